Context: an optimization exercise on an open-source flow, tuned for small area and a short achievable clock period. The choices shown serve that exercise and are no tape-out recipe. RTL that was checked went through simulation tests only; none was proved equivalent to the original. The runs stand in the order in which they began. Some may have run side by side, so a run need not build on the results above it, and the first need not be the original design. Not every run is shown, and edits may drop behaviour that the tests do not exercise. Function not checked in runs 8 to 10 and 12 to 15: the RTL went through the layout flow alone. No activity file was given, so power comes from the tool's default toggle rates.

==> flow/design.v <==
module alu_top (
    input             clk,
    input      [7:0]  a,
    input      [7:0]  b,
    input      [3:0]  sel,
    output reg [15:0] out
);
    reg  [7:0]  a_q, b_q;
    reg  [3:0]  sel_q;
    wire [15:0] alu_out;
    always @(posedge clk) begin
        a_q   <= a;
        b_q   <= b;
        sel_q <= sel;
        out   <= alu_out;
    end
    alu u_alu (.a(a_q), .b(b_q), .sel(sel_q), .out(alu_out));
endmodule

`timescale 1ns / 1ps
module alu(
    input [7:0] a,b,
    input [3:0] sel,
    output reg [15:0] out
    );
    always@(*)
        begin
            case(sel)
                4'b0000 : out=a+b;
                4'b0001 : out=a+1;
                4'b0010 : out=a-b;
                4'b0011 : out=a*b;
                4'b0100 : out=(b==0) ? 16'd0 : a/b;
                4'b0101 : out=(b==0) ? 16'd0 : a%b;
                4'b0110 : out=a&b;
                4'b0111 : out=a|b;
                4'b1000 : out=~(a&b);
                4'b1001 : out=~(a|b);
                4'b1010 : out=a^b;
                default: out=0;
            endcase        
        end    
endmodule
==> flow/run.sh <==
#!/bin/bash
# synth_recipe.tcl (not shown) runs the flow's synth.tcl, then flattens the netlist and writes it again
# the make line also repeats each setting of config.mk as NAME=value (left out here)
make -C /OpenROAD-flow-scripts/flow DESIGN_CONFIG=/design/flow/config.mk WORK_HOME=/design/flow/orfs CLKGATE_MAP_FILE= SYNTH_SCRIPT=/design/flow/synth_recipe.tcl finish
==> flow/config.mk <==
export PLATFORM = sky130hd
export DESIGN_NAME = alu_top
export DESIGN_NICKNAME = alu_top
export VERILOG_FILES = /design/flow/design.v
export SDC_FILE = /design/flow/constraint.sdc
export NUM_CORES = 4
export LEC_CHECK = 0
export CAP_MARGIN = 20
export CORE_MARGIN = 2
export CORE_UTILIZATION = 40
export SLEW_MARGIN = 20
==> flow/constraint.sdc <==
create_clock -name core_clock -period 32.0 [get_ports {clk}]
set_input_delay 6.4000 -clock core_clock [delete_from_list [all_inputs] [get_ports {clk}]]
set_output_delay 6.4000 -clock core_clock [all_outputs]
set_load 0.01 [all_outputs]
==> impl_metrics.json, run 1 <==
{
  "drive_above_1_share_pct": 10.6,
  "tightest_slew_ns": 1.04,
  "crit_slowest_cell": "or4_4",
  "synth.avg_cell_area_um2": 7.61,
  "numCtsBuffers": 5,
  "synth_flop_cell": "dfxtp_1",
  "finalHoldViolations": 0,
  "wl_per_cell_um": 19.4,
  "dp_hpwl_mm": 26.8,
  "max_freq_mhz": 33.4,
  "synth_edf_count": 0,
  "dieArea_um2": 27600,
  "crit_path_start_kind": "flop",
  "pre_cts_slack_ns": -0.926,
  "grt_pass1_wl_mm": 54.6,
  "critPathKind": "reg2reg",
  "start_util_pct": 40.5,
  "relSlewSlack_pct": 29.4,
  "async_reset_ff_share_pct": 0,
  "cts_tree": "built",
  "portBuffers": 36,
  "clk_pin_slew_ns": 0.07,
  "finalSetupViolCount": 0,
  "dieWidth_um": 166,
  "dieHeight_um": 166,
  "fin_nets": 1660,
  "grt_use_total_pct": 24.3,
  "ys_warn_count": 2,
  "min_period_ns": 29.98,
  "grt_pass1_vias": 9868,
  "rr_worst_depth": 136,
  "viasPerCell": 5.99,
  "status": "finished clean",
  "grt_overflow": 0,
  "grt_max_degree": 29,
  "htree_levels": 2,
  "drtAntennaViolNets": 0,
  "yosys_register_bits": 36,
  "path_max_fanout": 20,
  "critPathRequiredTime_ns": 32.12,
  "rows": 59,
  "syn2layout_area_growth_pct": 12.1,
  "slew_viol_final": 0,
  "critPathCaptureType": "flop",
  "hold_path.class": "reg2reg",
  "max_stage_delay_ns": 0.64,
  "clockBufferDepth": 2,
  "worstSetupStartpoint": "b_q[4]",
  "core-area_um2": 26000,
  "synthesis.area_um2": 10500,
  "whs_ns": 0.762,
  "drt-total-wl_mm": 34.3,
  "route.vias.total": 10600,
  "clock_skew_ns": 0.0118,
  "drt_pass1_iterations": 7,
  "period_share_pct": 93.7,
  "gp_congestion": 0.935,
  "holdBufCountCts": 0,
  "crit_end": "out[10]",
  "netlist_instances": 1384,
  "ys_types": 100,
  "clock_sink_count": 36,
  "drt_iter0_drc": 915,
  "antenna_found_initial": 0,
  "crit_top_cell": "o21a_1",
  "clock-root-buffer": "clkbuf_16",
  "antenna_cells": 0,
  "arrival_ns": 30.11,
  "post-route-drc-count": 0,
  "maxCapViolations": 0,
  "ys_seq_area_share_pct": 6.84,
  "worstSkewPairLatency_ns": 0.31,
  "regToRegSetupSlack_ns": 2.02,
  "timing.rr.end": "out[10]",
  "r2r-start": "b_q[4]",
  "pin_count": 37,
  "worst_slack_ns": 2.02
}
-- layout by cell type (no fill, tap or decap), types with 21 or more instances in the layout --
cell type,synthesis,layout
ha_1,170,169
nor2_1,156,152
nand2_1,108,106
inv_1,97,96
a21oi_1,74,70
nor3_1,64,62
o21ai_0,61,56
xnor2_1,51,51
o21a_1,50,50
fa_1,39,39
dfxtp_1,36,36
clkdlybuf4s50_1,0,36
buf_4,1,36
a21o_1,35,35
nand3_1,32,32
mux2_2,21,21
-- cell families (layout without fill, tap and decap cells) --
kind of cell / after synthesis / in the layout / synth area share (%)
AOI/OAI and AO/OA: 395 / 395 / 26.9
xor gates and xnor gates: 67 / 67 / 5.57
adders and majority gates: 209 / 209 / 27.6
buffers and inverters: 138 / 178 / 5.30
DFF: 36 / 36 / 6.84
muxes: 43 / 43 / 4.53
other: 1 / 8 / 0.0356
and+or+nand+nor: 495 / 495 / 23.2
-- state kept, by name, indices dropped and copies added (netlist names) --
name	flops
a_q	8
b_q	8
out	16
sel_q	4
-- critical path: cells and delay by family (launching register included) --
family,cells,cell delay [ns]
compound gates,74,14.62
flops,1,0.40
simple gates,39,8.29
fa+ha+maj,14,4.31
buf+inv,4,0.59
mux,5,1.56
-- timing repair --
action / in CTS / in global routing
gates resized for setup: 7 / 47
pin swaps: 0 / 7
endpoints found under the setup margin: 16 / 16
setup buffers: 0 / 5
-- area by class of cell --
class / instances / area (um2)
Fill cell: 2651 / 14200
Tap cell: 335 / 419
Clock inverter: 3 / 46.3
Clock buffer: 5 / 125
Sequential cell: 36 / 721
Multi-Input combinational cell: 1217 / 9500
Timing Repair Buffer: 72 / 631
Inverter: 98 / 368
-- cell usage after synthesis, drive strengths merged, types with 20 or more instances --
master,n,share of area [%]
o21ai,68,3.3
nand4,20,1.2
nand3,33,1.6
o21a,51,3.7
dfxtp,36,6.8
a21o,35,2.5
mux2i,21,2.1
inv,97,3.5
a21oi,74,3.5
or3,21,1.3
nor3,65,3.1
clkbuf,30,1.1
ha,170,20
mux2,22,2.4
nand2,109,3.9
nor2,156,5.6
xnor2,51,4.2
fa,39,7.4
-- how the worst min path moves through the flow --
| stage | startpoint | endpoint | slack, ns | cells after the start |
|---|---|---|---|---|
| global route | a_q[0] | out[0] | 0.84 | 2 |
| floorplan | a_q[0] | out[0] | 0.56 | 2 |
| global placement | sel_q[0] | out[0] | 0.76 | 3 |
| finish | sel_q[0] | out[0] | 0.76 | 3 |
| detailed placement | sel_q[0] | out[0] | 0.76 | 3 |
| CTS | sel_q[0] | out[0] | 0.77 | 3 |
-- routing by layer --
| layer | vias up | track usage (%) | part of all wire (%) |
|---|---|---|---|
| li1 | 5180 | - | - |
| met1 | 4982 | 35.7 | 47 |
| met2 | 374 | 38.5 | 44 |
| met3 | 36 | 2.31 | 6.9 |
| met4 | 0 | 5.70 | 2.0 |
| met5 | - | 0 | 0 |
-- metrics by stage --
stage / utilization, % / TNS (ns) / instances / area, um2
2_1_floorplan: - / 0 / 1391 / 10600
3_3_place_gp: 43.8 / -0.766 / 1753 / 11400
3_5_place_dp: 43.8 / -4.75 / 1753 / 11400
4_1_cts: 44.5 / 0 / 1761 / 11600
5_1_grt: 45.4 / -1.15 / 1766 / 11800
6_report: 45.4 / 0 / 1766 / 11800
Power of run 1 is left out: the tool's default activity adds up to more than one toggle a clock period on the data nets, which glitch-free logic cannot reach.
==> inputs of run 2 (changes only) <==
==> flow/design.v (replaced) <==
module alu_top (
    input             clk,
    input      [7:0]  a,
    input      [7:0]  b,
    input      [3:0]  sel,
    output reg [15:0] out
);
    reg  [7:0]  a_q, b_q;
    reg  [3:0]  sel_q;
    wire [15:0] alu_out;
    always @(posedge clk) begin
        a_q   <= a;
        b_q   <= b;
        sel_q <= sel;
        out   <= alu_out;
    end
    alu u_alu (.a(a_q), .b(b_q), .sel(sel_q), .out(alu_out));
endmodule

`timescale 1ns / 1ps
module alu(
    input  [7:0]  a, b,
    input  [3:0]  sel,
    output reg [15:0] out
    );
    wire        is_inc = (sel == 4'd1);
    wire        is_sub = (sel == 4'd2);
    wire [7:0]  bop    = is_inc ? 8'd0 : (is_sub ? ~b : b);
    wire [8:0]  sum    = {1'b0, a} + {1'b0, bop} + {8'd0, (is_inc | is_sub)};
    wire [15:0] prod = a * b;
    wire [7:0] q;
    wire [7:0] r7, r6, r5, r4, r3, r2, r1, r0;
    wire [0:0] t7 = a[7];
    assign q[7] = (b[7:1] == 0) && (t7 >= b[0:0]);
    assign r7   = q[7] ? {7'd0, t7 - b[0:0]} : {7'd0, t7};
    wire [1:0] t6 = {r7[0], a[6]};
    assign q[6] = (b[7:2] == 0) && (t6 >= b[1:0]);
    assign r6   = q[6] ? {6'd0, t6 - b[1:0]} : {6'd0, t6};
    wire [2:0] t5 = {r6[1:0], a[5]};
    assign q[5] = (b[7:3] == 0) && (t5 >= b[2:0]);
    assign r5   = q[5] ? {5'd0, t5 - b[2:0]} : {5'd0, t5};
    wire [3:0] t4 = {r5[2:0], a[4]};
    assign q[4] = (b[7:4] == 0) && (t4 >= b[3:0]);
    assign r4   = q[4] ? {4'd0, t4 - b[3:0]} : {4'd0, t4};
    wire [4:0] t3 = {r4[3:0], a[3]};
    assign q[3] = (b[7:5] == 0) && (t3 >= b[4:0]);
    assign r3   = q[3] ? {3'd0, t3 - b[4:0]} : {3'd0, t3};
    wire [5:0] t2 = {r3[4:0], a[2]};
    assign q[2] = (b[7:6] == 0) && (t2 >= b[5:0]);
    assign r2   = q[2] ? {2'd0, t2 - b[5:0]} : {2'd0, t2};
    wire [6:0] t1 = {r2[5:0], a[1]};
    assign q[1] = (b[7] == 1'b0) && (t1 >= b[6:0]);
    assign r1   = q[1] ? {1'd0, t1 - b[6:0]} : {1'd0, t1};
    wire [7:0] t0 = {r1[6:0], a[0]};
    assign q[0] = (t0 >= b);
    assign r0   = q[0] ? (t0 - b) : t0;
    wire bz = (b == 8'd0);
    always @(*) begin
        case (sel)
            4'd0:  out = {7'd0, sum};
            4'd1:  out = {7'd0, sum};
            4'd2:  out = {{8{~sum[8]}}, sum[7:0]};
            4'd3:  out = prod;
            4'd4:  out = bz ? 16'd0 : {8'd0, q};
            4'd5:  out = bz ? 16'd0 : {8'd0, r0};
            4'd6:  out = {8'd0, a & b};
            4'd7:  out = {8'd0, a | b};
            4'd8:  out = {8'hff, ~(a & b)};
            4'd9:  out = {8'hff, ~(a | b)};
            4'd10: out = {8'd0, a ^ b};
            default: out = 16'd0;
        endcase
    end
endmodule
==> run 2 against run 1 <==
  * Critical path type unchanged
  * Critical path depth fell by 94
  * Die area down 42%
  * Area after synthesis fell by 43%
  * First-iteration DRC count shrank 51%
==> impl_metrics.json, run 2 <==
{
  "clock-root-buffer": "clkbuf_16",
  "drtAntennaViolNets": 0,
  "ys_types": 62,
  "grt_max_degree": 35,
  "route.vias.total": 5591,
  "post_cts_buffers": 0,
  "pre_cts_slack_ns": 19.15,
  "pin_count": 37,
  "finalHoldViolations": 0,
  "grt_use_total_pct": 22.5,
  "critPathRequiredTime_ns": 32.18,
  "htree_levels": 2,
  "viasPerCell": 5.83,
  "clock_skew_ns": 0.0105,
  "maxCapViolations": 0,
  "dp_hpwl_mm": 13.9,
  "period_share_pct": 40.8,
  "top_register": "out",
  "syn2layout_area_growth_pct": 12.1,
  "holdBufCountCts": 0,
  "hold_path.class": "reg2reg",
  "rows": 44,
  "antenna_cells": 0,
  "crit_slowest_cell": "dfxtp_1",
  "gp_congestion": 0.963,
  "synth_top_area_share_pct": 21.3,
  "design_area_um2": 6720,
  "slew_viol_final": 0,
  "hold_depth": 3,
  "netlist_instances": 741,
  "synth_area_leaders": "ha_1 (21%), fa_1 (15%), dfxtp_1 (12%)",
  "dpl_cell_area_um2": 6570,
  "grt_pass1_wl_mm": 29.0,
  "fin_util_pct": 46.1,
  "synth_common_cells": "ha_1 (102), nor2_1 (89), inv_1 (86)",
  "dieWidth_um": 126,
  "start_util_pct": 41.1,
  "tns_ns": 0,
  "ys_seq_area_share_pct": 12.0,
  "synthesis.area_um2": 6000,
  "reg.largest.list": "out (16), a_q (8), b_q (8)",
  "vdd_drop_max_v": 0.0000357,
  "status": "finished clean",
  "worst_slack_ns": 18.94,
  "worstSkewPairLatency_ns": 0.29,
  "crit_top_cell": "ha_1",
  "numPlacedInstances": 952,
  "synth_edf_count": 0,
  "largest_register_ffs": 16,
  "portBuffers": 36,
  "numCtsBuffers": 5,
  "synth_most_common_cell": "ha_1",
  "async_reset_ff_share_pct": 0,
  "layout_common_cells": "ha_1 (102), nor2_1 (89), inv_1 (86)",
  "max_freq_mhz": 76.6,
  "finalSetupViolCount": 0,
  "max_stage_delay_ns": 0.85,
  "p_total_mw": 0.296,
  "tightest_slew_ns": 1.07,
  "grt_pass1_vias": 5661,
  "cts_tree": "built",
  "crit_path_start_kind": "flop",
  "critPathKind": "reg2reg",
  "cts_resized": 0,
  "rsz0062_at_grt": "false",
  "fin_nets": 943,
  "layoutNonFillerInstCount": 959,
  "min_period_ns": 13.06,
  "drt_iter0_drc": 447,
  "critPathCaptureType": "flop",
  "wl_per_cell_um": 18.3,
  "clock_sink_count": 36,
  "antenna_found_initial": 0,
  "dieHeight_um": 126,
  "synth_flop_cell": "dfxtp_1",
  "cellPowerDensity_nw_per_um2": 44.0,
  "dieArea_um2": 16000,
  "rr_worst_depth": 42,
  "final_common_cell": "ha_1",
  "drt-total-wl_mm": 17.6,
  "relSlewSlack_pct": 28.3,
  "ys_warn_count": 2,
  "fillers": 1456,
  "yosys_register_bits": 36,
  "clockBufferDepth": 2,
  "core-area_um2": 14600,
  "synth.avg_cell_area_um2": 8.10,
  "clk_pin_slew_ns": 0.06,
  "drt_pass1_iterations": 5,
  "arrival_ns": 13.24,
  "synth_top_cell_by_area": "ha_1",
  "drive_above_1_share_pct": 3.61,
  "post-route-drc-count": 0,
  "whs_ns": 0.819,
  "leakage_nw": 3.17,
  "grt_overflow": 0,
  "path_max_fanout": 15
}
## run 2: cell count changes after synthesis, sizes merged, moves of 33 or more
cell / previous run / this run
ha: 170 / 102
xnor2: 51 / 18
nor2: 156 / 89
o21a: 51 / 15
nor3: 65 / 16
a21oi: 74 / 33
nand2: 109 / 60
## run 2: kinds of logic (layout without fill, tap and decap cells)
| kind of cell | after synthesis | after routing | synth area share [%] |
|---|---|---|---|
| simple gates | 222 | 222 | 16.6 |
| mux | 9 | 9 | 1.58 |
| xor+xnor | 27 | 27 | 3.94 |
| fa+ha+maj | 147 | 147 | 36.3 |
| buf+inv | 102 | 136 | 6.44 |
| compound gates | 198 | 198 | 23.1 |
| flops | 36 | 36 | 12.0 |
## run 2: worst paths after layout
check           start     end  slack, ns
max            b_q[1]  out[4]      18.94
min          sel_q[0]  out[7]       0.82
max reg2reg    b_q[1]  out[4]      18.94
min reg2reg  sel_q[0]  out[7]       0.82
## run 2: worst max-delay path, delay by kind of cell (launching register included)
kind / cells / cell delay [ns]
AOI/OAI and AO/OA: 22 / 6.64
adders and majority gates: 7 / 2.52
buffers and inverters: 3 / 0.74
DFF: 1 / 0.85
muxes: 3 / 1.03
and+or+nand+nor: 7 / 1.17
## run 2: report_power, final
part / switching [mW] / internal (mW) / total (mW)
Sequential: 0.00522 / 0.0497 / 0.0549
Combinational: 0.105 / 0.0842 / 0.189
Clock: 0.0193 / 0.0327 / 0.0520
Total: 0.129 / 0.167 / 0.296
## run 2: layout make-up
type / instances / area (um2) / share of cell area [%]
timing repair buffer: 41 / 398 / 5.92
sequential: 36 / 721 / 10.7
multi-input combinational: 603 / 4890 / 72.8
tap: 184 / 230 / 3.42
inverter: 88 / 330 / 4.91
clock buffer: 7 / 153 / 2.27
## run 2: layer usage
layer / global-route usage (%) / vias to the layer above / wire, um / part of all wire (%)
met1: 29.6 / 2655 / 7730 / 44
met4: 8.73 / 0 / 621 / 3.5
li1: - / 2666 / - / -
met2: 36.9 / 229 / 8040 / 46
met3: 4.05 / 41 / 1180 / 6.7
met5: 0 / - / 0 / 0
==> inputs of run 3 (changes only) <==
--- a/flow/config.mk
+++ b/flow/config.mk
@@ -7,5 +7,6 @@
 export LEC_CHECK = 0
+export ABC_AREA = 1
 export CAP_MARGIN = 20
 export CORE_MARGIN = 2
-export CORE_UTILIZATION = 40
+export CORE_UTILIZATION = 70
 export SLEW_MARGIN = 20
==> run 3 against run 2 <==
  * Still clean on timing, DRC and antenna
  * Combinational power down 6%
  * Wire length down 7.2%
  * First-iteration DRC count shrank 13%
  * Global-route usage up 13 points
  * Clock skew grew 0.0081 ns
  * Register-to-register slack better by 2.3 ns
  * Hold slack worse by 0.15 ns
  * Power decreased by 9.3%
  * Sequential share of layout area increased by 0.19 points
  * Largest power group unchanged
==> impl_metrics.json, run 3 <==
{
  "ys_warn_count": 2,
  "netlist_instances": 836,
  "drive_above_1_share_pct": 6.71,
  "layout_common_cells": "nand2_1 (177), inv_1 (158), ha_1 (102)",
  "async_reset_ff_share_pct": 0,
  "leakage_nw": 3.64,
  "numCtsBuffers": 5,
  "path_delay_family": "simple AND/OR/NAND/NOR gates",
  "viasPerCell": 5.87,
  "core-area_um2": 8590,
  "route.vias.total": 5714,
  "design_area_um2": 6610,
  "crit_path_start_kind": "flop",
  "min_to": "out[8]",
  "arrival_ns": 10.96,
  "top_register": "out",
  "grt_pass1_vias": 5917,
  "multi_input_area_um2": 4660,
  "cts_resized": 0,
  "syn2layout_area_growth_pct": 7.87,
  "fin_util_pct": 76.9,
  "gp_congestion": 0.959,
  "synthesis.area_um2": 6120,
  "tightest_slew_ns": 0.776,
  "whs_ns": 0.670,
  "ys_types": 48,
  "p_comb_share_pct": 66.4,
  "status": "finished clean",
  "dp_hpwl_mm": 13.1,
  "critPathCaptureType": "flop",
  "holdBufCountCts": 0,
  "rows": 34,
  "grt_overflow": 0,
  "worstSkewPairLatency_ns": 0.31,
  "hp-start": "sel_q[3]",
  "cts_tree": "built",
  "p_total_mw": 0.268,
  "antenna_cells": 0,
  "pin_count": 37,
  "relSlewSlack_pct": 48.2,
  "cellPowerDensity_nw_per_um2": 40.6,
  "dieHeight_um": 97.5,
  "ys_seq_area_share_pct": 11.8,
  "final_common_cell": "nand2_1",
  "period_share_pct": 33.8,
  "yosys_register_bits": 36,
  "timing.rr.end": "out[1]",
  "synth_most_common_cell": "nand2_1",
  "r2r-start": "a_q[7]",
  "hold_path.class": "reg2reg",
  "drt_iter0_drc": 389,
  "htree_levels": 2,
  "synth_top_cell_by_area": "ha_1",
  "clk_pin_slew_ns": 0.08,
  "vdd_drop_max_v": 0.0000384,
  "min_period_ns": 10.80,
  "path_max_fanout": 11,
  "pwr-share-clk_pct": 13.1,
  "clock_sink_count": 36,
  "intPower_mw": 0.136,
  "grt_max_degree": 18,
  "start_util_pct": 71.3,
  "maxCapViolations": 0,
  "synth_common_cells": "nand2_1 (177), inv_1 (158), ha_1 (102)",
  "p_sw_share_pct": 49.4,
  "dieWidth_um": 97.5,
  "path_buf_inv": 9,
  "finalHoldViolations": 0,
  "tns_ns": 0,
  "rr_worst_depth": 58,
  "finalSetupViolCount": 0,
  "largest_register_ffs": 16,
  "critPathKind": "reg2reg",
  "critPathRequiredTime_ns": 32.15,
  "drt-total-wl_mm": 16.3,
  "clockBufferDepth": 2,
  "p_switching_mw": 0.133,
  "dpl_cell_area_um2": 6520,
  "pre_cts_slack_ns": 21.53,
  "synth_top_area_share_pct": 20.8,
  "hold_depth": 3,
  "clock_skew_ns": 0.0186,
  "dieArea_um2": 9510,
  "crit_slowest_cell": "dfxtp_1",
  "layoutNonFillerInstCount": 973,
  "clock-root-buffer": "clkbuf_8",
  "wl_per_cell_um": 16.8,
  "fillers": 650,
  "portBuffers": 36,
  "fin_nets": 1032,
  "crit_top_cell": "nand2_1",
  "grt_use_total_pct": 36.0,
  "post_cts_buffers": 0,
  "synth_flop_cell": "dfxtp_1",
  "pwr-share-seq_pct": 20.5,
  "synth.avg_cell_area_um2": 7.32,
  "seqCellArea_um2": 721,
  "regToRegSetupSlack_ns": 21.20,
  "worstSetupStartpoint": "a_q[7]",
  "grt_pass1_wl_mm": 27.9,
  "worst_slack_ns": 21.20,
  "slew_viol_final": 0,
  "max_freq_mhz": 92.6,
  "reg.largest.list": "out (16), a_q (8), b_q (8)",
  "antenna_found_initial": 0,
  "numPlacedInstances": 965,
  "drt_pass1_iterations": 8,
  "post-route-drc-count": 0,
  "drtAntennaViolNets": 0,
  "synth_area_leaders": "ha_1 (21%), fa_1 (15%), dfxtp_1 (12%)",
  "synth_edf_count": 0,
  "rsz0062_at_grt": "false",
  "max_stage_delay_ns": 0.62
}
[run 3: worst max-delay path by stage]
| stage | endpoint | slack, ns | cells past startpoint |
|---|---|---|---|
| final | out[1] | 21.20 | 58 |
| after global placement | out[1] | 22.10 | 58 |
| after CTS | out[1] | 21.38 | 58 |
| after global routing | out[1] | 20.29 | 58 |
| after detailed placement | out[1] | 21.53 | 58 |
| after floorplan | out[1] | 22.95 | 60 |
[run 3: layer usage]
layer  GRT usage (%)  vias up  share of wire [%]
li1                -     2743                  -
met1            46.8     2648                 43
met2            57.9      260                 45
met3            6.83       63                7.5
met4            16.7        0                4.2
met5               0        -                  0
[run 3: cells by family after synthesis]
logic type / synth area share (%)
and+or+nand+nor: 23.6
DFF: 11.8
AOI/OAI and AO/OA: 14.3
xor gates and xnor gates: 2.72
buffers and inverters: 12.1
adders and majority gates: 35.6
[run 3: cell type report]
type	count	share of cell area, %
multi-input combinational	617	70.6
sequential	36	10.9
tap	108	2.05
clock inverter	2	0.246
timing repair buffer	38	5.68
inverter	166	9.43
clock buffer	6	1.10
[run 3: power groups by stage]
stage / clock (mW) / sequential, mW / combinational (mW)
3_5_place_dp: 0 / 0.0558 / 0.174
3_3_place_gp: 0 / 0.0556 / 0.166
5_1_grt: 0.0369 / 0.0555 / 0.202
6_report: 0.0351 / 0.0550 / 0.178
2_1_floorplan: 0 / 0.0550 / 0.131
4_1_cts: 0.0353 / 0.0548 / 0.176
[run 3: worst min-delay path, cell delays in order, from the launching register on]
cell	delay (ns)
dfxtp_1	0.34
nor2_1	0.08
nand3_1	0.11
nand3_1	0.09
==> inputs of run 4 (changes only) <==
==> flow/flow/run.sh (new file) <==
#!/bin/bash
# Standard ORFS layout, with the resizer asked to keep a larger setup slack
# margin (so it sizes the critical paths instead of stopping at the 32 ns
# constraint) and with the smallest buffer on the ports.
set -euo pipefail
MARGIN=${MARGIN:-24}
bash standard.sh SETUP_SLACK_MARGIN=$MARGIN \
  "BUFFER_PORTS_ARGS=-buffer_cell sky130_fd_sc_hd__buf_1" finish > orfs_make.log 2>&1
==> flow/standard.sh (new file) <==
#!/bin/bash
# synth_recipe.tcl (not shown) runs the flow's synth.tcl, then flattens the netlist and writes it again
# the make line also repeats each setting of config.mk as NAME=value (left out here)
make -C /OpenROAD-flow-scripts/flow DESIGN_CONFIG=/design/flow/config.mk WORK_HOME=/design/flow/orfs CLKGATE_MAP_FILE= SYNTH_SCRIPT=/design/flow/synth_recipe.tcl "${@:-finish}"
removed: flow/run.sh
==> run 4 against run 3 <==
  * Die area stayed put
  * Final cell count rose by 7.6%
  * Clock power decreased by 2%
  * Combinational power grew 35%
  * Setup slack improved by 0.89 ns
  * Highest routed layer unchanged
  * Largest cell class unchanged
  * Sequential power is 1% higher
  * Via count rose by 23%
  * First-iteration DRC count rose to 2.6 times the previous value
  * Clock skew down 0.0072 ns
  * Synthesized cell count unchanged
==> impl_metrics.json, run 4 <==
{
  "critPathRequiredTime_ns": 32.20,
  "wl_per_cell_um": 23.4,
  "synth-simple-area-share_pct": 23.6,
  "synth.avg_cell_area_um2": 7.32,
  "synth_flop_cell": "dfxtp_1",
  "synth_fa_ha_area_share_pct": 35.6,
  "numCtsBuffers": 5,
  "start_util_pct": 71.3,
  "drt_iter0_drc": 1004,
  "design_area_um2": 7800,
  "cts_tree": "built",
  "dp_hpwl_mm": 13.0,
  "min_period_ns": 9.91,
  "grt_use_total_pct": 40.3,
  "finalSetupViolCount": 0,
  "final_common_cell": "inv_1",
  "path_max_fanout": 8,
  "synth_top_cell_by_area": "ha_1",
  "drive_above_1_share_pct": 27.7,
  "slew_viol_final": 0,
  "status": "finished clean",
  "async_reset_ff_share_pct": 0,
  "clockBufferDepth": 2,
  "synth_most_common_cell": "nand2_1",
  "clock_sink_count": 36,
  "drt-total-wl_mm": 24.4,
  "fin_nets": 1107,
  "drt_pass1_iterations": 10,
  "htree_levels": 2,
  "critPathCaptureType": "flop",
  "antenna_found_initial": 0,
  "reg.largest.list": "out (16), a_q (8), b_q (8)",
  "wl_met2_mm": 10.4,
  "dieHeight_um": 97.5,
  "synth_top_family_by_area": "adder cells",
  "dpl_cell_area_um2": 6630,
  "top_layer_used": "met4",
  "routed-wl-met3_mm": 3.32,
  "synth_compound_area_share_pct": 14.3,
  "pin_count": 37,
  "vdd_drop_max_v": 0.0000418,
  "ys_types": 48,
  "grt_pass1_vias": 6374,
  "ys_warn_count": 2,
  "antenna_cells": 0,
  "worstSkewPairLatency_ns": 0.32,
  "rows": 34,
  "max_freq_mhz": 101,
  "syn2layout_area_growth_pct": 27.4,
  "p_total_mw": 0.332,
  "route.vias.total": 7052,
  "crit_slowest_cell": "fa_2",
  "drtAntennaViolNets": 0,
  "critPathKind": "reg2reg",
  "ys_seq_area_share_pct": 11.8,
  "tns_ns": 0,
  "viasPerCell": 6.74,
  "clock_skew_ns": 0.0114,
  "synth_edf_count": 0,
  "cellPowerDensity_nw_per_um2": 42.5,
  "synth_common_cells": "nand2_1 (177), inv_1 (158), ha_1 (102)",
  "clock-root-buffer": "clkbuf_8",
  "synthesis.area_um2": 6120,
  "relSlewSlack_pct": 35.8,
  "dieArea_um2": 9510,
  "dieWidth_um": 97.5,
  "tightest_slew_ns": 0.962,
  "post-route-drc-count": 0,
  "core-area_um2": 8590,
  "crit_path_start_kind": "flop",
  "finalHoldViolations": 0,
  "synth_area_leaders": "ha_1 (21%), fa_1 (15%), dfxtp_1 (12%)",
  "gp_congestion": 0.980,
  "portBuffers": 36,
  "synth_xor_area_share_pct": 2.72,
  "grt_pass1_wl_mm": 30.8,
  "period_share_pct": 31.0,
  "synth_top_area_share_pct": 20.8,
  "max_stage_delay_ns": 0.44,
  "arrival_ns": 10.11,
  "largest_register_ffs": 16,
  "grt_max_degree": 18,
  "grt_overflow": 0,
  "netlist_instances": 836,
  "layout_common_cells": "inv_1 (147), nand2_1 (134), ha_1 (79)",
  "rsz0062_at_grt": "true",
  "leakage_nw": 4.01,
  "synthMuxAreaShare_pct": 0,
  "clk_pin_slew_ns": 0.09,
  "maxCapViolations": 0,
  "top_register": "out",
  "met1_length_mm": 8.37,
  "yosys_register_bits": 36,
  "hold_path.class": "reg2reg"
}
==> run 4: path summary, 6_finish.rpt <==
check,slack [ns],startpoint,to,cells past startpoint
worst max-delay path,22.09,a_q[7],out[7],58
worst min-delay path,0.67,sel_q[3],out[8],3
worst max register to register,22.09,a_q[7],out[7],58
worst min register to register,0.67,sel_q[3],out[8],3
==> run 4: worst max-delay path, delay by kind of cell (launching register included) <==
| kind | cells | cell delay (ns) |
|---|---|---|
| buffers and inverters | 9 | 0.90 |
| XOR/XNOR | 2 | 0.47 |
| AND/OR/NAND/NOR | 29 | 3.90 |
| adder cells (fa/ha/maj) | 8 | 2.34 |
| flip-flops | 1 | 0.39 |
| AO/OA/AOI/OAI | 10 | 1.76 |
==> run 4: routing by layer <==
metal,GRT usage (%),up-vias
met2,66.4,742
li1,-,2899
met3,8.13,290
met4,17.2,0
met5,0,-
met1,51.6,3121
==> run 4: cell families (layout without fill, tap and decap cells) <==
| logic type | Yosys count | after routing |
|---|---|---|
| simple gates | 308 | 309 |
| buf+inv | 183 | 285 |
| fa+ha+maj | 147 | 147 |
| flops | 36 | 36 |
| compound gates | 143 | 143 |
| xor+xnor | 19 | 19 |
==> run 4: what timing repair did <==
action / 4_1_cts / 5_1_grt
buffers inserted: 57 / 19
pin swaps: 54 / 25
endpoints found under the setup margin: 8 / 8
resized for setup: 68 / 58
cloned: 1 / 0
hold buffers: 0 / 0
==> run 4: layout make-up <==
cell class	instances	area [um2]
multi-input combinational	618	5460
fill	352	791
sequential	36	746
timing repair buffer	112	732
inverter	166	657
tap	108	135
clock buffer	6	72.6
clock inverter	1	5.00
==> run 4: metrics by stage <==
stage / std cells / hold slack [ns] / util, % / setup WS, ns
6_report: 1047 / 0.666 / 90.8 / 22.09
5_1_grt: 1047 / 0.695 / 90.8 / 22.00
4_1_cts: 1028 / 0.670 / 85.8 / 23.58
3_5_place_dp: 963 / 0.656 / 77.1 / 22.48
3_3_place_gp: 963 / 0.649 / 77.1 / 22.82
2_1_floorplan: 836 / 0.552 / - / 23.88
==> run 4: where the power goes <==
part	switching (mW)	leakage [nW]	internal, mW
sequential	0.00615	0.304	0.0496
clock	0.0197	0.0410	0.0149
combinational	0.144	3.66	0.0969
==> inputs of run 5 (changes only) <==
==> flow/design.v (replaced) <==
module alu_top (
    input             clk,
    input      [7:0]  a,
    input      [7:0]  b,
    input      [3:0]  sel,
    output reg [15:0] out
);
    reg  [7:0]  a_q, b_q;
    reg  [3:0]  sel_q;
    wire [15:0] alu_out;
    always @(posedge clk) begin
        a_q   <= a;
        b_q   <= b;
        sel_q <= sel;
        out   <= alu_out;
    end
    alu u_alu (.a(a_q), .b(b_q), .sel(sel_q), .out(alu_out));
endmodule

`timescale 1ns / 1ps
module alu(
    input  [7:0]  a, b,
    input  [3:0]  sel,
    output reg [15:0] out
    );
    wire        is_inc = (sel == 4'd1);
    wire        is_sub = (sel == 4'd2);
    wire [7:0]  bop    = is_inc ? 8'd0 : (is_sub ? ~b : b);
    wire [8:0]  sum    = {1'b0, a} + {1'b0, bop} + {8'd0, (is_inc | is_sub)};
    wire pp0_0 = a[0] & b[0];
    wire pp0_1 = a[1] & b[0];
    wire pp0_2 = a[2] & b[0];
    wire pp0_3 = a[3] & b[0];
    wire pp0_4 = a[4] & b[0];
    wire pp0_5 = a[5] & b[0];
    wire pp0_6 = a[6] & b[0];
    wire pp0_7 = a[7] & b[0];
    wire pp1_0 = a[0] & b[1];
    wire pp1_1 = a[1] & b[1];
    wire pp1_2 = a[2] & b[1];
    wire pp1_3 = a[3] & b[1];
    wire pp1_4 = a[4] & b[1];
    wire pp1_5 = a[5] & b[1];
    wire pp1_6 = a[6] & b[1];
    wire pp1_7 = a[7] & b[1];
    wire pp2_0 = a[0] & b[2];
    wire pp2_1 = a[1] & b[2];
    wire pp2_2 = a[2] & b[2];
    wire pp2_3 = a[3] & b[2];
    wire pp2_4 = a[4] & b[2];
    wire pp2_5 = a[5] & b[2];
    wire pp2_6 = a[6] & b[2];
    wire pp2_7 = a[7] & b[2];
    wire pp3_0 = a[0] & b[3];
    wire pp3_1 = a[1] & b[3];
    wire pp3_2 = a[2] & b[3];
    wire pp3_3 = a[3] & b[3];
    wire pp3_4 = a[4] & b[3];
    wire pp3_5 = a[5] & b[3];
    wire pp3_6 = a[6] & b[3];
    wire pp3_7 = a[7] & b[3];
    wire pp4_0 = a[0] & b[4];
    wire pp4_1 = a[1] & b[4];
    wire pp4_2 = a[2] & b[4];
    wire pp4_3 = a[3] & b[4];
    wire pp4_4 = a[4] & b[4];
    wire pp4_5 = a[5] & b[4];
    wire pp4_6 = a[6] & b[4];
    wire pp4_7 = a[7] & b[4];
    wire pp5_0 = a[0] & b[5];
    wire pp5_1 = a[1] & b[5];
    wire pp5_2 = a[2] & b[5];
    wire pp5_3 = a[3] & b[5];
    wire pp5_4 = a[4] & b[5];
    wire pp5_5 = a[5] & b[5];
    wire pp5_6 = a[6] & b[5];
    wire pp5_7 = a[7] & b[5];
    wire pp6_0 = a[0] & b[6];
    wire pp6_1 = a[1] & b[6];
    wire pp6_2 = a[2] & b[6];
    wire pp6_3 = a[3] & b[6];
    wire pp6_4 = a[4] & b[6];
    wire pp6_5 = a[5] & b[6];
    wire pp6_6 = a[6] & b[6];
    wire pp6_7 = a[7] & b[6];
    wire pp7_0 = a[0] & b[7];
    wire pp7_1 = a[1] & b[7];
    wire pp7_2 = a[2] & b[7];
    wire pp7_3 = a[3] & b[7];
    wire pp7_4 = a[4] & b[7];
    wire pp7_5 = a[5] & b[7];
    wire pp7_6 = a[6] & b[7];
    wire pp7_7 = a[7] & b[7];
    wire ms1 = pp0_6 ^ pp1_5;
    wire mc2 = pp0_6 & pp1_5;
    wire ms3 = pp0_7 ^ pp1_6 ^ pp2_5;
    wire mc4 = (pp0_7 & pp1_6) | (pp0_7 & pp2_5) | (pp1_6 & pp2_5);
    wire ms5 = pp3_4 ^ pp4_3;
    wire mc6 = pp3_4 & pp4_3;
    wire ms7 = pp1_7 ^ pp2_6 ^ pp3_5;
    wire mc8 = (pp1_7 & pp2_6) | (pp1_7 & pp3_5) | (pp2_6 & pp3_5);
    wire ms9 = pp4_4 ^ pp5_3;
    wire mc10 = pp4_4 & pp5_3;
    wire ms11 = pp2_7 ^ pp3_6 ^ pp4_5;
    wire mc12 = (pp2_7 & pp3_6) | (pp2_7 & pp4_5) | (pp3_6 & pp4_5);
    wire ms13 = pp0_4 ^ pp1_3;
    wire mc14 = pp0_4 & pp1_3;
    wire ms15 = pp0_5 ^ pp1_4 ^ pp2_3;
    wire mc16 = (pp0_5 & pp1_4) | (pp0_5 & pp2_3) | (pp1_4 & pp2_3);
    wire ms17 = pp3_2 ^ pp4_1;
    wire mc18 = pp3_2 & pp4_1;
    wire ms19 = ms1 ^ pp2_4 ^ pp3_3;
    wire mc20 = (ms1 & pp2_4) | (ms1 & pp3_3) | (pp2_4 & pp3_3);
    wire ms21 = pp4_2 ^ pp5_1 ^ pp6_0;
    wire mc22 = (pp4_2 & pp5_1) | (pp4_2 & pp6_0) | (pp5_1 & pp6_0);
    wire ms23 = mc2 ^ ms3 ^ ms5;
    wire mc24 = (mc2 & ms3) | (mc2 & ms5) | (ms3 & ms5);
    wire ms25 = pp5_2 ^ pp6_1 ^ pp7_0;
    wire mc26 = (pp5_2 & pp6_1) | (pp5_2 & pp7_0) | (pp6_1 & pp7_0);
    wire ms27 = mc4 ^ mc6 ^ ms7;
    wire mc28 = (mc4 & mc6) | (mc4 & ms7) | (mc6 & ms7);
    wire ms29 = ms9 ^ pp6_2 ^ pp7_1;
    wire mc30 = (ms9 & pp6_2) | (ms9 & pp7_1) | (pp6_2 & pp7_1);
    wire ms31 = mc8 ^ mc10 ^ ms11;
    wire mc32 = (mc8 & mc10) | (mc8 & ms11) | (mc10 & ms11);
    wire ms33 = pp5_4 ^ pp6_3 ^ pp7_2;
    wire mc34 = (pp5_4 & pp6_3) | (pp5_4 & pp7_2) | (pp6_3 & pp7_2);
    wire ms35 = mc12 ^ pp3_7 ^ pp4_6;
    wire mc36 = (mc12 & pp3_7) | (mc12 & pp4_6) | (pp3_7 & pp4_6);
    wire ms37 = pp5_5 ^ pp6_4 ^ pp7_3;
    wire mc38 = (pp5_5 & pp6_4) | (pp5_5 & pp7_3) | (pp6_4 & pp7_3);
    wire ms39 = pp4_7 ^ pp5_6 ^ pp6_5;
    wire mc40 = (pp4_7 & pp5_6) | (pp4_7 & pp6_5) | (pp5_6 & pp6_5);
    wire ms41 = pp0_3 ^ pp1_2;
    wire mc42 = pp0_3 & pp1_2;
    wire ms43 = ms13 ^ pp2_2 ^ pp3_1;
    wire mc44 = (ms13 & pp2_2) | (ms13 & pp3_1) | (pp2_2 & pp3_1);
    wire ms45 = mc14 ^ ms15 ^ ms17;
    wire mc46 = (mc14 & ms15) | (mc14 & ms17) | (ms15 & ms17);
    wire ms47 = mc16 ^ mc18 ^ ms19;
    wire mc48 = (mc16 & mc18) | (mc16 & ms19) | (mc18 & ms19);
    wire ms49 = mc20 ^ mc22 ^ ms23;
    wire mc50 = (mc20 & mc22) | (mc20 & ms23) | (mc22 & ms23);
    wire ms51 = mc24 ^ mc26 ^ ms27;
    wire mc52 = (mc24 & mc26) | (mc24 & ms27) | (mc26 & ms27);
    wire ms53 = mc28 ^ mc30 ^ ms31;
    wire mc54 = (mc28 & mc30) | (mc28 & ms31) | (mc30 & ms31);
    wire ms55 = mc32 ^ mc34 ^ ms35;
    wire mc56 = (mc32 & mc34) | (mc32 & ms35) | (mc34 & ms35);
    wire ms57 = mc36 ^ mc38 ^ ms39;
    wire mc58 = (mc36 & mc38) | (mc36 & ms39) | (mc38 & ms39);
    wire ms59 = mc40 ^ pp5_7 ^ pp6_6;
    wire mc60 = (mc40 & pp5_7) | (mc40 & pp6_6) | (pp5_7 & pp6_6);
    wire ms61 = pp0_2 ^ pp1_1;
    wire mc62 = pp0_2 & pp1_1;
    wire ms63 = ms41 ^ pp2_1 ^ pp3_0;
    wire mc64 = (ms41 & pp2_1) | (ms41 & pp3_0) | (pp2_1 & pp3_0);
    wire ms65 = mc42 ^ ms43 ^ pp4_0;
    wire mc66 = (mc42 & ms43) | (mc42 & pp4_0) | (ms43 & pp4_0);
    wire ms67 = mc44 ^ ms45 ^ pp5_0;
    wire mc68 = (mc44 & ms45) | (mc44 & pp5_0) | (ms45 & pp5_0);
    wire ms69 = mc46 ^ ms47 ^ ms21;
    wire mc70 = (mc46 & ms47) | (mc46 & ms21) | (ms47 & ms21);
    wire ms71 = mc48 ^ ms49 ^ ms25;
    wire mc72 = (mc48 & ms49) | (mc48 & ms25) | (ms49 & ms25);
    wire ms73 = mc50 ^ ms51 ^ ms29;
    wire mc74 = (mc50 & ms51) | (mc50 & ms29) | (ms51 & ms29);
    wire ms75 = mc52 ^ ms53 ^ ms33;
    wire mc76 = (mc52 & ms53) | (mc52 & ms33) | (ms53 & ms33);
    wire ms77 = mc54 ^ ms55 ^ ms37;
    wire mc78 = (mc54 & ms55) | (mc54 & ms37) | (ms55 & ms37);
    wire ms79 = mc56 ^ ms57 ^ pp7_4;
    wire mc80 = (mc56 & ms57) | (mc56 & pp7_4) | (ms57 & pp7_4);
    wire ms81 = mc58 ^ ms59 ^ pp7_5;
    wire mc82 = (mc58 & ms59) | (mc58 & pp7_5) | (ms59 & pp7_5);
    wire ms83 = mc60 ^ pp6_7 ^ pp7_6;
    wire mc84 = (mc60 & pp6_7) | (mc60 & pp7_6) | (pp6_7 & pp7_6);
    wire ms85 = pp0_1 ^ pp1_0;
    wire mc86 = pp0_1 & pp1_0;
    wire ms87 = ms61 ^ pp2_0 ^ mc86;
    wire mc88 = (ms61 & pp2_0) | (ms61 & mc86) | (pp2_0 & mc86);
    wire ms89 = mc62 ^ ms63 ^ mc88;
    wire mc90 = (mc62 & ms63) | (mc62 & mc88) | (ms63 & mc88);
    wire ms91 = mc64 ^ ms65 ^ mc90;
    wire mc92 = (mc64 & ms65) | (mc64 & mc90) | (ms65 & mc90);
    wire ms93 = mc66 ^ ms67 ^ mc92;
    wire mc94 = (mc66 & ms67) | (mc66 & mc92) | (ms67 & mc92);
    wire ms95 = mc68 ^ ms69 ^ mc94;
    wire mc96 = (mc68 & ms69) | (mc68 & mc94) | (ms69 & mc94);
    wire ms97 = mc70 ^ ms71 ^ mc96;
    wire mc98 = (mc70 & ms71) | (mc70 & mc96) | (ms71 & mc96);
    wire ms99 = mc72 ^ ms73 ^ mc98;
    wire mc100 = (mc72 & ms73) | (mc72 & mc98) | (ms73 & mc98);
    wire ms101 = mc74 ^ ms75 ^ mc100;
    wire mc102 = (mc74 & ms75) | (mc74 & mc100) | (ms75 & mc100);
    wire ms103 = mc76 ^ ms77 ^ mc102;
    wire mc104 = (mc76 & ms77) | (mc76 & mc102) | (ms77 & mc102);
    wire ms105 = mc78 ^ ms79 ^ mc104;
    wire mc106 = (mc78 & ms79) | (mc78 & mc104) | (ms79 & mc104);
    wire ms107 = mc80 ^ ms81 ^ mc106;
    wire mc108 = (mc80 & ms81) | (mc80 & mc106) | (ms81 & mc106);
    wire ms109 = mc82 ^ ms83 ^ mc108;
    wire mc110 = (mc82 & ms83) | (mc82 & mc108) | (ms83 & mc108);
    wire ms111 = mc84 ^ pp7_7 ^ mc110;
    wire mc112 = (mc84 & pp7_7) | (mc84 & mc110) | (pp7_7 & mc110);
    wire [15:0] prod = {mc112, ms111, ms109, ms107, ms105, ms103, ms101, ms99, ms97, ms95, ms93, ms91, ms89, ms87, ms85, pp0_0};
    wire [7:0] q;
    wire gs7_113 = (a[7] | ~b[0]);
    assign q[7] = (b[7:1] == 0) & gs7_113;
    wire [0:0] r7 = q[7] ? {(a[7] ^ b[0])} : {a[7]};
    wire gs6_114 = (a[6] | ~b[0]);
    wire gs6_115 = (r7[0] & ~b[1]);
    wire es6_116 = ~(r7[0] ^ b[1]);
    wire ps6_117 = gs6_115 | (es6_116 & gs6_114);
    assign q[6] = (b[7:2] == 0) & ps6_117;
    wire [1:0] r6 = q[6] ? {(r7[0] ^ b[1] ^ ~gs6_114), (a[6] ^ b[0])} : {r7[0], a[6]};
    wire gs5_118 = (a[5] | ~b[0]);
    wire gs5_119 = (r6[0] & ~b[1]);
    wire es5_120 = ~(r6[0] ^ b[1]);
    wire gs5_121 = (r6[1] & ~b[2]);
    wire es5_122 = ~(r6[1] ^ b[2]);
    wire ps5_123 = gs5_119 | (es5_120 & gs5_118);
    wire ps5_124 = gs5_121 | (es5_122 & ps5_123);
    assign q[5] = (b[7:3] == 0) & ps5_124;
    wire [2:0] r5 = q[5] ? {(r6[1] ^ b[2] ^ ~ps5_123), (r6[0] ^ b[1] ^ ~gs5_118), (a[5] ^ b[0])} : {r6[1], r6[0], a[5]};
    wire gs4_125 = (a[4] | ~b[0]);
    wire gs4_126 = (r5[0] & ~b[1]);
    wire es4_127 = ~(r5[0] ^ b[1]);
    wire gs4_128 = (r5[1] & ~b[2]);
    wire es4_129 = ~(r5[1] ^ b[2]);
    wire gs4_130 = (r5[2] & ~b[3]);
    wire es4_131 = ~(r5[2] ^ b[3]);
    wire ps4_132 = gs4_126 | (es4_127 & gs4_125);
    wire ps4_133 = gs4_130 | (es4_131 & gs4_128);
    wire qs4_134 = es4_131 & es4_129;
    wire ps4_135 = gs4_128 | (es4_129 & ps4_132);
    wire ps4_136 = ps4_133 | (qs4_134 & ps4_132);
    assign q[4] = (b[7:4] == 0) & ps4_136;
    wire [3:0] r4 = q[4] ? {(r5[2] ^ b[3] ^ ~ps4_135), (r5[1] ^ b[2] ^ ~ps4_132), (r5[0] ^ b[1] ^ ~gs4_125), (a[4] ^ b[0])} : {r5[2], r5[1], r5[0], a[4]};
    wire gs3_137 = (a[3] | ~b[0]);
    wire gs3_138 = (r4[0] & ~b[1]);
    wire es3_139 = ~(r4[0] ^ b[1]);
    wire gs3_140 = (r4[1] & ~b[2]);
    wire es3_141 = ~(r4[1] ^ b[2]);
    wire gs3_142 = (r4[2] & ~b[3]);
    wire es3_143 = ~(r4[2] ^ b[3]);
    wire gs3_144 = (r4[3] & ~b[4]);
    wire es3_145 = ~(r4[3] ^ b[4]);
    wire ps3_146 = gs3_138 | (es3_139 & gs3_137);
    wire ps3_147 = gs3_142 | (es3_143 & gs3_140);
    wire qs3_148 = es3_143 & es3_141;
    wire ps3_149 = gs3_140 | (es3_141 & ps3_146);
    wire ps3_150 = ps3_147 | (qs3_148 & ps3_146);
    wire ps3_151 = gs3_144 | (es3_145 & ps3_150);
    assign q[3] = (b[7:5] == 0) & ps3_151;
    wire [4:0] r3 = q[3] ? {(r4[3] ^ b[4] ^ ~ps3_150), (r4[2] ^ b[3] ^ ~ps3_149), (r4[1] ^ b[2] ^ ~ps3_146), (r4[0] ^ b[1] ^ ~gs3_137), (a[3] ^ b[0])} : {r4[3], r4[2], r4[1], r4[0], a[3]};
    wire gs2_152 = (a[2] | ~b[0]);
    wire gs2_153 = (r3[0] & ~b[1]);
    wire es2_154 = ~(r3[0] ^ b[1]);
    wire gs2_155 = (r3[1] & ~b[2]);
    wire es2_156 = ~(r3[1] ^ b[2]);
    wire gs2_157 = (r3[2] & ~b[3]);
    wire es2_158 = ~(r3[2] ^ b[3]);
    wire gs2_159 = (r3[3] & ~b[4]);
    wire es2_160 = ~(r3[3] ^ b[4]);
    wire gs2_161 = (r3[4] & ~b[5]);
    wire es2_162 = ~(r3[4] ^ b[5]);
    wire ps2_163 = gs2_153 | (es2_154 & gs2_152);
    wire ps2_164 = gs2_157 | (es2_158 & gs2_155);
    wire qs2_165 = es2_158 & es2_156;
    wire ps2_166 = gs2_161 | (es2_162 & gs2_159);
    wire qs2_167 = es2_162 & es2_160;
    wire ps2_168 = gs2_155 | (es2_156 & ps2_163);
    wire ps2_169 = ps2_164 | (qs2_165 & ps2_163);
    wire ps2_170 = gs2_159 | (es2_160 & ps2_169);
    wire ps2_171 = ps2_166 | (qs2_167 & ps2_169);
    assign q[2] = (b[7:6] == 0) & ps2_171;
    wire [5:0] r2 = q[2] ? {(r3[4] ^ b[5] ^ ~ps2_170), (r3[3] ^ b[4] ^ ~ps2_169), (r3[2] ^ b[3] ^ ~ps2_168), (r3[1] ^ b[2] ^ ~ps2_163), (r3[0] ^ b[1] ^ ~gs2_152), (a[2] ^ b[0])} : {r3[4], r3[3], r3[2], r3[1], r3[0], a[2]};
    wire gs1_172 = (a[1] | ~b[0]);
    wire gs1_173 = (r2[0] & ~b[1]);
    wire es1_174 = ~(r2[0] ^ b[1]);
    wire gs1_175 = (r2[1] & ~b[2]);
    wire es1_176 = ~(r2[1] ^ b[2]);
    wire gs1_177 = (r2[2] & ~b[3]);
    wire es1_178 = ~(r2[2] ^ b[3]);
    wire gs1_179 = (r2[3] & ~b[4]);
    wire es1_180 = ~(r2[3] ^ b[4]);
    wire gs1_181 = (r2[4] & ~b[5]);
    wire es1_182 = ~(r2[4] ^ b[5]);
    wire gs1_183 = (r2[5] & ~b[6]);
    wire es1_184 = ~(r2[5] ^ b[6]);
    wire ps1_185 = gs1_173 | (es1_174 & gs1_172);
    wire ps1_186 = gs1_177 | (es1_178 & gs1_175);
    wire qs1_187 = es1_178 & es1_176;
    wire ps1_188 = gs1_181 | (es1_182 & gs1_179);
    wire qs1_189 = es1_182 & es1_180;
    wire ps1_190 = gs1_175 | (es1_176 & ps1_185);
    wire ps1_191 = ps1_186 | (qs1_187 & ps1_185);
    wire ps1_192 = gs1_183 | (es1_184 & ps1_188);
    wire qs1_193 = es1_184 & qs1_189;
    wire ps1_194 = gs1_179 | (es1_180 & ps1_191);
    wire ps1_195 = ps1_188 | (qs1_189 & ps1_191);
    wire ps1_196 = ps1_192 | (qs1_193 & ps1_191);
    assign q[1] = (b[7:7] == 0) & ps1_196;
    wire [6:0] r1 = q[1] ? {(r2[5] ^ b[6] ^ ~ps1_195), (r2[4] ^ b[5] ^ ~ps1_194), (r2[3] ^ b[4] ^ ~ps1_191), (r2[2] ^ b[3] ^ ~ps1_190), (r2[1] ^ b[2] ^ ~ps1_185), (r2[0] ^ b[1] ^ ~gs1_172), (a[1] ^ b[0])} : {r2[5], r2[4], r2[3], r2[2], r2[1], r2[0], a[1]};
    wire gs0_197 = (a[0] | ~b[0]);
    wire gs0_198 = (r1[0] & ~b[1]);
    wire es0_199 = ~(r1[0] ^ b[1]);
    wire gs0_200 = (r1[1] & ~b[2]);
    wire es0_201 = ~(r1[1] ^ b[2]);
    wire gs0_202 = (r1[2] & ~b[3]);
    wire es0_203 = ~(r1[2] ^ b[3]);
    wire gs0_204 = (r1[3] & ~b[4]);
    wire es0_205 = ~(r1[3] ^ b[4]);
    wire gs0_206 = (r1[4] & ~b[5]);
    wire es0_207 = ~(r1[4] ^ b[5]);
    wire gs0_208 = (r1[5] & ~b[6]);
    wire es0_209 = ~(r1[5] ^ b[6]);
    wire gs0_210 = (r1[6] & ~b[7]);
    wire es0_211 = ~(r1[6] ^ b[7]);
    wire ps0_212 = gs0_198 | (es0_199 & gs0_197);
    wire ps0_213 = gs0_202 | (es0_203 & gs0_200);
    wire qs0_214 = es0_203 & es0_201;
    wire ps0_215 = gs0_206 | (es0_207 & gs0_204);
    wire qs0_216 = es0_207 & es0_205;
    wire ps0_217 = gs0_210 | (es0_211 & gs0_208);
    wire qs0_218 = es0_211 & es0_209;
    wire ps0_219 = gs0_200 | (es0_201 & ps0_212);
    wire ps0_220 = ps0_213 | (qs0_214 & ps0_212);
    wire ps0_221 = gs0_208 | (es0_209 & ps0_215);
    wire qs0_222 = es0_209 & qs0_216;
    wire ps0_223 = ps0_217 | (qs0_218 & ps0_215);
    wire qs0_224 = qs0_218 & qs0_216;
    wire ps0_225 = gs0_204 | (es0_205 & ps0_220);
    wire ps0_226 = ps0_215 | (qs0_216 & ps0_220);
    wire ps0_227 = ps0_221 | (qs0_222 & ps0_220);
    wire ps0_228 = ps0_223 | (qs0_224 & ps0_220);
    assign q[0] = 1'b1 & ps0_228;
    wire [7:0] r0 = q[0] ? {(r1[6] ^ b[7] ^ ~ps0_227), (r1[5] ^ b[6] ^ ~ps0_226), (r1[4] ^ b[5] ^ ~ps0_225), (r1[3] ^ b[4] ^ ~ps0_220), (r1[2] ^ b[3] ^ ~ps0_219), (r1[1] ^ b[2] ^ ~ps0_212), (r1[0] ^ b[1] ^ ~gs0_197), (a[0] ^ b[0])} : {r1[6], r1[5], r1[4], r1[3], r1[2], r1[1], r1[0], a[0]};
    wire bz = (b == 8'd0);
    always @(*) begin
        case (sel)
            4'd0:  out = {7'd0, sum};
            4'd1:  out = {7'd0, sum};
            4'd2:  out = {{8{~sum[8]}}, sum[7:0]};
            4'd3:  out = prod;
            4'd4:  out = bz ? 16'd0 : {8'd0, q};
            4'd5:  out = bz ? 16'd0 : {8'd0, r0};
            4'd6:  out = {8'd0, a & b};
            4'd7:  out = {8'd0, a | b};
            4'd8:  out = {8'hff, ~(a & b)};
            4'd9:  out = {8'hff, ~(a | b)};
            4'd10: out = {8'd0, a ^ b};
            default: out = 16'd0;
        endcase
    end
endmodule
==> flow/flow/run.sh (replaced) <==
#!/bin/bash
# Standard ORFS layout (standard.sh) with these changes:
#  - no Yosys full/half-adder cell mapping, so ABC maps all the logic;
#  - the resizer keeps a larger setup margin, so it sizes the critical
#    paths instead of stopping at the 32 ns constraint;
#  - the smallest buffer on each port.
set -euo pipefail
MARGIN=24
bash standard.sh ADDER_MAP_FILE= SETUP_SLACK_MARGIN=$MARGIN \
  "BUFFER_PORTS_ARGS=-buffer_cell sky130_fd_sc_hd__buf_1" finish > orfs_make.log 2>&1
--- a/flow/config.mk
+++ b/flow/config.mk
@@ -10,3 +10,3 @@
 export CORE_MARGIN = 2
-export CORE_UTILIZATION = 70
+export CORE_UTILIZATION = 60
 export SLEW_MARGIN = 20
==> run 5 against run 4 <==
  * Power fell by 35%
  * Count of clock-buffer cells in the layout unchanged
  * Hold slack better by 0.056 ns
  * Critical path type is now reg2out
  * Largest cell class unchanged
  * Largest power group unchanged
==> impl_metrics.json, run 5 <==
{
  "status": "finished clean",
  "relSlewSlack_pct": 39.2,
  "synth_area_leaders": "nand2_1 (26%), dfxtp_1 (12%), nand3_1 (9.4%)",
  "syn2layout_area_growth_pct": 4.70,
  "cts_resized": 0,
  "arrival_ns": 0.75,
  "portBuffers": 36,
  "ys_warn_count": 2,
  "synth_flop_cell": "dfxtp_1",
  "finalSetupViolCount": 0,
  "synth_most_common_cell": "nand2_1",
  "synth_top_cell_by_area": "nand2_1",
  "gp_congestion": 1.04,
  "rows": 36,
  "largest_register_ffs": 16,
  "core-area_um2": 9680,
  "reg.largest.list": "out (16), a_q (8), b_q (8)",
  "clk_pin_slew_ns": 0.07,
  "vdd_drop_max_v": 0.0000220,
  "synth.avg_cell_area_um2": 5.27,
  "start_util_pct": 61.3,
  "numCtsBuffers": 5,
  "grt_use_total_pct": 32.4,
  "path_max_fanout": 1,
  "final_common_cell": "nand2_1",
  "grt_max_degree": 25,
  "pin_count": 37,
  "synth_common_cells": "nand2_1 (414), inv_1 (146), nor2_1 (113)",
  "path_buf_inv": 1,
  "post-route-drc-count": 0,
  "synth_top_area_share_pct": 26.2,
  "period_share_pct": 22.3,
  "maxCapViolations": 0,
  "htree_levels": 2,
  "multi_input_area_um2": 4480,
  "critPathCaptureType": "primary output",
  "max_freq_mhz": 140,
  "async_reset_ff_share_pct": 0,
  "clock_skew_ns": 0.0118,
  "fin_nets": 1172,
  "netlist_instances": 1126,
  "clockBufferDepth": 2,
  "ys_seq_area_share_pct": 12.1,
  "dp_hpwl_mm": 13.1,
  "synthesis.area_um2": 5940,
  "dieWidth_um": 103,
  "finalHoldViolations": 0,
  "hold_path.class": "reg2reg",
  "crit_path_start_kind": "flop",
  "leakage_nw": 3.48,
  "min_period_ns": 7.15,
  "top_register": "out",
  "path_delay_family": "flip-flops",
  "crit_path_cell_trace": "buf_1",
  "fillers": 989,
  "ys_types": 47,
  "drive_above_1_share_pct": 9.38,
  "grt_pass1_vias": 5712,
  "grt_pass1_wl_mm": 27.5,
  "antenna_found_initial": 0,
  "synth_edf_count": 0,
  "route.vias.total": 6760,
  "viasPerCell": 5.26,
  "yosys_register_bits": 36,
  "seqCellArea_um2": 721,
  "post_cts_buffers": 0,
  "holdBufCountCts": 0,
  "cellPowerDensity_nw_per_um2": 34.5,
  "rsz0062_at_grt": "false",
  "drt-total-wl_mm": 16.6,
  "drt_iter0_drc": 599,
  "worstSkewPairLatency_ns": 0.31,
  "fin_util_pct": 64.2,
  "tns_ns": 0,
  "cts_tree": "built",
  "wl_per_cell_um": 12.9,
  "crit_slowest_cell": "dfxtp_1",
  "clock-root-buffer": "clkbuf_8",
  "antenna_cells": 0,
  "dieHeight_um": 103,
  "clock_sink_count": 36,
  "layoutNonFillerInstCount": 1284,
  "slew_viol_final": 0,
  "grt_overflow": 0,
  "layout_common_cells": "nand2_1 (414), inv_1 (146), nor2_1 (113)",
  "max_stage_delay_ns": 0.31,
  "critPathKind": "reg2out",
  "tightest_slew_ns": 0.889,
  "p_total_mw": 0.215,
  "critPathRequiredTime_ns": 25.60,
  "numPlacedInstances": 1277,
  "drtAntennaViolNets": 0,
  "drt_pass1_iterations": 5,
  "dieArea_um2": 10700
}
==> run 5: cell count changes after synthesis, moves of 12 or more <==
cell	delta
a21oi_1	-21
nor2_1	+68
xor2_1	+28
ha_1	-102
o21ai_0	+18
nand3_1	+81
inv_1	-12
fa_1	-45
nand2_2	+24
nand2_1	+237
==> run 5: cell type report <==
class / instances / area share [%]
clock buffers: 6 / 1.17
clock inverters: 1 / 0.0805
inverters: 159 / 9.60
multi-input cells: 907 / 72.0
flip-flops and latches: 36 / 11.6
well taps: 133 / 2.68
repair buffers: 42 / 2.90
==> run 5: kinds of logic after synthesis <==
kind of cell | Yosys count | share of synthesized area [%]
flops | 36 | 12.1
buf+inv | 183 | 12.5
xor+xnor | 46 | 6.78
fa+ha+maj | 2 | 0.337
simple gates | 731 | 55.7
compound gates | 128 | 12.6
==> run 5: path summary, 6_finish.rpt <==
kind | cells past startpoint | endpoint | start | slack (ns)
setup reg to reg | 65 | out[4] | b_q[1] | 25.02
setup / recovery | 1 | out[14] | out[14] | 24.85
hold reg to reg | 3 | out[8] | sel_q[1] | 0.72
hold / removal | 3 | out[8] | sel_q[1] | 0.72
==> run 5: routing by layer <==
layer	wire [um]	share of wire [%]	GRT usage [%]
met5	0	0	0
met4	464	2.8	9.11
met3	1680	10	5.91
met2	6830	41	49.3
met1	7630	46	46.7
==> run 5: per-stage QoR <==
stage | instance area [um2] | hold WS, ns | setup slack (ns)
after global placement | 6140 | 0.709 | 25.17
after detailed placement | 6140 | 0.703 | 25.16
after global routing | 6220 | 0.772 | 24.14
final | 6220 | 0.722 | 24.85
after CTS | 6220 | 0.720 | 24.86
after floorplan | 5940 | 0.618 | 25.27
==> run 5: where the power goes <==
group	total (mW)	internal (mW)	switching [mW]
logic	0.130	0.0438	0.0858
clock network	0.0319	0.0148	0.0171
registers	0.0533	0.0492	0.00415
total	0.215	0.108	0.107
==> inputs of run 6 (changes only) <==
==> flow/flow/run.sh (replaced) <==
#!/bin/bash
# Layout flow: the standard ORFS layout (standard.sh) with these changes:
#  - synthesis is synth_recipe.tcl unchanged except that ABC runs flow/synth.abc;
#  - no Yosys full/half-adder cell mapping (ADDER_MAP_FILE empty), so ABC maps
#    all of the logic;
#  - the resizer keeps a larger setup slack margin, so it sizes the critical
#    paths instead of stopping at the 32 ns constraint;
#  - the smallest buffer (buf_1) on each port.
# Each tool's output goes to a log file in this folder.
set -euo pipefail
W=$(pwd)
MARGIN=$(cat flow/margin.txt 2>/dev/null || echo 24)
{
  echo "proc abc {args} {"
  echo "  set i [lsearch \$args -script]"
  echo "  if {\$i >= 0} { lset args [expr {\$i + 1}] $W/flow/synth.abc }"
  echo "  yosys abc {*}\$args"
  echo "}"
  cat synth_recipe.tcl
} > my_synth.tcl
bash standard.sh SYNTH_SCRIPT=$W/my_synth.tcl ADDER_MAP_FILE= SETUP_SLACK_MARGIN=$MARGIN \
  "BUFFER_PORTS_ARGS=-buffer_cell sky130_fd_sc_hd__buf_1" finish > orfs_make.log 2>&1
cp orfs/logs/*/alu_top/base/*.log . 2>/dev/null || true
==> flow/flow/margin.txt (new file) <==
24
==> flow/flow/synth.abc (new file) <==
strash
 dch
 map -B 0.9
 topo
 stime -c
==> run 6 against run 5 <==
  * Still clean
  * Setup slack worse by 0.024 ns
  * Sequential power up 2%
  * Count of clock-buffer cells in the layout did not move
  * Largest power group unchanged
==> impl_metrics.json, run 6 <==
{
  "synth_flop_cell": "dfxtp_1",
  "path_delay_family": "flip-flops",
  "max_freq_mhz": 139,
  "dp_hpwl_mm": 13.0,
  "clock_sink_count": 36,
  "numCtsBuffers": 5,
  "netlist_instances": 1102,
  "route.vias.total": 7099,
  "ys_types": 29,
  "synth_common_cells": "nand2_1 (455), clkinv_1 (159), nand3_1 (132)",
  "synthesis.area_um2": 5430,
  "grt_overflow": 0,
  "critPathKind": "reg2out",
  "hold_path.class": "reg2reg",
  "rows": 34,
  "synth_area_leaders": "nand2_1 (31%), dfxtp_1 (13%), nand3_1 (12%)",
  "crit_slowest_cell": "dfxtp_1",
  "reg.largest.list": "out (16), a_q (8), b_q (8)",
  "status": "finished clean",
  "largest_register_ffs": 16,
  "async_reset_ff_share_pct": 0,
  "finalHoldViolations": 0,
  "drt_iter0_drc": 570,
  "finalSetupViolCount": 0,
  "arrival_ns": 0.77,
  "ys_warn_count": 2,
  "post-route-drc-count": 0,
  "gp_congestion": 1.03,
  "synth_most_common_cell": "nand2_1",
  "p_sw_share_pct": 50.4,
  "cellPowerDensity_nw_per_um2": 36.3,
  "drtAntennaViolNets": 0,
  "worstSkewPairLatency_ns": 0.31,
  "clockBufferDepth": 2,
  "max_stage_delay_ns": 0.32,
  "vdd_drop_max_v": 0.0000241,
  "critPathCaptureType": "primary output",
  "clock-root-buffer": "clkbuf_8",
  "relSlewSlack_pct": 44.0,
  "syn2layout_area_growth_pct": 11.9,
  "synth_top_cell_by_area": "nand2_1",
  "dieArea_um2": 9820,
  "numPlacedInstances": 1250,
  "synth_top_area_share_pct": 31.5,
  "period_share_pct": 22.4,
  "top_register": "out",
  "clk_pin_slew_ns": 0.10,
  "portBuffers": 36,
  "p_comb_share_pct": 57.3,
  "crit_path_cell_trace": "buf_1",
  "layoutNonFillerInstCount": 1269,
  "intPower_mw": 0.109,
  "crit_path_start_kind": "flop",
  "drt-total-wl_mm": 17.4,
  "dieHeight_um": 99.1,
  "ys_seq_area_share_pct": 13.3,
  "tightest_slew_ns": 0.818,
  "wl_per_cell_um": 13.7,
  "start_util_pct": 61.9,
  "p_switching_mw": 0.111,
  "fin_nets": 1181,
  "rsz0062_at_grt": "false",
  "fillers": 916,
  "tns_ns": 0,
  "yosys_register_bits": 36,
  "leakage_nw": 2.96,
  "grt_pass1_wl_mm": 28.9,
  "core-area_um2": 8760,
  "pwr-share-seq_pct": 24.6,
  "layout_common_cells": "nand2_1 (441), clkinv_1 (152), nand3_1 (129)",
  "drt_pass1_iterations": 9,
  "maxCapViolations": 0,
  "htree_levels": 2,
  "min_period_ns": 7.17,
  "cts_tree": "built",
  "slew_viol_final": 0,
  "critPathRequiredTime_ns": 25.60,
  "pwr-share-clk_pct": 18.0,
  "viasPerCell": 5.59,
  "final_common_cell": "nand2_1",
  "antenna_found_initial": 0,
  "path_buf_inv": 1,
  "clock_skew_ns": 0.0150,
  "grt_pass1_vias": 6284,
  "synth.avg_cell_area_um2": 4.93,
  "holdBufCountCts": 0,
  "dieWidth_um": 99.1,
  "pin_count": 37,
  "drive_above_1_share_pct": 6.12,
  "path_max_fanout": 1,
  "grt_use_total_pct": 35.9,
  "antenna_cells": 0,
  "synth_edf_count": 0,
  "grt_max_degree": 25
}
==> run 6: repair_timing <==
| action | 4_1_cts | 5_1_grt |
|---|---|---|
| endpoints found under the setup margin | 8 | 8 |
| gates resized for setup | 17 | 39 |
| buffers inserted | 1 | 10 |
| pin swaps | 1 | 2 |
==> run 6: through the flow <==
step / hold slack (ns) / total power, mW / setup slack, ns / instance area (um2) / util, %
finish: 0.715 / 0.221 / 24.83 / 6080 / 69.3
CTS: 0.718 / 0.215 / 24.02 / 5860 / 66.9
global route: 0.778 / 0.242 / 24.01 / 6080 / 69.3
global placement: 0.701 / 0.173 / 22.98 / 5730 / 65.4
floorplan: 0.612 / 0.149 / 24.47 / 5430 / -
detailed placement: 0.704 / 0.174 / 22.73 / 5730 / 65.4
==> run 6: cell families after synthesis <==
family	synth area share (%)
and+or+nand+nor	54.8
buffers and inverters	11.0
AOI/OAI and AO/OA	13.2
xor gates and xnor gates	7.42
DFF	13.3
adders and majority gates	0.369
==> run 6: path summary, 6_finish.rpt <==
check / start / end / slack, ns / cells after the start
min reg2reg: sel_q[1] / out[8] / 0.72 / 3
min: sel_q[1] / out[8] / 0.72 / 3
max reg2reg: b_q[6] / out[5] / 24.86 / 57
max: out[12] / out[12] / 24.83 / 1
==> run 6: routing by layer <==
layer | part of all wire (%) | vias to the layer above | global-route usage (%)
li1 | - | 3638 | -
met1 | 42 | 3045 | 46.1
met2 | 44 | 341 | 59.5
met3 | 9.7 | 75 | 5.97
met4 | 4.6 | 0 | 15.3
met5 | 0 | - | 0
==> run 6: layout make-up <==
type                    instances  area (um2)  share of cell area [%]
repair buffers                 51         248                    4.08
multi-input cells             907        4240                    69.7
well taps                     108         135                    2.22
inverters                     159         619                    10.2
clock buffers                   6        82.6                    1.36
clock inverters                 2        13.8                   0.227
flip-flops and latches         36         739                    12.2
==> run 6: power groups by stage <==
stage | Combinational (mW) | Clock (mW) | Sequential [mW]
after floorplan | 0.0936 | 0 | 0.0557
after global placement | 0.118 | 0 | 0.0550
after detailed placement | 0.119 | 0 | 0.0550
after CTS | 0.120 | 0.0400 | 0.0541
after global routing | 0.145 | 0.0426 | 0.0547
final | 0.127 | 0.0398 | 0.0544
==> inputs of run 7 (changes only) <==
==> flow/flow/synth.abc (replaced) <==
&get -n
 &st
 &dch
 &nf
 &put
 topo
 stime -c
 buffer -c
 upsize -c
 dnsize -c
==> run 7 against run 6 <==
  * Still clean
  * Critical path depth grew 35
  * Final cell count decreased by 27%
  * Area after synthesis decreased by 6.5%
  * Setup slack worse by 2.0 ns
  * Core utilization rose by 12 points
  * Power up 31%
  * Flip-flop and latch count unchanged
  * Combinational power grew 53%
  * Count of clock-buffer cells in the layout unchanged
  * First-iteration DRC count increased by 79%
  * Synthesized cell count is 32% lower
  * Critical endpoint is now out[6]
  * Largest cell class unchanged
  * Highest routed layer unchanged
==> impl_metrics.json, run 7 <==
{
  "ys_types": 72,
  "seqCellArea_um2": 748,
  "critPathKind": "reg2reg",
  "period_share_pct": 28.8,
  "synth_edf_count": 0,
  "synth_area_leaders": "xnor2_1 (16%), dfxtp_1 (14%), nand2_1 (7.9%)",
  "crit_top_cell": "maj3_2",
  "numCtsBuffers": 5,
  "max_stage_delay_ns": 0.46,
  "cellPowerDensity_nw_per_um2": 43.0,
  "synth_most_common_cell": "nand2_1",
  "ys_warn_count": 2,
  "finalSetupViolCount": 0,
  "ys_seq_area_share_pct": 14.2,
  "antenna_found_initial": 0,
  "use_met2_pct": 65.3,
  "synth_top_area_share_pct": 16.2,
  "viasPerCell": 6.75,
  "fillers": 484,
  "leakage_nw": 2.56,
  "cts_tree": "built",
  "hp-start": "a_q[7]",
  "async_reset_ff_share_pct": 0,
  "clock-root-buffer": "clkbuf_8",
  "tns_ns": 0,
  "core-area_um2": 8220,
  "crit_slowest_cell": "o31ai_1",
  "drt-total-wl_mm": 20.8,
  "holdBufCountCts": 0,
  "status": "finished clean",
  "synth_top_cell_by_area": "xnor2_1",
  "regToRegSetupSlack_ns": 22.79,
  "synth_flop_cell": "dfxtp_1",
  "largest_register_ffs": 16,
  "critPathCaptureType": "flop",
  "worstSkewPairLatency_ns": 0.32,
  "grt_use_total_pct": 38.0,
  "clockBufferDepth": 2,
  "hold_path.class": "reg2reg",
  "worstSetupStartpoint": "b_q[1]",
  "grt_pass1_wl_mm": 27.2,
  "final_common_cell": "nand2_1",
  "yosys_register_bits": 36,
  "synth_common_cells": "nand2_1 (107), nor2_1 (103), xnor2_1 (94)",
  "use_met1_pct": 43.3,
  "grt_overflow": 0,
  "design_area_um2": 6710,
  "pre_cts_slack_ns": 22.01,
  "route.vias.total": 6260,
  "dieWidth_um": 96.0,
  "reg.largest.list": "out (16), a_q (8), b_q (8)",
  "drtAntennaViolNets": 0,
  "synth.avg_cell_area_um2": 6.82,
  "start_util_pct": 61.8,
  "worst_slack_ns": 22.79,
  "drt_pass1_iterations": 6,
  "drt_iter0_drc": 1020,
  "gp_congestion": 0.925,
  "max_freq_mhz": 109,
  "rsz0062_at_grt": "true",
  "clock_skew_ns": 0.0226,
  "grt_util_met3_pct": 7.83,
  "pin_count": 37,
  "htree_levels": 2,
  "vdd_drop_max_v": 0.0000347,
  "grt_pass1_vias": 5450,
  "r2r-start": "b_q[1]",
  "slew_viol_final": 0,
  "dpl_cell_area_um2": 5290,
  "syn2layout_area_growth_pct": 32.2,
  "tightest_slew_ns": 0.920,
  "busiest_layer": "met2",
  "critPathRequiredTime_ns": 32.21,
  "arrival_ns": 9.42,
  "layout_common_cells": "nand2_1 (105), nor2_1 (98), xnor2_1 (79)",
  "relSlewSlack_pct": 38.6,
  "drive_above_1_share_pct": 23.7,
  "multi_input_area_um2": 4780,
  "antenna_cells": 0,
  "maxCapViolations": 0,
  "wl_per_cell_um": 22.4,
  "clk_pin_slew_ns": 0.11,
  "finalHoldViolations": 0,
  "portBuffers": 36,
  "fin_nets": 843,
  "dieHeight_um": 96.0,
  "clock_sink_count": 36,
  "post-route-drc-count": 0,
  "dp_hpwl_mm": 10.4,
  "grt_max_degree": 31,
  "synthesis.area_um2": 5080,
  "netlist_instances": 744,
  "rows": 33,
  "crit_path_start_kind": "flop",
  "top_register": "out",
  "dieArea_um2": 9210,
  "path_max_fanout": 7,
  "fin_util_pct": 81.7,
  "min_period_ns": 9.21
}
[run 7: repair_timing]
| action | CTS | global route |
|---|---|---|
| pin swaps | 31 | 26 |
| gates cloned | 1 | 3 |
| setup buffers | 45 | 19 |
| resized for setup | 96 | 46 |
| endpoints found under the setup margin | 8 | 8 |
[run 7: worst paths after layout]
path	cells after the start	end
setup reg to reg	36	out[6]
hold / removal	2	out[15]
hold reg to reg	2	out[15]
setup / recovery	36	out[6]
[run 7: kinds of logic after synthesis]
family / after synthesis / synth area share (%)
adders and majority gates: 23 / 4.68
and+or+nand+nor: 315 / 28.4
AOI/OAI and AO/OA: 163 / 21.8
buffers and inverters: 60 / 4.61
DFF: 36 / 14.2
muxes: 15 / 3.10
xor gates and xnor gates: 132 / 23.2
[run 7: final cells by class]
class / count / share of cell area [%]
Multi-Input combinational cell: 648 / 71.2
Timing Repair Buffer: 112 / 13.1
Sequential cell: 36 / 11.1
Clock buffer: 6 / 1.23
Clock inverter: 2 / 0.224
Inverter: 19 / 1.12
Tap cell: 105 / 1.96
[run 7: metal layers]
| layer | wire [um] | vias to the layer above |
|---|---|---|
| li1 | - | 2721 |
| met4 | 1840 | 0 |
| met2 | 9270 | 527 |
| met1 | 7210 | 2816 |
| met3 | 2470 | 196 |
| met5 | 0 | - |
[run 7: worst max-delay path: cells and delay by family, from the launching register on]
kind | cells | cell delay [ns]
AO/OA/AOI/OAI | 12 | 3.18
XOR/XNOR | 5 | 1.04
buffers and inverters | 4 | 0.62
adder cells (fa/ha/maj) | 4 | 1.39
multiplexers | 1 | 0.36
flip-flops | 1 | 0.36
AND/OR/NAND/NOR | 10 | 2.15
[run 7: power by group]
group          switching, mW  total, mW  leakage, nW  internal [mW]
combinational          0.109      0.194         2.21         0.0849
clock                 0.0218     0.0393       0.0434         0.0175
sequential           0.00603     0.0553        0.304         0.0493
[run 7: stage by stage]
step           power (mW)  hold WS [ns]  cells
2_1_floorplan       0.166         0.527    744
3_3_place_gp        0.185         0.713    852
3_5_place_dp        0.189         0.721    852
4_1_cts             0.256         0.640    906
5_1_grt             0.301         0.675    928
6_report            0.289         0.650    928
==> inputs of run 8 (changes only) <==
==> flow/design.v (replaced) <==
module alu_top (
    input             clk,
    input      [7:0]  a,
    input      [7:0]  b,
    input      [3:0]  sel,
    output reg [15:0] out
);
    reg  [7:0]  a_q, b_q;
    reg  [3:0]  sel_q;
    wire [15:0] alu_out;
    always @(posedge clk) begin
        a_q   <= a;
        b_q   <= b;
        sel_q <= sel;
        out   <= alu_out;
    end
    alu u_alu (.a(a_q), .b(b_q), .sel(sel_q), .out(alu_out));
endmodule

`timescale 1ns / 1ps
module alu(
    input  [7:0]  a, b,
    input  [3:0]  sel,
    output reg [15:0] out
    );
    wire        is_inc = (sel == 4'd1);
    wire        is_sub = (sel == 4'd2);
    wire [7:0]  bop    = is_inc ? 8'd0 : (is_sub ? ~b : b);
    wire [8:0]  sum    = {1'b0, a} + {1'b0, bop} + {8'd0, (is_inc | is_sub)};
    wire pp0_0 = a[0] & b[0];
    wire pp0_1 = a[1] & b[0];
    wire pp0_2 = a[2] & b[0];
    wire pp0_3 = a[3] & b[0];
    wire pp0_4 = a[4] & b[0];
    wire pp0_5 = a[5] & b[0];
    wire pp0_6 = a[6] & b[0];
    wire pp0_7 = a[7] & b[0];
    wire pp1_0 = a[0] & b[1];
    wire pp1_1 = a[1] & b[1];
    wire pp1_2 = a[2] & b[1];
    wire pp1_3 = a[3] & b[1];
    wire pp1_4 = a[4] & b[1];
    wire pp1_5 = a[5] & b[1];
    wire pp1_6 = a[6] & b[1];
    wire pp1_7 = a[7] & b[1];
    wire pp2_0 = a[0] & b[2];
    wire pp2_1 = a[1] & b[2];
    wire pp2_2 = a[2] & b[2];
    wire pp2_3 = a[3] & b[2];
    wire pp2_4 = a[4] & b[2];
    wire pp2_5 = a[5] & b[2];
    wire pp2_6 = a[6] & b[2];
    wire pp2_7 = a[7] & b[2];
    wire pp3_0 = a[0] & b[3];
    wire pp3_1 = a[1] & b[3];
    wire pp3_2 = a[2] & b[3];
    wire pp3_3 = a[3] & b[3];
    wire pp3_4 = a[4] & b[3];
    wire pp3_5 = a[5] & b[3];
    wire pp3_6 = a[6] & b[3];
    wire pp3_7 = a[7] & b[3];
    wire pp4_0 = a[0] & b[4];
    wire pp4_1 = a[1] & b[4];
    wire pp4_2 = a[2] & b[4];
    wire pp4_3 = a[3] & b[4];
    wire pp4_4 = a[4] & b[4];
    wire pp4_5 = a[5] & b[4];
    wire pp4_6 = a[6] & b[4];
    wire pp4_7 = a[7] & b[4];
    wire pp5_0 = a[0] & b[5];
    wire pp5_1 = a[1] & b[5];
    wire pp5_2 = a[2] & b[5];
    wire pp5_3 = a[3] & b[5];
    wire pp5_4 = a[4] & b[5];
    wire pp5_5 = a[5] & b[5];
    wire pp5_6 = a[6] & b[5];
    wire pp5_7 = a[7] & b[5];
    wire pp6_0 = a[0] & b[6];
    wire pp6_1 = a[1] & b[6];
    wire pp6_2 = a[2] & b[6];
    wire pp6_3 = a[3] & b[6];
    wire pp6_4 = a[4] & b[6];
    wire pp6_5 = a[5] & b[6];
    wire pp6_6 = a[6] & b[6];
    wire pp6_7 = a[7] & b[6];
    wire pp7_0 = a[0] & b[7];
    wire pp7_1 = a[1] & b[7];
    wire pp7_2 = a[2] & b[7];
    wire pp7_3 = a[3] & b[7];
    wire pp7_4 = a[4] & b[7];
    wire pp7_5 = a[5] & b[7];
    wire pp7_6 = a[6] & b[7];
    wire pp7_7 = a[7] & b[7];
    wire ms1 = pp0_1 ^ pp1_0;
    wire mc2 = pp0_1 & pp1_0;
    wire ms3 = pp0_2 ^ pp1_1 ^ pp2_0;
    wire mc4 = (pp0_2 & pp1_1) | (pp0_2 & pp2_0) | (pp1_1 & pp2_0);
    wire ms5 = mc2 ^ ms3;
    wire mc6 = mc2 & ms3;
    wire ms7 = pp0_3 ^ pp1_2 ^ pp2_1;
    wire mc8 = (pp0_3 & pp1_2) | (pp0_3 & pp2_1) | (pp1_2 & pp2_1);
    wire ms9 = pp3_0 ^ mc4 ^ mc6;
    wire mc10 = (pp3_0 & mc4) | (pp3_0 & mc6) | (mc4 & mc6);
    wire ms11 = ms7 ^ ms9;
    wire mc12 = ms7 & ms9;
    wire ms13 = pp0_4 ^ pp1_3 ^ pp2_2;
    wire mc14 = (pp0_4 & pp1_3) | (pp0_4 & pp2_2) | (pp1_3 & pp2_2);
    wire ms15 = pp3_1 ^ pp4_0 ^ mc8;
    wire mc16 = (pp3_1 & pp4_0) | (pp3_1 & mc8) | (pp4_0 & mc8);
    wire ms17 = mc10 ^ mc12 ^ ms13;
    wire mc18 = (mc10 & mc12) | (mc10 & ms13) | (mc12 & ms13);
    wire ms19 = ms15 ^ ms17;
    wire mc20 = ms15 & ms17;
    wire ms21 = pp0_5 ^ pp1_4 ^ pp2_3;
    wire mc22 = (pp0_5 & pp1_4) | (pp0_5 & pp2_3) | (pp1_4 & pp2_3);
    wire ms23 = pp3_2 ^ pp4_1 ^ pp5_0;
    wire mc24 = (pp3_2 & pp4_1) | (pp3_2 & pp5_0) | (pp4_1 & pp5_0);
    wire ms25 = mc14 ^ mc16 ^ mc18;
    wire mc26 = (mc14 & mc16) | (mc14 & mc18) | (mc16 & mc18);
    wire ms27 = mc20 ^ ms21 ^ ms23;
    wire mc28 = (mc20 & ms21) | (mc20 & ms23) | (ms21 & ms23);
    wire ms29 = ms25 ^ ms27;
    wire mc30 = ms25 & ms27;
    wire ms31 = pp0_6 ^ pp1_5 ^ pp2_4;
    wire mc32 = (pp0_6 & pp1_5) | (pp0_6 & pp2_4) | (pp1_5 & pp2_4);
    wire ms33 = pp3_3 ^ pp4_2 ^ pp5_1;
    wire mc34 = (pp3_3 & pp4_2) | (pp3_3 & pp5_1) | (pp4_2 & pp5_1);
    wire ms35 = pp6_0 ^ mc22 ^ mc24;
    wire mc36 = (pp6_0 & mc22) | (pp6_0 & mc24) | (mc22 & mc24);
    wire ms37 = mc26 ^ mc28 ^ mc30;
    wire mc38 = (mc26 & mc28) | (mc26 & mc30) | (mc28 & mc30);
    wire ms39 = ms31 ^ ms33 ^ ms35;
    wire mc40 = (ms31 & ms33) | (ms31 & ms35) | (ms33 & ms35);
    wire ms41 = ms37 ^ ms39;
    wire mc42 = ms37 & ms39;
    wire ms43 = pp0_7 ^ pp1_6 ^ pp2_5;
    wire mc44 = (pp0_7 & pp1_6) | (pp0_7 & pp2_5) | (pp1_6 & pp2_5);
    wire ms45 = pp3_4 ^ pp4_3 ^ pp5_2;
    wire mc46 = (pp3_4 & pp4_3) | (pp3_4 & pp5_2) | (pp4_3 & pp5_2);
    wire ms47 = pp6_1 ^ pp7_0 ^ mc32;
    wire mc48 = (pp6_1 & pp7_0) | (pp6_1 & mc32) | (pp7_0 & mc32);
    wire ms49 = mc34 ^ mc36 ^ mc38;
    wire mc50 = (mc34 & mc36) | (mc34 & mc38) | (mc36 & mc38);
    wire ms51 = mc40 ^ mc42 ^ ms43;
    wire mc52 = (mc40 & mc42) | (mc40 & ms43) | (mc42 & ms43);
    wire ms53 = ms45 ^ ms47 ^ ms49;
    wire mc54 = (ms45 & ms47) | (ms45 & ms49) | (ms47 & ms49);
    wire ms55 = ms51 ^ ms53;
    wire mc56 = ms51 & ms53;
    wire ms57 = pp1_7 ^ pp2_6 ^ pp3_5;
    wire mc58 = (pp1_7 & pp2_6) | (pp1_7 & pp3_5) | (pp2_6 & pp3_5);
    wire ms59 = pp4_4 ^ pp5_3 ^ pp6_2;
    wire mc60 = (pp4_4 & pp5_3) | (pp4_4 & pp6_2) | (pp5_3 & pp6_2);
    wire ms61 = pp7_1 ^ mc44 ^ mc46;
    wire mc62 = (pp7_1 & mc44) | (pp7_1 & mc46) | (mc44 & mc46);
    wire ms63 = mc48 ^ mc50 ^ mc52;
    wire mc64 = (mc48 & mc50) | (mc48 & mc52) | (mc50 & mc52);
    wire ms65 = mc54 ^ mc56 ^ ms57;
    wire mc66 = (mc54 & mc56) | (mc54 & ms57) | (mc56 & ms57);
    wire ms67 = ms59 ^ ms61 ^ ms63;
    wire mc68 = (ms59 & ms61) | (ms59 & ms63) | (ms61 & ms63);
    wire ms69 = ms65 ^ ms67;
    wire mc70 = ms65 & ms67;
    wire ms71 = pp2_7 ^ pp3_6 ^ pp4_5;
    wire mc72 = (pp2_7 & pp3_6) | (pp2_7 & pp4_5) | (pp3_6 & pp4_5);
    wire ms73 = pp5_4 ^ pp6_3 ^ pp7_2;
    wire mc74 = (pp5_4 & pp6_3) | (pp5_4 & pp7_2) | (pp6_3 & pp7_2);
    wire ms75 = mc58 ^ mc60 ^ mc62;
    wire mc76 = (mc58 & mc60) | (mc58 & mc62) | (mc60 & mc62);
    wire ms77 = mc64 ^ mc66 ^ mc68;
    wire mc78 = (mc64 & mc66) | (mc64 & mc68) | (mc66 & mc68);
    wire ms79 = mc70 ^ ms71 ^ ms73;
    wire mc80 = (mc70 & ms71) | (mc70 & ms73) | (ms71 & ms73);
    wire ms81 = ms75 ^ ms77 ^ ms79;
    wire mc82 = (ms75 & ms77) | (ms75 & ms79) | (ms77 & ms79);
    wire ms83 = pp3_7 ^ pp4_6 ^ pp5_5;
    wire mc84 = (pp3_7 & pp4_6) | (pp3_7 & pp5_5) | (pp4_6 & pp5_5);
    wire ms85 = pp6_4 ^ pp7_3 ^ mc72;
    wire mc86 = (pp6_4 & pp7_3) | (pp6_4 & mc72) | (pp7_3 & mc72);
    wire ms87 = mc74 ^ mc76 ^ mc78;
    wire mc88 = (mc74 & mc76) | (mc74 & mc78) | (mc76 & mc78);
    wire ms89 = mc80 ^ mc82 ^ ms83;
    wire mc90 = (mc80 & mc82) | (mc80 & ms83) | (mc82 & ms83);
    wire ms91 = ms85 ^ ms87 ^ ms89;
    wire mc92 = (ms85 & ms87) | (ms85 & ms89) | (ms87 & ms89);
    wire ms93 = pp4_7 ^ pp5_6 ^ pp6_5;
    wire mc94 = (pp4_7 & pp5_6) | (pp4_7 & pp6_5) | (pp5_6 & pp6_5);
    wire ms95 = pp7_4 ^ mc84 ^ mc86;
    wire mc96 = (pp7_4 & mc84) | (pp7_4 & mc86) | (mc84 & mc86);
    wire ms97 = mc88 ^ mc90 ^ mc92;
    wire mc98 = (mc88 & mc90) | (mc88 & mc92) | (mc90 & mc92);
    wire ms99 = ms93 ^ ms95 ^ ms97;
    wire mc100 = (ms93 & ms95) | (ms93 & ms97) | (ms95 & ms97);
    wire ms101 = pp5_7 ^ pp6_6 ^ pp7_5;
    wire mc102 = (pp5_7 & pp6_6) | (pp5_7 & pp7_5) | (pp6_6 & pp7_5);
    wire ms103 = mc94 ^ mc96 ^ mc98;
    wire mc104 = (mc94 & mc96) | (mc94 & mc98) | (mc96 & mc98);
    wire ms105 = mc100 ^ ms101 ^ ms103;
    wire mc106 = (mc100 & ms101) | (mc100 & ms103) | (ms101 & ms103);
    wire ms107 = pp6_7 ^ pp7_6 ^ mc102;
    wire mc108 = (pp6_7 & pp7_6) | (pp6_7 & mc102) | (pp7_6 & mc102);
    wire ms109 = mc104 ^ mc106 ^ ms107;
    wire mc110 = (mc104 & mc106) | (mc104 & ms107) | (mc106 & ms107);
    wire ms111 = pp7_7 ^ mc108 ^ mc110;
    wire mc112 = (pp7_7 & mc108) | (pp7_7 & mc110) | (mc108 & mc110);
    wire [15:0] prod = {mc112, ms111, ms109, ms105, ms99, ms91, ms81, ms69, ms55, ms41, ms29, ms19, ms11, ms5, ms1, pp0_0};
    wire [7:0] q;
    wire gs7_113 = (a[7] | ~b[0]);
    assign q[7] = (b[7:1] == 0) & gs7_113;
    wire [0:0] r7 = q[7] ? {(a[7] ^ b[0])} : {a[7]};
    wire gs6_114 = (a[6] | ~b[0]);
    wire gs6_115 = (r7[0] & ~b[1]);
    wire es6_116 = ~(r7[0] ^ b[1]);
    wire cs6_117 = gs6_115 | (es6_116 & gs6_114);
    assign q[6] = (b[7:2] == 0) & cs6_117;
    wire [1:0] r6 = q[6] ? {(r7[0] ^ b[1] ^ ~gs6_114), (a[6] ^ b[0])} : {r7[0], a[6]};
    wire gs5_118 = (a[5] | ~b[0]);
    wire gs5_119 = (r6[0] & ~b[1]);
    wire es5_120 = ~(r6[0] ^ b[1]);
    wire gs5_121 = (r6[1] & ~b[2]);
    wire es5_122 = ~(r6[1] ^ b[2]);
    wire cs5_123 = gs5_119 | (es5_120 & gs5_118);
    wire cs5_124 = gs5_121 | (es5_122 & cs5_123);
    assign q[5] = (b[7:3] == 0) & cs5_124;
    wire [2:0] r5 = q[5] ? {(r6[1] ^ b[2] ^ ~cs5_123), (r6[0] ^ b[1] ^ ~gs5_118), (a[5] ^ b[0])} : {r6[1], r6[0], a[5]};
    wire gs4_125 = (a[4] | ~b[0]);
    wire gs4_126 = (r5[0] & ~b[1]);
    wire es4_127 = ~(r5[0] ^ b[1]);
    wire gs4_128 = (r5[1] & ~b[2]);
    wire es4_129 = ~(r5[1] ^ b[2]);
    wire gs4_130 = (r5[2] & ~b[3]);
    wire es4_131 = ~(r5[2] ^ b[3]);
    wire cs4_132 = gs4_126 | (es4_127 & gs4_125);
    wire cs4_133 = gs4_128 | (es4_129 & cs4_132);
    wire cs4_134 = gs4_130 | (es4_131 & cs4_133);
    assign q[4] = (b[7:4] == 0) & cs4_134;
    wire [3:0] r4 = q[4] ? {(r5[2] ^ b[3] ^ ~cs4_133), (r5[1] ^ b[2] ^ ~cs4_132), (r5[0] ^ b[1] ^ ~gs4_125), (a[4] ^ b[0])} : {r5[2], r5[1], r5[0], a[4]};
    wire gs3_135 = (a[3] | ~b[0]);
    wire gs3_136 = (r4[0] & ~b[1]);
    wire es3_137 = ~(r4[0] ^ b[1]);
    wire gs3_138 = (r4[1] & ~b[2]);
    wire es3_139 = ~(r4[1] ^ b[2]);
    wire gs3_140 = (r4[2] & ~b[3]);
    wire es3_141 = ~(r4[2] ^ b[3]);
    wire gs3_142 = (r4[3] & ~b[4]);
    wire es3_143 = ~(r4[3] ^ b[4]);
    wire cs3_144 = gs3_136 | (es3_137 & gs3_135);
    wire cs3_145 = gs3_138 | (es3_139 & cs3_144);
    wire cs3_146 = gs3_140 | (es3_141 & cs3_145);
    wire cs3_147 = gs3_142 | (es3_143 & cs3_146);
    assign q[3] = (b[7:5] == 0) & cs3_147;
    wire [4:0] r3 = q[3] ? {(r4[3] ^ b[4] ^ ~cs3_146), (r4[2] ^ b[3] ^ ~cs3_145), (r4[1] ^ b[2] ^ ~cs3_144), (r4[0] ^ b[1] ^ ~gs3_135), (a[3] ^ b[0])} : {r4[3], r4[2], r4[1], r4[0], a[3]};
    wire gs2_148 = (a[2] | ~b[0]);
    wire gs2_149 = (r3[0] & ~b[1]);
    wire es2_150 = ~(r3[0] ^ b[1]);
    wire gs2_151 = (r3[1] & ~b[2]);
    wire es2_152 = ~(r3[1] ^ b[2]);
    wire gs2_153 = (r3[2] & ~b[3]);
    wire es2_154 = ~(r3[2] ^ b[3]);
    wire gs2_155 = (r3[3] & ~b[4]);
    wire es2_156 = ~(r3[3] ^ b[4]);
    wire gs2_157 = (r3[4] & ~b[5]);
    wire es2_158 = ~(r3[4] ^ b[5]);
    wire cs2_159 = gs2_149 | (es2_150 & gs2_148);
    wire cs2_160 = gs2_151 | (es2_152 & cs2_159);
    wire cs2_161 = gs2_153 | (es2_154 & cs2_160);
    wire cs2_162 = gs2_155 | (es2_156 & cs2_161);
    wire cs2_163 = gs2_157 | (es2_158 & cs2_162);
    assign q[2] = (b[7:6] == 0) & cs2_163;
    wire [5:0] r2 = q[2] ? {(r3[4] ^ b[5] ^ ~cs2_162), (r3[3] ^ b[4] ^ ~cs2_161), (r3[2] ^ b[3] ^ ~cs2_160), (r3[1] ^ b[2] ^ ~cs2_159), (r3[0] ^ b[1] ^ ~gs2_148), (a[2] ^ b[0])} : {r3[4], r3[3], r3[2], r3[1], r3[0], a[2]};
    wire gs1_164 = (a[1] | ~b[0]);
    wire gs1_165 = (r2[0] & ~b[1]);
    wire es1_166 = ~(r2[0] ^ b[1]);
    wire gs1_167 = (r2[1] & ~b[2]);
    wire es1_168 = ~(r2[1] ^ b[2]);
    wire gs1_169 = (r2[2] & ~b[3]);
    wire es1_170 = ~(r2[2] ^ b[3]);
    wire gs1_171 = (r2[3] & ~b[4]);
    wire es1_172 = ~(r2[3] ^ b[4]);
    wire gs1_173 = (r2[4] & ~b[5]);
    wire es1_174 = ~(r2[4] ^ b[5]);
    wire gs1_175 = (r2[5] & ~b[6]);
    wire es1_176 = ~(r2[5] ^ b[6]);
    wire cs1_177 = gs1_165 | (es1_166 & gs1_164);
    wire cs1_178 = gs1_167 | (es1_168 & cs1_177);
    wire cs1_179 = gs1_169 | (es1_170 & cs1_178);
    wire cs1_180 = gs1_171 | (es1_172 & cs1_179);
    wire cs1_181 = gs1_173 | (es1_174 & cs1_180);
    wire cs1_182 = gs1_175 | (es1_176 & cs1_181);
    assign q[1] = (b[7:7] == 0) & cs1_182;
    wire [6:0] r1 = q[1] ? {(r2[5] ^ b[6] ^ ~cs1_181), (r2[4] ^ b[5] ^ ~cs1_180), (r2[3] ^ b[4] ^ ~cs1_179), (r2[2] ^ b[3] ^ ~cs1_178), (r2[1] ^ b[2] ^ ~cs1_177), (r2[0] ^ b[1] ^ ~gs1_164), (a[1] ^ b[0])} : {r2[5], r2[4], r2[3], r2[2], r2[1], r2[0], a[1]};
    wire gs0_183 = (a[0] | ~b[0]);
    wire gs0_184 = (r1[0] & ~b[1]);
    wire es0_185 = ~(r1[0] ^ b[1]);
    wire gs0_186 = (r1[1] & ~b[2]);
    wire es0_187 = ~(r1[1] ^ b[2]);
    wire gs0_188 = (r1[2] & ~b[3]);
    wire es0_189 = ~(r1[2] ^ b[3]);
    wire gs0_190 = (r1[3] & ~b[4]);
    wire es0_191 = ~(r1[3] ^ b[4]);
    wire gs0_192 = (r1[4] & ~b[5]);
    wire es0_193 = ~(r1[4] ^ b[5]);
    wire gs0_194 = (r1[5] & ~b[6]);
    wire es0_195 = ~(r1[5] ^ b[6]);
    wire gs0_196 = (r1[6] & ~b[7]);
    wire es0_197 = ~(r1[6] ^ b[7]);
    wire cs0_198 = gs0_184 | (es0_185 & gs0_183);
    wire cs0_199 = gs0_186 | (es0_187 & cs0_198);
    wire cs0_200 = gs0_188 | (es0_189 & cs0_199);
    wire cs0_201 = gs0_190 | (es0_191 & cs0_200);
    wire cs0_202 = gs0_192 | (es0_193 & cs0_201);
    wire cs0_203 = gs0_194 | (es0_195 & cs0_202);
    wire cs0_204 = gs0_196 | (es0_197 & cs0_203);
    assign q[0] = 1'b1 & cs0_204;
    wire [7:0] r0 = q[0] ? {(r1[6] ^ b[7] ^ ~cs0_203), (r1[5] ^ b[6] ^ ~cs0_202), (r1[4] ^ b[5] ^ ~cs0_201), (r1[3] ^ b[4] ^ ~cs0_200), (r1[2] ^ b[3] ^ ~cs0_199), (r1[1] ^ b[2] ^ ~cs0_198), (r1[0] ^ b[1] ^ ~gs0_183), (a[0] ^ b[0])} : {r1[6], r1[5], r1[4], r1[3], r1[2], r1[1], r1[0], a[0]};
    wire bz = (b == 8'd0);
    wire s_as  = (sel == 4'd0) | (sel == 4'd1) | (sel == 4'd2);
    wire s_sub = (sel == 4'd2);
    wire s_addc= (sel == 4'd0) | (sel == 4'd1);
    wire s_mul = (sel == 4'd3);
    wire s_div = (sel == 4'd4) & ~bz;
    wire s_rem = (sel == 4'd5) & ~bz;
    wire s_and = (sel == 4'd6);
    wire s_or  = (sel == 4'd7);
    wire s_nand= (sel == 4'd8);
    wire s_nor = (sel == 4'd9);
    wire s_xor = (sel == 4'd10);
    wire s_ones = s_nand | s_nor | (s_sub & ~sum[8]);
    wire [7:0] lg = ({8{s_and}} & (a & b)) | ({8{s_or}} & (a | b)) | ({8{s_nand}} & ~(a & b))
                  | ({8{s_nor}} & ~(a | b)) | ({8{s_xor}} & (a ^ b));
    always @(*) begin
        out[7:0]  = ({8{s_as}} & sum[7:0]) | ({8{s_mul}} & prod[7:0]) | ({8{s_div}} & q) | ({8{s_rem}} & r0) | lg;
        out[8]    = (s_addc & sum[8]) | (s_mul & prod[8]) | s_ones;
        out[15:9] = ({7{s_mul}} & prod[15:9]) | {7{s_ones}};
    end
endmodule
==> flow/flow/synth.abc (replaced) <==
strash
 dch
 map -B 0.9
 topo
 stime -c
==> run 8 against run 7 <==
  * Sequential power is 2% lower
  * Clock power down 5.9%
  * Area after synthesis is 1.2% lower
  * Synthesized cell count grew 31%
  * Still clean on timing, DRC and antenna
  * Largest power group unchanged
  * Global-route usage fell by 1.7 points
  * Combinational power fell by about 20%
==> impl_metrics.json, run 8 <==
{
  "antenna_found_initial": 0,
  "synth_area_leaders": "nand2_1 (31%), dfxtp_1 (14%), nand3_1 (10%)",
  "clk_pin_slew_ns": 0.10,
  "max_stage_delay_ns": 0.35,
  "clock-root-buffer": "clkbuf_8",
  "vdd_drop_max_v": 0.0000301,
  "tns_ns": 0,
  "intPower_mw": 0.122,
  "grt_use_total_pct": 36.2,
  "drt-total-wl_mm": 19.9,
  "pwr-share-clk_pct": 15.0,
  "cellPowerDensity_nw_per_um2": 38.1,
  "synth_flop_cell": "dfxtp_1",
  "synth.avg_cell_area_um2": 5.16,
  "fillers": 624,
  "netlist_instances": 973,
  "numCtsBuffers": 5,
  "critPathCaptureType": "flop",
  "p_switching_mw": 0.125,
  "ys_seq_area_share_pct": 14.4,
  "crit_slowest_cell": "dfxtp_1",
  "drt_pass1_iterations": 10,
  "relSlewSlack_pct": 36.4,
  "start_util_pct": 61.4,
  "grt_pass1_vias": 5455,
  "grt_pass1_wl_mm": 26.0,
  "largest_register_ffs": 16,
  "multi_input_area_um2": 4390,
  "final_common_cell": "nand2_1",
  "reg.largest.list": "out (16), a_q (8), b_q (8)",
  "hold_path.class": "reg2reg",
  "leakage_nw": 3.07,
  "synth_top_area_share_pct": 31.0,
  "synth_top_cell_by_area": "nand2_1",
  "met1_length_mm": 7.39,
  "pin_count": 37,
  "finalHoldViolations": 0,
  "wl_met2_mm": 8.53,
  "grt_overflow": 0,
  "p_sw_share_pct": 50.6,
  "top_register": "out",
  "fin_nets": 1093,
  "pwr-share-seq_pct": 22.0,
  "arrival_ns": 8.29,
  "dieArea_um2": 9110,
  "ys_warn_count": 2,
  "clock_skew_ns": 0.0213,
  "post-route-drc-count": 0,
  "core-area_um2": 8180,
  "rows": 33,
  "maxCapViolations": 0,
  "wl_per_cell_um": 16.9,
  "grt_max_degree": 21,
  "clock_sink_count": 36,
  "holdBufCountCts": 0,
  "drt_iter0_drc": 952,
  "drive_above_1_share_pct": 21.3,
  "top_layer_used": "met4",
  "rsz0062_at_grt": "true",
  "clockBufferDepth": 2,
  "path_max_fanout": 10,
  "synth_edf_count": 0,
  "viasPerCell": 6.11,
  "seqCellArea_um2": 751,
  "crit_path_start_kind": "flop",
  "route.vias.total": 7203,
  "critPathKind": "reg2reg",
  "min_period_ns": 8.06,
  "synth_common_cells": "nand2_1 (415), clkinv_1 (115), nand3_1 (100)",
  "dp_hpwl_mm": 12.0,
  "status": "finished clean",
  "regToRegSetupSlack_ns": 23.94,
  "synthesis.area_um2": 5020,
  "critPathRequiredTime_ns": 32.24,
  "period_share_pct": 25.2,
  "design_area_um2": 6480,
  "cts_tree": "built",
  "yosys_register_bits": 36,
  "async_reset_ff_share_pct": 0,
  "layout_common_cells": "nand2_1 (344), clkinv_1 (102), nor2_1 (81)",
  "dieWidth_um": 95.4,
  "p_comb_share_pct": 63.0,
  "max_freq_mhz": 124,
  "dpl_cell_area_um2": 5320,
  "antenna_cells": 0,
  "finalSetupViolCount": 0,
  "dieHeight_um": 95.4,
  "crit_top_cell": "nand2_2",
  "synth_most_common_cell": "nand2_1",
  "slew_viol_final": 0,
  "syn2layout_area_growth_pct": 29.1,
  "tightest_slew_ns": 0.929,
  "routed-wl-met3_mm": 2.49,
  "ys_types": 32,
  "drtAntennaViolNets": 0,
  "portBuffers": 36,
  "gp_congestion": 0.990,
  "worstSkewPairLatency_ns": 0.31,
  "htree_levels": 2
}
## run 8: power groups by stage
| stage | clock network, mW | logic, mW | registers (mW) |
|---|---|---|---|
| 2_1_floorplan | 0 | 0.101 | 0.0559 |
| 3_3_place_gp | 0 | 0.124 | 0.0551 |
| 3_5_place_dp | 0 | 0.125 | 0.0552 |
| 4_1_cts | 0.0362 | 0.130 | 0.0538 |
| 5_1_grt | 0.0380 | 0.174 | 0.0547 |
| 6_report | 0.0370 | 0.155 | 0.0543 |
## run 8: cell families (layout without fill, tap and decap cells)
| kind of cell | after synthesis | after routing | synth area share [%] |
|---|---|---|---|
| simple gates | 649 | 650 | 53.1 |
| buf+inv | 115 | 214 | 8.60 |
| compound gates | 109 | 109 | 12.7 |
| xor+xnor | 60 | 60 | 10.5 |
| flops | 36 | 36 | 14.4 |
| fa+ha+maj | 4 | 4 | 0.798 |
## run 8: metrics by stage
stage	utilization (%)	hold slack (ns)	instances	power [mW]	setup slack, ns
finish	79.2	0.683	1178	0.246	23.94
global route	79.2	0.725	1178	0.267	23.37
CTS	68.4	0.680	1135	0.220	24.01
detailed placement	65.1	0.644	1119	0.181	22.47
global placement	65.1	0.639	1119	0.180	22.76
floorplan	-	0.561	973	0.157	24.06
## run 8: final timing paths
| check | endpoint | startpoint | cells past startpoint |
|---|---|---|---|
| setup reg to reg | out[5] | b_q[3] | 82 |
| setup / recovery | out[5] | b_q[3] | 82 |
| hold reg to reg | out[8] | sel_q[3] | 3 |
| hold / removal | out[8] | sel_q[3] | 3 |
## run 8: repair_timing
| item | 4_1_cts | 5_1_grt |
|---|---|---|
| cloned | 0 | 2 |
| buffers inserted | 8 | 41 |
| endpoints found under the hold margin | 0 | 0 |
| resized for setup | 43 | 163 |
| pin swaps | 5 | 59 |
| endpoints found under the setup margin | 8 | 12 |
## run 8: final cells by class
cell class / instances / share of cell area (%)
clock inverter: 3 / 0.290
inverter: 115 / 7.69
tap: 105 / 2.03
sequential: 36 / 11.6
clock buffer: 5 / 1.06
timing repair buffer: 91 / 9.49
multi-input combinational: 823 / 67.9
## run 8: worst max-delay path: cells and delay by family (launching register included)
kind / cells / cell delay, ns
AND/OR/NAND/NOR: 73 / 6.37
buffers and inverters: 5 / 0.43
AO/OA/AOI/OAI: 2 / 0.28
XOR/XNOR: 2 / 0.50
flip-flops: 1 / 0.35
## run 8: routing by layer
metal | GRT usage (%) | vias to the layer above
met5 | 0 | -
met1 | 48.3 | 3086
li1 | - | 3322
met2 | 57.9 | 607
met4 | 14.0 | 0
met3 | 6.64 | 188
==> inputs of run 9 (changes only) <==
==> flow/flow/synth.abc (replaced) <==
strash
dch
map -B 0.9
topo
stime -c
buffer -c
upsize -c
dnsize -c
==> run 9 against run 8 <==
  * Area after synthesis up 8.5%
  * Clock power is 12% higher
  * Critical endpoint is now out[4]
  * Via count is 12% lower
  * Register-to-register slack improved by 0.62 ns
  * Die area up 8.1%
  * Synthesized cell count up 2.5%
==> impl_metrics.json, run 9 <==
{
  "status": "finished clean",
  "grt_use_total_pct": 33.1,
  "numPlacedInstances": 1124,
  "rows": 34,
  "max_stage_delay_ns": 0.31,
  "dieArea_um2": 9850,
  "crit_slowest_cell": "dfxtp_1",
  "drt_pass1_iterations": 6,
  "clock_sink_count": 36,
  "p_comb_share_pct": 59.4,
  "period_share_pct": 23.2,
  "fin_nets": 1054,
  "tns_ns": 0,
  "dieHeight_um": 99.3,
  "clockBufferDepth": 2,
  "critPathRequiredTime_ns": 32.25,
  "maxCapViolations": 0,
  "viasPerCell": 5.56,
  "path_max_fanout": 12,
  "hold_depth": 3,
  "final_common_cell": "nand2_1",
  "finalHoldViolations": 0,
  "portBuffers": 36,
  "synth_top_area_share_pct": 25.1,
  "synth.avg_cell_area_um2": 5.46,
  "p_switching_mw": 0.112,
  "gp_congestion": 0.960,
  "start_util_pct": 62.1,
  "cts_tree": "built",
  "critPathKind": "reg2reg",
  "drt_iter0_drc": 618,
  "min_to": "out[8]",
  "r2r-start": "b_q[7]",
  "top_register": "out",
  "ys_warn_count": 2,
  "antenna_found_initial": 0,
  "yosys_register_bits": 36,
  "reg.largest.list": "out (16), a_q (8), b_q (8)",
  "design_area_um2": 5950,
  "dieWidth_um": 99.3,
  "max_freq_mhz": 134,
  "layout_common_cells": "nand2_1 (357), inv_1 (98), nor2_1 (88), nand3_1 (88)",
  "dpl_cell_area_um2": 5640,
  "layoutNonFillerInstCount": 1142,
  "drt-total-wl_mm": 16.3,
  "fillers": 875,
  "drive_above_1_share_pct": 13.0,
  "slew_viol_final": 0,
  "rsz0062_at_grt": "true",
  "worstSkewPairLatency_ns": 0.31,
  "clk_pin_slew_ns": 0.08,
  "syn2layout_area_growth_pct": 9.24,
  "min_period_ns": 7.44,
  "crit_path_start_kind": "flop",
  "async_reset_ff_share_pct": 0,
  "wl_per_cell_um": 14.3,
  "cellPowerDensity_nw_per_um2": 39.4,
  "grt_overflow": 0,
  "antenna_cells": 0,
  "largest_register_ffs": 16,
  "grt_max_degree": 21,
  "finalSetupViolCount": 0,
  "pwr-share-seq_pct": 22.9,
  "synth_most_common_cell": "nand2_1",
  "synth_top_cell_by_area": "nand2_1",
  "arrival_ns": 7.68,
  "ys_types": 54,
  "p_sw_share_pct": 47.8,
  "numCtsBuffers": 5,
  "ys_seq_area_share_pct": 13.2,
  "synth_common_cells": "nand2_1 (364), inv_1 (99), nand3_1 (94)",
  "rr_worst_depth": 78,
  "holdBufCountCts": 0,
  "clock-root-buffer": "clkbuf_8",
  "tightest_slew_ns": 0.847,
  "netlist_instances": 997,
  "pwr-share-clk_pct": 17.8,
  "path_delay_family": "simple AND/OR/NAND/NOR gates",
  "crit_top_cell": "nand2_2",
  "vdd_drop_max_v": 0.0000221,
  "grt_pass1_vias": 5857,
  "leakage_nw": 3.11,
  "hold_path.class": "reg2reg",
  "intPower_mw": 0.122,
  "drtAntennaViolNets": 0,
  "hp-start": "sel_q[3]",
  "clock_skew_ns": 0.00563,
  "pin_count": 37,
  "route.vias.total": 6346,
  "post-route-drc-count": 0,
  "htree_levels": 2,
  "critPathCaptureType": "flop",
  "dp_hpwl_mm": 12.1,
  "synth_flop_cell": "dfxtp_1",
  "timing.rr.end": "out[4]",
  "grt_pass1_wl_mm": 26.7,
  "regToRegSetupSlack_ns": 24.56,
  "path_buf_inv": 3,
  "synthesis.area_um2": 5440,
  "core-area_um2": 8760,
  "relSlewSlack_pct": 43.1,
  "synth_area_leaders": "nand2_1 (25%), dfxtp_1 (13%), nand3_1 (8.6%)",
  "synth_edf_count": 0
}
-- run 9: changes by cell type in the layout (fill, tap and decap cells not counted), sizes merged, moves of 3 or more --
cell,previous run,this run
clkinvlp,0,3
inv,8,108
clkinv,110,6
buf,90,53
-- run 9: cell type report --
class / count / area, um2 / area share [%]
multi-input cells: 822 / 4240 / 71.2
clock buffers: 5 / 68.8 / 1.16
flip-flops and latches: 36 / 728 / 12.2
inverters: 115 / 469 / 7.89
repair buffers: 53 / 267 / 4.48
well taps: 108 / 135 / 2.27
clock inverters: 3 / 42.5 / 0.715
-- run 9: worst max path at each step --
stage                     startpoint  endpoint  slack (ns)  cells past startpoint
after detailed placement      b_q[1]    out[0]       24.40                     85
after floorplan               out[0]    out[0]       25.27                      0
final                         b_q[7]    out[4]       24.56                     78
after global routing          b_q[7]    out[4]       23.88                     82
after CTS                     b_q[1]    out[0]       24.37                     85
after global placement        b_q[0]    out[0]       24.62                     75
-- run 9: worst reg2reg max path: cells and delay by family, from the launching register on --
family | cells | cell delay, ns
AO/OA/AOI/OAI | 2 | 0.36
buffers and inverters | 3 | 0.35
XOR/XNOR | 2 | 0.43
AND/OR/NAND/NOR | 71 | 5.89
flip-flops | 1 | 0.31
-- run 9: kinds of logic after synthesis --
group / synth area share [%]
xor gates and xnor gates: 9.93
DFF: 13.2
buffers and inverters: 10.4
adders and majority gates: 0.735
AOI/OAI and AO/OA: 11.9
and+or+nand+nor: 53.8
-- run 9: timing repair --
action	in CTS	in global routing
gates resized for setup	0	34
endpoints found under the hold margin	0	0
setup endpoints to repair	0	11
buffers inserted	0	10
-- run 9: stage by stage --
step | setup slack, ns | power, mW | util (%) | hold WS, ns
detailed placement | 24.40 | 0.188 | 64.4 | 0.629
global route | 23.88 | 0.256 | 67.9 | 0.709
CTS | 24.37 | 0.229 | 65.6 | 0.647
floorplan | 25.27 | 0.165 | - | 0.552
global placement | 24.62 | 0.186 | 64.4 | 0.630
finish | 24.56 | 0.234 | 67.9 | 0.630
-- run 9: per-layer routing --
metal | global-route usage, % | part of all wire [%]
met4 | 13.3 | 3.4
met3 | 5.48 | 10
met2 | 54.1 | 44
met5 | 0 | 0
met1 | 43.5 | 43
-- run 9: power by group through the flow --
stage / Clock, mW / Combinational [mW] / Sequential, mW
global route: 0.0433 / 0.158 / 0.0540
CTS: 0.0419 / 0.134 / 0.0532
global placement: 0 / 0.132 / 0.0543
finish: 0.0416 / 0.139 / 0.0535
detailed placement: 0 / 0.134 / 0.0543
floorplan: 0 / 0.112 / 0.0534
==> inputs of run 10 (changes only) <==
==> flow/design.v (replaced) <==
module alu_top (
    input             clk,
    input      [7:0]  a,
    input      [7:0]  b,
    input      [3:0]  sel,
    output reg [15:0] out
);
    reg  [7:0]  a_q, b_q;
    reg  [3:0]  sel_q;
    wire [15:0] alu_out;
    always @(posedge clk) begin
        a_q   <= a;
        b_q   <= b;
        sel_q <= sel;
        out   <= alu_out;
    end
    alu u_alu (.a(a_q), .b(b_q), .sel(sel_q), .out(alu_out));
endmodule

`timescale 1ns / 1ps
module alu_addsub(
    input  [7:0] a, b,
    input        inc, sub, cin,
    output [8:0] sum
    );
    wire [7:0] bop = inc ? 8'd0 : (sub ? ~b : b);
    wire as1 = a[0] ^ bop[0] ^ cin;
    wire ac2 = (a[0] & bop[0]) | (a[0] & cin) | (bop[0] & cin);
    wire as3 = a[1] ^ bop[1] ^ ac2;
    wire ac4 = (a[1] & bop[1]) | (a[1] & ac2) | (bop[1] & ac2);
    wire as5 = a[2] ^ bop[2] ^ ac4;
    wire ac6 = (a[2] & bop[2]) | (a[2] & ac4) | (bop[2] & ac4);
    wire as7 = a[3] ^ bop[3] ^ ac6;
    wire ac8 = (a[3] & bop[3]) | (a[3] & ac6) | (bop[3] & ac6);
    wire as9 = a[4] ^ bop[4] ^ ac8;
    wire ac10 = (a[4] & bop[4]) | (a[4] & ac8) | (bop[4] & ac8);
    wire as11 = a[5] ^ bop[5] ^ ac10;
    wire ac12 = (a[5] & bop[5]) | (a[5] & ac10) | (bop[5] & ac10);
    wire as13 = a[6] ^ bop[6] ^ ac12;
    wire ac14 = (a[6] & bop[6]) | (a[6] & ac12) | (bop[6] & ac12);
    wire as15 = a[7] ^ bop[7] ^ ac14;
    wire ac16 = (a[7] & bop[7]) | (a[7] & ac14) | (bop[7] & ac14);
    assign sum = {ac16, as15, as13, as11, as9, as7, as5, as3, as1};
endmodule
module alu_mul(
    input  [7:0]  a, b,
    output [15:0] prod
    );
    wire pp0_0 = a[0] & b[0];
    wire pp0_1 = a[1] & b[0];
    wire pp0_2 = a[2] & b[0];
    wire pp0_3 = a[3] & b[0];
    wire pp0_4 = a[4] & b[0];
    wire pp0_5 = a[5] & b[0];
    wire pp0_6 = a[6] & b[0];
    wire pp0_7 = a[7] & b[0];
    wire pp1_0 = a[0] & b[1];
    wire pp1_1 = a[1] & b[1];
    wire pp1_2 = a[2] & b[1];
    wire pp1_3 = a[3] & b[1];
    wire pp1_4 = a[4] & b[1];
    wire pp1_5 = a[5] & b[1];
    wire pp1_6 = a[6] & b[1];
    wire pp1_7 = a[7] & b[1];
    wire pp2_0 = a[0] & b[2];
    wire pp2_1 = a[1] & b[2];
    wire pp2_2 = a[2] & b[2];
    wire pp2_3 = a[3] & b[2];
    wire pp2_4 = a[4] & b[2];
    wire pp2_5 = a[5] & b[2];
    wire pp2_6 = a[6] & b[2];
    wire pp2_7 = a[7] & b[2];
    wire pp3_0 = a[0] & b[3];
    wire pp3_1 = a[1] & b[3];
    wire pp3_2 = a[2] & b[3];
    wire pp3_3 = a[3] & b[3];
    wire pp3_4 = a[4] & b[3];
    wire pp3_5 = a[5] & b[3];
    wire pp3_6 = a[6] & b[3];
    wire pp3_7 = a[7] & b[3];
    wire pp4_0 = a[0] & b[4];
    wire pp4_1 = a[1] & b[4];
    wire pp4_2 = a[2] & b[4];
    wire pp4_3 = a[3] & b[4];
    wire pp4_4 = a[4] & b[4];
    wire pp4_5 = a[5] & b[4];
    wire pp4_6 = a[6] & b[4];
    wire pp4_7 = a[7] & b[4];
    wire pp5_0 = a[0] & b[5];
    wire pp5_1 = a[1] & b[5];
    wire pp5_2 = a[2] & b[5];
    wire pp5_3 = a[3] & b[5];
    wire pp5_4 = a[4] & b[5];
    wire pp5_5 = a[5] & b[5];
    wire pp5_6 = a[6] & b[5];
    wire pp5_7 = a[7] & b[5];
    wire pp6_0 = a[0] & b[6];
    wire pp6_1 = a[1] & b[6];
    wire pp6_2 = a[2] & b[6];
    wire pp6_3 = a[3] & b[6];
    wire pp6_4 = a[4] & b[6];
    wire pp6_5 = a[5] & b[6];
    wire pp6_6 = a[6] & b[6];
    wire pp6_7 = a[7] & b[6];
    wire pp7_0 = a[0] & b[7];
    wire pp7_1 = a[1] & b[7];
    wire pp7_2 = a[2] & b[7];
    wire pp7_3 = a[3] & b[7];
    wire pp7_4 = a[4] & b[7];
    wire pp7_5 = a[5] & b[7];
    wire pp7_6 = a[6] & b[7];
    wire pp7_7 = a[7] & b[7];
    wire ms17 = pp0_6 ^ pp1_5;
    wire mc18 = pp0_6 & pp1_5;
    wire ms19 = pp0_7 ^ pp1_6 ^ pp2_5;
    wire mc20 = (pp0_7 & pp1_6) | (pp0_7 & pp2_5) | (pp1_6 & pp2_5);
    wire ms21 = pp3_4 ^ pp4_3;
    wire mc22 = pp3_4 & pp4_3;
    wire ms23 = pp1_7 ^ pp2_6 ^ pp3_5;
    wire mc24 = (pp1_7 & pp2_6) | (pp1_7 & pp3_5) | (pp2_6 & pp3_5);
    wire ms25 = pp4_4 ^ pp5_3;
    wire mc26 = pp4_4 & pp5_3;
    wire ms27 = pp2_7 ^ pp3_6 ^ pp4_5;
    wire mc28 = (pp2_7 & pp3_6) | (pp2_7 & pp4_5) | (pp3_6 & pp4_5);
    wire ms29 = pp0_4 ^ pp1_3;
    wire mc30 = pp0_4 & pp1_3;
    wire ms31 = pp0_5 ^ pp1_4 ^ pp2_3;
    wire mc32 = (pp0_5 & pp1_4) | (pp0_5 & pp2_3) | (pp1_4 & pp2_3);
    wire ms33 = pp3_2 ^ pp4_1;
    wire mc34 = pp3_2 & pp4_1;
    wire ms35 = ms17 ^ pp2_4 ^ pp3_3;
    wire mc36 = (ms17 & pp2_4) | (ms17 & pp3_3) | (pp2_4 & pp3_3);
    wire ms37 = pp4_2 ^ pp5_1 ^ pp6_0;
    wire mc38 = (pp4_2 & pp5_1) | (pp4_2 & pp6_0) | (pp5_1 & pp6_0);
    wire ms39 = mc18 ^ ms19 ^ ms21;
    wire mc40 = (mc18 & ms19) | (mc18 & ms21) | (ms19 & ms21);
    wire ms41 = pp5_2 ^ pp6_1 ^ pp7_0;
    wire mc42 = (pp5_2 & pp6_1) | (pp5_2 & pp7_0) | (pp6_1 & pp7_0);
    wire ms43 = mc20 ^ mc22 ^ ms23;
    wire mc44 = (mc20 & mc22) | (mc20 & ms23) | (mc22 & ms23);
    wire ms45 = ms25 ^ pp6_2 ^ pp7_1;
    wire mc46 = (ms25 & pp6_2) | (ms25 & pp7_1) | (pp6_2 & pp7_1);
    wire ms47 = mc24 ^ mc26 ^ ms27;
    wire mc48 = (mc24 & mc26) | (mc24 & ms27) | (mc26 & ms27);
    wire ms49 = pp5_4 ^ pp6_3 ^ pp7_2;
    wire mc50 = (pp5_4 & pp6_3) | (pp5_4 & pp7_2) | (pp6_3 & pp7_2);
    wire ms51 = mc28 ^ pp3_7 ^ pp4_6;
    wire mc52 = (mc28 & pp3_7) | (mc28 & pp4_6) | (pp3_7 & pp4_6);
    wire ms53 = pp5_5 ^ pp6_4 ^ pp7_3;
    wire mc54 = (pp5_5 & pp6_4) | (pp5_5 & pp7_3) | (pp6_4 & pp7_3);
    wire ms55 = pp4_7 ^ pp5_6 ^ pp6_5;
    wire mc56 = (pp4_7 & pp5_6) | (pp4_7 & pp6_5) | (pp5_6 & pp6_5);
    wire ms57 = pp0_3 ^ pp1_2;
    wire mc58 = pp0_3 & pp1_2;
    wire ms59 = ms29 ^ pp2_2 ^ pp3_1;
    wire mc60 = (ms29 & pp2_2) | (ms29 & pp3_1) | (pp2_2 & pp3_1);
    wire ms61 = mc30 ^ ms31 ^ ms33;
    wire mc62 = (mc30 & ms31) | (mc30 & ms33) | (ms31 & ms33);
    wire ms63 = mc32 ^ mc34 ^ ms35;
    wire mc64 = (mc32 & mc34) | (mc32 & ms35) | (mc34 & ms35);
    wire ms65 = mc36 ^ mc38 ^ ms39;
    wire mc66 = (mc36 & mc38) | (mc36 & ms39) | (mc38 & ms39);
    wire ms67 = mc40 ^ mc42 ^ ms43;
    wire mc68 = (mc40 & mc42) | (mc40 & ms43) | (mc42 & ms43);
    wire ms69 = mc44 ^ mc46 ^ ms47;
    wire mc70 = (mc44 & mc46) | (mc44 & ms47) | (mc46 & ms47);
    wire ms71 = mc48 ^ mc50 ^ ms51;
    wire mc72 = (mc48 & mc50) | (mc48 & ms51) | (mc50 & ms51);
    wire ms73 = mc52 ^ mc54 ^ ms55;
    wire mc74 = (mc52 & mc54) | (mc52 & ms55) | (mc54 & ms55);
    wire ms75 = mc56 ^ pp5_7 ^ pp6_6;
    wire mc76 = (mc56 & pp5_7) | (mc56 & pp6_6) | (pp5_7 & pp6_6);
    wire ms77 = pp0_2 ^ pp1_1;
    wire mc78 = pp0_2 & pp1_1;
    wire ms79 = ms57 ^ pp2_1 ^ pp3_0;
    wire mc80 = (ms57 & pp2_1) | (ms57 & pp3_0) | (pp2_1 & pp3_0);
    wire ms81 = mc58 ^ ms59 ^ pp4_0;
    wire mc82 = (mc58 & ms59) | (mc58 & pp4_0) | (ms59 & pp4_0);
    wire ms83 = mc60 ^ ms61 ^ pp5_0;
    wire mc84 = (mc60 & ms61) | (mc60 & pp5_0) | (ms61 & pp5_0);
    wire ms85 = mc62 ^ ms63 ^ ms37;
    wire mc86 = (mc62 & ms63) | (mc62 & ms37) | (ms63 & ms37);
    wire ms87 = mc64 ^ ms65 ^ ms41;
    wire mc88 = (mc64 & ms65) | (mc64 & ms41) | (ms65 & ms41);
    wire ms89 = mc66 ^ ms67 ^ ms45;
    wire mc90 = (mc66 & ms67) | (mc66 & ms45) | (ms67 & ms45);
    wire ms91 = mc68 ^ ms69 ^ ms49;
    wire mc92 = (mc68 & ms69) | (mc68 & ms49) | (ms69 & ms49);
    wire ms93 = mc70 ^ ms71 ^ ms53;
    wire mc94 = (mc70 & ms71) | (mc70 & ms53) | (ms71 & ms53);
    wire ms95 = mc72 ^ ms73 ^ pp7_4;
    wire mc96 = (mc72 & ms73) | (mc72 & pp7_4) | (ms73 & pp7_4);
    wire ms97 = mc74 ^ ms75 ^ pp7_5;
    wire mc98 = (mc74 & ms75) | (mc74 & pp7_5) | (ms75 & pp7_5);
    wire ms99 = mc76 ^ pp6_7 ^ pp7_6;
    wire mc100 = (mc76 & pp6_7) | (mc76 & pp7_6) | (pp6_7 & pp7_6);
    wire ms101 = pp0_1 ^ pp1_0;
    wire mc102 = pp0_1 & pp1_0;
    wire ms103 = ms77 ^ pp2_0 ^ mc102;
    wire mc104 = (ms77 & pp2_0) | (ms77 & mc102) | (pp2_0 & mc102);
    wire ms105 = mc78 ^ ms79 ^ mc104;
    wire mc106 = (mc78 & ms79) | (mc78 & mc104) | (ms79 & mc104);
    wire ms107 = mc80 ^ ms81 ^ mc106;
    wire mc108 = (mc80 & ms81) | (mc80 & mc106) | (ms81 & mc106);
    wire ms109 = mc82 ^ ms83 ^ mc108;
    wire mc110 = (mc82 & ms83) | (mc82 & mc108) | (ms83 & mc108);
    wire ms111 = mc84 ^ ms85 ^ mc110;
    wire mc112 = (mc84 & ms85) | (mc84 & mc110) | (ms85 & mc110);
    wire ms113 = mc86 ^ ms87 ^ mc112;
    wire mc114 = (mc86 & ms87) | (mc86 & mc112) | (ms87 & mc112);
    wire ms115 = mc88 ^ ms89 ^ mc114;
    wire mc116 = (mc88 & ms89) | (mc88 & mc114) | (ms89 & mc114);
    wire ms117 = mc90 ^ ms91 ^ mc116;
    wire mc118 = (mc90 & ms91) | (mc90 & mc116) | (ms91 & mc116);
    wire ms119 = mc92 ^ ms93 ^ mc118;
    wire mc120 = (mc92 & ms93) | (mc92 & mc118) | (ms93 & mc118);
    wire ms121 = mc94 ^ ms95 ^ mc120;
    wire mc122 = (mc94 & ms95) | (mc94 & mc120) | (ms95 & mc120);
    wire ms123 = mc96 ^ ms97 ^ mc122;
    wire mc124 = (mc96 & ms97) | (mc96 & mc122) | (ms97 & mc122);
    wire ms125 = mc98 ^ ms99 ^ mc124;
    wire mc126 = (mc98 & ms99) | (mc98 & mc124) | (ms99 & mc124);
    wire ms127 = mc100 ^ pp7_7 ^ mc126;
    wire mc128 = (mc100 & pp7_7) | (mc100 & mc126) | (pp7_7 & mc126);
    assign prod = {mc128, ms127, ms125, ms123, ms121, ms119, ms117, ms115, ms113, ms111, ms109, ms107, ms105, ms103, ms101, pp0_0};
endmodule
module alu(
    input  [7:0]  a, b,
    input  [3:0]  sel,
    output reg [15:0] out
    );
    wire is_inc = (sel == 4'd1);
    wire is_sub = (sel == 4'd2);
    wire [8:0]  sum;
    wire [15:0] prod;
    alu_addsub u_addsub (.a(a), .b(b), .inc(is_inc), .sub(is_sub), .cin(is_inc | is_sub), .sum(sum));
    alu_mul    u_mul    (.a(a), .b(b), .prod(prod));
    wire [7:0] q;
    wire gs7_129 = a[7] | ~b[0];
    assign q[7] = (b[7:1] == 0) & gs7_129;
    wire [0:0] r7 = q[7] ? {(a[7] ^ b[0])} : {a[7]};
    wire gs6_130 = a[6] | ~b[0];
    wire gs6_131 = r7[0] & ~b[1];
    wire es6_132 = ~(r7[0] ^ b[1]);
    wire cs6_133 = gs6_131 | (es6_132 & gs6_130);
    assign q[6] = (b[7:2] == 0) & cs6_133;
    wire [1:0] r6 = q[6] ? {(r7[0] ^ b[1] ^ ~gs6_130), (a[6] ^ b[0])} : {r7[0], a[6]};
    wire gs5_134 = a[5] | ~b[0];
    wire gs5_135 = r6[0] & ~b[1];
    wire es5_136 = ~(r6[0] ^ b[1]);
    wire gs5_137 = r6[1] & ~b[2];
    wire es5_138 = ~(r6[1] ^ b[2]);
    wire cs5_139 = gs5_135 | (es5_136 & gs5_134);
    wire cs5_140 = gs5_137 | (es5_138 & cs5_139);
    assign q[5] = (b[7:3] == 0) & cs5_140;
    wire [2:0] r5 = q[5] ? {(r6[1] ^ b[2] ^ ~cs5_139), (r6[0] ^ b[1] ^ ~gs5_134), (a[5] ^ b[0])} : {r6[1], r6[0], a[5]};
    wire gs4_141 = a[4] | ~b[0];
    wire gs4_142 = r5[0] & ~b[1];
    wire es4_143 = ~(r5[0] ^ b[1]);
    wire gs4_144 = r5[1] & ~b[2];
    wire es4_145 = ~(r5[1] ^ b[2]);
    wire gs4_146 = r5[2] & ~b[3];
    wire es4_147 = ~(r5[2] ^ b[3]);
    wire cs4_148 = gs4_142 | (es4_143 & gs4_141);
    wire cs4_149 = gs4_144 | (es4_145 & cs4_148);
    wire cs4_150 = gs4_146 | (es4_147 & cs4_149);
    assign q[4] = (b[7:4] == 0) & cs4_150;
    wire [3:0] r4 = q[4] ? {(r5[2] ^ b[3] ^ ~cs4_149), (r5[1] ^ b[2] ^ ~cs4_148), (r5[0] ^ b[1] ^ ~gs4_141), (a[4] ^ b[0])} : {r5[2], r5[1], r5[0], a[4]};
    wire gs3_151 = a[3] | ~b[0];
    wire gs3_152 = r4[0] & ~b[1];
    wire es3_153 = ~(r4[0] ^ b[1]);
    wire gs3_154 = r4[1] & ~b[2];
    wire es3_155 = ~(r4[1] ^ b[2]);
    wire gs3_156 = r4[2] & ~b[3];
    wire es3_157 = ~(r4[2] ^ b[3]);
    wire gs3_158 = r4[3] & ~b[4];
    wire es3_159 = ~(r4[3] ^ b[4]);
    wire cs3_160 = gs3_152 | (es3_153 & gs3_151);
    wire cs3_161 = gs3_154 | (es3_155 & cs3_160);
    wire cs3_162 = gs3_156 | (es3_157 & cs3_161);
    wire cs3_163 = gs3_158 | (es3_159 & cs3_162);
    assign q[3] = (b[7:5] == 0) & cs3_163;
    wire [4:0] r3 = q[3] ? {(r4[3] ^ b[4] ^ ~cs3_162), (r4[2] ^ b[3] ^ ~cs3_161), (r4[1] ^ b[2] ^ ~cs3_160), (r4[0] ^ b[1] ^ ~gs3_151), (a[3] ^ b[0])} : {r4[3], r4[2], r4[1], r4[0], a[3]};
    wire gs2_164 = a[2] | ~b[0];
    wire gs2_165 = r3[0] & ~b[1];
    wire es2_166 = ~(r3[0] ^ b[1]);
    wire gs2_167 = r3[1] & ~b[2];
    wire es2_168 = ~(r3[1] ^ b[2]);
    wire gs2_169 = r3[2] & ~b[3];
    wire es2_170 = ~(r3[2] ^ b[3]);
    wire gs2_171 = r3[3] & ~b[4];
    wire es2_172 = ~(r3[3] ^ b[4]);
    wire gs2_173 = r3[4] & ~b[5];
    wire es2_174 = ~(r3[4] ^ b[5]);
    wire cs2_175 = gs2_165 | (es2_166 & gs2_164);
    wire cs2_176 = gs2_167 | (es2_168 & cs2_175);
    wire cs2_177 = gs2_169 | (es2_170 & cs2_176);
    wire cs2_178 = gs2_171 | (es2_172 & cs2_177);
    wire cs2_179 = gs2_173 | (es2_174 & cs2_178);
    assign q[2] = (b[7:6] == 0) & cs2_179;
    wire [5:0] r2 = q[2] ? {(r3[4] ^ b[5] ^ ~cs2_178), (r3[3] ^ b[4] ^ ~cs2_177), (r3[2] ^ b[3] ^ ~cs2_176), (r3[1] ^ b[2] ^ ~cs2_175), (r3[0] ^ b[1] ^ ~gs2_164), (a[2] ^ b[0])} : {r3[4], r3[3], r3[2], r3[1], r3[0], a[2]};
    wire gs1_180 = a[1] | ~b[0];
    wire gs1_181 = r2[0] & ~b[1];
    wire es1_182 = ~(r2[0] ^ b[1]);
    wire gs1_183 = r2[1] & ~b[2];
    wire es1_184 = ~(r2[1] ^ b[2]);
    wire gs1_185 = r2[2] & ~b[3];
    wire es1_186 = ~(r2[2] ^ b[3]);
    wire gs1_187 = r2[3] & ~b[4];
    wire es1_188 = ~(r2[3] ^ b[4]);
    wire gs1_189 = r2[4] & ~b[5];
    wire es1_190 = ~(r2[4] ^ b[5]);
    wire gs1_191 = r2[5] & ~b[6];
    wire es1_192 = ~(r2[5] ^ b[6]);
    wire cs1_193 = gs1_181 | (es1_182 & gs1_180);
    wire cs1_194 = gs1_183 | (es1_184 & cs1_193);
    wire cs1_195 = gs1_185 | (es1_186 & cs1_194);
    wire cs1_196 = gs1_187 | (es1_188 & cs1_195);
    wire cs1_197 = gs1_189 | (es1_190 & cs1_196);
    wire cs1_198 = gs1_191 | (es1_192 & cs1_197);
    assign q[1] = (b[7:7] == 0) & cs1_198;
    wire [6:0] r1 = q[1] ? {(r2[5] ^ b[6] ^ ~cs1_197), (r2[4] ^ b[5] ^ ~cs1_196), (r2[3] ^ b[4] ^ ~cs1_195), (r2[2] ^ b[3] ^ ~cs1_194), (r2[1] ^ b[2] ^ ~cs1_193), (r2[0] ^ b[1] ^ ~gs1_180), (a[1] ^ b[0])} : {r2[5], r2[4], r2[3], r2[2], r2[1], r2[0], a[1]};
    wire gs0_199 = a[0] | ~b[0];
    wire gs0_200 = r1[0] & ~b[1];
    wire es0_201 = ~(r1[0] ^ b[1]);
    wire gs0_202 = r1[1] & ~b[2];
    wire es0_203 = ~(r1[1] ^ b[2]);
    wire gs0_204 = r1[2] & ~b[3];
    wire es0_205 = ~(r1[2] ^ b[3]);
    wire gs0_206 = r1[3] & ~b[4];
    wire es0_207 = ~(r1[3] ^ b[4]);
    wire gs0_208 = r1[4] & ~b[5];
    wire es0_209 = ~(r1[4] ^ b[5]);
    wire gs0_210 = r1[5] & ~b[6];
    wire es0_211 = ~(r1[5] ^ b[6]);
    wire gs0_212 = r1[6] & ~b[7];
    wire es0_213 = ~(r1[6] ^ b[7]);
    wire cs0_214 = gs0_200 | (es0_201 & gs0_199);
    wire cs0_215 = gs0_202 | (es0_203 & cs0_214);
    wire cs0_216 = gs0_204 | (es0_205 & cs0_215);
    wire cs0_217 = gs0_206 | (es0_207 & cs0_216);
    wire cs0_218 = gs0_208 | (es0_209 & cs0_217);
    wire cs0_219 = gs0_210 | (es0_211 & cs0_218);
    wire cs0_220 = gs0_212 | (es0_213 & cs0_219);
    assign q[0] = 1'b1 & cs0_220;
    wire [7:0] r0 = q[0] ? {(r1[6] ^ b[7] ^ ~cs0_219), (r1[5] ^ b[6] ^ ~cs0_218), (r1[4] ^ b[5] ^ ~cs0_217), (r1[3] ^ b[4] ^ ~cs0_216), (r1[2] ^ b[3] ^ ~cs0_215), (r1[1] ^ b[2] ^ ~cs0_214), (r1[0] ^ b[1] ^ ~gs0_199), (a[0] ^ b[0])} : {r1[6], r1[5], r1[4], r1[3], r1[2], r1[1], r1[0], a[0]};
    wire bz = (b == 8'd0);
    wire s_as   = (sel == 4'd0) | (sel == 4'd1) | (sel == 4'd2);
    wire s_addc = (sel == 4'd0) | (sel == 4'd1);
    wire s_mul  = (sel == 4'd3);
    wire s_div  = (sel == 4'd4) & ~bz;
    wire s_rem  = (sel == 4'd5) & ~bz;
    wire s_and  = (sel == 4'd6);
    wire s_or   = (sel == 4'd7);
    wire s_nand = (sel == 4'd8);
    wire s_nor  = (sel == 4'd9);
    wire s_xor  = (sel == 4'd10);
    wire s_ones = s_nand | s_nor | (is_sub & ~sum[8]);
    wire [7:0] lg = ({8{s_and}} & (a & b)) | ({8{s_or}} & (a | b)) | ({8{s_nand}} & ~(a & b))
                  | ({8{s_nor}} & ~(a | b)) | ({8{s_xor}} & (a ^ b));
    always @(*) begin
        out[7:0]  = ({8{s_as}} & sum[7:0]) | ({8{s_mul}} & prod[7:0]) | ({8{s_div}} & q) | ({8{s_rem}} & r0) | lg;
        out[8]    = (s_addc & sum[8]) | (s_mul & prod[8]) | s_ones;
        out[15:9] = ({7{s_mul}} & prod[15:9]) | {7{s_ones}};
    end
endmodule
==> flow/flow/run.sh (replaced) <==
#!/bin/bash
# Layout flow: the standard ORFS layout (standard.sh) with these changes:
#  - synthesis is synth_recipe.tcl, except that ABC runs flow/synth.abc and
#    Yosys's full/half-adder extraction (extract_fa) is applied only to the
#    adder and multiplier modules (flow/fa_modules.txt), which are kept as
#    separate modules until the end of synthesis (SYNTH_HIERARCHICAL=1) and
#    then flattened by synth_recipe.tcl as usual;
#  - the resizer keeps a larger setup slack margin (flow/margin.txt), so it
#    sizes the critical paths instead of stopping at the 32 ns constraint;
#  - the smallest buffer (buf_1) on each port.
# Each tool's output goes to a log file in this folder.
set -euo pipefail
W=$(pwd)
MARGIN=$(cat flow/margin.txt)
FAMODS=$(cat flow/fa_modules.txt)
{
  echo "proc abc {args} {"
  echo "  set i [lsearch \$args -script]"
  echo "  if {\$i >= 0} { lset args [expr {\$i + 1}] $W/flow/synth.abc }"
  echo "  yosys abc {*}\$args"
  echo "}"
  echo "proc extract_fa {args} { yosys extract_fa {*}\$args $FAMODS }"
  cat synth_recipe.tcl
} > my_synth.tcl
EXTRA=()
[ -n "$FAMODS" ] && EXTRA+=(SYNTH_HIERARCHICAL=1 SYNTH_INSBUF=0)
[ -z "$FAMODS" ] && EXTRA+=(ADDER_MAP_FILE=)
bash standard.sh SYNTH_SCRIPT=$W/my_synth.tcl SETUP_SLACK_MARGIN=$MARGIN "${EXTRA[@]}" \
  "BUFFER_PORTS_ARGS=-buffer_cell sky130_fd_sc_hd__buf_1" finish > orfs_make.log 2>&1
cp orfs/logs/*/alu_top/base/*.log . 2>/dev/null || true
==> flow/flow/fa_modules.txt (new file) <==
alu_addsub alu_mul
==> flow/flow/synth.abc (replaced) <==
strash
 dch
 map -B 0.9
 topo
 stime -c
==> run 10 against run 9 <==
  * Still clean on timing, DRC and antenna
  * Via count shrank 17%
  * Critical path depth is 56 lower
  * Power decreased by 15%
  * Global-route usage fell by 0.48 points
  * Clock skew rose by 0.0029 ns
  * Sequential share of layout area is 0.61 points higher
  * Final cell count shrank 15%
  * Final area shrank 4.5%
  * Synthesized cell count decreased by 19%
  * Combinational power is 19% lower
  * Flip-flop and latch count unchanged
  * Critical path type unchanged
==> impl_metrics.json, run 10 <==
{
  "status": "finished clean",
  "vdd_drop_max_v": 0.0000329,
  "tns_ns": 0,
  "gp_congestion": 0.925,
  "p_sw_share_pct": 45.5,
  "dpl_cell_area_um2": 5220,
  "finalSetupViolCount": 0,
  "tightest_slew_ns": 0.846,
  "path_max_fanout": 15,
  "worstSkewPairLatency_ns": 0.28,
  "path_buf_inv": 5,
  "dieWidth_um": 94.4,
  "core-area_um2": 7810,
  "reg.largest.list": "out (16), a_q (8), b_q (8)",
  "netlist_instances": 808,
  "antenna_found_initial": 0,
  "grt_overflow": 0,
  "syn2layout_area_growth_pct": 15.9,
  "finalHoldViolations": 0,
  "dieHeight_um": 94.4,
  "viasPerCell": 5.41,
  "numCtsBuffers": 5,
  "clock_sink_count": 36,
  "ys_types": 27,
  "drt-total-wl_mm": 13.8,
  "start_util_pct": 62.7,
  "whs_ns": 0.677,
  "top_register": "out",
  "drt_pass1_iterations": 6,
  "portBuffers": 36,
  "clock-root-buffer": "clkbuf_8",
  "clk_pin_slew_ns": 0.08,
  "min_period_ns": 7.58,
  "post-route-drc-count": 0,
  "crit_path_cell_trace": "nand2_1 > clkinv_1 > ha_1 > fa_1 > clkinv_1 > fa_1 > clkinv_1 > fa_1 > clkinv_1 > fa_1 > clkinv_1 > fa_1 > fa_1 > fa_1 > fa_1 > fa_1 > fa_1 > fa_1 > fa_1 > fa_1 > nand2_1 > nand2_1",
  "pwr-share-clk_pct": 15.7,
  "design_area_um2": 5680,
  "layout_common_cells": "nand2_1 (283), clkinv_1 (167), nand3_1 (61)",
  "synth.avg_cell_area_um2": 6.06,
  "cts_tree": "built",
  "synth_top_cell_by_area": "nand2_1",
  "critPathKind": "reg2reg",
  "p_switching_mw": 0.0903,
  "max_stage_delay_ns": 0.75,
  "synth_top_area_share_pct": 24.8,
  "crit_slowest_cell": "dfxtp_1",
  "clock_skew_ns": 0.00853,
  "synth_flop_cell": "dfxtp_1",
  "synth_area_leaders": "nand2_1 (25%), fa_1 (23%), dfxtp_1 (15%)",
  "hold_path.class": "reg2reg",
  "grt_use_total_pct": 32.6,
  "seqCellArea_um2": 729,
  "arrival_ns": 7.80,
  "ys_warn_count": 8,
  "grt_max_degree": 24,
  "pin_count": 37,
  "grt_pass1_vias": 5121,
  "ys_seq_area_share_pct": 14.7,
  "path_delay_family": "adder cells",
  "rows": 32,
  "dp_hpwl_mm": 10.0,
  "htree_levels": 2,
  "synthesis.area_um2": 4900,
  "p_comb_share_pct": 57.0,
  "crit_top_cell": "fa_1",
  "rsz0062_at_grt": "false",
  "clockBufferDepth": 2,
  "critPathRequiredTime_ns": 32.22,
  "leakage_nw": 2.66,
  "async_reset_ff_share_pct": 0,
  "pwr-share-seq_pct": 27.3,
  "maxCapViolations": 0,
  "yosys_register_bits": 36,
  "synth_edf_count": 0,
  "slew_viol_final": 0,
  "max_freq_mhz": 132,
  "p_total_mw": 0.199,
  "route.vias.total": 5261,
  "grt_pass1_wl_mm": 22.6,
  "drt_iter0_drc": 372,
  "fin_nets": 955,
  "largest_register_ffs": 16,
  "critPathCaptureType": "flop",
  "drtAntennaViolNets": 0,
  "period_share_pct": 23.7,
  "crit_path_start_kind": "flop",
  "cellPowerDensity_nw_per_um2": 35.0,
  "intPower_mw": 0.108,
  "antenna_cells": 0,
  "drive_above_1_share_pct": 12.4,
  "fillers": 704,
  "synth_common_cells": "nand2_1 (323), clkinv_1 (181), nand3_1 (75)",
  "synth_most_common_cell": "nand2_1",
  "final_common_cell": "nand2_1",
  "multi_input_area_um2": 3750,
  "wl_per_cell_um": 14.2,
  "relSlewSlack_pct": 43.2,
  "dieArea_um2": 8900
}
run 10: cell count changes after synthesis, moves of 28 or more:
| cell | delta |
|---|---|
| clkinv_1 | +176 |
| inv_1 | -99 |
| fa_1 | +56 |
| nand2_1 | -41 |
| nand2_2 | -38 |
| xor2_1 | -36 |
| nor2_1 | -31 |
| o21ai_0 | -28 |
run 10: power groups by stage:
stage	Clock, mW	Sequential (mW)	Combinational [mW]
after global routing	0.0340	0.0548	0.131
final	0.0311	0.0542	0.113
after global placement	0	0.0551	0.102
after floorplan	0	0.0567	0.0768
after detailed placement	0	0.0551	0.105
after CTS	0.0314	0.0541	0.107
run 10: per-module statistics from Yosys, one instance, submodules excluded:
module / flops+latches / area [um2] / copies in the design / cells
alu_top: 36 / 721 / 1 / 36
alu_addsub: 0 / 304 / 1 / 46
alu_mul: 0 / 1690 / 1 / 224
alu: 0 / 2180 / 1 / 502
run 10: path summary, 6_finish.rpt:
path              slack, ns      end      from  depth (start not counted)
hold reg to reg        0.68   out[8]  sel_q[3]                          3
hold / removal         0.68   out[8]  sel_q[3]                          3
setup reg to reg      24.42  out[14]    a_q[3]                         22
setup / recovery      24.42  out[14]    a_q[3]                         22
run 10: cells by family after synthesis:
logic type / count (synthesis) / share of synthesized area (%)
AO/OA/AOI/OAI: 37 / 4.88
XOR/XNOR: 10 / 1.79
adder cells (fa/ha/maj): 64 / 24.9
buffers and inverters: 181 / 13.9
flip-flops: 36 / 14.7
AND/OR/NAND/NOR: 480 / 39.8
run 10: final cells by class:
cell class	instances	area share, %
Multi-Input combinational cell	592	66.0
Sequential cell	36	12.8
Inverter	181	12.5
Timing Repair Buffer	54	5.09
Tap cell	102	2.25
Clock buffer	6	1.28
Clock inverter	1	0.0882
run 10: per-layer routing:
layer,vias to the layer above,routed length [um],global-route usage [%]
met3,59,975,4.31
met2,217,6760,57.4
met1,2406,5490,39.6
li1,2579,-,-
met4,0,619,15.1
met5,-,0,0
run 10: timing repair:
action / in CTS / in global routing
setup endpoints to repair: 8 / 8
hold endpoints to repair: 0 / 0
gates cloned: 0 / 1
hold buffers: 0 / 0
pin swaps: 2 / 12
buffers inserted: 2 / 9
gates resized for setup: 22 / 78
run 10: stage by stage:
step	instances	setup slack [ns]	utilization, %
2_1_floorplan	808	24.55	-
3_3_place_gp	953	23.39	66.8
3_5_place_dp	953	22.82	66.8
4_1_cts	962	24.00	68.7
5_1_grt	972	23.85	72.7
6_report	972	24.42	72.7
run 10: tightest hold or removal path, stage by stage (launching register included):
cell and delay, ns:
dfxtp_1 0.35, nor2_1 0.08, nand3_1 0.11, nand3_1 0.08
==> inputs of run 11 (changes only) <==
==> flow/design.v: back to that of run 5 <==
==> flow/flow/fa_modules.txt (replaced) <==

==> flow/flow/margin.txt (replaced) <==
25
==> flow/flow/synth.abc (replaced) <==
strash
dch
map -B 0.9
topo
stime -c
buffer -c
upsize -c
dnsize -c
==> run 11 against run 10 <==
  * Flip-flop and latch count unchanged
  * First-iteration DRC count up 55%
  * Power up 13%
  * Sequential power up 0.7%
  * Still clean on timing, DRC and antenna
  * Count of clock-buffer cells in the layout did not move
  * Non-clock buffer count is 3 higher
  * Critical path depth fell by 21
==> impl_metrics.json, run 11 <==
{
  "whs_ns": 0.711,
  "clk_pin_slew_ns": 0.07,
  "maxCapViolations": 0,
  "rr_worst_depth": 61,
  "arrival_ns": 0.72,
  "dieHeight_um": 103,
  "rsz0062_at_grt": "true",
  "synthesis.area_um2": 5940,
  "synth_top_area_share_pct": 26.2,
  "path_delay_family": "flip-flops",
  "critPathCaptureType": "primary output",
  "critPathRequiredTime_ns": 25.60,
  "fillers": 951,
  "drtAntennaViolNets": 0,
  "crit_path_cell_trace": "buf_6",
  "reg.largest.list": "out (16), a_q (8), b_q (8)",
  "synth_most_common_cell": "nand2_1",
  "top_register": "out",
  "dieArea_um2": 10700,
  "antenna_found_initial": 0,
  "gp_congestion": 1.04,
  "grt_pass1_wl_mm": 27.6,
  "path_depth": 1,
  "synth_area_leaders": "nand2_1 (26%), dfxtp_1 (12%), nand3_1 (9.4%)",
  "hp-start": "sel_q[1]",
  "grt_pass1_vias": 5721,
  "post-route-drc-count": 0,
  "drive_above_1_share_pct": 14.3,
  "wl_per_cell_um": 13.3,
  "hold_path.class": "reg2reg",
  "portBuffers": 36,
  "hold_depth": 3,
  "slew_viol_final": 0,
  "viasPerCell": 5.31,
  "largest_register_ffs": 16,
  "r2r-start": "b_q[6]",
  "dieWidth_um": 103,
  "finalSetupViolCount": 0,
  "tightest_slew_ns": 1.08,
  "leakage_nw": 3.64,
  "cellPowerDensity_nw_per_um2": 34.1,
  "antenna_cells": 0,
  "pin_count": 37,
  "critPathKind": "reg2out",
  "yosys_register_bits": 36,
  "async_reset_ff_share_pct": 0,
  "worstSetupStartpoint": "out[14]",
  "min_period_ns": 7.12,
  "status": "finished clean",
  "finalHoldViolations": 0,
  "synth_top_cell_by_area": "nand2_1",
  "synth.avg_cell_area_um2": 5.27,
  "drt_iter0_drc": 578,
  "start_util_pct": 61.3,
  "cts_tree": "built",
  "grt_overflow": 0,
  "clock-root-buffer": "clkbuf_8",
  "worstSkewPairLatency_ns": 0.30,
  "grt_use_total_pct": 32.5,
  "tns_ns": 0,
  "crit_slowest_cell": "dfxtp_2",
  "layout_common_cells": "nand2_1 (409), inv_1 (144), nor2_1 (110)",
  "max_stage_delay_ns": 0.32,
  "fin_nets": 1188,
  "ys_types": 47,
  "period_share_pct": 22.3,
  "clock_skew_ns": 0.00952,
  "ys_warn_count": 2,
  "htree_levels": 2,
  "ys_seq_area_share_pct": 12.1,
  "clock_sink_count": 36,
  "final_common_cell": "nand2_1",
  "netlist_instances": 1126,
  "synth_flop_cell": "dfxtp_1",
  "grt_max_degree": 25,
  "rows": 36,
  "synth_edf_count": 0,
  "relSlewSlack_pct": 26.2,
  "vdd_drop_max_v": 0.0000225,
  "drt-total-wl_mm": 17.3,
  "dp_hpwl_mm": 13.1,
  "syn2layout_area_growth_pct": 10.4,
  "drt_pass1_iterations": 6,
  "holdBufCountCts": 0,
  "numCtsBuffers": 5,
  "core-area_um2": 9680,
  "crit_path_start_kind": "flop",
  "path_buf_inv": 1,
  "max_freq_mhz": 140,
  "synth_common_cells": "nand2_1 (414), inv_1 (146), nor2_1 (113)",
  "path_max_fanout": 1,
  "route.vias.total": 6899,
  "clockBufferDepth": 2
}
[run 11: final cells by class]
cell class              count  area [um2]  area share (%)
clock inverters             1        5.00          0.0763
clock buffers               6        72.6            1.11
multi-input cells         908        4540            69.3
flip-flops and latches     36         744            11.4
inverters                 159         629            9.60
repair buffers             57         398            6.07
well taps                 133         166            2.54
[run 11: metrics by stage]
| step | worst slack, ns | total power [mW] | util (%) | cells | cell area (um2) |
|---|---|---|---|---|---|
| after floorplan | 25.27 | 0.159 | - | 1126 | 5940 |
| after global placement | 25.17 | 0.181 | 63.4 | 1277 | 6140 |
| after detailed placement | 25.16 | 0.182 | 63.4 | 1277 | 6140 |
| after CTS | 24.88 | 0.214 | 64.4 | 1284 | 6240 |
| after global routing | 24.85 | 0.246 | 67.7 | 1300 | 6560 |
| final | 24.88 | 0.224 | 67.7 | 1300 | 6560 |
[run 11: logic make-up after synthesis]
| kind of cell | share of synthesized area [%] |
|---|---|
| flip-flops | 12.1 |
| buffers and inverters | 12.5 |
| AND/OR/NAND/NOR | 55.7 |
| AO/OA/AOI/OAI | 12.6 |
| adder cells (fa/ha/maj) | 0.337 |
| XOR/XNOR | 6.78 |
[run 11: repair_timing]
action,in CTS,in global routing
endpoints found under the setup margin,16,24
buffers inserted,0,15
hold endpoints to repair,0,0
gates cloned,0,1
pin swaps,0,9
gates resized for setup,16,59
[run 11: worst paths after layout]
| path | to | slack (ns) |
|---|---|---|
| worst max-delay path | out[14] | 24.88 |
| worst min-delay path | out[8] | 0.71 |
| worst max register to register | out[5] | 25.62 |
| worst min register to register | out[8] | 0.71 |
[run 11: routing by layer]
layer  up-vias  GRT usage, %  part of all wire [%]
met5         -             0                     0
met4         0          9.11                   2.7
met3        42          5.91                    10
met2       314          49.4                    42
met1      2903          46.7                    45
li1       3640             -                     -
[run 11: power breakdown]
group / switching, mW / internal, mW
clock: 0.0168 / 0.0148
sequential: 0.00498 / 0.0497
combinational: 0.0882 / 0.0492
==> inputs of run 12 (changes only) <==
==> flow/design.v: back to that of run 10 <==
==> flow/flow/fa_modules.txt (replaced) <==
alu_addsub alu_mul
==> flow/flow/synth.abc (replaced) <==
strash
 dch
 map -a
 topo
 stime -c
 buffer -c
 upsize -c
 dnsize -c
==> run 12 against run 11 <==
  * Synthesized cell count fell by 43%
  * Via count is 27% lower
  * Clock power rose by 14%
  * Core utilization rose by 11 points
  * Critical endpoint is now out[6]
  * Hold slack lost 0.061 ns
  * Critical path type is now reg2reg
  * Sequential share of layout area is 1.1 points higher
  * Clock skew rose by 0.0031 ns
  * First-iteration DRC count shrank 8.1%
  * Die area is 20% lower
  * Highest routed layer unchanged
  * Maximum frequency fell by 20%
  * Still clean
==> impl_metrics.json, run 12 <==
{
  "maxCapViolations": 0,
  "relSlewSlack_pct": 41.1,
  "tns_ns": 0,
  "path_max_fanout": 6,
  "htree_levels": 2,
  "gp_congestion": 0.938,
  "synth_edf_count": 0,
  "ys_warn_count": 8,
  "vdd_drop_max_v": 0.0000278,
  "yosys_register_bits": 36,
  "period_share_pct": 28.0,
  "rr_worst_depth": 71,
  "finalSetupViolCount": 0,
  "pin_count": 37,
  "status": "finished clean",
  "rsz0062_at_grt": "true",
  "synth_top_cell_by_area": "fa_1",
  "critPathCaptureType": "flop",
  "synth-simple-area-share_pct": 25.2,
  "grt_use_total_pct": 35.5,
  "synth_area_leaders": "fa_1 (24%), dfxtp_1 (15%), inv_1 (9.0%)",
  "wl_per_cell_um": 17.5,
  "layout_common_cells": "inv_1 (110), nor2_1 (104), nand2_1 (92)",
  "synth_flop_cell": "dfxtp_1",
  "fillers": 545,
  "top_register": "out",
  "drt_pass1_iterations": 8,
  "dieHeight_um": 92.7,
  "portBuffers": 36,
  "largest_register_ffs": 16,
  "ys_seq_area_share_pct": 15.3,
  "cellPowerDensity_nw_per_um2": 38.1,
  "dieWidth_um": 92.7,
  "p_total_mw": 0.231,
  "grt_overflow": 0,
  "antenna_found_initial": 0,
  "reg.largest.list": "out (16), a_q (8), b_q (8)",
  "core-area_um2": 7690,
  "grt_max_degree": 19,
  "grt_pass1_wl_mm": 23.8,
  "synth_common_cells": "inv_1 (113), nor2_1 (113), nand2_1 (98)",
  "cts_tree": "built",
  "synth_fa_ha_area_share_pct": 26.3,
  "synthMuxAreaShare_pct": 0.450,
  "async_reset_ff_share_pct": 0,
  "holdBufCountCts": 0,
  "crit_path_start_kind": "flop",
  "drt-total-wl_mm": 15.3,
  "synth_compound_area_share_pct": 15.7,
  "hold_path.class": "reg2reg",
  "antenna_cells": 0,
  "syn2layout_area_growth_pct": 28.2,
  "clock_skew_ns": 0.0126,
  "dieArea_um2": 8600,
  "multi_input_area_um2": 3650,
  "regToRegSetupSlack_ns": 23.05,
  "synth_xor_area_share_pct": 5.19,
  "drtAntennaViolNets": 0,
  "fin_util_pct": 78.8,
  "final_common_cell": "inv_1",
  "clock-root-buffer": "clkbuf_8",
  "slew_viol_final": 0,
  "post-route-drc-count": 0,
  "viasPerCell": 5.76,
  "synth_top_family_by_area": "adder cells",
  "drt_iter0_drc": 531,
  "start_util_pct": 61.4,
  "clock_sink_count": 36,
  "synthesis.area_um2": 4720,
  "leakage_nw": 2.95,
  "finalHoldViolations": 0,
  "route.vias.total": 5032,
  "worstSkewPairLatency_ns": 0.30,
  "max_stage_delay_ns": 0.37,
  "clk_pin_slew_ns": 0.08,
  "arrival_ns": 9.10,
  "clockBufferDepth": 2,
  "netlist_instances": 643,
  "seqCellArea_um2": 757,
  "rows": 32,
  "synth_top_area_share_pct": 23.7,
  "critPathRequiredTime_ns": 32.15,
  "fin_nets": 855,
  "max_freq_mhz": 112,
  "drive_above_1_share_pct": 32.7,
  "min_period_ns": 8.95,
  "dp_hpwl_mm": 9.89,
  "synth.avg_cell_area_um2": 7.34,
  "tightest_slew_ns": 0.861,
  "crit_slowest_cell": "dfxtp_4",
  "grt_pass1_vias": 4882,
  "numCtsBuffers": 5,
  "hold_depth": 3,
  "critPathKind": "reg2reg",
  "ys_types": 48
}
-- run 12: cell types whose count changed after synthesis, sizes merged, moves of 7 or more --
cell,change
nor3,+8
ha,+8
nand3,-123
o21ai,-32
nand2,-344
fa,+56
xor2,-17
inv,-34
buf,-7
-- run 12: timing repair --
item | CTS | global route
hold endpoints to repair | 0 | 0
endpoints found under the setup margin | 27 | 26
setup buffers | 70 | 22
pin swaps | 29 | 41
gates resized for setup | 69 | 33
cloned | 1 | 0
-- run 12: power by group --
| part | switching (mW) | internal [mW] | total [mW] |
|---|---|---|---|
| Clock | 0.0184 | 0.0176 | 0.0360 |
| Sequential | 0.00476 | 0.0495 | 0.0542 |
| Combinational | 0.0759 | 0.0644 | 0.140 |
-- run 12: modules after synthesis, one instance, submodules excluded --
module      times used  flip-flops and latches  cells inside  area (um2)
alu_addsub           1                       0            31         308
alu                  1                       0           388        2140
alu_top              1                      36            36         721
alu_mul              1                       0           188        1560
-- run 12: per-stage QoR --
step                std cells  hold WS [ns]  instance area [um2]  setup slack [ns]
CTS                       851         0.647                 5770             23.41
global placement          772         0.617                 4960             22.85
finish                    873         0.650                 6050             23.05
floorplan                 643         0.567                 4770             24.08
global route              873         0.697                 6050             22.53
detailed placement        772         0.627                 4960             22.56
-- run 12: path summary, 6_finish.rpt --
| path | startpoint | end |
|---|---|---|
| max | b_q[7] | out[6] |
| min | sel_q[1] | out[8] |
| max reg2reg | b_q[7] | out[6] |
| min reg2reg | sel_q[1] | out[8] |
-- run 12: cell type report --
cell class                 count  share of cell area (%)
inverter                     126                    8.10
clock buffer                   6                    1.36
clock inverter                 2                   0.227
multi-input combinational    470                    60.3
tap                          102                    2.11
sequential                    36                    12.5
timing repair buffer         130                    15.3
timing repair inverter         1                  0.0620
-- run 12: critical path: cells and delay by family (launching register included) --
kind                       cells  cell delay, ns
AOI/OAI and AO/OA             22            3.10
DFF                            1            0.37
adders and majority gates      1            0.31
and+or+nand+nor               31            3.22
buffers and inverters         17            1.77
-- run 12: logic make-up after synthesis --
group,count (synthesis)
compound gates,104
xor+xnor,28
fa+ha+maj,66
buf+inv,137
flops,36
mux,2
simple gates,270
-- run 12: routing by layer --
| metal | global-route usage, % | share of wire [%] | vias to the layer above |
|---|---|---|---|
| met4 | 14.1 | 5.7 | 0 |
| met5 | 0 | 0 | - |
| met1 | 45.6 | 37 | 2355 |
| li1 | - | - | 2259 |
| met3 | 6.10 | 9.2 | 99 |
| met2 | 59.9 | 48 | 319 |
==> inputs of run 13 (changes only) <==
--- a/flow/design.v
+++ b/flow/design.v
@@ -352,10 +352,17 @@
     wire s_rem  = (sel == 4'd5) & ~bz;
-    wire s_and  = (sel == 4'd6);
-    wire s_or   = (sel == 4'd7);
     wire s_nand = (sel == 4'd8);
     wire s_nor  = (sel == 4'd9);
-    wire s_xor  = (sel == 4'd10);
     wire s_ones = s_nand | s_nor | (is_sub & ~sum[8]);
-    wire [7:0] lg = ({8{s_and}} & (a & b)) | ({8{s_or}} & (a | b)) | ({8{s_nand}} & ~(a & b))
-                  | ({8{s_nor}} & ~(a | b)) | ({8{s_xor}} & (a ^ b));
+    wire [3:0] tt = (sel == 4'd6)  ? 4'b1000 :    
+                    (sel == 4'd7)  ? 4'b1110 :    
+                    (sel == 4'd8)  ? 4'b0111 :    
+                    (sel == 4'd9)  ? 4'b0001 :    
+                    (sel == 4'd10) ? 4'b0110 :    
+                                     4'b0000;
+    reg [7:0] lg;
+    integer i;
+    always @(*) begin
+        for (i = 0; i < 8; i = i + 1)
+            lg[i] = tt[{a[i], b[i]}];
+    end
     always @(*) begin
--- a/flow/flow/run.sh
+++ b/flow/flow/run.sh
@@ -9,2 +9,4 @@
 #    sizes the critical paths instead of stopping at the 32 ns constraint;
+#  - Yosys's synth runs with -noabc, so the adder extraction sees the logic as
+#    written and the one ABC run (flow/synth.abc) maps everything;
 #  - the smallest buffer (buf_1) on each port.
@@ -24,3 +26,3 @@
 } > my_synth.tcl
-EXTRA=()
+EXTRA=(SYNTH_ARGS=-noabc)
 [ -n "$FAMODS" ] && EXTRA+=(SYNTH_HIERARCHICAL=1 SYNTH_INSBUF=0)
==> flow/flow/margin.txt (replaced) <==
24
==> flow/flow/synth.abc (replaced) <==
strash
 dch
 map -B 0.9
 topo
 stime -c
==> run 13 against run 12 <==
  * Via count shrank 3.8%
  * Wire length shrank 17%
  * Area after synthesis shrank 4.9%
  * Setup slack gained 1.5 ns
  * Sequential share of layout area grew 1.6 points
==> impl_metrics.json, run 13 <==
{
  "status": "finished clean",
  "grt_use_total_pct": 31.3,
  "gp_congestion": 0.929,
  "rows": 31,
  "synth_most_common_cell": "nand2_1",
  "core-area_um2": 7250,
  "grt_max_degree": 22,
  "path_max_fanout": 20,
  "viasPerCell": 5.54,
  "drt_pass1_iterations": 5,
  "netlist_instances": 708,
  "synth_common_cells": "nand2_1 (285), clkinv_1 (128), nand3_1 (71)",
  "ys_types": 22,
  "syn2layout_area_growth_pct": 17.1,
  "tightest_slew_ns": 0.929,
  "fin_util_pct": 72.5,
  "synth.avg_cell_area_um2": 6.34,
  "relSlewSlack_pct": 37.6,
  "async_reset_ff_share_pct": 0,
  "start_util_pct": 61.9,
  "wl_per_cell_um": 14.6,
  "numCtsBuffers": 5,
  "maxCapViolations": 0,
  "dieWidth_um": 90.5,
  "grt_overflow": 0,
  "critPathCaptureType": "flop",
  "reg.largest.list": "out (16), a_q (8), b_q (8)",
  "tns_ns": 0,
  "ys_warn_count": 8,
  "ys_seq_area_share_pct": 16.0,
  "synth_edf_count": 0,
  "top_register": "out",
  "max_freq_mhz": 134,
  "vdd_drop_max_v": 0.0000281,
  "use_met1_pct": 44.6,
  "hp-start": "sel_q[1]",
  "max_stage_delay_ns": 0.47,
  "holdBufCountCts": 0,
  "clock_skew_ns": 0.00924,
  "slew_viol_final": 0,
  "post-route-drc-count": 0,
  "rsz0062_at_grt": "false",
  "yosys_register_bits": 36,
  "crit_path_start_kind": "flop",
  "use_met2_pct": 49.3,
  "synth_flop_cell": "dfxtp_1",
  "cts_tree": "built",
  "p_total_mw": 0.193,
  "fin_nets": 859,
  "synthesis.area_um2": 4490,
  "synth_top_cell_by_area": "fa_1",
  "drtAntennaViolNets": 0,
  "largest_register_ffs": 16,
  "finalHoldViolations": 0,
  "busiest_layer": "met2",
  "clock-root-buffer": "clkbuf_8",
  "min_period_ns": 7.49,
  "dieArea_um2": 8190,
  "dieHeight_um": 90.5,
  "hold_path.class": "reg2reg",
  "grt_pass1_wl_mm": 20.8,
  "portBuffers": 36,
  "period_share_pct": 23.4,
  "antenna_found_initial": 0,
  "finalSetupViolCount": 0,
  "final_common_cell": "nand2_1",
  "clockBufferDepth": 2,
  "regToRegSetupSlack_ns": 24.51,
  "synth_top_area_share_pct": 25.0,
  "r2r-start": "b_q[3]",
  "pin_count": 37,
  "route.vias.total": 4840,
  "cellPowerDensity_nw_per_um2": 36.8,
  "min_to": "out[8]",
  "htree_levels": 2,
  "arrival_ns": 7.68,
  "dp_hpwl_mm": 9.08,
  "leakage_nw": 2.53,
  "crit_top_cell": "nand2_1",
  "timing.rr.end": "out[0]",
  "clock_sink_count": 36,
  "critPathRequiredTime_ns": 32.19,
  "worstSkewPairLatency_ns": 0.30,
  "antenna_cells": 0,
  "grt_util_met3_pct": 4.92,
  "drive_above_1_share_pct": 11.7,
  "synth_area_leaders": "fa_1 (25%), nand2_1 (24%), dfxtp_1 (16%)",
  "critPathKind": "reg2reg",
  "crit_slowest_cell": "nor4_1",
  "drt_iter0_drc": 473,
  "grt_pass1_vias": 4431,
  "drt-total-wl_mm": 12.8,
  "clk_pin_slew_ns": 0.09,
  "hold_depth": 3,
  "layout_common_cells": "nand2_1 (265), clkinv_1 (123), nand3_1 (59)",
  "rr_worst_depth": 65
}
## run 13: worst max path at each step
stage	start	to	slack, ns	cells after the start
6_report	b_q[3]	out[0]	24.51	65
5_1_grt	b_q[3]	out[2]	23.83	73
4_1_cts	b_q[7]	out[0]	24.05	71
3_5_place_dp	b_q[1]	out[0]	22.80	68
3_3_place_gp	b_q[1]	out[0]	23.43	68
2_1_floorplan	b_q[1]	out[0]	24.65	68
## run 13: what timing repair did
action | 4_1_cts | 5_1_grt
buffers inserted | 0 | 15
cloned | 0 | 1
gates resized for setup | 21 | 59
setup endpoints to repair | 8 | 8
pin swaps | 0 | 10
## run 13: report_power, final
part	total [mW]	internal (mW)	switching, mW
combinational	0.104	0.0419	0.0623
clock	0.0347	0.0154	0.0193
sequential	0.0544	0.0491	0.00523
## run 13: logic make-up after synthesis
logic type,after synthesis,synth area share [%]
AO/OA/AOI/OAI,62,8.16
adder cells (fa/ha/maj),64,27.2
AND/OR/NAND/NOR,417,37.7
buffers and inverters,128,10.7
flip-flops,36,16.0
XOR/XNOR,1,0.195
## run 13: modules after synthesis, one instance, submodules excluded
module / cell area [um2] / times used
alu_mul: 1540 / 1
alu_top: 721 / 1
alu_addsub: 284 / 1
alu: 1940 / 1
## run 13: cell type report
class,count,area [um2]
repair buffers,58,320
inverters,128,494
well taps,99,124
clock buffers,5,68.8
flip-flops and latches,36,742
clock inverters,3,23.8
fillers,635,2000
multi-input cells,545,3480
## run 13: critical path: cells and delay by family, from the launching register on
family                 cells  cell delay (ns)
AOI/OAI and AO/OA          3             0.35
buffers and inverters      8             1.22
DFF                        1             0.31
and+or+nand+nor           54             5.49
## run 13: stage by stage
step	hold WS [ns]	std cells	setup slack [ns]	instance area [um2]
after floorplan	0.563	708	24.65	4490
after global placement	0.657	850	23.43	4800
after detailed placement	0.657	850	22.80	4800
after CTS	0.676	858	24.05	4930
after global routing	0.738	874	23.83	5260
final	0.704	874	24.51	5260
## run 13: per-layer routing
metal | wire length, um | up-vias
met2 | 5970 | 252
met3 | 1150 | 30
met1 | 5340 | 2214
li1 | - | 2344
met4 | 298 | 0
met5 | 0 | -
==> inputs of run 14 (changes only) <==
==> flow/flow/synth.abc (replaced) <==
strash
 dch
 map -D 5000
 topo
 stime -c
--- a/flow/config.mk
+++ b/flow/config.mk
@@ -10,3 +10,3 @@
 export CORE_MARGIN = 2
-export CORE_UTILIZATION = 60
+export CORE_UTILIZATION = 50
 export SLEW_MARGIN = 20
==> run 14 against run 13 <==
  * Clock skew is essentially flat
  * Final area shrank 2.5%
  * Hold slack lost 0.050 ns
  * Highest routed layer unchanged
==> impl_metrics.json, run 14 <==
{
  "clock_skew_ns": 0.00909,
  "grt_max_degree": 24,
  "rows": 33,
  "clk_pin_slew_ns": 0.08,
  "drt_iter0_drc": 240,
  "max_freq_mhz": 130,
  "r2r-start": "b_q[4]",
  "yosys_register_bits": 36,
  "arrival_ns": 7.81,
  "dieHeight_um": 97.0,
  "finalHoldViolations": 0,
  "finalSetupViolCount": 0,
  "synth_common_cells": "nor2_1 (116), nand2_1 (99), clkinv_1 (69)",
  "synth_top_area_share_pct": 25.9,
  "grt_use_total_pct": 27.4,
  "grt_pass1_vias": 4514,
  "start_util_pct": 52.1,
  "regToRegSetupSlack_ns": 24.34,
  "drtAntennaViolNets": 0,
  "hp-start": "sel_q[1]",
  "clock-root-buffer": "clkbuf_8",
  "min_to": "out[8]",
  "layout_common_cells": "nor2_1 (115), nand2_1 (94), clkinv_1 (63)",
  "async_reset_ff_share_pct": 0,
  "critPathCaptureType": "flop",
  "tns_ns": 0,
  "p_total_mw": 0.210,
  "top_register": "out",
  "antenna_found_initial": 0,
  "largest_register_ffs": 16,
  "final_common_cell": "nor2_1",
  "ys_warn_count": 8,
  "ys_seq_area_share_pct": 16.7,
  "fin_nets": 742,
  "status": "finished clean",
  "multi_input_area_um2": 3640,
  "reg.largest.list": "out (16), a_q (8), b_q (8)",
  "grt_pass1_wl_mm": 20.9,
  "relSlewSlack_pct": 34.5,
  "seqCellArea_um2": 743,
  "vdd_drop_max_v": 0.0000294,
  "grt_overflow": 0,
  "pre_cts_slack_ns": 22.45,
  "design_area_um2": 5130,
  "drive_above_1_share_pct": 13.4,
  "crit_path_start_kind": "flop",
  "dieWidth_um": 97.0,
  "wl_per_cell_um": 16.9,
  "clock_sink_count": 36,
  "dp_hpwl_mm": 9.61,
  "synth_area_leaders": "fa_1 (26%), dfxtp_1 (17%), nor2_1 (10%)",
  "dpl_cell_area_um2": 4610,
  "gp_congestion": 0.925,
  "critPathRequiredTime_ns": 32.15,
  "critPathKind": "reg2reg",
  "portBuffers": 36,
  "hold_path.class": "reg2reg",
  "numCtsBuffers": 5,
  "min_period_ns": 7.66,
  "crit_top_cell": "a21oi_2",
  "leakage_nw": 2.09,
  "dieArea_um2": 9410,
  "path_max_fanout": 12,
  "drt_pass1_iterations": 5,
  "hold_depth": 3,
  "rsz0062_at_grt": "false",
  "period_share_pct": 24.0,
  "pin_count": 37,
  "synth_flop_cell": "dfxtp_1",
  "synth_edf_count": 0,
  "timing.rr.end": "out[5]",
  "rr_worst_depth": 41,
  "core-area_um2": 8300,
  "clockBufferDepth": 2,
  "worst_slack_ns": 24.34,
  "synth.avg_cell_area_um2": 7.19,
  "viasPerCell": 5.84,
  "maxCapViolations": 0,
  "fillers": 809,
  "synth_most_common_cell": "nor2_1",
  "synthesis.area_um2": 4320,
  "fin_util_pct": 61.8,
  "route.vias.total": 4454,
  "max_stage_delay_ns": 0.55,
  "cellPowerDensity_nw_per_um2": 41.0,
  "netlist_instances": 601,
  "syn2layout_area_growth_pct": 18.5,
  "crit_slowest_cell": "dfxtp_2",
  "drt-total-wl_mm": 12.9,
  "cts_tree": "built",
  "tightest_slew_ns": 0.978,
  "synth_top_cell_by_area": "fa_1",
  "antenna_cells": 0,
  "slew_viol_final": 0,
  "post-route-drc-count": 0,
  "ys_types": 31,
  "worstSkewPairLatency_ns": 0.29,
  "htree_levels": 2
}
run 14: changes by cell type after synthesis, sizes merged, moves of 8 or more:
cell,change
nor2,+72
a21oi,+45
nand2,-186
o21a,+11
xor2,+17
nand3,-44
o21bai,+8
clkinv,-59
o21ai,+18
run 14: through the flow:
| stage | hold WS, ns | std cells |
|---|---|---|
| finish | 0.654 | 763 |
| detailed placement | 0.638 | 744 |
| global placement | 0.640 | 744 |
| floorplan | 0.566 | 601 |
| global route | 0.724 | 763 |
| CTS | 0.655 | 753 |
run 14: cell type report:
| cell class | count | share of cell area [%] |
|---|---|---|
| inverter | 69 | 5.35 |
| tap | 105 | 2.56 |
| clock buffer | 6 | 1.42 |
| multi-input combinational | 497 | 71.1 |
| timing repair buffer | 48 | 4.39 |
| sequential | 36 | 14.5 |
| clock inverter | 2 | 0.683 |
run 14: logic make-up (layout without fill, tap and decap cells):
| kind of cell | count (synthesis) | in the layout | synth area share (%) |
|---|---|---|---|
| compound gates | 158 | 159 | 21.6 |
| buf+inv | 69 | 125 | 5.99 |
| xor+xnor | 20 | 20 | 4.05 |
| fa+ha+maj | 64 | 64 | 28.2 |
| flops | 36 | 36 | 16.7 |
| simple gates | 254 | 254 | 23.4 |
run 14: modules after synthesis, one instance, submodules excluded:
module | flip-flops and latches | area, um2 | copies in the design
alu | 0 | 1980 | 1
alu_addsub | 0 | 260 | 1
alu_mul | 0 | 1360 | 1
alu_top | 36 | 721 | 1
run 14: how the worst max path moves through the flow:
stage | from | end | cells after the start
finish | b_q[4] | out[5] | 41
CTS | b_q[5] | out[2] | 45
global placement | b_q[1] | out[2] | 43
detailed placement | b_q[1] | out[2] | 43
floorplan | b_q[1] | out[2] | 45
global route | b_q[3] | out[0] | 41
run 14: critical path: cells and delay by family (launching register included):
family	cells	cell delay [ns]
buffers and inverters	4	0.69
xor gates and xnor gates	1	0.24
DFF	1	0.55
AOI/OAI and AO/OA	29	5.11
and+or+nand+nor	7	0.91
run 14: per-layer routing:
metal / routed length, um / share of wire, % / vias up / GRT usage [%]
li1: - / - / 2134 / -
met1: 5140 / 40 / 2138 / 32.7
met2: 6580 / 51 / 141 / 48.6
met3: 635 / 4.9 / 41 / 4.19
met4: 534 / 4.1 / 0 / 12.5
met5: 0 / 0 / - / 0
run 14: power by group:
group	leakage, nW	switching [mW]	internal (mW)
Combinational	1.73	0.0686	0.0473
Sequential	0.304	0.00511	0.0492
Clock	0.0552	0.0168	0.0231
Total	2.09	0.0906	0.120
run 14: what timing repair did:
item / CTS / global route
hold buffers: 0 / 0
pin swaps: 1 / 16
buffers inserted: 1 / 9
resized for setup: 27 / 61
cloned: 0 / 1
setup endpoints to repair: 8 / 8
==> inputs of run 15 (changes only) <==
==> flow/flow/synth.abc (replaced) <==
strash
 dch
 map -D 6000
 topo
 stime -c
==> run 15 against run 14 <==
  * Still clean on timing, DRC and antenna
  * Sequential share of layout area is 1.6 points lower
  * Combinational power increased by 16%
  * Count of clock-buffer cells in the layout is 1 lower
  * Hold slack better by 0.0018 ns
  * First-iteration DRC count up 13%
  * Die area decreased by 2.9%
  * Via count increased by 4.2%
  * Setup slack got worse by 0.42 ns
  * Clock power decreased by 12%
  * Largest power group unchanged
==> impl_metrics.json, run 15 <==
{
  "timing.rr.end": "out[3]",
  "route.vias.total": 4643,
  "regToRegSetupSlack_ns": 23.92,
  "portBuffers": 36,
  "path_depth": 57,
  "pwr-share-clk_pct": 15.7,
  "htree_levels": 2,
  "seqCellArea_um2": 746,
  "pin_count": 37,
  "dp_hpwl_mm": 9.36,
  "crit_slowest_cell": "dfxtp_4",
  "numCtsBuffers": 5,
  "status": "finished clean",
  "worstSkewPairLatency_ns": 0.30,
  "grt_pass1_wl_mm": 22.2,
  "fillers": 661,
  "cellPowerDensity_nw_per_um2": 38.8,
  "top_register": "out",
  "clockBufferDepth": 2,
  "maxCapViolations": 0,
  "rows": 33,
  "dieHeight_um": 95.6,
  "layout_common_cells": "nor2_1 (99), buf_4 (71), nand2_1 (70)",
  "hold_depth": 3,
  "critPathKind": "reg2reg",
  "clock-root-buffer": "clkbuf_8",
  "rsz0062_at_grt": "true",
  "start_util_pct": 51.3,
  "path_delay_family": "compound AO/OA/AOI/OAI gates",
  "cts_tree": "built",
  "netlist_instances": 567,
  "core-area_um2": 8180,
  "pwr-share-seq_pct": 24.2,
  "drive_above_1_share_pct": 29.7,
  "crit_path_start_kind": "flop",
  "tns_ns": 0,
  "grt_max_degree": 18,
  "finalHoldViolations": 0,
  "largest_register_ffs": 16,
  "intPower_mw": 0.124,
  "wl_per_cell_um": 18.5,
  "finalSetupViolCount": 0,
  "holdBufCountCts": 0,
  "syn2layout_area_growth_pct": 38.4,
  "min_period_ns": 8.08,
  "critPathCaptureType": "flop",
  "async_reset_ff_share_pct": 0,
  "antenna_cells": 0,
  "synth.avg_cell_area_um2": 7.39,
  "arrival_ns": 8.33,
  "clk_pin_slew_ns": 0.09,
  "p_total_mw": 0.225,
  "crit_end": "out[3]",
  "ys_warn_count": 8,
  "reg.largest.list": "out (16), a_q (8), b_q (8)",
  "drt-total-wl_mm": 14.7,
  "p_switching_mw": 0.101,
  "max_stage_delay_ns": 0.37,
  "hold_path.class": "reg2reg",
  "path_buf_inv": 5,
  "whs_ns": 0.656,
  "leakage_nw": 2.44,
  "drt_pass1_iterations": 5,
  "drtAntennaViolNets": 0,
  "worstSetupStartpoint": "b_q[7]",
  "vdd_drop_max_v": 0.0000208,
  "r2r-start": "b_q[7]",
  "ys_types": 32,
  "post-route-drc-count": 0,
  "grt_use_total_pct": 31.8,
  "synthesis.area_um2": 4190,
  "slew_viol_final": 0,
  "synth_top_area_share_pct": 26.7,
  "ys_seq_area_share_pct": 17.2,
  "synth_top_cell_by_area": "fa_1",
  "synth_most_common_cell": "nor2_1",
  "period_share_pct": 25.3,
  "clock_sink_count": 36,
  "yosys_register_bits": 36,
  "synth_common_cells": "nor2_1 (115), nand2_1 (89), clkinv_1 (61)",
  "fin_nets": 774,
  "grt_pass1_vias": 4619,
  "p_comb_share_pct": 60.1,
  "synth_flop_cell": "dfxtp_1",
  "critPathRequiredTime_ns": 32.24,
  "final_common_cell": "nor2_1",
  "dieArea_um2": 9130,
  "tightest_slew_ns": 0.994,
  "drt_iter0_drc": 272,
  "clock_skew_ns": 0.00618,
  "synth_area_leaders": "fa_1 (27%), dfxtp_1 (17%), nor2_1 (10%)",
  "viasPerCell": 5.84,
  "dieWidth_um": 95.6,
  "grt_overflow": 0,
  "relSlewSlack_pct": 33.5,
  "antenna_found_initial": 0,
  "synth_edf_count": 0,
  "path_max_fanout": 7,
  "crit_top_cell": "nand2_1",
  "max_freq_mhz": 124,
  "multi_input_area_um2": 3840,
  "gp_congestion": 0.896,
  "p_sw_share_pct": 44.9,
  "rr_worst_depth": 57
}
-- run 15: changes by cell type after synthesis, moves of 4 or more --
cell / change
nand2_1: -10
a21oi_1: -8
clkinv_1: -8
nand3_1: -8
o21a_1: +4
-- run 15: routing by layer --
metal  vias to the layer above  GRT usage [%]  part of all wire, %  wire, um
li1                       2127              -                    -         -
met1                      2210           36.7                   37      5470
met2                       234           57.6                   51      7520
met3                        72           4.43                  7.6      1110
met4                         0           14.9                  4.3       638
met5                         -              0                    0         0
-- run 15: worst min-delay path by stage --
stage                   from     end  slack, ns
finish              sel_q[1]  out[8]       0.66
global route        sel_q[1]  out[8]       0.70
CTS                 sel_q[1]  out[8]       0.66
detailed placement  sel_q[1]  out[8]       0.64
global placement    sel_q[1]  out[8]       0.63
floorplan           sel_q[1]  out[8]       0.57
-- run 15: Yosys stat by module, one instance, submodules excluded --
module	cells	flops+latches	times used
alu	371	0	1
alu_addsub	24	0	1
alu_top	36	36	1
alu_mul	136	0	1
-- run 15: layout make-up --
type / instances / share of cell area [%]
tap: 105 / 2.26
multi-input combinational: 471 / 66.2
clock buffer: 5 / 1.19
inverter: 61 / 4.18
timing repair buffer: 114 / 12.9
sequential: 36 / 12.9
clock inverter: 3 / 0.410
-- run 15: worst reg2reg max path: cells and delay by family, from the launching register on --
kind            cells  cell delay (ns)
compound gates     24             3.55
flops               1             0.37
simple gates       26             3.17
buf+inv             5             0.55
xor+xnor            2             0.39
-- run 15: logic make-up after synthesis --
kind of cell	share of synthesized area (%)
adders and majority gates	29.1
DFF	17.2
xor gates and xnor gates	5.22
AOI/OAI and AO/OA	20.5
and+or+nand+nor	22.5
buffers and inverters	5.46
-- run 15: timing repair --
action,4_1_cts,5_1_grt
gates cloned,1,0
buffers inserted,49,27
pin swaps,45,61
gates resized for setup,89,89
setup endpoints to repair,8,8
-- run 15: power groups by stage --
stage,sequential [mW],clock [mW],combinational (mW)
after floorplan,0.0553,0,0.0724
final,0.0545,0.0353,0.135
after detailed placement,0.0550,0,0.104
after global placement,0.0550,0,0.102
after CTS,0.0540,0.0358,0.121
after global routing,0.0550,0.0368,0.150
-- run 15: through the flow --
step / cell area, um2 / worst slack (ns) / utilization (%) / cells
after floorplan: 4220 / 24.02 / - / 567
after global placement: 4500 / 22.38 / 55.0 / 710
after detailed placement: 4500 / 22.26 / 55.0 / 710
after CTS: 5250 / 24.00 / 64.3 / 768
after global routing: 5800 / 23.47 / 71.0 / 795
final: 5800 / 23.92 / 71.0 / 795
==> inputs of run 16 (changes only) <==
--- a/flow/design.v
+++ b/flow/design.v
@@ -244,4 +244,4 @@
     wire es6_132 = ~(r7[0] ^ b[1]);
-    wire cs6_133 = gs6_131 | (es6_132 & gs6_130);
-    assign q[6] = (b[7:2] == 0) & cs6_133;
+    wire ps6_133 = gs6_131 | (es6_132 & gs6_130);
+    assign q[6] = (b[7:2] == 0) & ps6_133;
     wire [1:0] r6 = q[6] ? {(r7[0] ^ b[1] ^ ~gs6_130), (a[6] ^ b[0])} : {r7[0], a[6]};
@@ -252,6 +252,6 @@
     wire es5_138 = ~(r6[1] ^ b[2]);
-    wire cs5_139 = gs5_135 | (es5_136 & gs5_134);
-    wire cs5_140 = gs5_137 | (es5_138 & cs5_139);
-    assign q[5] = (b[7:3] == 0) & cs5_140;
-    wire [2:0] r5 = q[5] ? {(r6[1] ^ b[2] ^ ~cs5_139), (r6[0] ^ b[1] ^ ~gs5_134), (a[5] ^ b[0])} : {r6[1], r6[0], a[5]};
+    wire ps5_139 = gs5_135 | (es5_136 & gs5_134);
+    wire ps5_140 = gs5_137 | (es5_138 & ps5_139);
+    assign q[5] = (b[7:3] == 0) & ps5_140;
+    wire [2:0] r5 = q[5] ? {(r6[1] ^ b[2] ^ ~ps5_139), (r6[0] ^ b[1] ^ ~gs5_134), (a[5] ^ b[0])} : {r6[1], r6[0], a[5]};
     wire gs4_141 = a[4] | ~b[0];
@@ -263,85 +263,109 @@
     wire es4_147 = ~(r5[2] ^ b[3]);
-    wire cs4_148 = gs4_142 | (es4_143 & gs4_141);
-    wire cs4_149 = gs4_144 | (es4_145 & cs4_148);
-    wire cs4_150 = gs4_146 | (es4_147 & cs4_149);
-    assign q[4] = (b[7:4] == 0) & cs4_150;
-    wire [3:0] r4 = q[4] ? {(r5[2] ^ b[3] ^ ~cs4_149), (r5[1] ^ b[2] ^ ~cs4_148), (r5[0] ^ b[1] ^ ~gs4_141), (a[4] ^ b[0])} : {r5[2], r5[1], r5[0], a[4]};
-    wire gs3_151 = a[3] | ~b[0];
-    wire gs3_152 = r4[0] & ~b[1];
-    wire es3_153 = ~(r4[0] ^ b[1]);
-    wire gs3_154 = r4[1] & ~b[2];
-    wire es3_155 = ~(r4[1] ^ b[2]);
-    wire gs3_156 = r4[2] & ~b[3];
-    wire es3_157 = ~(r4[2] ^ b[3]);
-    wire gs3_158 = r4[3] & ~b[4];
-    wire es3_159 = ~(r4[3] ^ b[4]);
-    wire cs3_160 = gs3_152 | (es3_153 & gs3_151);
-    wire cs3_161 = gs3_154 | (es3_155 & cs3_160);
-    wire cs3_162 = gs3_156 | (es3_157 & cs3_161);
-    wire cs3_163 = gs3_158 | (es3_159 & cs3_162);
-    assign q[3] = (b[7:5] == 0) & cs3_163;
-    wire [4:0] r3 = q[3] ? {(r4[3] ^ b[4] ^ ~cs3_162), (r4[2] ^ b[3] ^ ~cs3_161), (r4[1] ^ b[2] ^ ~cs3_160), (r4[0] ^ b[1] ^ ~gs3_151), (a[3] ^ b[0])} : {r4[3], r4[2], r4[1], r4[0], a[3]};
-    wire gs2_164 = a[2] | ~b[0];
-    wire gs2_165 = r3[0] & ~b[1];
-    wire es2_166 = ~(r3[0] ^ b[1]);
-    wire gs2_167 = r3[1] & ~b[2];
-    wire es2_168 = ~(r3[1] ^ b[2]);
-    wire gs2_169 = r3[2] & ~b[3];
-    wire es2_170 = ~(r3[2] ^ b[3]);
-    wire gs2_171 = r3[3] & ~b[4];
-    wire es2_172 = ~(r3[3] ^ b[4]);
-    wire gs2_173 = r3[4] & ~b[5];
-    wire es2_174 = ~(r3[4] ^ b[5]);
-    wire cs2_175 = gs2_165 | (es2_166 & gs2_164);
-    wire cs2_176 = gs2_167 | (es2_168 & cs2_175);
-    wire cs2_177 = gs2_169 | (es2_170 & cs2_176);
-    wire cs2_178 = gs2_171 | (es2_172 & cs2_177);
-    wire cs2_179 = gs2_173 | (es2_174 & cs2_178);
-    assign q[2] = (b[7:6] == 0) & cs2_179;
-    wire [5:0] r2 = q[2] ? {(r3[4] ^ b[5] ^ ~cs2_178), (r3[3] ^ b[4] ^ ~cs2_177), (r3[2] ^ b[3] ^ ~cs2_176), (r3[1] ^ b[2] ^ ~cs2_175), (r3[0] ^ b[1] ^ ~gs2_164), (a[2] ^ b[0])} : {r3[4], r3[3], r3[2], r3[1], r3[0], a[2]};
-    wire gs1_180 = a[1] | ~b[0];
-    wire gs1_181 = r2[0] & ~b[1];
-    wire es1_182 = ~(r2[0] ^ b[1]);
-    wire gs1_183 = r2[1] & ~b[2];
-    wire es1_184 = ~(r2[1] ^ b[2]);
-    wire gs1_185 = r2[2] & ~b[3];
-    wire es1_186 = ~(r2[2] ^ b[3]);
-    wire gs1_187 = r2[3] & ~b[4];
-    wire es1_188 = ~(r2[3] ^ b[4]);
-    wire gs1_189 = r2[4] & ~b[5];
-    wire es1_190 = ~(r2[4] ^ b[5]);
-    wire gs1_191 = r2[5] & ~b[6];
-    wire es1_192 = ~(r2[5] ^ b[6]);
-    wire cs1_193 = gs1_181 | (es1_182 & gs1_180);
-    wire cs1_194 = gs1_183 | (es1_184 & cs1_193);
-    wire cs1_195 = gs1_185 | (es1_186 & cs1_194);
-    wire cs1_196 = gs1_187 | (es1_188 & cs1_195);
-    wire cs1_197 = gs1_189 | (es1_190 & cs1_196);
-    wire cs1_198 = gs1_191 | (es1_192 & cs1_197);
-    assign q[1] = (b[7:7] == 0) & cs1_198;
-    wire [6:0] r1 = q[1] ? {(r2[5] ^ b[6] ^ ~cs1_197), (r2[4] ^ b[5] ^ ~cs1_196), (r2[3] ^ b[4] ^ ~cs1_195), (r2[2] ^ b[3] ^ ~cs1_194), (r2[1] ^ b[2] ^ ~cs1_193), (r2[0] ^ b[1] ^ ~gs1_180), (a[1] ^ b[0])} : {r2[5], r2[4], r2[3], r2[2], r2[1], r2[0], a[1]};
-    wire gs0_199 = a[0] | ~b[0];
-    wire gs0_200 = r1[0] & ~b[1];
-    wire es0_201 = ~(r1[0] ^ b[1]);
-    wire gs0_202 = r1[1] & ~b[2];
-    wire es0_203 = ~(r1[1] ^ b[2]);
-    wire gs0_204 = r1[2] & ~b[3];
-    wire es0_205 = ~(r1[2] ^ b[3]);
-    wire gs0_206 = r1[3] & ~b[4];
-    wire es0_207 = ~(r1[3] ^ b[4]);
-    wire gs0_208 = r1[4] & ~b[5];
-    wire es0_209 = ~(r1[4] ^ b[5]);
-    wire gs0_210 = r1[5] & ~b[6];
-    wire es0_211 = ~(r1[5] ^ b[6]);
-    wire gs0_212 = r1[6] & ~b[7];
-    wire es0_213 = ~(r1[6] ^ b[7]);
-    wire cs0_214 = gs0_200 | (es0_201 & gs0_199);
-    wire cs0_215 = gs0_202 | (es0_203 & cs0_214);
-    wire cs0_216 = gs0_204 | (es0_205 & cs0_215);
-    wire cs0_217 = gs0_206 | (es0_207 & cs0_216);
-    wire cs0_218 = gs0_208 | (es0_209 & cs0_217);
-    wire cs0_219 = gs0_210 | (es0_211 & cs0_218);
-    wire cs0_220 = gs0_212 | (es0_213 & cs0_219);
-    assign q[0] = 1'b1 & cs0_220;
-    wire [7:0] r0 = q[0] ? {(r1[6] ^ b[7] ^ ~cs0_219), (r1[5] ^ b[6] ^ ~cs0_218), (r1[4] ^ b[5] ^ ~cs0_217), (r1[3] ^ b[4] ^ ~cs0_216), (r1[2] ^ b[3] ^ ~cs0_215), (r1[1] ^ b[2] ^ ~cs0_214), (r1[0] ^ b[1] ^ ~gs0_199), (a[0] ^ b[0])} : {r1[6], r1[5], r1[4], r1[3], r1[2], r1[1], r1[0], a[0]};
+    wire ps4_148 = gs4_142 | (es4_143 & gs4_141);
+    wire ps4_149 = gs4_146 | (es4_147 & gs4_144);
+    wire qs4_150 = es4_147 & es4_145;
+    wire ps4_151 = gs4_144 | (es4_145 & ps4_148);
+    wire ps4_152 = ps4_149 | (qs4_150 & ps4_148);
+    assign q[4] = (b[7:4] == 0) & ps4_152;
+    wire [3:0] r4 = q[4] ? {(r5[2] ^ b[3] ^ ~ps4_151), (r5[1] ^ b[2] ^ ~ps4_148), (r5[0] ^ b[1] ^ ~gs4_141), (a[4] ^ b[0])} : {r5[2], r5[1], r5[0], a[4]};
+    wire gs3_153 = a[3] | ~b[0];
+    wire gs3_154 = r4[0] & ~b[1];
+    wire es3_155 = ~(r4[0] ^ b[1]);
+    wire gs3_156 = r4[1] & ~b[2];
+    wire es3_157 = ~(r4[1] ^ b[2]);
+    wire gs3_158 = r4[2] & ~b[3];
+    wire es3_159 = ~(r4[2] ^ b[3]);
+    wire gs3_160 = r4[3] & ~b[4];
+    wire es3_161 = ~(r4[3] ^ b[4]);
+    wire ps3_162 = gs3_154 | (es3_155 & gs3_153);
+    wire ps3_163 = gs3_158 | (es3_159 & gs3_156);
+    wire qs3_164 = es3_159 & es3_157;
+    wire ps3_165 = gs3_156 | (es3_157 & ps3_162);
+    wire ps3_166 = ps3_163 | (qs3_164 & ps3_162);
+    wire ps3_167 = gs3_160 | (es3_161 & ps3_166);
+    assign q[3] = (b[7:5] == 0) & ps3_167;
+    wire [4:0] r3 = q[3] ? {(r4[3] ^ b[4] ^ ~ps3_166), (r4[2] ^ b[3] ^ ~ps3_165), (r4[1] ^ b[2] ^ ~ps3_162), (r4[0] ^ b[1] ^ ~gs3_153), (a[3] ^ b[0])} : {r4[3], r4[2], r4[1], r4[0], a[3]};
+    wire gs2_168 = a[2] | ~b[0];
+    wire gs2_169 = r3[0] & ~b[1];
+    wire es2_170 = ~(r3[0] ^ b[1]);
+    wire gs2_171 = r3[1] & ~b[2];
+    wire es2_172 = ~(r3[1] ^ b[2]);
+    wire gs2_173 = r3[2] & ~b[3];
+    wire es2_174 = ~(r3[2] ^ b[3]);
+    wire gs2_175 = r3[3] & ~b[4];
+    wire es2_176 = ~(r3[3] ^ b[4]);
+    wire gs2_177 = r3[4] & ~b[5];
+    wire es2_178 = ~(r3[4] ^ b[5]);
+    wire ps2_179 = gs2_169 | (es2_170 & gs2_168);
+    wire ps2_180 = gs2_173 | (es2_174 & gs2_171);
+    wire qs2_181 = es2_174 & es2_172;
+    wire ps2_182 = gs2_177 | (es2_178 & gs2_175);
+    wire qs2_183 = es2_178 & es2_176;
+    wire ps2_184 = gs2_171 | (es2_172 & ps2_179);
+    wire ps2_185 = ps2_180 | (qs2_181 & ps2_179);
+    wire ps2_186 = gs2_175 | (es2_176 & ps2_185);
+    wire ps2_187 = ps2_182 | (qs2_183 & ps2_185);
+    assign q[2] = (b[7:6] == 0) & ps2_187;
+    wire [5:0] r2 = q[2] ? {(r3[4] ^ b[5] ^ ~ps2_186), (r3[3] ^ b[4] ^ ~ps2_185), (r3[2] ^ b[3] ^ ~ps2_184), (r3[1] ^ b[2] ^ ~ps2_179), (r3[0] ^ b[1] ^ ~gs2_168), (a[2] ^ b[0])} : {r3[4], r3[3], r3[2], r3[1], r3[0], a[2]};
+    wire gs1_188 = a[1] | ~b[0];
+    wire gs1_189 = r2[0] & ~b[1];
+    wire es1_190 = ~(r2[0] ^ b[1]);
+    wire gs1_191 = r2[1] & ~b[2];
+    wire es1_192 = ~(r2[1] ^ b[2]);
+    wire gs1_193 = r2[2] & ~b[3];
+    wire es1_194 = ~(r2[2] ^ b[3]);
+    wire gs1_195 = r2[3] & ~b[4];
+    wire es1_196 = ~(r2[3] ^ b[4]);
+    wire gs1_197 = r2[4] & ~b[5];
+    wire es1_198 = ~(r2[4] ^ b[5]);
+    wire gs1_199 = r2[5] & ~b[6];
+    wire es1_200 = ~(r2[5] ^ b[6]);
+    wire ps1_201 = gs1_189 | (es1_190 & gs1_188);
+    wire ps1_202 = gs1_193 | (es1_194 & gs1_191);
+    wire qs1_203 = es1_194 & es1_192;
+    wire ps1_204 = gs1_197 | (es1_198 & gs1_195);
+    wire qs1_205 = es1_198 & es1_196;
+    wire ps1_206 = gs1_191 | (es1_192 & ps1_201);
+    wire ps1_207 = ps1_202 | (qs1_203 & ps1_201);
+    wire ps1_208 = gs1_199 | (es1_200 & ps1_204);
+    wire qs1_209 = es1_200 & qs1_205;
+    wire ps1_210 = gs1_195 | (es1_196 & ps1_207);
+    wire ps1_211 = ps1_204 | (qs1_205 & ps1_207);
+    wire ps1_212 = ps1_208 | (qs1_209 & ps1_207);
+    assign q[1] = (b[7:7] == 0) & ps1_212;
+    wire [6:0] r1 = q[1] ? {(r2[5] ^ b[6] ^ ~ps1_211), (r2[4] ^ b[5] ^ ~ps1_210), (r2[3] ^ b[4] ^ ~ps1_207), (r2[2] ^ b[3] ^ ~ps1_206), (r2[1] ^ b[2] ^ ~ps1_201), (r2[0] ^ b[1] ^ ~gs1_188), (a[1] ^ b[0])} : {r2[5], r2[4], r2[3], r2[2], r2[1], r2[0], a[1]};
+    wire gs0_213 = a[0] | ~b[0];
+    wire gs0_214 = r1[0] & ~b[1];
+    wire es0_215 = ~(r1[0] ^ b[1]);
+    wire gs0_216 = r1[1] & ~b[2];
+    wire es0_217 = ~(r1[1] ^ b[2]);
+    wire gs0_218 = r1[2] & ~b[3];
+    wire es0_219 = ~(r1[2] ^ b[3]);
+    wire gs0_220 = r1[3] & ~b[4];
+    wire es0_221 = ~(r1[3] ^ b[4]);
+    wire gs0_222 = r1[4] & ~b[5];
+    wire es0_223 = ~(r1[4] ^ b[5]);
+    wire gs0_224 = r1[5] & ~b[6];
+    wire es0_225 = ~(r1[5] ^ b[6]);
+    wire gs0_226 = r1[6] & ~b[7];
+    wire es0_227 = ~(r1[6] ^ b[7]);
+    wire ps0_228 = gs0_214 | (es0_215 & gs0_213);
+    wire ps0_229 = gs0_218 | (es0_219 & gs0_216);
+    wire qs0_230 = es0_219 & es0_217;
+    wire ps0_231 = gs0_222 | (es0_223 & gs0_220);
+    wire qs0_232 = es0_223 & es0_221;
+    wire ps0_233 = gs0_226 | (es0_227 & gs0_224);
+    wire qs0_234 = es0_227 & es0_225;
+    wire ps0_235 = gs0_216 | (es0_217 & ps0_228);
+    wire ps0_236 = ps0_229 | (qs0_230 & ps0_228);
+    wire ps0_237 = gs0_224 | (es0_225 & ps0_231);
+    wire qs0_238 = es0_225 & qs0_232;
+    wire ps0_239 = ps0_233 | (qs0_234 & ps0_231);
+    wire qs0_240 = qs0_234 & qs0_232;
+    wire ps0_241 = gs0_220 | (es0_221 & ps0_236);
+    wire ps0_242 = ps0_231 | (qs0_232 & ps0_236);
+    wire ps0_243 = ps0_237 | (qs0_238 & ps0_236);
+    wire ps0_244 = ps0_239 | (qs0_240 & ps0_236);
+    assign q[0] = 1'b1 & ps0_244;
+    wire [7:0] r0 = q[0] ? {(r1[6] ^ b[7] ^ ~ps0_243), (r1[5] ^ b[6] ^ ~ps0_242), (r1[4] ^ b[5] ^ ~ps0_241), (r1[3] ^ b[4] ^ ~ps0_236), (r1[2] ^ b[3] ^ ~ps0_235), (r1[1] ^ b[2] ^ ~ps0_228), (r1[0] ^ b[1] ^ ~gs0_213), (a[0] ^ b[0])} : {r1[6], r1[5], r1[4], r1[3], r1[2], r1[1], r1[0], a[0]};
     wire bz = (b == 8'd0);
==> flow/flow/synth.abc (replaced) <==
strash
 dch
 map -B 0.9
 topo
 stime -c
==> run 16 against run 15 <==
  * Clock skew up 0.0095 ns
  * Highest routed layer unchanged
  * Maximum frequency up 12%
  * Sequential share of layout area up 0.78 points
  * Combinational power down 19%
  * Sequential power down 0.7%
  * Still clean
==> impl_metrics.json, run 16 <==
{
  "min_period_ns": 7.21,
  "fin_nets": 913,
  "largest_register_ffs": 16,
  "crit_path_start_kind": "flop",
  "critPathKind": "reg2out",
  "netlist_instances": 771,
  "tns_ns": 0,
  "clock_sink_count": 36,
  "fillers": 963,
  "maxCapViolations": 0,
  "dp_hpwl_mm": 10.6,
  "rr_worst_depth": 56,
  "route.vias.total": 5131,
  "max_freq_mhz": 139,
  "fin_util_pct": 58.1,
  "drt_iter0_drc": 346,
  "synthesis.area_um2": 4780,
  "syn2layout_area_growth_pct": 12.3,
  "top_register": "out",
  "clock-root-buffer": "clkbuf_8",
  "async_reset_ff_share_pct": 0,
  "final_common_cell": "nand2_1",
  "crit_path_cell_trace": "buf_1",
  "synth_top_area_share_pct": 24.9,
  "seqCellArea_um2": 732,
  "max_stage_delay_ns": 0.35,
  "synth_flop_cell": "dfxtp_1",
  "worstSkewPairLatency_ns": 0.30,
  "core-area_um2": 9240,
  "rows": 35,
  "r2r-start": "b_q[1]",
  "start_util_pct": 51.7,
  "critPathRequiredTime_ns": 25.60,
  "timing.rr.end": "out[2]",
  "slew_viol_final": 0,
  "grt_max_degree": 24,
  "multi_input_area_um2": 3640,
  "crit_slowest_cell": "dfxtp_1",
  "clockBufferDepth": 2,
  "critPathCaptureType": "primary output",
  "ys_seq_area_share_pct": 15.1,
  "vdd_drop_max_v": 0.0000218,
  "synth_edf_count": 0,
  "period_share_pct": 22.5,
  "arrival_ns": 0.81,
  "wl_per_cell_um": 14.6,
  "portBuffers": 36,
  "leakage_nw": 2.63,
  "path_buf_inv": 1,
  "path_max_fanout": 1,
  "reg.largest.list": "out (16), a_q (8), b_q (8)",
  "ys_types": 28,
  "layout_common_cells": "nand2_1 (311), clkinv_1 (125), nand3_1 (97)",
  "relSlewSlack_pct": 30.3,
  "ys_warn_count": 8,
  "hp-start": "sel_q[1]",
  "post-route-drc-count": 0,
  "hold_depth": 3,
  "htree_levels": 2,
  "drt_pass1_iterations": 5,
  "yosys_register_bits": 36,
  "synth_top_cell_by_area": "nand2_1",
  "grt_pass1_vias": 4770,
  "rsz0062_at_grt": "false",
  "antenna_cells": 0,
  "cellPowerDensity_nw_per_um2": 36.8,
  "dieWidth_um": 102,
  "hold_path.class": "reg2reg",
  "synth_common_cells": "nand2_1 (317), clkinv_1 (131), nand3_1 (97)",
  "status": "finished clean",
  "drive_above_1_share_pct": 6.27,
  "pin_count": 37,
  "viasPerCell": 5.36,
  "dieHeight_um": 102,
  "finalSetupViolCount": 0,
  "grt_pass1_wl_mm": 23.3,
  "path_delay_family": "flip-flops",
  "drtAntennaViolNets": 0,
  "finalHoldViolations": 0,
  "grt_use_total_pct": 29.1,
  "synth_area_leaders": "nand2_1 (25%), fa_1 (23%), dfxtp_1 (15%)",
  "drt-total-wl_mm": 14.0,
  "numCtsBuffers": 5,
  "antenna_found_initial": 0,
  "clk_pin_slew_ns": 0.09,
  "min_to": "out[8]",
  "regToRegSetupSlack_ns": 25.06,
  "gp_congestion": 0.925,
  "tightest_slew_ns": 1.04,
  "cts_tree": "built",
  "clock_skew_ns": 0.0157,
  "synth.avg_cell_area_um2": 6.20,
  "dieArea_um2": 10400,
  "synth_most_common_cell": "nand2_1",
  "grt_overflow": 0
}
[run 16: changes by cell type in the layout (fill, tap and decap cells not counted), moves of 8 or more]
cell and delta:
buf_4 -59, clkinv_1 +71, o21ai_1 -8, nand3_1 +87, xor2_1 -15, o21ai_2 -11
a21oi_2 -8, o21a_1 -10, nor2_1 -55, a21oi_1 -21, nand2_1 +241, nand3_2 -8
[run 16: where the power goes]
group	switching, mW	leakage (nW)	internal, mW
clock	0.0191	0.0424	0.0156
sequential	0.00483	0.303	0.0493
combinational	0.0661	2.29	0.0426
total	0.0901	2.63	0.108
[run 16: kinds of logic (layout without fill, tap and decap cells)]
kind of cell,Yosys count,after routing,share of synthesized area (%)
AO/OA/AOI/OAI,57,57,7.07
XOR/XNOR,6,6,1.10
adder cells (fa/ha/maj),64,64,25.5
buffers and inverters,131,189,10.3
flip-flops,36,36,15.1
AND/OR/NAND/NOR,477,477,40.9
[run 16: per-stage QoR]
step           std cells  total power, mW  hold slack [ns]  area [um2]  worst slack [ns]
2_1_floorplan        771            0.133            0.563        4780             25.27
3_3_place_gp         944            0.159            0.663        5140             23.45
3_5_place_dp         944            0.161            0.690        5140             23.15
4_1_cts              952            0.197            0.698        5250             24.01
5_1_grt              958            0.219            0.739        5370             24.04
6_report             958            0.198            0.695        5370             24.79
[run 16: layout make-up]
class                           instances  area share (%)
Tap cell                              129            3.01
Sequential cell                        36            13.6
Clock inverter                          1           0.163
Clock buffer                            7            1.42
Timing Repair Buffer                   50            4.61
Inverter                              131            9.35
Multi-Input combinational cell        604            67.8
[run 16: worst max path at each step]
stage | from | to | cells after the start
after floorplan | out[0] | out[0] | 0
after global placement | b_q[1] | out[7] | 49
after detailed placement | b_q[1] | out[7] | 49
after CTS | b_q[2] | out[3] | 52
after global routing | b_q[3] | out[7] | 58
final | out[7] | out[7] | 1
[run 16: timing repair]
| action | 4_1_cts | 5_1_grt |
|---|---|---|
| setup endpoints to repair | 8 | 8 |
| resized for setup | 7 | 26 |
| buffers inserted | 0 | 6 |
| hold buffers | 0 | 0 |
| pin swaps | 0 | 1 |
[run 16: modules after synthesis (local to each module, per instance)]
module,cells inside,flops+latches
alu,510,0
alu_mul,184,0
alu_top,36,36
alu_addsub,41,0
[run 16: metal layers]
metal / routed length, um / global-route usage (%) / part of all wire [%] / vias to the layer above
met5: 0 / 0 / 0 / -
li1: - / - / - / 2525
met4: 143 / 6.34 / 1.0 / 0
met1: 6650 / 43.1 / 47 / 2415
met2: 6280 / 44.4 / 45 / 181
met3: 948 / 4.90 / 6.8 / 10
==> inputs of run 17 (changes only) <==
==> flow/flow/synth.abc (replaced) <==
strash
 dch
 map -D 5000
 topo
 stime -c
==> run 17 against run 16 <==
  * Final cell count fell by 13%
  * Power rose by 5.9%
  * Die area shrank 4.7%
  * Clock skew grew 0.0031 ns
  * Clock power about the same
  * Sequential power hardly changed
  * Final area increased by 1.4%
  * Largest cell class unchanged
  * Largest power group unchanged
==> impl_metrics.json, run 17 <==
{
  "synth_edf_count": 0,
  "leakage_nw": 2.30,
  "synth_top_area_share_pct": 24.7,
  "hold_depth": 3,
  "synthesis.area_um2": 4550,
  "post-route-drc-count": 0,
  "synth-simple-area-share_pct": 27.5,
  "period_share_pct": 23.5,
  "grt_max_degree": 18,
  "regToRegSetupSlack_ns": 24.49,
  "maxCapViolations": 0,
  "route.vias.total": 4970,
  "synth_xor_area_share_pct": 2.50,
  "p_comb_share_pct": 57.4,
  "htree_levels": 2,
  "pwr-share-clk_pct": 16.8,
  "min_to": "out[8]",
  "antenna_cells": 0,
  "cellPowerDensity_nw_per_um2": 38.4,
  "cts_tree": "built",
  "path_max_fanout": 14,
  "grt_overflow": 0,
  "dieHeight_um": 99.4,
  "drt-total-wl_mm": 15.0,
  "synthMuxAreaShare_pct": 0,
  "tightest_slew_ns": 0.982,
  "synth_fa_ha_area_share_pct": 27.1,
  "crit_slowest_cell": "dfxtp_2",
  "hold_path.class": "reg2reg",
  "synth_most_common_cell": "nand2_1",
  "antenna_found_initial": 0,
  "rows": 34,
  "clockBufferDepth": 2,
  "min_period_ns": 7.51,
  "synth_flop_cell": "dfxtp_1",
  "drive_above_1_share_pct": 14.6,
  "drt_pass1_iterations": 5,
  "clock_sink_count": 36,
  "async_reset_ff_share_pct": 0,
  "fin_nets": 809,
  "critPathCaptureType": "flop",
  "grt_pass1_wl_mm": 23.7,
  "rsz0062_at_grt": "false",
  "largest_register_ffs": 16,
  "viasPerCell": 5.97,
  "wl_per_cell_um": 18.1,
  "synth.avg_cell_area_um2": 7.02,
  "fillers": 820,
  "p_sw_share_pct": 43.9,
  "max_freq_mhz": 133,
  "ys_seq_area_share_pct": 15.9,
  "gp_congestion": 0.954,
  "crit_top_cell": "nand2_1",
  "fin_util_pct": 62.2,
  "dieWidth_um": 99.4,
  "portBuffers": 36,
  "top_register": "out",
  "slew_viol_final": 0,
  "core-area_um2": 8760,
  "synth_top_cell_by_area": "fa_1",
  "clk_pin_slew_ns": 0.08,
  "max_stage_delay_ns": 0.56,
  "holdBufCountCts": 0,
  "grt_use_total_pct": 30.5,
  "synth_area_leaders": "fa_1 (25%), dfxtp_1 (16%), nand2_1 (9.7%)",
  "critPathRequiredTime_ns": 32.15,
  "vdd_drop_max_v": 0.0000213,
  "synth_compound_area_share_pct": 20.3,
  "layout_common_cells": "nand2_1 (108), nor2_1 (99), clkinv_1 (76)",
  "r2r-start": "b_q[2]",
  "dp_hpwl_mm": 11.4,
  "clock_skew_ns": 0.0187,
  "tns_ns": 0,
  "syn2layout_area_growth_pct": 19.8,
  "reg.largest.list": "out (16), a_q (8), b_q (8)",
  "numCtsBuffers": 5,
  "final_common_cell": "nand2_1",
  "crit_path_start_kind": "flop",
  "p_switching_mw": 0.0918,
  "rr_worst_depth": 44,
  "netlist_instances": 648,
  "clock-root-buffer": "clkbuf_8",
  "critPathKind": "reg2reg",
  "drtAntennaViolNets": 0,
  "synth_top_family_by_area": "simple AND/OR/NAND/NOR gates",
  "yosys_register_bits": 36,
  "ys_types": 36,
  "worstSkewPairLatency_ns": 0.29,
  "hp-start": "sel_q[1]",
  "finalHoldViolations": 0,
  "ys_warn_count": 8,
  "drt_iter0_drc": 318,
  "start_util_pct": 51.9,
  "grt_pass1_vias": 4862,
  "dieArea_um2": 9870,
  "relSlewSlack_pct": 34.3,
  "finalSetupViolCount": 0,
  "timing.rr.end": "out[3]",
  "intPower_mw": 0.117,
  "pin_count": 37,
  "synth_common_cells": "nand2_1 (117), nor2_1 (105), clkinv_1 (81)",
  "arrival_ns": 7.66,
  "status": "finished clean",
  "pwr-share-seq_pct": 25.8
}
==> run 17: cells by family after synthesis <==
logic type,Yosys count
fa+ha+maj,65
flops,36
simple gates,299
xor+xnor,13
buf+inv,81
compound gates,154
==> run 17: power by group through the flow <==
stage,sequential (mW),clock (mW),combinational [mW]
floorplan,0.0551,0,0.0758
global placement,0.0549,0,0.102
detailed placement,0.0549,0,0.104
CTS,0.0540,0.0358,0.109
global route,0.0546,0.0376,0.134
finish,0.0540,0.0351,0.120
==> run 17: worst max path at each step <==
stage	cells after the start	end	slack, ns	start
3_3_place_gp	46	out[3]	22.64	b_q[7]
4_1_cts	47	out[3]	24.02	b_q[5]
6_report	44	out[3]	24.49	b_q[2]
3_5_place_dp	46	out[3]	22.10	b_q[7]
5_1_grt	50	out[4]	23.88	b_q[6]
2_1_floorplan	46	out[0]	24.04	b_q[7]
==> run 17: modules after synthesis (local to each module, per instance) <==
| module | cell area [um2] | cells | flip-flops and latches |
|---|---|---|---|
| alu_addsub | 260 | 24 | 0 |
| alu | 2200 | 452 | 0 |
| alu_mul | 1360 | 136 | 0 |
| alu_top | 721 | 36 | 36 |
==> run 17: repair_timing <==
| action | 4_1_cts | 5_1_grt |
|---|---|---|
| gates cloned | 0 | 1 |
| buffers inserted | 9 | 20 |
| resized for setup | 26 | 65 |
| setup endpoints to repair | 8 | 8 |
| pin swaps | 8 | 21 |
==> run 17: metrics by stage <==
stage | cell area [um2] | setup slack (ns) | total power, mW | hold WS, ns | cells
floorplan | 4560 | 24.04 | 0.131 | 0.565 | 648
global placement | 4850 | 22.64 | 0.157 | 0.639 | 795
detailed placement | 4850 | 22.10 | 0.159 | 0.629 | 795
CTS | 5090 | 24.02 | 0.199 | 0.651 | 811
global route | 5450 | 23.88 | 0.227 | 0.708 | 832
finish | 5450 | 24.49 | 0.209 | 0.660 | 832
==> run 17: cell type report <==
cell class / count / area, um2 / share of cell area (%)
tap: 108 / 135 / 2.48
sequential: 36 / 732 / 13.4
inverter: 81 / 308 / 5.65
clock buffer: 7 / 96.3 / 1.77
multi-input combinational: 532 / 3800 / 69.8
timing repair buffer: 68 / 375 / 6.89
==> run 17: worst max-delay path, delay by kind of cell, from the launching register on <==
family                 cells  cell delay [ns]
XOR/XNOR                   2             0.35
flip-flops                 1             0.56
AO/OA/AOI/OAI             18             3.34
buffers and inverters      6             1.08
AND/OR/NAND/NOR           18             2.03
==> run 17: layer usage <==
layer | part of all wire (%) | track usage (%)
met5 | 0 | 0
met4 | 5.4 | 17.6
met3 | 6.0 | 4.85
met2 | 50 | 52.5
met1 | 38 | 36.0
==> inputs of run 18 (changes only) <==
==> flow/flow/margin.txt (replaced) <==
23.5
==> flow/flow/synth.abc (replaced) <==
strash
 dch
 map -B 0.9
 topo
 stime -c
==> run 18 against run 17 <==
  * Still clean on timing, DRC and antenna
  * Hold slack better by 0.041 ns
  * Critical path depth is 8 higher
  * Combinational power is about 10% lower
  * Final cell count is 15% higher
==> impl_metrics.json, run 18 <==
{
  "ys_seq_area_share_pct": 15.1,
  "async_reset_ff_share_pct": 0,
  "slew_viol_final": 0,
  "synth_top_cell_by_area": "nand2_1",
  "post-route-drc-count": 0,
  "dieArea_um2": 10400,
  "wl_per_cell_um": 14.6,
  "dieWidth_um": 102,
  "tns_ns": 0,
  "numCtsBuffers": 5,
  "route.vias.total": 5108,
  "crit_path_start_kind": "flop",
  "relSlewSlack_pct": 32.8,
  "portBuffers": 36,
  "drive_above_1_share_pct": 5.06,
  "crit_slowest_cell": "nor3_1",
  "dieHeight_um": 102,
  "maxCapViolations": 0,
  "rsz0062_at_grt": "false",
  "synth_common_cells": "nand2_1 (317), clkinv_1 (131), nand3_1 (97)",
  "drt_pass1_iterations": 5,
  "rows": 35,
  "seqCellArea_um2": 727,
  "pre_cts_slack_ns": 23.15,
  "clockBufferDepth": 2,
  "synth_edf_count": 0,
  "top_register": "out",
  "grt_max_degree": 24,
  "htree_levels": 2,
  "final_common_cell": "nand2_1",
  "finalSetupViolCount": 0,
  "arrival_ns": 7.76,
  "critPathKind": "reg2reg",
  "leakage_nw": 2.61,
  "synth_most_common_cell": "nand2_1",
  "fin_util_pct": 57.8,
  "synth.avg_cell_area_um2": 6.20,
  "worstSkewPairLatency_ns": 0.31,
  "viasPerCell": 5.33,
  "vdd_drop_max_v": 0.0000220,
  "multi_input_area_um2": 3620,
  "max_stage_delay_ns": 0.41,
  "cellPowerDensity_nw_per_um2": 37.0,
  "max_freq_mhz": 132,
  "hold_path.class": "reg2reg",
  "yosys_register_bits": 36,
  "antenna_cells": 0,
  "pin_count": 37,
  "antenna_found_initial": 0,
  "tightest_slew_ns": 1.00,
  "critPathRequiredTime_ns": 32.20,
  "crit_top_cell": "nand2_1",
  "synth_area_leaders": "nand2_1 (25%), fa_1 (23%), dfxtp_1 (15%)",
  "path_max_fanout": 14,
  "min_period_ns": 7.56,
  "drtAntennaViolNets": 0,
  "core-area_um2": 9240,
  "clock_skew_ns": 0.0170,
  "synthesis.area_um2": 4780,
  "fin_nets": 914,
  "layout_common_cells": "nand2_1 (314), clkinv_1 (128), nand3_1 (97)",
  "grt_pass1_wl_mm": 23.3,
  "worst_slack_ns": 24.44,
  "syn2layout_area_growth_pct": 11.7,
  "cts_tree": "built",
  "critPathCaptureType": "flop",
  "clock-root-buffer": "clkbuf_8",
  "grt_pass1_vias": 4768,
  "synth_flop_cell": "dfxtp_1",
  "largest_register_ffs": 16,
  "status": "finished clean",
  "dp_hpwl_mm": 10.6,
  "gp_congestion": 0.925,
  "synth_top_area_share_pct": 24.9,
  "start_util_pct": 51.7,
  "period_share_pct": 23.6,
  "reg.largest.list": "out (16), a_q (8), b_q (8)",
  "ys_warn_count": 8,
  "drt_iter0_drc": 372,
  "ys_types": 28,
  "clk_pin_slew_ns": 0.09,
  "fillers": 953,
  "grt_use_total_pct": 29.0,
  "clock_sink_count": 36,
  "netlist_instances": 771,
  "drt-total-wl_mm": 14.0,
  "grt_overflow": 0,
  "finalHoldViolations": 0
}
[run 18: changes by cell type in the layout (fill, tap and decap cells not counted), moves of 18 or more]
cell      delta
a21oi_1     -20
clkinv_1    +52
nand2_1    +206
nand3_1     +49
nor2_1      -55
o21ai_0     -18
[run 18: cell type report]
cell class	count	area share (%)
Clock buffer	7	1.43
Sequential cell	36	13.6
Multi-Input combinational cell	604	67.7
Inverter	131	9.42
Clock inverter	1	0.164
Tap cell	129	3.02
Timing Repair Buffer	51	4.64
[run 18: worst paths after layout]
check                           cells past startpoint  slack [ns]   start      to
worst max-delay path                               52       24.44  b_q[6]  out[2]
worst min-delay path                                3        0.70  a_q[4]  out[4]
worst max register to register                     52       24.44  b_q[6]  out[2]
worst min register to register                      3        0.70  a_q[4]  out[4]
[run 18: logic make-up (layout without fill, tap and decap cells)]
kind of cell | Yosys count | in the layout | share of synthesized area, %
compound gates | 57 | 57 | 7.07
xor+xnor | 6 | 6 | 1.10
fa+ha+maj | 64 | 64 | 25.5
buf+inv | 131 | 190 | 10.3
flops | 36 | 36 | 15.1
simple gates | 477 | 477 | 40.9
[run 18: report_power, final]
part / internal [mW] / switching [mW] / leakage (nW)
Sequential: 0.0493 / 0.00504 / 0.303
Clock: 0.0156 / 0.0193 / 0.0424
Combinational: 0.0425 / 0.0657 / 2.27
[run 18: worst max-delay path: cells and delay by family, from the launching register on]
kind / cells / cell delay [ns]
AO/OA/AOI/OAI: 2 / 0.50
buffers and inverters: 6 / 1.09
flip-flops: 1 / 0.30
AND/OR/NAND/NOR: 44 / 5.55
[run 18: routing by layer]
layer,wire length [um],GRT usage (%),vias to the layer above
li1,-,-,2539
met3,1100,4.90,14
met1,6570,43.0,2353
met4,164,6.34,0
met5,0,0,-
met2,6210,44.4,202
[run 18: through the flow]
step                hold WS (ns)  cell area, um2  power (mW)  instances
floorplan                  0.563            4780       0.133        771
global placement           0.663            5140       0.159        944
detailed placement         0.690            5140       0.161        944
CTS                        0.698            5230       0.197        952
global route               0.739            5340       0.218        959
finish                     0.701            5340       0.197        959
[run 18: repair_timing]
action,CTS,global route
hold endpoints to repair,0,0
cloned,0,0
hold buffers,0,0
setup endpoints to repair,8,8
resized for setup,2,17
buffers inserted,0,7
[run 18: per-module statistics from Yosys (local to each module, per instance)]
module	cells	times used
alu	510	1
alu_addsub	41	1
alu_mul	184	1
alu_top	36	1
==> inputs of run 19 (changes only) <==
==> flow/flow/margin.txt (replaced) <==
24.5
==> run 19 against run 18 <==
  * First-iteration DRC count down 0.81%
  * Clock skew is 0.0010 ns higher
  * Global-route usage rose by 0.12 points
  * Sequential share of layout area shrank 0.074 points
  * Synthesized cell count unchanged
  * Flip-flop and latch count unchanged
  * Sequential power about the same
  * Final cell count shrank 0.42%
  * Highest routed layer unchanged
  * Final area rose by 1.2%
  * Clock power about the same
  * Die area unchanged
  * Still clean
  * Hold slack worse by 0.0017 ns
==> impl_metrics.json, run 19 <==
{
  "path_buf_inv": 1,
  "synth_flop_cell": "dfxtp_1",
  "pin_count": 37,
  "hp-start": "sel_q[1]",
  "synth_top_area_share_pct": 24.9,
  "layoutNonFillerInstCount": 955,
  "numPlacedInstances": 944,
  "clk_pin_slew_ns": 0.09,
  "synth_edf_count": 0,
  "core-area_um2": 9240,
  "path_delay_family": "flip-flops",
  "async_reset_ff_share_pct": 0,
  "crit_slowest_cell": "dfxtp_1",
  "netlist_instances": 771,
  "p_total_mw": 0.199,
  "leakage_nw": 2.64,
  "worstSkewPairLatency_ns": 0.30,
  "min_period_ns": 7.21,
  "htree_levels": 2,
  "portBuffers": 36,
  "period_share_pct": 22.5,
  "synthesis.area_um2": 4780,
  "dieWidth_um": 102,
  "drt-total-wl_mm": 14.2,
  "dieArea_um2": 10400,
  "drt_iter0_drc": 369,
  "maxCapViolations": 0,
  "hold_path.class": "reg2reg",
  "max_freq_mhz": 139,
  "pre_cts_slack_ns": 23.15,
  "post-route-drc-count": 0,
  "holdBufCountCts": 0,
  "gp_congestion": 0.925,
  "worst_slack_ns": 24.79,
  "tns_ns": 0,
  "largest_register_ffs": 16,
  "drt_pass1_iterations": 5,
  "clock_skew_ns": 0.0180,
  "rsz0062_at_grt": "false",
  "ys_seq_area_share_pct": 15.1,
  "viasPerCell": 5.39,
  "fin_nets": 910,
  "final_common_cell": "nand2_1",
  "crit_path_start_kind": "flop",
  "grt_use_total_pct": 29.1,
  "grt_pass1_wl_mm": 23.4,
  "arrival_ns": 0.81,
  "antenna_cells": 0,
  "relSlewSlack_pct": 30.9,
  "dieHeight_um": 102,
  "syn2layout_area_growth_pct": 13.1,
  "critPathRequiredTime_ns": 25.60,
  "critPathCaptureType": "primary output",
  "max_stage_delay_ns": 0.35,
  "wl_per_cell_um": 14.9,
  "slew_viol_final": 0,
  "dpl_cell_area_um2": 5140,
  "finalSetupViolCount": 0,
  "critPathKind": "reg2out",
  "synth_most_common_cell": "nand2_1",
  "route.vias.total": 5148,
  "grt_pass1_vias": 4780,
  "design_area_um2": 5410,
  "crit_path_cell_trace": "buf_1",
  "synth_area_leaders": "nand2_1 (25%), fa_1 (23%), dfxtp_1 (15%)",
  "ys_warn_count": 8,
  "finalHoldViolations": 0,
  "start_util_pct": 51.7,
  "status": "finished clean",
  "r2r-start": "a_q[3]",
  "yosys_register_bits": 36,
  "drtAntennaViolNets": 0,
  "top_register": "out",
  "layout_common_cells": "nand2_1 (307), clkinv_1 (124), nand3_1 (93)",
  "clock_sink_count": 36,
  "synth.avg_cell_area_um2": 6.20,
  "cts_tree": "built",
  "numCtsBuffers": 5,
  "vdd_drop_max_v": 0.0000219,
  "worstSetupStartpoint": "out[2]",
  "dp_hpwl_mm": 10.6,
  "clockBufferDepth": 2,
  "clock-root-buffer": "clkbuf_8",
  "antenna_found_initial": 0,
  "tightest_slew_ns": 1.03,
  "synth_top_cell_by_area": "nand2_1",
  "grt_overflow": 0,
  "path_max_fanout": 1,
  "cellPowerDensity_nw_per_um2": 36.8,
  "reg.largest.list": "out (16), a_q (8), b_q (8)",
  "rows": 35,
  "drive_above_1_share_pct": 7.26,
  "synth_common_cells": "nand2_1 (317), clkinv_1 (131), nand3_1 (97)",
  "ys_types": 28,
  "grt_max_degree": 24
}
==> run 19: cell counts after synthesis <==
Identical to the previous run, type by type.
==> run 19: final timing paths <==
kind / end / slack (ns) / cells past startpoint
setup / recovery: out[2] / 24.79 / 1
hold / removal: out[8] / 0.70 / 3
setup reg to reg: out[14] / 25.27 / 18
hold reg to reg: out[8] / 0.70 / 3
==> run 19: cell families after synthesis <==
logic type / share of synthesized area (%)
AO/OA/AOI/OAI: 7.07
XOR/XNOR: 1.10
adder cells (fa/ha/maj): 25.5
buffers and inverters: 10.3
flip-flops: 15.1
AND/OR/NAND/NOR: 40.9
==> run 19: where the power goes <==
part	leakage, nW	switching [mW]	internal [mW]
combinational	2.30	0.0672	0.0429
sequential	0.303	0.00490	0.0493
clock	0.0424	0.0192	0.0156
==> run 19: layout make-up <==
cell class	count	area (um2)
Timing Repair Buffer	47	225
Clock inverter	1	8.76
Sequential cell	36	732
Clock buffer	7	76.3
Multi-Input combinational cell	604	3700
Fill cell	948	3830
Tap cell	129	161
Inverter	131	502
==> run 19: routing by layer <==
layer	track usage (%)	vias to the layer above	share of wire, %
met5	0	-	0
met4	6.44	0	1.6
met3	4.97	21	7.2
met2	44.7	182	45
met1	43.1	2431	47
li1	-	2514	-
==> run 19: Yosys stat by module (local to each module, per instance) <==
module	cell area, um2	cells inside
alu_mul	1540	184
alu	2230	510
alu_addsub	284	41
alu_top	721	36
==> run 19: timing repair <==
item / in CTS / in global routing
setup buffers: 0 / 3
gates resized for setup: 16 / 35
hold endpoints to repair: 0 / 0
pin swaps: 0 / 3
gates cloned: 0 / 0
endpoints found under the setup margin: 8 / 8
==> run 19: metrics by stage <==
stage               hold slack, ns  utilization, %
CTS                          0.698            57.0
detailed placement           0.690            55.7
floorplan                    0.563               -
finish                       0.700            58.5
global placement             0.663            55.7
global route                 0.739            58.5
==> inputs of run 20 (changes only) <==
==> flow/flow/run.sh (replaced) <==
#!/bin/bash
# Layout flow: the standard ORFS layout (standard.sh) with these changes:
#  - synthesis is synth_recipe.tcl, except that
#    * the adder and multiplier modules (flow/fa_modules.txt) are kept as
#      separate modules until the end of synthesis (SYNTH_HIERARCHICAL=1,
#      then synth_recipe.tcl flattens as usual), and Yosys's full/half-adder
#      extraction (extract_fa) is applied to those modules only;
#    * Yosys's synth runs with -noabc, so the adder extraction sees the logic
#      as written;
#    * ABC maps the multiplier module with flow/synth_mul.abc (area-oriented)
#      and everything else with flow/synth.abc (delay-oriented);
#  - the resizer keeps a larger setup slack margin (flow/margin.txt), so it
#    sizes the critical paths instead of stopping at the 32 ns constraint;
#  - the smallest buffer (buf_1) on each port.
# Each tool's output goes to a log file in this folder.
set -euo pipefail
W=$(pwd)
MARGIN=$(cat flow/margin.txt)
FAMODS=$(cat flow/fa_modules.txt)
MULMODS=$(cat flow/mul_modules.txt)
{
  echo "proc abc {args} {"
  echo "  set i [lsearch \$args -script]"
  echo "  if {\$i < 0} { yosys abc {*}\$args; return }"
  echo "  set a1 \$args; lset a1 [expr {\$i + 1}] $W/flow/synth.abc"
  echo "  set a2 \$args; lset a2 [expr {\$i + 1}] $W/flow/synth_mul.abc"
  echo "  yosys abc {*}\$a2 $MULMODS"
  echo "  yosys abc {*}\$a1"
  echo "}"
  echo "proc extract_fa {args} { yosys extract_fa {*}\$args $FAMODS }"
  cat synth_recipe.tcl
} > my_synth.tcl
bash standard.sh SYNTH_SCRIPT=$W/my_synth.tcl SETUP_SLACK_MARGIN=$MARGIN \
  SYNTH_ARGS=-noabc SYNTH_HIERARCHICAL=1 SYNTH_INSBUF=0 \
  "BUFFER_PORTS_ARGS=-buffer_cell sky130_fd_sc_hd__buf_1" finish > orfs_make.log 2>&1
cp orfs/logs/*/alu_top/base/*.log . 2>/dev/null || true
==> flow/flow/margin.txt (replaced) <==
24
==> flow/flow/mul_modules.txt (new file) <==
alu_addsub alu_mul
==> flow/flow/synth_mul.abc (new file) <==
strash
 dch
 map -a
 topo
 stime -c
 buffer -c
 upsize -c
 dnsize -c
==> run 20 against run 19 <==
  * Clock power increased by 6.6%
  * Still clean
  * Via count shrank 5.3%
  * Synthesized cell count down 8.0%
  * Critical endpoint is now out[4]
  * First-iteration DRC count decreased by 26%
  * Count of clock-buffer cells in the layout stayed put
  * Power rose by 1.5%
==> impl_metrics.json, run 20 <==
{
  "status": "finished clean",
  "clock-root-buffer": "clkbuf_8",
  "period_share_pct": 22.6,
  "regToRegSetupSlack_ns": 24.99,
  "dieArea_um2": 9980,
  "critPathCaptureType": "primary output",
  "p_sw_share_pct": 45.3,
  "layoutNonFillerInstCount": 870,
  "clock_skew_ns": 0.0292,
  "timing.rr.end": "out[7]",
  "hold_depth": 3,
  "syn2layout_area_growth_pct": 10.9,
  "synth_area_leaders": "fa_1 (24%), nand2_1 (19%), dfxtp_1 (16%)",
  "viasPerCell": 5.60,
  "netlist_instances": 709,
  "drt-total-wl_mm": 13.7,
  "synth_common_cells": "nand2_1 (237), nand3_1 (97), nor2_1 (94)",
  "max_freq_mhz": 138,
  "synth_top_cell_by_area": "fa_1",
  "grt_max_degree": 18,
  "wl_per_cell_um": 15.7,
  "drtAntennaViolNets": 0,
  "vdd_drop_max_v": 0.0000222,
  "clk_pin_slew_ns": 0.11,
  "top_register": "out",
  "intPower_mw": 0.111,
  "p_total_mw": 0.202,
  "whs_ns": 0.628,
  "pre_cts_slack_ns": 23.57,
  "ys_types": 32,
  "min_to": "out[8]",
  "ys_warn_count": 8,
  "finalSetupViolCount": 0,
  "worstSkewPairLatency_ns": 0.32,
  "crit_path_cell_trace": "buf_1",
  "htree_levels": 2,
  "route.vias.total": 4874,
  "numPlacedInstances": 853,
  "hold_path.class": "reg2reg",
  "antenna_found_initial": 0,
  "finalHoldViolations": 0,
  "numCtsBuffers": 5,
  "grt_pass1_wl_mm": 22.9,
  "grt_pass1_vias": 4788,
  "synth.avg_cell_area_um2": 6.48,
  "core-area_um2": 8810,
  "drt_iter0_drc": 274,
  "synth_top_area_share_pct": 24.4,
  "final_common_cell": "nand2_1",
  "p_comb_share_pct": 54.9,
  "rows": 34,
  "tns_ns": 0,
  "async_reset_ff_share_pct": 0,
  "max_stage_delay_ns": 0.35,
  "arrival_ns": 0.83,
  "tightest_slew_ns": 0.973,
  "pin_count": 37,
  "cts_tree": "built",
  "relSlewSlack_pct": 34.9,
  "worst_slack_ns": 24.77,
  "clock_sink_count": 36,
  "path_delay_family": "flip-flops",
  "hp-start": "sel_q[1]",
  "slew_viol_final": 0,
  "pwr-share-seq_pct": 26.7,
  "rr_worst_depth": 53,
  "synth_most_common_cell": "nand2_1",
  "synthesis.area_um2": 4600,
  "path_buf_inv": 1,
  "synth_edf_count": 0,
  "leakage_nw": 2.45,
  "post-route-drc-count": 0,
  "synth_flop_cell": "dfxtp_1",
  "fin_nets": 846,
  "holdBufCountCts": 0,
  "dieWidth_um": 99.9,
  "critPathKind": "reg2out",
  "clockBufferDepth": 2,
  "pwr-share-clk_pct": 18.4,
  "dieHeight_um": 99.9,
  "dp_hpwl_mm": 10.7,
  "crit_path_start_kind": "flop",
  "cellPowerDensity_nw_per_um2": 39.6,
  "min_period_ns": 7.23,
  "crit_slowest_cell": "dfxtp_1",
  "rsz0062_at_grt": "false",
  "path_max_fanout": 1,
  "largest_register_ffs": 16,
  "yosys_register_bits": 36,
  "reg.largest.list": "out (16), a_q (8), b_q (8)",
  "grt_use_total_pct": 29.1,
  "grt_overflow": 0,
  "maxCapViolations": 0,
  "drive_above_1_share_pct": 7.87,
  "gp_congestion": 0.973,
  "layout_common_cells": "nand2_1 (233), nand3_1 (97), nor2_1 (92)",
  "r2r-start": "b_q[6]",
  "start_util_pct": 52.2,
  "critPathRequiredTime_ns": 25.60,
  "fillers": 900,
  "p_switching_mw": 0.0915,
  "portBuffers": 36,
  "ys_seq_area_share_pct": 15.7,
  "antenna_cells": 0,
  "drt_pass1_iterations": 5
}
==> run 20: cell count changes after synthesis <==
cell / previous run / this run
a21oi_1: 23 / 31
nor2_1: 46 / 94
nand2_1: 317 / 237
clkbuf_2: 0 / 1
clkinv_1: 131 / 66
clkbuf_1: 0 / 1
inv_2: 0 / 16
buf_6: 0 / 1
o21a_1: 2 / 10
==> run 20: worst max-delay path by stage <==
stage / startpoint / to / slack (ns) / cells after the start
CTS: b_q[0] / out[1] / 24.08 / 53
global placement: b_q[7] / out[7] / 23.76 / 50
floorplan: out[0] / out[0] / 25.27 / 0
finish: out[4] / out[4] / 24.77 / 1
global route: b_q[1] / out[2] / 23.95 / 58
detailed placement: b_q[7] / out[7] / 23.57 / 50
==> run 20: final cells by class <==
type                    count  area [um2]  share of cell area (%)
well taps                 108         135                    2.65
multi-input cells         588        3590                    70.5
flip-flops and latches     36         728                    14.3
clock buffers               7        86.3                    1.69
repair buffers             48         225                    4.42
clock inverters             1        7.51                   0.147
inverters                  82         323                    6.33
==> run 20: repair_timing <==
action / 4_1_cts / 5_1_grt
buffers inserted: 0 / 9
pin swaps: 0 / 1
gates resized for setup: 3 / 21
cloned: 0 / 0
endpoints found under the setup margin: 8 / 8
==> run 20: logic make-up after synthesis <==
kind of cell,share of synthesized area [%]
buf+inv,7.13
flops,15.7
xor+xnor,1.14
simple gates,40.0
fa+ha+maj,26.6
compound gates,9.53
==> run 20: per-stage QoR <==
step                      cell area, um2  utilization (%)
after floorplan                     4600                -
after global placement              4870             55.3
after detailed placement            4870             55.3
after CTS                           4970             56.5
after global routing                5100             57.9
final                               5100             57.9
==> run 20: metal layers <==
metal,GRT usage [%],vias up,wire length (um)
met1,35.9,2282,5690
met5,0,-,0
met2,52.4,150,6930
met3,2.72,39,616
li1,-,2403,-
met4,11.9,0,463
==> run 20: Yosys stat by module (local to each module, per instance) <==
module	flip-flops and latches	cells
alu_mul	0	136
alu_top	36	36
alu	0	510
alu_addsub	0	27
==> run 20: worst register-to-register path, delay by kind of cell, from the launching register on <==
| kind | cells | cell delay [ns] |
|---|---|---|
| AND/OR/NAND/NOR | 46 | 5.58 |
| flip-flops | 1 | 0.44 |
| buffers and inverters | 5 | 0.59 |
| AO/OA/AOI/OAI | 2 | 0.36 |
==> run 20: power by group through the flow <==
stage	Combinational [mW]	Sequential [mW]	Clock, mW
6_report	0.111	0.0540	0.0371
3_3_place_gp	0.109	0.0548	0
2_1_floorplan	0.0771	0.0552	0
4_1_cts	0.111	0.0538	0.0371
5_1_grt	0.128	0.0546	0.0388
3_5_place_dp	0.110	0.0548	0
==> inputs of run 21 (changes only) <==
==> flow/flow/mul_modules.txt (replaced) <==
alu_mul
==> run 21 against run 20 <==
  * Combinational power about the same
  * Wire length up 0.53%
  * Hold slack improved by 0.011 ns
  * Clock skew is 0.018 ns lower
  * Die area about the same
  * Final area about the same
  * Count of clock-buffer cells in the layout fell by 2
  * Area after synthesis barely moved
  * Critical path depth did not move
  * Maximum frequency up 0.60%
==> impl_metrics.json, run 21 <==
{
  "cellPowerDensity_nw_per_um2": 39.2,
  "portBuffers": 36,
  "synth_edf_count": 0,
  "leakage_nw": 2.49,
  "critPathCaptureType": "primary output",
  "clockBufferDepth": 2,
  "crit_slowest_cell": "dfxtp_1",
  "timing.rr.end": "out[2]",
  "arrival_ns": 0.78,
  "rsz0062_at_grt": "false",
  "grt_use_total_pct": 29.7,
  "dieWidth_um": 99.9,
  "drtAntennaViolNets": 0,
  "clock_sink_count": 36,
  "core-area_um2": 9060,
  "slew_viol_final": 0,
  "worstSetupStartpoint": "out[4]",
  "crit_path_start_kind": "flop",
  "fin_nets": 857,
  "synth_area_leaders": "fa_1 (24%), nand2_1 (21%), dfxtp_1 (16%)",
  "critPathKind": "reg2out",
  "grt_pass1_vias": 4782,
  "final_common_cell": "nand2_1",
  "synth_flop_cell": "dfxtp_1",
  "path_buf_inv": 1,
  "finalHoldViolations": 0,
  "drt_iter0_drc": 194,
  "path_depth": 1,
  "largest_register_ffs": 16,
  "fin_util_pct": 56.2,
  "ys_warn_count": 8,
  "synth_top_cell_by_area": "fa_1",
  "start_util_pct": 50.8,
  "whs_ns": 0.639,
  "maxCapViolations": 0,
  "clock-root-buffer": "clkbuf_8",
  "rows": 35,
  "status": "finished clean",
  "critPathRequiredTime_ns": 25.60,
  "async_reset_ff_share_pct": 0,
  "tns_ns": 0,
  "period_share_pct": 22.4,
  "worstSkewPairLatency_ns": 0.30,
  "dieArea_um2": 9990,
  "path_delay_family": "flip-flops",
  "dpl_cell_area_um2": 4890,
  "top_register": "out",
  "finalSetupViolCount": 0,
  "netlist_instances": 723,
  "synth_common_cells": "nand2_1 (253), nor2_1 (110), nand3_1 (97)",
  "drt_pass1_iterations": 5,
  "post-route-drc-count": 0,
  "synth_most_common_cell": "nand2_1",
  "yosys_register_bits": 36,
  "grt_pass1_wl_mm": 23.4,
  "ys_seq_area_share_pct": 15.7,
  "tightest_slew_ns": 1.01,
  "relSlewSlack_pct": 32.6,
  "hold_depth": 3,
  "vdd_drop_max_v": 0.0000297,
  "gp_congestion": 0.966,
  "layout_common_cells": "nand2_1 (247), nor2_1 (108), nand3_1 (97)",
  "max_freq_mhz": 139,
  "r2r-start": "b_q[6]",
  "antenna_found_initial": 0,
  "crit_end": "out[4]",
  "pin_count": 37,
  "cts_tree": "built",
  "syn2layout_area_growth_pct": 10.8,
  "crit_path_cell_trace": "buf_1",
  "htree_levels": 2,
  "regToRegSetupSlack_ns": 25.04,
  "wl_per_cell_um": 15.6,
  "antenna_cells": 0,
  "pre_cts_slack_ns": 23.58,
  "synthesis.area_um2": 4600,
  "min_period_ns": 7.18,
  "clock_skew_ns": 0.0115,
  "dp_hpwl_mm": 11.0,
  "synth.avg_cell_area_um2": 6.36,
  "max_stage_delay_ns": 0.33,
  "grt_max_degree": 18,
  "drive_above_1_share_pct": 7.63,
  "route.vias.total": 4866,
  "path_max_fanout": 1,
  "design_area_um2": 5100,
  "synth_top_area_share_pct": 24.4,
  "reg.largest.list": "out (16), a_q (8), b_q (8)",
  "numCtsBuffers": 5,
  "grt_overflow": 0,
  "hold_path.class": "reg2reg",
  "dieHeight_um": 99.9,
  "drt-total-wl_mm": 13.8,
  "viasPerCell": 5.50,
  "rr_worst_depth": 53,
  "clk_pin_slew_ns": 0.08,
  "worst_slack_ns": 24.82,
  "ys_types": 29
}
## run 21: changes by cell type after synthesis
| cell | change |
|---|---|
| buf_6 | -1 |
| nand2_1 | +16 |
| clkbuf_2 | -1 |
| a21oi_1 | -8 |
| clkbuf_1 | -1 |
| o21a_1 | -8 |
| clkinv_1 | +1 |
| nor2_1 | +16 |
## run 21: Yosys stat by module, one instance, submodules excluded
module,cells inside,copies in the design,flops+latches
alu_top,36,1,36
alu_addsub,41,1,0
alu,510,1,0
alu_mul,136,1,0
## run 21: worst reg2reg max path: cells and delay by family (launching register included)
family          cells  cell delay [ns]
buf+inv             4             0.49
simple gates       48             5.74
flops               1             0.45
compound gates      1             0.16
## run 21: final cells by class
type | count | area (um2)
fill | 932 | 3970
multi-input combinational | 604 | 3620
sequential | 36 | 738
inverter | 83 | 322
timing repair buffer | 42 | 180
tap | 111 | 139
clock buffer | 5 | 68.8
clock inverter | 3 | 23.8
## run 21: what timing repair did
action	in CTS	in global routing
hold buffers	0	0
setup buffers	0	4
pin swaps	0	1
setup endpoints to repair	8	8
resized for setup	6	26
cloned	0	0
## run 21: where the power goes
group / switching [mW] / internal (mW)
clock: 0.0188 / 0.0154
sequential: 0.00521 / 0.0492
combinational: 0.0677 / 0.0437
total: 0.0917 / 0.108
## run 21: per-layer routing
layer	vias up	share of wire (%)	GRT usage, %
met5	-	0	0
met3	36	5.5	4.60
li1	2413	-	-
met4	0	3.5	11.8
met2	147	50	52.3
met1	2270	41	36.5
## run 21: kinds of logic (layout without fill, tap and decap cells)
logic type / Yosys count / after routing / share of synthesized area [%]
xor+xnor: 6 / 6 / 1.14
simple gates: 477 / 477 / 42.5
flops: 36 / 36 / 15.7
buf+inv: 83 / 133 / 6.77
fa+ha+maj: 64 / 64 / 26.5
compound gates: 57 / 57 / 7.34
## run 21: stage by stage
step	cells	power, mW
after global routing	884	0.220
after global placement	872	0.165
final	884	0.200
after floorplan	723	0.132
after CTS	880	0.200
after detailed placement	872	0.166
## run 21: worst min path at each step
stage / from / endpoint / slack, ns
after floorplan: sel_q[1] / out[8] / 0.56
after detailed placement: sel_q[1] / out[8] / 0.62
after global placement: sel_q[1] / out[8] / 0.62
after CTS: sel_q[1] / out[8] / 0.64
final: sel_q[1] / out[8] / 0.64
after global routing: b_q[2] / out[2] / 0.71
==> inputs of run 22 (changes only) <==
==> flow/flow/mul_modules.txt (replaced) <==
alu_addsub alu_mul
==> flow/flow/synth.abc (replaced) <==
strash
 dc2
 dch
 map -B 0.9
 topo
 stime -c
==> run 22 against run 21 <==
  * Sequential power fell by 0.7%
  * Synthesized cell count down 13%
  * Count of clock-buffer cells in the layout up 1
  * Sequential share of layout area is 0.89 points higher
  * Final cell count decreased by 11%
  * Power down 2.6%
  * Non-clock buffer count rose by 2
  * Critical path depth grew 62
  * Wire length is 7.1% lower
==> impl_metrics.json, run 22 <==
{
  "status": "finished clean",
  "clock_sink_count": 36,
  "finalSetupViolCount": 0,
  "htree_levels": 2,
  "grt_overflow": 0,
  "synth_edf_count": 0,
  "hold_path.class": "reg2reg",
  "synth_top_family_by_area": "simple AND/OR/NAND/NOR gates",
  "vdd_drop_max_v": 0.0000184,
  "clock_skew_ns": 0.00272,
  "period_share_pct": 22.8,
  "layout_common_cells": "nand2_1 (191), nor2_1 (80), nand3_1 (64)",
  "netlist_instances": 631,
  "gp_congestion": 0.929,
  "tightest_slew_ns": 0.661,
  "drtAntennaViolNets": 0,
  "leakage_nw": 2.27,
  "fillers": 829,
  "ys_types": 28,
  "clockBufferDepth": 2,
  "path_max_fanout": 24,
  "synth_xor_area_share_pct": 1.44,
  "slew_viol_final": 0,
  "regToRegSetupSlack_ns": 24.70,
  "ys_seq_area_share_pct": 16.9,
  "synth_top_cell_by_area": "fa_1",
  "r2r-start": "b_q[0]",
  "clk_pin_slew_ns": 0.08,
  "cts_tree": "built",
  "final_common_cell": "nand2_1",
  "hold_depth": 2,
  "min_period_ns": 7.30,
  "tns_ns": 0,
  "grt_pass1_wl_mm": 20.9,
  "dp_hpwl_mm": 9.84,
  "portBuffers": 36,
  "grt_max_degree": 25,
  "drt_iter0_drc": 463,
  "pin_count": 37,
  "rr_worst_depth": 63,
  "core-area_um2": 8260,
  "drt_pass1_iterations": 5,
  "rsz0062_at_grt": "false",
  "antenna_cells": 0,
  "antenna_found_initial": 0,
  "max_freq_mhz": 137,
  "post-route-drc-count": 0,
  "hp-start": "a_q[0]",
  "relSlewSlack_pct": 55.7,
  "synth_fa_ha_area_share_pct": 28.6,
  "yosys_register_bits": 36,
  "grt_pass1_vias": 4338,
  "synth_compound_area_share_pct": 11.0,
  "wl_per_cell_um": 16.3,
  "route.vias.total": 4439,
  "cellPowerDensity_nw_per_um2": 40.4,
  "syn2layout_area_growth_pct": 13.0,
  "drive_above_1_share_pct": 10.4,
  "critPathKind": "reg2reg",
  "min_to": "out[0]",
  "synth_common_cells": "nand2_1 (196), nor2_1 (82), nand3_1 (73)",
  "finalHoldViolations": 0,
  "critPathRequiredTime_ns": 32.19,
  "viasPerCell": 5.65,
  "holdBufCountCts": 0,
  "maxCapViolations": 0,
  "synthMuxAreaShare_pct": 0,
  "critPathCaptureType": "flop",
  "dieArea_um2": 9290,
  "path_buf_inv": 6,
  "ys_warn_count": 8,
  "crit_path_start_kind": "flop",
  "p_total_mw": 0.195,
  "crit_top_cell": "nand2_1",
  "drt-total-wl_mm": 12.8,
  "rows": 33,
  "dieWidth_um": 96.4,
  "synthesis.area_um2": 4270,
  "synth-simple-area-share_pct": 35.0,
  "crit_slowest_cell": "dfxtp_4",
  "synth_top_area_share_pct": 26.3,
  "reg.largest.list": "out (16), a_q (8), b_q (8)",
  "synth_most_common_cell": "nand2_1",
  "start_util_pct": 51.7,
  "path_delay_family": "simple AND/OR/NAND/NOR gates",
  "async_reset_ff_share_pct": 0,
  "largest_register_ffs": 16,
  "arrival_ns": 7.49,
  "synth_flop_cell": "dfxtp_1",
  "synth.avg_cell_area_um2": 6.77,
  "clock-root-buffer": "clkbuf_8",
  "timing.rr.end": "out[5]",
  "worstSkewPairLatency_ns": 0.30,
  "synth_area_leaders": "fa_1 (26%), nand2_1 (17%), dfxtp_1 (17%)",
  "max_stage_delay_ns": 0.53,
  "top_register": "out",
  "dieHeight_um": 96.4,
  "grt_use_total_pct": 29.6,
  "numCtsBuffers": 5,
  "fin_nets": 765
}
## run 22: changes by cell type in the layout (fill, tap and decap cells not counted), sizes merged, moves of 5 or more
cell    previous run  this run
o21a               2         8
clkinv            65        57
nor2             110        82
nand3             97        74
o21ai             16        27
a21oi             23        28
nand2            253       196
## run 22: what timing repair did
item	in CTS	in global routing
endpoints found under the setup margin	8	8
pin swaps	0	4
gates resized for setup	11	37
cloned	0	1
endpoints found under the hold margin	0	0
setup buffers	0	5
## run 22: kinds of logic (layout without fill, tap and decap cells)
kind of cell    Yosys count  after routing
flops                    36             36
buf+inv                  79            128
xor+xnor                  7              7
simple gates            365            366
fa+ha+maj                64             64
compound gates           80             80
## run 22: worst min-delay path: stages (launching register included)
cell and delay, ns:
dfxtp_1 0.40, nand3_1 0.12, nand2_1 0.04
## run 22: worst max-delay path by stage
stage / start / end / slack, ns / depth (start not counted)
6_report: b_q[0] / out[5] / 24.70 / 63
5_1_grt: b_q[7] / out[6] / 23.90 / 66
4_1_cts: b_q[7] / out[5] / 24.00 / 66
3_5_place_dp: b_q[0] / out[5] / 23.18 / 59
3_3_place_gp: b_q[0] / out[3] / 23.44 / 63
2_1_floorplan: b_q[0] / out[6] / 25.03 / 59
## run 22: per-layer routing
layer	share of wire (%)	vias to the layer above	GRT usage [%]
li1	-	2146	-
met2	50	165	52.5
met1	41	2098	36.2
met5	0	-	0
met3	6.2	30	6.05
met4	2.2	0	8.69
## run 22: layout make-up
| type | instances | area (um2) | area share, % |
|---|---|---|---|
| multi-input combinational | 517 | 3370 | 69.8 |
| sequential | 36 | 742 | 15.4 |
| inverter | 76 | 294 | 6.09 |
| timing repair buffer | 44 | 195 | 4.04 |
| tap | 105 | 131 | 2.72 |
| clock buffer | 6 | 82.6 | 1.71 |
| clock inverter | 2 | 13.8 | 0.285 |
## run 22: power by group
group / total (mW) / internal [mW] / switching [mW]
sequential: 0.0540 / 0.0491 / 0.00483
clock: 0.0365 / 0.0176 / 0.0188
combinational: 0.104 / 0.0413 / 0.0631
## run 22: stage by stage
stage | std cells | setup slack (ns) | util [%] | instance area (um2) | hold WS, ns
2_1_floorplan | 631 | 25.03 | - | 4270 | 0.521
3_3_place_gp | 772 | 23.44 | 55.0 | 4540 | 0.602
3_5_place_dp | 772 | 23.18 | 55.0 | 4540 | 0.593
4_1_cts | 780 | 24.00 | 56.4 | 4660 | 0.606
5_1_grt | 786 | 23.90 | 58.4 | 4830 | 0.648
6_report | 786 | 24.70 | 58.4 | 4830 | 0.600
## run 22: modules after synthesis (local to each module, per instance)
module,times used,area [um2]
alu_addsub,1,280
alu_mul,1,1360
alu,1,1910
alu_top,1,721
==> inputs of run 23 (changes only) <==
==> flow/flow/synth.abc (replaced) <==
strash
 dch
 map -B 0.5
 topo
 stime -c
==> run 23 against run 22 <==
  * Combinational power is essentially flat
  * Via count up 5.8%
  * Wire length is 4.1% higher
  * Critical path depth decreased by 15
  * Synthesized cell count is 4.4% higher
  * Largest power group unchanged
==> impl_metrics.json, run 23 <==
{
  "crit_path_start_kind": "flop",
  "critPathRequiredTime_ns": 32.17,
  "ys_warn_count": 8,
  "maxCapViolations": 0,
  "fin_nets": 790,
  "drt_iter0_drc": 305,
  "start_util_pct": 51.5,
  "p_switching_mw": 0.0869,
  "p_sw_share_pct": 43.2,
  "p_total_mw": 0.201,
  "finalSetupViolCount": 0,
  "synthesis.area_um2": 4490,
  "crit_slowest_cell": "dfxtp_1",
  "grt_overflow": 0,
  "critPathCaptureType": "flop",
  "finalHoldViolations": 0,
  "clock-root-buffer": "clkbuf_8",
  "yosys_register_bits": 36,
  "netlist_instances": 659,
  "ys_seq_area_share_pct": 16.1,
  "top_register": "out",
  "relSlewSlack_pct": 43.9,
  "final_common_cell": "nand2_1",
  "route.vias.total": 4695,
  "crit_top_cell": "nand2_1",
  "clock_skew_ns": 0.00905,
  "numPlacedInstances": 803,
  "clk_pin_slew_ns": 0.08,
  "drt-total-wl_mm": 13.3,
  "pwr-share-seq_pct": 27.0,
  "synth_edf_count": 0,
  "synth_area_leaders": "fa_1 (25%), dfxtp_1 (16%), nand2_1 (15%)",
  "tns_ns": 0,
  "synth_flop_cell": "dfxtp_1",
  "worst_slack_ns": 24.75,
  "largest_register_ffs": 16,
  "tightest_slew_ns": 0.834,
  "rows": 34,
  "p_comb_share_pct": 52.8,
  "antenna_found_initial": 0,
  "reg.largest.list": "out (16), a_q (8), b_q (8)",
  "cts_tree": "built",
  "synth_common_cells": "nand2_1 (179), nor2_1 (93), nand3_1 (57)",
  "wl_per_cell_um": 16.4,
  "layout_common_cells": "nand2_1 (174), nor2_1 (91), nand3_1 (56), fa_1 (56), clkinv_1 (49)",
  "post-route-drc-count": 0,
  "grt_pass1_vias": 4730,
  "layoutNonFillerInstCount": 814,
  "worstSkewPairLatency_ns": 0.29,
  "clock_sink_count": 36,
  "slew_viol_final": 0,
  "synth.avg_cell_area_um2": 6.81,
  "dieArea_um2": 9750,
  "max_stage_delay_ns": 0.32,
  "grt_pass1_wl_mm": 22.7,
  "whs_ns": 0.648,
  "synth_top_area_share_pct": 25.0,
  "portBuffers": 36,
  "max_freq_mhz": 138,
  "clockBufferDepth": 2,
  "ys_types": 34,
  "antenna_cells": 0,
  "pin_count": 37,
  "viasPerCell": 5.77,
  "cellPowerDensity_nw_per_um2": 40.3,
  "dieHeight_um": 98.8,
  "synth_most_common_cell": "nand2_1",
  "status": "finished clean",
  "drt_pass1_iterations": 5,
  "pre_cts_slack_ns": 23.41,
  "hold_path.class": "reg2reg",
  "critPathKind": "reg2reg",
  "synth_top_cell_by_area": "fa_1",
  "dieWidth_um": 98.8,
  "dp_hpwl_mm": 10.5,
  "arrival_ns": 7.43,
  "numCtsBuffers": 5,
  "vdd_drop_max_v": 0.0000313,
  "htree_levels": 2,
  "core-area_um2": 8720,
  "intPower_mw": 0.114,
  "rsz0062_at_grt": "false",
  "gp_congestion": 0.905,
  "drive_above_1_share_pct": 8.92,
  "min_period_ns": 7.25,
  "grt_use_total_pct": 29.0,
  "syn2layout_area_growth_pct": 11.2,
  "grt_max_degree": 22,
  "pwr-share-clk_pct": 20.2,
  "async_reset_ff_share_pct": 0,
  "drtAntennaViolNets": 0,
  "path_max_fanout": 21,
  "leakage_nw": 2.26,
  "period_share_pct": 22.7
}
==> run 23: cell count changes after synthesis, sizes merged, moves of 3 or more <==
cell    previous run  this run
a21oi             28        46
nand2            196       179
nand3             73        57
nor2              82        93
nand4              6        15
a31oi              2         8
clkinv            60        55
o21ai             27        31
a211oi             3         6
xor2               4         7
==> run 23: cell type report <==
class	instances	area, um2
Timing Repair Buffer	42	180
Tap cell	108	135
Clock inverter	3	42.5
Multi-Input combinational cell	549	3550
Inverter	71	282
Fill cell	871	3730
Sequential cell	36	731
Clock buffer	5	68.8
==> run 23: cell families after synthesis <==
family          share of synthesized area (%)
flops                                    16.1
compound gates                           15.6
xor+xnor                                 1.76
fa+ha+maj                                27.2
simple gates                             33.0
buf+inv                                  6.38
==> run 23: Yosys stat by module, one instance, submodules excluded <==
module / area, um2 / copies in the design / flops+latches / cells
alu_addsub: 280 / 1 / 0 / 27
alu_mul: 1360 / 1 / 0 / 136
alu_top: 721 / 1 / 36 / 36
alu: 2130 / 1 / 0 / 460
==> run 23: power groups by stage <==
stage | clock, mW | sequential (mW) | combinational, mW
after floorplan | 0 | 0.0554 | 0.0740
after global placement | 0 | 0.0548 | 0.102
after detailed placement | 0 | 0.0549 | 0.103
after CTS | 0.0417 | 0.0541 | 0.104
after global routing | 0.0431 | 0.0548 | 0.122
final | 0.0407 | 0.0543 | 0.106
==> run 23: path summary, 6_finish.rpt <==
path | cells past startpoint | from | endpoint | slack [ns]
worst max-delay path | 48 | b_q[1] | out[3] | 24.75
worst min-delay path | 3 | sel_q[1] | out[8] | 0.65
worst max register to register | 48 | b_q[1] | out[3] | 24.75
worst min register to register | 3 | sel_q[1] | out[8] | 0.65
==> run 23: through the flow <==
stage / instance area [um2] / utilization [%]
6_report: 4990 / 57.2
5_1_grt: 4990 / 57.2
3_5_place_dp: 4760 / 54.6
2_1_floorplan: 4490 / -
4_1_cts: 4900 / 56.1
3_3_place_gp: 4760 / 54.6
==> run 23: per-layer routing <==
layer / up-vias / GRT usage, % / wire (um)
li1: 2282 / - / -
met1: 2223 / 36.2 / 5490
met4: 0 / 11.0 / 398
met2: 152 / 51.4 / 6810
met5: - / 0 / 0
met3: 38 / 3.33 / 632
==> run 23: critical path, delay by kind of cell (launching register included) <==
kind / cells / cell delay, ns
AND/OR/NAND/NOR: 42 / 5.20
AO/OA/AOI/OAI: 4 / 1.00
buffers and inverters: 2 / 0.59
flip-flops: 1 / 0.32
==> run 23: what timing repair did <==
action	4_1_cts	5_1_grt
gates resized for setup	11	27
endpoints found under the setup margin	8	8
hold endpoints to repair	0	0
pin swaps	0	1
hold buffers	0	0
buffers inserted	0	3
==> inputs of run 24 (changes only) <==
==> flow/flow/margin.txt (replaced) <==
24.5
==> flow/flow/synth.abc (replaced) <==
strash
 dc2
 dch
 map -B 0.9
 topo
 stime -c
==> run 24 against run 23 <==
  * Synthesized cell count fell by 4.2%
  * Highest routed layer unchanged
  * Critical endpoint is now out[10]
  * First-iteration DRC count rose by 27%
  * Flip-flop and latch count did not move
  * Combinational power barely moved
  * Maximum frequency rose by 1.3%
  * Setup slack improved by 0.090 ns
  * Wire length fell by 1.1%
  * Clock power fell by about 10%
  * Still clean
  * Die area fell by 4.7%
  * Global-route usage rose by 0.62 points
  * Final cell count fell by 2.0%
  * Sequential power fell by 2%
==> impl_metrics.json, run 24 <==
{
  "portBuffers": 36,
  "grt_overflow": 0,
  "clk_pin_slew_ns": 0.08,
  "drt-total-wl_mm": 13.2,
  "wl_per_cell_um": 16.5,
  "async_reset_ff_share_pct": 0,
  "fin_util_pct": 61.0,
  "reg.largest.list": "out (16), a_q (8), b_q (8)",
  "worstSkewPairLatency_ns": 0.30,
  "antenna_cells": 0,
  "leakage_nw": 2.36,
  "r2r-start": "b_q[3]",
  "ys_warn_count": 8,
  "whs_ns": 0.596,
  "crit_slowest_cell": "dfxtp_1",
  "min_period_ns": 7.16,
  "synth_top_cell_by_area": "fa_1",
  "p_comb_share_pct": 54.9,
  "synth_top_area_share_pct": 26.3,
  "netlist_instances": 631,
  "numCtsBuffers": 5,
  "hold_path.class": "reg2reg",
  "maxCapViolations": 0,
  "ys_types": 28,
  "crit_path_cell_trace": "buf_1",
  "antenna_found_initial": 0,
  "largest_register_ffs": 16,
  "clock-root-buffer": "clkbuf_8",
  "synth_most_common_cell": "nand2_1",
  "drt_pass1_iterations": 5,
  "final_common_cell": "nand2_1",
  "intPower_mw": 0.110,
  "max_stage_delay_ns": 0.32,
  "clock_sink_count": 36,
  "clockBufferDepth": 2,
  "layout_common_cells": "nand2_1 (175), nor2_1 (79), nand3_1 (59)",
  "rsz0062_at_grt": "false",
  "slew_viol_final": 0,
  "p_switching_mw": 0.0892,
  "status": "finished clean",
  "grt_util_met3_pct": 6.05,
  "cts_tree": "built",
  "drt_iter0_drc": 387,
  "pre_cts_slack_ns": 23.18,
  "dieWidth_um": 96.4,
  "finalSetupViolCount": 0,
  "critPathRequiredTime_ns": 25.60,
  "grt_pass1_vias": 4351,
  "drive_above_1_share_pct": 15.6,
  "grt_max_degree": 25,
  "path_buf_inv": 1,
  "synth_flop_cell": "dfxtp_1",
  "yosys_register_bits": 36,
  "pin_count": 37,
  "worst_slack_ns": 24.84,
  "grt_use_total_pct": 29.6,
  "finalHoldViolations": 0,
  "tns_ns": 0,
  "p_total_mw": 0.199,
  "path_delay_family": "flip-flops",
  "start_util_pct": 51.7,
  "gp_congestion": 0.929,
  "critPathKind": "reg2out",
  "p_sw_share_pct": 44.8,
  "dieArea_um2": 9290,
  "synth.avg_cell_area_um2": 6.77,
  "fin_nets": 777,
  "critPathCaptureType": "primary output",
  "pwr-share-clk_pct": 18.3,
  "worstSetupStartpoint": "out[10]",
  "period_share_pct": 22.4,
  "rows": 33,
  "relSlewSlack_pct": 55.2,
  "viasPerCell": 5.64,
  "route.vias.total": 4502,
  "busiest_layer": "met2",
  "pwr-share-seq_pct": 26.7,
  "arrival_ns": 0.76,
  "crit_path_start_kind": "flop",
  "synth_area_leaders": "fa_1 (26%), nand2_1 (17%), dfxtp_1 (17%)",
  "syn2layout_area_growth_pct": 17.9,
  "top_register": "out",
  "use_met2_pct": 52.5,
  "cellPowerDensity_nw_per_um2": 39.6,
  "grt_pass1_wl_mm": 20.9,
  "synthesis.area_um2": 4270,
  "max_freq_mhz": 140,
  "synth_common_cells": "nand2_1 (196), nor2_1 (82), nand3_1 (73)",
  "fillers": 806,
  "synth_edf_count": 0,
  "clock_skew_ns": 0.00353,
  "core-area_um2": 8260,
  "path_max_fanout": 1,
  "tightest_slew_ns": 0.669,
  "post-route-drc-count": 0,
  "use_met1_pct": 36.4,
  "hp-start": "a_q[0]",
  "dp_hpwl_mm": 9.84,
  "vdd_drop_max_v": 0.0000187,
  "dieHeight_um": 96.4,
  "ys_seq_area_share_pct": 16.9,
  "drtAntennaViolNets": 0,
  "htree_levels": 2
}
## run 24: cell count changes in the layout (fill, tap and decap cells not counted), sizes merged, moves of 3 or more
cell,previous run,this run
a31oi,8,2
nand4,15,6
nand3,57,74
xor2,7,4
nand2,179,196
a211oi,6,3
a21oi,46,28
buf,42,56
o21ai,31,27
inv,16,23
nor2,93,82
## run 24: path summary, 6_finish.rpt
check,end,slack (ns),depth (start not counted)
worst max-delay path,out[10],24.84,1
worst min-delay path,out[0],0.60,2
worst max register to register,out[5],25.06,68
worst min register to register,out[0],0.60,2
## run 24: kinds of logic (layout without fill, tap and decap cells)
group | after synthesis | count (layout) | share of synthesized area [%]
compound gates | 80 | 80 | 11.0
xor+xnor | 7 | 7 | 1.44
fa+ha+maj | 64 | 64 | 28.6
buf+inv | 79 | 140 | 7.15
flops | 36 | 36 | 16.9
simple gates | 365 | 366 | 35.0
## run 24: layer usage
metal,part of all wire [%],wire [um]
met4,2.0,267
met1,42,5480
met5,0,0
met3,5.5,730
met2,51,6690
## run 24: layout make-up
cell class / instances / area, um2 / share of cell area (%)
multi-input cells: 517 / 3470 / 68.9
flip-flops and latches: 36 / 744 / 14.8
inverters: 76 / 304 / 6.04
repair buffers: 56 / 289 / 5.74
well taps: 105 / 131 / 2.61
clock buffers: 6 / 82.6 / 1.64
clock inverters: 2 / 13.8 / 0.273
## run 24: metrics by stage
stage	instance area, um2	std cells
floorplan	4270	631
global placement	4540	772
detailed placement	4540	772
CTS	4700	781
global route	5030	798
finish	5030	798
## run 24: per-module statistics from Yosys (local to each module, per instance)
module / area (um2) / flip-flops and latches
alu: 1910 / 0
alu_top: 721 / 36
alu_addsub: 280 / 0
alu_mul: 1360 / 0
## run 24: power groups by stage
stage / clock network [mW] / registers, mW / logic (mW)
final: 0.0365 / 0.0533 / 0.109
after detailed placement: 0 / 0.0550 / 0.0983
after global placement: 0 / 0.0549 / 0.0960
after global routing: 0.0388 / 0.0539 / 0.124
after floorplan: 0 / 0.0553 / 0.0709
after CTS: 0.0374 / 0.0541 / 0.100
## run 24: timing repair
action                     in CTS  in global routing
buffers inserted                1                 16
setup endpoints to repair       8                  8
pin swaps                       2                 11
resized for setup              28                 58
gates cloned                    0                  1
hold buffers                    0                  0
==> inputs of run 25 (changes only) <==
==> flow/flow/margin.txt (replaced) <==
24.25
==> run 25 against run 24 <==
  * Still clean on timing, DRC and antenna
  * Global-route usage about the same
  * Combinational power is 4% lower
  * Setup slack worse by 0.0019 ns
  * Final cell count fell by 1.0%
  * Final area decreased by 2.7%
  * Register-to-register slack got worse by 0.13 ns
  * Critical path depth did not move
  * Clock skew increased by 0.0030 ns
  * Area after synthesis is the same
  * First-iteration DRC count is 0.52% higher
  * Count of clock-buffer cells in the layout did not move
  * Non-clock buffer count fell by 8
  * Critical path type unchanged
  * Largest cell class unchanged
==> impl_metrics.json, run 25 <==
{
  "crit_path_start_kind": "flop",
  "antenna_cells": 0,
  "critPathCaptureType": "primary output",
  "htree_levels": 2,
  "antenna_found_initial": 0,
  "fin_util_pct": 59.3,
  "numCtsBuffers": 5,
  "worstSetupStartpoint": "out[7]",
  "pwr-share-seq_pct": 27.6,
  "intPower_mw": 0.109,
  "synth_edf_count": 0,
  "drive_above_1_share_pct": 12.6,
  "drtAntennaViolNets": 0,
  "synth.avg_cell_area_um2": 6.77,
  "dieWidth_um": 96.4,
  "synth_area_leaders": "fa_1 (26%), nand2_1 (17%), dfxtp_1 (17%)",
  "gp_congestion": 0.929,
  "design_area_um2": 4900,
  "multi_input_area_um2": 3400,
  "max_freq_mhz": 140,
  "start_util_pct": 51.7,
  "crit_path_cell_trace": "buf_1",
  "clk_pin_slew_ns": 0.09,
  "synth_top_area_share_pct": 26.3,
  "drt_pass1_iterations": 5,
  "hp-start": "a_q[0]",
  "worst_slack_ns": 24.83,
  "clockBufferDepth": 2,
  "largest_register_ffs": 16,
  "crit_slowest_cell": "dfxtp_1",
  "grt_overflow": 0,
  "leakage_nw": 2.30,
  "wl_per_cell_um": 16.4,
  "vdd_drop_max_v": 0.0000185,
  "finalHoldViolations": 0,
  "rsz0062_at_grt": "false",
  "path_max_fanout": 1,
  "clock_sink_count": 36,
  "rows": 33,
  "syn2layout_area_growth_pct": 14.8,
  "netlist_instances": 631,
  "core-area_um2": 8260,
  "holdBufCountCts": 0,
  "grt_max_degree": 25,
  "status": "finished clean",
  "tightest_slew_ns": 0.675,
  "critPathKind": "reg2out",
  "dieArea_um2": 9290,
  "cts_tree": "built",
  "dp_hpwl_mm": 9.84,
  "ys_types": 28,
  "arrival_ns": 0.77,
  "synthesis.area_um2": 4270,
  "synth_flop_cell": "dfxtp_1",
  "layoutNonFillerInstCount": 790,
  "drt_iter0_drc": 389,
  "async_reset_ff_share_pct": 0,
  "p_switching_mw": 0.0876,
  "portBuffers": 36,
  "dpl_cell_area_um2": 4540,
  "whs_ns": 0.607,
  "fin_nets": 769,
  "drt-total-wl_mm": 13.0,
  "route.vias.total": 4476,
  "cellPowerDensity_nw_per_um2": 40.0,
  "synth_common_cells": "nand2_1 (196), nor2_1 (82), nand3_1 (73)",
  "critPathRequiredTime_ns": 25.60,
  "p_sw_share_pct": 44.6,
  "min_period_ns": 7.17,
  "viasPerCell": 5.67,
  "ys_seq_area_share_pct": 16.9,
  "worstSkewPairLatency_ns": 0.30,
  "grt_use_total_pct": 29.6,
  "final_common_cell": "nand2_1",
  "hold_path.class": "reg2reg",
  "period_share_pct": 22.4,
  "synth_most_common_cell": "nand2_1",
  "pin_count": 37,
  "max_stage_delay_ns": 0.32,
  "grt_pass1_vias": 4346,
  "r2r-start": "b_q[0]",
  "p_comb_share_pct": 53.7,
  "grt_pass1_wl_mm": 20.9,
  "maxCapViolations": 0,
  "pre_cts_slack_ns": 23.18,
  "fillers": 822,
  "top_register": "out",
  "dieHeight_um": 96.4,
  "p_total_mw": 0.196,
  "numPlacedInstances": 772,
  "synth_top_cell_by_area": "fa_1",
  "clock-root-buffer": "clkbuf_8",
  "tns_ns": 0,
  "pwr-share-clk_pct": 18.7,
  "slew_viol_final": 0,
  "path_delay_family": "flip-flops",
  "layout_common_cells": "nand2_1 (185), nor2_1 (80), nand3_1 (61)",
  "post-route-drc-count": 0,
  "path_buf_inv": 1,
  "relSlewSlack_pct": 54.8,
  "yosys_register_bits": 36,
  "ys_warn_count": 8,
  "seqCellArea_um2": 742,
  "clock_skew_ns": 0.00657,
  "reg.largest.list": "out (16), a_q (8), b_q (8)",
  "finalSetupViolCount": 0
}
==> run 25: cell counts after synthesis <==
Identical to the previous run, type by type.
==> run 25: path summary, 6_finish.rpt <==
kind / to / slack (ns) / depth (start not counted)
min reg2reg: out[0] / 0.61 / 2
max: out[7] / 24.83 / 1
max reg2reg: out[5] / 24.93 / 60
min: out[0] / 0.61 / 2
==> run 25: cell type report <==
| type | count | area share [%] |
|---|---|---|
| clock buffers | 6 | 1.68 |
| clock inverters | 2 | 0.281 |
| inverters | 76 | 6.18 |
| multi-input cells | 517 | 69.4 |
| flip-flops and latches | 36 | 15.1 |
| well taps | 105 | 2.68 |
| repair buffers | 48 | 4.60 |
==> run 25: kinds of logic after synthesis <==
group                    Yosys count  share of synthesized area [%]
AO/OA/AOI/OAI                     80                           11.0
XOR/XNOR                           7                           1.44
adder cells (fa/ha/maj)           64                           28.6
buffers and inverters             79                           7.15
flip-flops                        36                           16.9
AND/OR/NAND/NOR                  365                           35.0
==> run 25: power by group through the flow <==
| stage | Sequential (mW) | Combinational, mW | Clock [mW] |
|---|---|---|---|
| final | 0.0542 | 0.105 | 0.0367 |
| after global placement | 0.0549 | 0.0960 | 0 |
| after detailed placement | 0.0550 | 0.0983 | 0 |
| after CTS | 0.0540 | 0.0993 | 0.0374 |
| after floorplan | 0.0553 | 0.0709 | 0 |
| after global routing | 0.0548 | 0.120 | 0.0389 |
==> run 25: what timing repair did <==
action / 4_1_cts / 5_1_grt
setup buffers: 0 / 9
pin swaps: 0 / 5
gates cloned: 0 / 1
endpoints found under the setup margin: 8 / 8
gates resized for setup: 17 / 45
==> run 25: routing by layer <==
layer	global-route usage [%]	vias up	routed length, um
li1	-	2151	-
met1	36.2	2123	5410
met2	52.5	176	6490
met3	6.05	26	814
met4	8.69	0	269
met5	0	-	0
==> run 25: worst register-to-register path, delay by kind of cell (launching register included) <==
| kind | cells | cell delay, ns |
|---|---|---|
| AOI/OAI and AO/OA | 3 | 0.42 |
| buffers and inverters | 6 | 0.74 |
| DFF | 1 | 0.55 |
| and+or+nand+nor | 51 | 5.25 |
==> run 25: per-module statistics from Yosys (local to each module, per instance) <==
module / times used / area, um2 / flops+latches / cells inside
alu_mul: 1 / 1360 / 0 / 136
alu_top: 1 / 721 / 36 / 36
alu: 1 / 1910 / 0 / 432
alu_addsub: 1 / 280 / 0 / 27
==> inputs of run 26 (changes only) <==
--- a/flow/config.mk
+++ b/flow/config.mk
@@ -10,3 +10,3 @@
 export CORE_MARGIN = 2
-export CORE_UTILIZATION = 50
+export CORE_UTILIZATION = 65
 export SLEW_MARGIN = 20
==> run 26 against run 25 <==
  * Hold slack better by 0.0062 ns
  * Sequential power down 0.9%
  * Sequential share of layout area about the same
  * Maximum frequency down 0.18%
  * Flip-flop and latch count unchanged
  * Synthesized cell count unchanged
  * First-iteration DRC count up 47%
  * Final cell count down 3.7%
  * Count of clock-buffer cells in the layout down 1
  * Non-clock buffer count down 1
  * Critical path depth unchanged
==> impl_metrics.json, run 26 <==
{
  "period_share_pct": 22.4,
  "ys_types": 28,
  "slew_viol_final": 0,
  "core-area_um2": 6350,
  "synth_top_family_by_area": "simple AND/OR/NAND/NOR gates",
  "htree_levels": 2,
  "wl_per_cell_um": 16.0,
  "relSlewSlack_pct": 54.7,
  "synthesis.area_um2": 4270,
  "tightest_slew_ns": 0.679,
  "vdd_drop_max_v": 0.0000293,
  "numCtsBuffers": 5,
  "maxCapViolations": 0,
  "ys_warn_count": 8,
  "yosys_register_bits": 36,
  "intPower_mw": 0.116,
  "synthMuxAreaShare_pct": 0,
  "path_buf_inv": 1,
  "drtAntennaViolNets": 0,
  "clock_skew_ns": 0.00909,
  "pwr-share-seq_pct": 26.1,
  "synth_top_cell_by_area": "fa_1",
  "ys_seq_area_share_pct": 16.9,
  "syn2layout_area_growth_pct": 14.6,
  "whs_ns": 0.613,
  "pwr-share-clk_pct": 20.1,
  "clock-root-buffer": "clkbuf_8",
  "synth_xor_area_share_pct": 1.44,
  "crit_path_start_kind": "flop",
  "synth-simple-area-share_pct": 35.0,
  "multi_input_area_um2": 3420,
  "numPlacedInstances": 743,
  "fin_nets": 768,
  "netlist_instances": 631,
  "synth_compound_area_share_pct": 11.0,
  "cellPowerDensity_nw_per_um2": 42.1,
  "drive_above_1_share_pct": 12.6,
  "seqCellArea_um2": 742,
  "synth_most_common_cell": "nand2_1",
  "p_switching_mw": 0.0897,
  "grt_overflow": 0,
  "clockBufferDepth": 2,
  "rows": 29,
  "critPathRequiredTime_ns": 25.60,
  "top_register": "out",
  "cts_tree": "built",
  "pin_count": 37,
  "critPathKind": "reg2out",
  "synth_fa_ha_area_share_pct": 28.6,
  "grt_pass1_wl_mm": 20.1,
  "grt_pass1_vias": 4519,
  "portBuffers": 36,
  "route.vias.total": 4566,
  "clk_pin_slew_ns": 0.08,
  "status": "finished clean",
  "largest_register_ffs": 16,
  "dieWidth_um": 85.0,
  "dieArea_um2": 7230,
  "grt_max_degree": 25,
  "tns_ns": 0,
  "crit_path_cell_trace": "buf_1",
  "critPathCaptureType": "primary output",
  "design_area_um2": 4890,
  "synth_common_cells": "nand2_1 (196), nor2_1 (82), nand3_1 (73)",
  "crit_slowest_cell": "dfxtp_1",
  "max_freq_mhz": 139,
  "gp_congestion": 0.976,
  "rsz0062_at_grt": "false",
  "post-route-drc-count": 0,
  "holdBufCountCts": 0,
  "min_period_ns": 7.18,
  "start_util_pct": 67.2,
  "worstSkewPairLatency_ns": 0.30,
  "antenna_found_initial": 0,
  "final_common_cell": "nand2_1",
  "synth_top_area_share_pct": 26.3,
  "finalSetupViolCount": 0,
  "p_sw_share_pct": 43.6,
  "drt_iter0_drc": 570,
  "p_comb_share_pct": 53.8,
  "antenna_cells": 0,
  "layout_common_cells": "nand2_1 (184), nor2_1 (79), nand3_1 (61)",
  "fillers": 473,
  "path_max_fanout": 1,
  "dpl_cell_area_um2": 4500,
  "drt_pass1_iterations": 5,
  "synth_flop_cell": "dfxtp_1",
  "path_delay_family": "flip-flops",
  "grt_use_total_pct": 34.3,
  "layoutNonFillerInstCount": 761,
  "dieHeight_um": 85.0,
  "finalHoldViolations": 0,
  "drt-total-wl_mm": 12.2,
  "synth_area_leaders": "fa_1 (26%), nand2_1 (17%), dfxtp_1 (17%)",
  "synth_edf_count": 0,
  "async_reset_ff_share_pct": 0,
  "hold_path.class": "reg2reg",
  "dp_hpwl_mm": 9.15,
  "synth.avg_cell_area_um2": 6.77,
  "max_stage_delay_ns": 0.33,
  "leakage_nw": 2.30,
  "pre_cts_slack_ns": 23.47,
  "arrival_ns": 0.78,
  "clock_sink_count": 36,
  "worst_slack_ns": 24.82,
  "reg.largest.list": "out (16), a_q (8), b_q (8)",
  "viasPerCell": 6.00
}
run 26: cell count changes in the layout (fill, tap and decap cells not counted), sizes merged:
cell    before  now
inv         21   20
clkbuf       6    5
clkinv      53   54
bufinv       0    1
buf         48   47
run 26: repair_timing:
item / in CTS / in global routing
setup buffers: 0 / 9
pin swaps: 0 / 8
endpoints found under the setup margin: 8 / 8
gates resized for setup: 16 / 50
cloned: 0 / 1
run 26: final timing paths:
path / slack (ns) / depth (start not counted) / startpoint / to
setup / recovery: 24.82 / 1 / out[2] / out[2]
hold / removal: 0.61 / 2 / a_q[0] / out[0]
setup reg to reg: 24.90 / 58 / b_q[1] / out[5]
hold reg to reg: 0.61 / 2 / a_q[0] / out[0]
run 26: per-stage QoR:
step                      utilization (%)  power, mW
after floorplan                         -      0.126
after global placement               70.8      0.153
after detailed placement             70.8      0.156
after CTS                            73.0      0.198
after global routing                 77.0      0.221
final                                77.0      0.206
run 26: modules after synthesis (local to each module, per instance):
module      times used  cells inside  flops+latches
alu_mul              1           136              0
alu                  1           432              0
alu_addsub           1            27              0
alu_top              1            36             36
run 26: power groups by stage:
stage | Sequential, mW | Combinational (mW) | Clock (mW)
after floorplan | 0.0553 | 0.0709 | 0
after global placement | 0.0546 | 0.0989 | 0
after detailed placement | 0.0547 | 0.102 | 0
after CTS | 0.0538 | 0.103 | 0.0412
after global routing | 0.0542 | 0.124 | 0.0428
final | 0.0537 | 0.111 | 0.0413
run 26: logic make-up after synthesis:
family / count (synthesis)
AND/OR/NAND/NOR: 365
AO/OA/AOI/OAI: 80
buffers and inverters: 79
adder cells (fa/ha/maj): 64
flip-flops: 36
XOR/XNOR: 7
run 26: layout make-up:
cell class	count	share of cell area, %
inverter	76	6.16
tap	77	1.97
multi-input combinational	517	70.0
clock buffer	5	1.41
timing repair buffer	47	4.45
clock inverter	3	0.870
sequential	36	15.2
run 26: per-layer routing:
metal	global-route usage [%]	part of all wire (%)	vias up
li1	-	-	2146
met1	41.1	38	2112
met2	60.7	49	242
met3	4.47	7.1	66
met4	16.5	5.3	0
met5	0	0	-
==> inputs of run 27 (changes only) <==
==> flow/flow/synth.abc (replaced) <==
strash
 dc2
 dch
 map -B 0.5
 topo
 stime -c
--- a/flow/config.mk
+++ b/flow/config.mk
@@ -10,3 +10,3 @@
 export CORE_MARGIN = 2
-export CORE_UTILIZATION = 65
+export CORE_UTILIZATION = 50
 export SLEW_MARGIN = 20
==> run 27 against run 26 <==
  * Still clean
  * Clock skew is 0.0021 ns higher
  * Flip-flop and latch count is the same
  * Final cell count is 0.39% higher
  * Final area is 0.51% higher
  * Core utilization shrank 18 points
  * Wire length grew 3.5%
  * Largest cell class unchanged
  * Highest routed layer unchanged
==> impl_metrics.json, run 27 <==
{
  "status": "finished clean",
  "cts_tree": "built",
  "top_layer_used": "met4",
  "p_total_mw": 0.203,
  "core-area_um2": 8300,
  "max_freq_mhz": 139,
  "finalSetupViolCount": 0,
  "worstSetupStartpoint": "out[3]",
  "max_stage_delay_ns": 0.34,
  "synth_flop_cell": "dfxtp_1",
  "drt_pass1_iterations": 4,
  "clockBufferDepth": 2,
  "reg.largest.list": "out (16), a_q (8), b_q (8)",
  "ys_types": 32,
  "synth_common_cells": "nand2_1 (150), nor2_1 (83), nand3_1 (64)",
  "grt_overflow": 0,
  "path_buf_inv": 1,
  "viasPerCell": 5.67,
  "dieWidth_um": 96.8,
  "critPathCaptureType": "primary output",
  "antenna_found_initial": 0,
  "wl_met2_mm": 6.74,
  "grt_pass1_vias": 4357,
  "numCtsBuffers": 5,
  "maxCapViolations": 0,
  "synth_top_area_share_pct": 26.0,
  "vdd_drop_max_v": 0.0000242,
  "leakage_nw": 2.23,
  "ys_seq_area_share_pct": 16.7,
  "synth_most_common_cell": "nand2_1",
  "clk_pin_slew_ns": 0.08,
  "path_max_fanout": 1,
  "top_register": "out",
  "crit_end": "out[3]",
  "critPathKind": "reg2out",
  "start_util_pct": 51.9,
  "fillers": 811,
  "pre_cts_slack_ns": 23.30,
  "htree_levels": 2,
  "dieHeight_um": 96.8,
  "synthesis.area_um2": 4310,
  "fin_nets": 743,
  "clock_sink_count": 36,
  "route.vias.total": 4331,
  "timing.rr.end": "out[7]",
  "tns_ns": 0,
  "tightest_slew_ns": 0.752,
  "finalHoldViolations": 0,
  "crit_path_start_kind": "flop",
  "clock_skew_ns": 0.0112,
  "pin_count": 37,
  "dp_hpwl_mm": 9.69,
  "min_period_ns": 7.19,
  "worstSkewPairLatency_ns": 0.30,
  "synth_edf_count": 0,
  "synth_top_cell_by_area": "fa_1",
  "portBuffers": 36,
  "grt_pass1_wl_mm": 20.9,
  "clock-root-buffer": "clkbuf_8",
  "met1_length_mm": 5.09,
  "numPlacedInstances": 746,
  "arrival_ns": 0.79,
  "relSlewSlack_pct": 49.5,
  "r2r-start": "b_q[5]",
  "crit_slowest_cell": "dfxtp_1",
  "gp_congestion": 0.911,
  "drtAntennaViolNets": 0,
  "wl_per_cell_um": 16.5,
  "rr_worst_depth": 56,
  "crit_path_cell_trace": "buf_1",
  "netlist_instances": 608,
  "period_share_pct": 22.5,
  "grt_max_degree": 21,
  "synth.avg_cell_area_um2": 7.09,
  "slew_viol_final": 0,
  "post-route-drc-count": 0,
  "cellPowerDensity_nw_per_um2": 41.4,
  "path_depth": 1,
  "regToRegSetupSlack_ns": 24.88,
  "async_reset_ff_share_pct": 0,
  "grt_use_total_pct": 27.2,
  "rsz0062_at_grt": "false",
  "drive_above_1_share_pct": 13.7,
  "routed-wl-met3_um": 556,
  "drt-total-wl_mm": 12.6,
  "hold_depth": 2,
  "rows": 33,
  "antenna_cells": 0,
  "hold_path.class": "reg2reg",
  "yosys_register_bits": 36,
  "largest_register_ffs": 16,
  "path_delay_family": "flip-flops",
  "ys_warn_count": 8,
  "drt_iter0_drc": 208,
  "worst_slack_ns": 24.81,
  "synth_area_leaders": "fa_1 (26%), dfxtp_1 (17%), nand2_1 (13%)",
  "layoutNonFillerInstCount": 764,
  "layout_common_cells": "nand2_1 (145), nor2_1 (81), nand3_1 (57)",
  "syn2layout_area_growth_pct": 14.1,
  "critPathRequiredTime_ns": 25.60,
  "dieArea_um2": 9380,
  "final_common_cell": "nand2_1"
}
[run 27: per-layer routing]
layer,vias to the layer above,track usage (%)
li1,2091,-
met1,2093,33.5
met2,123,49.9
met3,24,3.03
met4,0,7.80
met5,-,0
[run 27: power by group]
part | total, mW | switching [mW] | internal (mW)
sequential | 0.0544 | 0.00527 | 0.0491
clock | 0.0412 | 0.0181 | 0.0231
combinational | 0.108 | 0.0641 | 0.0437
total | 0.203 | 0.0875 | 0.116
[run 27: how the worst min path moves through the flow]
stage | startpoint | endpoint | slack, ns
floorplan | a_q[0] | out[0] | 0.53
global placement | a_q[0] | out[0] | 0.59
detailed placement | a_q[0] | out[0] | 0.59
CTS | a_q[0] | out[0] | 0.60
global route | a_q[0] | out[0] | 0.64
finish | a_q[0] | out[0] | 0.60
[run 27: per-module statistics from Yosys (local to each module, per instance)]
module      cells inside  copies in the design  area (um2)  flip-flops and latches
alu                  409                     1        1950                       0
alu_mul              136                     1        1360                       0
alu_top               36                     1         721                      36
alu_addsub            27                     1         280                       0
[run 27: tightest hold or removal path: cells and delay by family (launching register included)]
family	cells	cell delay, ns
simple gates	2	0.16
flops	1	0.40
[run 27: cell type report]
class | instances | area (um2) | share of cell area, %
Sequential cell | 36 | 748 | 15.2
Timing Repair Buffer | 45 | 203 | 4.12
Multi-Input combinational cell | 499 | 3440 | 70.0
Tap cell | 105 | 131 | 2.67
Clock inverter | 3 | 42.5 | 0.865
Inverter | 71 | 280 | 5.70
Clock buffer | 5 | 68.8 | 1.40
[run 27: cells by family (layout without fill, tap and decap cells)]
| group | count (synthesis) | count (layout) | share of synthesized area [%] |
|---|---|---|---|
| compound gates | 97 | 97 | 13.7 |
| simple gates | 319 | 320 | 30.9 |
| fa+ha+maj | 64 | 64 | 28.3 |
| flops | 36 | 36 | 16.7 |
| buf+inv | 74 | 124 | 6.65 |
| xor+xnor | 18 | 18 | 3.66 |
[run 27: metrics by stage]
stage,util (%),hold slack [ns],area (um2)
finish,59.2,0.597,4920
global route,59.2,0.638,4920
floorplan,-,0.528,4310
global placement,54.9,0.589,4560
CTS,56.6,0.599,4700
detailed placement,54.9,0.589,4560
[run 27: repair_timing]
| item | CTS | global route |
|---|---|---|
| gates cloned | 0 | 1 |
| gates resized for setup | 17 | 38 |
| hold buffers | 0 | 0 |
| pin swaps | 0 | 5 |
| setup buffers | 0 | 9 |
| setup endpoints to repair | 8 | 8 |
==> inputs of run 28 (changes only) <==
==> flow/flow/synth.abc (replaced) <==
strash
 dc2
 dch
 map -B 0.9
 topo
 stime -c
--- a/flow/config.mk
+++ b/flow/config.mk
@@ -11,2 +11,3 @@
 export CORE_UTILIZATION = 50
+export CTS_BUF_LIST = sky130_fd_sc_hd__clkbuf_4
 export SLEW_MARGIN = 20
==> run 28 against run 27 <==
  * Critical path depth stayed put
  * Maximum frequency is 0.64% lower
  * Sequential power is 1% lower
  * Combinational power hardly changed
  * First-iteration DRC count is 140% higher
  * Clock skew is 0.0049 ns lower
  * Highest routed layer unchanged
==> impl_metrics.json, run 28 <==
{
  "yosys_register_bits": 36,
  "fin_util_pct": 59.2,
  "largest_register_ffs": 16,
  "synth_common_cells": "nand2_1 (196), nor2_1 (82), nand3_1 (73)",
  "rows": 33,
  "maxCapViolations": 0,
  "ys_warn_count": 8,
  "wl_per_cell_um": 16.3,
  "htree_levels": 2,
  "synth_top_area_share_pct": 26.3,
  "clk_pin_slew_ns": 0.13,
  "clockBufferDepth": 2,
  "drt_pass1_iterations": 5,
  "pin_count": 37,
  "ys_seq_area_share_pct": 16.9,
  "async_reset_ff_share_pct": 0,
  "critPathCaptureType": "primary output",
  "gp_congestion": 0.929,
  "cts_tree": "built",
  "cellPowerDensity_nw_per_um2": 37.9,
  "hp-start": "a_q[0]",
  "finalSetupViolCount": 0,
  "route.vias.total": 4510,
  "grt_overflow": 0,
  "synth_edf_count": 0,
  "critPathKind": "reg2out",
  "path_max_fanout": 1,
  "top_register": "out",
  "synthesis.area_um2": 4270,
  "r2r-start": "b_q[0]",
  "critPathRequiredTime_ns": 25.60,
  "hold_path.class": "reg2reg",
  "relSlewSlack_pct": 55.4,
  "dieHeight_um": 96.4,
  "grt_use_total_pct": 29.4,
  "arrival_ns": 0.83,
  "numPlacedInstances": 772,
  "start_util_pct": 51.7,
  "layout_common_cells": "nand2_1 (187), nor2_1 (80), nand3_1 (61)",
  "portBuffers": 36,
  "slew_viol_final": 0,
  "worstSetupStartpoint": "out[10]",
  "rsz0062_at_grt": "false",
  "syn2layout_area_growth_pct": 14.6,
  "grt_pass1_vias": 4318,
  "tns_ns": 0,
  "viasPerCell": 5.67,
  "layoutNonFillerInstCount": 796,
  "path_delay_family": "flip-flops",
  "synth_flop_cell": "dfxtp_1",
  "crit_slowest_cell": "dfxtp_1",
  "synth_top_cell_by_area": "fa_1",
  "synth_area_leaders": "fa_1 (26%), nand2_1 (17%), dfxtp_1 (17%)",
  "antenna_cells": 0,
  "finalHoldViolations": 0,
  "clock_skew_ns": 0.00632,
  "leakage_nw": 2.31,
  "max_stage_delay_ns": 0.33,
  "vdd_drop_max_v": 0.0000185,
  "netlist_instances": 631,
  "numCtsBuffers": 5,
  "path_buf_inv": 1,
  "max_freq_mhz": 138,
  "crit_path_cell_trace": "buf_1",
  "grt_pass1_wl_mm": 20.8,
  "min_period_ns": 7.23,
  "synth.avg_cell_area_um2": 6.77,
  "drive_above_1_share_pct": 12.7,
  "period_share_pct": 22.6,
  "dieWidth_um": 96.4,
  "reg.largest.list": "out (16), a_q (8), b_q (8)",
  "antenna_found_initial": 0,
  "synth_most_common_cell": "nand2_1",
  "dieArea_um2": 9290,
  "crit_path_start_kind": "flop",
  "core-area_um2": 8260,
  "clock-root-buffer": "clkbuf_4",
  "clock_sink_count": 36,
  "status": "finished clean",
  "holdBufCountCts": 0,
  "drt_iter0_drc": 507,
  "drt-total-wl_mm": 12.9,
  "worstSkewPairLatency_ns": 0.35,
  "fin_nets": 775,
  "dp_hpwl_mm": 9.84,
  "post-route-drc-count": 0,
  "drtAntennaViolNets": 0,
  "final_common_cell": "nand2_1",
  "tightest_slew_ns": 0.666,
  "grt_max_degree": 25,
  "ys_types": 28
}
==> run 28: layout make-up <==
cell class / instances / area, um2
multi-input cells: 517 / 3390
fillers: 829 / 3370
flip-flops and latches: 36 / 744
inverters: 76 / 298
repair buffers: 54 / 270
well taps: 105 / 131
clock buffers: 5 / 37.5
clock inverters: 3 / 17.5
==> run 28: repair_timing <==
| item | in CTS | in global routing |
|---|---|---|
| endpoints found under the setup margin | 8 | 8 |
| setup buffers | 0 | 15 |
| resized for setup | 17 | 41 |
| hold endpoints to repair | 0 | 0 |
| cloned | 0 | 1 |
| pin swaps | 0 | 4 |
==> run 28: worst paths after layout <==
| path | to | slack, ns | cells after the start |
|---|---|---|---|
| hold / removal | out[0] | 0.60 | 2 |
| hold reg to reg | out[0] | 0.60 | 2 |
| setup / recovery | out[10] | 24.77 | 1 |
| setup reg to reg | out[6] | 24.86 | 60 |
==> run 28: per-stage QoR <==
stage | power [mW] | hold WS, ns | setup slack [ns] | cell area, um2
finish | 0.186 | 0.604 | 24.77 | 4890
global route | 0.203 | 0.654 | 24.14 | 4890
CTS | 0.180 | 0.612 | 24.27 | 4630
detailed placement | 0.153 | 0.593 | 23.18 | 4540
global placement | 0.151 | 0.602 | 23.44 | 4540
floorplan | 0.126 | 0.521 | 25.03 | 4270
==> run 28: cells by family after synthesis <==
| group | synth area share (%) |
|---|---|
| and+or+nand+nor | 35.0 |
| AOI/OAI and AO/OA | 11.0 |
| buffers and inverters | 7.15 |
| adders and majority gates | 28.6 |
| DFF | 16.9 |
| xor gates and xnor gates | 1.44 |
==> run 28: per-module statistics from Yosys (local to each module, per instance) <==
module	copies in the design	flops+latches	cells	area, um2
alu	1	0	432	1910
alu_addsub	1	0	27	280
alu_mul	1	0	136	1360
alu_top	1	36	36	721
==> run 28: report_power, final <==
part,internal [mW],switching (mW)
registers,0.0491,0.00461
clock network,0.00849,0.0176
logic,0.0422,0.0636
==> run 28: tightest hold or removal path: stages, from the launching register on <==
cell     delay (ns)
dfxtp_1        0.41
nand3_1        0.12
nand2_1        0.04
==> run 28: routing by layer <==
layer	share of wire (%)	global-route usage [%]	up-vias
met5	0	0	-
met3	6.0	5.82	28
met2	50	52.5	163
li1	-	-	2156
met1	41	36.2	2163
met4	2.3	7.98	0
==> inputs of run 29 (changes only) <==
==> flow/flow/synth.abc (replaced) <==
strash
 dc2
 dch -f
 map -B 0.9
 topo
 stime -c
--- a/flow/config.mk
+++ b/flow/config.mk
@@ -11,3 +11,2 @@
 export CORE_UTILIZATION = 50
-export CTS_BUF_LIST = sky130_fd_sc_hd__clkbuf_4
 export SLEW_MARGIN = 20
==> run 29 against run 28 <==
  * Still clean
  * Register-to-register slack gained 0.06 ns
  * Final cell count shrank 1.4%
  * Clock skew grew 0.0048 ns
  * Hold slack lost 0.018 ns
  * Area after synthesis shrank 0.15%
  * Setup slack gained 0.065 ns
  * First-iteration DRC count shrank 45%
  * Maximum frequency grew 0.91%
  * Via count shrank 3.1%
  * Wire length shrank 3.7%
  * Combinational power is essentially flat
  * Non-clock buffer count shrank 4
==> impl_metrics.json, run 29 <==
{
  "critPathKind": "reg2out",
  "ys_warn_count": 8,
  "clk_pin_slew_ns": 0.09,
  "synth_xor_area_share_pct": 1.44,
  "rr_worst_depth": 67,
  "crit_path_cell_trace": "buf_1",
  "regToRegSetupSlack_ns": 24.92,
  "async_reset_ff_share_pct": 0,
  "synth-simple-area-share_pct": 34.8,
  "r2r-start": "b_q[3]",
  "clock_sink_count": 36,
  "p_total_mw": 0.195,
  "ys_types": 29,
  "gp_congestion": 0.971,
  "drt-total-wl_mm": 12.5,
  "max_freq_mhz": 139,
  "crit_slowest_cell": "dfxtp_1",
  "drt_iter0_drc": 280,
  "cellPowerDensity_nw_per_um2": 40.0,
  "pin_count": 37,
  "portBuffers": 36,
  "drtAntennaViolNets": 0,
  "hold_path.class": "reg2reg",
  "dp_hpwl_mm": 9.76,
  "synthesis.area_um2": 4260,
  "crit_path_start_kind": "flop",
  "holdBufCountCts": 0,
  "dieArea_um2": 9280,
  "synth_flop_cell": "dfxtp_1",
  "synth.avg_cell_area_um2": 6.82,
  "synth_common_cells": "nand2_1 (192), nor2_1 (79), nand3_1 (76)",
  "netlist_instances": 625,
  "min_period_ns": 7.17,
  "synth_edf_count": 0,
  "cts_tree": "built",
  "viasPerCell": 5.57,
  "route.vias.total": 4370,
  "post-route-drc-count": 0,
  "timing.rr.end": "out[7]",
  "grt_pass1_wl_mm": 20.5,
  "yosys_register_bits": 36,
  "ys_seq_area_share_pct": 16.9,
  "path_buf_inv": 1,
  "layout_common_cells": "nand2_1 (181), nor2_1 (77), nand3_1 (63)",
  "status": "finished clean",
  "antenna_cells": 0,
  "drt_pass1_iterations": 5,
  "largest_register_ffs": 16,
  "synthMuxAreaShare_pct": 0,
  "maxCapViolations": 0,
  "syn2layout_area_growth_pct": 14.2,
  "dieHeight_um": 96.3,
  "dieWidth_um": 96.3,
  "path_delay_family": "flip-flops",
  "core-area_um2": 8260,
  "clock-root-buffer": "clkbuf_8",
  "vdd_drop_max_v": 0.0000322,
  "path_max_fanout": 1,
  "start_util_pct": 51.6,
  "htree_levels": 2,
  "synth_top_cell_by_area": "fa_1",
  "tns_ns": 0,
  "fin_nets": 764,
  "drive_above_1_share_pct": 12.8,
  "grt_max_degree": 25,
  "synth_compound_area_share_pct": 11.2,
  "worstSetupStartpoint": "out[10]",
  "synth_most_common_cell": "nand2_1",
  "tightest_slew_ns": 0.589,
  "synth_fa_ha_area_share_pct": 28.6,
  "synth_top_area_share_pct": 26.3,
  "top_register": "out",
  "finalHoldViolations": 0,
  "grt_overflow": 0,
  "clock_skew_ns": 0.0111,
  "rsz0062_at_grt": "false",
  "finalSetupViolCount": 0,
  "rows": 33,
  "reg.largest.list": "out (16), a_q (8), b_q (8)",
  "clockBufferDepth": 2,
  "antenna_found_initial": 0,
  "relSlewSlack_pct": 60.5,
  "synth_area_leaders": "fa_1 (26%), dfxtp_1 (17%), nand2_1 (17%)",
  "critPathCaptureType": "primary output",
  "arrival_ns": 0.77,
  "leakage_nw": 2.28,
  "crit_end": "out[10]",
  "period_share_pct": 22.4,
  "max_stage_delay_ns": 0.32,
  "grt_pass1_vias": 4320,
  "synth_top_family_by_area": "simple AND/OR/NAND/NOR gates",
  "numCtsBuffers": 5,
  "final_common_cell": "nand2_1",
  "wl_per_cell_um": 15.9,
  "critPathRequiredTime_ns": 25.60,
  "slew_viol_final": 0,
  "path_depth": 1,
  "grt_use_total_pct": 28.7,
  "worstSkewPairLatency_ns": 0.30
}
[run 29: cell types whose count changed in the layout (fill, tap and decap cells not counted), sizes merged, moves of 2 or more]
| cell | change |
|---|---|
| o21ai | -5 |
| buf | -4 |
| nand2 | -4 |
| nor2 | -3 |
| or2 | +3 |
| clkinvlp | -2 |
| nand3 | +2 |
| nand4 | -2 |
[run 29: modules after synthesis (local to each module, per instance)]
module      flops+latches  copies in the design  cells
alu_addsub              0                     1     27
alu_mul                 0                     1    136
alu                     0                     1    426
alu_top                36                     1     36
[run 29: cell families after synthesis]
logic type | count (synthesis)
xor+xnor | 7
flops | 36
fa+ha+maj | 64
buf+inv | 77
simple gates | 361
compound gates | 80
[run 29: repair_timing]
action | 4_1_cts | 5_1_grt
pin swaps | 1 | 9
buffers inserted | 1 | 10
setup endpoints to repair | 8 | 8
resized for setup | 16 | 41
[run 29: worst min-delay path by stage]
stage,startpoint,to,slack [ns],cells past startpoint
after floorplan,a_q[0],out[0],0.52,2
after global placement,a_q[0],out[0],0.58,2
after detailed placement,a_q[0],out[0],0.59,2
after CTS,a_q[0],out[0],0.60,2
after global routing,a_q[0],out[0],0.62,2
final,a_q[0],out[0],0.59,2
[run 29: per-stage QoR]
stage | util, % | std cells | cell area (um2) | hold WS, ns | setup WS, ns
after floorplan | - | 625 | 4260 | 0.521 | 24.95
after global placement | 54.9 | 766 | 4530 | 0.580 | 23.70
after detailed placement | 54.9 | 766 | 4530 | 0.588 | 23.37
after CTS | 56.4 | 775 | 4660 | 0.598 | 24.28
after global routing | 59.0 | 785 | 4870 | 0.624 | 24.16
final | 59.0 | 785 | 4870 | 0.586 | 24.83
[run 29: area by class of cell]
class / instances / area, um2
clock buffers: 5 / 68.8
clock inverters: 3 / 18.8
fillers: 838 / 3390
inverters: 74 / 289
multi-input cells: 512 / 3380
flip-flops and latches: 36 / 742
well taps: 105 / 131
repair buffers: 50 / 240
[run 29: worst reg2reg max path: cells and delay by family (launching register included)]
kind                   cells  cell delay, ns
AND/OR/NAND/NOR           56            5.58
buffers and inverters      8            0.71
flip-flops                 1            0.41
AO/OA/AOI/OAI              3            0.30
[run 29: power by group]
group / leakage [nW] / switching [mW] / internal (mW)
Combinational: 1.93 / 0.0628 / 0.0433
Clock: 0.0479 / 0.0198 / 0.0152
Sequential: 0.304 / 0.00433 / 0.0492
[run 29: metal layers]
| layer | wire length [um] | part of all wire, % | GRT usage (%) | vias to the layer above |
|---|---|---|---|---|
| met5 | 0 | 0 | 0 | - |
| met4 | 384 | 3.1 | 10.4 | 0 |
| met3 | 538 | 4.3 | 3.37 | 28 |
| met2 | 6510 | 52 | 53.6 | 113 |
| met1 | 5030 | 40 | 33.7 | 2096 |
| li1 | - | - | - | 2133 |
==> inputs of run 30 (changes only) <==
--- a/flow/flow/run.sh
+++ b/flow/flow/run.sh
@@ -13,3 +13,4 @@
 #    sizes the critical paths instead of stopping at the 32 ns constraint;
-#  - the smallest buffer (buf_1) on each port.
+#  - the smallest buffer (buf_1) on each port;
+#  - any further ORFS make variables listed in flow/make_vars.txt.
 # Each tool's output goes to a log file in this folder.
@@ -32,5 +33,7 @@
 } > my_synth.tcl
+EXTRA=()
+if [ -f flow/make_vars.txt ]; then mapfile -t EXTRA < flow/make_vars.txt; fi
 bash standard.sh SYNTH_SCRIPT=$W/my_synth.tcl SETUP_SLACK_MARGIN=$MARGIN \
   SYNTH_ARGS=-noabc SYNTH_HIERARCHICAL=1 SYNTH_INSBUF=0 \
-  "BUFFER_PORTS_ARGS=-buffer_cell sky130_fd_sc_hd__buf_1" finish > orfs_make.log 2>&1
+  "BUFFER_PORTS_ARGS=-buffer_cell sky130_fd_sc_hd__buf_1" "${EXTRA[@]}" finish > orfs_make.log 2>&1
 cp orfs/logs/*/alu_top/base/*.log . 2>/dev/null || true
==> flow/flow/make_vars.txt (new file) <==
SETUP_MOVE_SEQUENCE=unbuffer,sizeup,swap
==> run 30 against run 29 <==
  * Final cell count is 1.4% lower
  * Critical path type is now reg2reg
  * Still clean on timing, DRC and antenna
  * Clock power barely moved
  * First-iteration DRC count shrank 21%
  * Largest cell class unchanged
  * Critical endpoint is now out[6]
  * Final area grew 3.4%
==> impl_metrics.json, run 30 <==
{
  "drive_above_1_share_pct": 17.6,
  "synthMuxAreaShare_pct": 0,
  "post-route-drc-count": 0,
  "grt_max_degree": 25,
  "start_util_pct": 51.6,
  "intPower_mw": 0.108,
  "rows": 33,
  "worstSkewPairLatency_ns": 0.30,
  "p_comb_share_pct": 55.3,
  "max_freq_mhz": 136,
  "drt-total-wl_mm": 12.7,
  "synth_edf_count": 0,
  "tns_ns": 0,
  "critPathRequiredTime_ns": 32.18,
  "dp_hpwl_mm": 9.76,
  "grt_pass1_vias": 4323,
  "leakage_nw": 2.31,
  "design_area_um2": 5040,
  "antenna_cells": 0,
  "synth_top_area_share_pct": 26.3,
  "holdBufCountCts": 0,
  "clk_pin_slew_ns": 0.08,
  "hold_path.class": "reg2reg",
  "final_common_cell": "nand2_1",
  "synth_flop_cell": "dfxtp_1",
  "post_cts_buffers": 0,
  "dieHeight_um": 96.3,
  "synth_compound_area_share_pct": 11.2,
  "rsz0062_at_grt": "false",
  "max_stage_delay_ns": 0.55,
  "numCtsBuffers": 5,
  "ys_types": 29,
  "clock_skew_ns": 0.00920,
  "gp_congestion": 0.971,
  "status": "finished clean",
  "core-area_um2": 8260,
  "busiest_layer": "met2",
  "pre_cts_slack_ns": 23.37,
  "top_register": "out",
  "dpl_cell_area_um2": 4530,
  "path_max_fanout": 15,
  "arrival_ns": 7.51,
  "use_met1_pct": 33.7,
  "ys_warn_count": 8,
  "p_switching_mw": 0.0900,
  "synth.avg_cell_area_um2": 6.82,
  "grt_use_total_pct": 28.8,
  "slew_viol_final": 0,
  "vdd_drop_max_v": 0.0000321,
  "critPathKind": "reg2reg",
  "portBuffers": 36,
  "grt_pass1_wl_mm": 20.5,
  "crit_top_cell": "nand2_2",
  "htree_levels": 2,
  "drtAntennaViolNets": 0,
  "use_met2_pct": 53.4,
  "largest_register_ffs": 16,
  "crit_path_start_kind": "flop",
  "tightest_slew_ns": 0.762,
  "critPathCaptureType": "flop",
  "grt_util_met3_pct": 3.45,
  "synthesis.area_um2": 4260,
  "clock-root-buffer": "clkbuf_8",
  "maxCapViolations": 0,
  "worst_slack_ns": 24.67,
  "p_total_mw": 0.198,
  "yosys_register_bits": 36,
  "grt_overflow": 0,
  "clockBufferDepth": 2,
  "route.vias.total": 4383,
  "syn2layout_area_growth_pct": 18.2,
  "fin_nets": 753,
  "synth-simple-area-share_pct": 34.8,
  "pin_count": 37,
  "layout_common_cells": "nand2_1 (157), nor2_1 (77), fa_1 (56)",
  "wl_per_cell_um": 16.4,
  "pwr-share-seq_pct": 27.2,
  "synth_fa_ha_area_share_pct": 28.6,
  "clock_sink_count": 36,
  "viasPerCell": 5.66,
  "regToRegSetupSlack_ns": 24.67,
  "synth_top_cell_by_area": "fa_1",
  "finalHoldViolations": 0,
  "dieArea_um2": 9280,
  "cellPowerDensity_nw_per_um2": 39.3,
  "dieWidth_um": 96.3,
  "drt_pass1_iterations": 6,
  "synth_common_cells": "nand2_1 (192), nor2_1 (79), nand3_1 (76)",
  "finalSetupViolCount": 0,
  "reg.largest.list": "out (16), a_q (8), b_q (8)",
  "pwr-share-clk_pct": 17.5,
  "synth_area_leaders": "fa_1 (26%), dfxtp_1 (17%), nand2_1 (17%)",
  "drt_iter0_drc": 221,
  "synth_xor_area_share_pct": 1.44,
  "relSlewSlack_pct": 49.1,
  "synth_most_common_cell": "nand2_1",
  "crit_slowest_cell": "dfxtp_2",
  "layoutNonFillerInstCount": 774,
  "antenna_found_initial": 0,
  "min_period_ns": 7.33,
  "synth_top_family_by_area": "simple AND/OR/NAND/NOR gates",
  "netlist_instances": 625,
  "cts_tree": "built",
  "ys_seq_area_share_pct": 16.9,
  "numPlacedInstances": 766,
  "async_reset_ff_share_pct": 0,
  "p_sw_share_pct": 45.5,
  "period_share_pct": 22.9
}
[run 30: changes by cell type in the layout (fill, tap and decap cells not counted), sizes merged]
cell	change
inv	+6
clkinv	-6
buf	-11
[run 30: modules after synthesis, one instance, submodules excluded]
| module | flops+latches | cells inside | cell area (um2) |
|---|---|---|---|
| alu_top | 36 | 36 | 721 |
| alu | 0 | 426 | 1900 |
| alu_addsub | 0 | 27 | 280 |
| alu_mul | 0 | 136 | 1360 |
[run 30: path summary, 6_finish.rpt]
path,from,to,cells past startpoint
worst max-delay path,b_q[1],out[6],54
worst min-delay path,a_q[0],out[0],2
worst max register to register,b_q[1],out[6],54
worst min register to register,a_q[0],out[0],2
[run 30: logic make-up (layout without fill, tap and decap cells)]
family / after synthesis / count (layout)
compound gates: 80 / 80
xor+xnor: 7 / 7
fa+ha+maj: 64 / 64
buf+inv: 77 / 121
flops: 36 / 36
simple gates: 361 / 361
[run 30: final cells by class]
class / instances / area, um2
tap: 105 / 131
multi-input combinational: 512 / 3620
timing repair buffer: 39 / 158
clock buffer: 5 / 68.8
sequential: 36 / 741
inverter: 74 / 295
fill: 804 / 3220
clock inverter: 3 / 18.8
[run 30: worst max-delay path: cells and delay by family (launching register included)]
family | cells | cell delay [ns]
compound gates | 2 | 0.47
buf+inv | 4 | 0.77
flops | 1 | 0.55
simple gates | 48 | 5.33
[run 30: stage by stage]
| stage | hold slack, ns | utilization [%] |
|---|---|---|
| after floorplan | 0.521 | - |
| after global routing | 0.624 | 61.0 |
| after CTS | 0.598 | 56.5 |
| final | 0.584 | 61.0 |
| after global placement | 0.580 | 54.9 |
| after detailed placement | 0.588 | 54.9 |
[run 30: per-layer routing]
layer / share of wire [%] / wire length [um] / vias to the layer above
li1: - / - / 2123
met1: 39 / 5010 / 2083
met2: 51 / 6510 / 133
met3: 5.5 / 693 / 44
met4: 4.0 / 503 / 0
met5: 0 / 0 / -
[run 30: power groups by stage]
stage	clock [mW]	combinational, mW	sequential, mW
6_report	0.0347	0.109	0.0538
5_1_grt	0.0369	0.123	0.0543
4_1_cts	0.0359	0.101	0.0535
3_5_place_dp	0	0.0981	0.0545
3_3_place_gp	0	0.0968	0.0545
2_1_floorplan	0	0.0697	0.0553
[run 30: repair_timing]
action                                  4_1_cts  5_1_grt
gates resized for setup                      19      100
cloned                                        0        0
pin swaps                                     2       33
endpoints found under the setup margin        8        8
==> inputs of run 31 (changes only) <==
==> flow/flow/make_vars.txt (replaced) <==
SKIP_GATE_CLONING=1
==> run 31 against run 30 <==
  * Still clean
  * Via count shrank 0.30%
  * Clock power is essentially flat
  * Global-route usage is essentially flat
  * Maximum frequency grew 2.3%
  * Clock skew grew 0.0019 ns
  * Non-clock buffer count grew 11
  * Core utilization shrank 2.0 points
  * Final area shrank 3.3%
  * Flip-flop and latch count is the same
  * Wire length shrank 2.0%
  * Die area is the same
  * Critical endpoint is now out[10]
==> impl_metrics.json, run 31 <==
{
  "drt-total-wl_mm": 12.5,
  "relSlewSlack_pct": 60.5,
  "max_stage_delay_ns": 0.32,
  "top_register": "out",
  "synth_xor_area_share_pct": 1.44,
  "cellPowerDensity_nw_per_um2": 40.0,
  "synth_top_cell_by_area": "fa_1",
  "htree_levels": 2,
  "syn2layout_area_growth_pct": 14.2,
  "critPathKind": "reg2out",
  "portBuffers": 36,
  "grt_pass1_vias": 4320,
  "finalHoldViolations": 0,
  "drt_iter0_drc": 280,
  "layout_common_cells": "nand2_1 (181), nor2_1 (77), nand3_1 (63)",
  "hold_path.class": "reg2reg",
  "dp_hpwl_mm": 9.76,
  "synth_fa_ha_area_share_pct": 28.6,
  "status": "finished clean",
  "critPathRequiredTime_ns": 25.60,
  "start_util_pct": 51.6,
  "largest_register_ffs": 16,
  "post-route-drc-count": 0,
  "drtAntennaViolNets": 0,
  "rsz0062_at_grt": "false",
  "maxCapViolations": 0,
  "viasPerCell": 5.57,
  "worstSkewPairLatency_ns": 0.30,
  "path_delay_family": "flip-flops",
  "synth_common_cells": "nand2_1 (192), nor2_1 (79), nand3_1 (76)",
  "pin_count": 37,
  "tightest_slew_ns": 0.589,
  "dieWidth_um": 96.3,
  "route.vias.total": 4370,
  "slew_viol_final": 0,
  "wl_per_cell_um": 15.9,
  "p_switching_mw": 0.0869,
  "synth_top_area_share_pct": 26.3,
  "leakage_nw": 2.28,
  "synthMuxAreaShare_pct": 0,
  "synth_flop_cell": "dfxtp_1",
  "clockBufferDepth": 2,
  "ys_warn_count": 8,
  "synth_area_leaders": "fa_1 (26%), dfxtp_1 (17%), nand2_1 (17%)",
  "synth.avg_cell_area_um2": 6.82,
  "design_area_um2": 4870,
  "synth-simple-area-share_pct": 34.8,
  "min_period_ns": 7.17,
  "yosys_register_bits": 36,
  "fillers": 838,
  "ys_types": 29,
  "p_sw_share_pct": 44.7,
  "period_share_pct": 22.4,
  "grt_max_degree": 25,
  "pwr-share-seq_pct": 27.5,
  "final_common_cell": "nand2_1",
  "core-area_um2": 8260,
  "crit_path_cell_trace": "buf_1",
  "max_freq_mhz": 139,
  "clk_pin_slew_ns": 0.09,
  "fin_nets": 764,
  "gp_congestion": 0.971,
  "synth_most_common_cell": "nand2_1",
  "dpl_cell_area_um2": 4530,
  "numCtsBuffers": 5,
  "arrival_ns": 0.77,
  "p_comb_share_pct": 54.5,
  "p_total_mw": 0.195,
  "finalSetupViolCount": 0,
  "drive_above_1_share_pct": 12.8,
  "path_max_fanout": 1,
  "grt_use_total_pct": 28.7,
  "clock-root-buffer": "clkbuf_8",
  "netlist_instances": 625,
  "pwr-share-clk_pct": 18.0,
  "drt_pass1_iterations": 5,
  "antenna_cells": 0,
  "crit_slowest_cell": "dfxtp_1",
  "cts_tree": "built",
  "synthesis.area_um2": 4260,
  "dieArea_um2": 9280,
  "crit_path_start_kind": "flop",
  "synth_edf_count": 0,
  "path_buf_inv": 1,
  "async_reset_ff_share_pct": 0,
  "grt_overflow": 0,
  "dieHeight_um": 96.3,
  "synth_top_family_by_area": "simple AND/OR/NAND/NOR gates",
  "tns_ns": 0,
  "clock_skew_ns": 0.0111,
  "grt_pass1_wl_mm": 20.5,
  "rows": 33,
  "ys_seq_area_share_pct": 16.9,
  "antenna_found_initial": 0,
  "reg.largest.list": "out (16), a_q (8), b_q (8)",
  "synth_compound_area_share_pct": 11.2,
  "critPathCaptureType": "primary output",
  "vdd_drop_max_v": 0.0000322,
  "intPower_mw": 0.108,
  "clock_sink_count": 36
}
[run 31: cell counts after synthesis]
Identical to the previous run, type by type.
[run 31: cell families after synthesis]
| family | Yosys count |
|---|---|
| flops | 36 |
| fa+ha+maj | 64 |
| compound gates | 80 |
| buf+inv | 77 |
| simple gates | 361 |
| xor+xnor | 7 |
[run 31: path summary, 6_finish.rpt]
check,slack [ns],from,to,cells past startpoint
worst max-delay path,24.83,out[10],out[10],1
worst min-delay path,0.59,a_q[0],out[0],2
worst max register to register,24.92,b_q[3],out[7],67
worst min register to register,0.59,a_q[0],out[0],2
[run 31: metrics by stage]
stage,utilization [%],instances,hold WS [ns],setup WS (ns)
finish,59.0,785,0.586,24.83
global route,59.0,785,0.624,24.16
CTS,56.4,775,0.598,24.28
detailed placement,54.9,766,0.588,23.37
global placement,54.9,766,0.580,23.70
floorplan,-,625,0.521,24.95
[run 31: Yosys stat by module, one instance, submodules excluded]
module,cells,flops+latches
alu,426,0
alu_addsub,27,0
alu_mul,136,0
alu_top,36,36
[run 31: cell type report]
cell class / instances / area [um2] / share of cell area (%)
clock inverters: 3 / 18.8 / 0.385
well taps: 105 / 131 / 2.70
multi-input cells: 512 / 3380 / 69.4
repair buffers: 50 / 240 / 4.93
flip-flops and latches: 36 / 742 / 15.2
clock buffers: 5 / 68.8 / 1.41
inverters: 74 / 289 / 5.94
[run 31: per-layer routing]
layer | part of all wire [%] | GRT usage (%) | vias to the layer above | wire length [um]
li1 | - | - | 2133 | -
met1 | 40 | 33.7 | 2096 | 5030
met2 | 52 | 53.6 | 113 | 6510
met3 | 4.3 | 3.37 | 28 | 538
met4 | 3.1 | 10.4 | 0 | 384
met5 | 0 | 0 | - | 0
[run 31: what timing repair did]
item / CTS / global route
gates resized for setup: 16 / 41
setup buffers: 1 / 10
cloned: 0 / 0
pin swaps: 1 / 9
endpoints found under the setup margin: 8 / 8
hold buffers: 0 / 0
[run 31: power groups by stage]
stage / Combinational (mW) / Clock [mW] / Sequential, mW
after CTS: 0.100 / 0.0359 / 0.0535
after global routing: 0.120 / 0.0369 / 0.0540
after global placement: 0.0968 / 0 / 0.0545
after detailed placement: 0.0981 / 0 / 0.0545
final: 0.106 / 0.0350 / 0.0535
after floorplan: 0.0697 / 0 / 0.0553

[separate check: timing with driven ports]
The results above use ideal ports. As a check the final layouts listed here were re-extracted and re-timed, cells and wires unchanged. Step 1, drivers: a clkbuf_16 drives clk and a buf_2 each remaining input, both assumed. Step 2 moves the port delays by t, midway between the first and last clock arrival at a register: inputs arrive t later, outputs are due t later. That takes back most of the time a late clock gives input paths. Slacks: no drivers / after step 1 / after step 2; pairs: no drivers / after step 1.
run	t (ns)	slack for setup (ns)	latest minus earliest clock arrival (ns)
run 1	0.340	2.016 / 2.016 / 2.016	0.012 / 0.012
run 2	0.327	18.944 / 18.944 / 18.944	0.010 / 0.010
run 3	0.334	21.196 / 21.196 / 21.196	0.018 / 0.019
run 4	0.355	22.085 / 22.085 / 22.085	0.012 / 0.012
run 5	0.340	24.851 / 24.816 / 25.021	0.012 / 0.012
run 6	0.336	24.827 / 24.793 / 24.859	0.015 / 0.015
run 7	0.345	22.787 / 22.787 / 22.787	0.022 / 0.023
run 8	0.338	23.944 / 23.944 / 23.944	0.021 / 0.021
run 9	0.338	24.562 / 24.562 / 24.562	0.005 / 0.006
run 10	0.314	24.420 / 24.420 / 24.420	0.008 / 0.008
run 11	0.333	24.875 / 24.841 / 25.174	0.010 / 0.010
run 12	0.323	23.051 / 23.051 / 23.051	0.014 / 0.014
run 13	0.329	24.514 / 24.514 / 24.514	0.009 / 0.009
run 14	0.327	24.335 / 24.335 / 24.335	0.009 / 0.009
run 15	0.334	23.916 / 23.916 / 23.916	0.006 / 0.007
run 16	0.324	24.794 / 24.764 / 25.060	0.016 / 0.016
run 17	0.316	24.489 / 24.489 / 24.489	0.019 / 0.019
run 18	0.328	24.442 / 24.442 / 24.442	0.017 / 0.017
run 19	0.325	24.791 / 24.761 / 25.086	0.018 / 0.018
run 20	0.335	24.775 / 24.742 / 24.993	0.030 / 0.029
run 21	0.322	24.818 / 24.786 / 25.043	0.012 / 0.012
run 22	0.331	24.703 / 24.703 / 24.703	0.003 / 0.003
run 23	0.322	24.747 / 24.747 / 24.747	0.010 / 0.009
run 24	0.332	24.836 / 24.800 / 25.058	0.004 / 0.004
run 25	0.332	24.835 / 24.799 / 24.931	0.006 / 0.006
run 26	0.325	24.821 / 24.789 / 24.897	0.009 / 0.009
run 27	0.322	24.812 / 24.783 / 24.879	0.011 / 0.012
run 28	0.381	24.766 / 24.733 / 24.861	0.006 / 0.006
run 29	0.327	24.831 / 24.797 / 24.920	0.011 / 0.011
run 30	0.328	24.665 / 24.665 / 24.665	0.009 / 0.009
run 31	0.327	24.831 / 24.797 / 24.920	0.011 / 0.011
After both steps setup and hold are still met in every run listed.
